Context: an optimization exercise on an open-source flow, tuned for a short achievable clock period and few clock cycles. The choices shown serve that exercise and are no tape-out recipe.
Where RTL was checked, it was by simulation tests only, not by an equivalence proof against the original.
Order is by start time. A run may have started before the one above it ended, and the first run may already hold edits.
Some runs may be left out. An edit can pass the tests and still lose a function that they never use.
Only the layout flow was run in runs 5 to 7, 9 and 12; the RTL was not checked for function there.
Power and IR drop assume default switching activity.

$ cat flow/design.v
module IF (   
    input clk,
    input rst,
    input [32-1:0] inst_i,   
    input pcsrc,   
    input pcwrite,   
    input [32-1:0] pctarget,   
    output [32-1:0] pcplus4,   
    output reg [32-1:0] pc,   
    output [32-1:0] inst_addr_o,   
    output inst_ce_o,   
    output [32-1:0] instruction   
);
    assign inst_ce_o = ~rst;   
    assign instruction = inst_i;
    assign pcplus4 = pc + 4;
    always @(posedge clk or posedge rst) begin
        if (rst) begin
            pc <= 0;   
        end else if (pcwrite || pcsrc) begin   
            if (pcsrc) begin
                pc <= pctarget;
            end else begin
                pc <= pcplus4;
            end
        end else begin
            pc <= pc;
        end
    end
    assign inst_addr_o = pc;
endmodule
module IFID (
    input clk,
    input rst,
    input ifidwrite,   
    input ifflush,   
    input [32-1:0] pcplus4_if,
    input [32-1:0] pc_if,
    input [32-1:0] instruction_if,
    output reg [32-1:0] pcplus4_id,
    output reg [32-1:0] pc_id,
    output reg [32-1:0] instruction_id
);
    always @(posedge clk or posedge rst) begin
        if (rst) begin
            pcplus4_id <= 0;
            pc_id <= 0;
            instruction_id <= 0;
        end else if (ifflush) begin
            pcplus4_id <= 0;
            pc_id <= 0;
            instruction_id <= 0;
        end else if (ifidwrite) begin
            pcplus4_id <= pcplus4_if;
            pc_id <= pc_if;
            instruction_id <= instruction_if;
        end else begin
            pcplus4_id <= pcplus4_id;
            pc_id <= pc_id;
            instruction_id <= instruction_id;
        end
    end
endmodule
module Control (
    input clk,
    input rst,
    input [7-1:0] opcode,
    input clearcontrol,   
    output branch,
    output memread,
    output memtoreg,
    output [1:0] aluop,
    output memwrite,
    output alusrc,
    output regwrite,
    output reg aluinputpc,   
    output reg branchjalx,   
    output reg alu2pc   
);
    reg [7:0] ctrlcode;
    assign {alusrc, memtoreg, regwrite, memread, memwrite, branch, aluop} = ctrlcode;
    always @(*) begin
        if (clearcontrol || opcode[1:0] == 2'b00) begin
            ctrlcode = 8'b00000000;
        end else begin
        case (opcode[6:2])
            5'b01100: ctrlcode = 8'b00100010;   
            5'b11001: ctrlcode = 8'b10100001;   
            5'b00000: ctrlcode = 8'b11110000;   
            5'b00100: ctrlcode = 8'b10100011;   
            5'b01000: ctrlcode = 8'b10001000;   
            5'b11000: ctrlcode = 8'b00000101;   
            5'b01101: ctrlcode = 8'b10100000;   
            5'b00101: ctrlcode = 8'b10100000;   
            5'b11011: ctrlcode = 8'b00100100;   
            default: ctrlcode = 8'b00000000;
        endcase
        end
    end
    always @(*) begin
        if (clearcontrol) begin
            aluinputpc = 1'b0;
        end else if (opcode[6:2] == 5'b00101) begin
            aluinputpc = 1'b1;
        end else begin
            aluinputpc = 1'b0;
        end
    end
    always @(*) begin
        if (clearcontrol) begin
            branchjalx = 1'b0;
        end else if (opcode[6:2] == 5'b11011 || opcode[6:2] == 5'b11001) begin
            branchjalx = 1'b1;
        end else begin
            branchjalx = 1'b0;
        end
    end
    always @(*) begin
        if (clearcontrol) begin
            alu2pc = 1'b0;
        end else if (opcode[6:2] == 5'b11001) begin
            alu2pc = 1'b1;
        end else begin
            alu2pc = 1'b0;
        end
    end
endmodule
module HazardDetection (
    input clk,
    input rst,
    input [5-1:0] rs1_id,
    input [5-1:0] rs2_id,
    input [5-1:0] rd_ex,
    input memread_ex,
    output pcwrite,
    output ifidwrite,
    output clearcontrol   
);
    wire stall;
    assign stall = memread_ex && ((rd_ex == rs1_id) || (rd_ex == rs2_id));
    assign pcwrite = ~stall;
    assign ifidwrite = ~stall;
    assign clearcontrol = stall;
endmodule
module ImmGen (
    input clk,
    input rst,
    input [32-1:0] instruction,
    output reg [32-1:0] imm   
);
    wire [7-1:0] opcode;   
    assign opcode = instruction[6:0];
    always @(*) begin
        case (opcode[6:2])
            5'b01000:   
            imm = {
                {20{instruction[31]}},
                instruction[31:25],
                instruction[11:8],
                instruction[7]
            };
            5'b11000:   
            imm = {
                {19{instruction[31]}},
                instruction[31],
                instruction[7],
                instruction[30:25],
                instruction[11:8],
                1'b0
            };
            5'b01101, 5'b00101:
            imm = {instruction[31:12], {12{1'b0}}};   
            5'b11011:   
            imm = {
                {11{instruction[31]}},
                instruction[31],
                instruction[19:12],
                instruction[20],
                instruction[30:25],
                instruction[24:21],
                1'b0
            };
            default:   
            imm = {{20{instruction[31]}}, instruction[31:20]};
        endcase
    end
endmodule
module Registers (
    input clk,
    input rst,
    input regwrite,   
    input [5-1:0] rs1,   
    input [5-1:0] rs2,   
    input [5-1:0] rd,   
    input [32-1:0] write_data,
    output reg [32-1:0] read_data1,
    output reg [32-1:0] read_data2
);
    reg [32-1:0] registers[0:32-1];
    always @(posedge clk) begin
        if (rst) begin
            registers[0] <= 0;   
        end else if (regwrite && rd != 0) begin
            registers[rd] <= write_data;
        end else begin
            registers[0] <= 0;
        end
    end
    always @(*) begin
        if (rst) begin
            read_data1 = 0;
            read_data2 = 0;
        end else begin
            read_data1 = (regwrite && rd != 0 && rs1 == rd) ? write_data : registers[rs1];
            read_data2 = (regwrite && rd != 0 && rs2 == rd) ? write_data : registers[rs2];
        end
    end
endmodule
module ID (   
    input clk,
    input rst,
    input [32-1:0] instruction,   
    input [5-1:0] rd_wb,   
    input [32-1:0] write_data_wb,   
    input [5-1:0] rd_ex,   
    input memread_ex,   
    input regwrite_wb,   
    output inst30,   
    output [3-1:0] funct3,   
    output [5-1:0] rd,   
    output [5-1:0] rs2,   
    output [5-1:0] rs1,   
    output branch,   
    output memread,   
    output memtoreg,   
    output [1:0] aluop,   
    output memwrite,   
    output alusrc,   
    output regwrite,   
    output aluinputpc,   
    output branchjalx,   
    output alu2pc,   
    output pcwrite,   
    output ifidwrite,   
    output [32-1:0] read_data1,   
    output [32-1:0] read_data2,   
    output [32-1:0] immediate   
);
    assign inst30 = instruction[30];
    wire [7-1:0] opcode;   
    assign opcode = instruction[6:0];
    assign rs2 = instruction[24:20];
    assign rs1 = (opcode[6:2] == 5'b01101) ? 0 : instruction[19:15];   
    assign funct3 = instruction[14:12];
    assign rd = instruction[11:7];
    wire clearcontrol;   
    Control u_control (
        .clk(clk),
        .rst(rst),
        .opcode(opcode),
        .clearcontrol(clearcontrol),
        .branch(branch),
        .memread(memread),
        .memtoreg(memtoreg),
        .aluop(aluop),
        .memwrite(memwrite),
        .alusrc(alusrc),
        .regwrite(regwrite),
        .aluinputpc(aluinputpc),
        .branchjalx(branchjalx),
        .alu2pc(alu2pc)
    );
    Registers u_registers (
        .clk(clk),
        .rst(rst),
        .regwrite(regwrite_wb),
        .rs1(rs1),
        .rs2(rs2),
        .rd(rd_wb),
        .write_data(write_data_wb),
        .read_data1(read_data1),
        .read_data2(read_data2)
    );
    ImmGen u_immgen (
        .clk(clk),
        .rst(rst),
        .instruction(instruction),
        .imm(immediate)
    );
    HazardDetection u_hazard_detection (
        .clk(clk),
        .rst(rst),
        .rs1_id(rs1),
        .rs2_id(rs2),
        .rd_ex(rd_ex),
        .memread_ex(memread_ex),
        .pcwrite(pcwrite),
        .ifidwrite(ifidwrite),
        .clearcontrol(clearcontrol)
    );
endmodule
module IDEX (
    input clk,
    input rst,
    input idflush,   
    input inst30_id,
    input [3-1:0] funct3_id,
    input [5-1:0] rd_id,
    input [5-1:0] rs2_id,
    input [5-1:0] rs1_id,
    input branch_id,
    input memread_id,
    input memtoreg_id,
    input [1:0] aluop_id,
    input memwrite_id,
    input alusrc_id,
    input regwrite_id,
    input aluinputpc_id,
    input branchjalx_id,
    input alu2pc_id,
    input [32-1:0] read_data1_id,
    input [32-1:0] read_data2_id,
    input [32-1:0] immediate_id,
    input [32-1:0] pcplus4_id,
    input [32-1:0] pc_id,
    output reg inst30_ex,
    output reg [3-1:0] funct3_ex,
    output reg [5-1:0] rd_ex,
    output reg [5-1:0] rs2_ex,
    output reg [5-1:0] rs1_ex,
    output reg branch_ex,
    output reg memread_ex,
    output reg memtoreg_ex,
    output reg [1:0] aluop_ex,
    output reg memwrite_ex,
    output reg alusrc_ex,
    output reg regwrite_ex,
    output reg aluinputpc_ex,
    output reg branchjalx_ex,
    output reg alu2pc_ex,
    output reg [32-1:0] read_data1_ex,
    output reg [32-1:0] read_data2_ex,
    output reg [32-1:0] immediate_ex,
    output reg [32-1:0] pcplus4_ex,
    output reg [32-1:0] pc_ex
);
    always @(posedge clk or posedge rst) begin
        if (rst) begin
            inst30_ex <= 0;
            funct3_ex <= 0;
            rd_ex <= 0;
            rs2_ex <= 0;
            rs1_ex <= 0;
            branch_ex <= 0;
            memread_ex <= 0;
            memtoreg_ex <= 0;
            aluop_ex <= 0;
            memwrite_ex <= 0;
            alusrc_ex <= 0;
            regwrite_ex <= 0;
            aluinputpc_ex <= 0;
            branchjalx_ex <= 0;
            alu2pc_ex <= 0;
            read_data1_ex <= 0;
            read_data2_ex <= 0;
            immediate_ex <= 0;
            pcplus4_ex <= 0;
            pc_ex <= 0;
        end else if (idflush) begin
            inst30_ex <= 0;
            funct3_ex <= 0;
            rd_ex <= 0;
            rs2_ex <= 0;
            rs1_ex <= 0;
            branch_ex <= 0;
            memread_ex <= 0;
            memtoreg_ex <= 0;
            aluop_ex <= 0;
            memwrite_ex <= 0;
            alusrc_ex <= 0;
            regwrite_ex <= 0;
            aluinputpc_ex <= 0;
            branchjalx_ex <= 0;
            alu2pc_ex <= 0;
            read_data1_ex <= 0;
            read_data2_ex <= 0;
            immediate_ex <= 0;
            pcplus4_ex <= 0;
            pc_ex <= 0;
        end else begin
            inst30_ex <= inst30_id;
            funct3_ex <= funct3_id;
            rd_ex <= rd_id;
            rs2_ex <= rs2_id;
            rs1_ex <= rs1_id;
            branch_ex <= branch_id;
            memread_ex <= memread_id;
            memtoreg_ex <= memtoreg_id;
            aluop_ex <= aluop_id;
            memwrite_ex <= memwrite_id;
            alusrc_ex <= alusrc_id;
            regwrite_ex <= regwrite_id;
            aluinputpc_ex <= aluinputpc_id;
            branchjalx_ex <= branchjalx_id;
            alu2pc_ex <= alu2pc_id;
            read_data1_ex <= read_data1_id;
            read_data2_ex <= read_data2_id;
            immediate_ex <= immediate_id;
            pcplus4_ex <= pcplus4_id;
            pc_ex <= pc_id;
        end
    end
endmodule
module Add (
    input clk,
    input rst,
    input signed [32-1:0] pc,
    input signed [32-1:0] immediate,
    output signed [32-1:0] sum   
);
    assign sum = pc + immediate;
endmodule
module ALUMux (
    input clk,
    input rst,
    input [32-1:0] read_data1_ex,
    input [32-1:0] read_data2_ex,
    input [32-1:0] pc_ex,
    input [32-1:0] immediate_ex,
    input [32-1:0] wb_data_mem,   
    input [32-1:0] write_data_wb,   
    input aluinputpc_ex,
    input alusrc_ex,
    input [1:0] forwarda,
    input [1:0] forwardb,
    output reg [32-1:0] read_data2_forwarded,
    output signed [32-1:0] alu_op1,
    output signed [32-1:0] alu_op2
);
    reg [32-1:0] read_data1_forwarded;
    always @(*) begin
        case (forwarda)
            2'b00:   read_data1_forwarded = read_data1_ex;
            2'b10:   read_data1_forwarded = wb_data_mem;
            2'b01:   read_data1_forwarded = write_data_wb;
            2'b11:   read_data1_forwarded = read_data1_ex;
            default: read_data1_forwarded = 0;   
        endcase
    end
    always @(*) begin
        case (forwardb)
            2'b00:   read_data2_forwarded = read_data2_ex;
            2'b10:   read_data2_forwarded = wb_data_mem;
            2'b01:   read_data2_forwarded = write_data_wb;
            2'b11:   read_data2_forwarded = read_data2_ex;
            default: read_data2_forwarded = 0;   
        endcase
    end
    assign alu_op1 = (aluinputpc_ex) ? pc_ex : read_data1_forwarded;   
    assign alu_op2 = (alusrc_ex) ? immediate_ex : read_data2_forwarded;   
endmodule
module ALU (
    input clk,
    input rst,
    input signed [32-1:0] alu_op1,
    input signed [32-1:0] alu_op2,
    input inst30,
    input [3-1:0] funct3,
    input [1:0] aluop,   
    output reg alu_branch,   
    output reg [32-1:0] alu_result
);
    wire [32-1:0] alu_op1_unsigned, alu_op2_unsigned;
    assign alu_op1_unsigned = alu_op1;   
    assign alu_op2_unsigned = alu_op2;   
    always @(*) begin
        case (aluop)   
            2'b00: begin   
                alu_result = alu_op1 + alu_op2;
                alu_branch = 0;
            end
            2'b01: begin   
                alu_result = (alu_op1 + alu_op2) & 32'hFFFFFFFE;   
                case (funct3)
                    3'b000: begin   
                        alu_branch = (alu_op1 == alu_op2);
                    end
                    3'b001: begin   
                        alu_branch = (alu_op1 != alu_op2);
                    end
                    3'b100: begin   
                        alu_branch = (alu_op1 < alu_op2);
                    end
                    3'b101: begin   
                        alu_branch = (alu_op1 >= alu_op2);
                    end
                    3'b110: begin   
                        alu_branch = (alu_op1_unsigned < alu_op2_unsigned);
                    end
                    3'b111: begin   
                        alu_branch = (alu_op1_unsigned >= alu_op2_unsigned);
                    end
                    default: begin   
                        alu_branch = 0;
                    end
                endcase
            end
            2'b10: begin   
                alu_branch = 0;
                case (funct3)
                    3'b000: begin   
                        alu_result = inst30 ? alu_op1 - alu_op2 : alu_op1 + alu_op2;
                    end
                    3'b001: begin   
                        alu_result = alu_op1 << alu_op2[4:0];
                    end
                    3'b010: begin   
                        alu_result = (alu_op1 < alu_op2);
                    end
                    3'b011: begin   
                        alu_result = (alu_op1_unsigned < alu_op2_unsigned);
                    end
                    3'b100: begin   
                        alu_result = alu_op1 ^ alu_op2;
                    end
                    3'b101: begin   
                        alu_result = inst30 ? alu_op1 >>> alu_op2[4:0] : alu_op1 >> alu_op2[4:0];
                    end
                    3'b110: begin   
                        alu_result = alu_op1 | alu_op2;
                    end
                    3'b111: begin   
                        alu_result = alu_op1 & alu_op2;
                    end
                    default: begin   
                        alu_result = 0;
                    end
                endcase
            end
            2'b11: begin   
                alu_branch = 0;
                case (funct3)
                    3'b000: begin   
                        alu_result = alu_op1 + alu_op2;
                    end
                    3'b001: begin   
                        alu_result = alu_op1 << alu_op2[4:0];
                    end
                    3'b010: begin   
                        alu_result = (alu_op1 < alu_op2);
                    end
                    3'b011: begin   
                        alu_result = (alu_op1_unsigned < alu_op2_unsigned);
                    end
                    3'b100: begin   
                        alu_result = alu_op1 ^ alu_op2;
                    end
                    3'b101: begin   
                        alu_result = inst30 ? alu_op1 >>> alu_op2[4:0] : alu_op1 >> alu_op2[4:0];
                    end
                    3'b110: begin   
                        alu_result = alu_op1 | alu_op2;
                    end
                    3'b111: begin   
                        alu_result = alu_op1 & alu_op2;
                    end
                    default: begin   
                        alu_result = 0;
                    end
                endcase
            end
            default: begin   
                alu_result = 0;
                alu_branch = 0;
            end
        endcase
    end
endmodule
module Forwarding (
    input clk,
    input rst,
    input [5-1:0] rs1_ex,
    input [5-1:0] rs2_ex,
    input [5-1:0] rd_mem,
    input [5-1:0] rd_wb,
    input regwrite_mem,
    input regwrite_wb,
    output reg [1:0] forwarda,
    output reg [1:0] forwardb
);
    always @(*) begin
        if (regwrite_mem && rd_mem != 0 && rd_mem == rs1_ex) begin
            forwarda = 2'b10;
        end else if (regwrite_wb && rd_wb != 0 && rd_wb == rs1_ex) begin
            forwarda = 2'b01;
        end else begin
            forwarda = 2'b00;
        end
    end
    always @(*) begin
        if (regwrite_mem && rd_mem != 0 && rd_mem == rs2_ex) begin
            forwardb = 2'b10;
        end else if (regwrite_wb && rd_wb != 0 && rd_wb == rs2_ex) begin
            forwardb = 2'b01;
        end else begin
            forwardb = 2'b00;
        end
    end
endmodule
module EX (   
    input clk,
    input rst,
    input [5-1:0] rs1,
    input [5-1:0] rs2,
    input [32-1:0] pc,   
    input [32-1:0] read_data1,   
    input [32-1:0] read_data2,   
    input [32-1:0] immediate,   
    input [32-1:0] wb_data_mem,   
    input [32-1:0] write_data_wb,   
    input aluinputpc,   
    input alusrc,   
    input inst30,   
    input [3-1:0] funct3,   
    input [1:0] aluop,   
    input [5-1:0] rd_mem,   
    input [5-1:0] rd_wb,   
    input regwrite_mem,   
    input regwrite_wb,   
    output [32-1:0] read_data2_forwarded,   
    output [32-1:0] sum,   
    output alu_branch,   
    output [32-1:0] alu_result   
);
    Add u_add (
        .clk(clk),
        .rst(rst),
        .pc(pc),
        .immediate(immediate),
        .sum(sum)
    );
    wire [32-1:0] alu_op1;
    wire [32-1:0] alu_op2;
    wire [1:0] forwarda;   
    wire [1:0] forwardb;   
    ALUMux u_alumux (
        .clk(clk),
        .rst(rst),
        .read_data1_ex(read_data1),
        .read_data2_ex(read_data2),
        .pc_ex(pc),
        .immediate_ex(immediate),
        .wb_data_mem(wb_data_mem),
        .write_data_wb(write_data_wb),
        .aluinputpc_ex(aluinputpc),
        .alusrc_ex(alusrc),
        .forwarda(forwarda),
        .forwardb(forwardb),
        .read_data2_forwarded(read_data2_forwarded),
        .alu_op1(alu_op1),
        .alu_op2(alu_op2)
    );
    ALU u_alu (
        .clk(clk),
        .rst(rst),
        .alu_op1(alu_op1),
        .alu_op2(alu_op2),
        .inst30(inst30),
        .funct3(funct3),
        .aluop(aluop),
        .alu_branch(alu_branch),
        .alu_result(alu_result)
    );
    Forwarding u_forwarding (
        .clk(clk),
        .rst(rst),
        .rs1_ex(rs1),
        .rs2_ex(rs2),
        .rd_mem(rd_mem),
        .rd_wb(rd_wb),
        .regwrite_mem(regwrite_mem),
        .regwrite_wb(regwrite_wb),
        .forwarda(forwarda),
        .forwardb(forwardb)
    );
endmodule
module EXMEM (
    input clk,
    input rst,
    input exflush,   
    input [32-1:0] read_data2_forwarded_ex,
    input [32-1:0] sum_ex,
    input alu_branch_ex,
    input [32-1:0] alu_result_ex,
    input [5-1:0] rd_ex,
    input branch_ex,
    input memread_ex,
    input memtoreg_ex,
    input memwrite_ex,
    input regwrite_ex,
    input aluinputpc_ex,
    input branchjalx_ex,
    input alu2pc_ex,
    input [32-1:0] pcplus4_ex,
    output reg [32-1:0] read_data2_forwarded_mem,
    output reg [32-1:0] sum_mem,
    output reg alu_branch_mem,
    output reg [32-1:0] alu_result_mem,
    output reg [5-1:0] rd_mem,
    output reg branch_mem,
    output reg memread_mem,
    output reg memtoreg_mem,
    output reg memwrite_mem,
    output reg regwrite_mem,
    output reg aluinputpc_mem,
    output reg branchjalx_mem,
    output reg alu2pc_mem,
    output reg [32-1:0] pcplus4_mem
);
    always @(posedge clk or posedge rst) begin
        if (rst) begin
            read_data2_forwarded_mem <= 0;
            sum_mem <= 0;
            alu_branch_mem <= 0;
            alu_result_mem <= 0;
            rd_mem <= 0;
            branch_mem <= 0;
            memread_mem <= 0;
            memtoreg_mem <= 0;
            memwrite_mem <= 0;
            regwrite_mem <= 0;
            aluinputpc_mem <= 0;
            branchjalx_mem <= 0;
            alu2pc_mem <= 0;
            pcplus4_mem <= 0;
        end else if (exflush) begin
            read_data2_forwarded_mem <= 0;
            sum_mem <= 0;
            alu_branch_mem <= 0;
            alu_result_mem <= 0;
            rd_mem <= 0;
            branch_mem <= 0;
            memread_mem <= 0;
            memtoreg_mem <= 0;
            memwrite_mem <= 0;
            regwrite_mem <= 0;
            aluinputpc_mem <= 0;
            branchjalx_mem <= 0;
            alu2pc_mem <= 0;
            pcplus4_mem <= 0;
        end else begin
            read_data2_forwarded_mem <= read_data2_forwarded_ex;
            sum_mem <= sum_ex;
            alu_branch_mem <= alu_branch_ex;
            alu_result_mem <= alu_result_ex;
            rd_mem <= rd_ex;
            branch_mem <= branch_ex;
            memread_mem <= memread_ex;
            memtoreg_mem <= memtoreg_ex;
            memwrite_mem <= memwrite_ex;
            regwrite_mem <= regwrite_ex;
            aluinputpc_mem <= aluinputpc_ex;
            branchjalx_mem <= branchjalx_ex;
            alu2pc_mem <= alu2pc_ex;
            pcplus4_mem <= pcplus4_ex;
        end
    end
endmodule
module Branch (
    input  clk,
    input  rst,
    input  branch,
    input  alu_branch,
    input  branchjalx,
    output pcsrc,
    output ifflush,
    output idflush,
    output exflush
);
    assign pcsrc = branchjalx || (branch & alu_branch);
    wire flush;
    assign flush = branchjalx || (branch & alu_branch);
    assign ifflush = flush;
    assign idflush = flush;
    assign exflush = flush;
endmodule
module MEM (   
    input clk,
    input rst,
    input memread,   
    input memwrite,   
    input [32-1:0] alu_result,   
    input [32-1:0] read_data2_forwarded,   
    input [32-1:0] pcplus4,   
    input branchjalx,   
    input branch,   
    input alu_branch,   
    input [32-1:0] sum,   
    input alu2pc,   
    output data_we_o,   
    output data_ce_o,   
    output pcsrc,   
    output ifflush,   
    output idflush,   
    output exflush,   
    output [32-1:0] data_addr_o,   
    output [32-1:0] data_o,   
    output [32-1:0] wb_data,   
    output [32-1:0] pctarget   
);
    assign data_ce_o = memread || memwrite;
    assign data_we_o = memwrite;
    assign data_addr_o = alu_result;
    assign data_o = read_data2_forwarded;
    assign wb_data = branchjalx? pcplus4 : alu_result;   
    assign pctarget = alu2pc? alu_result : sum;   
    Branch u_branch (
        .clk(clk),
        .rst(rst),
        .branch(branch),
        .alu_branch(alu_branch),
        .branchjalx(branchjalx),
        .pcsrc(pcsrc),
        .ifflush(ifflush),
        .idflush(idflush),
        .exflush(exflush)
    );
endmodule
module MEMWB (
    input clk,
    input rst,
    input [32-1:0] data_i_mem,
    input [32-1:0] wb_data_mem,
    input [5-1:0] rd_mem,
    input memtoreg_mem,
    input regwrite_mem,
    output reg [32-1:0] data_i_wb,
    output reg [32-1:0] wb_data_wb,
    output reg [5-1:0] rd_wb,
    output reg memtoreg_wb,
    output reg regwrite_wb
);
    always @(posedge clk or posedge rst) begin
        if (rst) begin
            data_i_wb <= 0;
            wb_data_wb <= 0;
            rd_wb <= 0;
            memtoreg_wb <= 0;
            regwrite_wb <= 0;
        end else begin
            data_i_wb <= data_i_mem;
            wb_data_wb <= wb_data_mem;
            rd_wb <= rd_mem;
            memtoreg_wb <= memtoreg_mem;
            regwrite_wb <= regwrite_mem;
        end
    end
endmodule
module WB (
    input clk,
    input rst,
    input [32-1:0] data_i,   
    input [32-1:0] wb_data,   
    input memtoreg,   
    output [32-1:0] write_data   
);
    assign write_data = (memtoreg) ? data_i : wb_data;
endmodule
module riscv (
    input wire clk,
    input wire rst,   
    input  wire [31:0] inst_i,        
    output wire [31:0] inst_addr_o,   
    output wire        inst_ce_o,     
    input wire [31:0] data_i,   
    output wire data_we_o,   
    output wire data_ce_o,   
    output wire [31:0] data_addr_o,   
    output wire [31:0] data_o   
);
    wire pcsrc;
    wire pcwrite;
    wire [32-1:0] pctarget;
    wire [32-1:0] pcplus4_if;
    wire [32-1:0] pc_if;
    wire [32-1:0] instruction_if;
    IF u_IF (
        .clk(clk),
        .rst(rst),
        .inst_i(inst_i),
        .pcsrc(pcsrc),
        .pcwrite(pcwrite),
        .pctarget(pctarget),
        .pcplus4(pcplus4_if),
        .pc(pc_if),
        .inst_addr_o(inst_addr_o),
        .inst_ce_o(inst_ce_o),
        .instruction(instruction_if)
    );
    wire ifidwrite;
    wire ifflush;
    wire [32-1:0] pcplus4_id;
    wire [32-1:0] pc_id;
    wire [32-1:0] instruction_id;
    IFID u_IFID (
        .clk(clk),
        .rst(rst),
        .ifidwrite(ifidwrite),
        .ifflush(ifflush),
        .pcplus4_if(pcplus4_if),
        .pc_if(pc_if),
        .instruction_if(instruction_if),
        .pcplus4_id(pcplus4_id),
        .pc_id(pc_id),
        .instruction_id(instruction_id)
    );
    wire [5-1:0] rd_wb;
    wire [32-1:0] write_data_wb;
    wire [5-1:0] rd_ex;
    wire memread_ex;
    wire regwrite_wb;
    wire inst30_id;
    wire [3-1:0] funct3_id;
    wire [5-1:0] rd_id;
    wire [5-1:0] rs2_id;
    wire [5-1:0] rs1_id;
    wire branch_id;
    wire memread_id;
    wire memtoreg_id;
    wire [1:0] aluop_id;
    wire memwrite_id;
    wire alusrc_id;
    wire regwrite_id;
    wire aluinputpc_id;
    wire branchjalx_id;
    wire alu2pc_id;
    wire [32-1:0] read_data1_id;
    wire [32-1:0] read_data2_id;
    wire [32-1:0] immediate_id;
    ID u_ID (
        .clk(clk),
        .rst(rst),
        .instruction(instruction_id),
        .rd_wb(rd_wb),
        .write_data_wb(write_data_wb),
        .rd_ex(rd_ex),
        .memread_ex(memread_ex),
        .regwrite_wb(regwrite_wb),
        .inst30(inst30_id),
        .funct3(funct3_id),
        .rd(rd_id),
        .rs2(rs2_id),
        .rs1(rs1_id),
        .branch(branch_id),
        .memread(memread_id),
        .memtoreg(memtoreg_id),
        .aluop(aluop_id),
        .memwrite(memwrite_id),
        .alusrc(alusrc_id),
        .regwrite(regwrite_id),
        .aluinputpc(aluinputpc_id),
        .branchjalx(branchjalx_id),
        .alu2pc(alu2pc_id),
        .pcwrite(pcwrite),
        .ifidwrite(ifidwrite),
        .read_data1(read_data1_id),
        .read_data2(read_data2_id),
        .immediate(immediate_id)
    );
    wire idflush;
    wire inst30_ex;
    wire [3-1:0] funct3_ex;
    wire [5-1:0] rs2_ex;
    wire [5-1:0] rs1_ex;
    wire branch_ex;
    wire memtoreg_ex;
    wire [1:0] aluop_ex;
    wire memwrite_ex;
    wire alusrc_ex;
    wire regwrite_ex;
    wire aluinputpc_ex;
    wire branchjalx_ex;
    wire alu2pc_ex;
    wire [32-1:0] read_data1_ex;
    wire [32-1:0] read_data2_ex;
    wire [32-1:0] immediate_ex;
    wire [32-1:0] pcplus4_ex;
    wire [32-1:0] pc_ex;
    IDEX u_IDEX (
        .clk(clk),
        .rst(rst),
        .idflush(idflush),
        .inst30_id(inst30_id),
        .funct3_id(funct3_id),
        .rd_id(rd_id),
        .rs2_id(rs2_id),
        .rs1_id(rs1_id),
        .branch_id(branch_id),
        .memread_id(memread_id),
        .memtoreg_id(memtoreg_id),
        .aluop_id(aluop_id),
        .memwrite_id(memwrite_id),
        .alusrc_id(alusrc_id),
        .regwrite_id(regwrite_id),
        .aluinputpc_id(aluinputpc_id),
        .branchjalx_id(branchjalx_id),
        .alu2pc_id(alu2pc_id),
        .read_data1_id(read_data1_id),
        .read_data2_id(read_data2_id),
        .immediate_id(immediate_id),
        .pcplus4_id(pcplus4_id),
        .pc_id(pc_id),
        .inst30_ex(inst30_ex),
        .funct3_ex(funct3_ex),
        .rd_ex(rd_ex),
        .rs2_ex(rs2_ex),
        .rs1_ex(rs1_ex),
        .branch_ex(branch_ex),
        .memread_ex(memread_ex),
        .memtoreg_ex(memtoreg_ex),
        .aluop_ex(aluop_ex),
        .memwrite_ex(memwrite_ex),
        .alusrc_ex(alusrc_ex),
        .regwrite_ex(regwrite_ex),
        .aluinputpc_ex(aluinputpc_ex),
        .branchjalx_ex(branchjalx_ex),
        .alu2pc_ex(alu2pc_ex),
        .read_data1_ex(read_data1_ex),
        .read_data2_ex(read_data2_ex),
        .immediate_ex(immediate_ex),
        .pcplus4_ex(pcplus4_ex),
        .pc_ex(pc_ex)
    );
    wire [32-1:0] wb_data_mem;
    wire [5-1:0] rd_mem;
    wire regwrite_mem;
    wire [32-1:0] read_data2_forwarded_ex;
    wire [32-1:0] sum_ex;
    wire alu_branch_ex;
    wire [32-1:0] alu_result_ex;
    EX u_EX (
        .clk(clk),
        .rst(rst),
        .rs1(rs1_ex),
        .rs2(rs2_ex),
        .pc(pc_ex),
        .read_data1(read_data1_ex),
        .read_data2(read_data2_ex),
        .immediate(immediate_ex),
        .wb_data_mem(wb_data_mem),
        .write_data_wb(write_data_wb),
        .aluinputpc(aluinputpc_ex),
        .alusrc(alusrc_ex),
        .inst30(inst30_ex),
        .funct3(funct3_ex),
        .aluop(aluop_ex),
        .rd_mem(rd_mem),
        .rd_wb(rd_wb),
        .regwrite_mem(regwrite_mem),
        .regwrite_wb(regwrite_wb),
        .read_data2_forwarded(read_data2_forwarded_ex),
        .sum(sum_ex),
        .alu_branch(alu_branch_ex),
        .alu_result(alu_result_ex)
    );
    wire exflush;
    wire [32-1:0] read_data2_forwarded_mem;
    wire [32-1:0] sum_mem;
    wire alu_branch_mem;
    wire [32-1:0] alu_result_mem;
    wire branch_mem;
    wire memread_mem;
    wire memtoreg_mem;
    wire memwrite_mem;
    wire aluinputpc_mem;
    wire branchjalx_mem;
    wire alu2pc_mem;
    wire [32-1:0] pcplus4_mem;
    EXMEM u_EXMEM (
        .clk(clk),
        .rst(rst),
        .exflush(exflush),
        .read_data2_forwarded_ex(read_data2_forwarded_ex),
        .sum_ex(sum_ex),
        .alu_branch_ex(alu_branch_ex),
        .alu_result_ex(alu_result_ex),
        .rd_ex(rd_ex),
        .branch_ex(branch_ex),
        .memread_ex(memread_ex),
        .memtoreg_ex(memtoreg_ex),
        .memwrite_ex(memwrite_ex),
        .regwrite_ex(regwrite_ex),
        .aluinputpc_ex(aluinputpc_ex),
        .branchjalx_ex(branchjalx_ex),
        .alu2pc_ex(alu2pc_ex),
        .pcplus4_ex(pcplus4_ex),
        .read_data2_forwarded_mem(read_data2_forwarded_mem),
        .sum_mem(sum_mem),
        .alu_branch_mem(alu_branch_mem),
        .alu_result_mem(alu_result_mem),
        .rd_mem(rd_mem),
        .branch_mem(branch_mem),
        .memread_mem(memread_mem),
        .memtoreg_mem(memtoreg_mem),
        .memwrite_mem(memwrite_mem),
        .regwrite_mem(regwrite_mem),
        .aluinputpc_mem(aluinputpc_mem),
        .branchjalx_mem(branchjalx_mem),
        .alu2pc_mem(alu2pc_mem),
        .pcplus4_mem(pcplus4_mem)
    );
    MEM u_MEM (
        .clk(clk),
        .rst(rst),
        .memread(memread_mem),
        .memwrite(memwrite_mem),
        .alu_result(alu_result_mem),
        .read_data2_forwarded(read_data2_forwarded_mem),
        .pcplus4(pcplus4_mem),
        .branchjalx(branchjalx_mem),
        .branch(branch_mem),
        .alu_branch(alu_branch_mem),
        .sum(sum_mem),
        .alu2pc(alu2pc_mem),
        .data_we_o(data_we_o),
        .data_ce_o(data_ce_o),
        .pcsrc(pcsrc),
        .ifflush(ifflush),
        .idflush(idflush),
        .exflush(exflush),
        .data_addr_o(data_addr_o),
        .data_o(data_o),
        .wb_data(wb_data_mem),
        .pctarget(pctarget)
    );
    wire [32-1:0] wb_data_wb;
    wire memtoreg_wb;
    wire [32-1:0] data_i_wb;
    MEMWB u_MEMWB (
        .clk(clk),
        .rst(rst),
        .data_i_mem(data_i),
        .wb_data_mem(wb_data_mem),
        .rd_mem(rd_mem),
        .memtoreg_mem(memtoreg_mem),
        .regwrite_mem(regwrite_mem),
        .data_i_wb(data_i_wb),
        .wb_data_wb(wb_data_wb),
        .rd_wb(rd_wb),
        .memtoreg_wb(memtoreg_wb),
        .regwrite_wb(regwrite_wb)
    );
    WB u_WB (
        .clk(clk),
        .rst(rst),
        .data_i(data_i_wb),
        .wb_data(wb_data_wb),
        .memtoreg(memtoreg_wb),
        .write_data(write_data_wb)
    );
endmodule
$ cat flow/run.sh
#!/bin/bash
# synth_recipe.tcl (not shown) runs the flow's synth.tcl, then flattens the netlist and writes it again
# the make line also repeats each setting of config.mk as NAME=value (left out here)
make -C /OpenROAD-flow-scripts/flow DESIGN_CONFIG=/design/flow/config.mk WORK_HOME=/design/flow/orfs CLKGATE_MAP_FILE= SYNTH_SCRIPT=/design/flow/synth_recipe.tcl finish
$ cat flow/config.mk
export PLATFORM = sky130hd
export DESIGN_NAME = riscv
export DESIGN_NICKNAME = riscv
export VERILOG_FILES = /design/flow/design.v
export SDC_FILE = /design/flow/constraint.sdc
export NUM_CORES = 4
export LEC_CHECK = 0
export CAP_MARGIN = 20
export CORE_MARGIN = 2
export CORE_UTILIZATION = 40
export SLEW_MARGIN = 20
$ cat flow/constraint.sdc
create_clock -name core_clock -period 8.0 [get_ports {clk}]
set_input_delay 1.6000 -clock core_clock [delete_from_list [all_inputs] [get_ports {clk}]]
set_output_delay 1.6000 -clock core_clock [all_outputs]
set_load 0.01 [all_outputs]
==> results of run 1 <==
==> kinds of logic after synthesis <==
family	synth area share [%]
buffers and inverters	3.237
DFF	54.64
xor gates and xnor gates	1.647
muxes	15.50
and+or+nand+nor	11.32
AOI/OAI and AO/OA	11.53
adders and majority gates	2.132
==> area by class of cell <==
| class | count | area share, % |
|---|---|---|
| multi-input combinational | 4475 | 37.58 |
| antenna | 15 | 0.04126 |
| tap | 2656 | 3.653 |
| sequential | 1548 | 48.24 |
| clock inverter | 88 | 1.177 |
| timing repair buffer | 365 | 3.870 |
| clock buffer | 216 | 4.930 |
| inverter | 119 | 0.5033 |
==> per-layer routing <==
layer	global-route usage [%]	vias up	wire length, um
met1	38.16	30620	119400
li1	-	25300	-
met4	15.29	0	17730
met2	46.82	3460	142100
met3	5.302	718	26140
met5	0	-	0
==> stage by stage <==
stage / TNS [ns] / cell area, sq um / hold WS, ns
CTS: 0 / 90900 / 0.4247
global placement: 0 / 85320 / 0.4155
finish: 0 / 90980 / 0.4389
detailed placement: 0 / 85340 / 0.4010
floorplan: -609.17 / 80280 / 0.3461
global route: 0 / 90980 / 0.4342
==> worst max-delay path, stage by stage (launching register included) <==
cell and delay, ns:
dfrtp_1 0.63, or3_4 0.29, o31ai_4 0.13, nor4_4 0.61, buf_4 0.34, nor3_1 0.09, o41ai_2 0.74, ha_1 0.41
inv_1 0.14, a221o_1 0.36, a221oi_2 0.46, nor3_1 0.22, o311ai_1 0.82, o211a_1 0.26, nor4b_1 0.06, a221o_1 0.31
o41a_1 0.41, a311o_1 0.37, a221o_1 0.31, a22oi_1 0.16
==> worst max path at each step <==
stage	startpoint	end
floorplan	rst	u_IDEX.read_data2_ex[0]$_DFF_PP0_
global placement	u_MEMWB.rd_wb[2]$_DFF_PP0_	u_EXMEM.alu_result_mem[31]$_DFF_PP0_
detailed placement	u_MEMWB.rd_wb[4]$_DFF_PP0_	u_EXMEM.alu_result_mem[31]$_DFF_PP0_
CTS	u_MEMWB.rd_wb[4]$_DFF_PP0_	u_EXMEM.alu_result_mem[31]$_DFF_PP0_
global route	u_MEMWB.rd_wb[4]$_DFF_PP0_	u_EXMEM.alu_result_mem[31]$_DFF_PP0_
finish	u_MEMWB.rd_wb[4]$_DFF_PP0_	u_EXMEM.alu_result_mem[31]$_DFF_PP0_
==> cell usage after synthesis (all sizes together) (13+ instances only) <==
| master | instances | area share (%) |
|---|---|---|
| inv | 116 | 0.54 |
| a211oi | 213 | 2.0 |
| mux2i | 461 | 5.7 |
| nor2b | 46 | 0.36 |
| nand2 | 922 | 4.3 |
| buf | 141 | 0.80 |
| clkbuf | 400 | 1.9 |
| and3 | 87 | 0.68 |
| and2 | 138 | 1.1 |
| or3 | 17 | 0.14 |
| xnor2 | 104 | 1.1 |
| a22oi | 19 | 0.18 |
| nor2 | 364 | 1.7 |
| mux2 | 51 | 0.72 |
| o211ai | 25 | 0.24 |
| o31ai | 20 | 0.20 |
| a21o | 32 | 0.30 |
| a21oi | 321 | 2.0 |
| nand2b | 19 | 0.15 |
| edfxtp | 1024 | 38 |
| a31oi | 91 | 0.71 |
| o22ai | 13 | 0.10 |
| xor2 | 47 | 0.51 |
| a311oi | 41 | 0.45 |
| o41ai | 35 | 0.68 |
| a221o | 13 | 0.16 |
| mux4 | 322 | 9.0 |
| o221ai | 178 | 1.9 |
| nand3 | 311 | 1.9 |
| ha | 132 | 2.1 |
| dfrtp | 524 | 16 |
| o21bai | 18 | 0.17 |
| nor3 | 77 | 0.48 |
| o21ai | 203 | 1.3 |
| a221oi | 15 | 0.18 |
==> power by group through the flow <==
stage / Combinational (mW) / Sequential [mW] / Clock (mW)
global placement: 5.78 / 10.4 / 0
floorplan: 3.65 / 9.92 / 0
detailed placement: 5.81 / 10.4 / 0
global route: 6.30 / 10.3 / 8.37
finish: 5.93 / 10.2 / 7.93
CTS: 5.84 / 10.2 / 8.05
==> results.sh, run 1 <==
export IMPL_multi_input_comb_area_sq_um=34200
export IMPL_floorplan_die_height_um=452.0
export IMPL_wire_per_inst_um=32.21
export IMPL_run_status="no timing/DRC/antenna violations"
export IMPL_netlist_area_before_placement_sq_um=80280
export IMPL_ys_dominant_reg_cell="edfxtp_1"
export IMPL_route_antenna_remaining_nets=0
export IMPL_worstPathRequired_ns=8.76
export IMPL_cp_start_kind="flop"
export IMPL_sequentialPowerShare_pct=42.5
export IMPL_antenna_violations_before_repair=14
export IMPL_final_min_clock_period_ns=7.215
export IMPL_worstMarginPinSlew_ns=1.194
export IMPL_vias_per_cell=6.338
export IMPL_finalCoreUtilization_pct=45.57
export IMPL_cp_arrival_ns=7.97
export IMPL_postCtsResizedCells=0
export IMPL_fin_total_pwr_mw=24.11
export IMPL_reg2reg_to="u_EXMEM.alu_result_mem[31]$_DFF_PP0_"
export IMPL_finalNonFillerCells=9482
export IMPL_cts_reportedPaths_clkPinSlew_ns=0.06
export IMPL_place_inst=9161
export IMPL_power_density_nw_per_um2=265.0
export IMPL_finalNetCount=6875
export IMPL_start_util_pct=40.21
export IMPL_switchingPower_mw=7.880
export IMPL_min_delay_start="u_EXMEM.regwrite_mem$_DFF_PP0_"
export IMPL_synth_seq_area_share_pct=54.64
export IMPL_worst_ir_drop_vdd_mv=0.1748
export IMPL_floorplan_die_area_sq_um=204300
export IMPL_detailedPlacementHpwl_um=197600
export IMPL_edff_count_synth=1024
export IMPL_grt_max_degree=159
export IMPL_core_region_area_sq_um=199700
export IMPL_report_final_setup_viol=0
export IMPL_min_delay_path_class="reg2reg"
export IMPL_p_sw_share_pct=32.68
export IMPL_finalWorstSetupSlack_ns=0.7850
export IMPL_drt_iter0_drcs=7600
export IMPL_number_of_global_route_vias_before_repair=58660
export IMPL_remaining_drc_errors=0
export IMPL_power_leakage_nw=33.65
export IMPL_number_of_buffers_added_by_the_clock_tree_synthesis_step=165
export IMPL_clock_fmax_mhz=138.6
export IMPL_largest_register_ffs=1024
export IMPL_globalplace_congestion=1.022
export IMPL_timing_max_cap_violations=0
export IMPL_syn_avg_cell_area_sq_um=12.01
export IMPL_reg2reg_setup_slack_ns=0.79
export IMPL_largest_register="u_ID.u_registers.registers"
export IMPL_synth_fp_nets=6884
export IMPL_tritoncts="done"
export IMPL_portBuffers=164
export IMPL_cts_sink_count=1548
export IMPL_final_layout_size_suffix_gt1_share_pct=13.85
export IMPL_final_min_period_over_clock_period_pct=90.19
export IMPL_number_of_vias_after_detailed_routing=60100
export IMPL_hold_violations=0
export IMPL_ys_warn_count=11
export IMPL_cts_root_buffer="clkbuf_16"
export IMPL_r2r_start="u_MEMWB.rd_wb[4]$_DFF_PP0_"
export IMPL_fraction_of_synthesis_flops_using_an_asynchronous_set_or_reset_pin_pct=33.85
export IMPL_layout_filler_cells=17870
export IMPL_worstRegToRegCells=19
export IMPL_clock_buffer_depth=3
export IMPL_chipWidth_um=452.0
export IMPL_max_slew_margin_pct=18.34
export IMPL_worst_path_max_fanout=19
export IMPL_end_kind="flop"
export IMPL_mostFrequentLayoutCells="edfxtp_1, nand2_1, dfrtp_1, mux2i_1, nor2_1"
export IMPL_top_level_ports=165
export IMPL_std_cell_rows=164
export IMPL_report_final_slew_viol_count=0
export IMPL_postCtsSetupBuffers=0
export IMPL_post_place_ws_ns=0.9444
export IMPL_synthToLayoutAreaGrowth_pct=13.33
export IMPL_post_synth_num_cell_types=97
export IMPL_drt_first_pass_iters=6
export IMPL_grt_remaining_overflow=0
export IMPL_layout_cells_most_common="edfxtp_1"
export IMPL_grt_pass1_wl_um=433800
export IMPL_worstHoldEndpoint="u_MEMWB.regwrite_wb$_DFF_PP0_"
export IMPL_routed_wirelength_um=305400
export IMPL_grt_use_total_pct=29.32
export IMPL_seqCellArea_sq_um=43890
export IMPL_worstSetupPathType="reg2reg"
export IMPL_rsz_0062_raised_after_global_routing="false"
export IMPL_combinationalPowerShare_pct=24.6
export IMPL_syn_inst=6683
export IMPL_power_share_clock_pct=32.9
export IMPL_clock_skew_ns=0.05807
export IMPL_worstHoldPathCells=0
export IMPL_worst_skew_pair_late_latency_ns=0.85
export IMPL_cts_htree_levels=4
export IMPL_internal_power_mw=16.23
export IMPL_holdBufCountCts=0
export IMPL_synth_seq_cells=1548
Testbench counts, summed over its fixed seeds: cycles 60,270.
==> inputs of run 2 (changes only) <==
==> flow/design.v (replaced) <==
module riscv (
    input wire clk,
    input wire rst,   
    input  wire [31:0] inst_i,
    output wire [31:0] inst_addr_o,
    output wire        inst_ce_o,
    input  wire [31:0] data_i,
    output wire        data_we_o,
    output wire        data_ce_o,
    output wire [31:0] data_addr_o,
    output wire [31:0] data_o
);
    reg  [31:0] f_pc;
    reg         f_run;
    reg         d_valid;
    reg  [31:0] d_inst;
    reg  [31:0] d_pc;
    reg  [31:0] d_pc4;
    reg         x_valid;
    reg         x_wen;
    reg         x_load;
    reg         x_store;
    reg         x_br;
    reg         x_jalr;
    reg         x_pred;
    reg  [4:0]  x_rd;
    reg  [31:0] x_a, x_b, x_s, x_pre, x_alt;
    reg         x_fwda, x_fwdb, x_fwds;
    reg         x_add, x_sub, x_sll, x_slt, x_sltu, x_xor, x_srl, x_sra, x_or, x_and, x_selpre;
    reg         x_beq, x_bne, x_blt, x_bge, x_bltu, x_bgeu;
    reg         m_wen;
    reg         m_load;
    reg         m_store;
    reg  [4:0]  m_rd;
    reg  [31:0] m_res;
    reg  [31:0] m_sdata;
    reg  [31:0] rf [1:31];
    wire [31:0] wb_data = m_load ? data_i : m_res;
    assign data_addr_o = m_res;
    assign data_o      = m_sdata;
    assign data_we_o   = m_store;
    assign data_ce_o   = m_store | m_load;
    always @(posedge clk) begin
        if (m_wen) rf[m_rd] <= wb_data;
    end
    wire [4:0] op  = d_inst[6:2];
    wire       ok  = d_inst[1:0] == 2'b11;
    wire [2:0] f3  = d_inst[14:12];
    wire       i30 = d_inst[30];
    wire [4:0] rs1 = d_inst[19:15];
    wire [4:0] rs2 = d_inst[24:20];
    wire [4:0] rd  = d_inst[11:7];
    wire is_op    = ok && op == 5'b01100;
    wire is_opimm = ok && op == 5'b00100;
    wire is_load  = ok && op == 5'b00000;
    wire is_store = ok && op == 5'b01000;
    wire is_br    = ok && op == 5'b11000;
    wire is_lui   = ok && op == 5'b01101;
    wire is_auipc = ok && op == 5'b00101;
    wire is_jal   = ok && op == 5'b11011;
    wire is_jalr  = ok && op == 5'b11001;
    wire use_rs1 = is_op | is_opimm | is_load | is_store | is_br | is_jalr;
    wire use_rs2 = is_op | is_store | is_br;
    wire use_imm = is_opimm | is_load | is_store | is_jalr;
    wire writes  = (is_op | is_opimm | is_load | is_lui | is_auipc | is_jal | is_jalr) && rd != 5'd0;
    wire [31:0] imm_i = {{20{d_inst[31]}}, d_inst[31:20]};
    wire [31:0] imm_s = {{20{d_inst[31]}}, d_inst[31:25], d_inst[11:7]};
    wire [31:0] imm_b = {{20{d_inst[31]}}, d_inst[7], d_inst[30:25], d_inst[11:8], 1'b0};
    wire [31:0] imm_u = {d_inst[31:12], 12'b0};
    wire [31:0] imm_j = {{12{d_inst[31]}}, d_inst[19:12], d_inst[20], d_inst[30:21], 1'b0};
    wire [31:0] imm_alu = is_store ? imm_s : imm_i;
    wire [31:0] imm_pc  = is_jal ? imm_j : (is_br ? imm_b : imm_u);
    wire [31:0] d_target = d_pc + imm_pc;
    wire [31:0] rf1 = (rs1 == 5'd0) ? 32'd0 : rf[rs1];
    wire [31:0] rf2 = (rs2 == 5'd0) ? 32'd0 : rf[rs2];
    wire [31:0] rs1_val = (m_wen && m_rd == rs1) ? wb_data : rf1;
    wire [31:0] rs2_val = (m_wen && m_rd == rs2) ? wb_data : rf2;
    wire load_use = d_valid && x_valid && x_load &&
                    ((use_rs1 && x_rd == rs1) || (use_rs2 && x_rd == rs2));
    wire d_pred   = is_jal | (is_br & d_inst[31]);
    wire d_redir  = d_valid && d_pred && !load_use;
    wire [31:0] a = x_fwda ? m_res : x_a;
    wire [31:0] b = x_fwdb ? m_res : x_b;
    wire [31:0] s = x_fwds ? m_res : x_s;
    wire [31:0] sum  = a + b;
    wire [31:0] diff = a - b;
    wire        eq   = a == b;
    wire        ltu  = a < b;
    wire        lt   = (a[31] ^ b[31]) ? a[31] : ltu;
    wire signed [31:0] a_s = a;
    wire [31:0] shl  = a << b[4:0];
    wire [31:0] shr  = a >> b[4:0];
    wire [31:0] sha  = a_s >>> b[4:0];
    wire [31:0] result =
        ({32{x_add}}    & sum) |
        ({32{x_sub}}    & diff) |
        ({32{x_sll}}    & shl) |
        ({32{x_slt}}    & {31'd0, lt}) |
        ({32{x_sltu}}   & {31'd0, ltu}) |
        ({32{x_xor}}    & (a ^ b)) |
        ({32{x_srl}}    & shr) |
        ({32{x_sra}}    & sha) |
        ({32{x_or}}     & (a | b)) |
        ({32{x_and}}    & (a & b)) |
        ({32{x_selpre}} & x_pre);
    wire taken = (x_beq & eq) | (x_bne & ~eq) | (x_blt & lt) | (x_bge & ~lt) |
                 (x_bltu & ltu) | (x_bgeu & ~ltu);
    wire x_mispred = x_valid & x_br & (taken ^ x_pred);
    wire x_jr      = x_valid & x_jalr;
    wire x_redir   = x_mispred | x_jr;
    wire [31:0] x_target = x_jr ? {sum[31:1], 1'b0} : x_alt;
    assign inst_addr_o = f_pc;
    assign inst_ce_o   = f_run;
    wire [31:0] f_pc4 = f_pc + 32'd4;
    always @(posedge clk or posedge rst) begin
        if (rst) begin
            f_pc  <= 32'd0;
            f_run <= 1'b0;
        end else begin
            f_run <= 1'b1;
            if (x_redir)
                f_pc <= x_target;
            else if (load_use || !f_run)
                f_pc <= f_pc;
            else if (d_redir)
                f_pc <= d_target;
            else
                f_pc <= f_pc4;
        end
    end
    always @(posedge clk or posedge rst) begin
        if (rst) begin
            d_valid <= 1'b0;
        end else if (x_redir) begin
            d_valid <= 1'b0;
        end else if (!load_use) begin
            d_valid <= f_run && !d_redir;
        end
    end
    always @(posedge clk) begin
        if (!load_use) begin
            d_inst <= inst_i;
            d_pc   <= f_pc;
            d_pc4  <= f_pc4;
        end
    end
    always @(posedge clk or posedge rst) begin
        if (rst) begin
            x_valid <= 1'b0;
        end else begin
            x_valid <= d_valid && !load_use && !x_redir;
        end
    end
    wire fwd_ok = x_valid && x_wen && !x_load;
    always @(posedge clk) begin
        x_wen   <= writes;
        x_load  <= is_load;
        x_store <= is_store;
        x_br    <= is_br;
        x_jalr  <= is_jalr;
        x_pred  <= d_pred;
        x_rd    <= rd;
        x_a     <= rs1_val;
        x_b     <= use_imm ? imm_alu : rs2_val;
        x_s     <= rs2_val;
        x_pre   <= is_lui ? imm_u : (is_auipc ? d_target : d_pc4);
        x_alt   <= d_pred ? d_pc4 : d_target;
        x_fwda  <= fwd_ok && x_rd == rs1;
        x_fwdb  <= fwd_ok && x_rd == rs2 && !use_imm;
        x_fwds  <= fwd_ok && x_rd == rs2;
        x_add   <= ((is_op & ~i30) | is_opimm) & f3 == 3'b000 | is_load | is_store;
        x_sub   <= is_op & i30 & f3 == 3'b000;
        x_sll   <= (is_op | is_opimm) & f3 == 3'b001;
        x_slt   <= (is_op | is_opimm) & f3 == 3'b010;
        x_sltu  <= (is_op | is_opimm) & f3 == 3'b011;
        x_xor   <= (is_op | is_opimm) & f3 == 3'b100;
        x_srl   <= (is_op | is_opimm) & f3 == 3'b101 & ~i30;
        x_sra   <= (is_op | is_opimm) & f3 == 3'b101 & i30;
        x_or    <= (is_op | is_opimm) & f3 == 3'b110;
        x_and   <= (is_op | is_opimm) & f3 == 3'b111;
        x_selpre <= is_lui | is_auipc | is_jal | is_jalr;
        x_beq   <= f3 == 3'b000;
        x_bne   <= f3 == 3'b001;
        x_blt   <= f3 == 3'b100;
        x_bge   <= f3 == 3'b101;
        x_bltu  <= f3 == 3'b110;
        x_bgeu  <= f3 == 3'b111;
    end
    always @(posedge clk or posedge rst) begin
        if (rst) begin
            m_wen   <= 1'b0;
            m_load  <= 1'b0;
            m_store <= 1'b0;
        end else begin
            m_wen   <= x_valid & x_wen;
            m_load  <= x_valid & x_load;
            m_store <= x_valid & x_store;
        end
    end
    always @(posedge clk) begin
        m_rd    <= x_rd;
        m_res   <= result;
        m_sdata <= s;
    end
endmodule
==> run 2 against run 1 <==
Still clean on timing, DRC and antenna. Fmax grew 18%. Critical path depth shrank 7. Largest cell class unchanged. Count of clock-buffer cells in the layout shrank 27. Via count shrank 20%. Clock power shrank 11%.
==> results.sh, run 2 <==
export IMPL_run_status="no timing/DRC/antenna violations"
export IMPL_floorplan_die_height_um=425.1
export IMPL_final_min_clock_period_ns=6.104
export IMPL_max_slew_margin_pct=15.31
export IMPL_synthDominantAreaCellType="edfxtp_1"
export IMPL_wire_per_inst_um=32.77
export IMPL_globalplace_congestion=0.9888
export IMPL_final_layout_size_suffix_gt1_share_pct=19.88
export IMPL_crit_path_cell_trace="mux2i_1 -> ha_1 -> nor4_2 -> nand3_1 -> nor4_1 -> mux2i_1 -> and3b_1 -> mux2_4 -> nand3_1 -> nand3_1 -> nor2_1 -> a22o_1"
export IMPL_fraction_of_synthesis_flops_using_an_asynchronous_set_or_reset_pin_pct=2.726
export IMPL_grt_pass1_wl_um=351800
export IMPL_ys_warn_count=1
export IMPL_tritoncts="done"
export IMPL_cp_arrival_ns=6.89
export IMPL_chipWidth_um=425.1
export IMPL_worstMarginPinSlew_ns=1.257
export IMPL_synthMostInstantiatedCell="edfxtp_1"
export IMPL_rsz_0062_raised_after_global_routing="false"
export IMPL_routed_wirelength_um=249700
export IMPL_drt_first_pass_iters=6
export IMPL_finalWorstSetupSlack_ns=1.896
export IMPL_grt_use_total_pct=27.27
export IMPL_number_of_global_route_vias_before_repair=47490
export IMPL_grt_remaining_overflow=0
export IMPL_postCtsSetupBuffers=0
export IMPL_vias_per_cell=6.279
export IMPL_syn_avg_cell_area_sq_um=13.93
export IMPL_setup_total_negative_slack_ns=0
export IMPL_floorplan_die_area_sq_um=180700
export IMPL_drt_iter0_drcs=5770
export IMPL_post_place_ws_ns=2.109
export IMPL_portBuffers=164
export IMPL_post_synth_num_cell_types=89
export IMPL_critPathSlowestCell="dfxtp_2"
export IMPL_cp_start_kind="flop"
export IMPL_min_delay_path_class="reg2reg"
export IMPL_route_antenna_remaining_nets=0
export IMPL_power_density_nw_per_um2=244.3
export IMPL_critical_path_max_stage_delay_ns=1.09
export IMPL_synth_top_cells_by_area="edfxtp_1, mux4_2, dfxtp_1, mux2i_1, ha_1"
export IMPL_power_leakage_nw=27.85
export IMPL_postCtsResizedCells=0
export IMPL_number_of_vias_after_detailed_routing=47830
export IMPL_end_kind="flop"
export IMPL_crit_path_frequent_cell="nand3_1"
export IMPL_antenna_violations_before_repair=8
export IMPL_cts_root_buffer="clkbuf_16"
export IMPL_start_util_pct=40.27
export IMPL_clock_buffer_depth=3
export IMPL_mostFrequentLayoutCells="edfxtp_1, mux4_2, nand2_1, nor2_1, mux2i_1"
export IMPL_finalNetCount=5358
export IMPL_synth_seq_area_share_pct=54.94
export IMPL_synth_seq_cells=1394
export IMPL_clock_skew_ns=0.04942
export IMPL_worst_skew_pair_late_latency_ns=0.84
export IMPL_edff_count_synth=1086
export IMPL_cts_reportedPaths_clkPinSlew_ns=0.06
export IMPL_top_level_ports=165
export IMPL_synth_fp_nets=5297
export IMPL_number_of_buffers_added_by_the_clock_tree_synthesis_step=151
export IMPL_holdBufCountCts=0
export IMPL_core_region_area_sq_um=176100
export IMPL_worstSetupPathType="reg2reg"
export IMPL_largest_register="rf"
export IMPL_cts_htree_levels=4
export IMPL_layout_cells_most_common="edfxtp_1"
export IMPL_clock_fmax_mhz=163.8
export IMPL_netlist_top_cells_count="edfxtp_1, mux4_2, nor2_1, nand2_1, mux2i_1"
export IMPL_post_synth_top_area_fraction_pct=45.98
export IMPL_largest_register_ffs=992
export IMPL_synthToLayoutAreaGrowth_pct=13.33
export IMPL_timing_max_cap_violations=0
export IMPL_netlist_area_before_placement_sq_um=70920
export IMPL_report_final_slew_viol_count=0
export IMPL_grt_max_degree=111
export IMPL_hold_violations=0
export IMPL_final_min_period_over_clock_period_pct=76.30
export IMPL_cts_sink_count=1394
export IMPL_worst_ir_drop_vdd_mv=0.2196
export IMPL_syn_inst=5092
export IMPL_report_final_setup_viol=0
export IMPL_worstPathRequired_ns=8.78
export IMPL_remaining_drc_errors=0
export IMPL_worst_path_max_fanout=23
export IMPL_std_cell_rows=154
export IMPL_detailedPlacementHpwl_um=161800
export IMPL_ys_dominant_reg_cell="edfxtp_1"
[run 2: cell count changes after synthesis, moves of 63 or more]
cell | before | now
o221ai_1 | 178 | 11
mux4_2 | 322 | 549
o22ai_1 | 13 | 81
dfxtp_1 | 0 | 270
nand3_1 | 311 | 63
a21oi_1 | 321 | 258
dfrtp_1 | 524 | 38
and3_1 | 87 | 21
a211oi_1 | 213 | 119
clkbuf_1 | 399 | 278
mux2i_1 | 461 | 317
and2_1 | 138 | 17
nand2_1 | 922 | 336
[run 2: metrics by stage]
stage	power, mW	cell area, sq um	utilization (%)	hold slack (ns)	cells
final	19.63	80370	45.64	0.3968	7618
after global routing	20.26	80370	45.63	0.4049	7616
after CTS	19.69	80370	45.63	0.3964	7616
after detailed placement	12.65	75410	42.82	0.3828	7340
after global placement	12.66	75410	42.82	0.3840	7340
after floorplan	11.03	70920	-	0.3732	5092
[run 2: logic make-up after synthesis]
| group | after synthesis | synth area share, % |
|---|---|---|
| and+or+nand+nor | 950 | 5.854 |
| adders and majority gates | 139 | 2.484 |
| other | 1 | 0.005288 |
| DFF | 1394 | 54.94 |
| buffers and inverters | 529 | 2.883 |
| xor gates and xnor gates | 110 | 1.358 |
| AOI/OAI and AO/OA | 1052 | 9.749 |
| muxes | 917 | 22.72 |
[run 2: area by class of cell]
class / instances / area, sq um
fill: 15580 / 95740
sequential: 1394 / 39010
multi-input combinational: 3169 / 30270
clock buffer: 189 / 4089
tap: 2340 / 2928
timing repair buffer: 284 / 2630
clock inverter: 87 / 864.6
inverter: 153 / 574.3
antenna: 2 / 5.005
[run 2: worst paths after layout]
path | end | startpoint | slack (ns) | cells after the start
setup / recovery | f_pc[5]$_DFFE_PP0P_ | x_fwdb$_DFF_P_ | 1.90 | 12
min in group asynchronous | f_pc[9]$_DFFE_PP0P_ | rst | 1.30 | 2
hold / removal | m_rd[3]$_DFF_P_ | x_rd[3]$_DFF_P_ | 0.40 | 0
max in group asynchronous | m_load$_DFF_PP0_ | rst | 6.00 | 2
hold reg to reg | m_rd[3]$_DFF_P_ | x_rd[3]$_DFF_P_ | 0.40 | 0
setup reg to reg | f_pc[5]$_DFFE_PP0P_ | x_fwdb$_DFF_P_ | 1.90 | 12
[run 2: critical path: cells and delay by family, from the launching register on]
kind	cells	cell delay [ns]
DFF	1	1.09
and+or+nand+nor	7	3.33
adders and majority gates	1	0.44
AOI/OAI and AO/OA	1	0.24
muxes	3	0.93
[run 2: power by group]
part / internal (mW) / switching [mW]
sequential: 8.42 / 0.495
combinational: 1.32 / 2.35
clock: 4.01 / 3.04
[run 2: routing by layer]
metal  global-route usage (%)  routed length, um  vias up
met5                        0                 23        -
met4                    14.42              14860        4
met3                    5.316              19860      584
met2                    44.28             119400     2417
met1                    34.60              95570    24610
li1                         -                  -    20220
Testbench counts for the RTL of run 2, summed over its fixed seeds: cycles 54,883.
==> inputs of run 3 (changes only) <==
--- a/flow/config.mk
+++ b/flow/config.mk
@@ -7,2 +7,3 @@
 export LEC_CHECK = 0
+export ABC_CLOCK_PERIOD_IN_PS = 2500
 export CAP_MARGIN = 20
@@ -10,2 +11,3 @@
 export CORE_UTILIZATION = 40
+export SETUP_SLACK_MARGIN = 5
 export SLEW_MARGIN = 20
==> run 3 against run 2 <==
Still clean. Design area is 11% higher. Die area stayed put. Sequential power is 0.7% lower. Register-to-register slack better by 1.8 ns. Combinational power is 42% higher. Fmax is 42% higher. Final cell count is 5.6% higher. Critical endpoint is now f_pc[22]$_DFFE_PP0P_.
==> results.sh, run 3 <==
export IMPL_number_of_vias_after_detailed_routing=51130
export IMPL_number_of_buffers_added_by_the_clock_tree_synthesis_step=152
export IMPL_chipWidth_um=425.1
export IMPL_power_leakage_nw=31.33
export IMPL_portBuffers=164
export IMPL_cp_start_kind="flop"
export IMPL_largest_register_ffs=992
export IMPL_syn_inst=5092
export IMPL_top_level_ports=165
export IMPL_wire_per_inst_um=34.02
export IMPL_sequentialPowerShare_pct=41.7
export IMPL_cts_sink_count=1394
export IMPL_synthDominantAreaCellType="edfxtp_1"
export IMPL_final_layout_size_suffix_gt1_share_pct=36.53
export IMPL_layout_filler_cells=14610
export IMPL_ys_dominant_reg_cell="edfxtp_1"
export IMPL_finalCoreUtilization_pct=50.65
export IMPL_netlist_top_cells_count="edfxtp_1, mux4_2, nor2_1, nand2_1, mux2i_1"
export IMPL_report_final_setup_viol=0
export IMPL_core_region_area_sq_um=176100
export IMPL_fin_total_pwr_mw=21.26
export IMPL_floorplan_die_height_um=425.1
export IMPL_ys_warn_count=1
export IMPL_final_min_clock_period_ns=4.310
export IMPL_p_sw_share_pct=30.84
export IMPL_grt_use_total_pct=29.47
export IMPL_worst_skew_pair_late_latency_ns=0.84
export IMPL_fraction_of_synthesis_flops_using_an_asynchronous_set_or_reset_pin_pct=2.726
export IMPL_worst_ir_drop_vdd_mv=0.2169
export IMPL_critical_path_max_stage_delay_ns=0.47
export IMPL_remaining_drc_errors=0
export IMPL_max_slew_margin_pct=31.93
export IMPL_netlist_area_before_placement_sq_um=70920
export IMPL_start_util_pct=40.27
export IMPL_synth_top_cells_by_area="edfxtp_1, mux4_2, dfxtp_1, mux2i_1, ha_1"
export IMPL_post_synth_top_area_fraction_pct=45.98
export IMPL_grt_remaining_overflow=0
export IMPL_post_place_ws_ns=1.979
export IMPL_largest_register="rf"
export IMPL_rsz_0062_raised_after_global_routing="true"
export IMPL_final_min_period_over_clock_period_pct=53.88
export IMPL_report_final_slew_viol_count=0
export IMPL_hold_ws_ns=0.3917
export IMPL_route_antenna_remaining_nets=0
export IMPL_cp_arrival_ns=5.02
export IMPL_finalWorstSetupSlack_ns=3.690
export IMPL_worst_path_max_fanout=8
export IMPL_crit_path_cell_trace="buf_12 -> mux2i_4 -> buf_12 -> ha_4 -> nor2b_4 -> or3_4 -> a221o_2 -> a221oi_4 -> buf_4 -> o2bb2ai_4 -> mux2_4 -> and3_4 -> nor3_4 -> buf_12 -> buf_8 -> nand3_1 -> a32o_1"
export IMPL_mostFrequentLayoutCells="edfxtp_1, mux4_2, buf_4, nand2_1, nor2_1"
export IMPL_end_kind="flop"
export IMPL_finalNetCount=5778
export IMPL_layout_cells_most_common="edfxtp_1"
export IMPL_synth_fp_nets=5297
export IMPL_cts_htree_levels=4
export IMPL_globalplace_congestion=0.9803
export IMPL_antenna_violations_before_repair=5
export IMPL_total_buffers_and_inverters_traversed_by_the_critical_path=5
export IMPL_synthMostInstantiatedCell="edfxtp_1"
export IMPL_synth_seq_area_share_pct=54.94
export IMPL_vias_per_cell=6.357
export IMPL_routed_wirelength_um=273600
export IMPL_worstSetupPathType="reg2reg"
export IMPL_run_status="no timing/DRC/antenna violations"
export IMPL_crit_path_frequent_cell="buf_12"
export IMPL_clock_skew_ns=0.04014
export IMPL_number_of_global_route_vias_before_repair=49880
export IMPL_drt_first_pass_iters=8
export IMPL_synthToLayoutAreaGrowth_pct=25.78
export IMPL_setup_total_negative_slack_ns=0
export IMPL_syn_avg_cell_area_sq_um=13.93
export IMPL_cts_reportedPaths_clkPinSlew_ns=0.06
export IMPL_power_share_clock_pct=33.9
export IMPL_internal_power_mw=14.70
export IMPL_switchingPower_mw=6.555
export IMPL_worstPathRequired_ns=8.71
export IMPL_post_synth_num_cell_types=89
export IMPL_synth_seq_cells=1394
export IMPL_tritoncts="done"
export IMPL_clock_fmax_mhz=232.0
export IMPL_edff_count_synth=1086
export IMPL_critPathSlowestCell="a221o_2"
export IMPL_critPathTopFamily="compound AO/OA/AOI/OAI gates"
export IMPL_grt_pass1_wl_um=377600
export IMPL_power_density_nw_per_um2=238.3
export IMPL_min_delay_path_class="reg2reg"
export IMPL_grt_max_degree=69
export IMPL_floorplan_die_area_sq_um=180700
export IMPL_timing_max_cap_violations=0
export IMPL_worstMarginPinSlew_ns=1.017
export IMPL_std_cell_rows=154
export IMPL_clock_buffer_depth=3
export IMPL_hold_violations=0
export IMPL_drt_iter0_drcs=6469
export IMPL_cts_root_buffer="clkbuf_16"
export IMPL_combinationalPowerShare_pct=24.4
export IMPL_detailedPlacementHpwl_um=158600
export IMPL_holdBufCountCts=0
==> run 3: path summary, 6_finish.rpt <==
path / start / end / slack, ns / cells after the start
setup / recovery: x_fwdb$_DFF_P_ / f_pc[22]$_DFFE_PP0P_ / 3.69 / 17
hold / removal: x_rd[1]$_DFF_P_ / m_rd[1]$_DFF_P_ / 0.39 / 0
setup reg to reg: x_fwdb$_DFF_P_ / f_pc[22]$_DFFE_PP0P_ / 3.69 / 17
hold reg to reg: x_rd[1]$_DFF_P_ / m_rd[1]$_DFF_P_ / 0.39 / 0
max in group asynchronous: rst / f_run$_DFF_PP0_ / 5.95 / 2
min in group asynchronous: rst / f_pc[13]$_DFFE_PP0P_ / 1.31 / 2
==> run 3: layout make-up <==
cell class	instances	area, sq um	share of cell area (%)
Antenna cell	3	7.507	0.008416
Multi-Input combinational cell	3172	33930	38.04
Tap cell	2340	2928	3.282
Timing Repair Buffer	694	7456	8.358
Inverter	153	626.9	0.7027
Timing Repair inverter	6	45.04	0.05049
Clock inverter	89	950.9	1.066
Clock buffer	191	4076	4.570
Sequential cell	1394	39180	43.92
==> run 3: power by group through the flow <==
stage	clock, mW	sequential, mW	combinational, mW
after floorplan	0	8.76	2.33
after global placement	0	9.02	3.69
after detailed placement	0	9.02	3.70
after CTS	7.26	8.84	4.68
after global routing	7.55	8.87	5.41
final	7.20	8.86	5.20
==> run 3: routing by layer <==
metal / vias to the layer above / routed length (um) / track usage, %
met5: - / 25 / 0
met3: 728 / 23340 / 6.038
met4: 4 / 20520 / 19.01
li1: 21120 / - / -
met1: 26320 / 98440 / 35.71
met2: 2954 / 131300 / 47.98
==> run 3: repair_timing <==
item / CTS / global route
gates resized for setup: 1172 / 259
endpoints found under the setup margin: 536 / 444
pin swaps: 133 / 130
buffers inserted: 276 / 115
cloned: 26 / 14
==> run 3: through the flow <==
step | instances | area [sq um]
finish | 8042 | 89210
global route | 8039 | 89200
CTS | 7910 | 86850
detailed placement | 7328 | 75630
global placement | 7327 | 75610
floorplan | 5092 | 71400
==> run 3: cell families after synthesis <==
family	count (synthesis)	synth area share, %
AO/OA/AOI/OAI	1052	9.749
flip-flops	1394	54.94
adder cells (fa/ha/maj)	139	2.484
buffers and inverters	529	2.883
multiplexers	917	22.72
XOR/XNOR	110	1.358
AND/OR/NAND/NOR	950	5.854
other	1	0.005288
==> inputs of run 4 (changes only) <==
==> flow/design.v (replaced) <==
module riscv (
    input wire clk,
    input wire rst,   
    input  wire [31:0] inst_i,
    output wire [31:0] inst_addr_o,
    output wire        inst_ce_o,
    input  wire [31:0] data_i,
    output wire        data_we_o,
    output wire        data_ce_o,
    output wire [31:0] data_addr_o,
    output wire [31:0] data_o
);
    reg  [31:0] f_pc;
    reg         f_run;
    reg         btb_v;
    reg  [29:0] btb_tag;
    reg  [11:0] btb_off;
    reg         d_valid;
    reg  [4:0]  d_rs1, d_rs2, d_rd;
    reg  [31:0] d_pc, d_pc4;
    reg  [31:0] d_r1, d_r2;           
    reg  [31:0] d_immpc;              
    reg  [31:0] d_immalu;             
    reg         d_op, d_opimm, d_load, d_store, d_br, d_lui, d_auipc, d_jal, d_jalr;
    reg         d_use1, d_use2, d_useimm, d_wen, d_pred;
    reg  [10:0] d_alu;                
    reg  [5:0]  d_bf;                 
    reg         d_bpred;              
    reg  [11:0] d_boff;
    reg         d_bok;                
    reg         x_valid;
    reg         x_wen, x_load, x_store, x_br, x_jalr, x_pred;
    reg  [4:0]  x_rd;
    reg  [31:0] x_a, x_b, x_s, x_pre, x_alt;
    reg         x_fa, x_fb, x_fs;     
    reg  [10:0] x_alu;
    reg  [5:0]  x_bf;
    reg         m_wen, m_load, m_store;
    reg  [4:0]  m_rd;
    reg  [31:0] m_res, m_sdata;
    reg         w_wen;
    reg  [4:0]  w_rd;
    reg  [31:0] w_data;
    reg  [31:0] rf [1:31];
    localparam A_ADD = 0, A_SUB = 1, A_SLL = 2, A_SLT = 3, A_SLTU = 4, A_XOR = 5,
               A_SRL = 6, A_SRA = 7, A_OR = 8, A_AND = 9, A_PRE = 10;
    localparam B_EQ = 0, B_NE = 1, B_LT = 2, B_GE = 3, B_LTU = 4, B_GEU = 5;
    wire [31:0] wb_data = m_load ? data_i : m_res;
    assign data_addr_o = m_res;
    assign data_o      = m_sdata;
    assign data_we_o   = m_store;
    assign data_ce_o   = m_store | m_load;
    always @(posedge clk) begin
        if (m_wen) rf[m_rd] <= wb_data;
        w_rd   <= m_rd;
        w_data <= wb_data;
    end
    always @(posedge clk or posedge rst) begin
        if (rst) w_wen <= 1'b0;
        else     w_wen <= m_wen;
    end
    wire [31:0] fi  = inst_i;
    wire [4:0]  fop = fi[6:2];
    wire        fok = fi[1:0] == 2'b11;
    wire [2:0]  ff3 = fi[14:12];
    wire        f30 = fi[30];
    wire [4:0]  frs1 = fi[19:15];
    wire [4:0]  frs2 = fi[24:20];
    wire [4:0]  frd  = fi[11:7];
    wire f_op    = fok && fop == 5'b01100;
    wire f_opimm = fok && fop == 5'b00100;
    wire f_load  = fok && fop == 5'b00000;
    wire f_store = fok && fop == 5'b01000;
    wire f_br    = fok && fop == 5'b11000;
    wire f_lui   = fok && fop == 5'b01101;
    wire f_auipc = fok && fop == 5'b00101;
    wire f_jal   = fok && fop == 5'b11011;
    wire f_jalr  = fok && fop == 5'b11001;
    wire f_arith = f_op | f_opimm;
    wire [31:0] fimm_i = {{20{fi[31]}}, fi[31:20]};
    wire [31:0] fimm_s = {{20{fi[31]}}, fi[31:25], fi[11:7]};
    wire [31:0] fimm_b = {{20{fi[31]}}, fi[7], fi[30:25], fi[11:8], 1'b0};
    wire [31:0] fimm_u = {fi[31:12], 12'b0};
    wire [31:0] fimm_j = {{12{fi[31]}}, fi[19:12], fi[20], fi[30:21], 1'b0};
    wire [10:0] f_alu;
    assign f_alu[A_ADD]  = (f_arith & ff3 == 3'b000 & ~(f_op & f30)) | f_load | f_store;
    assign f_alu[A_SUB]  = f_op & ff3 == 3'b000 & f30;
    assign f_alu[A_SLL]  = f_arith & ff3 == 3'b001;
    assign f_alu[A_SLT]  = f_arith & ff3 == 3'b010;
    assign f_alu[A_SLTU] = f_arith & ff3 == 3'b011;
    assign f_alu[A_XOR]  = f_arith & ff3 == 3'b100;
    assign f_alu[A_SRL]  = f_arith & ff3 == 3'b101 & ~f30;
    assign f_alu[A_SRA]  = f_arith & ff3 == 3'b101 & f30;
    assign f_alu[A_OR]   = f_arith & ff3 == 3'b110;
    assign f_alu[A_AND]  = f_arith & ff3 == 3'b111;
    assign f_alu[A_PRE]  = f_lui | f_auipc | f_jal | f_jalr;
    wire [5:0] f_bf;
    assign f_bf[B_EQ]  = ff3 == 3'b000;
    assign f_bf[B_NE]  = ff3 == 3'b001;
    assign f_bf[B_LT]  = ff3 == 3'b100;
    assign f_bf[B_GE]  = ff3 == 3'b101;
    assign f_bf[B_LTU] = ff3 == 3'b110;
    assign f_bf[B_GEU] = ff3 == 3'b111;
    wire [31:0] f_r1 = (frs1 == 5'd0) ? 32'd0 : rf[frs1];
    wire [31:0] f_r2 = (frs2 == 5'd0) ? 32'd0 : rf[frs2];
    wire [31:0] d_target = d_pc + d_immpc;
    wire [31:0] rs1_val = (m_wen && m_rd == d_rs1) ? wb_data :
                          (w_wen && w_rd == d_rs1) ? w_data : d_r1;
    wire [31:0] rs2_val = (m_wen && m_rd == d_rs2) ? wb_data :
                          (w_wen && w_rd == d_rs2) ? w_data : d_r2;
    wire load_use = d_valid && x_valid && x_load &&
                    ((d_use1 && x_rd == d_rs1) || (d_use2 && x_rd == d_rs2));
    wire btb_ok   = d_bok && d_immpc[12:1] == d_boff;
    wire d_redir  = d_valid && !load_use && (d_bpred ? !btb_ok : d_pred);
    wire [31:0] d_rtarget = d_pred ? d_target : d_pc4;
    wire btb_ins  = d_valid && !load_use && d_bok && !(d_bpred && btb_ok);
    wire c00 = ~x_fa & ~x_fb;
    wire c10 =  x_fa & ~x_fb;
    wire c01 = ~x_fa &  x_fb;
    wire c11 =  x_fa &  x_fb;
    wire [31:0] a = x_fa ? m_res : x_a;
    wire [31:0] b = x_fb ? m_res : x_b;
    wire [31:0] s = x_fs ? m_res : x_s;
    wire [31:0] sum00 = x_a + x_b;
    wire [31:0] sum10 = m_res + x_b;
    wire [31:0] sum01 = x_a + m_res;
    wire [31:0] sum11 = {m_res[30:0], 1'b0};
    wire [31:0] sum = ({32{c00}} & sum00) | ({32{c10}} & sum10) |
                      ({32{c01}} & sum01) | ({32{c11}} & sum11);
    wire [31:0] dif00 = x_a - x_b;
    wire [31:0] dif10 = m_res - x_b;
    wire [31:0] dif01 = x_a - m_res;
    wire [31:0] dif = ({32{c00}} & dif00) | ({32{c10}} & dif10) | ({32{c01}} & dif01);
    wire ltu00 = x_a < x_b;
    wire ltu10 = m_res < x_b;
    wire ltu01 = x_a < m_res;
    wire lt00  = (x_a[31] ^ x_b[31]) ? x_a[31] : ltu00;
    wire lt10  = (m_res[31] ^ x_b[31]) ? m_res[31] : ltu10;
    wire lt01  = (x_a[31] ^ m_res[31]) ? x_a[31] : ltu01;
    wire eq00  = x_a == x_b;
    wire eq10  = m_res == x_b;
    wire eq01  = x_a == m_res;
    wire ltu = (c00 & ltu00) | (c10 & ltu10) | (c01 & ltu01);
    wire lt  = (c00 & lt00) | (c10 & lt10) | (c01 & lt01);
    wire t00 = (x_bf[B_EQ] & eq00) | (x_bf[B_NE] & ~eq00) | (x_bf[B_LT] & lt00) |
               (x_bf[B_GE] & ~lt00) | (x_bf[B_LTU] & ltu00) | (x_bf[B_GEU] & ~ltu00);
    wire t10 = (x_bf[B_EQ] & eq10) | (x_bf[B_NE] & ~eq10) | (x_bf[B_LT] & lt10) |
               (x_bf[B_GE] & ~lt10) | (x_bf[B_LTU] & ltu10) | (x_bf[B_GEU] & ~ltu10);
    wire t01 = (x_bf[B_EQ] & eq01) | (x_bf[B_NE] & ~eq01) | (x_bf[B_LT] & lt01) |
               (x_bf[B_GE] & ~lt01) | (x_bf[B_LTU] & ltu01) | (x_bf[B_GEU] & ~ltu01);
    wire t11 = x_bf[B_EQ] | x_bf[B_GE] | x_bf[B_GEU];
    wire taken = (c00 & t00) | (c10 & t10) | (c01 & t01) | (c11 & t11);
    wire signed [31:0] a_s = a;
    wire [31:0] shl = a << b[4:0];
    wire [31:0] shr = a >> b[4:0];
    wire [31:0] sha = a_s >>> b[4:0];
    wire [31:0] result =
        ({32{x_alu[A_ADD]}}  & sum) |
        ({32{x_alu[A_SUB]}}  & dif) |
        ({32{x_alu[A_SLL]}}  & shl) |
        ({32{x_alu[A_SLT]}}  & {31'd0, lt}) |
        ({32{x_alu[A_SLTU]}} & {31'd0, ltu}) |
        ({32{x_alu[A_XOR]}}  & (a ^ b)) |
        ({32{x_alu[A_SRL]}}  & shr) |
        ({32{x_alu[A_SRA]}}  & sha) |
        ({32{x_alu[A_OR]}}   & (a | b)) |
        ({32{x_alu[A_AND]}}  & (a & b)) |
        ({32{x_alu[A_PRE]}}  & x_pre);
    wire x_mispred = x_valid & x_br & (taken ^ x_pred);
    wire x_jr      = x_valid & x_jalr;
    wire x_redir   = x_mispred | x_jr;
    wire [31:0] x_target = x_jalr ? {sum[31:1], 1'b0} : x_alt;
    assign inst_addr_o = f_pc;
    assign inst_ce_o   = f_run;
    wire [31:0] f_pc4  = f_pc + 32'd4;
    wire        f_hit  = btb_v && btb_tag == f_pc[31:2];
    wire [31:0] f_btgt = f_pc + {{19{btb_off[11]}}, btb_off, 1'b0};
    always @(posedge clk or posedge rst) begin
        if (rst) begin
            f_pc  <= 32'd0;
            f_run <= 1'b0;
        end else begin
            f_run <= 1'b1;
            if (x_redir)
                f_pc <= x_target;
            else if (load_use || !f_run)
                f_pc <= f_pc;
            else if (d_redir)
                f_pc <= d_rtarget;
            else if (f_hit)
                f_pc <= f_btgt;
            else
                f_pc <= f_pc4;
        end
    end
    always @(posedge clk or posedge rst) begin
        if (rst) begin
            btb_v <= 1'b0;
        end else if (btb_ins) begin
            btb_v <= 1'b1;
        end
    end
    always @(posedge clk) begin
        if (btb_ins) begin
            btb_tag <= d_pc[31:2];
            btb_off <= d_immpc[12:1];
        end
    end
    always @(posedge clk or posedge rst) begin
        if (rst) begin
            d_valid <= 1'b0;
        end else if (x_redir) begin
            d_valid <= 1'b0;
        end else if (!load_use) begin
            d_valid <= f_run && !d_redir;
        end
    end
    always @(posedge clk) begin
        if (load_use) begin
            d_r1 <= rs1_val;
            d_r2 <= rs2_val;
        end else begin
            d_rs1    <= frs1;
            d_rs2    <= frs2;
            d_rd     <= frd;
            d_pc     <= f_pc;
            d_pc4    <= f_pc4;
            d_r1     <= f_r1;
            d_r2     <= f_r2;
            d_immpc  <= f_jal ? fimm_j : (f_br ? fimm_b : fimm_u);
            d_immalu <= f_store ? fimm_s : fimm_i;
            d_op     <= f_op;
            d_opimm  <= f_opimm;
            d_load   <= f_load;
            d_store  <= f_store;
            d_br     <= f_br;
            d_lui    <= f_lui;
            d_auipc  <= f_auipc;
            d_jal    <= f_jal;
            d_jalr   <= f_jalr;
            d_use1   <= f_arith | f_load | f_store | f_br | f_jalr;
            d_use2   <= f_op | f_store | f_br;
            d_useimm <= f_opimm | f_load | f_store | f_jalr;
            d_wen    <= (f_arith | f_load | f_lui | f_auipc | f_jal | f_jalr) && frd != 5'd0;
            d_pred   <= f_jal | (f_br & fi[31]);
            d_alu    <= f_alu;
            d_bf     <= f_bf;
            d_bpred  <= f_hit;
            d_boff   <= btb_off;
            d_bok    <= f_br & fi[31];
        end
    end
    always @(posedge clk or posedge rst) begin
        if (rst) begin
            x_valid <= 1'b0;
        end else begin
            x_valid <= d_valid && !load_use && !x_redir;
        end
    end
    wire fwd_ok = x_valid && x_wen && !x_load;
    always @(posedge clk) begin
        x_wen   <= d_wen;
        x_load  <= d_load;
        x_store <= d_store;
        x_br    <= d_br;
        x_jalr  <= d_jalr;
        x_pred  <= d_pred;
        x_rd    <= d_rd;
        x_a     <= rs1_val;
        x_b     <= d_useimm ? d_immalu : rs2_val;
        x_s     <= rs2_val;
        x_pre   <= d_lui ? d_immpc : (d_auipc ? d_target : d_pc4);
        x_alt   <= d_pred ? d_pc4 : d_target;
        x_fa    <= fwd_ok && x_rd == d_rs1;
        x_fb    <= fwd_ok && x_rd == d_rs2 && !d_useimm;
        x_fs    <= fwd_ok && x_rd == d_rs2;
        x_alu   <= d_alu;
        x_bf    <= d_bf;
    end
    always @(posedge clk or posedge rst) begin
        if (rst) begin
            m_wen   <= 1'b0;
            m_load  <= 1'b0;
            m_store <= 1'b0;
        end else begin
            m_wen   <= x_valid & x_wen;
            m_load  <= x_valid & x_load;
            m_store <= x_valid & x_store;
        end
    end
    always @(posedge clk) begin
        m_rd    <= x_rd;
        m_res   <= result;
        m_sdata <= s;
    end
endmodule
==> run 4 against run 3 <==
Still clean on timing, DRC and antenna. First-iteration DRC count up 60%. Clock power grew 14%. Sequential share of layout area decreased by 3.7 points.
==> results.sh, run 4 <==
export IMPL_run_status="no timing/DRC/antenna violations"
export IMPL_clock_buffer_depth=3
export IMPL_cp_start_kind="flop"
export IMPL_hold_ws_ns=0.3400
export IMPL_chipWidth_um=474.7
export IMPL_grt_remaining_overflow=0
export IMPL_finish_instance_area_sq_um=110400
export IMPL_synthAdderAreaFrac_pct=4.628
export IMPL_cts_sink_count=1596
export IMPL_synth_fp_nets=7604
export IMPL_worst_skew_pair_late_latency_ns=0.86
export IMPL_holdBufCountCts=0
export IMPL_cp_endpoint="m_res[27]$_DFF_P_"
export IMPL_remaining_drc_errors=0
export IMPL_report_final_slew_viol_count=0
export IMPL_multi_input_comb_area_sq_um=46800
export IMPL_synthMostInstantiatedCell="edfxtp_1"
export IMPL_worst_path_max_fanout=7
export IMPL_fin_total_pwr_mw=24.94
export IMPL_drt_first_pass_iters=8
export IMPL_synth_compound_area_share_pct=11.92
export IMPL_synth_top_family_by_area="multiplexers"
export IMPL_synth_seq_area_share_pct=49.77
export IMPL_grt_pass1_wl_um=501500
export IMPL_tritoncts="done"
export IMPL_rsz_0062_raised_after_global_routing="true"
export IMPL_cts_root_buffer="clkbuf_16"
export IMPL_reg2reg_to="m_res[27]$_DFF_P_"
export IMPL_synthDominantAreaCellType="edfxtp_1"
export IMPL_start_util_pct=40.30
export IMPL_finalNetCount=8130
export IMPL_portBuffers=164
export IMPL_cts_reportedPaths_clkPinSlew_ns=0.07
export IMPL_post_synth_top_area_fraction_pct=40.49
export IMPL_routed_wirelength_um=365900
export IMPL_globalRoute_busiestLayer="met2"
export IMPL_final_layout_size_suffix_gt1_share_pct=32.48
export IMPL_number_of_global_route_vias_before_repair=66020
export IMPL_syn_inst=7215
export IMPL_edff_count_synth=1195
export IMPL_worstRegToRegCells=11
export IMPL_number_of_buffers_added_by_the_clock_tree_synthesis_step=168
export IMPL_layout_filler_cells=18880
export IMPL_clock_fmax_mhz=263.6
export IMPL_globalRouteMet3Util_pct=6.664
export IMPL_synthToLayoutAreaGrowth_pct=24.56
export IMPL_fraction_of_synthesis_flops_using_an_asynchronous_set_or_reset_pin_pct=2.506
export IMPL_clock_skew_ns=0.07062
export IMPL_report_final_setup_viol=0
export IMPL_layout_cells_most_common="edfxtp_1"
export IMPL_ys_warn_count=1
export IMPL_antenna_violations_before_repair=19
export IMPL_place_inst=10010
export IMPL_ys_dominant_reg_cell="edfxtp_1"
export IMPL_worstMarginPinSlew_ns=1.189
export IMPL_dpl_cell_area_sq_um=94350
export IMPL_power_leakage_nw=39.49
export IMPL_met1_usage_pct=38.46
export IMPL_synth_simple_area_share_pct=8.031
export IMPL_mux_cell_area_share_after_synthesis_pct=19.41
export IMPL_hold_violations=0
export IMPL_r2r_start="x_a[10]$_DFF_P_"
export IMPL_timing_max_cap_violations=0
export IMPL_cp_startpoint="x_a[10]$_DFF_P_"
export IMPL_end_kind="flop"
export IMPL_max_slew_margin_pct=19.88
export IMPL_seqCellArea_sq_um=44400
export IMPL_drt_iter0_drcs=10360
export IMPL_core_region_area_sq_um=219900
export IMPL_grt_use_total_pct=31.30
export IMPL_top_level_ports=165
export IMPL_synth_top_cells_by_area="edfxtp_1, mux4_2, dfxtp_1, ha_1, mux2i_1"
export IMPL_mostFrequentLayoutCells="edfxtp_1, mux4_2, nand2_1, buf_4, nor2_1"
export IMPL_number_of_vias_after_detailed_routing=69420
export IMPL_final_min_period_over_clock_period_pct=47.43
export IMPL_detailedPlacementHpwl_um=227400
export IMPL_worstPathRequired_ns=8.70
export IMPL_floorplan_die_area_sq_um=225400
export IMPL_vias_per_cell=6.396
export IMPL_globalplace_congestion=1.073
export IMPL_reg2reg_setup_slack_ns=4.21
export IMPL_met2_usage_pct=50.53
export IMPL_cts_htree_levels=4
export IMPL_syn_avg_cell_area_sq_um=12.28
export IMPL_synth_seq_cells=1596
export IMPL_largest_register="rf"
export IMPL_cp_arrival_ns=4.49
export IMPL_largest_register_ffs=992
export IMPL_netlist_area_before_placement_sq_um=88630
export IMPL_min_delay_path_class="reg2reg"
export IMPL_power_density_nw_per_um2=225.9
export IMPL_worstSetupPathType="reg2reg"
export IMPL_post_synth_num_cell_types=99
export IMPL_final_min_clock_period_ns=3.794
export IMPL_route_antenna_remaining_nets=0
export IMPL_setup_total_negative_slack_ns=0
export IMPL_std_cell_rows=172
export IMPL_netlist_top_cells_count="edfxtp_1, mux4_2, nand2_1, nor2_1, a21oi_1"
export IMPL_floorplan_die_height_um=474.7
export IMPL_synth_xor_xnor_area_share_pct=2.901
export IMPL_worst_ir_drop_vdd_mv=0.2358
export IMPL_grt_max_degree=108
export IMPL_wire_per_inst_um=33.71
export IMPL_finalNonFillerCells=10850
[run 4: changes by cell type in the layout (fill, tap and decap cells not counted), moves of 55 or more]
cell	before	now
nand2_1	324	529
ha_1	77	205
edfxtp_1	1086	1195
nor2_1	301	456
mux2i_1	221	290
a211oi_1	102	47
o21ai_0	130	253
a21oi_1	201	415
buf_4	367	482
xnor2_1	45	193
inv_1	124	222
[run 4: cell families after synthesis]
group | count (synthesis)
flops | 1596
buf+inv | 771
other cells | 1
fa+ha+maj | 323
mux | 995
simple gates | 1581
compound gates | 1656
xor+xnor | 292
[run 4: what timing repair did]
item / in CTS / in global routing
pin swaps: 143 / 170
setup endpoints to repair: 611 / 830
gates resized for setup: 1303 / 399
setup buffers: 303 / 177
gates cloned: 25 / 17
[run 4: routing by layer]
layer | vias to the layer above | share of wire, %
met1 | 34950 | 36
li1 | 28820 | -
met3 | 1136 | 10
met2 | 4501 | 46
met4 | 12 | 7.8
met5 | - | 0.036
[run 4: through the flow]
| stage | worst slack (ns) | util [%] |
|---|---|---|
| global route | 4.161 | 50.19 |
| detailed placement | 2.975 | 42.90 |
| floorplan | 4.604 | - |
| CTS | 4.290 | 48.51 |
| finish | 4.206 | 50.19 |
| global placement | 3.091 | 42.89 |
[run 4: final cells by class]
| class | instances | area share (%) |
|---|---|---|
| multi-input combinational | 4852 | 42.39 |
| sequential | 1596 | 40.22 |
| timing repair buffer | 837 | 7.795 |
| clock buffer | 227 | 4.205 |
| tap | 2958 | 3.353 |
| inverter | 286 | 1.044 |
| clock inverter | 88 | 0.9702 |
| antenna | 10 | 0.02267 |
[run 4: worst min-delay path by stage]
stage / startpoint / endpoint / slack, ns / cells past startpoint
finish: d_jalr$_DFFE_PN_ / x_jalr$_DFF_P_ / 0.34 / 0
floorplan: d_alu[0]$_DFFE_PN_ / x_alu[0]$_DFF_P_ / 0.32 / 0
global route: d_jalr$_DFFE_PN_ / x_jalr$_DFF_P_ / 0.34 / 0
detailed placement: d_jalr$_DFFE_PN_ / x_jalr$_DFF_P_ / 0.33 / 0
CTS: d_alu[1]$_DFFE_PN_ / x_alu[1]$_DFF_P_ / 0.34 / 0
global placement: d_alu[5]$_DFFE_PN_ / x_alu[5]$_DFF_P_ / 0.33 / 0
[run 4: critical path, cell delays in order, from the launching register on]
cell	delay, ns
dfxtp_2	0.49
ha_4	0.28
nor4_4	0.33
o211ai_1	0.16
a21o_4	0.23
a2111oi_4	0.64
o21ai_4	0.20
o41ai_4	0.31
xnor2_1	0.11
mux4_2	0.54
a221oi_2	0.26
nand3_1	0.10
[run 4: where the power goes]
group          leakage, nW  internal (mW)  switching, mW
registers             14.8           9.33          0.450
clock network         2.77           4.72           3.49
logic                 21.9           2.87           4.08
total                 39.5           16.9           8.02
Testbench counts for the RTL of run 4, summed over its fixed seeds: cycles 52,866.
==> inputs of run 5 (changes only) <==
--- a/flow/design.v
+++ b/flow/design.v
@@ -34,6 +34,14 @@
     reg  [31:0] x_a, x_b, x_s, x_pre, x_alt;
-    reg         x_fa, x_fb, x_fs;     
-    reg  [10:0] x_alu;
-    reg  [5:0]  x_bf;
-    reg         m_wen, m_load, m_store;
+    reg         x_fs;                 
+    reg         x_fash, x_fbsh;       
+    reg         x_falg, x_fblg;       
+    reg         r_add00, r_add10, r_add01, r_add11;
+    reg         r_sub00, r_sub10, r_sub01;
+    reg         r_slt00, r_slt10, r_slt01;
+    reg         r_sltu00, r_sltu10, r_sltu01;
+    reg         r_sll, r_srl, r_sra, r_xor, r_or, r_and, r_pre;
+    reg         j00, j10, j01, j11;
+    reg  [5:0]  x_bm;
+    reg         b00, b10, b01, b11;
+    reg         m_wen, m_load, m_store, m_ce;
     reg  [4:0]  m_rd;
@@ -51,3 +59,3 @@
     assign data_we_o   = m_store;
-    assign data_ce_o   = m_store | m_load;
+    assign data_ce_o   = m_ce;
     always @(posedge clk) begin
@@ -57,5 +65,4 @@
     end
-    always @(posedge clk or posedge rst) begin
-        if (rst) w_wen <= 1'b0;
-        else     w_wen <= m_wen;
+    always @(posedge clk) begin
+        w_wen <= m_wen;
     end
@@ -105,3 +112,11 @@
     wire [31:0] f_r2 = (frs2 == 5'd0) ? 32'd0 : rf[frs2];
-    wire [31:0] d_target = d_pc + d_immpc;
+    wire [21:0] t_lo   = {1'b0, d_pc[20:0]} + {1'b0, d_immpc[20:0]};
+    wire [10:0] t_hi0  = d_pc[31:21];
+    wire [10:0] t_hip  = d_pc[31:21] + 11'd1;
+    wire [10:0] t_him  = d_pc[31:21] - 11'd1;
+    wire [10:0] t_hiu  = d_pc[31:21] + d_immpc[31:21];
+    wire        t_neg  = d_immpc[20];
+    wire [10:0] t_hi   = d_auipc ? t_hiu + {10'd0, t_lo[21]} :
+                         (t_lo[21] == t_neg) ? t_hi0 : (t_lo[21] ? t_hip : t_him);
+    wire [31:0] d_target = {t_hi, t_lo[20:0]};
     wire [31:0] rs1_val = (m_wen && m_rd == d_rs1) ? wb_data :
@@ -116,9 +131,7 @@
     wire btb_ins  = d_valid && !load_use && d_bok && !(d_bpred && btb_ok);
-    wire c00 = ~x_fa & ~x_fb;
-    wire c10 =  x_fa & ~x_fb;
-    wire c01 = ~x_fa &  x_fb;
-    wire c11 =  x_fa &  x_fb;
-    wire [31:0] a = x_fa ? m_res : x_a;
-    wire [31:0] b = x_fb ? m_res : x_b;
-    wire [31:0] s = x_fs ? m_res : x_s;
+    wire [31:0] s   = x_fs ? m_res : x_s;
+    wire [31:0] ash = x_fash ? m_res : x_a;
+    wire [31:0] bsh = x_fbsh ? m_res : x_b;
+    wire [31:0] alg = x_falg ? m_res : x_a;
+    wire [31:0] blg = x_fblg ? m_res : x_b;
     wire [31:0] sum00 = x_a + x_b;
@@ -127,4 +140,2 @@
     wire [31:0] sum11 = {m_res[30:0], 1'b0};
-    wire [31:0] sum = ({32{c00}} & sum00) | ({32{c10}} & sum10) |
-                      ({32{c01}} & sum01) | ({32{c11}} & sum11);
     wire [31:0] dif00 = x_a - x_b;
@@ -132,3 +143,2 @@
     wire [31:0] dif01 = x_a - m_res;
-    wire [31:0] dif = ({32{c00}} & dif00) | ({32{c10}} & dif10) | ({32{c01}} & dif01);
     wire ltu00 = x_a < x_b;
@@ -142,32 +152,29 @@
     wire eq01  = x_a == m_res;
-    wire ltu = (c00 & ltu00) | (c10 & ltu10) | (c01 & ltu01);
-    wire lt  = (c00 & lt00) | (c10 & lt10) | (c01 & lt01);
-    wire t00 = (x_bf[B_EQ] & eq00) | (x_bf[B_NE] & ~eq00) | (x_bf[B_LT] & lt00) |
-               (x_bf[B_GE] & ~lt00) | (x_bf[B_LTU] & ltu00) | (x_bf[B_GEU] & ~ltu00);
-    wire t10 = (x_bf[B_EQ] & eq10) | (x_bf[B_NE] & ~eq10) | (x_bf[B_LT] & lt10) |
-               (x_bf[B_GE] & ~lt10) | (x_bf[B_LTU] & ltu10) | (x_bf[B_GEU] & ~ltu10);
-    wire t01 = (x_bf[B_EQ] & eq01) | (x_bf[B_NE] & ~eq01) | (x_bf[B_LT] & lt01) |
-               (x_bf[B_GE] & ~lt01) | (x_bf[B_LTU] & ltu01) | (x_bf[B_GEU] & ~ltu01);
-    wire t11 = x_bf[B_EQ] | x_bf[B_GE] | x_bf[B_GEU];
-    wire taken = (c00 & t00) | (c10 & t10) | (c01 & t01) | (c11 & t11);
-    wire signed [31:0] a_s = a;
-    wire [31:0] shl = a << b[4:0];
-    wire [31:0] shr = a >> b[4:0];
-    wire [31:0] sha = a_s >>> b[4:0];
+    wire signed [31:0] ash_s = ash;
+    wire [31:0] shl = ash << bsh[4:0];
+    wire [31:0] shr = ash >> bsh[4:0];
+    wire [31:0] sha = ash_s >>> bsh[4:0];
     wire [31:0] result =
-        ({32{x_alu[A_ADD]}}  & sum) |
-        ({32{x_alu[A_SUB]}}  & dif) |
-        ({32{x_alu[A_SLL]}}  & shl) |
-        ({32{x_alu[A_SLT]}}  & {31'd0, lt}) |
-        ({32{x_alu[A_SLTU]}} & {31'd0, ltu}) |
-        ({32{x_alu[A_XOR]}}  & (a ^ b)) |
-        ({32{x_alu[A_SRL]}}  & shr) |
-        ({32{x_alu[A_SRA]}}  & sha) |
-        ({32{x_alu[A_OR]}}   & (a | b)) |
-        ({32{x_alu[A_AND]}}  & (a & b)) |
-        ({32{x_alu[A_PRE]}}  & x_pre);
-    wire x_mispred = x_valid & x_br & (taken ^ x_pred);
+        ({32{r_add00}} & sum00) | ({32{r_add10}} & sum10) |
+        ({32{r_add01}} & sum01) | ({32{r_add11}} & sum11) |
+        ({32{r_sub00}} & dif00) | ({32{r_sub10}} & dif10) | ({32{r_sub01}} & dif01) |
+        {31'd0, (r_slt00 & lt00) | (r_slt10 & lt10) | (r_slt01 & lt01) |
+                (r_sltu00 & ltu00) | (r_sltu10 & ltu10) | (r_sltu01 & ltu01)} |
+        ({32{r_sll}} & shl) | ({32{r_srl}} & shr) | ({32{r_sra}} & sha) |
+        ({32{r_xor}} & (alg ^ blg)) | ({32{r_or}} & (alg | blg)) |
+        ({32{r_and}} & (alg & blg)) |
+        ({32{r_pre}} & x_pre);
+    wire m00 = (x_bm[B_EQ] & eq00) | (x_bm[B_NE] & ~eq00) | (x_bm[B_LT] & lt00) |
+               (x_bm[B_GE] & ~lt00) | (x_bm[B_LTU] & ltu00) | (x_bm[B_GEU] & ~ltu00);
+    wire m10 = (x_bm[B_EQ] & eq10) | (x_bm[B_NE] & ~eq10) | (x_bm[B_LT] & lt10) |
+               (x_bm[B_GE] & ~lt10) | (x_bm[B_LTU] & ltu10) | (x_bm[B_GEU] & ~ltu10);
+    wire m01 = (x_bm[B_EQ] & eq01) | (x_bm[B_NE] & ~eq01) | (x_bm[B_LT] & lt01) |
+               (x_bm[B_GE] & ~lt01) | (x_bm[B_LTU] & ltu01) | (x_bm[B_GEU] & ~ltu01);
+    wire m11 = x_bm[B_EQ] | x_bm[B_GE] | x_bm[B_GEU];
+    wire x_mispred = x_valid & ((b00 & m00) | (b10 & m10) | (b01 & m01) | (b11 & m11));
     wire x_jr      = x_valid & x_jalr;
     wire x_redir   = x_mispred | x_jr;
-    wire [31:0] x_target = x_jalr ? {sum[31:1], 1'b0} : x_alt;
+    wire [31:0] jt = ({32{j00}} & sum00) | ({32{j10}} & sum10) |
+                     ({32{j01}} & sum01) | ({32{j11}} & sum11);
+    wire [31:0] x_target = x_jalr ? {jt[31:1], 1'b0} : x_alt;
     assign inst_addr_o = f_pc;
@@ -260,2 +267,12 @@
     wire fwd_ok = x_valid && x_wen && !x_load;
+    wire fa = fwd_ok && x_rd == d_rs1;
+    wire fb = fwd_ok && x_rd == d_rs2 && !d_useimm;
+    wire k00 = ~fa & ~fb;
+    wire k10 =  fa & ~fb;
+    wire k01 = ~fa &  fb;
+    wire k11 =  fa &  fb;
+    wire d_shift = d_alu[A_SLL] | d_alu[A_SRL] | d_alu[A_SRA];
+    wire d_logic = d_alu[A_XOR] | d_alu[A_OR] | d_alu[A_AND];
+    wire [5:0] d_bm = d_pred ? {d_bf[B_LTU], d_bf[B_GEU], d_bf[B_LT], d_bf[B_GE],
+                                d_bf[B_EQ], d_bf[B_NE]} : d_bf;
     always @(posedge clk) begin
@@ -273,18 +290,42 @@
         x_alt   <= d_pred ? d_pc4 : d_target;
-        x_fa    <= fwd_ok && x_rd == d_rs1;
-        x_fb    <= fwd_ok && x_rd == d_rs2 && !d_useimm;
         x_fs    <= fwd_ok && x_rd == d_rs2;
-        x_alu   <= d_alu;
-        x_bf    <= d_bf;
+        x_fash  <= fa & d_shift;
+        x_fbsh  <= fb & d_shift;
+        x_falg  <= fa & d_logic;
+        x_fblg  <= fb & d_logic;
+        r_add00 <= d_alu[A_ADD] & k00;
+        r_add10 <= d_alu[A_ADD] & k10;
+        r_add01 <= d_alu[A_ADD] & k01;
+        r_add11 <= d_alu[A_ADD] & k11;
+        r_sub00 <= d_alu[A_SUB] & k00;
+        r_sub10 <= d_alu[A_SUB] & k10;
+        r_sub01 <= d_alu[A_SUB] & k01;
+        r_slt00 <= d_alu[A_SLT] & k00;
+        r_slt10 <= d_alu[A_SLT] & k10;
+        r_slt01 <= d_alu[A_SLT] & k01;
+        r_sltu00 <= d_alu[A_SLTU] & k00;
+        r_sltu10 <= d_alu[A_SLTU] & k10;
+        r_sltu01 <= d_alu[A_SLTU] & k01;
+        r_sll   <= d_alu[A_SLL];
+        r_srl   <= d_alu[A_SRL];
+        r_sra   <= d_alu[A_SRA];
+        r_xor   <= d_alu[A_XOR];
+        r_or    <= d_alu[A_OR];
+        r_and   <= d_alu[A_AND];
+        r_pre   <= d_alu[A_PRE];
+        j00     <= d_jalr & k00;
+        j10     <= d_jalr & k10;
+        j01     <= d_jalr & k01;
+        j11     <= d_jalr & k11;
+        b00     <= d_br & k00;
+        b10     <= d_br & k10;
+        b01     <= d_br & k01;
+        b11     <= d_br & k11;
+        x_bm    <= d_bm;
     end
-    always @(posedge clk or posedge rst) begin
-        if (rst) begin
-            m_wen   <= 1'b0;
-            m_load  <= 1'b0;
-            m_store <= 1'b0;
-        end else begin
-            m_wen   <= x_valid & x_wen;
-            m_load  <= x_valid & x_load;
-            m_store <= x_valid & x_store;
-        end
+    always @(posedge clk) begin
+        m_wen   <= x_valid & x_wen;
+        m_load  <= x_valid & x_load;
+        m_store <= x_valid & x_store;
+        m_ce    <= x_valid & (x_load | x_store);
     end
==> run 5 against run 4 <==
Critical path type unchanged. Worst setup slack worse by 1.2 ns. Sequential power up 6%. First-iteration DRC count down 8.3%. Clock power barely moved. Total power up 13%. Synthesized cell count grew 1.7%. Fmax shrank 24%. Non-clock buffer count shrank 93. Utilization down 0.79 points. Critical path depth increased by 14. Critical endpoint is now f_pc[30]$_DFFE_PP0P_. Die area increased by 2.3%.
==> results.sh, run 5 <==
export IMPL_detailedPlacementHpwl_um=239100
export IMPL_report_final_slew_viol_count=0
export IMPL_worst_ir_drop_vdd_mv=0.2544
export IMPL_sequentialPowerShare_pct=36.8
export IMPL_power_leakage_nw=39.40
export IMPL_seqCellArea_sq_um=44700
export IMPL_floorplan_die_height_um=480.1
export IMPL_r2r_start="d_pc[1]$_DFFE_PN_"
export IMPL_grt_max_degree=107
export IMPL_std_cell_rows=174
export IMPL_drt_first_pass_iters=9
export IMPL_portBuffers=164
export IMPL_internal_power_mw=18.28
export IMPL_cts_sink_count=1614
export IMPL_layout_cells_most_common="edfxtp_1"
export IMPL_worst_path_max_fanout=4
export IMPL_clock_fmax_mhz=200.7
export IMPL_cts_htree_levels=4
export IMPL_worstMarginPinSlew_ns=1.278
export IMPL_tritoncts="done"
export IMPL_hold_violations=0
export IMPL_max_slew_margin_pct=13.93
export IMPL_ys_dominant_reg_cell="edfxtp_1"
export IMPL_cts_root_buffer="clkbuf_16"
export IMPL_dr_max_layer_used="met5"
export IMPL_synthMostInstantiatedCell="edfxtp_1"
export IMPL_end_kind="flop"
export IMPL_wire_length_the_detailed_router_placed_on_met1_um=144000
export IMPL_finalWorstSetupSlack_ns=3.017
export IMPL_number_of_vias_after_detailed_routing=70080
export IMPL_layout_filler_cells=19440
export IMPL_cp_start_kind="flop"
export IMPL_holdBufCountCts=0
export IMPL_chipWidth_um=480.1
export IMPL_power_density_nw_per_um2=253.2
export IMPL_reg2reg_to="f_pc[30]$_DFFE_PP0P_"
export IMPL_grt_use_total_pct=31.49
export IMPL_report_final_setup_viol=0
export IMPL_clock_buffer_depth=3
export IMPL_post_synth_top_area_fraction_pct=39.57
export IMPL_wire_per_inst_um=34.27
export IMPL_globalplace_congestion=0.9951
export IMPL_largest_register_ffs=992
export IMPL_synthToLayoutAreaGrowth_pct=22.63
export IMPL_number_of_buffers_added_by_the_clock_tree_synthesis_step=174
export IMPL_setup_total_negative_slack_ns=0
export IMPL_ys_warn_count=1
export IMPL_worstHoldPathCells=0
export IMPL_rsz_0062_raised_after_global_routing="true"
export IMPL_vias_per_cell=6.424
export IMPL_final_min_clock_period_ns=4.983
export IMPL_synthDominantAreaCellType="edfxtp_1"
export IMPL_route_antenna_remaining_nets=0
export IMPL_edff_count_synth=1195
export IMPL_fraction_of_synthesis_flops_using_an_asynchronous_set_or_reset_pin_pct=2.230
export IMPL_routed_wirelength_um=373900
export IMPL_netlist_area_before_placement_sq_um=90680
export IMPL_synth_top_cells_by_area="edfxtp_1, mux4_2, dfxtp_1, mux2i_1, ha_1"
export IMPL_wl_met3_um=33640
export IMPL_mostFrequentLayoutCells="edfxtp_1, mux4_2, nand2_1, nor2_1, a21oi_1"
export IMPL_met2_length_um=170600
export IMPL_run_status="no timing/DRC/antenna violations"
export IMPL_worstSetupPathType="reg2reg"
export IMPL_post_synth_num_cell_types=116
export IMPL_worstHoldEndpoint="x_rd[4]$_DFF_P_"
export IMPL_syn_avg_cell_area_sq_um=12.35
export IMPL_start_util_pct=40.28
export IMPL_multi_input_comb_area_sq_um=47760
export IMPL_largest_register="rf"
export IMPL_drt_iter0_drcs=9494
export IMPL_power_share_clock_pct=29.2
export IMPL_final_min_period_over_clock_period_pct=62.29
export IMPL_worst_skew_pair_late_latency_ns=0.87
export IMPL_reg2reg_setup_slack_ns=3.02
export IMPL_remaining_drc_errors=0
export IMPL_netlist_top_cells_count="edfxtp_1, mux4_2, nor2_1, a21oi_1, nand2_1"
export IMPL_clock_skew_ns=0.05645
export IMPL_finalNetCount=8158
export IMPL_number_of_global_route_vias_before_repair=67570
export IMPL_worstPathRequired_ns=8.69
export IMPL_timing_max_cap_violations=0
export IMPL_floorplan_die_area_sq_um=230500
export IMPL_post_place_ws_ns=2.435
export IMPL_grt_pass1_wl_um=517100
export IMPL_min_delay_path_class="reg2reg"
export IMPL_cts_reportedPaths_clkPinSlew_ns=0.06
export IMPL_top_level_ports=165
export IMPL_final_layout_size_suffix_gt1_share_pct=31.02
export IMPL_combinationalPowerShare_pct=34.0
export IMPL_synth_fp_nets=7740
export IMPL_min_delay_start="d_rd[4]$_DFFE_PN_"
export IMPL_p_sw_share_pct=35.07
export IMPL_switchingPower_mw=9.874
export IMPL_synth_seq_area_share_pct=49.02
export IMPL_syn_inst=7341
export IMPL_synth_seq_cells=1614
export IMPL_grt_remaining_overflow=0
export IMPL_cp_arrival_ns=5.67
export IMPL_antenna_violations_before_repair=9
export IMPL_core_region_area_sq_um=225100
export IMPL_worstRegToRegCells=25
==> run 5: changes by cell type after synthesis, moves of 22 or more <==
cell / change
dfxtp_1: +22
mux2i_1: +60
a221oi_1: +30
a222oi_1: +22
o21a_1: +24
a21boi_0: -31
a221o_1: +23
mux2_2: +30
buf_2: +34
nand2_1: -78
nand3_1: +25
inv_1: +37
==> run 5: logic make-up (layout without fill, tap and decap cells) <==
kind of cell	Yosys count	after routing	share of synthesized area [%]
buffers and inverters	811	1378	3.538
AND/OR/NAND/NOR	1510	1510	7.599
multiplexers	1076	1077	19.76
AO/OA/AOI/OAI	1710	1710	12.62
adder cells (fa/ha/maj)	333	333	4.686
other	1	9	0.004135
XOR/XNOR	286	286	2.779
flip-flops	1614	1614	49.02
==> run 5: per-layer routing <==
layer | up-vias | GRT usage [%]
met5 | - | 0
met4 | 8 | 18.00
met3 | 855 | 5.907
met2 | 3988 | 49.15
met1 | 35940 | 41.18
li1 | 29290 | -
==> run 5: power groups by stage <==
stage / clock network (mW) / registers (mW) / logic [mW]
6_report: 8.21 / 10.4 / 9.59
5_1_grt: 8.62 / 10.4 / 10.0
4_1_cts: 8.30 / 10.3 / 8.73
3_5_place_dp: 0 / 10.6 / 7.09
3_3_place_gp: 0 / 10.6 / 7.05
2_1_floorplan: 0 / 10.3 / 4.71
==> run 5: how the worst max path moves through the flow <==
stage                                     from              endpoint  slack [ns]  cells past startpoint
after CTS                    d_pc[1]$_DFFE_PN_  f_pc[29]$_DFFE_PP0P_        3.03                     22
after floorplan           d_immpc[1]$_DFFE_PN_  f_pc[31]$_DFFE_PP0P_        3.29                     22
after global routing      d_immpc[1]$_DFFE_PN_  f_pc[29]$_DFFE_PP0P_        2.80                     22
final                        d_pc[1]$_DFFE_PN_  f_pc[30]$_DFFE_PP0P_        3.02                     25
after detailed placement  d_immpc[1]$_DFFE_PN_  f_pc[30]$_DFFE_PP0P_        2.43                     22
after global placement    d_immpc[1]$_DFFE_PN_  f_pc[30]$_DFFE_PP0P_        2.38                     22
==> run 5: critical path, cell delays in order (launching register included) <==
cell and delay, ns:
edfxtp_1 0.36, ha_2 0.20, inv_2 0.04, fa_2 0.37
nor2b_4 0.16, o31ai_4 0.12, a2111oi_4 0.43, nor2_4 0.10
o31ai_4 0.23, a311o_2 0.31, buf_6 0.12, buf_6 0.09
clkinvlp_4 0.07, buf_6 0.12, ha_4 0.20, a21o_1 0.16
a21oi_2 0.16, o21bai_1 0.11, a2111o_1 0.41, a31o_2 0.26
a21oi_2 0.15, xnor2_1 0.08, mux2i_1 0.14, mux2i_1 0.12
o211ai_1 0.22, o22ai_1 0.10
==> run 5: cell type report <==
cell class                      count  area share, %
Antenna cell                        8        0.01800
Clock buffer                      225          4.189
Inverter                          308          1.105
Multi-Input combinational cell   4917          42.95
Tap cell                         2992          3.366
Timing Repair Buffer              744          7.179
Sequential cell                  1614          40.20
Clock inverter                    101         0.9991
==> run 5: stage by stage <==
stage	total power [mW]	cell area, sq um	hold WS, ns	util, %	cells
after floorplan	15.00	92030	0.3233	-	7341
after global placement	17.67	96320	0.3263	42.79	10170
after detailed placement	17.71	96360	0.3269	42.81	10170
after CTS	27.35	108700	0.3279	48.30	10810
after global routing	29.04	111200	0.3429	49.39	10900
final	28.16	111200	0.3208	49.40	10910
==> run 5: repair_timing <==
action / 4_1_cts / 5_1_grt
endpoints found under the hold margin: 0 / 0
pin swaps: 143 / 142
endpoints found under the setup margin: 441 / 339
resized for setup: 1312 / 326
setup buffers: 279 / 85
gates cloned: 30 / 7
==> inputs of run 6 (changes only) <==
--- a/flow/design.v
+++ b/flow/design.v
@@ -116,7 +116,6 @@
     wire [10:0] t_him  = d_pc[31:21] - 11'd1;
-    wire [10:0] t_hiu  = d_pc[31:21] + d_immpc[31:21];
     wire        t_neg  = d_immpc[20];
-    wire [10:0] t_hi   = d_auipc ? t_hiu + {10'd0, t_lo[21]} :
-                         (t_lo[21] == t_neg) ? t_hi0 : (t_lo[21] ? t_hip : t_him);
-    wire [31:0] d_target = {t_hi, t_lo[20:0]};
+    wire [10:0] t_hi   = (t_lo[21] == t_neg) ? t_hi0 : (t_lo[21] ? t_hip : t_him);
+    wire [31:0] d_target = {t_hi, t_lo[20:0]};    
+    wire [31:0] d_auipc_val = d_pc + d_immpc;
     wire [31:0] rs1_val = (m_wen && m_rd == d_rs1) ? wb_data :
@@ -288,3 +287,3 @@
         x_s     <= rs2_val;
-        x_pre   <= d_lui ? d_immpc : (d_auipc ? d_target : d_pc4);
+        x_pre   <= d_lui ? d_immpc : (d_auipc ? d_auipc_val : d_pc4);
         x_alt   <= d_pred ? d_pc4 : d_target;
==> run 6 against run 5 <==
Largest power group unchanged. Critical path type unchanged. Combinational power is 1% higher. Via count is 1.4% lower. Die area is 0.88% lower. Clock skew is 0.0085 ns lower. Still clean on timing, DRC and antenna.
==> results.sh, run 6 <==
export IMPL_synthToLayoutAreaGrowth_pct=22.52
export IMPL_timing_max_cap_violations=0
export IMPL_hold_violations=0
export IMPL_largest_register="rf"
export IMPL_power_leakage_nw=39.06
export IMPL_globalRoute_busiestLayer="met2"
export IMPL_cts_htree_levels=4
export IMPL_met1_usage_pct=39.08
export IMPL_mostFrequentLayoutCells="edfxtp_1, mux4_2, nor2_1, nand2_1, buf_4"
export IMPL_crit_path_cell_trace="ha_2 -> inv_2 -> fa_2 -> nor2b_2 -> o31a_1 -> a31o_2 -> o31ai_4 -> a31oi_4 -> inv_4 -> ha_4 -> or2_4 -> a21oi_2 -> a31oi_2 -> a21o_1 -> a21oi_2 -> mux2i_2 -> xnor2_1 -> o211ai_1 -> o311ai_1 -> nand2_1 -> a32o_1"
export IMPL_fraction_of_synthesis_flops_using_an_asynchronous_set_or_reset_pin_pct=2.230
export IMPL_layout_cells_most_common="edfxtp_1"
export IMPL_synth_fp_nets=7614
export IMPL_floorplan_die_height_um=478.0
export IMPL_netlist_area_before_placement_sq_um=89870
export IMPL_core_region_area_sq_um=224000
export IMPL_syn_inst=7216
export IMPL_cp_endpoint="f_pc[31]$_DFFE_PP0P_"
export IMPL_std_cell_rows=174
export IMPL_worstPathRequired_ns=8.74
export IMPL_grt_remaining_overflow=0
export IMPL_chipWidth_um=478.0
export IMPL_crit_path_frequent_cell="a21oi_2"
export IMPL_post_synth_top_area_fraction_pct=39.93
export IMPL_synthDominantAreaCellType="edfxtp_1"
export IMPL_portBuffers=164
export IMPL_clock_buffer_depth=3
export IMPL_finalWorstSetupSlack_ns=3.610
export IMPL_synthMostInstantiatedCell="edfxtp_1"
export IMPL_final_min_period_over_clock_period_pct=54.88
export IMPL_report_final_slew_viol_count=0
export IMPL_finalNetCount=8052
export IMPL_clock_fmax_mhz=227.8
export IMPL_rsz_0062_raised_after_global_routing="true"
export IMPL_ys_warn_count=1
export IMPL_tritoncts="done"
export IMPL_floorplan_die_area_sq_um=228500
export IMPL_largest_register_ffs=992
export IMPL_syn_avg_cell_area_sq_um=12.45
export IMPL_netlist_top_cells_count="edfxtp_1, mux4_2, nor2_1, a21oi_1, nand2_1"
export IMPL_wire_per_inst_um=34.10
export IMPL_final_layout_size_suffix_gt1_share_pct=31.47
export IMPL_reg2reg_to="f_pc[31]$_DFFE_PP0P_"
export IMPL_critical_path_max_stage_delay_ns=0.41
export IMPL_drt_first_pass_iters=10
export IMPL_top_level_ports=165
export IMPL_worstHoldPathCells=0
export IMPL_worstMarginPinSlew_ns=1.292
export IMPL_layout_filler_cells=19260
export IMPL_ys_dominant_reg_cell="edfxtp_1"
export IMPL_start_util_pct=40.12
export IMPL_cts_root_buffer="clkbuf_16"
export IMPL_grt_pass1_wl_um=508700
export IMPL_vias_per_cell=6.401
export IMPL_worst_ir_drop_vdd_mv=0.2425
export IMPL_r2r_start="d_pc[1]$_DFFE_PN_"
export IMPL_grt_max_degree=81
export IMPL_route_antenna_remaining_nets=0
export IMPL_setup_total_negative_slack_ns=0
export IMPL_run_status="no timing/DRC/antenna violations"
export IMPL_cp_arrival_ns=5.13
export IMPL_synth_seq_area_share_pct=49.46
export IMPL_report_final_setup_viol=0
export IMPL_globalRouteMet3Util_pct=6.076
export IMPL_number_of_buffers_added_by_the_clock_tree_synthesis_step=173
export IMPL_power_density_nw_per_um2=257.1
export IMPL_post_place_ws_ns=2.606
export IMPL_cts_sink_count=1614
export IMPL_min_delay_path_class="reg2reg"
export IMPL_worstSetupPathType="reg2reg"
export IMPL_cts_reportedPaths_clkPinSlew_ns=0.07
export IMPL_edff_count_synth=1195
export IMPL_antenna_violations_before_repair=18
export IMPL_end_kind="flop"
export IMPL_reg2reg_setup_slack_ns=3.61
export IMPL_grt_use_total_pct=31.20
export IMPL_worstRegToRegCells=21
export IMPL_post_synth_num_cell_types=94
export IMPL_critPathSlowestCell="edfxtp_1"
export IMPL_met2_usage_pct=50.19
export IMPL_routed_wirelength_um=368200
export IMPL_synth_seq_cells=1614
export IMPL_worst_skew_pair_late_latency_ns=0.87
export IMPL_worst_path_max_fanout=7
export IMPL_cp_startpoint="d_pc[1]$_DFFE_PN_"
export IMPL_drt_iter0_drcs=9142
export IMPL_max_slew_margin_pct=13.32
export IMPL_remaining_drc_errors=0
export IMPL_synth_top_cells_by_area="edfxtp_1, mux4_2, dfxtp_1, ha_1, mux2i_1"
export IMPL_final_min_clock_period_ns=4.390
export IMPL_globalplace_congestion=1.030
export IMPL_detailedPlacementHpwl_um=234800
export IMPL_cp_start_kind="flop"
export IMPL_number_of_global_route_vias_before_repair=66740
export IMPL_fin_total_pwr_mw=28.31
export IMPL_clock_skew_ns=0.04793
export IMPL_number_of_vias_after_detailed_routing=69110
[run 6: cell types whose count changed after synthesis, sizes merged, moves of 10 or more]
cell and change:
mux4 +38, nor2 +38, xnor2 +14, a21o +10, nand2 -33, mux2 -15, clkbuf +29, inv -21
nand3 -27, o22ai -12, a221oi -11, mux2i -51, buf -16, o21ai -11
[run 6: layout make-up]
| class | count | area, sq um | share of cell area [%] |
|---|---|---|---|
| multi-input cells | 4795 | 46690 | 42.40 |
| flip-flops and latches | 1614 | 44670 | 40.57 |
| well taps | 2992 | 3744 | 3.400 |
| clock inverters | 91 | 958.4 | 0.8704 |
| repair buffers | 778 | 8069 | 7.328 |
| diodes | 7 | 17.52 | 0.01591 |
| clock buffers | 229 | 4806 | 4.364 |
| inverters | 292 | 1160 | 1.053 |
[run 6: worst max-delay path, delay by kind of cell, from the launching register on]
kind	cells	cell delay, ns
compound gates	11	2.10
fa+ha+maj	3	0.64
buf+inv	2	0.23
flops	1	0.41
simple gates	3	0.38
mux	1	0.31
xor+xnor	1	0.19
[run 6: worst min path at each step]
stage / from / slack, ns / endpoint
floorplan: d_alu[10]$_DFFE_PN_ / 0.32 / r_pre$_DFF_P_
global placement: d_store$_DFFE_PN_ / 0.33 / x_store$_DFF_P_
detailed placement: d_rd[2]$_DFFE_PN_ / 0.33 / x_rd[2]$_DFF_P_
CTS: d_rd[2]$_DFFE_PN_ / 0.34 / x_rd[2]$_DFF_P_
global route: d_alu[10]$_DFFE_PN_ / 0.36 / r_pre$_DFF_P_
finish: d_rd[2]$_DFFE_PN_ / 0.34 / x_rd[2]$_DFF_P_
[run 6: routing by layer]
metal	wire length [um]	up-vias
met5	68	-
met4	26350	10
met3	34200	1011
met2	171800	4095
met1	135800	35190
li1	-	28800
[run 6: metrics by stage]
step	hold WS, ns	util (%)	cell area (sq um)	instances
2_1_floorplan	0.3233	-	91860	7216
3_3_place_gp	0.3281	42.74	95740	10010
3_5_place_dp	0.3291	42.76	95790	10020
4_1_cts	0.3433	48.06	107700	10660
5_1_grt	0.3550	49.15	110100	10790
6_report	0.3421	49.15	110100	10800
[run 6: repair_timing]
item,CTS,global route
hold buffers,0,0
setup buffers,299,127
gates resized for setup,1258,290
pin swaps,178,159
cloned,24,5
setup endpoints to repair,452,416
[run 6: kinds of logic after synthesis]
logic type | Yosys count | share of synthesized area, %
AOI/OAI and AO/OA | 1658 | 12.06
DFF | 1614 | 49.46
and+or+nand+nor | 1456 | 7.248
muxes | 1048 | 20.14
buffers and inverters | 808 | 3.472
adders and majority gates | 332 | 4.697
xor gates and xnor gates | 299 | 2.922
other | 1 | 0.004172
[run 6: power breakdown]
group	internal (mW)	leakage (nW)	switching, mW
combinational	4.02	21.5	5.68
sequential	9.83	14.8	0.570
clock	4.57	2.79	3.63
total	18.4	39.1	9.89
==> inputs of run 7 (changes only) <==
--- a/flow/config.mk
+++ b/flow/config.mk
@@ -10,3 +10,4 @@
 export CORE_MARGIN = 2
-export CORE_UTILIZATION = 40
+export CORE_UTILIZATION = 60
+export CTS_CLUSTER_SIZE = 30
 export SETUP_SLACK_MARGIN = 5
==> run 7 against run 6 <==
Still clean. Register-to-register slack improved by 0.06 ns. Wire length rose by 3.9%. Synthesized cell count did not move. Critical path depth did not move. Combinational power rose by 2%. Fmax rose by 1.3%. Sequential power barely moved. Worst hold slack improved by 0.00067 ns. Sequential share of layout area rose by 0.35 points. Synthesized area did not move. Design area fell by 0.84%. First-iteration DRC count rose by 39%. Critical endpoint unchanged.
==> results.sh, run 7 <==
export IMPL_ys_dominant_reg_cell="edfxtp_1"
export IMPL_final_layout_size_suffix_gt1_share_pct=31.76
export IMPL_tritoncts="done"
export IMPL_grt_pass1_wl_um=525900
export IMPL_route_antenna_remaining_nets=0
export IMPL_cts_htree_levels=4
export IMPL_drt_iter0_drcs=12670
export IMPL_synth_seq_area_share_pct=49.46
export IMPL_mostFrequentLayoutCells="edfxtp_1, mux4_2, nor2_1, buf_4, nand2_1"
export IMPL_final_min_period_over_clock_period_pct=54.16
export IMPL_layout_filler_cells=9467
export IMPL_layout_cells_most_common="edfxtp_1"
export IMPL_ys_warn_count=1
export IMPL_std_cell_rows=142
export IMPL_chipWidth_um=391.0
export IMPL_hold_violations=0
export IMPL_end_kind="flop"
export IMPL_clock_skew_ns=0.05224
export IMPL_detailedPlacementHpwl_um=231200
export IMPL_grt_remaining_overflow=0
export IMPL_clock_buffer_depth=3
export IMPL_worstSetupPathType="reg2reg"
export IMPL_min_delay_path_class="reg2reg"
export IMPL_syn_avg_cell_area_sq_um=12.45
export IMPL_p_sw_share_pct=35.17
export IMPL_worst_ir_drop_vdd_mv=0.2635
export IMPL_globalRoute_busiestLayer="met2"
export IMPL_syn_inst=7216
export IMPL_worst_path_max_fanout=7
export IMPL_cp_arrival_ns=5.08
export IMPL_power_leakage_nw=39.29
export IMPL_worst_skew_pair_late_latency_ns=0.86
export IMPL_netlist_area_before_placement_sq_um=89870
export IMPL_cts_sink_count=1614
export IMPL_synthToLayoutAreaGrowth_pct=21.49
export IMPL_run_status="no timing/DRC/antenna violations"
export IMPL_holdBufCountCts=0
export IMPL_globalRouteMet3Util_pct=15.86
export IMPL_core_region_area_sq_um=149200
export IMPL_synthMostInstantiatedCell="edfxtp_1"
export IMPL_number_of_vias_after_detailed_routing=73380
export IMPL_floorplan_die_height_um=391.0
export IMPL_timing_max_cap_violations=0
export IMPL_routed_wirelength_um=382500
export IMPL_synthDominantAreaCellType="edfxtp_1"
export IMPL_switchingPower_mw=10.08
export IMPL_power_share_clock_pct=29.1
export IMPL_sequentialPowerShare_pct=36.4
export IMPL_fraction_of_synthesis_flops_using_an_asynchronous_set_or_reset_pin_pct=2.230
export IMPL_finalCoreUtilization_pct=73.16
export IMPL_top_level_ports=165
export IMPL_fin_total_pwr_mw=28.66
export IMPL_synth_seq_cells=1614
export IMPL_report_final_setup_viol=0
export IMPL_met2_usage_pct=71.22
export IMPL_largest_register_ffs=992
export IMPL_post_synth_top_area_fraction_pct=39.93
export IMPL_worstMarginPinSlew_ns=1.089
export IMPL_edff_count_synth=1195
export IMPL_max_slew_margin_pct=27.43
export IMPL_rsz_0062_raised_after_global_routing="true"
export IMPL_cts_root_buffer="clkbuf_16"
export IMPL_clock_fmax_mhz=230.8
export IMPL_portBuffers=164
export IMPL_number_of_global_route_vias_before_repair=70310
export IMPL_netlist_top_cells_count="edfxtp_1, mux4_2, nor2_1, a21oi_1, nand2_1"
export IMPL_drt_first_pass_iters=9
export IMPL_cp_start_kind="flop"
export IMPL_grt_use_total_pct=49.03
export IMPL_synth_top_cells_by_area="edfxtp_1, mux4_2, dfxtp_1, ha_1, mux2i_1"
export IMPL_post_synth_num_cell_types=94
export IMPL_internal_power_mw=18.58
export IMPL_globalplace_congestion=1.097
export IMPL_largest_register="rf"
export IMPL_number_of_buffers_added_by_the_clock_tree_synthesis_step=165
export IMPL_cts_reportedPaths_clkPinSlew_ns=0.06
export IMPL_floorplan_die_area_sq_um=152900
export IMPL_wire_per_inst_um=39.14
export IMPL_final_min_clock_period_ns=4.333
export IMPL_start_util_pct=60.22
export IMPL_antenna_violations_before_repair=36
export IMPL_grt_max_degree=84
export IMPL_setup_total_negative_slack_ns=0
export IMPL_finalNetCount=8073
export IMPL_remaining_drc_errors=0
export IMPL_synth_fp_nets=7614
export IMPL_combinationalPowerShare_pct=34.5
export IMPL_worstPathRequired_ns=8.74
export IMPL_power_density_nw_per_um2=262.4
export IMPL_vias_per_cell=7.510
export IMPL_report_final_slew_viol_count=0
export IMPL_met1_usage_pct=61.34
run 7: cell counts after synthesis:
No cell type changed its count.
run 7: layer usage:
metal | wire, um | vias to the layer above
met5 | 135 | -
met4 | 35980 | 22
met3 | 57110 | 1833
met2 | 162900 | 6819
met1 | 126400 | 35850
li1 | - | 28860
run 7: repair_timing:
action / in CTS / in global routing
cloned: 24 / 7
endpoints found under the setup margin: 579 / 586
buffers inserted: 356 / 73
gates resized for setup: 1174 / 317
pin swaps: 210 / 155
run 7: logic make-up (layout without fill, tap and decap cells):
family / count (synthesis) / count (layout) / share of synthesized area (%)
AO/OA/AOI/OAI: 1658 / 1659 / 12.06
XOR/XNOR: 299 / 299 / 2.922
adder cells (fa/ha/maj): 332 / 332 / 4.697
buffers and inverters: 808 / 1406 / 3.472
flip-flops: 1614 / 1614 / 49.46
multiplexers: 1048 / 1048 / 20.14
other: 1 / 12 / 0.004172
AND/OR/NAND/NOR: 1456 / 1457 / 7.248
run 7: final timing paths:
kind	start	end	slack [ns]	cells past startpoint
worst max-delay path	d_pc[1]$_DFFE_PN_	f_pc[31]$_DFFE_PP0P_	3.67	21
worst max register to register	d_pc[1]$_DFFE_PN_	f_pc[31]$_DFFE_PP0P_	3.67	21
worst min register to register	d_wen$_DFFE_PN_	x_wen$_DFF_P_	0.34	0
worst min-delay path	d_wen$_DFFE_PN_	x_wen$_DFF_P_	0.34	0
max in group asynchronous	rst	f_pc[0]$_DFFE_PP0P_	6.30	3
min in group asynchronous	rst	btb_v$_DFFE_PP0P_	1.12	2
run 7: power by group through the flow:
stage	logic [mW]	clock network (mW)	registers, mW
2_1_floorplan	5.00	0	10.3
6_report	9.88	8.34	10.4
4_1_cts	8.95	8.29	10.4
5_1_grt	10.2	8.61	10.4
3_3_place_gp	7.29	0	10.7
3_5_place_dp	7.31	0	10.7
run 7: area by class of cell:
class	count	area (sq um)	share of cell area, %
flip-flops and latches	1614	44680	40.92
multi-input cells	4796	46710	42.78
diodes	11	27.53	0.02521
well taps	1944	2432	2.228
clock buffers	202	4358	3.991
clock inverters	106	1478	1.353
repair inverters	4	31.28	0.02865
repair buffers	802	8287	7.589
inverters	292	1184	1.084
run 7: worst max-delay path, stage by stage (launching register included):
cell and delay [ns]:
edfxtp_1 0.40, ha_2 0.22, inv_2 0.05, fa_2 0.20, nor2b_2 0.05, o31a_1 0.28
a31o_4 0.28, o31ai_4 0.28, a31oi_4 0.19, clkinv_4 0.14, ha_4 0.21, a21o_1 0.20
nand4_1 0.16, a31oi_2 0.12, a21o_1 0.19, a21oi_2 0.18, mux2i_2 0.33, xnor2_2 0.16
o211ai_1 0.10, o311ai_1 0.13, nand2_1 0.13, a32o_1 0.24
run 7: metrics by stage:
stage / instance area [sq um] / cells / hold WS, ns / setup WS (ns)
floorplan: 91860 / 7216 / 0.3233 / 3.994
global placement: 94610 / 8990 / 0.3290 / 2.946
detailed placement: 94630 / 8991 / 0.3285 / 2.876
CTS: 107100 / 9679 / 0.3469 / 3.778
global route: 109200 / 9761 / 0.3505 / 3.525
finish: 109200 / 9771 / 0.3428 / 3.667
==> inputs of run 8 (changes only) <==
--- a/flow/design.v
+++ b/flow/design.v
@@ -14,5 +14,2 @@
     reg         f_run;
-    reg         btb_v;
-    reg  [29:0] btb_tag;
-    reg  [11:0] btb_off;
     reg         d_valid;
@@ -21,3 +18,5 @@
     reg  [31:0] d_r1, d_r2;           
-    reg  [31:0] d_immpc;              
+    reg  [31:0] d_immu;               
+    reg  [31:0] d_btgt;               
+    reg  [31:0] d_jtgt;               
     reg  [31:0] d_immalu;             
@@ -27,5 +26,2 @@
     reg  [5:0]  d_bf;                 
-    reg         d_bpred;              
-    reg  [11:0] d_boff;
-    reg         d_bok;                
     reg         x_valid;
@@ -34,13 +30,5 @@
     reg  [31:0] x_a, x_b, x_s, x_pre, x_alt;
-    reg         x_fs;                 
-    reg         x_fash, x_fbsh;       
-    reg         x_falg, x_fblg;       
-    reg         r_add00, r_add10, r_add01, r_add11;
-    reg         r_sub00, r_sub10, r_sub01;
-    reg         r_slt00, r_slt10, r_slt01;
-    reg         r_sltu00, r_sltu10, r_sltu01;
-    reg         r_sll, r_srl, r_sra, r_xor, r_or, r_and, r_pre;
-    reg         j00, j10, j01, j11;
-    reg  [5:0]  x_bm;
-    reg         b00, b10, b01, b11;
+    reg         x_fa, x_fb, x_fs;     
+    reg  [10:0] x_alu;
+    reg  [5:0]  x_bf;
     reg         m_wen, m_load, m_store, m_ce;
@@ -110,12 +98,19 @@
     assign f_bf[B_GEU] = ff3 == 3'b111;
+    wire [31:0] f_pc4 = f_pc + 32'd4;
+    wire [18:0] f_hi13   = f_pc[31:13];
+    wire [18:0] f_hi13p  = f_pc[31:13] + 19'd1;
+    wire [18:0] f_hi13m  = f_pc[31:13] - 19'd1;
+    wire [13:0] f_blo    = {1'b0, f_pc[12:0]} + {1'b0, fimm_b[12:0]};
+    wire [18:0] f_bhi    = (f_blo[13] == fimm_b[12]) ? f_hi13 : (f_blo[13] ? f_hi13p : f_hi13m);
+    wire [31:0] f_btgt   = {f_bhi, f_blo[12:0]};
+    wire [10:0] f_hi21   = f_pc[31:21];
+    wire [10:0] f_hi21p  = f_pc[31:21] + 11'd1;
+    wire [10:0] f_hi21m  = f_pc[31:21] - 11'd1;
+    wire [21:0] f_jlo    = {1'b0, f_pc[20:0]} + {1'b0, fimm_j[20:0]};
+    wire [10:0] f_jhi    = (f_jlo[21] == fimm_j[20]) ? f_hi21 : (f_jlo[21] ? f_hi21p : f_hi21m);
+    wire [31:0] f_jtgt   = {f_jhi, f_jlo[20:0]};
+    wire        f_bpred  = f_br & fi[31];    
     wire [31:0] f_r1 = (frs1 == 5'd0) ? 32'd0 : rf[frs1];
     wire [31:0] f_r2 = (frs2 == 5'd0) ? 32'd0 : rf[frs2];
-    wire [21:0] t_lo   = {1'b0, d_pc[20:0]} + {1'b0, d_immpc[20:0]};
-    wire [10:0] t_hi0  = d_pc[31:21];
-    wire [10:0] t_hip  = d_pc[31:21] + 11'd1;
-    wire [10:0] t_him  = d_pc[31:21] - 11'd1;
-    wire        t_neg  = d_immpc[20];
-    wire [10:0] t_hi   = (t_lo[21] == t_neg) ? t_hi0 : (t_lo[21] ? t_hip : t_him);
-    wire [31:0] d_target = {t_hi, t_lo[20:0]};    
-    wire [31:0] d_auipc_val = d_pc + d_immpc;
+    wire [31:0] d_auipc_val = d_pc + d_immu;
     wire [31:0] rs1_val = (m_wen && m_rd == d_rs1) ? wb_data :
@@ -126,11 +121,10 @@
                     ((d_use1 && x_rd == d_rs1) || (d_use2 && x_rd == d_rs2));
-    wire btb_ok   = d_bok && d_immpc[12:1] == d_boff;
-    wire d_redir  = d_valid && !load_use && (d_bpred ? !btb_ok : d_pred);
-    wire [31:0] d_rtarget = d_pred ? d_target : d_pc4;
-    wire btb_ins  = d_valid && !load_use && d_bok && !(d_bpred && btb_ok);
-    wire [31:0] s   = x_fs ? m_res : x_s;
-    wire [31:0] ash = x_fash ? m_res : x_a;
-    wire [31:0] bsh = x_fbsh ? m_res : x_b;
-    wire [31:0] alg = x_falg ? m_res : x_a;
-    wire [31:0] blg = x_fblg ? m_res : x_b;
+    wire d_redir  = d_valid && !load_use && d_jal;
+    wire c00 = ~x_fa & ~x_fb;
+    wire c10 =  x_fa & ~x_fb;
+    wire c01 = ~x_fa &  x_fb;
+    wire c11 =  x_fa &  x_fb;
+    wire [31:0] a = x_fa ? m_res : x_a;
+    wire [31:0] b = x_fb ? m_res : x_b;
+    wire [31:0] s = x_fs ? m_res : x_s;
     wire [31:0] sum00 = x_a + x_b;
@@ -139,2 +133,4 @@
     wire [31:0] sum11 = {m_res[30:0], 1'b0};
+    wire [31:0] sum = ({32{c00}} & sum00) | ({32{c10}} & sum10) |
+                      ({32{c01}} & sum01) | ({32{c11}} & sum11);
     wire [31:0] dif00 = x_a - x_b;
@@ -142,2 +138,3 @@
     wire [31:0] dif01 = x_a - m_res;
+    wire [31:0] dif = ({32{c00}} & dif00) | ({32{c10}} & dif10) | ({32{c01}} & dif01);
     wire ltu00 = x_a < x_b;
@@ -151,34 +148,34 @@
     wire eq01  = x_a == m_res;
-    wire signed [31:0] ash_s = ash;
-    wire [31:0] shl = ash << bsh[4:0];
-    wire [31:0] shr = ash >> bsh[4:0];
-    wire [31:0] sha = ash_s >>> bsh[4:0];
+    wire ltu = (c00 & ltu00) | (c10 & ltu10) | (c01 & ltu01);
+    wire lt  = (c00 & lt00) | (c10 & lt10) | (c01 & lt01);
+    wire t00 = (x_bf[B_EQ] & eq00) | (x_bf[B_NE] & ~eq00) | (x_bf[B_LT] & lt00) |
+               (x_bf[B_GE] & ~lt00) | (x_bf[B_LTU] & ltu00) | (x_bf[B_GEU] & ~ltu00);
+    wire t10 = (x_bf[B_EQ] & eq10) | (x_bf[B_NE] & ~eq10) | (x_bf[B_LT] & lt10) |
+               (x_bf[B_GE] & ~lt10) | (x_bf[B_LTU] & ltu10) | (x_bf[B_GEU] & ~ltu10);
+    wire t01 = (x_bf[B_EQ] & eq01) | (x_bf[B_NE] & ~eq01) | (x_bf[B_LT] & lt01) |
+               (x_bf[B_GE] & ~lt01) | (x_bf[B_LTU] & ltu01) | (x_bf[B_GEU] & ~ltu01);
+    wire t11 = x_bf[B_EQ] | x_bf[B_GE] | x_bf[B_GEU];
+    wire taken = (c00 & t00) | (c10 & t10) | (c01 & t01) | (c11 & t11);
+    wire signed [31:0] a_s = a;
+    wire [31:0] shl = a << b[4:0];
+    wire [31:0] shr = a >> b[4:0];
+    wire [31:0] sha = a_s >>> b[4:0];
     wire [31:0] result =
-        ({32{r_add00}} & sum00) | ({32{r_add10}} & sum10) |
-        ({32{r_add01}} & sum01) | ({32{r_add11}} & sum11) |
-        ({32{r_sub00}} & dif00) | ({32{r_sub10}} & dif10) | ({32{r_sub01}} & dif01) |
-        {31'd0, (r_slt00 & lt00) | (r_slt10 & lt10) | (r_slt01 & lt01) |
-                (r_sltu00 & ltu00) | (r_sltu10 & ltu10) | (r_sltu01 & ltu01)} |
-        ({32{r_sll}} & shl) | ({32{r_srl}} & shr) | ({32{r_sra}} & sha) |
-        ({32{r_xor}} & (alg ^ blg)) | ({32{r_or}} & (alg | blg)) |
-        ({32{r_and}} & (alg & blg)) |
-        ({32{r_pre}} & x_pre);
-    wire m00 = (x_bm[B_EQ] & eq00) | (x_bm[B_NE] & ~eq00) | (x_bm[B_LT] & lt00) |
-               (x_bm[B_GE] & ~lt00) | (x_bm[B_LTU] & ltu00) | (x_bm[B_GEU] & ~ltu00);
-    wire m10 = (x_bm[B_EQ] & eq10) | (x_bm[B_NE] & ~eq10) | (x_bm[B_LT] & lt10) |
-               (x_bm[B_GE] & ~lt10) | (x_bm[B_LTU] & ltu10) | (x_bm[B_GEU] & ~ltu10);
-    wire m01 = (x_bm[B_EQ] & eq01) | (x_bm[B_NE] & ~eq01) | (x_bm[B_LT] & lt01) |
-               (x_bm[B_GE] & ~lt01) | (x_bm[B_LTU] & ltu01) | (x_bm[B_GEU] & ~ltu01);
-    wire m11 = x_bm[B_EQ] | x_bm[B_GE] | x_bm[B_GEU];
-    wire x_mispred = x_valid & ((b00 & m00) | (b10 & m10) | (b01 & m01) | (b11 & m11));
+        ({32{x_alu[A_ADD]}}  & sum) |
+        ({32{x_alu[A_SUB]}}  & dif) |
+        ({32{x_alu[A_SLL]}}  & shl) |
+        ({32{x_alu[A_SLT]}}  & {31'd0, lt}) |
+        ({32{x_alu[A_SLTU]}} & {31'd0, ltu}) |
+        ({32{x_alu[A_XOR]}}  & (a ^ b)) |
+        ({32{x_alu[A_SRL]}}  & shr) |
+        ({32{x_alu[A_SRA]}}  & sha) |
+        ({32{x_alu[A_OR]}}   & (a | b)) |
+        ({32{x_alu[A_AND]}}  & (a & b)) |
+        ({32{x_alu[A_PRE]}}  & x_pre);
+    wire x_mispred = x_valid & x_br & (taken ^ x_pred);
     wire x_jr      = x_valid & x_jalr;
     wire x_redir   = x_mispred | x_jr;
-    wire [31:0] jt = ({32{j00}} & sum00) | ({32{j10}} & sum10) |
-                     ({32{j01}} & sum01) | ({32{j11}} & sum11);
-    wire [31:0] x_target = x_jalr ? {jt[31:1], 1'b0} : x_alt;
+    wire [31:0] x_target = x_jalr ? {sum[31:1], 1'b0} : x_alt;
     assign inst_addr_o = f_pc;
     assign inst_ce_o   = f_run;
-    wire [31:0] f_pc4  = f_pc + 32'd4;
-    wire        f_hit  = btb_v && btb_tag == f_pc[31:2];
-    wire [31:0] f_btgt = f_pc + {{19{btb_off[11]}}, btb_off, 1'b0};
     always @(posedge clk or posedge rst) begin
@@ -194,4 +191,4 @@
             else if (d_redir)
-                f_pc <= d_rtarget;
-            else if (f_hit)
+                f_pc <= d_jtgt;
+            else if (f_bpred)
                 f_pc <= f_btgt;
@@ -203,15 +200,2 @@
         if (rst) begin
-            btb_v <= 1'b0;
-        end else if (btb_ins) begin
-            btb_v <= 1'b1;
-        end
-    end
-    always @(posedge clk) begin
-        if (btb_ins) begin
-            btb_tag <= d_pc[31:2];
-            btb_off <= d_immpc[12:1];
-        end
-    end
-    always @(posedge clk or posedge rst) begin
-        if (rst) begin
             d_valid <= 1'b0;
@@ -235,3 +219,5 @@
             d_r2     <= f_r2;
-            d_immpc  <= f_jal ? fimm_j : (f_br ? fimm_b : fimm_u);
+            d_immu   <= fimm_u;
+            d_btgt   <= f_btgt;
+            d_jtgt   <= f_jtgt;
             d_immalu <= f_store ? fimm_s : fimm_i;
@@ -253,5 +239,2 @@
             d_bf     <= f_bf;
-            d_bpred  <= f_hit;
-            d_boff   <= btb_off;
-            d_bok    <= f_br & fi[31];
         end
@@ -266,12 +249,2 @@
     wire fwd_ok = x_valid && x_wen && !x_load;
-    wire fa = fwd_ok && x_rd == d_rs1;
-    wire fb = fwd_ok && x_rd == d_rs2 && !d_useimm;
-    wire k00 = ~fa & ~fb;
-    wire k10 =  fa & ~fb;
-    wire k01 = ~fa &  fb;
-    wire k11 =  fa &  fb;
-    wire d_shift = d_alu[A_SLL] | d_alu[A_SRL] | d_alu[A_SRA];
-    wire d_logic = d_alu[A_XOR] | d_alu[A_OR] | d_alu[A_AND];
-    wire [5:0] d_bm = d_pred ? {d_bf[B_LTU], d_bf[B_GEU], d_bf[B_LT], d_bf[B_GE],
-                                d_bf[B_EQ], d_bf[B_NE]} : d_bf;
     always @(posedge clk) begin
@@ -287,38 +260,9 @@
         x_s     <= rs2_val;
-        x_pre   <= d_lui ? d_immpc : (d_auipc ? d_auipc_val : d_pc4);
-        x_alt   <= d_pred ? d_pc4 : d_target;
+        x_pre   <= d_lui ? d_immu : (d_auipc ? d_auipc_val : d_pc4);
+        x_alt   <= d_pred ? d_pc4 : d_btgt;
+        x_fa    <= fwd_ok && x_rd == d_rs1;
+        x_fb    <= fwd_ok && x_rd == d_rs2 && !d_useimm;
         x_fs    <= fwd_ok && x_rd == d_rs2;
-        x_fash  <= fa & d_shift;
-        x_fbsh  <= fb & d_shift;
-        x_falg  <= fa & d_logic;
-        x_fblg  <= fb & d_logic;
-        r_add00 <= d_alu[A_ADD] & k00;
-        r_add10 <= d_alu[A_ADD] & k10;
-        r_add01 <= d_alu[A_ADD] & k01;
-        r_add11 <= d_alu[A_ADD] & k11;
-        r_sub00 <= d_alu[A_SUB] & k00;
-        r_sub10 <= d_alu[A_SUB] & k10;
-        r_sub01 <= d_alu[A_SUB] & k01;
-        r_slt00 <= d_alu[A_SLT] & k00;
-        r_slt10 <= d_alu[A_SLT] & k10;
-        r_slt01 <= d_alu[A_SLT] & k01;
-        r_sltu00 <= d_alu[A_SLTU] & k00;
-        r_sltu10 <= d_alu[A_SLTU] & k10;
-        r_sltu01 <= d_alu[A_SLTU] & k01;
-        r_sll   <= d_alu[A_SLL];
-        r_srl   <= d_alu[A_SRL];
-        r_sra   <= d_alu[A_SRA];
-        r_xor   <= d_alu[A_XOR];
-        r_or    <= d_alu[A_OR];
-        r_and   <= d_alu[A_AND];
-        r_pre   <= d_alu[A_PRE];
-        j00     <= d_jalr & k00;
-        j10     <= d_jalr & k10;
-        j01     <= d_jalr & k01;
-        j11     <= d_jalr & k11;
-        b00     <= d_br & k00;
-        b10     <= d_br & k10;
-        b01     <= d_br & k01;
-        b11     <= d_br & k11;
-        x_bm    <= d_bm;
+        x_alu   <= d_alu;
+        x_bf    <= d_bf;
     end
--- a/flow/config.mk
+++ b/flow/config.mk
@@ -10,4 +10,3 @@
 export CORE_MARGIN = 2
-export CORE_UTILIZATION = 60
-export CTS_CLUSTER_SIZE = 30
+export CORE_UTILIZATION = 40
 export SETUP_SLACK_MARGIN = 5
==> run 8 against run 7 <==
Still clean on timing, DRC and antenna. Synthesized area decreased by 3.6%. Sequential power decreased by 4%. Combinational power decreased by 14%. Clock skew increased by 0.0074 ns. Die area increased by 44%. First-iteration DRC count decreased by 34%. Global-route usage decreased by 20 points. Non-clock buffer count increased by 134. Synthesized cell count decreased by 4.5%. Critical path type is now in2reg.
==> results.sh, run 8 <==
export IMPL_remaining_drc_errors=0
export IMPL_number_of_buffers_added_by_the_clock_tree_synthesis_step=169
export IMPL_portBuffers=164
export IMPL_chipWidth_um=469.3
export IMPL_edff_count_synth=1175
export IMPL_layout_filler_cells=18040
export IMPL_finalCoreUtilization_pct=51.15
export IMPL_min_delay_path_class="reg2reg"
export IMPL_report_final_slew_viol_count=0
export IMPL_layout_cells_most_common="edfxtp_1"
export IMPL_cp_arrival_ns=5.73
export IMPL_wire_per_inst_um=32.50
export IMPL_grt_max_degree=66
export IMPL_final_min_period_over_clock_period_pct=62.25
export IMPL_dr_max_layer_used="met5"
export IMPL_post_synth_top_area_fraction_pct=40.73
export IMPL_number_of_global_route_vias_before_repair=64310
export IMPL_clock_buffer_depth=3
export IMPL_tritoncts="done"
export IMPL_synthDominantAreaCellType="edfxtp_1"
export IMPL_routed_wirelength_um=342500
export IMPL_detailedPlacementHpwl_um=207500
export IMPL_grt_use_total_pct=29.51
export IMPL_netlist_area_before_placement_sq_um=86620
export IMPL_std_cell_rows=170
export IMPL_drt_iter0_drcs=8382
export IMPL_synth_top_cells_by_area="edfxtp_1, mux4_2, dfxtp_1, ha_1, mux2i_1"
export IMPL_clock_fmax_mhz=200.8
export IMPL_syn_inst=6889
export IMPL_fraction_of_synthesis_flops_using_an_asynchronous_set_or_reset_pin_pct=2.221
export IMPL_wl_met3_um=31530
export IMPL_end_kind="flop"
export IMPL_synth_seq_area_share_pct=50.20
export IMPL_clock_skew_ns=0.05961
export IMPL_ys_dominant_reg_cell="edfxtp_1"
export IMPL_netlist_top_cells_count="edfxtp_1, mux4_2, nor2_1, a21oi_1, nand2_1"
export IMPL_cts_sink_count=1576
export IMPL_vias_per_cell=6.286
export IMPL_globalplace_congestion=0.9901
export IMPL_cts_root_buffer="clkbuf_16"
export IMPL_number_of_vias_after_detailed_routing=66230
export IMPL_grt_pass1_wl_um=470400
export IMPL_dpl_cell_area_sq_um=92520
export IMPL_largest_register="rf"
export IMPL_synthToLayoutAreaGrowth_pct=26.86
export IMPL_timing_max_cap_violations=0
export IMPL_power_leakage_nw=39.81
export IMPL_worstPathRequired_ns=8.75
export IMPL_route_antenna_remaining_nets=0
export IMPL_worstSetupPathType="in2reg"
export IMPL_cp_start_kind="primary input"
export IMPL_synth_fp_nets=7292
export IMPL_start_util_pct=40.32
export IMPL_grt_remaining_overflow=0
export IMPL_largest_register_ffs=992
export IMPL_wire_length_the_detailed_router_placed_on_met1_um=127600
export IMPL_floorplan_die_height_um=469.3
export IMPL_syn_avg_cell_area_sq_um=12.57
export IMPL_cts_htree_levels=4
export IMPL_finish_instance_area_sq_um=109900
export IMPL_worst_path_max_fanout=2
export IMPL_cts_reportedPaths_clkPinSlew_ns=0.06
export IMPL_rsz_0062_raised_after_global_routing="true"
export IMPL_synthMostInstantiatedCell="edfxtp_1"
export IMPL_hold_violations=0
export IMPL_floorplan_die_area_sq_um=220300
export IMPL_antenna_violations_before_repair=13
export IMPL_post_synth_num_cell_types=91
export IMPL_mostFrequentLayoutCells="edfxtp_1, mux4_2, buf_4, nor2_1, nand2_1"
export IMPL_core_region_area_sq_um=214800
export IMPL_top_level_ports=165
export IMPL_worst_skew_pair_late_latency_ns=0.87
export IMPL_final_min_clock_period_ns=4.980
export IMPL_setup_total_negative_slack_ns=0
export IMPL_met2_length_um=159800
export IMPL_max_slew_margin_pct=24.66
export IMPL_power_density_nw_per_um2=240.2
export IMPL_drt_first_pass_iters=6
export IMPL_synth_seq_cells=1576
export IMPL_report_final_setup_viol=0
export IMPL_run_status="no timing/DRC/antenna violations"
export IMPL_ys_warn_count=1
export IMPL_finalNetCount=7951
export IMPL_worstMarginPinSlew_ns=1.120
export IMPL_holdBufCountCts=0
export IMPL_worst_ir_drop_vdd_mv=0.2215
export IMPL_final_layout_size_suffix_gt1_share_pct=35.85
## run 8: power breakdown
group	switching [mW]	internal [mW]	leakage [nW]	total, mW
logic	4.63	3.84	22.4	8.47
registers	0.481	9.47	14.7	9.95
clock network	3.51	4.46	2.71	7.98
## run 8: final timing paths
check / start / endpoint / slack, ns / cells past startpoint
hold reg to reg: d_rd[2]$_DFFE_PN_ / x_rd[2]$_DFF_P_ / 0.32 / 0
setup / recovery: inst_i[8] / f_pc[29]$_DFFE_PP0P_ / 3.02 / 22
max in group asynchronous: rst / f_pc[2]$_DFFE_PP0P_ / 6.36 / 3
hold / removal: d_rd[2]$_DFFE_PN_ / x_rd[2]$_DFF_P_ / 0.32 / 0
min in group asynchronous: rst / f_pc[31]$_DFFE_PP0P_ / 1.18 / 3
setup reg to reg: f_pc[1]$_DFFE_PP0P_ / f_pc[29]$_DFFE_PP0P_ / 3.31 / 22
## run 8: repair_timing
item,CTS,global route
gates cloned,32,23
resized for setup,1531,378
endpoints found under the setup margin,489,302
setup buffers,395,164
pin swaps,240,220
## run 8: cell families after synthesis
kind of cell,after synthesis,synth area share [%]
AO/OA/AOI/OAI,1522,11.05
XOR/XNOR,280,2.831
adder cells (fa/ha/maj),337,4.963
buffers and inverters,758,3.341
flip-flops,1576,50.20
multiplexers,999,20.24
other,1,0.004329
AND/OR/NAND/NOR,1416,7.365
## run 8: final cells by class
type                    count  area, sq um  area share [%]
multi-input cells        4562        45590           41.48
flip-flops and latches   1576        43790           39.85
repair buffers            936        10100           9.190
clock buffers             222         4562           4.151
well taps                2838         3551           3.231
inverters                 302         1225           1.115
clock inverters            92         1050          0.9553
diodes                      7        17.52         0.01594
repair inverters            1        6.256        0.005693
## run 8: through the flow
| stage | hold slack (ns) | setup WS (ns) | total power, mW | cells |
|---|---|---|---|---|
| after detailed placement | 0.3269 | 1.297 | 15.98 | 9601 |
| after floorplan | 0.3233 | 2.022 | 13.92 | 6889 |
| after global placement | 0.3271 | 1.206 | 15.94 | 9598 |
| final | 0.3215 | 3.020 | 26.40 | 10540 |
| after CTS | 0.3294 | 2.854 | 25.52 | 10340 |
| after global routing | 0.3414 | 2.817 | 27.25 | 10530 |
## run 8: metal layers
metal / vias to the layer above / global-route usage (%)
met5: - / 0
met4: 4 / 17.17
met3: 847 / 5.111
met2: 3844 / 46.92
met1: 33730 / 38.07
li1: 27810 / -
## run 8: critical path, stage by stage
cell       delay (ns)
buf_8            0.10
ha_4             0.16
fa_2             0.39
a21o_1           0.19
a21oi_4          0.19
nor2_4           0.07
o31ai_4          0.25
a21oi_4          0.13
buf_6            0.14
fa_2             0.39
nor2b_4          0.14
o21ai_2          0.08
a21oi_2          0.16
o211ai_1         0.13
a211oi_2         0.39
o31ai_2          0.13
a21oi_1          0.18
xnor2_1          0.14
o21ai_1          0.09
o2111ai_1        0.22
nand3_1          0.11
a221o_2          0.35
Testbench counts for the RTL of run 8, summed over its fixed seeds: cycles 51,863.
==> inputs of run 9 (changes only) <==
--- a/flow/design.v
+++ b/flow/design.v
@@ -30,8 +30,16 @@
     reg  [31:0] x_a, x_b, x_s, x_pre, x_alt;
-    reg         x_fa, x_fb, x_fs;     
-    reg  [10:0] x_alu;
-    reg  [5:0]  x_bf;
+    reg         x_issum;              
+    reg         x_fss, x_fso;         
+    reg         x_fas, x_fao, x_fbs, x_fbo;   
+    reg         r_addNN, r_addSN, r_addON, r_addNS, r_addNO, r_addSS, r_addOO;
+    reg         r_subNN, r_subSN, r_subON, r_subNS, r_subNO;
+    reg         kNN, kSN, kON, kNS, kNO;      
+    reg         jNN, jSN, jON, jNS, jNO, jSS, jOO;    
+    reg         bNN, bSN, bON, bNS, bNO, bSS;         
+    reg         r_slt, r_sltu, r_sll, r_srl, r_sra, r_xor, r_or, r_and, r_pre;
+    reg  [5:0]  x_bm;                 
     reg         m_wen, m_load, m_store, m_ce;
     reg  [4:0]  m_rd;
-    reg  [31:0] m_res, m_sdata;
+    reg         m_isoth;
+    reg  [31:0] m_sum, m_oth, m_sdata;
     reg         w_wen;
@@ -43,4 +51,5 @@
     localparam B_EQ = 0, B_NE = 1, B_LT = 2, B_GE = 3, B_LTU = 4, B_GEU = 5;
+    wire [31:0] m_res   = m_isoth ? m_oth : m_sum;
     wire [31:0] wb_data = m_load ? data_i : m_res;
-    assign data_addr_o = m_res;
+    assign data_addr_o = m_sum;
     assign data_o      = m_sdata;
@@ -114,3 +123,3 @@
     wire [31:0] f_r2 = (frs2 == 5'd0) ? 32'd0 : rf[frs2];
-    wire [31:0] d_auipc_val = d_pc + d_immu;
+    wire [31:0] d_auipc_val = {d_pc[31:12] + d_immu[31:12], d_pc[11:0]};
     wire [31:0] rs1_val = (m_wen && m_rd == d_rs1) ? wb_data :
@@ -122,38 +131,25 @@
     wire d_redir  = d_valid && !load_use && d_jal;
-    wire c00 = ~x_fa & ~x_fb;
-    wire c10 =  x_fa & ~x_fb;
-    wire c01 = ~x_fa &  x_fb;
-    wire c11 =  x_fa &  x_fb;
-    wire [31:0] a = x_fa ? m_res : x_a;
-    wire [31:0] b = x_fb ? m_res : x_b;
-    wire [31:0] s = x_fs ? m_res : x_s;
-    wire [31:0] sum00 = x_a + x_b;
-    wire [31:0] sum10 = m_res + x_b;
-    wire [31:0] sum01 = x_a + m_res;
-    wire [31:0] sum11 = {m_res[30:0], 1'b0};
-    wire [31:0] sum = ({32{c00}} & sum00) | ({32{c10}} & sum10) |
-                      ({32{c01}} & sum01) | ({32{c11}} & sum11);
-    wire [31:0] dif00 = x_a - x_b;
-    wire [31:0] dif10 = m_res - x_b;
-    wire [31:0] dif01 = x_a - m_res;
-    wire [31:0] dif = ({32{c00}} & dif00) | ({32{c10}} & dif10) | ({32{c01}} & dif01);
-    wire ltu00 = x_a < x_b;
-    wire ltu10 = m_res < x_b;
-    wire ltu01 = x_a < m_res;
-    wire lt00  = (x_a[31] ^ x_b[31]) ? x_a[31] : ltu00;
-    wire lt10  = (m_res[31] ^ x_b[31]) ? m_res[31] : ltu10;
-    wire lt01  = (x_a[31] ^ m_res[31]) ? x_a[31] : ltu01;
-    wire eq00  = x_a == x_b;
-    wire eq10  = m_res == x_b;
-    wire eq01  = x_a == m_res;
-    wire ltu = (c00 & ltu00) | (c10 & ltu10) | (c01 & ltu01);
-    wire lt  = (c00 & lt00) | (c10 & lt10) | (c01 & lt01);
-    wire t00 = (x_bf[B_EQ] & eq00) | (x_bf[B_NE] & ~eq00) | (x_bf[B_LT] & lt00) |
-               (x_bf[B_GE] & ~lt00) | (x_bf[B_LTU] & ltu00) | (x_bf[B_GEU] & ~ltu00);
-    wire t10 = (x_bf[B_EQ] & eq10) | (x_bf[B_NE] & ~eq10) | (x_bf[B_LT] & lt10) |
-               (x_bf[B_GE] & ~lt10) | (x_bf[B_LTU] & ltu10) | (x_bf[B_GEU] & ~ltu10);
-    wire t01 = (x_bf[B_EQ] & eq01) | (x_bf[B_NE] & ~eq01) | (x_bf[B_LT] & lt01) |
-               (x_bf[B_GE] & ~lt01) | (x_bf[B_LTU] & ltu01) | (x_bf[B_GEU] & ~ltu01);
-    wire t11 = x_bf[B_EQ] | x_bf[B_GE] | x_bf[B_GEU];
-    wire taken = (c00 & t00) | (c10 & t10) | (c01 & t01) | (c11 & t11);
+    wire [31:0] sNN, sSN, sON, sNS, sNO;
+    wire [31:0] dNN, dSN, dON, dNS, dNO;
+    wire        lNN, lSN, lON, lNS, lNO;
+    wire        uNN, uSN, uON, uNS, uNO;
+    wire        eNN, eSN, eON, eNS, eNO;
+    riscv_arith aNN (.a(x_a),   .b(x_b),   .sum(sNN), .dif(dNN), .lt(lNN), .ltu(uNN), .eq(eNN));
+    riscv_arith aSN (.a(m_sum), .b(x_b),   .sum(sSN), .dif(dSN), .lt(lSN), .ltu(uSN), .eq(eSN));
+    riscv_arith aON (.a(m_oth), .b(x_b),   .sum(sON), .dif(dON), .lt(lON), .ltu(uON), .eq(eON));
+    riscv_arith aNS (.a(x_a),   .b(m_sum), .sum(sNS), .dif(dNS), .lt(lNS), .ltu(uNS), .eq(eNS));
+    riscv_arith aNO (.a(x_a),   .b(m_oth), .sum(sNO), .dif(dNO), .lt(lNO), .ltu(uNO), .eq(eNO));
+    wire [31:0] sSS = {m_sum[30:0], 1'b0};
+    wire [31:0] sOO = {m_oth[30:0], 1'b0};
+    wire [31:0] sum_res =
+        ({32{r_addNN}} & sNN) | ({32{r_addSN}} & sSN) | ({32{r_addON}} & sON) |
+        ({32{r_addNS}} & sNS) | ({32{r_addNO}} & sNO) | ({32{r_addSS}} & sSS) |
+        ({32{r_addOO}} & sOO) |
+        ({32{r_subNN}} & dNN) | ({32{r_subSN}} & dSN) | ({32{r_subON}} & dON) |
+        ({32{r_subNS}} & dNS) | ({32{r_subNO}} & dNO);
+    wire lt  = (kNN & lNN) | (kSN & lSN) | (kON & lON) | (kNS & lNS) | (kNO & lNO);
+    wire ltu = (kNN & uNN) | (kSN & uSN) | (kON & uON) | (kNS & uNS) | (kNO & uNO);
+    wire [31:0] a = x_fas ? m_sum : (x_fao ? m_oth : x_a);
+    wire [31:0] b = x_fbs ? m_sum : (x_fbo ? m_oth : x_b);
+    wire [31:0] s = x_fss ? m_sum : (x_fso ? m_oth : x_s);
     wire signed [31:0] a_s = a;
@@ -162,18 +158,26 @@
     wire [31:0] sha = a_s >>> b[4:0];
-    wire [31:0] result =
-        ({32{x_alu[A_ADD]}}  & sum) |
-        ({32{x_alu[A_SUB]}}  & dif) |
-        ({32{x_alu[A_SLL]}}  & shl) |
-        ({32{x_alu[A_SLT]}}  & {31'd0, lt}) |
-        ({32{x_alu[A_SLTU]}} & {31'd0, ltu}) |
-        ({32{x_alu[A_XOR]}}  & (a ^ b)) |
-        ({32{x_alu[A_SRL]}}  & shr) |
-        ({32{x_alu[A_SRA]}}  & sha) |
-        ({32{x_alu[A_OR]}}   & (a | b)) |
-        ({32{x_alu[A_AND]}}  & (a & b)) |
-        ({32{x_alu[A_PRE]}}  & x_pre);
-    wire x_mispred = x_valid & x_br & (taken ^ x_pred);
+    wire [31:0] oth_res =
+        ({32{r_sll}} & shl) | ({32{r_srl}} & shr) | ({32{r_sra}} & sha) |
+        ({32{r_xor}} & (a ^ b)) | ({32{r_or}} & (a | b)) | ({32{r_and}} & (a & b)) |
+        {31'd0, (r_slt & lt) | (r_sltu & ltu)} |
+        ({32{r_pre}} & x_pre);
+    wire mNN = (x_bm[B_EQ] & eNN) | (x_bm[B_NE] & ~eNN) | (x_bm[B_LT] & lNN) |
+               (x_bm[B_GE] & ~lNN) | (x_bm[B_LTU] & uNN) | (x_bm[B_GEU] & ~uNN);
+    wire mSN = (x_bm[B_EQ] & eSN) | (x_bm[B_NE] & ~eSN) | (x_bm[B_LT] & lSN) |
+               (x_bm[B_GE] & ~lSN) | (x_bm[B_LTU] & uSN) | (x_bm[B_GEU] & ~uSN);
+    wire mON = (x_bm[B_EQ] & eON) | (x_bm[B_NE] & ~eON) | (x_bm[B_LT] & lON) |
+               (x_bm[B_GE] & ~lON) | (x_bm[B_LTU] & uON) | (x_bm[B_GEU] & ~uON);
+    wire mNS = (x_bm[B_EQ] & eNS) | (x_bm[B_NE] & ~eNS) | (x_bm[B_LT] & lNS) |
+               (x_bm[B_GE] & ~lNS) | (x_bm[B_LTU] & uNS) | (x_bm[B_GEU] & ~uNS);
+    wire mNO = (x_bm[B_EQ] & eNO) | (x_bm[B_NE] & ~eNO) | (x_bm[B_LT] & lNO) |
+               (x_bm[B_GE] & ~lNO) | (x_bm[B_LTU] & uNO) | (x_bm[B_GEU] & ~uNO);
+    wire mSS = x_bm[B_EQ] | x_bm[B_GE] | x_bm[B_GEU];
+    wire x_mispred = x_valid & ((bNN & mNN) | (bSN & mSN) | (bON & mON) |
+                                (bNS & mNS) | (bNO & mNO) | (bSS & mSS));
     wire x_jr      = x_valid & x_jalr;
     wire x_redir   = x_mispred | x_jr;
-    wire [31:0] x_target = x_jalr ? {sum[31:1], 1'b0} : x_alt;
+    wire [31:0] jt =
+        ({32{jNN}} & sNN) | ({32{jSN}} & sSN) | ({32{jON}} & sON) |
+        ({32{jNS}} & sNS) | ({32{jNO}} & sNO) | ({32{jSS}} & sSS) | ({32{jOO}} & sOO);
+    wire [31:0] x_target = x_jalr ? {jt[31:1], 1'b0} : x_alt;
     assign inst_addr_o = f_pc;
@@ -249,2 +253,16 @@
     wire fwd_ok = x_valid && x_wen && !x_load;
+    wire fa  = fwd_ok && x_rd == d_rs1;
+    wire fb  = fwd_ok && x_rd == d_rs2 && !d_useimm;
+    wire fs2 = fwd_ok && x_rd == d_rs2;
+    wire cNN = ~fa & ~fb;
+    wire cSN =  fa & ~fb &  x_issum;
+    wire cON =  fa & ~fb & ~x_issum;
+    wire cNS = ~fa &  fb &  x_issum;
+    wire cNO = ~fa &  fb & ~x_issum;
+    wire cSS =  fa &  fb &  x_issum;
+    wire cOO =  fa &  fb & ~x_issum;
+    wire d_so = d_alu[A_SLL] | d_alu[A_SRL] | d_alu[A_SRA] |
+                d_alu[A_XOR] | d_alu[A_OR] | d_alu[A_AND];
+    wire [5:0] d_bm = d_pred ? {d_bf[B_LTU], d_bf[B_GEU], d_bf[B_LT], d_bf[B_GE],
+                                d_bf[B_EQ], d_bf[B_NE]} : d_bf;
     always @(posedge clk) begin
@@ -262,7 +280,49 @@
         x_alt   <= d_pred ? d_pc4 : d_btgt;
-        x_fa    <= fwd_ok && x_rd == d_rs1;
-        x_fb    <= fwd_ok && x_rd == d_rs2 && !d_useimm;
-        x_fs    <= fwd_ok && x_rd == d_rs2;
-        x_alu   <= d_alu;
-        x_bf    <= d_bf;
+        x_issum <= d_alu[A_ADD] | d_alu[A_SUB];
+        x_fss   <= fs2 & x_issum;
+        x_fso   <= fs2 & ~x_issum;
+        x_fas   <= fa & x_issum & d_so;
+        x_fao   <= fa & ~x_issum & d_so;
+        x_fbs   <= fb & x_issum & d_so;
+        x_fbo   <= fb & ~x_issum & d_so;
+        r_addNN <= d_alu[A_ADD] & cNN;
+        r_addSN <= d_alu[A_ADD] & cSN;
+        r_addON <= d_alu[A_ADD] & cON;
+        r_addNS <= d_alu[A_ADD] & cNS;
+        r_addNO <= d_alu[A_ADD] & cNO;
+        r_addSS <= d_alu[A_ADD] & cSS;
+        r_addOO <= d_alu[A_ADD] & cOO;
+        r_subNN <= d_alu[A_SUB] & cNN;
+        r_subSN <= d_alu[A_SUB] & cSN;
+        r_subON <= d_alu[A_SUB] & cON;
+        r_subNS <= d_alu[A_SUB] & cNS;
+        r_subNO <= d_alu[A_SUB] & cNO;
+        kNN     <= cNN;
+        kSN     <= cSN;
+        kON     <= cON;
+        kNS     <= cNS;
+        kNO     <= cNO;
+        jNN     <= d_jalr & cNN;
+        jSN     <= d_jalr & cSN;
+        jON     <= d_jalr & cON;
+        jNS     <= d_jalr & cNS;
+        jNO     <= d_jalr & cNO;
+        jSS     <= d_jalr & cSS;
+        jOO     <= d_jalr & cOO;
+        bNN     <= d_br & cNN;
+        bSN     <= d_br & cSN;
+        bON     <= d_br & cON;
+        bNS     <= d_br & cNS;
+        bNO     <= d_br & cNO;
+        bSS     <= d_br & (cSS | cOO);
+        r_slt   <= d_alu[A_SLT];
+        r_sltu  <= d_alu[A_SLTU];
+        r_sll   <= d_alu[A_SLL];
+        r_srl   <= d_alu[A_SRL];
+        r_sra   <= d_alu[A_SRA];
+        r_xor   <= d_alu[A_XOR];
+        r_or    <= d_alu[A_OR];
+        r_and   <= d_alu[A_AND];
+        r_pre   <= d_alu[A_PRE];
+        x_bm    <= d_bm;
     end
@@ -276,3 +336,5 @@
         m_rd    <= x_rd;
-        m_res   <= result;
+        m_isoth <= ~x_issum;
+        m_sum   <= sum_res;
+        m_oth   <= oth_res;
         m_sdata <= s;
@@ -280 +342,16 @@
 endmodule
+module riscv_arith (
+    input  wire [31:0] a,
+    input  wire [31:0] b,
+    output wire [31:0] sum,
+    output wire [31:0] dif,
+    output wire        lt,
+    output wire        ltu,
+    output wire        eq
+);
+    assign sum = a + b;
+    assign dif = a - b;
+    assign ltu = a < b;
+    assign lt  = (a[31] ^ b[31]) ? a[31] : ltu;
+    assign eq  = a == b;
+endmodule
==> run 9 against run 8 <==
Utilization fell by 0.66 points. Register-to-register slack worse by 0.13 ns. Worst setup slack lost 0.017 ns. Clock power up 7.9%. Total power up 15%. Fmax down 0.33%. Critical path type unchanged. Largest power group is now combinational logic. Highest routed layer unchanged.
==> results.sh, run 9 <==
export IMPL_synthToLayoutAreaGrowth_pct=25.48
export IMPL_synth_seq_cells=1639
export IMPL_synth_seq_area_share_pct=45.68
export IMPL_worstHoldEndpoint="x_store$_DFF_P_"
export IMPL_crit_path_frequent_cell="o21bai_1"
export IMPL_min_delay_path_class="reg2reg"
export IMPL_cts_reportedPaths_clkPinSlew_ns=0.06
export IMPL_final_min_period_over_clock_period_pct=62.46
export IMPL_globalplace_congestion=1.014
export IMPL_hold_violations=0
export IMPL_synth_top_cells_by_area="edfxtp_1, mux4_2, dfxtp_1, ha_1, mux2i_1"
export IMPL_max_slew_margin_pct=25.92
export IMPL_grt_max_degree=89
export IMPL_report_final_slew_viol_count=0
export IMPL_run_status="no timing/DRC/antenna violations"
export IMPL_number_of_vias_after_detailed_routing=81380
export IMPL_detailedPlacementHpwl_um=268600
export IMPL_synthDominantAreaCellType="edfxtp_1"
export IMPL_min_delay_start="d_store$_DFFE_PN_"
export IMPL_post_synth_top_area_fraction_pct=36.02
export IMPL_grt_remaining_overflow=0
export IMPL_routed_wirelength_um=430000
export IMPL_tritoncts="done"
export IMPL_netlist_top_cells_count="edfxtp_1, nor2_1, nand2_1, mux4_2, a21oi_1"
export IMPL_worstRegToRegCells=23
export IMPL_ys_dominant_reg_cell="edfxtp_1"
export IMPL_critPathSlowestCell="fa_2"
export IMPL_reg2reg_setup_slack_ns=3.18
export IMPL_start_util_pct=40.24
export IMPL_cp_start_kind="primary input"
export IMPL_syn_inst=8513
export IMPL_number_of_buffers_added_by_the_clock_tree_synthesis_step=179
export IMPL_antenna_violations_before_repair=20
export IMPL_post_synth_num_cell_types=102
export IMPL_synthMostInstantiatedCell="edfxtp_1"
export IMPL_power_leakage_nw=44.65
export IMPL_cts_root_buffer="clkbuf_16"
export IMPL_end_kind="flop"
export IMPL_worstHoldPathCells=0
export IMPL_worstPathRequired_ns=8.62
export IMPL_critPathTopFamily="compound AO/OA/AOI/OAI gates"
export IMPL_finalNetCount=9630
export IMPL_rsz_0062_raised_after_global_routing="true"
export IMPL_fraction_of_synthesis_flops_using_an_asynchronous_set_or_reset_pin_pct=2.135
export IMPL_route_antenna_remaining_nets=0
export IMPL_drt_iter0_drcs=11340
export IMPL_finalCoreUtilization_pct=50.49
export IMPL_syn_avg_cell_area_sq_um=11.51
export IMPL_wire_per_inst_um=34.48
export IMPL_largest_register="rf"
export IMPL_cp_arrival_ns=5.62
export IMPL_std_cell_rows=181
export IMPL_r2r_start="f_pc[1]$_DFFE_PP0P_"
export IMPL_drt_first_pass_iters=9
export IMPL_cts_sink_count=1639
export IMPL_reg2reg_to="f_pc[28]$_DFFE_PP0P_"
export IMPL_ys_warn_count=1
export IMPL_cts_htree_levels=4
export IMPL_worst_path_max_fanout=4
export IMPL_floorplan_die_height_um=498.9
export IMPL_vias_per_cell=6.527
export IMPL_number_of_global_route_vias_before_repair=77320
export IMPL_worst_ir_drop_vdd_mv=0.2009
export IMPL_clock_buffer_depth=3
export IMPL_floorplan_die_area_sq_um=248900
export IMPL_worstSetupPathType="in2reg"
export IMPL_timing_max_cap_violations=0
export IMPL_worst_skew_pair_late_latency_ns=0.88
export IMPL_layout_cells_most_common="edfxtp_1"
export IMPL_grt_pass1_wl_um=582600
export IMPL_grt_use_total_pct=32.62
export IMPL_netlist_area_before_placement_sq_um=97960
export IMPL_edff_count_synth=1175
export IMPL_clock_fmax_mhz=200.1
export IMPL_worstMarginPinSlew_ns=1.111
export IMPL_report_final_setup_viol=0
export IMPL_total_buffers_and_inverters_traversed_by_the_critical_path=4
export IMPL_critical_path_max_stage_delay_ns=0.34
export IMPL_power_density_nw_per_um2=246.6
export IMPL_remaining_drc_errors=0
export IMPL_final_min_clock_period_ns=4.997
export IMPL_chipWidth_um=498.9
export IMPL_synth_fp_nets=9046
export IMPL_top_level_ports=165
export IMPL_portBuffers=164
export IMPL_core_region_area_sq_um=243500
export IMPL_final_layout_size_suffix_gt1_share_pct=30.86
export IMPL_largest_register_ffs=992
export IMPL_clock_skew_ns=0.06995
export IMPL_setup_total_negative_slack_ns=0
export IMPL_holdBufCountCts=0
export IMPL_mostFrequentLayoutCells="edfxtp_1, nand2_1, mux4_2, nor2_1, buf_4"
## run 9: cell count changes after synthesis, moves of 40 or more
| cell | previous run | this run |
|---|---|---|
| o21ai_0 | 391 | 479 |
| a22oi_1 | 26 | 86 |
| mux2i_1 | 319 | 424 |
| dfxtp_1 | 366 | 429 |
| clkbuf_1 | 334 | 422 |
| nand2_1 | 403 | 606 |
| ha_1 | 326 | 452 |
| a21oi_1 | 464 | 558 |
| nor2_1 | 536 | 619 |
| o21a_1 | 27 | 88 |
| nor3_1 | 85 | 125 |
| a221oi_1 | 20 | 77 |
| xnor2_1 | 191 | 261 |
| inv_1 | 296 | 385 |
## run 9: repair_timing
item,4_1_cts,5_1_grt
gates resized for setup,1534,429
cloned,54,32
setup endpoints to repair,550,362
buffers inserted,382,143
pin swaps,225,170
## run 9: worst max-delay path by stage
stage          startpoint                    to  slack, ns  cells after the start
2_1_floorplan  inst_i[22]  d_jtgt[31]$_DFFE_PN_       2.21                     29
3_3_place_gp    inst_i[8]  f_pc[28]$_DFFE_PP0P_       0.96                     22
3_5_place_dp   inst_i[30]  f_pc[28]$_DFFE_PP0P_       0.94                     20
4_1_cts        inst_i[21]  d_jtgt[31]$_DFFE_PN_       3.11                     28
5_1_grt        inst_i[21]  d_jtgt[31]$_DFFE_PN_       2.76                     27
6_report       inst_i[21]  d_jtgt[31]$_DFFE_PN_       3.00                     27
## run 9: layer usage
layer | GRT usage (%) | part of all wire [%] | vias to the layer above
met5 | 0 | 0.017 | -
met4 | 19.44 | 7.8 | 12
met3 | 6.501 | 10 | 1222
met2 | 51.41 | 45 | 5402
met1 | 41.59 | 37 | 40960
li1 | - | - | 33790
## run 9: area by class of cell
| type | instances | area (sq um) |
|---|---|---|
| diodes | 19 | 47.55 |
| clock buffers | 219 | 4775 |
| clock inverters | 113 | 1227 |
| fillers | 20690 | 120500 |
| inverters | 401 | 1603 |
| multi-input cells | 5904 | 55070 |
| flip-flops and latches | 1639 | 45150 |
| well taps | 3202 | 4006 |
| repair buffers | 970 | 11020 |
| repair inverters | 2 | 20.02 |
## run 9: kinds of logic after synthesis
family          Yosys count  share of synthesized area (%)
simple gates           1901                          8.789
mux                    1056                          18.12
fa+ha+maj               467                          6.080
buf+inv                 974                          3.989
xor+xnor                359                          3.217
other cells               1                       0.003828
compound gates         2116                          14.13
flops                  1639                          45.68
## run 9: worst reg2reg max path: stages (launching register included)
cell      delay [ns]
dfrtp_2         0.48
buf_4           0.18
ha_4            0.16
inv_2           0.05
fa_2            0.21
nor2b_2         0.06
o31a_1          0.34
o31ai_4         0.26
a31oi_4         0.14
buf_12          0.16
inv_12          0.08
ha_4            0.21
a211oi_4        0.33
o21bai_4        0.13
o311ai_4        0.29
o21ai_2         0.12
o311a_1         0.34
and3_1          0.19
or4_4           0.44
nand3_4         0.08
nor2_1          0.05
nor3_1          0.18
o221ai_1        0.12
o21a_1          0.12
## run 9: where the power goes
group / internal [mW] / total [mW] / switching [mW]
Clock: 4.89 / 8.61 / 3.72
Combinational: 4.76 / 11.2 / 6.43
Sequential: 9.86 / 10.5 / 0.647
Total: 19.5 / 30.3 / 10.8
## run 9: through the flow
| stage | total power [mW] | std cells | instance area (sq um) | setup WS, ns | hold slack (ns) |
|---|---|---|---|---|---|
| global route | 31.26 | 12460 | 122900 | 2.764 | 0.3484 |
| detailed placement | 18.70 | 11510 | 104300 | 0.9419 | 0.3269 |
| finish | 30.31 | 12470 | 122900 | 3.003 | 0.3410 |
| CTS | 29.18 | 12280 | 119200 | 3.106 | 0.3411 |
| floorplan | 15.90 | 8513 | 100100 | 2.211 | 0.3233 |
| global placement | 18.63 | 11510 | 104200 | 0.9630 | 0.3267 |
==> inputs of run 10 (changes only) <==
==> flow/design.v (replaced) <==
module riscv (
    input wire clk,
    input wire rst,   
    input  wire [31:0] inst_i,
    output wire [31:0] inst_addr_o,
    output wire        inst_ce_o,
    input  wire [31:0] data_i,
    output wire        data_we_o,
    output wire        data_ce_o,
    output wire [31:0] data_addr_o,
    output wire [31:0] data_o
);
    reg  [31:0] f_pc;
    reg         f_run;
    reg         btb_v;
    reg  [29:0] btb_tag;
    reg  [11:0] btb_off;
    reg         d_valid;
    reg  [4:0]  d_rs1, d_rs2, d_rd;
    reg  [31:0] d_pc, d_pc4;
    reg  [31:0] d_r1, d_r2;           
    reg  [31:0] d_immpc;              
    reg  [31:0] d_immalu;             
    reg         d_op, d_opimm, d_load, d_store, d_br, d_lui, d_auipc, d_jal, d_jalr;
    reg         d_use1, d_use2, d_useimm, d_wen, d_pred;
    reg  [10:0] d_alu;                
    reg  [5:0]  d_bf;                 
    reg         d_bpred;              
    reg  [11:0] d_boff;
    reg         d_bok;                
    reg         x_valid;
    reg         x_wen, x_load, x_store, x_br, x_jalr, x_pred;
    reg  [4:0]  x_rd;
    reg  [31:0] x_a, x_b, x_s, x_pre, x_alt;
    reg         x_fa, x_fb, x_fs;     
    reg  [10:0] x_alu;
    reg  [5:0]  x_bf;
    reg         m_wen, m_load, m_store, m_ce;
    reg  [4:0]  m_rd;
    reg  [31:0] m_res, m_sdata;
    reg         w_wen;
    reg  [4:0]  w_rd;
    reg  [31:0] w_data;
    reg  [31:0] rf [1:31];
    localparam A_ADD = 0, A_SUB = 1, A_SLL = 2, A_SLT = 3, A_SLTU = 4, A_XOR = 5,
               A_SRL = 6, A_SRA = 7, A_OR = 8, A_AND = 9, A_PRE = 10;
    localparam B_EQ = 0, B_NE = 1, B_LT = 2, B_GE = 3, B_LTU = 4, B_GEU = 5;
    wire [31:0] wb_data = m_load ? data_i : m_res;
    assign data_addr_o = m_res;
    assign data_o      = m_sdata;
    assign data_we_o   = m_store;
    assign data_ce_o   = m_ce;
    always @(posedge clk) begin
        if (m_wen) rf[m_rd] <= wb_data;
        w_rd   <= m_rd;
        w_data <= wb_data;
    end
    always @(posedge clk) begin
        w_wen <= m_wen;
    end
    wire [31:0] fi  = inst_i;
    wire [4:0]  fop = fi[6:2];
    wire        fok = fi[1:0] == 2'b11;
    wire [2:0]  ff3 = fi[14:12];
    wire        f30 = fi[30];
    wire [4:0]  frs1 = fi[19:15];
    wire [4:0]  frs2 = fi[24:20];
    wire [4:0]  frd  = fi[11:7];
    wire f_op    = fok && fop == 5'b01100;
    wire f_opimm = fok && fop == 5'b00100;
    wire f_load  = fok && fop == 5'b00000;
    wire f_store = fok && fop == 5'b01000;
    wire f_br    = fok && fop == 5'b11000;
    wire f_lui   = fok && fop == 5'b01101;
    wire f_auipc = fok && fop == 5'b00101;
    wire f_jal   = fok && fop == 5'b11011;
    wire f_jalr  = fok && fop == 5'b11001;
    wire f_arith = f_op | f_opimm;
    wire [31:0] fimm_i = {{20{fi[31]}}, fi[31:20]};
    wire [31:0] fimm_s = {{20{fi[31]}}, fi[31:25], fi[11:7]};
    wire [31:0] fimm_b = {{20{fi[31]}}, fi[7], fi[30:25], fi[11:8], 1'b0};
    wire [31:0] fimm_u = {fi[31:12], 12'b0};
    wire [31:0] fimm_j = {{12{fi[31]}}, fi[19:12], fi[20], fi[30:21], 1'b0};
    wire [10:0] f_alu;
    assign f_alu[A_ADD]  = (f_arith & ff3 == 3'b000 & ~(f_op & f30)) | f_load | f_store;
    assign f_alu[A_SUB]  = f_op & ff3 == 3'b000 & f30;
    assign f_alu[A_SLL]  = f_arith & ff3 == 3'b001;
    assign f_alu[A_SLT]  = f_arith & ff3 == 3'b010;
    assign f_alu[A_SLTU] = f_arith & ff3 == 3'b011;
    assign f_alu[A_XOR]  = f_arith & ff3 == 3'b100;
    assign f_alu[A_SRL]  = f_arith & ff3 == 3'b101 & ~f30;
    assign f_alu[A_SRA]  = f_arith & ff3 == 3'b101 & f30;
    assign f_alu[A_OR]   = f_arith & ff3 == 3'b110;
    assign f_alu[A_AND]  = f_arith & ff3 == 3'b111;
    assign f_alu[A_PRE]  = f_lui | f_auipc | f_jal | f_jalr;
    wire [5:0] f_bf;
    assign f_bf[B_EQ]  = ff3 == 3'b000;
    assign f_bf[B_NE]  = ff3 == 3'b001;
    assign f_bf[B_LT]  = ff3 == 3'b100;
    assign f_bf[B_GE]  = ff3 == 3'b101;
    assign f_bf[B_LTU] = ff3 == 3'b110;
    assign f_bf[B_GEU] = ff3 == 3'b111;
    wire [31:0] f_r1 = (frs1 == 5'd0) ? 32'd0 : rf[frs1];
    wire [31:0] f_r2 = (frs2 == 5'd0) ? 32'd0 : rf[frs2];
    wire [31:0] d_target = d_pc + d_immpc;       
    wire [31:0] d_auipc_val = {d_pc[31:12] + d_immpc[31:12], d_pc[11:0]};
    wire [31:0] rs1_val = (m_wen && m_rd == d_rs1) ? wb_data :
                          (w_wen && w_rd == d_rs1) ? w_data : d_r1;
    wire [31:0] rs2_val = (m_wen && m_rd == d_rs2) ? wb_data :
                          (w_wen && w_rd == d_rs2) ? w_data : d_r2;
    wire load_use = d_valid && x_valid && x_load &&
                    ((d_use1 && x_rd == d_rs1) || (d_use2 && x_rd == d_rs2));
    wire btb_ok   = d_bok && d_immpc[12:1] == d_boff;
    wire d_redir  = d_valid && !load_use && (d_bpred ? !btb_ok : d_pred);
    wire [31:0] d_rtarget = d_pred ? d_target : d_pc4;
    wire btb_ins  = d_valid && !load_use && d_bok && !(d_bpred && btb_ok);
    wire c00 = ~x_fa & ~x_fb;
    wire c10 =  x_fa & ~x_fb;
    wire c01 = ~x_fa &  x_fb;
    wire c11 =  x_fa &  x_fb;
    wire [31:0] a = x_fa ? m_res : x_a;
    wire [31:0] b = x_fb ? m_res : x_b;
    wire [31:0] s = x_fs ? m_res : x_s;
    wire [31:0] sum00 = x_a + x_b;
    wire [31:0] sum10 = m_res + x_b;
    wire [31:0] sum01 = x_a + m_res;
    wire [31:0] sum11 = {m_res[30:0], 1'b0};
    wire [31:0] sum = ({32{c00}} & sum00) | ({32{c10}} & sum10) |
                      ({32{c01}} & sum01) | ({32{c11}} & sum11);
    wire [31:0] dif00 = x_a - x_b;
    wire [31:0] dif10 = m_res - x_b;
    wire [31:0] dif01 = x_a - m_res;
    wire [31:0] dif = ({32{c00}} & dif00) | ({32{c10}} & dif10) | ({32{c01}} & dif01);
    wire ltu00 = x_a < x_b;
    wire ltu10 = m_res < x_b;
    wire ltu01 = x_a < m_res;
    wire lt00  = (x_a[31] ^ x_b[31]) ? x_a[31] : ltu00;
    wire lt10  = (m_res[31] ^ x_b[31]) ? m_res[31] : ltu10;
    wire lt01  = (x_a[31] ^ m_res[31]) ? x_a[31] : ltu01;
    wire eq00  = x_a == x_b;
    wire eq10  = m_res == x_b;
    wire eq01  = x_a == m_res;
    wire ltu = (c00 & ltu00) | (c10 & ltu10) | (c01 & ltu01);
    wire lt  = (c00 & lt00) | (c10 & lt10) | (c01 & lt01);
    wire t00 = (x_bf[B_EQ] & eq00) | (x_bf[B_NE] & ~eq00) | (x_bf[B_LT] & lt00) |
               (x_bf[B_GE] & ~lt00) | (x_bf[B_LTU] & ltu00) | (x_bf[B_GEU] & ~ltu00);
    wire t10 = (x_bf[B_EQ] & eq10) | (x_bf[B_NE] & ~eq10) | (x_bf[B_LT] & lt10) |
               (x_bf[B_GE] & ~lt10) | (x_bf[B_LTU] & ltu10) | (x_bf[B_GEU] & ~ltu10);
    wire t01 = (x_bf[B_EQ] & eq01) | (x_bf[B_NE] & ~eq01) | (x_bf[B_LT] & lt01) |
               (x_bf[B_GE] & ~lt01) | (x_bf[B_LTU] & ltu01) | (x_bf[B_GEU] & ~ltu01);
    wire t11 = x_bf[B_EQ] | x_bf[B_GE] | x_bf[B_GEU];
    wire taken = (c00 & t00) | (c10 & t10) | (c01 & t01) | (c11 & t11);
    wire signed [31:0] a_s = a;
    wire [31:0] shl = a << b[4:0];
    wire [31:0] shr = a >> b[4:0];
    wire [31:0] sha = a_s >>> b[4:0];
    wire [31:0] result =
        ({32{x_alu[A_ADD]}}  & sum) |
        ({32{x_alu[A_SUB]}}  & dif) |
        ({32{x_alu[A_SLL]}}  & shl) |
        ({32{x_alu[A_SLT]}}  & {31'd0, lt}) |
        ({32{x_alu[A_SLTU]}} & {31'd0, ltu}) |
        ({32{x_alu[A_XOR]}}  & (a ^ b)) |
        ({32{x_alu[A_SRL]}}  & shr) |
        ({32{x_alu[A_SRA]}}  & sha) |
        ({32{x_alu[A_OR]}}   & (a | b)) |
        ({32{x_alu[A_AND]}}  & (a & b)) |
        ({32{x_alu[A_PRE]}}  & x_pre);
    wire x_mispred = x_valid & x_br & (taken ^ x_pred);
    wire x_jr      = x_valid & x_jalr;
    wire x_redir   = x_mispred | x_jr;
    wire [31:0] x_target = x_jalr ? {sum[31:1], 1'b0} : x_alt;
    assign inst_addr_o = f_pc;
    assign inst_ce_o   = f_run;
    wire [31:0] f_pc4  = f_pc + 32'd4;
    wire        f_hit  = btb_v && btb_tag == f_pc[31:2];
    wire [31:0] f_btgt = f_pc + {{19{btb_off[11]}}, btb_off, 1'b0};
    always @(posedge clk or posedge rst) begin
        if (rst) begin
            f_pc  <= 32'd0;
            f_run <= 1'b0;
        end else begin
            f_run <= 1'b1;
            if (x_redir)
                f_pc <= x_target;
            else if (load_use || !f_run)
                f_pc <= f_pc;
            else if (d_redir)
                f_pc <= d_rtarget;
            else if (f_hit)
                f_pc <= f_btgt;
            else
                f_pc <= f_pc4;
        end
    end
    always @(posedge clk or posedge rst) begin
        if (rst) begin
            btb_v <= 1'b0;
        end else if (btb_ins) begin
            btb_v <= 1'b1;
        end
    end
    always @(posedge clk) begin
        if (btb_ins) begin
            btb_tag <= d_pc[31:2];
            btb_off <= d_immpc[12:1];
        end
    end
    always @(posedge clk or posedge rst) begin
        if (rst) begin
            d_valid <= 1'b0;
        end else if (x_redir) begin
            d_valid <= 1'b0;
        end else if (!load_use) begin
            d_valid <= f_run && !d_redir;
        end
    end
    always @(posedge clk) begin
        if (load_use) begin
            d_r1 <= rs1_val;
            d_r2 <= rs2_val;
        end else begin
            d_rs1    <= frs1;
            d_rs2    <= frs2;
            d_rd     <= frd;
            d_pc     <= f_pc;
            d_pc4    <= f_pc4;
            d_r1     <= f_r1;
            d_r2     <= f_r2;
            d_immpc  <= f_jal ? fimm_j : (f_br ? fimm_b : fimm_u);
            d_immalu <= f_store ? fimm_s : fimm_i;
            d_op     <= f_op;
            d_opimm  <= f_opimm;
            d_load   <= f_load;
            d_store  <= f_store;
            d_br     <= f_br;
            d_lui    <= f_lui;
            d_auipc  <= f_auipc;
            d_jal    <= f_jal;
            d_jalr   <= f_jalr;
            d_use1   <= f_arith | f_load | f_store | f_br | f_jalr;
            d_use2   <= f_op | f_store | f_br;
            d_useimm <= f_opimm | f_load | f_store | f_jalr;
            d_wen    <= (f_arith | f_load | f_lui | f_auipc | f_jal | f_jalr) && frd != 5'd0;
            d_pred   <= f_jal | (f_br & fi[31]);
            d_alu    <= f_alu;
            d_bf     <= f_bf;
            d_bpred  <= f_hit;
            d_boff   <= btb_off;
            d_bok    <= f_br & fi[31];
        end
    end
    always @(posedge clk or posedge rst) begin
        if (rst) begin
            x_valid <= 1'b0;
        end else begin
            x_valid <= d_valid && !load_use && !x_redir;
        end
    end
    wire fwd_ok = x_valid && x_wen && !x_load;
    always @(posedge clk) begin
        x_wen   <= d_wen;
        x_load  <= d_load;
        x_store <= d_store;
        x_br    <= d_br;
        x_jalr  <= d_jalr;
        x_pred  <= d_pred;
        x_rd    <= d_rd;
        x_a     <= rs1_val;
        x_b     <= d_useimm ? d_immalu : rs2_val;
        x_s     <= rs2_val;
        x_pre   <= d_lui ? d_immpc : (d_auipc ? d_auipc_val : d_pc4);
        x_alt   <= d_pred ? d_pc4 : d_target;
        x_fa    <= fwd_ok && x_rd == d_rs1;
        x_fb    <= fwd_ok && x_rd == d_rs2 && !d_useimm;
        x_fs    <= fwd_ok && x_rd == d_rs2;
        x_alu   <= d_alu;
        x_bf    <= d_bf;
    end
    always @(posedge clk) begin
        m_wen   <= x_valid & x_wen;
        m_load  <= x_valid & x_load;
        m_store <= x_valid & x_store;
        m_ce    <= x_valid & (x_load | x_store);
    end
    always @(posedge clk) begin
        m_rd    <= x_rd;
        m_res   <= result;
        m_sdata <= s;
    end
endmodule
==> run 10 against run 9 <==
Critical path depth shrank 12. Count of clock-buffer cells in the layout up 2. Synthesized area decreased by 9.7%.
==> results.sh, run 10 <==
export IMPL_place_inst=9997
export IMPL_post_synth_top_area_fraction_pct=40.56
export IMPL_worstHoldEndpoint="x_load$_DFF_P_"
export IMPL_number_of_buffers_added_by_the_clock_tree_synthesis_step=173
export IMPL_floorplan_die_area_sq_um=225000
export IMPL_cts_root_buffer="clkbuf_16"
export IMPL_finalWorstSetupSlack_ns=4.013
export IMPL_worst_skew_pair_late_latency_ns=0.89
export IMPL_grt_use_total_pct=30.75
export IMPL_synth_fp_nets=7585
export IMPL_mostFrequentLayoutCells="edfxtp_1, mux4_2, nand2_1, nor2_1, buf_4"
export IMPL_portBuffers=164
export IMPL_rsz_0062_raised_after_global_routing="true"
export IMPL_largest_register_ffs=992
export IMPL_min_delay_path_class="reg2reg"
export IMPL_power_share_clock_pct=33.3
export IMPL_worst_path_max_fanout=6
export IMPL_timing_max_cap_violations=0
export IMPL_crit_path_cell_trace="inv_2 -> ha_4 -> o21ai_0 -> o21ai_2 -> a41oi_2 -> o311a_4 -> a31o_4 -> mux2i_2 -> o32ai_2 -> nand4_1 -> mux2i_4 -> nor2_4 -> buf_12 -> clkinv_8 -> mux2_2"
export IMPL_final_min_period_over_clock_period_pct=49.84
export IMPL_max_slew_margin_pct=17.86
export IMPL_cts_htree_levels=4
export IMPL_globalplace_congestion=1.019
export IMPL_final_layout_size_suffix_gt1_share_pct=33.19
export IMPL_min_delay_start="d_load$_DFFE_PN_"
export IMPL_worstRegToRegCells=15
export IMPL_synth_seq_cells=1597
export IMPL_dpl_cell_area_sq_um=94210
export IMPL_post_synth_num_cell_types=98
export IMPL_grt_remaining_overflow=0
export IMPL_clock_buffer_depth=3
export IMPL_tritoncts="done"
export IMPL_worstSetupPathType="reg2reg"
export IMPL_ys_warn_count=1
export IMPL_power_density_nw_per_um2=229.9
export IMPL_chipWidth_um=474.3
export IMPL_hold_violations=0
export IMPL_clock_fmax_mhz=250.8
export IMPL_run_status="no timing/DRC/antenna violations"
export IMPL_fraction_of_synthesis_flops_using_an_asynchronous_set_or_reset_pin_pct=2.254
export IMPL_p_sw_share_pct=32.49
export IMPL_synth_top_cells_by_area="edfxtp_1, mux4_2, dfxtp_1, ha_1, mux2i_1"
export IMPL_detailedPlacementHpwl_um=233600
export IMPL_r2r_start="m_res[19]$_DFF_P_"
export IMPL_routed_wirelength_um=358000
export IMPL_top_level_ports=165
export IMPL_reg2reg_to="f_pc[25]$_DFFE_PP0P_"
export IMPL_remaining_drc_errors=0
export IMPL_netlist_area_before_placement_sq_um=88480
export IMPL_fin_total_pwr_mw=25.36
export IMPL_route_antenna_remaining_nets=0
export IMPL_core_region_area_sq_um=219700
export IMPL_grt_max_degree=102
export IMPL_switchingPower_mw=8.239
export IMPL_number_of_global_route_vias_before_repair=65030
export IMPL_cp_arrival_ns=4.73
export IMPL_reg2reg_setup_slack_ns=4.01
export IMPL_combinationalPowerShare_pct=28.1
export IMPL_sequentialPowerShare_pct=38.6
export IMPL_floorplan_die_height_um=474.3
export IMPL_power_leakage_nw=39.41
export IMPL_synthMostInstantiatedCell="edfxtp_1"
export IMPL_worstMarginPinSlew_ns=1.230
export IMPL_synthToLayoutAreaGrowth_pct=24.63
export IMPL_setup_total_negative_slack_ns=0
export IMPL_cts_reportedPaths_clkPinSlew_ns=0.06
export IMPL_critPathSlowestCell="o311a_4"
export IMPL_edff_count_synth=1195
export IMPL_layout_cells_most_common="edfxtp_1"
export IMPL_number_of_vias_after_detailed_routing=67740
export IMPL_wire_per_inst_um=33.11
export IMPL_std_cell_rows=172
export IMPL_synth_seq_area_share_pct=49.86
export IMPL_syn_inst=7195
export IMPL_ys_dominant_reg_cell="edfxtp_1"
export IMPL_clock_skew_ns=0.06978
export IMPL_synthDominantAreaCellType="edfxtp_1"
export IMPL_cts_sink_count=1597
export IMPL_worstPathRequired_ns=8.74
export IMPL_critical_path_max_stage_delay_ns=0.47
export IMPL_final_min_clock_period_ns=3.987
export IMPL_antenna_violations_before_repair=12
export IMPL_drt_iter0_drcs=9299
export IMPL_syn_avg_cell_area_sq_um=12.30
export IMPL_worstHoldPathCells=0
export IMPL_cp_startpoint="m_res[19]$_DFF_P_"
export IMPL_finalNetCount=8083
export IMPL_end_kind="flop"
export IMPL_largest_register="rf"
export IMPL_post_place_ws_ns=2.496
export IMPL_report_final_slew_viol_count=0
export IMPL_internal_power_mw=17.12
export IMPL_finalNonFillerCells=10810
export IMPL_netlist_top_cells_count="edfxtp_1, mux4_2, nor2_1, a21oi_1, nand2_1"
export IMPL_grt_pass1_wl_um=491900
export IMPL_finish_instance_area_sq_um=110300
export IMPL_drt_first_pass_iters=5
export IMPL_vias_per_cell=6.264
export IMPL_start_util_pct=40.27
export IMPL_report_final_setup_viol=0
export IMPL_worst_ir_drop_vdd_mv=0.2034
export IMPL_cp_start_kind="flop"
-- run 10: cell count changes after synthesis, moves of 54 or more --
cell / change
o21a_1: -67
clkbuf_1: -77
inv_1: -112
mux2i_1: -140
nand2_1: -106
nor2_1: -85
o21ai_0: -111
ha_1: -137
dfxtp_1: -63
nand2b_1: -54
-- run 10: metrics by stage --
stage	hold WS, ns	util [%]
floorplan	0.3233	-
global placement	0.3243	42.85
detailed placement	0.3268	42.88
CTS	0.3107	48.43
global route	0.3221	50.18
finish	0.3062	50.19
-- run 10: power by group through the flow --
stage / clock network (mW) / registers [mW] / logic (mW)
4_1_cts: 8.53 / 9.76 / 6.40
6_report: 8.45 / 9.79 / 7.12
3_3_place_gp: 0 / 9.97 / 5.44
5_1_grt: 8.86 / 9.81 / 7.46
3_5_place_dp: 0 / 9.99 / 5.42
2_1_floorplan: 0 / 9.74 / 3.54
-- run 10: cell families after synthesis --
family                   share of synthesized area, %
buffers and inverters                           3.381
AO/OA/AOI/OAI                                   11.94
multiplexers                                    18.90
flip-flops                                      49.86
AND/OR/NAND/NOR                                 8.019
XOR/XNOR                                        3.237
other                                        0.004238
adder cells (fa/ha/maj)                         4.658
-- run 10: final cells by class --
| class | count | area, sq um |
|---|---|---|
| diodes | 10 | 25.02 |
| clock buffers | 221 | 4703 |
| fillers | 18600 | 109500 |
| flip-flops and latches | 1597 | 44370 |
| clock inverters | 107 | 1301 |
| inverters | 282 | 1136 |
| well taps | 2958 | 3701 |
| multi-input cells | 4828 | 46670 |
| repair buffers | 811 | 8364 |
-- run 10: worst max path at each step --
stage,endpoint,slack [ns],cells after the start
6_report,f_pc[25]$_DFFE_PP0P_,4.01,15
5_1_grt,f_pc[12]$_DFFE_PP0P_,3.99,18
4_1_cts,f_pc[25]$_DFFE_PP0P_,4.07,18
3_5_place_dp,f_pc[25]$_DFFE_PP0P_,2.50,14
3_3_place_gp,f_pc[25]$_DFFE_PP0P_,2.58,14
2_1_floorplan,d_r2[11]$_DFF_P_,4.64,7
-- run 10: critical path, delay by kind of cell (launching register included) --
kind,cells,cell delay (ns)
AO/OA/AOI/OAI,6,1.40
adder cells (fa/ha/maj),1,0.28
buffers and inverters,3,0.31
flip-flops,1,0.40
multiplexers,3,0.81
AND/OR/NAND/NOR,2,0.67
-- run 10: timing repair --
item                       4_1_cts  5_1_grt
setup endpoints to repair      452      340
cloned                          21       12
gates resized for setup       1312      523
pin swaps                      151      194
buffers inserted               261      185
hold buffers                     0        0
hold endpoints to repair         0        0
-- run 10: layer usage --
layer  vias up  GRT usage [%]  share of wire (%)  routed length [um]
li1      28680              -                  -                   -
met1     34480          40.44                 38              137600
met2      3763          48.46                 46              164800
met3       819          5.581                9.1               32430
met4         4          16.19                6.5               23200
met5         -              0             0.0075                  27
Testbench counts for the RTL of run 10, summed over its fixed seeds: cycles 52,866.
==> inputs of run 11 (changes only) <==
--- a/flow/design.v
+++ b/flow/design.v
@@ -28,2 +28,3 @@
     reg         d_bpred;              
+    reg         d_bnop, d_bskip;      
     reg  [11:0] d_boff;
@@ -31,3 +32,3 @@
     reg         x_valid;
-    reg         x_wen, x_load, x_store, x_br, x_jalr, x_pred;
+    reg         x_wen, x_load, x_store, x_br, x_jalr, x_pred, x_skip;
     reg  [4:0]  x_rd;
@@ -169,2 +170,3 @@
     wire x_mispred = x_valid & x_br & (taken ^ x_pred);
+    wire x_kill    = x_valid & x_skip & taken;    
     wire x_jr      = x_valid & x_jalr;
@@ -250,2 +252,4 @@
             d_bok    <= f_br & fi[31];
+            d_bnop   <= f_br & fimm_b == 32'd4;
+            d_bskip  <= f_br & fimm_b == 32'd8;
         end
@@ -256,3 +260,3 @@
         end else begin
-            x_valid <= d_valid && !load_use && !x_redir;
+            x_valid <= d_valid && !load_use && !x_redir && !x_kill;
         end
@@ -260,2 +264,3 @@
     wire fwd_ok = x_valid && x_wen && !x_load;
+    wire skip_ok = d_bskip && !d_bpred && !(f_jal || (f_br && fi[31]) || f_hit);
     always @(posedge clk) begin
@@ -264,3 +269,4 @@
         x_store <= d_store;
-        x_br    <= d_br;
+        x_br    <= d_br & !d_bnop & !skip_ok;
+        x_skip  <= skip_ok;
         x_jalr  <= d_jalr;
==> run 11 against run 10 <==
Still clean on timing, DRC and antenna. Count of clock-buffer cells in the layout is 4 higher. Total power down 0.28%. Synthesized cell count about the same. Largest cell class unchanged.
==> results.sh, run 11 <==
export IMPL_floorplan_die_height_um=476.1
export IMPL_synthMostInstantiatedCell="edfxtp_1"
export IMPL_synth_fp_nets=7590
export IMPL_grt_max_degree=81
export IMPL_cts_sink_count=1600
export IMPL_drt_first_pass_iters=8
export IMPL_grt_remaining_overflow=0
export IMPL_route_antenna_remaining_nets=0
export IMPL_max_slew_margin_pct=19.03
export IMPL_cts_htree_levels=4
export IMPL_clock_skew_ns=0.07138
export IMPL_report_final_slew_viol_count=0
export IMPL_worstHoldPathCells=0
export IMPL_ys_dominant_reg_cell="edfxtp_1"
export IMPL_largest_register_ffs=992
export IMPL_syn_avg_cell_area_sq_um=12.38
export IMPL_top_level_ports=165
export IMPL_grt_pass1_wl_um=501100
export IMPL_final_layout_size_suffix_gt1_share_pct=31.42
export IMPL_netlist_area_before_placement_sq_um=89130
export IMPL_reg2reg_setup_slack_ns=3.92
export IMPL_worstPathRequired_ns=8.79
export IMPL_finalNetCount=8013
export IMPL_layout_filler_cells=19040
export IMPL_drt_iter0_drcs=9733
export IMPL_end_kind="flop"
export IMPL_finalCoreUtilization_pct=49.53
export IMPL_critical_path_max_stage_delay_ns=0.72
export IMPL_setup_total_negative_slack_ns=0
export IMPL_cts_root_buffer="clkbuf_16"
export IMPL_remaining_drc_errors=0
export IMPL_antenna_violations_before_repair=14
export IMPL_power_density_nw_per_um2=230.1
export IMPL_chipWidth_um=476.1
export IMPL_synth_top_cells_by_area="edfxtp_1, mux4_2, dfxtp_1, ha_1, mux2i_1"
export IMPL_worstRegToRegCells=14
export IMPL_tritoncts="done"
export IMPL_post_synth_top_area_fraction_pct=40.33
export IMPL_fraction_of_synthesis_flops_using_an_asynchronous_set_or_reset_pin_pct=2.250
export IMPL_portBuffers=164
export IMPL_syn_inst=7200
export IMPL_clock_buffer_depth=3
export IMPL_cts_reportedPaths_clkPinSlew_ns=0.06
export IMPL_grt_use_total_pct=31.20
export IMPL_ys_warn_count=1
export IMPL_synth_seq_cells=1600
export IMPL_largest_register="rf"
export IMPL_min_delay_path_class="reg2reg"
export IMPL_hold_violations=0
export IMPL_synthDominantAreaCellType="edfxtp_1"
export IMPL_final_min_clock_period_ns=4.077
export IMPL_worstMarginPinSlew_ns=1.203
export IMPL_crit_path_cell_trace="inv_1 -> ha_4 -> nor3_2 -> nand2_1 -> a2111o_1 -> and2_4 -> o41ai_4 -> buf_4 -> a41oi_4 -> o211ai_2 -> nand2_1 -> o2111a_1 -> o41ai_4 -> mux2_4"
export IMPL_std_cell_rows=173
export IMPL_run_status="no timing/DRC/antenna violations"
export IMPL_number_of_global_route_vias_before_repair=65800
export IMPL_mostFrequentLayoutCells="edfxtp_1, mux4_2, nor2_1, nand2_1, a21oi_1"
export IMPL_detailedPlacementHpwl_um=229000
export IMPL_clock_fmax_mhz=245.3
export IMPL_layout_cells_most_common="edfxtp_1"
export IMPL_number_of_buffers_added_by_the_clock_tree_synthesis_step=170
export IMPL_post_synth_num_cell_types=99
export IMPL_finalWorstSetupSlack_ns=3.923
export IMPL_core_region_area_sq_um=221900
export IMPL_rsz_0062_raised_after_global_routing="true"
export IMPL_worst_path_max_fanout=8
export IMPL_netlist_top_cells_count="edfxtp_1, mux4_2, nor2_1, a21oi_1, nand2_1"
export IMPL_vias_per_cell=6.408
export IMPL_cp_start_kind="flop"
export IMPL_routed_wirelength_um=366900
export IMPL_timing_max_cap_violations=0
export IMPL_post_place_ws_ns=2.775
export IMPL_critPathSlowestCell="o41ai_4"
export IMPL_synthToLayoutAreaGrowth_pct=23.30
export IMPL_worstSetupPathType="reg2reg"
export IMPL_number_of_vias_after_detailed_routing=68920
export IMPL_power_leakage_nw=38.68
export IMPL_synth_seq_area_share_pct=49.58
export IMPL_cp_arrival_ns=4.87
export IMPL_start_util_pct=40.17
export IMPL_worst_ir_drop_vdd_mv=0.1818
export IMPL_edff_count_synth=1197
export IMPL_worst_skew_pair_late_latency_ns=0.88
export IMPL_report_final_setup_viol=0
export IMPL_globalplace_congestion=1.025
export IMPL_wire_per_inst_um=34.11
export IMPL_floorplan_die_area_sq_um=226600
export IMPL_final_min_period_over_clock_period_pct=50.96
[run 11: cell types whose count changed after synthesis, moves of 10 or more]
| cell | before | now |
|---|---|---|
| clkbuf_1 | 345 | 331 |
| nand3_1 | 102 | 84 |
| o21ai_0 | 368 | 399 |
| a31oi_1 | 51 | 39 |
| nand2_1 | 500 | 446 |
| a21oi_1 | 519 | 504 |
| inv_1 | 273 | 288 |
| mux4_2 | 575 | 589 |
| a21o_1 | 96 | 79 |
| or3_1 | 19 | 33 |
| nor3_1 | 91 | 106 |
| o21a_1 | 21 | 31 |
| mux2i_1 | 284 | 332 |
| o211ai_1 | 40 | 65 |
[run 11: area by class of cell]
| class | count | area (sq um) | share of cell area, % |
|---|---|---|---|
| inverters | 299 | 1216 | 1.107 |
| clock buffers | 225 | 4633 | 4.216 |
| multi-input cells | 4829 | 46740 | 42.53 |
| clock inverters | 96 | 1194 | 1.086 |
| well taps | 2975 | 3722 | 3.387 |
| flip-flops and latches | 1600 | 44460 | 40.46 |
| repair buffers | 722 | 7899 | 7.188 |
| repair inverters | 1 | 8.758 | 0.007970 |
| diodes | 9 | 22.52 | 0.02049 |
[run 11: layer usage]
metal  vias to the layer above  GRT usage (%)  wire, um
met2                      4368          48.21    165500
met1                     34880          40.60    136400
met5                         -              0        28
met3                       994          5.942     37240
li1                      28680              -         -
met4                         4          19.30     27730
[run 11: cells by family after synthesis]
kind of cell | Yosys count | share of synthesized area, %
multiplexers | 1000 | 19.61
buffers and inverters | 774 | 3.365
flip-flops | 1600 | 49.58
AND/OR/NAND/NOR | 1513 | 7.752
other | 1 | 0.004207
XOR/XNOR | 312 | 3.066
AO/OA/AOI/OAI | 1676 | 12.00
adder cells (fa/ha/maj) | 324 | 4.624
[run 11: final timing paths]
path | to | from
worst max-delay path | f_pc[26]$_DFFE_PP0P_ | x_b[11]$_DFF_P_
worst min-delay path | x_wen$_DFF_P_ | d_wen$_DFFE_PN_
min in group asynchronous | x_valid$_DFF_PP0_ | rst
worst min register to register | x_wen$_DFF_P_ | d_wen$_DFFE_PN_
worst max register to register | f_pc[26]$_DFFE_PP0P_ | x_b[11]$_DFF_P_
max in group asynchronous | f_pc[19]$_DFFE_PP0P_ | rst
[run 11: repair_timing]
action                                   CTS  global route
hold buffers                               0             0
pin swaps                                148           136
endpoints found under the setup margin   543           297
resized for setup                       1298           371
setup buffers                            269           106
cloned                                    25            22
[run 11: where the power goes]
part           switching (mW)  internal, mW
Sequential              0.469          9.36
Combinational            4.23          2.97
Clock                    3.60          4.66
Total                    8.30          17.0
[run 11: worst max-delay path, delay by kind of cell, from the launching register on]
family	cells	cell delay (ns)
compound gates	6	2.12
flops	1	0.42
buf+inv	2	0.32
simple gates	4	0.57
fa+ha+maj	1	0.28
mux	1	0.27
[run 11: through the flow]
stage / hold WS, ns / cell area, sq um / total power [mW] / cells
after global placement: 0.3252 / 94780 / 15.52 / 10000
after global routing: 0.3263 / 109900 / 26.02 / 10750
after detailed placement: 0.3269 / 94850 / 15.53 / 10000
after floorplan: 0.3233 / 90600 / 13.43 / 7200
final: 0.3278 / 109900 / 25.29 / 10760
after CTS: 0.3298 / 106900 / 24.69 / 10620
Testbench counts for the RTL of run 11, summed over its fixed seeds: cycles 52,414.
==> inputs of run 12 (changes only) <==
--- a/flow/design.v
+++ b/flow/design.v
@@ -114,4 +114,6 @@
     wire btb_ok   = d_bok && d_immpc[12:1] == d_boff;
-    wire d_redir  = d_valid && !load_use && (d_bpred ? !btb_ok : d_pred);
-    wire [31:0] d_rtarget = d_pred ? d_target : d_pc4;
+    wire jr_early = d_jalr && x_valid && x_wen && x_alu[A_PRE] && x_rd == d_rs1;
+    wire [31:0] jr_sum = x_pre + d_immalu;
+    wire d_redir  = d_valid && !load_use && (jr_early || (d_bpred ? !btb_ok : d_pred));
+    wire [31:0] d_rtarget = jr_early ? {jr_sum[31:1], 1'b0} : (d_pred ? d_target : d_pc4);
     wire btb_ins  = d_valid && !load_use && d_bok && !(d_bpred && btb_ok);
@@ -271,3 +273,3 @@
         x_skip  <= skip_ok;
-        x_jalr  <= d_jalr;
+        x_jalr  <= d_jalr & !jr_early;
         x_pred  <= d_pred;
--- a/flow/config.mk
+++ b/flow/config.mk
@@ -10,3 +10,4 @@
 export CORE_MARGIN = 2
-export CORE_UTILIZATION = 40
+export CORE_UTILIZATION = 55
+export PLACE_DENSITY = 0.75
 export SETUP_SLACK_MARGIN = 5
==> run 12 against run 11 <==
Still clean. Utilization up 19 points. Non-clock buffer count up 127. Register-to-register slack better by 0.14 ns. Wire length up 8.2%. Global-route usage up 14 points. Combinational power up 12%. Critical path depth up 1. Synthesized area up 1.8%. Clock power down 2%. Sequential share of layout area down 0.81 points. Critical path type unchanged. Largest power group unchanged.
==> results.sh, run 12 <==
export IMPL_power_leakage_nw=40.23
export IMPL_clock_skew_ns=0.08504
export IMPL_cts_htree_levels=4
export IMPL_report_final_setup_viol=0
export IMPL_final_min_period_over_clock_period_pct=49.26
export IMPL_floorplan_die_height_um=410.1
export IMPL_holdBufCountCts=0
export IMPL_fraction_of_synthesis_flops_using_an_asynchronous_set_or_reset_pin_pct=2.250
export IMPL_cp_start_kind="flop"
export IMPL_synthToLayoutAreaGrowth_pct=23.74
export IMPL_detailedPlacementHpwl_um=241200
export IMPL_largest_register="rf"
export IMPL_reg2reg_to="f_pc[30]$_DFFE_PP0P_"
export IMPL_synthMostInstantiatedCell="edfxtp_1"
export IMPL_routed_wirelength_um=397200
export IMPL_hold_violations=0
export IMPL_synth_xor_xnor_area_share_pct=3.341
export IMPL_rsz_0062_raised_after_global_routing="true"
export IMPL_chipWidth_um=410.1
export IMPL_portBuffers=164
export IMPL_worstMarginPinSlew_ns=1.277
export IMPL_worstHoldEndpoint="x_alu[1]$_DFF_P_"
export IMPL_core_region_area_sq_um=164400
export IMPL_edff_count_synth=1197
export IMPL_vias_per_cell=7.344
export IMPL_run_status="no timing/DRC/antenna violations"
export IMPL_clock_buffer_depth=3
export IMPL_drt_iter0_drcs=13290
export IMPL_end_kind="flop"
export IMPL_sequentialPowerShare_pct=37.9
export IMPL_synthDominantAreaCellType="edfxtp_1"
export IMPL_ys_warn_count=1
export IMPL_post_synth_top_area_fraction_pct=39.63
export IMPL_mostFrequentLayoutCells="edfxtp_1, mux4_2, nand2_1, nor2_1, buf_4"
export IMPL_layout_cells_most_common="edfxtp_1"
export IMPL_grt_pass1_wl_um=540000
export IMPL_drt_first_pass_iters=9
export IMPL_combinationalPowerShare_pct=30.9
export IMPL_globalplace_congestion=1.039
export IMPL_syn_inst=7460
export IMPL_cts_reportedPaths_clkPinSlew_ns=0.06
export IMPL_final_layout_size_suffix_gt1_share_pct=31.78
export IMPL_synth_top_cells_by_area="edfxtp_1, mux4_2, dfxtp_1, ha_1, mux2i_1"
export IMPL_timing_max_cap_violations=0
export IMPL_cts_sink_count=1600
export IMPL_synthAdderAreaFrac_pct=4.980
export IMPL_worstPathRequired_ns=8.73
export IMPL_top_level_ports=165
export IMPL_number_of_buffers_added_by_the_clock_tree_synthesis_step=167
export IMPL_min_delay_path_class="reg2reg"
export IMPL_min_delay_start="d_alu[1]$_DFFE_PN_"
export IMPL_report_final_slew_viol_count=0
export IMPL_synth_seq_area_share_pct=48.73
export IMPL_start_util_pct=55.16
export IMPL_layout_filler_cells=11410
export IMPL_r2r_start="x_b[10]$_DFF_P_"
export IMPL_post_synth_num_cell_types=103
export IMPL_worstRegToRegCells=15
export IMPL_std_cell_rows=149
export IMPL_worst_skew_pair_late_latency_ns=0.87
export IMPL_cp_arrival_ns=4.67
export IMPL_cts_root_buffer="clkbuf_16"
export IMPL_synth_fp_nets=7881
export IMPL_finalNetCount=8404
export IMPL_netlist_area_before_placement_sq_um=90700
export IMPL_route_antenna_remaining_nets=0
export IMPL_worst_ir_drop_vdd_mv=0.2487
export IMPL_remaining_drc_errors=0
export IMPL_grt_remaining_overflow=0
export IMPL_largest_register_ffs=992
export IMPL_reg2reg_setup_slack_ns=4.06
export IMPL_synth_simple_area_share_pct=8.141
export IMPL_worstHoldPathCells=0
export IMPL_clock_fmax_mhz=253.7
export IMPL_fin_total_pwr_mw=26.08
export IMPL_worst_path_max_fanout=7
export IMPL_tritoncts="done"
export IMPL_antenna_violations_before_repair=28
export IMPL_grt_use_total_pct=45.51
export IMPL_floorplan_die_area_sq_um=168200
export IMPL_final_min_clock_period_ns=3.941
export IMPL_power_density_nw_per_um2=232.4
export IMPL_power_share_clock_pct=31.2
export IMPL_max_slew_margin_pct=14.55
export IMPL_synth_top_family_by_area="multiplexers"
export IMPL_internal_power_mw=17.14
export IMPL_mux_cell_area_share_after_synthesis_pct=18.81
export IMPL_ys_dominant_reg_cell="edfxtp_1"
export IMPL_p_sw_share_pct=34.28
export IMPL_synth_compound_area_share_pct=12.62
export IMPL_worstSetupPathType="reg2reg"
export IMPL_netlist_top_cells_count="edfxtp_1, mux4_2, a21oi_1, nor2_1, nand2_1"
export IMPL_number_of_global_route_vias_before_repair=72010
export IMPL_grt_max_degree=85
export IMPL_switchingPower_mw=8.942
export IMPL_setup_total_negative_slack_ns=0
export IMPL_wire_per_inst_um=38.43
export IMPL_syn_avg_cell_area_sq_um=12.16
export IMPL_number_of_vias_after_detailed_routing=75890
export IMPL_synth_seq_cells=1600
## run 12: worst max-delay path, cell delays in order, from the launching register on
cell       delay (ns)
dfxtp_4          0.40
inv_2            0.08
ha_4             0.31
and4_4           0.26
and3_4           0.25
o31ai_4          0.12
a311o_1          0.45
a31oi_4          0.20
a2bb2oi_4        0.32
mux2i_2          0.31
nor3_2           0.09
a2111oi_4        0.35
buf_6            0.19
buf_12           0.15
nand2_1          0.06
o32a_1           0.28
## run 12: layout make-up
type | instances | area (sq um) | area share [%]
Timing Repair Buffer | 849 | 9136 | 8.141
Clock buffer | 224 | 4616 | 4.113
Multi-Input combinational cell | 5066 | 48950 | 43.61
Clock inverter | 87 | 1017 | 0.9064
Inverter | 299 | 1229 | 1.095
Tap cell | 2189 | 2739 | 2.441
Antenna cell | 20 | 50.05 | 0.04460
Sequential cell | 1600 | 44490 | 39.65
## run 12: power by group through the flow
stage          clock network, mW  logic (mW)  registers [mW]
3_3_place_gp                   0        5.96            10.1
3_5_place_dp                   0        5.96            10.1
5_1_grt                     8.41        8.32            9.88
2_1_floorplan                  0        3.89            9.77
6_report                    8.13        8.07            9.89
4_1_cts                     8.08        7.24            9.83
## run 12: worst max path at each step
stage / from / to / slack, ns / cells after the start
2_1_floorplan: inst_i[20] / d_r2[22]$_DFF_P_ / 4.64 / 7
3_3_place_gp: m_res[31]$_DFF_P_ / f_pc[30]$_DFFE_PP0P_ / 2.75 / 14
3_5_place_dp: m_res[31]$_DFF_P_ / f_pc[30]$_DFFE_PP0P_ / 2.73 / 14
4_1_cts: x_b[1]$_DFF_P_ / f_pc[29]$_DFFE_PP0P_ / 4.11 / 14
5_1_grt: x_b[24]$_DFF_P_ / f_pc[8]$_DFFE_PP0P_ / 4.05 / 17
6_report: x_b[10]$_DFF_P_ / f_pc[30]$_DFFE_PP0P_ / 4.06 / 15
## run 12: what timing repair did
action	4_1_cts	5_1_grt
pin swaps	162	159
buffers inserted	324	145
setup endpoints to repair	458	314
gates resized for setup	1362	362
gates cloned	28	17
## run 12: cells by family (layout without fill, tap and decap cells)
logic type,after synthesis,count (layout)
xor+xnor,346,346
fa+ha+maj,355,355
buf+inv,794,1459
other cells,1,21
simple gates,1612,1612
flops,1600,1600
compound gates,1783,1783
mux,969,969
## run 12: metrics by stage
step	instances	hold slack [ns]	util, %	setup slack [ns]	instance area, sq um
after floorplan	7460	0.3233	-	4.641	92450
after global placement	9484	0.3235	58.21	2.746	95710
after detailed placement	9488	0.3285	58.24	2.727	95760
after CTS	10150	0.3206	66.38	4.112	109200
after global routing	10320	0.3282	68.22	4.054	112200
final	10330	0.3191	68.25	4.059	112200
## run 12: metal layers
layer / GRT usage, % / share of wire (%) / up-vias
met5: 0 / 0.030 / -
met4: 29.72 / 8.5 / 16
met3: 15.04 / 15 / 1823
met2: 65.58 / 42 / 7155
met1: 58.92 / 35 / 37080
li1: - / - / 29820
==> inputs of run 13 (changes only) <==
--- a/flow/design.v
+++ b/flow/design.v
@@ -14,5 +14,2 @@
     reg         f_run;
-    reg         btb_v;
-    reg  [29:0] btb_tag;
-    reg  [11:0] btb_off;
     reg         d_valid;
@@ -27,6 +24,4 @@
     reg  [5:0]  d_bf;                 
-    reg         d_bpred;              
+    reg         d_fpred;              
     reg         d_bnop, d_bskip;      
-    reg  [11:0] d_boff;
-    reg         d_bok;                
     reg         x_valid;
@@ -113,8 +108,6 @@
                     ((d_use1 && x_rd == d_rs1) || (d_use2 && x_rd == d_rs2));
-    wire btb_ok   = d_bok && d_immpc[12:1] == d_boff;
     wire jr_early = d_jalr && x_valid && x_wen && x_alu[A_PRE] && x_rd == d_rs1;
     wire [31:0] jr_sum = x_pre + d_immalu;
-    wire d_redir  = d_valid && !load_use && (jr_early || (d_bpred ? !btb_ok : d_pred));
+    wire d_redir  = d_valid && !load_use && (jr_early || (d_pred && !d_fpred));
     wire [31:0] d_rtarget = jr_early ? {jr_sum[31:1], 1'b0} : (d_pred ? d_target : d_pc4);
-    wire btb_ins  = d_valid && !load_use && d_bok && !(d_bpred && btb_ok);
     wire c00 = ~x_fa & ~x_fb;
@@ -179,4 +172,11 @@
     wire [31:0] f_pc4  = f_pc + 32'd4;
-    wire        f_hit  = btb_v && btb_tag == f_pc[31:2];
-    wire [31:0] f_btgt = f_pc + {{19{btb_off[11]}}, btb_off, 1'b0};
+    wire        f_isgn  = fi[31];
+    wire [8:0]  f_jlo   = {1'b0, f_pc[7:0]} + {1'b0, fimm_j[7:0]};
+    wire [8:0]  f_blo   = {1'b0, f_pc[7:0]} + {1'b0, fimm_b[7:0]};
+    wire        f_jnear = fimm_j[20:8] == {13{f_isgn}} && f_jlo[8] == f_isgn;
+    wire        f_bnear = fimm_b[12:8] == {5{f_isgn}} && f_blo[8] == f_isgn;
+    wire        f_jp    = f_jal & f_jnear;
+    wire        f_bp    = f_br & f_isgn & f_bnear;
+    wire        f_fpred = f_jp | f_bp;
+    wire [31:0] f_btgt  = {f_pc[31:8], f_jal ? f_jlo[7:0] : f_blo[7:0]};
     always @(posedge clk or posedge rst) begin
@@ -193,3 +193,3 @@
                 f_pc <= d_rtarget;
-            else if (f_hit)
+            else if (f_fpred)
                 f_pc <= f_btgt;
@@ -197,15 +197,2 @@
                 f_pc <= f_pc4;
-        end
-    end
-    always @(posedge clk or posedge rst) begin
-        if (rst) begin
-            btb_v <= 1'b0;
-        end else if (btb_ins) begin
-            btb_v <= 1'b1;
-        end
-    end
-    always @(posedge clk) begin
-        if (btb_ins) begin
-            btb_tag <= d_pc[31:2];
-            btb_off <= d_immpc[12:1];
         end
@@ -251,5 +238,3 @@
             d_bf     <= f_bf;
-            d_bpred  <= f_hit;
-            d_boff   <= btb_off;
-            d_bok    <= f_br & fi[31];
+            d_fpred  <= f_fpred;
             d_bnop   <= f_br & fimm_b == 32'd4;
@@ -266,3 +251,3 @@
     wire fwd_ok = x_valid && x_wen && !x_load;
-    wire skip_ok = d_bskip && !d_bpred && !(f_jal || (f_br && fi[31]) || f_hit);
+    wire skip_ok = d_bskip && !(f_jal || (f_br && fi[31]));
     always @(posedge clk) begin
--- a/flow/config.mk
+++ b/flow/config.mk
@@ -10,4 +10,3 @@
 export CORE_MARGIN = 2
-export CORE_UTILIZATION = 55
-export PLACE_DENSITY = 0.75
+export CORE_UTILIZATION = 40
 export SETUP_SLACK_MARGIN = 5
==> run 13 against run 12 <==
Still clean on timing, DRC and antenna. Non-clock buffer count is 57 lower. Final cell count is 2.5% higher. Design area is 3.4% lower. Die area is 32% higher. Count of clock-buffer cells in the layout is 18 lower. First-iteration DRC count is 33% lower. Sequential power is 3.5% lower. Critical endpoint unchanged. Largest cell class unchanged. Largest power group unchanged.
==> results.sh, run 13 <==
export IMPL_syn_avg_cell_area_sq_um=12.29
export IMPL_grt_pass1_wl_um=496500
export IMPL_cts_reportedPaths_clkPinSlew_ns=0.06
export IMPL_worstPathRequired_ns=8.73
export IMPL_top_level_ports=165
export IMPL_wire_per_inst_um=34.07
export IMPL_clock_buffer_depth=3
export IMPL_synthToLayoutAreaGrowth_pct=24.20
export IMPL_grt_remaining_overflow=0
export IMPL_antenna_violations_before_repair=13
export IMPL_grt_use_total_pct=31.16
export IMPL_synth_simple_area_share_pct=7.915
export IMPL_synth_top_family_by_area="multiplexers"
export IMPL_vias_per_cell=6.440
export IMPL_core_region_area_sq_um=217200
export IMPL_grt_max_degree=90
export IMPL_synth_seq_cells=1544
export IMPL_finalNonFillerCells=10600
export IMPL_critical_path_max_stage_delay_ns=0.46
export IMPL_floorplan_die_height_um=471.2
export IMPL_edff_count_synth=1142
export IMPL_mostFrequentLayoutCells="edfxtp_1, mux4_2, nand2_1, nor2_1, buf_4"
export IMPL_max_slew_margin_pct=18.22
export IMPL_remaining_drc_errors=0
export IMPL_worstSetupPathType="reg2reg"
export IMPL_post_synth_top_area_fraction_pct=39.27
export IMPL_number_of_global_route_vias_before_repair=66200
export IMPL_start_util_pct=40.21
export IMPL_hold_violations=0
export IMPL_worst_skew_pair_late_latency_ns=0.87
export IMPL_end_kind="flop"
export IMPL_run_status="no timing/DRC/antenna violations"
export IMPL_clock_skew_ns=0.05085
export IMPL_ys_warn_count=1
export IMPL_timing_max_cap_violations=0
export IMPL_routed_wirelength_um=361000
export IMPL_number_of_buffers_added_by_the_clock_tree_synthesis_step=165
export IMPL_worst_path_max_fanout=6
export IMPL_power_leakage_nw=38.81
export IMPL_synth_compound_area_share_pct=12.10
export IMPL_fraction_of_synthesis_flops_using_an_asynchronous_set_or_reset_pin_pct=2.267
export IMPL_detailedPlacementHpwl_um=227000
export IMPL_final_min_clock_period_ns=4.039
export IMPL_cp_start_kind="flop"
export IMPL_final_min_period_over_clock_period_pct=50.49
export IMPL_rsz_0062_raised_after_global_routing="true"
export IMPL_synth_fp_nets=7511
export IMPL_post_synth_num_cell_types=115
export IMPL_crit_path_cell_trace="inv_1 -> ha_4 -> buf_4 -> nor2_1 -> a211oi_1 -> nor2_1 -> or4_1 -> a311o_1 -> a31oi_1 -> a21oi_1 -> xnor2_1 -> a22oi_2 -> o211ai_1 -> a32o_1"
export IMPL_cts_sink_count=1544
export IMPL_tritoncts="done"
export IMPL_globalplace_congestion=1.032
export IMPL_floorplan_die_area_sq_um=222100
export IMPL_cts_htree_levels=4
export IMPL_report_final_slew_viol_count=0
export IMPL_number_of_vias_after_detailed_routing=68240
export IMPL_clock_fmax_mhz=247.6
export IMPL_synthMostInstantiatedCell="edfxtp_1"
export IMPL_largest_register="rf"
export IMPL_worstMarginPinSlew_ns=1.225
export IMPL_chipWidth_um=471.2
export IMPL_power_density_nw_per_um2=229.0
export IMPL_final_layout_size_suffix_gt1_share_pct=32.82
export IMPL_mux_cell_area_share_after_synthesis_pct=19.91
export IMPL_place_inst=9816
export IMPL_report_final_setup_viol=0
export IMPL_cp_arrival_ns=4.76
export IMPL_netlist_area_before_placement_sq_um=87320
export IMPL_std_cell_rows=171
export IMPL_syn_inst=7107
export IMPL_ys_dominant_reg_cell="edfxtp_1"
export IMPL_finalNetCount=7999
export IMPL_holdBufCountCts=0
export IMPL_setup_total_negative_slack_ns=0
export IMPL_crit_path_frequent_cell="nor2_1"
export IMPL_synth_xor_xnor_area_share_pct=2.949
export IMPL_worst_ir_drop_vdd_mv=0.2600
export IMPL_drt_first_pass_iters=6
export IMPL_cts_root_buffer="clkbuf_16"
export IMPL_largest_register_ffs=992
export IMPL_synth_seq_area_share_pct=48.69
export IMPL_netlist_top_cells_count="edfxtp_1, mux4_2, nand2_1, nor2_1, a21oi_1"
export IMPL_route_antenna_remaining_nets=0
export IMPL_critPathSlowestCell="o211ai_1"
export IMPL_layout_cells_most_common="edfxtp_1"
export IMPL_layout_filler_cells=18530
export IMPL_synthAdderAreaFrac_pct=4.938
export IMPL_drt_iter0_drcs=8935
export IMPL_synthDominantAreaCellType="edfxtp_1"
export IMPL_synth_top_cells_by_area="edfxtp_1, mux4_2, dfxtp_1, ha_1, mux2i_1"
export IMPL_min_delay_path_class="reg2reg"
export IMPL_portBuffers=164
run 13: critical path: cells and delay by family (launching register included):
kind	cells	cell delay (ns)
AO/OA/AOI/OAI	7	2.18
adder cells (fa/ha/maj)	1	0.30
AND/OR/NAND/NOR	3	0.61
flip-flops	1	0.39
buffers and inverters	2	0.24
XOR/XNOR	1	0.20
run 13: final timing paths:
path | startpoint | endpoint | slack (ns) | cells past startpoint
hold reg to reg | d_rd[0]$_DFFE_PN_ | x_rd[0]$_DFF_P_ | 0.34 | 0
hold / removal | d_rd[0]$_DFFE_PN_ | x_rd[0]$_DFF_P_ | 0.34 | 0
setup reg to reg | x_b[21]$_DFF_P_ | f_pc[30]$_DFFE_PP0P_ | 3.96 | 14
setup / recovery | x_b[21]$_DFF_P_ | f_pc[30]$_DFFE_PP0P_ | 3.96 | 14
min in group asynchronous | rst | f_pc[9]$_DFFE_PP0P_ | 1.20 | 3
max in group asynchronous | rst | f_pc[29]$_DFFE_PP0P_ | 6.31 | 3
run 13: logic make-up (layout without fill, tap and decap cells):
| logic type | after synthesis | after routing |
|---|---|---|
| AOI/OAI and AO/OA | 1634 | 1634 |
| DFF | 1544 | 1544 |
| and+or+nand+nor | 1523 | 1523 |
| muxes | 996 | 996 |
| buffers and inverters | 777 | 1404 |
| adders and majority gates | 338 | 338 |
| xor gates and xnor gates | 294 | 294 |
| other | 1 | 10 |
run 13: layer usage:
layer | GRT usage [%] | routed length (um) | up-vias
li1 | - | - | 28380
met1 | 39.18 | 132600 | 34600
met2 | 49.82 | 166600 | 4245
met3 | 5.207 | 33020 | 1021
met4 | 20.21 | 28770 | 4
met5 | 0 | 29 | -
run 13: timing repair:
item	4_1_cts	5_1_grt
setup buffers	296	118
endpoints found under the hold margin	0	0
setup endpoints to repair	586	315
gates resized for setup	1407	359
pin swaps	164	168
cloned	32	20
run 13: layout make-up:
type	instances	area [sq um]	share of cell area [%]
timing repair inverter	2	15.01	0.01384
antenna	9	22.52	0.02077
timing repair buffer	792	8668	7.993
tap	2854	3571	3.293
sequential	1544	42820	39.48
inverter	304	1221	1.126
clock inverter	100	1122	1.035
clock buffer	206	4429	4.084
multi-input combinational	4786	46580	42.95
run 13: power by group:
group          internal [mW]  total, mW  switching [mW]
Sequential              9.04       9.54           0.504
Clock                   4.54       7.93            3.39
Combinational           3.08       7.37            4.29
run 13: metrics by stage:
stage          cell area (sq um)  utilization [%]  hold WS, ns  setup WS [ns]  power, mW
2_1_floorplan              88690                -       0.3233          3.863      13.20
3_3_place_gp               92780            42.72       0.3245          2.410      15.30
3_5_place_dp               92820            42.74       0.3278          2.377      15.30
4_1_cts                   105600            48.62       0.3417          4.076      24.21
5_1_grt                   108400            49.93       0.3439          3.945      25.55
6_report                  108500            49.94       0.3412          3.961      24.84
Testbench counts for the RTL of run 13, summed over its fixed seeds: cycles 50,859.
==> inputs of run 14 (changes only) <==
--- a/flow/design.v
+++ b/flow/design.v
@@ -25,2 +25,3 @@
     reg         d_fpred;              
+    reg         d_dep1, d_dep2, d_nm1, d_nm2, d_nml1, d_nml2, d_nw1, d_nw2;
     reg         d_bnop, d_bskip;      
@@ -30,2 +31,4 @@
     reg  [31:0] x_a, x_b, x_s, x_pre, x_alt;
+    reg  [31:0] x_eb;                 
+    reg         x_nf;                 
     reg         x_fa, x_fb, x_fs;     
@@ -110,4 +113,2 @@
     wire [31:0] jr_sum = x_pre + d_immalu;
-    wire d_redir  = d_valid && !load_use && (jr_early || (d_pred && !d_fpred));
-    wire [31:0] d_rtarget = jr_early ? {jr_sum[31:1], 1'b0} : (d_pred ? d_target : d_pc4);
     wire c00 = ~x_fa & ~x_fb;
@@ -169,2 +170,35 @@
     wire [31:0] x_target = x_jalr ? {sum[31:1], 1'b0} : x_alt;
+    wire fwd_ok = x_valid && x_wen && !x_load;
+    wire dep1 = d_dep1;
+    wire dep2 = d_dep2;
+    wire mld1 = d_nml1;
+    wire mld2 = d_nml2;
+    wire x_add_t = x_alu[A_ADD] | x_alu[A_SUB];
+    wire x_pre_t = x_alu[A_PRE];
+    function eqsum;
+        input [31:0] ea, eb, v;
+        input        cin;
+        reg   [31:0] c, m;
+        begin
+            c = ea ^ eb ^ v;
+            m = (ea & eb) | (ea & c) | (eb & c);
+            eqsum = (c[0] == cin) && (c[31:1] == m[30:0]);
+        end
+    endfunction
+    wire e_m  = eqsum(x_a, x_eb, m_res, x_alu[A_SUB]);
+    wire e_w  = eqsum(x_a, x_eb, w_data, x_alu[A_SUB]);
+    wire e_r1 = eqsum(x_a, x_eb, d_r1, x_alu[A_SUB]);
+    wire e_r2 = eqsum(x_a, x_eb, d_r2, x_alu[A_SUB]);
+    wire e_o1 = d_nm1 ? e_m : (d_nw1 ? e_w : e_r1);     
+    wire e_o2 = d_nm2 ? e_m : (d_nw2 ? e_w : e_r2);     
+    wire e_eq = (dep1 & dep2) | (dep1 ? e_o2 : e_o1);
+    wire e_ok = d_br && (d_bf[B_EQ] | d_bf[B_NE]) && !d_bnop && !d_bskip &&
+                ((dep1 && dep2) ||
+                 (dep1 && !dep2 && !mld2 && x_add_t && x_nf) ||
+                 (dep2 && !dep1 && !mld1 && x_add_t && x_nf));
+    wire e_taken = d_bf[B_EQ] ? e_eq : ~e_eq;
+    wire e_mis  = e_ok && (e_taken ^ d_pred);
+    wire d_redir  = d_valid && !load_use && (jr_early || (d_pred && !d_fpred) || e_mis);
+    wire [31:0] d_rtarget = jr_early ? {jr_sum[31:1], 1'b0} :
+                            ((d_pred ^ e_mis) ? d_target : d_pc4);
     assign inst_addr_o = f_pc;
@@ -208,2 +242,15 @@
     end
+    wire [4:0] n_rs1 = load_use ? d_rs1 : frs1;
+    wire [4:0] n_rs2 = load_use ? d_rs2 : frs2;
+    wire       n_xw  = d_valid && !load_use && !x_kill && d_wen && !d_load;
+    always @(posedge clk) begin
+        d_dep1 <= n_xw && d_rd == frs1;
+        d_dep2 <= n_xw && d_rd == frs2;
+        d_nm1  <= x_valid && x_wen && x_rd == n_rs1;
+        d_nm2  <= x_valid && x_wen && x_rd == n_rs2;
+        d_nml1 <= x_valid && x_wen && x_load && x_rd == n_rs1;
+        d_nml2 <= x_valid && x_wen && x_load && x_rd == n_rs2;
+        d_nw1  <= m_wen && m_rd == n_rs1;
+        d_nw2  <= m_wen && m_rd == n_rs2;
+    end
     always @(posedge clk) begin
@@ -250,3 +297,2 @@
     end
-    wire fwd_ok = x_valid && x_wen && !x_load;
     wire skip_ok = d_bskip && !(f_jal || (f_br && fi[31]));
@@ -256,3 +302,3 @@
         x_store <= d_store;
-        x_br    <= d_br & !d_bnop & !skip_ok;
+        x_br    <= d_br & !d_bnop & !skip_ok & !e_ok;
         x_skip  <= skip_ok;
@@ -263,2 +309,4 @@
         x_b     <= d_useimm ? d_immalu : rs2_val;
+        x_eb    <= (d_useimm ? d_immalu : rs2_val) ^ {32{d_alu[A_SUB]}};
+        x_nf    <= !(fwd_ok && (x_rd == d_rs1 || (x_rd == d_rs2 && !d_useimm)));
         x_s     <= rs2_val;
==> run 14 against run 13 <==
Design area up 6.6%. Wire length grew 7.9%. Final cell count is 8.3% higher. Synthesized cell count rose by 9.2%. Largest power group unchanged.
==> results.sh, run 14 <==
export IMPL_run_status="no timing/DRC/antenna violations"
export IMPL_clock_fmax_mhz=228.1
export IMPL_grt_remaining_overflow=0
export IMPL_floorplan_die_height_um=486.7
export IMPL_netlist_area_before_placement_sq_um=93220
export IMPL_start_util_pct=40.16
export IMPL_finalNonFillerCells=11470
export IMPL_grt_max_degree=66
export IMPL_routed_wirelength_um=389600
export IMPL_number_of_global_route_vias_before_repair=70730
export IMPL_number_of_buffers_added_by_the_clock_tree_synthesis_step=175
export IMPL_total_buffers_and_inverters_traversed_by_the_critical_path=3
export IMPL_synthToLayoutAreaGrowth_pct=24.03
export IMPL_max_slew_margin_pct=12.13
export IMPL_portBuffers=164
export IMPL_antenna_violations_before_repair=20
export IMPL_detailedPlacementHpwl_um=253100
export IMPL_drt_iter0_drcs=8525
export IMPL_worstHoldPathCells=0
export IMPL_setup_total_negative_slack_ns=0
export IMPL_worstMarginPinSlew_ns=1.315
export IMPL_cp_start_kind="flop"
export IMPL_final_layout_size_suffix_gt1_share_pct=30.97
export IMPL_worstPathRequired_ns=8.72
export IMPL_worst_ir_drop_vdd_mv=0.2017
export IMPL_min_delay_path_class="reg2reg"
export IMPL_wire_per_inst_um=33.96
export IMPL_reg2reg_setup_slack_ns=3.62
export IMPL_post_synth_top_area_fraction_pct=36.47
export IMPL_worst_path_max_fanout=8
export IMPL_tritoncts="done"
export IMPL_critical_path_max_stage_delay_ns=0.60
export IMPL_synth_seq_area_share_pct=46.38
export IMPL_timing_max_cap_violations=0
export IMPL_top_level_ports=165
export IMPL_synth_top_cells_by_area="edfxtp_1, mux4_2, dfxtp_1, ha_1, mux2i_1"
export IMPL_report_final_slew_viol_count=0
export IMPL_syn_avg_cell_area_sq_um=12.01
export IMPL_power_leakage_nw=41.93
export IMPL_place_inst=10630
export IMPL_layout_cells_most_common="edfxtp_1"
export IMPL_largest_register_ffs=992
export IMPL_syn_inst=7764
export IMPL_final_min_period_over_clock_period_pct=54.80
export IMPL_largest_register="rf"
export IMPL_std_cell_rows=177
export IMPL_remaining_drc_errors=0
export IMPL_critPathSlowestCell="or4_4"
export IMPL_synthDominantAreaCellType="edfxtp_1"
export IMPL_rsz_0062_raised_after_global_routing="true"
export IMPL_cts_reportedPaths_clkPinSlew_ns=0.06
export IMPL_critPathTopFamily="simple AND/OR/NAND/NOR gates"
export IMPL_synthMostInstantiatedCell="edfxtp_1"
export IMPL_worstHoldEndpoint="x_store$_DFF_P_"
export IMPL_number_of_vias_after_detailed_routing=72560
export IMPL_power_density_nw_per_um2=228.3
export IMPL_cts_root_buffer="clkbuf_16"
export IMPL_core_region_area_sq_um=232100
export IMPL_cts_sink_count=1585
export IMPL_hold_violations=0
export IMPL_worstRegToRegCells=16
export IMPL_mostFrequentLayoutCells="edfxtp_1, mux4_2, nand2_1, buf_4, nor2_1"
export IMPL_netlist_top_cells_count="edfxtp_1, mux4_2, nand2_1, nor2_1, o21ai_0"
export IMPL_ys_warn_count=1
export IMPL_route_antenna_remaining_nets=0
export IMPL_crit_path_cell_trace="clkinvlp_4 -> ha_4 -> nand4_1 -> or4_4 -> o31a_1 -> a211oi_2 -> nand2_1 -> mux2_4 -> a221oi_4 -> buf_12 -> nor2_4 -> or3_4 -> or2_4 -> buf_12 -> nor2_4 -> a31oi_1"
export IMPL_finalWorstSetupSlack_ns=3.616
export IMPL_end_kind="flop"
export IMPL_final_min_clock_period_ns=4.384
export IMPL_chipWidth_um=486.7
export IMPL_cp_arrival_ns=5.10
export IMPL_post_place_ws_ns=2.132
export IMPL_drt_first_pass_iters=6
export IMPL_report_final_setup_viol=0
export IMPL_clock_skew_ns=0.08808
export IMPL_cts_htree_levels=4
export IMPL_ys_dominant_reg_cell="edfxtp_1"
export IMPL_vias_per_cell=6.324
export IMPL_post_synth_num_cell_types=100
export IMPL_worstSetupPathType="reg2reg"
export IMPL_min_delay_start="d_store$_DFFE_PN_"
export IMPL_globalplace_congestion=1.025
export IMPL_synth_seq_cells=1585
export IMPL_grt_use_total_pct=31.88
export IMPL_reg2reg_to="f_pc[28]$_DFFE_PP0P_"
export IMPL_r2r_start="m_res[31]$_DFF_P_"
export IMPL_worst_skew_pair_late_latency_ns=0.87
export IMPL_clock_buffer_depth=3
export IMPL_edff_count_synth=1132
export IMPL_synth_fp_nets=8292
export IMPL_floorplan_die_area_sq_um=236900
export IMPL_finalNetCount=8798
export IMPL_fraction_of_synthesis_flops_using_an_asynchronous_set_or_reset_pin_pct=2.208
export IMPL_grt_pass1_wl_um=536400
==> run 14: final cells by class <==
class                           count  area, sq um
Clock inverter                     94         1023
Fill cell                       20010       116500
Inverter                          413         1703
Tap cell                         3043         3807
Sequential cell                  1585        43580
Timing Repair Buffer              811         8788
Clock buffer                      231         4755
Multi-Input combinational cell   5278        51870
Antenna cell                       13        32.53
Timing Repair inverter              6        65.06
==> run 14: repair_timing <==
action	4_1_cts	5_1_grt
gates cloned	39	16
hold buffers	0	0
pin swaps	176	149
endpoints found under the hold margin	0	0
gates resized for setup	1384	422
buffers inserted	314	140
endpoints found under the setup margin	474	375
==> run 14: how the worst max path moves through the flow <==
stage                                      from                   end  slack, ns  depth (start not counted)
after floorplan               m_res[22]$_DFF_P_  f_pc[16]$_DFFE_PP0P_       4.12                         16
after global placement           x_a[4]$_DFF_P_  f_pc[15]$_DFFE_PP0P_       2.27                         14
after detailed placement         x_a[4]$_DFF_P_  f_pc[13]$_DFFE_PP0P_       2.13                         13
after CTS                     m_res[24]$_DFF_P_  f_pc[28]$_DFFE_PP0P_       3.71                         16
after global routing      d_immpc[31]$_DFFE_PN_  f_pc[30]$_DFFE_PP0P_       3.58                         14
final                         m_res[31]$_DFF_P_  f_pc[28]$_DFFE_PP0P_       3.62                         16
==> run 14: kinds of logic after synthesis <==
group,after synthesis,synth area share (%)
simple gates,1685,8.278
compound gates,1662,11.20
flops,1585,46.38
mux,974,18.49
buf+inv,907,3.769
xor+xnor,488,4.585
fa+ha+maj,462,7.288
other cells,1,0.004023
==> run 14: per-layer routing <==
layer | GRT usage, % | part of all wire (%) | vias up
met2 | 51.00 | 46 | 4241
met3 | 4.950 | 8.4 | 1025
met5 | 0 | 0.0062 | -
li1 | - | - | 30330
met1 | 40.33 | 37 | 36960
met4 | 20.70 | 8.0 | 4
==> run 14: power by group <==
part	total [mW]	internal (mW)	switching (mW)
clock	8.23	4.59	3.64
combinational	8.28	3.37	4.92
sequential	9.89	9.27	0.614
==> run 14: through the flow <==
step | hold slack [ns] | cell area [sq um] | util, % | power, mW
after floorplan | 0.3233 | 95080 | - | 14.02
after global placement | 0.3283 | 99140 | 42.71 | 16.59
after detailed placement | 0.3294 | 99180 | 42.73 | 16.59
after CTS | 0.3442 | 112400 | 48.44 | 25.83
after global routing | 0.3488 | 115600 | 49.81 | 27.19
final | 0.3419 | 115600 | 49.82 | 26.39
Testbench counts for the RTL of run 14, summed over its fixed seeds: cycles 49,649.
==> inputs of run 15 (changes only) <==
--- a/flow/design.v
+++ b/flow/design.v
@@ -37,2 +37,4 @@
     reg         m_wen, m_load, m_store, m_ce;
+    reg         m_jr;                 
+    reg  [31:0] m_jtgt;
     reg  [4:0]  m_rd;
@@ -167,5 +169,5 @@
     wire x_kill    = x_valid & x_skip & taken;    
-    wire x_jr      = x_valid & x_jalr;
-    wire x_redir   = x_mispred | x_jr;
-    wire [31:0] x_target = x_jalr ? {sum[31:1], 1'b0} : x_alt;
+    wire x_jr      = x_valid & x_jalr & !m_jr;
+    wire x_redir   = x_mispred;
+    wire [31:0] x_target = x_alt;
     wire fwd_ok = x_valid && x_wen && !x_load;
@@ -221,3 +223,5 @@
             f_run <= 1'b1;
-            if (x_redir)
+            if (m_jr)
+                f_pc <= m_jtgt;
+            else if (x_redir)
                 f_pc <= x_target;
@@ -236,3 +240,3 @@
             d_valid <= 1'b0;
-        end else if (x_redir) begin
+        end else if (m_jr || x_redir) begin
             d_valid <= 1'b0;
@@ -294,3 +298,3 @@
         end else begin
-            x_valid <= d_valid && !load_use && !x_redir && !x_kill;
+            x_valid <= d_valid && !load_use && !x_redir && !x_kill && !m_jr;
         end
@@ -321,6 +325,8 @@
     always @(posedge clk) begin
-        m_wen   <= x_valid & x_wen;
-        m_load  <= x_valid & x_load;
-        m_store <= x_valid & x_store;
-        m_ce    <= x_valid & (x_load | x_store);
+        m_wen   <= x_valid & !m_jr & x_wen;
+        m_load  <= x_valid & !m_jr & x_load;
+        m_store <= x_valid & !m_jr & x_store;
+        m_ce    <= x_valid & !m_jr & (x_load | x_store);
+        m_jr    <= x_jr;
+        m_jtgt  <= {sum[31:1], 1'b0};
     end
==> run 15 against run 14 <==
Highest routed layer unchanged. Clock power up 3.2%. Count of clock-buffer cells in the layout down 4. Via count up 1.2%. Final cell count up 1.2%. Still clean. Wire length up 0.20%. Total power up 1.2%. Non-clock buffer count up 6. Die area up 0.74%. Combinational power down 2.8%.
==> results.sh, run 15 <==
export IMPL_reg2reg_to="f_pc[17]$_DFFE_PP0P_"
export IMPL_worstHoldEndpoint="x_alu[3]$_DFF_P_"
export IMPL_clock_skew_ns=0.1002
export IMPL_reg2reg_setup_slack_ns=3.61
export IMPL_timing_max_cap_violations=0
export IMPL_synth_xor_xnor_area_share_pct=4.327
export IMPL_synth_seq_cells=1617
export IMPL_worstPathRequired_ns=8.74
export IMPL_grt_remaining_overflow=0
export IMPL_synth_seq_area_share_pct=46.72
export IMPL_globalplace_congestion=1.030
export IMPL_synthDominantAreaCellType="edfxtp_1"
export IMPL_grt_pass1_wl_um=538900
export IMPL_min_delay_path_class="reg2reg"
export IMPL_top_level_ports=165
export IMPL_syn_inst=7802
export IMPL_syn_avg_cell_area_sq_um=12.04
export IMPL_min_delay_start="d_alu[3]$_DFFE_PN_"
export IMPL_grt_max_degree=106
export IMPL_worstSetupPathType="reg2reg"
export IMPL_number_of_buffers_added_by_the_clock_tree_synthesis_step=177
export IMPL_worst_ir_drop_vdd_mv=0.2321
export IMPL_ys_dominant_reg_cell="edfxtp_1"
export IMPL_number_of_global_route_vias_before_repair=71200
export IMPL_edff_count_synth=1132
export IMPL_hold_violations=0
export IMPL_synth_top_family_by_area="multiplexers"
export IMPL_place_inst=10770
export IMPL_worstMarginPinSlew_ns=1.040
export IMPL_cts_reportedPaths_clkPinSlew_ns=0.06
export IMPL_tritoncts="done"
export IMPL_fraction_of_synthesis_flops_using_an_asynchronous_set_or_reset_pin_pct=2.165
export IMPL_post_synth_top_area_fraction_pct=36.19
export IMPL_largest_register_ffs=992
export IMPL_finalNetCount=8857
export IMPL_netlist_top_cells_count="edfxtp_1, mux4_2, nand2_1, nor2_1, a21oi_1"
export IMPL_power_density_nw_per_um2=228.0
export IMPL_clock_fmax_mhz=227.9
export IMPL_setup_total_negative_slack_ns=0
export IMPL_report_final_setup_viol=0
export IMPL_cp_arrival_ns=5.13
export IMPL_layout_cells_most_common="edfxtp_1"
export IMPL_floorplan_die_height_um=488.6
export IMPL_number_of_vias_after_detailed_routing=73450
export IMPL_finalNonFillerCells=11620
export IMPL_final_min_clock_period_ns=4.389
export IMPL_largest_register="rf"
export IMPL_synthAdderAreaFrac_pct=7.234
export IMPL_vias_per_cell=6.323
export IMPL_finalCoreUtilization_pct=50.28
export IMPL_remaining_drc_errors=0
export IMPL_cts_sink_count=1617
export IMPL_end_kind="flop"
export IMPL_ys_warn_count=1
export IMPL_mostFrequentLayoutCells="edfxtp_1, mux4_2, nand2_1, nor2_1, buf_4"
export IMPL_cp_start_kind="flop"
export IMPL_post_synth_num_cell_types=99
export IMPL_final_layout_size_suffix_gt1_share_pct=31.96
export IMPL_routed_wirelength_um=390400
export IMPL_synth_compound_area_share_pct=11.47
export IMPL_report_final_slew_viol_count=0
export IMPL_detailedPlacementHpwl_um=247700
export IMPL_fin_total_pwr_mw=26.71
export IMPL_cts_htree_levels=4
export IMPL_drt_first_pass_iters=6
export IMPL_route_antenna_remaining_nets=0
export IMPL_drt_iter0_drcs=9316
export IMPL_cp_startpoint="m_res[0]$_DFF_P_"
export IMPL_netlist_area_before_placement_sq_um=93920
export IMPL_floorplan_die_area_sq_um=238700
export IMPL_power_leakage_nw=41.94
export IMPL_synth_fp_nets=8330
export IMPL_antenna_violations_before_repair=24
export IMPL_mux_cell_area_share_after_synthesis_pct=18.34
export IMPL_std_cell_rows=177
export IMPL_rsz_0062_raised_after_global_routing="true"
export IMPL_r2r_start="m_res[0]$_DFF_P_"
export IMPL_worstRegToRegCells=17
export IMPL_synth_top_cells_by_area="edfxtp_1, mux4_2, dfxtp_1, ha_1, mux2i_1"
export IMPL_worstHoldPathCells=0
export IMPL_grt_use_total_pct=31.75
export IMPL_portBuffers=164
export IMPL_final_min_period_over_clock_period_pct=54.86
export IMPL_worst_skew_pair_late_latency_ns=0.88
export IMPL_start_util_pct=40.31
export IMPL_chipWidth_um=488.6
export IMPL_synthMostInstantiatedCell="edfxtp_1"
export IMPL_clock_buffer_depth=3
export IMPL_run_status="no timing/DRC/antenna violations"
export IMPL_wire_per_inst_um=33.61
export IMPL_core_region_area_sq_um=233000
export IMPL_synth_simple_area_share_pct=8.267
export IMPL_cts_root_buffer="clkbuf_16"
export IMPL_synthToLayoutAreaGrowth_pct=24.74
export IMPL_max_slew_margin_pct=30.68
export IMPL_worst_path_max_fanout=5
==> run 15: cell types whose count changed in the layout (fill, tap and decap cells not counted), moves of 21 or more <==
cell	delta
ha_4	+21
buf_6	+34
ha_1	-26
a21oi_1	+23
o21ai_1	-47
dfxtp_1	+39
o2bb2ai_1	+33
buf_4	-21
xor2_2	+26
o21ai_0	-25
o211ai_1	+31
nor2_1	+37
xnor2_1	-47
==> run 15: power breakdown <==
group | internal [mW] | switching [mW] | total [mW]
combinational | 3.31 | 4.75 | 8.05
sequential | 9.48 | 0.693 | 10.2
clock | 4.78 | 3.71 | 8.49
total | 17.6 | 9.15 | 26.7
==> run 15: critical path, stage by stage, from the launching register on <==
cell and delay [ns]:
dfxtp_4 0.40, inv_8 0.07, ha_4 0.13, inv_2 0.04
fa_2 0.39, a211oi_4 0.29, o31ai_4 0.10, o311ai_4 0.45
a211oi_4 0.16, o311ai_2 0.30, a31oi_2 0.16, a2111oi_4 0.36
buf_12 0.19, mux2_8 0.40, or3_4 0.40, nor2_1 0.18
o21ai_1 0.09, o211ai_1 0.15
==> run 15: worst max-delay path by stage <==
| stage | to | slack, ns | cells past startpoint |
|---|---|---|---|
| floorplan | f_pc[10]$_DFFE_PP0P_ | 3.99 | 14 |
| CTS | f_pc[9]$_DFFE_PP0P_ | 3.72 | 14 |
| global route | f_pc[17]$_DFFE_PP0P_ | 3.61 | 17 |
| global placement | f_pc[15]$_DFFE_PP0P_ | 2.15 | 13 |
| detailed placement | f_pc[5]$_DFFE_PP0P_ | 2.41 | 13 |
| finish | f_pc[17]$_DFFE_PP0P_ | 3.61 | 17 |
==> run 15: kinds of logic after synthesis <==
logic type / after synthesis
flip-flops: 1617
adder cells (fa/ha/maj): 462
multiplexers: 970
AND/OR/NAND/NOR: 1716
buffers and inverters: 887
AO/OA/AOI/OAI: 1685
other: 1
XOR/XNOR: 464
==> run 15: cell type report <==
class                      count  area, sq um
fill                       20130       115800
multi-input combinational   5310        52420
sequential                  1617        44230
timing repair buffer         817         8955
clock buffer                 227         4771
tap                         3132         3919
inverter                     406         1638
clock inverter                99         1194
antenna                        8        20.02
==> run 15: through the flow <==
step | setup slack [ns] | hold WS, ns | area, sq um
after detailed placement | 2.412 | 0.3296 | 100100
after floorplan | 3.988 | 0.3233 | 95670
after CTS | 3.719 | 0.3459 | 113700
after global placement | 2.151 | 0.3251 | 100000
after global routing | 3.611 | 0.3484 | 117100
final | 3.611 | 0.3435 | 117200
==> run 15: what timing repair did <==
item,CTS,global route
setup endpoints to repair,427,341
pin swaps,180,158
resized for setup,1380,441
buffers inserted,312,147
hold buffers,0,0
cloned,41,14
==> run 15: per-layer routing <==
layer  wire (um)  vias to the layer above  share of wire (%)  GRT usage (%)
met4       28150                       10                7.2          18.12
met5          69                        -              0.018              0
met3       38260                      975                9.8          6.322
li1            -                    30570                  -              -
met2      178000                     4343                 46          49.74
met1      145900                    37550                 37          41.08
Testbench counts for the RTL of run 15, summed over its fixed seeds: cycles 49,649.
==> inputs of run 16 (changes only) <==
--- a/flow/design.v
+++ b/flow/design.v
@@ -189,3 +189,2 @@
     endfunction
-    wire e_m  = eqsum(x_a, x_eb, m_res, x_alu[A_SUB]);
     wire e_w  = eqsum(x_a, x_eb, w_data, x_alu[A_SUB]);
@@ -193,4 +192,4 @@
     wire e_r2 = eqsum(x_a, x_eb, d_r2, x_alu[A_SUB]);
-    wire e_o1 = d_nm1 ? e_m : (d_nw1 ? e_w : e_r1);     
-    wire e_o2 = d_nm2 ? e_m : (d_nw2 ? e_w : e_r2);     
+    wire e_o1 = d_nw1 ? e_w : e_r1;     
+    wire e_o2 = d_nw2 ? e_w : e_r2;     
     wire e_eq = (dep1 & dep2) | (dep1 ? e_o2 : e_o1);
@@ -198,4 +197,4 @@
                 ((dep1 && dep2) ||
-                 (dep1 && !dep2 && !mld2 && x_add_t && x_nf) ||
-                 (dep2 && !dep1 && !mld1 && x_add_t && x_nf));
+                 (dep1 && !dep2 && !d_nm2 && x_add_t && x_nf) ||
+                 (dep2 && !dep1 && !d_nm1 && x_add_t && x_nf));
     wire e_taken = d_bf[B_EQ] ? e_eq : ~e_eq;
==> run 16 against run 15 <==
Still clean. Worst hold slack got worse by 0.0023 ns. Count of clock-buffer cells in the layout is 3 higher. Total power grew 4.3%. First-iteration DRC count shrank 7.7%. Sequential cell count is 2 lower. Synthesized area shrank 1.2%. Critical path depth shrank 1. Via count down 3.0%. Synthesized cell count is 1.6% lower. Final cell count down 1.8%. Register-to-register slack gained 0.11 ns. Critical path type unchanged. Largest power group unchanged. Highest routed layer unchanged.
==> results.sh, run 16 <==
export IMPL_run_status="no timing/DRC/antenna violations"
export IMPL_hold_violations=0
export IMPL_worst_ir_drop_vdd_mv=0.1970
export IMPL_finish_instance_area_sq_um=115700
export IMPL_number_of_global_route_vias_before_repair=69550
export IMPL_max_slew_margin_pct=27.18
export IMPL_netlist_area_before_placement_sq_um=92820
export IMPL_report_final_slew_viol_count=0
export IMPL_post_synth_top_area_fraction_pct=36.62
export IMPL_tritoncts="done"
export IMPL_synth_seq_area_share_pct=47.23
export IMPL_portBuffers=164
export IMPL_floorplan_die_height_um=485.7
export IMPL_clock_skew_ns=0.1023
export IMPL_synth_fp_nets=8174
export IMPL_cts_htree_levels=4
export IMPL_grt_pass1_wl_um=531600
export IMPL_layout_cells_most_common="edfxtp_1"
export IMPL_synth_top_cells_by_area="edfxtp_1, mux4_2, dfxtp_1, ha_1, mux2i_1"
export IMPL_power_density_nw_per_um2=240.9
export IMPL_synthMostInstantiatedCell="edfxtp_1"
export IMPL_route_antenna_remaining_nets=0
export IMPL_worstSetupPathType="reg2reg"
export IMPL_final_layout_size_suffix_gt1_share_pct=31.66
export IMPL_remaining_drc_errors=0
export IMPL_cts_root_buffer="clkbuf_16"
export IMPL_ys_warn_count=1
export IMPL_chipWidth_um=485.7
export IMPL_reg2reg_setup_slack_ns=3.73
export IMPL_cts_reportedPaths_clkPinSlew_ns=0.06
export IMPL_holdBufCountCts=0
export IMPL_cp_arrival_ns=5.06
export IMPL_syn_inst=7677
export IMPL_setup_total_negative_slack_ns=0
export IMPL_synth_seq_cells=1615
export IMPL_reg2reg_to="f_pc[16]$_DFFE_PP0P_"
export IMPL_layout_filler_cells=19810
export IMPL_worstRegToRegCells=16
export IMPL_syn_avg_cell_area_sq_um=12.09
export IMPL_grt_max_degree=65
export IMPL_vias_per_cell=6.249
export IMPL_end_kind="flop"
export IMPL_drt_iter0_drcs=8602
export IMPL_timing_max_cap_violations=0
export IMPL_worstHoldEndpoint="x_alu[6]$_DFF_P_"
export IMPL_worstHoldPathCells=0
export IMPL_wire_per_inst_um=33.84
export IMPL_cp_start_kind="flop"
export IMPL_netlist_top_cells_count="edfxtp_1, mux4_2, nor2_1, nand2_1, o21ai_0"
export IMPL_worstPathRequired_ns=8.79
export IMPL_number_of_buffers_added_by_the_clock_tree_synthesis_step=178
export IMPL_synthToLayoutAreaGrowth_pct=24.63
export IMPL_mostFrequentLayoutCells="edfxtp_1, mux4_2, nand2_1, nor2_1, buf_4"
export IMPL_floorplan_die_area_sq_um=235900
export IMPL_clock_buffer_depth=3
export IMPL_place_inst=10540
export IMPL_final_min_clock_period_ns=4.275
export IMPL_report_final_setup_viol=0
export IMPL_largest_register_ffs=992
export IMPL_power_leakage_nw=41.84
export IMPL_finalNonFillerCells=11400
export IMPL_std_cell_rows=176
export IMPL_fraction_of_synthesis_flops_using_an_asynchronous_set_or_reset_pin_pct=2.167
export IMPL_r2r_start="x_a[30]$_DFF_P_"
export IMPL_worst_path_max_fanout=11
export IMPL_antenna_violations_before_repair=28
export IMPL_start_util_pct=40.30
export IMPL_ys_dominant_reg_cell="edfxtp_1"
export IMPL_globalplace_congestion=1.010
export IMPL_final_min_period_over_clock_period_pct=53.43
export IMPL_finalNetCount=8701
export IMPL_clock_fmax_mhz=233.9
export IMPL_drt_first_pass_iters=5
export IMPL_core_region_area_sq_um=230300
export IMPL_grt_use_total_pct=31.75
export IMPL_synthDominantAreaCellType="edfxtp_1"
export IMPL_worstMarginPinSlew_ns=1.083
export IMPL_largest_register="rf"
export IMPL_number_of_vias_after_detailed_routing=71250
export IMPL_cts_sink_count=1615
export IMPL_grt_remaining_overflow=0
export IMPL_top_level_ports=165
export IMPL_dpl_cell_area_sq_um=98860
export IMPL_worst_skew_pair_late_latency_ns=0.89
export IMPL_post_synth_num_cell_types=109
export IMPL_min_delay_start="d_alu[6]$_DFFE_PN_"
export IMPL_routed_wirelength_um=385900
export IMPL_rsz_0062_raised_after_global_routing="true"
export IMPL_detailedPlacementHpwl_um=251700
export IMPL_min_delay_path_class="reg2reg"
export IMPL_edff_count_synth=1132
==> run 16: changes by cell type after synthesis, moves of 17 or more <==
cell	delta
fa_1	-31
nand2_1	-47
o2bb2ai_1	-33
clkbuf_1	-17
buf_1	+17
nand4_1	-29
xnor2_1	+58
o211ai_1	-22
o21ai_0	+64
a21oi_1	-30
nor3_1	-27
mux2i_1	+28
xor2_1	-67
==> run 16: final cells by class <==
cell class                      count  area (sq um)  share of cell area, %
Clock inverter                    101          1154                 0.9972
Tap cell                         3026          3786                  3.273
Timing Repair Buffer              830          9169                  7.926
Inverter                          427          1673                  1.446
Timing Repair inverter              1         8.758               0.007571
Multi-Input combinational cell   5151         50790                  43.90
Clock buffer                      230          4846                  4.189
Sequential cell                  1615         44200                  38.21
Antenna cell                       22         55.05                0.04759
==> run 16: power by group <==
group / switching (mW) / total, mW / internal, mW
Clock: 3.73 / 8.48 / 4.75
Sequential: 0.742 / 10.4 / 9.61
Combinational: 5.30 / 9.04 / 3.74
Total: 9.77 / 27.9 / 18.1
==> run 16: repair_timing <==
| item | CTS | global route |
|---|---|---|
| setup buffers | 299 | 158 |
| pin swaps | 180 | 157 |
| gates resized for setup | 1480 | 313 |
| gates cloned | 41 | 10 |
| endpoints found under the setup margin | 471 | 324 |
==> run 16: how the worst max path moves through the flow <==
stage                                 start              endpoint  slack, ns  cells after the start
after floorplan                  inst_i[22]   f_pc[7]$_DFFE_PP0P_       4.19                     17
after global placement      x_a[29]$_DFF_P_  f_pc[30]$_DFFE_PP0P_       2.42                     14
after detailed placement  m_res[30]$_DFF_P_  f_pc[30]$_DFFE_PP0P_       2.41                     15
after CTS                   x_a[20]$_DFF_P_  f_pc[31]$_DFFE_PP0P_       3.82                     14
after global routing       d_r1[30]$_DFF_P_  f_pc[16]$_DFFE_PP0P_       3.62                     16
final                       x_a[30]$_DFF_P_  f_pc[16]$_DFFE_PP0P_       3.73                     16
==> run 16: stage by stage <==
step                power [mW]  worst slack (ns)  utilization, %  hold slack, ns
detailed placement       17.65             2.410           42.92          0.3269
global placement         17.66             2.423           42.90          0.3249
global route             28.76             3.623           50.21          0.3465
CTS                      27.33             3.820           48.93          0.3410
floorplan                14.82             4.190               -          0.3233
finish                   27.87             3.725           50.22          0.3411
==> run 16: layer usage <==
layer	GRT usage [%]	wire length (um)	part of all wire (%)	up-vias
met1	40.34	145700	38	36360
met4	19.90	29420	7.6	14
met3	5.412	32430	8.4	941
met2	50.54	178200	46	3849
li1	-	-	-	30090
met5	0	98	0.025	-
==> run 16: worst max-delay path, cell delays in order (launching register included) <==
cell and delay (ns):
dfxtp_2 0.35, buf_8 0.17, fa_1 0.47, xnor2_1 0.16, nor4_2 0.40, nand4_1 0.37
o31ai_4 0.48, buf_4 0.19, o2bb2ai_1 0.08, o211ai_4 0.25, buf_6 0.19, buf_12 0.16
mux2_2 0.34, nor2_1 0.10, a211oi_1 0.07, o21ai_0 0.28, o211a_1 0.19
==> run 16: cell families (layout without fill, tap and decap cells) <==
logic type | Yosys count | in the layout | synth area share (%)
fa+ha+maj | 431 | 431 | 6.651
other cells | 1 | 23 | 0.004040
simple gates | 1647 | 1651 | 8.065
flops | 1615 | 1615 | 47.23
xor+xnor | 455 | 455 | 4.293
mux | 987 | 987 | 18.72
compound gates | 1626 | 1626 | 11.21
buf+inv | 915 | 1589 | 3.831
Testbench counts for the RTL of run 16, summed over its fixed seeds: cycles 49,649.
==> inputs of run 17 (changes only) <==
--- a/flow/design.v
+++ b/flow/design.v
@@ -25,3 +25,2 @@
     reg         d_fpred;              
-    reg         d_dep1, d_dep2, d_nm1, d_nm2, d_nml1, d_nml2, d_nw1, d_nw2;
     reg         d_bnop, d_bskip;      
@@ -31,4 +30,2 @@
     reg  [31:0] x_a, x_b, x_s, x_pre, x_alt;
-    reg  [31:0] x_eb;                 
-    reg         x_nf;                 
     reg         x_fa, x_fb, x_fs;     
@@ -115,2 +112,4 @@
     wire [31:0] jr_sum = x_pre + d_immalu;
+    wire d_redir  = d_valid && !load_use && (jr_early || (d_pred && !d_fpred));
+    wire [31:0] d_rtarget = jr_early ? {jr_sum[31:1], 1'b0} : (d_pred ? d_target : d_pc4);
     wire c00 = ~x_fa & ~x_fb;
@@ -172,34 +171,2 @@
     wire [31:0] x_target = x_alt;
-    wire fwd_ok = x_valid && x_wen && !x_load;
-    wire dep1 = d_dep1;
-    wire dep2 = d_dep2;
-    wire mld1 = d_nml1;
-    wire mld2 = d_nml2;
-    wire x_add_t = x_alu[A_ADD] | x_alu[A_SUB];
-    wire x_pre_t = x_alu[A_PRE];
-    function eqsum;
-        input [31:0] ea, eb, v;
-        input        cin;
-        reg   [31:0] c, m;
-        begin
-            c = ea ^ eb ^ v;
-            m = (ea & eb) | (ea & c) | (eb & c);
-            eqsum = (c[0] == cin) && (c[31:1] == m[30:0]);
-        end
-    endfunction
-    wire e_w  = eqsum(x_a, x_eb, w_data, x_alu[A_SUB]);
-    wire e_r1 = eqsum(x_a, x_eb, d_r1, x_alu[A_SUB]);
-    wire e_r2 = eqsum(x_a, x_eb, d_r2, x_alu[A_SUB]);
-    wire e_o1 = d_nw1 ? e_w : e_r1;     
-    wire e_o2 = d_nw2 ? e_w : e_r2;     
-    wire e_eq = (dep1 & dep2) | (dep1 ? e_o2 : e_o1);
-    wire e_ok = d_br && (d_bf[B_EQ] | d_bf[B_NE]) && !d_bnop && !d_bskip &&
-                ((dep1 && dep2) ||
-                 (dep1 && !dep2 && !d_nm2 && x_add_t && x_nf) ||
-                 (dep2 && !dep1 && !d_nm1 && x_add_t && x_nf));
-    wire e_taken = d_bf[B_EQ] ? e_eq : ~e_eq;
-    wire e_mis  = e_ok && (e_taken ^ d_pred);
-    wire d_redir  = d_valid && !load_use && (jr_early || (d_pred && !d_fpred) || e_mis);
-    wire [31:0] d_rtarget = jr_early ? {jr_sum[31:1], 1'b0} :
-                            ((d_pred ^ e_mis) ? d_target : d_pc4);
     assign inst_addr_o = f_pc;
@@ -245,15 +212,2 @@
     end
-    wire [4:0] n_rs1 = load_use ? d_rs1 : frs1;
-    wire [4:0] n_rs2 = load_use ? d_rs2 : frs2;
-    wire       n_xw  = d_valid && !load_use && !x_kill && d_wen && !d_load;
-    always @(posedge clk) begin
-        d_dep1 <= n_xw && d_rd == frs1;
-        d_dep2 <= n_xw && d_rd == frs2;
-        d_nm1  <= x_valid && x_wen && x_rd == n_rs1;
-        d_nm2  <= x_valid && x_wen && x_rd == n_rs2;
-        d_nml1 <= x_valid && x_wen && x_load && x_rd == n_rs1;
-        d_nml2 <= x_valid && x_wen && x_load && x_rd == n_rs2;
-        d_nw1  <= m_wen && m_rd == n_rs1;
-        d_nw2  <= m_wen && m_rd == n_rs2;
-    end
     always @(posedge clk) begin
@@ -300,2 +254,3 @@
     end
+    wire fwd_ok = x_valid && x_wen && !x_load;
     wire skip_ok = d_bskip && !(f_jal || (f_br && fi[31]));
@@ -305,3 +260,3 @@
         x_store <= d_store;
-        x_br    <= d_br & !d_bnop & !skip_ok & !e_ok;
+        x_br    <= d_br & !d_bnop & !skip_ok;
         x_skip  <= skip_ok;
@@ -312,4 +267,2 @@
         x_b     <= d_useimm ? d_immalu : rs2_val;
-        x_eb    <= (d_useimm ? d_immalu : rs2_val) ^ {32{d_alu[A_SUB]}};
-        x_nf    <= !(fwd_ok && (x_rd == d_rs1 || (x_rd == d_rs2 && !d_useimm)));
         x_s     <= rs2_val;
==> run 17 against run 16 <==
Still clean. Synthesized area is 5.5% lower. Combinational power is 18% lower. Fmax is 1.6% higher. Non-clock buffer count is 115 lower. Register-to-register slack better by 0.07 ns. Worst setup slack better by 0.066 ns. Synthesized cell count is 5.7% lower. Final cell count is 6.6% lower. Sequential share of layout area is 2.0 points higher. Sequential cell count is 39 lower. Via count is 5.0% lower. Largest cell class unchanged. Largest power group unchanged. Highest routed layer unchanged.
==> results.sh, run 17 <==
export IMPL_run_status="no timing/DRC/antenna violations"
export IMPL_synth_seq_area_share_pct=49.23
export IMPL_synth_fp_nets=7642
export IMPL_worst_skew_pair_late_latency_ns=0.87
export IMPL_routed_wirelength_um=353400
export IMPL_antenna_violations_before_repair=14
export IMPL_drt_iter0_drcs=7952
export IMPL_post_synth_top_area_fraction_pct=39.12
export IMPL_grt_max_degree=80
export IMPL_layout_filler_cells=18590
export IMPL_cp_start_kind="flop"
export IMPL_largest_register_ffs=992
export IMPL_cts_reportedPaths_clkPinSlew_ns=0.06
export IMPL_mostFrequentLayoutCells="edfxtp_1, mux4_2, nand2_1, nor2_1, a21oi_1"
export IMPL_edff_count_synth=1142
export IMPL_wire_per_inst_um=33.16
export IMPL_top_level_ports=165
export IMPL_final_layout_size_suffix_gt1_share_pct=31.43
export IMPL_synthToLayoutAreaGrowth_pct=23.29
export IMPL_grt_pass1_wl_um=488500
export IMPL_cts_htree_levels=4
export IMPL_ys_dominant_reg_cell="edfxtp_1"
export IMPL_timing_max_cap_violations=0
export IMPL_synth_seq_cells=1576
export IMPL_multi_input_comb_area_sq_um=46570
export IMPL_start_util_pct=40.29
export IMPL_clock_fmax_mhz=237.6
export IMPL_finalNonFillerCells=10660
export IMPL_fin_total_pwr_mw=25.35
export IMPL_power_density_nw_per_um2=234.5
export IMPL_ys_warn_count=1
export IMPL_number_of_buffers_added_by_the_clock_tree_synthesis_step=172
export IMPL_std_cell_rows=171
export IMPL_tritoncts="done"
export IMPL_remaining_drc_errors=0
export IMPL_setup_total_negative_slack_ns=0
export IMPL_finalNetCount=8053
export IMPL_floorplan_die_area_sq_um=222900
export IMPL_worstMarginPinSlew_ns=1.206
export IMPL_seqCellArea_sq_um=43430
export IMPL_grt_remaining_overflow=0
export IMPL_fraction_of_synthesis_flops_using_an_asynchronous_set_or_reset_pin_pct=2.221
export IMPL_cts_root_buffer="clkbuf_16"
export IMPL_place_inst=9934
export IMPL_max_slew_margin_pct=19.06
export IMPL_grt_use_total_pct=30.62
export IMPL_largest_register="rf"
export IMPL_min_delay_path_class="reg2reg"
export IMPL_core_region_area_sq_um=217600
export IMPL_synth_top_cells_by_area="edfxtp_1, mux4_2, dfxtp_1, ha_1, mux2i_1"
export IMPL_synthMostInstantiatedCell="edfxtp_1"
export IMPL_layout_cells_most_common="edfxtp_1"
export IMPL_worstPathRequired_ns=8.75
export IMPL_rsz_0062_raised_after_global_routing="true"
export IMPL_cp_arrival_ns=4.96
export IMPL_synthDominantAreaCellType="edfxtp_1"
export IMPL_worstSetupPathType="reg2reg"
export IMPL_end_kind="flop"
export IMPL_final_min_period_over_clock_period_pct=52.61
export IMPL_syn_avg_cell_area_sq_um=12.11
export IMPL_number_of_global_route_vias_before_repair=65440
export IMPL_globalplace_congestion=1.009
export IMPL_floorplan_die_height_um=472.2
export IMPL_detailedPlacementHpwl_um=230200
export IMPL_syn_inst=7238
export IMPL_vias_per_cell=6.355
export IMPL_netlist_top_cells_count="edfxtp_1, mux4_2, nor2_1, a21oi_1, nand2_1"
export IMPL_drt_first_pass_iters=8
export IMPL_route_antenna_remaining_nets=0
export IMPL_netlist_area_before_placement_sq_um=87670
export IMPL_number_of_vias_after_detailed_routing=67720
export IMPL_portBuffers=164
export IMPL_hold_violations=0
export IMPL_worst_path_max_fanout=7
export IMPL_power_leakage_nw=38.83
export IMPL_cts_sink_count=1576
export IMPL_chipWidth_um=472.2
export IMPL_clock_buffer_depth=3
export IMPL_report_final_setup_viol=0
export IMPL_post_synth_num_cell_types=98
export IMPL_final_min_clock_period_ns=4.209
export IMPL_worst_ir_drop_vdd_mv=0.1832
export IMPL_clock_skew_ns=0.05539
export IMPL_report_final_slew_viol_count=0
[run 17: per-stage QoR]
step           utilization [%]  hold WS (ns)  instance area (sq um)  setup WS (ns)
6_report                 49.67        0.3238                 108100          3.791
5_1_grt                  49.67        0.3450                 108100          3.681
4_1_cts                  48.04        0.3298                 104500          3.773
3_5_place_dp             42.95        0.3269                  93460          2.473
3_3_place_gp             42.92        0.3259                  93400          2.583
2_1_floorplan                -        0.3233                  89530          4.193
[run 17: timing repair]
item / CTS / global route
cloned: 31 / 13
buffers inserted: 206 / 145
pin swaps: 127 / 171
resized for setup: 1204 / 520
hold buffers: 0 / 0
endpoints found under the setup margin: 581 / 335
endpoints found under the hold margin: 0 / 0
[run 17: cells by family (layout without fill, tap and decap cells)]
logic type	count (synthesis)	count (layout)	share of synthesized area (%)
xor+xnor	288	288	2.877
compound gates	1711	1713	12.35
buf+inv	791	1342	3.495
fa+ha+maj	338	338	4.918
flops	1576	1576	49.23
other cells	1	9	0.004278
simple gates	1564	1567	8.005
mux	969	969	19.12
[run 17: area by class of cell]
type	instances	area share, %
multi-input combinational	4876	43.09
sequential	1576	40.18
timing repair buffer	715	7.046
clock buffer	223	4.351
tap	2854	3.304
inverter	308	1.128
clock inverter	96	0.8833
antenna	8	0.01852
[run 17: worst paths after layout]
| path | startpoint | endpoint | slack (ns) | cells past startpoint |
|---|---|---|---|---|
| min reg2reg | d_rd[4]$_DFFE_PN_ | x_rd[4]$_DFF_P_ | 0.32 | 0 |
| max reg2reg | m_res[0]$_DFF_P_ | f_pc[19]$_DFFE_PP0P_ | 3.79 | 16 |
| min | d_rd[4]$_DFFE_PN_ | x_rd[4]$_DFF_P_ | 0.32 | 0 |
| max in group asynchronous | rst | f_pc[14]$_DFFE_PP0P_ | 6.36 | 3 |
| min in group asynchronous | rst | f_pc[20]$_DFFE_PP0P_ | 1.18 | 3 |
| max | m_res[0]$_DFF_P_ | f_pc[19]$_DFFE_PP0P_ | 3.79 | 16 |
[run 17: per-layer routing]
metal	wire length [um]	vias to the layer above	GRT usage [%]	part of all wire, %
met5	36	-	0	0.010
met4	23760	8	17.89	6.7
met3	31210	827	5.058	8.8
met2	163000	3833	48.21	46
met1	135400	34470	39.99	38
li1	-	28580	-	-
[run 17: worst max-delay path: stages (launching register included)]
cell	delay, ns
dfxtp_4	0.37
inv_4	0.07
ha_4	0.14
inv_2	0.04
fa_2	0.33
a21o_1	0.20
a21oi_4	0.19
o211ai_4	0.11
a2111o_1	0.44
a31o_4	0.28
a2111o_1	0.37
nand4bb_4	0.30
o21a_4	0.28
or2_4	0.31
buf_12	0.18
and3_1	0.18
or3_1	0.31
[run 17: power breakdown]
part / internal (mW) / switching [mW]
Clock: 4.54 / 3.51
Combinational: 3.04 / 4.36
Sequential: 9.30 / 0.594
Testbench counts for the RTL of run 17, summed over its fixed seeds: cycles 50,859.
==> inputs of run 18 (changes only) <==
--- a/flow/config.mk
+++ b/flow/config.mk
@@ -7,3 +7,3 @@
 export LEC_CHECK = 0
-export ABC_CLOCK_PERIOD_IN_PS = 2500
+export ABC_CLOCK_PERIOD_IN_PS = 3500
 export CAP_MARGIN = 20
@@ -11,3 +11,3 @@
 export CORE_UTILIZATION = 40
-export SETUP_SLACK_MARGIN = 5
+export SETUP_SLACK_MARGIN = 4.3
 export SLEW_MARGIN = 20
==> run 18 against run 17 <==
Still clean on timing, DRC and antenna. Sequential power up 0.7%. Synthesized area unchanged. Fmax down 1.7%. Count of clock-buffer cells in the layout down 8. Clock skew down 0.0036 ns. Via count down 3.3%. Design area down 4.6%. Combinational power down 14%. Worst hold slack better by 0.017 ns. Critical path type unchanged. Largest cell class unchanged.
==> results.sh, run 18 <==
export IMPL_place_inst=9941
export IMPL_cts_root_buffer="clkbuf_16"
export IMPL_globalplace_congestion=1.034
export IMPL_worstPathRequired_ns=8.73
export IMPL_end_kind="flop"
export IMPL_grt_max_degree=115
export IMPL_route_antenna_remaining_nets=0
export IMPL_ys_dominant_reg_cell="edfxtp_1"
export IMPL_power_share_clock_pct=34.0
export IMPL_portBuffers=164
export IMPL_wire_length_the_detailed_router_placed_on_met1_um=132600
export IMPL_internal_power_mw=16.57
export IMPL_synth_top_cells_by_area="edfxtp_1, mux4_2, dfxtp_1, ha_1, mux2i_1"
export IMPL_worstMarginPinSlew_ns=1.112
export IMPL_sequentialPowerShare_pct=40.3
export IMPL_syn_avg_cell_area_sq_um=12.11
export IMPL_largest_register_ffs=992
export IMPL_remaining_drc_errors=0
export IMPL_grt_use_total_pct=29.06
export IMPL_hold_ws_ns=0.3404
export IMPL_synthDominantAreaCellType="edfxtp_1"
export IMPL_clock_skew_ns=0.05175
export IMPL_power_density_nw_per_um2=239.3
export IMPL_detailedPlacementHpwl_um=229600
export IMPL_netlist_area_before_placement_sq_um=87670
export IMPL_worst_path_max_fanout=7
export IMPL_setup_total_negative_slack_ns=0
export IMPL_wl_met3_um=25920
export IMPL_max_slew_margin_pct=25.89
export IMPL_chipWidth_um=472.2
export IMPL_rsz_0062_raised_after_global_routing="true"
export IMPL_report_final_setup_viol=0
export IMPL_clock_fmax_mhz=233.6
export IMPL_run_status="no timing/DRC/antenna violations"
export IMPL_cp_arrival_ns=5.01
export IMPL_combinationalPowerShare_pct=25.6
export IMPL_dr_max_layer_used="met5"
export IMPL_netlist_top_cells_count="edfxtp_1, mux4_2, nor2_1, a21oi_1, nand2_1"
export IMPL_cts_reportedPaths_clkPinSlew_ns=0.06
export IMPL_cp_start_kind="flop"
export IMPL_worstSetupPathType="reg2reg"
export IMPL_hold_violations=0
export IMPL_power_leakage_nw=36.87
export IMPL_p_sw_share_pct=32.90
export IMPL_ys_warn_count=1
export IMPL_synthMostInstantiatedCell="edfxtp_1"
export IMPL_layout_cells_most_common="edfxtp_1"
export IMPL_total_buffers_and_inverters_traversed_by_the_critical_path=3
export IMPL_syn_inst=7238
export IMPL_post_synth_top_area_fraction_pct=39.12
export IMPL_critPathTopFamily="simple AND/OR/NAND/NOR gates"
export IMPL_finalNonFillerCells=10430
export IMPL_fraction_of_synthesis_flops_using_an_asynchronous_set_or_reset_pin_pct=2.221
export IMPL_met2_length_um=157800
export IMPL_final_min_period_over_clock_period_pct=53.50
export IMPL_wire_per_inst_um=32.09
export IMPL_mostFrequentLayoutCells="edfxtp_1, mux4_2, nand2_1, nor2_1, a21oi_1"
export IMPL_cts_htree_levels=4
export IMPL_std_cell_rows=171
export IMPL_worst_skew_pair_late_latency_ns=0.86
export IMPL_synthToLayoutAreaGrowth_pct=17.67
export IMPL_switchingPower_mw=8.121
export IMPL_core_region_area_sq_um=217600
export IMPL_antenna_violations_before_repair=11
export IMPL_finalCoreUtilization_pct=47.41
export IMPL_grt_pass1_wl_um=467100
export IMPL_number_of_global_route_vias_before_repair=63040
export IMPL_final_layout_size_suffix_gt1_share_pct=23.02
export IMPL_critPathSlowestCell="ha_1"
export IMPL_min_delay_path_class="reg2reg"
export IMPL_tritoncts="done"
export IMPL_floorplan_die_area_sq_um=222900
export IMPL_routed_wirelength_um=334700
export IMPL_vias_per_cell=6.278
export IMPL_largest_register="rf"
export IMPL_drt_first_pass_iters=6
export IMPL_post_synth_num_cell_types=98
export IMPL_finalNetCount=7814
export IMPL_grt_remaining_overflow=0
export IMPL_final_min_clock_period_ns=4.280
export IMPL_floorplan_die_height_um=472.2
export IMPL_number_of_buffers_added_by_the_clock_tree_synthesis_step=175
export IMPL_report_final_slew_viol_count=0
export IMPL_worst_ir_drop_vdd_mv=0.2059
export IMPL_holdBufCountCts=0
export IMPL_start_util_pct=40.29
export IMPL_cts_sink_count=1576
export IMPL_synth_seq_area_share_pct=49.23
export IMPL_synth_fp_nets=7642
export IMPL_drt_iter0_drcs=7248
export IMPL_critical_path_max_stage_delay_ns=0.51
export IMPL_edff_count_synth=1142
export IMPL_number_of_vias_after_detailed_routing=65490
export IMPL_synth_seq_cells=1576
export IMPL_timing_max_cap_violations=0
export IMPL_fin_total_pwr_mw=24.69
export IMPL_top_level_ports=165
export IMPL_clock_buffer_depth=3
export IMPL_crit_path_cell_trace="inv_1 -> ha_1 -> nand4_1 -> nor2_1 -> nand4_1 -> mux2_2 -> o211ai_1 -> a2111o_1 -> nand4bb_4 -> nor3_4 -> buf_4 -> or2_4 -> buf_4 -> nor4b_1 -> or3_1"
-- run 18: cell count changes in the layout (fill, tap and decap cells not counted), sizes merged, moves of 6 or more --
| cell | previous run | this run |
|---|---|---|
| buf | 637 | 313 |
| diode | 8 | 15 |
| bufinv | 11 | 17 |
| clkdlybuf4s50 | 47 | 137 |
| bufbuf | 11 | 3 |
| clkbuf | 235 | 219 |
| dlygate4sd2 | 1 | 9 |
| clkinv | 69 | 83 |
-- run 18: layout make-up --
cell class / count / area, sq um
clock buffer: 215 / 4715
timing repair buffer: 474 / 4656
inverter: 308 / 1192
fill: 19110 / 114400
sequential: 1576 / 43270
multi-input combinational: 4875 / 44400
clock inverter: 114 / 1310
tap: 2854 / 3571
antenna: 15 / 37.54
-- run 18: worst paths after layout --
| path | start | end | slack (ns) | cells after the start |
|---|---|---|---|---|
| max | x_b[25]$_DFF_P_ | f_pc[19]$_DFFE_PP0P_ | 3.72 | 15 |
| min | d_load$_DFFE_PN_ | x_load$_DFF_P_ | 0.34 | 0 |
| min in group asynchronous | rst | f_pc[24]$_DFFE_PP0P_ | 1.17 | 3 |
| min reg2reg | d_load$_DFFE_PN_ | x_load$_DFF_P_ | 0.34 | 0 |
| max reg2reg | x_b[25]$_DFF_P_ | f_pc[19]$_DFFE_PP0P_ | 3.72 | 15 |
| max in group asynchronous | rst | f_pc[7]$_DFFE_PP0P_ | 6.42 | 3 |
-- run 18: kinds of logic (layout without fill, tap and decap cells) --
| family | count (synthesis) | count (layout) | share of synthesized area, % |
|---|---|---|---|
| AOI/OAI and AO/OA | 1711 | 1712 | 12.35 |
| xor gates and xnor gates | 288 | 288 | 2.877 |
| adders and majority gates | 338 | 338 | 4.918 |
| buffers and inverters | 791 | 1111 | 3.495 |
| DFF | 1576 | 1576 | 49.23 |
| muxes | 969 | 969 | 19.12 |
| other | 1 | 16 | 0.004278 |
| and+or+nand+nor | 1564 | 1567 | 8.005 |
-- run 18: stage by stage --
stage	area [sq um]	setup WS [ns]
2_1_floorplan	87990	4.221
3_3_place_gp	92920	2.660
3_5_place_dp	92980	2.603
4_1_cts	101500	3.874
5_1_grt	103100	3.691
6_report	103200	3.720
-- run 18: routing by layer --
| metal | vias up | track usage [%] |
|---|---|---|
| met5 | - | 0 |
| met4 | 10 | 14.25 |
| met3 | 636 | 4.586 |
| met2 | 3276 | 46.86 |
| met1 | 33500 | 38.20 |
| li1 | 28070 | - |
-- run 18: power by group through the flow --
stage / Clock (mW) / Sequential [mW] / Combinational, mW
final: 8.40 / 9.96 / 6.33
after global routing: 8.83 / 9.97 / 6.68
after CTS: 8.52 / 9.94 / 5.95
after detailed placement: 0 / 10.1 / 5.59
after global placement: 0 / 10.1 / 5.62
after floorplan: 0 / 9.73 / 3.64
-- run 18: timing repair --
action,4_1_cts,5_1_grt
gates resized for setup,429,237
gates cloned,8,4
pin swaps,81,95
setup buffers,71,63
endpoints found under the setup margin,227,125
==> inputs of run 19 (changes only) <==
--- a/flow/design.v
+++ b/flow/design.v
@@ -34,4 +34,2 @@
     reg         m_wen, m_load, m_store, m_ce;
-    reg         m_jr;                 
-    reg  [31:0] m_jtgt;
     reg  [4:0]  m_rd;
@@ -41,2 +39,5 @@
     reg  [31:0] w_data;
+    reg         v_wen;
+    reg  [4:0]  v_rd;
+    reg  [31:0] v_data;
     reg  [31:0] rf [1:31];
@@ -51,5 +52,8 @@
     always @(posedge clk) begin
-        if (m_wen) rf[m_rd] <= wb_data;
+        if (w_wen) rf[w_rd] <= w_data;
         w_rd   <= m_rd;
         w_data <= wb_data;
+        v_wen  <= w_wen;
+        v_rd   <= w_rd;
+        v_data <= w_data;
     end
@@ -105,5 +109,7 @@
     wire [31:0] rs1_val = (m_wen && m_rd == d_rs1) ? wb_data :
-                          (w_wen && w_rd == d_rs1) ? w_data : d_r1;
+                          (w_wen && w_rd == d_rs1) ? w_data :
+                          (v_wen && v_rd == d_rs1) ? v_data : d_r1;
     wire [31:0] rs2_val = (m_wen && m_rd == d_rs2) ? wb_data :
-                          (w_wen && w_rd == d_rs2) ? w_data : d_r2;
+                          (w_wen && w_rd == d_rs2) ? w_data :
+                          (v_wen && v_rd == d_rs2) ? v_data : d_r2;
     wire load_use = d_valid && x_valid && x_load &&
@@ -168,5 +174,5 @@
     wire x_kill    = x_valid & x_skip & taken;    
-    wire x_jr      = x_valid & x_jalr & !m_jr;
-    wire x_redir   = x_mispred;
-    wire [31:0] x_target = x_alt;
+    wire x_jr      = x_valid & x_jalr;
+    wire x_redir   = x_mispred | x_jr;
+    wire [31:0] x_target = x_jalr ? {sum[31:1], 1'b0} : x_alt;
     assign inst_addr_o = f_pc;
@@ -189,5 +195,3 @@
             f_run <= 1'b1;
-            if (m_jr)
-                f_pc <= m_jtgt;
-            else if (x_redir)
+            if (x_redir)
                 f_pc <= x_target;
@@ -206,3 +210,3 @@
             d_valid <= 1'b0;
-        end else if (m_jr || x_redir) begin
+        end else if (x_redir) begin
             d_valid <= 1'b0;
@@ -251,3 +255,3 @@
         end else begin
-            x_valid <= d_valid && !load_use && !x_redir && !x_kill && !m_jr;
+            x_valid <= d_valid && !load_use && !x_redir && !x_kill;
         end
@@ -277,8 +281,6 @@
     always @(posedge clk) begin
-        m_wen   <= x_valid & !m_jr & x_wen;
-        m_load  <= x_valid & !m_jr & x_load;
-        m_store <= x_valid & !m_jr & x_store;
-        m_ce    <= x_valid & !m_jr & (x_load | x_store);
-        m_jr    <= x_jr;
-        m_jtgt  <= {sum[31:1], 1'b0};
+        m_wen   <= x_valid & x_wen;
+        m_load  <= x_valid & x_load;
+        m_store <= x_valid & x_store;
+        m_ce    <= x_valid & (x_load | x_store);
     end
--- a/flow/config.mk
+++ b/flow/config.mk
@@ -7,3 +7,3 @@
 export LEC_CHECK = 0
-export ABC_CLOCK_PERIOD_IN_PS = 3500
+export ABC_CLOCK_PERIOD_IN_PS = 2500
 export CAP_MARGIN = 20
@@ -11,3 +11,3 @@
 export CORE_UTILIZATION = 40
-export SETUP_SLACK_MARGIN = 4.3
+export SETUP_SLACK_MARGIN = 5
 export SLEW_MARGIN = 20
==> run 19 against run 18 <==
Wire length increased by 10%. Critical endpoint is now m_res[28]$_DFF_P_. Sequential power shrank 0.9%. Via count up 6.1%. Worst hold slack better by 0.0061 ns. Fmax increased by 5.7%. Utilization increased by 2.8 points. Synthesized cell count grew 0.58%. Clock power decreased by 1%. Sequential cell count rose by 6. Combinational power grew 14%. Critical path depth fell by 1.
==> results.sh, run 19 <==
export IMPL_grt_pass1_wl_um=506100
export IMPL_worstMarginPinSlew_ns=1.407
export IMPL_mostFrequentLayoutCells="edfxtp_1, mux4_2, nor2_1, nand2_1, buf_4"
export IMPL_worstSetupPathType="reg2reg"
export IMPL_tritoncts="done"
export IMPL_synth_fp_nets=7684
export IMPL_syn_inst=7280
export IMPL_r2r_start="x_b[0]$_DFF_P_"
export IMPL_reg2reg_to="m_res[28]$_DFF_P_"
export IMPL_power_density_nw_per_um2=230.8
export IMPL_remaining_drc_errors=0
export IMPL_timing_max_cap_violations=0
export IMPL_worst_ir_drop_vdd_mv=0.1917
export IMPL_drt_iter0_drcs=8679
export IMPL_worst_path_max_fanout=3
export IMPL_worst_skew_pair_late_latency_ns=0.85
export IMPL_synthDominantAreaCellType="edfxtp_1"
export IMPL_min_delay_path_class="reg2reg"
export IMPL_final_layout_size_suffix_gt1_share_pct=32.62
export IMPL_synth_seq_area_share_pct=49.18
export IMPL_post_synth_num_cell_types=93
export IMPL_clock_buffer_depth=3
export IMPL_route_antenna_remaining_nets=0
export IMPL_std_cell_rows=172
export IMPL_largest_register="rf"
export IMPL_antenna_violations_before_repair=14
export IMPL_final_min_period_over_clock_period_pct=50.64
export IMPL_globalplace_congestion=0.9956
export IMPL_post_place_ws_ns=2.581
export IMPL_dpl_cell_area_sq_um=93420
export IMPL_finalNonFillerCells=10830
export IMPL_start_util_pct=40.13
export IMPL_rsz_0062_raised_after_global_routing="true"
export IMPL_critPathSlowestCell="or4_4"
export IMPL_synth_top_cells_by_area="edfxtp_1, mux4_2, dfxtp_1, ha_1, mux2i_1"
export IMPL_crit_path_cell_trace="buf_6 -> ha_4 -> fa_2 -> nand2b_4 -> a221oi_2 -> or4_4 -> a31o_4 -> a211oi_4 -> o22a_2 -> nand2_2 -> a2111oi_4 -> a311oi_2 -> o311a_4 -> a221o_1"
export IMPL_floorplan_die_height_um=473.1
export IMPL_synthMostInstantiatedCell="edfxtp_1"
export IMPL_fin_total_pwr_mw=25.40
export IMPL_ys_warn_count=1
export IMPL_reg2reg_setup_slack_ns=3.95
export IMPL_edff_count_synth=1142
export IMPL_chipWidth_um=473.1
export IMPL_end_kind="flop"
export IMPL_clock_fmax_mhz=246.8
export IMPL_syn_avg_cell_area_sq_um=12.09
export IMPL_wire_per_inst_um=34.13
export IMPL_worstRegToRegCells=14
export IMPL_synth_seq_cells=1582
export IMPL_grt_max_degree=80
export IMPL_clock_skew_ns=0.04139
export IMPL_post_synth_top_area_fraction_pct=38.97
export IMPL_detailedPlacementHpwl_um=230700
export IMPL_fraction_of_synthesis_flops_using_an_asynchronous_set_or_reset_pin_pct=2.212
export IMPL_cp_arrival_ns=4.75
export IMPL_hold_ws_ns=0.3466
export IMPL_cts_reportedPaths_clkPinSlew_ns=0.06
export IMPL_run_status="no timing/DRC/antenna violations"
export IMPL_cp_start_kind="flop"
export IMPL_number_of_buffers_added_by_the_clock_tree_synthesis_step=173
export IMPL_number_of_global_route_vias_before_repair=66500
export IMPL_vias_per_cell=6.418
export IMPL_worstHoldEndpoint="x_bf[3]$_DFF_P_"
export IMPL_final_min_clock_period_ns=4.051
export IMPL_finalNetCount=8209
export IMPL_hold_violations=0
export IMPL_cts_sink_count=1582
export IMPL_finalWorstSetupSlack_ns=3.949
export IMPL_critical_path_max_stage_delay_ns=0.52
export IMPL_place_inst=9952
export IMPL_netlist_top_cells_count="edfxtp_1, mux4_2, nor2_1, a21oi_1, nand2_1"
export IMPL_routed_wirelength_um=369700
export IMPL_max_slew_margin_pct=5.232
export IMPL_cts_htree_levels=4
export IMPL_worstHoldPathCells=0
export IMPL_grt_remaining_overflow=0
export IMPL_number_of_vias_after_detailed_routing=69510
export IMPL_worstPathRequired_ns=8.70
export IMPL_ys_dominant_reg_cell="edfxtp_1"
export IMPL_portBuffers=164
export IMPL_finish_instance_area_sq_um=110100
export IMPL_power_leakage_nw=39.71
export IMPL_top_level_ports=165
export IMPL_cts_root_buffer="clkbuf_16"
export IMPL_layout_cells_most_common="edfxtp_1"
export IMPL_setup_total_negative_slack_ns=0
export IMPL_report_final_setup_viol=0
export IMPL_core_region_area_sq_um=219300
export IMPL_report_final_slew_viol_count=0
export IMPL_floorplan_die_area_sq_um=223800
export IMPL_largest_register_ffs=992
export IMPL_finalCoreUtilization_pct=50.19
export IMPL_synthToLayoutAreaGrowth_pct=25.06
export IMPL_grt_use_total_pct=31.71
export IMPL_netlist_area_before_placement_sq_um=88000
export IMPL_drt_first_pass_iters=5
export IMPL_min_delay_start="d_bf[3]$_DFFE_PN_"
==> run 19: cell types whose count changed after synthesis, sizes merged, moves of 25 or more <==
cell     change
a211oi      +46
o22ai       +38
mux2i       -37
clkbuf      +31
o2bb2ai     -31
a21oi       +28
buf         -26
inv         +26
nor3        -25
==> run 19: layer usage <==
metal / routed length [um] / vias up / track usage [%] / part of all wire [%]
met5: 66 / - / 0 / 0.018
met4: 27830 / 12 / 19.88 / 7.5
met3: 35260 / 1002 / 5.934 / 9.5
met2: 168500 / 4243 / 49.70 / 46
met1: 138000 / 35210 / 40.60 / 37
li1: - / 29050 / - / -
==> run 19: cells by family (layout without fill, tap and decap cells) <==
family                   after synthesis  in the layout  synth area share, %
AO/OA/AOI/OAI                       1775           1780                12.72
flip-flops                          1582           1582                49.18
AND/OR/NAND/NOR                     1528           1532                7.764
multiplexers                         937            937                18.92
buffers and inverters                823           1487                3.576
adder cells (fa/ha/maj)              338            338                4.899
XOR/XNOR                             296            296                2.946
other                                  1              7             0.004261
==> run 19: report_power, final <==
group | total (mW) | internal, mW | leakage (nW) | switching (mW)
Combinational | 7.22 | 3.02 | 22.2 | 4.20
Clock | 8.31 | 4.76 | 2.86 | 3.55
Sequential | 9.87 | 9.23 | 14.6 | 0.637
==> run 19: cell type report <==
class | instances | area [sq um]
Timing Repair inverter | 1 | 7.507
Multi-Input combinational cell | 4884 | 46630
Clock inverter | 102 | 1152
Clock buffer | 221 | 4725
Sequential cell | 1582 | 43660
Timing Repair Buffer | 828 | 8955
Fill cell | 18740 | 109200
Antenna cell | 6 | 15.01
Tap cell | 2871 | 3592
Inverter | 335 | 1330
==> run 19: worst max-delay path, delay by kind of cell (launching register included) <==
family                     cells  cell delay (ns)
AOI/OAI and AO/OA              8             2.12
adders and majority gates      2             0.54
buffers and inverters          1             0.14
DFF                            1             0.38
and+or+nand+nor                3             0.71
==> run 19: worst max path at each step <==
stage | cells past startpoint | start | end
3_5_place_dp | 12 | inst_i[25] | f_pc[17]$_DFFE_PP0P_
4_1_cts | 13 | d_immalu[4]$_DFFE_PN_ | f_pc[31]$_DFFE_PP0P_
2_1_floorplan | 14 | inst_i[4] | f_pc[30]$_DFFE_PP0P_
3_3_place_gp | 12 | inst_i[25] | f_pc[8]$_DFFE_PP0P_
6_report | 14 | x_b[0]$_DFF_P_ | m_res[28]$_DFF_P_
5_1_grt | 14 | m_res[9]$_DFF_P_ | f_pc[29]$_DFFE_PP0P_
==> run 19: what timing repair did <==
| item | 4_1_cts | 5_1_grt |
|---|---|---|
| hold endpoints to repair | 0 | 0 |
| pin swaps | 192 | 169 |
| hold buffers | 0 | 0 |
| setup buffers | 356 | 136 |
| gates cloned | 42 | 15 |
| resized for setup | 1423 | 359 |
| endpoints found under the setup margin | 737 | 342 |
Testbench counts for the RTL of run 19, summed over its fixed seeds: cycles 50,859.
==> inputs of run 20 (changes only) <==
--- a/flow/design.v
+++ b/flow/design.v
@@ -31,2 +31,3 @@
     reg         x_fa, x_fb, x_fs;     
+    reg         x_faa, x_fba, x_fac, x_fbc;   
     reg  [10:0] x_alu;
@@ -120,6 +121,2 @@
     wire [31:0] d_rtarget = jr_early ? {jr_sum[31:1], 1'b0} : (d_pred ? d_target : d_pc4);
-    wire c00 = ~x_fa & ~x_fb;
-    wire c10 =  x_fa & ~x_fb;
-    wire c01 = ~x_fa &  x_fb;
-    wire c11 =  x_fa &  x_fb;
     wire [31:0] a = x_fa ? m_res : x_a;
@@ -127,31 +124,13 @@
     wire [31:0] s = x_fs ? m_res : x_s;
-    wire [31:0] sum00 = x_a + x_b;
-    wire [31:0] sum10 = m_res + x_b;
-    wire [31:0] sum01 = x_a + m_res;
-    wire [31:0] sum11 = {m_res[30:0], 1'b0};
-    wire [31:0] sum = ({32{c00}} & sum00) | ({32{c10}} & sum10) |
-                      ({32{c01}} & sum01) | ({32{c11}} & sum11);
-    wire [31:0] dif00 = x_a - x_b;
-    wire [31:0] dif10 = m_res - x_b;
-    wire [31:0] dif01 = x_a - m_res;
-    wire [31:0] dif = ({32{c00}} & dif00) | ({32{c10}} & dif10) | ({32{c01}} & dif01);
-    wire ltu00 = x_a < x_b;
-    wire ltu10 = m_res < x_b;
-    wire ltu01 = x_a < m_res;
-    wire lt00  = (x_a[31] ^ x_b[31]) ? x_a[31] : ltu00;
-    wire lt10  = (m_res[31] ^ x_b[31]) ? m_res[31] : ltu10;
-    wire lt01  = (x_a[31] ^ m_res[31]) ? x_a[31] : ltu01;
-    wire eq00  = x_a == x_b;
-    wire eq10  = m_res == x_b;
-    wire eq01  = x_a == m_res;
-    wire ltu = (c00 & ltu00) | (c10 & ltu10) | (c01 & ltu01);
-    wire lt  = (c00 & lt00) | (c10 & lt10) | (c01 & lt01);
-    wire t00 = (x_bf[B_EQ] & eq00) | (x_bf[B_NE] & ~eq00) | (x_bf[B_LT] & lt00) |
-               (x_bf[B_GE] & ~lt00) | (x_bf[B_LTU] & ltu00) | (x_bf[B_GEU] & ~ltu00);
-    wire t10 = (x_bf[B_EQ] & eq10) | (x_bf[B_NE] & ~eq10) | (x_bf[B_LT] & lt10) |
-               (x_bf[B_GE] & ~lt10) | (x_bf[B_LTU] & ltu10) | (x_bf[B_GEU] & ~ltu10);
-    wire t01 = (x_bf[B_EQ] & eq01) | (x_bf[B_NE] & ~eq01) | (x_bf[B_LT] & lt01) |
-               (x_bf[B_GE] & ~lt01) | (x_bf[B_LTU] & ltu01) | (x_bf[B_GEU] & ~ltu01);
-    wire t11 = x_bf[B_EQ] | x_bf[B_GE] | x_bf[B_GEU];
-    wire taken = (c00 & t00) | (c10 & t10) | (c01 & t01) | (c11 & t11);
+    wire [31:0] aa = x_faa ? m_res : x_a;      
+    wire [31:0] ba = x_fba ? m_res : x_b;
+    wire [31:0] ac = x_fac ? m_res : x_a;      
+    wire [31:0] bc = x_fbc ? m_res : x_b;
+    wire [31:0] sum = aa + ba;
+    wire [31:0] dif = ac - bc;
+    wire        ltu = ac < bc;
+    wire        lt  = (ac[31] ^ bc[31]) ? ac[31] : ltu;
+    wire        eq  = ac == bc;
+    wire taken = (x_bf[B_EQ] & eq) | (x_bf[B_NE] & ~eq) | (x_bf[B_LT] & lt) |
+                 (x_bf[B_GE] & ~lt) | (x_bf[B_LTU] & ltu) | (x_bf[B_GEU] & ~ltu);
     wire signed [31:0] a_s = a;
@@ -276,2 +255,6 @@
         x_fb    <= fwd_ok && x_rd == d_rs2 && !d_useimm;
+        x_faa   <= fwd_ok && x_rd == d_rs1 && (d_alu[A_ADD] | d_jalr);
+        x_fba   <= fwd_ok && x_rd == d_rs2 && !d_useimm && (d_alu[A_ADD] | d_jalr);
+        x_fac   <= fwd_ok && x_rd == d_rs1 && (d_alu[A_SUB] | d_alu[A_SLT] | d_alu[A_SLTU] | d_br);
+        x_fbc   <= fwd_ok && x_rd == d_rs2 && !d_useimm && (d_alu[A_SUB] | d_alu[A_SLT] | d_alu[A_SLTU] | d_br);
         x_fs    <= fwd_ok && x_rd == d_rs2;
==> run 20 against run 19 <==
Via count is 14% lower. Fmax up 2.9%. First-iteration DRC count shrank 16%. Still clean. Sequential cell count rose by 4. Critical path type unchanged. Design area decreased by 8.5%. Total power down 6.9%. Non-clock buffer count fell by 176. Sequential power is 1% lower. Die area fell by 6.1%. Clock power down 1%. Highest routed layer is now met4.
==> results.sh, run 20 <==
export IMPL_final_min_period_over_clock_period_pct=49.21
export IMPL_power_leakage_nw=35.99
export IMPL_chipWidth_um=458.4
export IMPL_edff_count_synth=1142
export IMPL_synth_fp_nets=6476
export IMPL_seqCellArea_sq_um=43610
export IMPL_core_region_area_sq_um=205000
export IMPL_netlist_area_before_placement_sq_um=82590
export IMPL_layout_filler_cells=17300
export IMPL_power_density_nw_per_um2=234.7
export IMPL_wire_per_inst_um=33.26
export IMPL_multi_input_comb_area_sq_um=39730
export IMPL_grt_remaining_overflow=0
export IMPL_post_synth_top_area_fraction_pct=41.52
export IMPL_synth_seq_area_share_pct=52.50
export IMPL_finalNetCount=6888
export IMPL_run_status="no timing/DRC/antenna violations"
export IMPL_largest_register_ffs=992
export IMPL_worstPathRequired_ns=8.75
export IMPL_setup_total_negative_slack_ns=0
export IMPL_place_inst=8760
export IMPL_clock_fmax_mhz=254.0
export IMPL_largest_register="rf"
export IMPL_tritoncts="done"
export IMPL_cts_root_buffer="clkbuf_16"
export IMPL_ys_dominant_reg_cell="edfxtp_1"
export IMPL_clock_skew_ns=0.03376
export IMPL_cts_htree_levels=4
export IMPL_reg2reg_setup_slack_ns=4.06
export IMPL_finalWorstSetupSlack_ns=4.064
export IMPL_rsz_0062_raised_after_global_routing="true"
export IMPL_worst_ir_drop_vdd_mv=0.2282
export IMPL_syn_inst=6202
export IMPL_dr_max_layer_used="met4"
export IMPL_routed_wirelength_um=314400
export IMPL_post_synth_num_cell_types=103
export IMPL_grt_max_degree=65
export IMPL_remaining_drc_errors=0
export IMPL_hold_violations=0
export IMPL_layout_cells_most_common="edfxtp_1"
export IMPL_r2r_start="x_fac$_DFF_P_"
export IMPL_worstMarginPinSlew_ns=1.207
export IMPL_finalNonFillerCells=9454
export IMPL_drt_first_pass_iters=6
export IMPL_worst_path_max_fanout=8
export IMPL_report_final_setup_viol=0
export IMPL_met2_length_um=149300
export IMPL_wl_met3_um=23920
export IMPL_grt_pass1_wl_um=436500
export IMPL_std_cell_rows=166
export IMPL_vias_per_cell=6.332
export IMPL_max_slew_margin_pct=18.82
export IMPL_globalplace_congestion=0.9824
export IMPL_floorplan_die_area_sq_um=210100
export IMPL_cp_start_kind="flop"
export IMPL_fraction_of_synthesis_flops_using_an_asynchronous_set_or_reset_pin_pct=2.207
export IMPL_mostFrequentLayoutCells="edfxtp_1, mux4_2, mux2i_1, nand2_1, dfxtp_1"
export IMPL_grt_use_total_pct=29.03
export IMPL_detailedPlacementHpwl_um=192200
export IMPL_post_place_ws_ns=2.540
export IMPL_final_layout_size_suffix_gt1_share_pct=32.04
export IMPL_cts_reportedPaths_clkPinSlew_ns=0.06
export IMPL_min_delay_path_class="reg2reg"
export IMPL_final_min_clock_period_ns=3.936
export IMPL_top_level_ports=165
export IMPL_end_kind="flop"
export IMPL_synthMostInstantiatedCell="edfxtp_1"
export IMPL_cts_sink_count=1586
export IMPL_synth_top_cells_by_area="edfxtp_1, mux4_2, dfxtp_1, mux2i_1, ha_1"
export IMPL_synth_seq_cells=1586
export IMPL_synthDominantAreaCellType="edfxtp_1"
export IMPL_synthToLayoutAreaGrowth_pct=21.97
export IMPL_clock_buffer_depth=3
export IMPL_start_util_pct=40.29
export IMPL_wire_length_the_detailed_router_placed_on_met1_um=116500
export IMPL_antenna_violations_before_repair=2
export IMPL_timing_max_cap_violations=0
export IMPL_reg2reg_to="f_pc[4]$_DFFE_PP0P_"
export IMPL_syn_avg_cell_area_sq_um=13.32
export IMPL_route_antenna_remaining_nets=0
export IMPL_cp_arrival_ns=4.69
export IMPL_hold_ws_ns=0.3394
export IMPL_number_of_buffers_added_by_the_clock_tree_synthesis_step=173
export IMPL_number_of_global_route_vias_before_repair=58450
export IMPL_worstHoldPathCells=0
export IMPL_ys_warn_count=1
export IMPL_worst_skew_pair_late_latency_ns=0.85
export IMPL_netlist_top_cells_count="edfxtp_1, mux4_2, mux2i_1, dfxtp_1, nand2_1"
export IMPL_worstHoldEndpoint="x_alu[8]$_DFF_P_"
export IMPL_holdBufCountCts=0
export IMPL_number_of_vias_after_detailed_routing=59870
export IMPL_fin_total_pwr_mw=23.65
export IMPL_min_delay_start="d_alu[8]$_DFFE_PN_"
export IMPL_report_final_slew_viol_count=0
export IMPL_drt_iter0_drcs=7290
export IMPL_portBuffers=164
export IMPL_floorplan_die_height_um=458.4
export IMPL_cp_startpoint="x_fac$_DFF_P_"
export IMPL_worstSetupPathType="reg2reg"
export IMPL_worstRegToRegCells=16
## run 20: cell types whose count changed after synthesis, sizes merged, moves of 42 or more
cell and delta:
xnor2 -88, a21oi -170, nor2 -194, mux2i +154, clkbuf -85, mux2 +130, o21ai -105, ha -126
inv -123, nand2 -98, nor3 -42
## run 20: stage by stage
stage | instance area (sq um) | utilization, %
floorplan | 84480 | -
global placement | 88000 | 42.93
detailed placement | 88000 | 42.93
CTS | 98380 | 47.99
global route | 100700 | 49.14
finish | 100700 | 49.14
## run 20: power breakdown
group	switching [mW]	leakage (nW)	internal (mW)
registers	0.513	14.6	9.25
logic	3.26	18.6	2.40
clock network	3.47	2.84	4.76
## run 20: routing by layer
layer / track usage [%] / vias to the layer above
met1: 35.92 / 30670
met5: 0 / -
met2: 47.39 / 3263
met3: 4.483 / 827
met4: 18.93 / 0
li1: - / 25100
## run 20: cells by family (layout without fill, tap and decap cells)
logic type | Yosys count | after routing | share of synthesized area, %
buf+inv | 629 | 1188 | 3.038
flops | 1586 | 1586 | 52.50
xor+xnor | 194 | 194 | 2.057
other cells | 1 | 3 | 0.004541
fa+ha+maj | 208 | 208 | 3.215
compound gates | 1280 | 1280 | 9.870
mux | 1202 | 1202 | 23.30
simple gates | 1102 | 1105 | 6.021
## run 20: final cells by class
type | instances | share of cell area [%]
Antenna cell | 2 | 0.004968
Clock buffer | 244 | 4.981
Clock inverter | 81 | 0.8123
Inverter | 210 | 0.8049
Multi-Input combinational cell | 3990 | 39.44
Sequential cell | 1586 | 43.29
Tap cell | 2688 | 3.339
Timing Repair Buffer | 652 | 7.314
Timing Repair inverter | 1 | 0.004968
## run 20: worst max path at each step
stage	cells after the start	endpoint	slack, ns
after floorplan	12	f_pc[9]$_DFFE_PP0P_	4.36
after detailed placement	13	f_pc[17]$_DFFE_PP0P_	2.54
after global routing	17	f_pc[25]$_DFFE_PP0P_	3.97
after CTS	15	f_pc[19]$_DFFE_PP0P_	4.10
after global placement	13	f_pc[17]$_DFFE_PP0P_	2.60
final	16	f_pc[4]$_DFFE_PP0P_	4.06
## run 20: what timing repair did
action                                 4_1_cts  5_1_grt
setup buffers                              205      118
cloned                                      36        8
setup endpoints to repair                  443      819
resized for setup                          943      273
endpoints found under the hold margin        0        0
pin swaps                                   66       96
## run 20: critical path, stage by stage (launching register included)
cell	delay, ns
dfxtp_4	0.43
buf_12	0.13
buf_16	0.14
mux2_2	0.36
ha_4	0.30
and3_4	0.19
nand4_1	0.22
a211oi_4	0.29
buf_4	0.15
a21oi_4	0.06
nor2_4	0.20
mux2_4	0.35
nor4_4	0.32
a211o_4	0.19
buf_12	0.14
buf_16	0.15
mux2i_1	0.20
Testbench counts for the RTL of run 20, summed over its fixed seeds: cycles 50,859.
==> inputs of run 21 (changes only) <==
--- a/flow/design.v
+++ b/flow/design.v
@@ -31,2 +31,3 @@
     reg         x_fa, x_fb, x_fs;     
+    reg         x_rz, x_rzv;          
     reg         x_faa, x_fba, x_fac, x_fbc;   
@@ -119,4 +120,19 @@
     wire [31:0] jr_sum = x_pre + d_immalu;
-    wire d_redir  = d_valid && !load_use && (jr_early || (d_pred && !d_fpred));
-    wire [31:0] d_rtarget = jr_early ? {jr_sum[31:1], 1'b0} : (d_pred ? d_target : d_pc4);
+    wire e_dep1 = x_valid && x_wen && !x_load && x_rd == d_rs1;
+    wire e_dep2 = x_valid && x_wen && !x_load && x_rd == d_rs2;
+    wire e_ok   = d_br && (d_bf[B_EQ] | d_bf[B_NE]) && !d_bnop && !d_bskip && x_rzv &&
+                  ((e_dep1 && d_rs2 == 5'd0) || (e_dep2 && d_rs1 == 5'd0));
+    wire e_mis  = e_ok && ((d_bf[B_EQ] ? x_rz : ~x_rz) ^ d_pred);
+    wire d_redir  = d_valid && !load_use && (jr_early || (d_pred && !d_fpred) || e_mis);
+    wire [31:0] d_rtarget = jr_early ? {jr_sum[31:1], 1'b0} :
+                            ((d_pred ^ e_mis) ? d_target : d_pc4);
+    function sum_is_zero;
+        input [31:0] za, zb;
+        reg   [31:0] c, m;
+        begin
+            c = za ^ zb;
+            m = (za & zb) | (za & c) | (zb & c);
+            sum_is_zero = !c[0] && (c[31:1] == m[30:0]);
+        end
+    endfunction
     wire [31:0] a = x_fa ? m_res : x_a;
@@ -243,3 +259,5 @@
         x_store <= d_store;
-        x_br    <= d_br & !d_bnop & !skip_ok;
+        x_br    <= d_br & !d_bnop & !skip_ok & !e_ok;
+        x_rz    <= sum_is_zero(rs1_val, d_useimm ? d_immalu : rs2_val);
+        x_rzv   <= d_alu[A_ADD] && !(fwd_ok && (x_rd == d_rs1 || (x_rd == d_rs2 && !d_useimm)));
         x_skip  <= skip_ok;
==> run 21 against run 20 <==
Critical path depth down 1. First-iteration DRC count up 13%. Global-route usage up 1.3 points. Wire length up 6.6%. Design area up 3.3%. Die area up 1.1%. Final cell count up 4.0%. Sequential cell count up 2. Utilization up 1.1 points. Sequential power up 2%. Fmax down 5.4%. Via count up 3.6%.
==> results.sh, run 21 <==
export IMPL_worst_path_max_fanout=8
export IMPL_layout_filler_cells=17490
export IMPL_worstPathRequired_ns=8.76
export IMPL_layout_cells_most_common="edfxtp_1"
export IMPL_report_final_setup_viol=0
export IMPL_top_level_ports=165
export IMPL_clock_fmax_mhz=240.4
export IMPL_final_min_clock_period_ns=4.160
export IMPL_routed_wirelength_um=335100
export IMPL_chipWidth_um=460.9
export IMPL_floorplan_die_height_um=460.9
export IMPL_worstSetupPathType="reg2reg"
export IMPL_synth_seq_area_share_pct=51.96
export IMPL_remaining_drc_errors=0
export IMPL_max_slew_margin_pct=25.34
export IMPL_netlist_top_cells_count="edfxtp_1, mux4_2, nand2_1, o21ai_0, dfxtp_1"
export IMPL_std_cell_rows=167
export IMPL_tritoncts="done"
export IMPL_post_synth_num_cell_types=90
export IMPL_number_of_global_route_vias_before_repair=59220
export IMPL_worst_skew_pair_late_latency_ns=0.87
export IMPL_worst_ir_drop_vdd_mv=0.2490
export IMPL_mostFrequentLayoutCells="edfxtp_1, mux4_2, nand2_1, buf_4, dfxtp_1"
export IMPL_detailedPlacementHpwl_um=204100
export IMPL_syn_avg_cell_area_sq_um=13.08
export IMPL_edff_count_synth=1142
export IMPL_timing_max_cap_violations=0
export IMPL_cts_reportedPaths_clkPinSlew_ns=0.06
export IMPL_cts_htree_levels=4
export IMPL_cp_arrival_ns=4.92
export IMPL_synth_top_cells_by_area="edfxtp_1, mux4_2, dfxtp_1, mux2i_1, ha_1"
export IMPL_synthToLayoutAreaGrowth_pct=24.63
export IMPL_ys_warn_count=1
export IMPL_synthDominantAreaCellType="edfxtp_1"
export IMPL_floorplan_die_area_sq_um=212500
export IMPL_run_status="no timing/DRC/antenna violations"
export IMPL_wire_per_inst_um=34.09
export IMPL_drt_first_pass_iters=6
export IMPL_finalCoreUtilization_pct=50.22
export IMPL_cts_sink_count=1588
export IMPL_clock_buffer_depth=3
export IMPL_min_delay_path_class="reg2reg"
export IMPL_post_synth_top_area_fraction_pct=41.06
export IMPL_portBuffers=164
export IMPL_grt_use_total_pct=30.29
export IMPL_synth_seq_cells=1588
export IMPL_cts_root_buffer="clkbuf_16"
export IMPL_core_region_area_sq_um=207300
export IMPL_synth_fp_nets=6690
export IMPL_post_place_ws_ns=2.667
export IMPL_route_antenna_remaining_nets=0
export IMPL_start_util_pct=40.29
export IMPL_report_final_slew_viol_count=0
export IMPL_final_layout_size_suffix_gt1_share_pct=34.62
export IMPL_finalNonFillerCells=9830
export IMPL_antenna_violations_before_repair=13
export IMPL_number_of_vias_after_detailed_routing=62000
export IMPL_power_leakage_nw=37.59
export IMPL_drt_iter0_drcs=8229
export IMPL_place_inst=9027
export IMPL_grt_pass1_wl_um=456000
export IMPL_grt_remaining_overflow=0
export IMPL_synthMostInstantiatedCell="edfxtp_1"
export IMPL_number_of_buffers_added_by_the_clock_tree_synthesis_step=172
export IMPL_fraction_of_synthesis_flops_using_an_asynchronous_set_or_reset_pin_pct=2.204
export IMPL_largest_register_ffs=992
export IMPL_ys_dominant_reg_cell="edfxtp_1"
export IMPL_finalWorstSetupSlack_ns=3.840
export IMPL_seqCellArea_sq_um=43660
export IMPL_cp_start_kind="flop"
export IMPL_grt_max_degree=80
export IMPL_syn_inst=6385
export IMPL_worstMarginPinSlew_ns=1.118
export IMPL_end_kind="flop"
export IMPL_globalplace_congestion=1.009
export IMPL_largest_register="rf"
export IMPL_multi_input_comb_area_sq_um=41670
export IMPL_reg2reg_setup_slack_ns=3.84
export IMPL_finalNetCount=7189
export IMPL_clock_skew_ns=0.05438
export IMPL_vias_per_cell=6.307
export IMPL_hold_violations=0
export IMPL_power_density_nw_per_um2=234.5
export IMPL_rsz_0062_raised_after_global_routing="true"
export IMPL_final_min_period_over_clock_period_pct=52.00
export IMPL_netlist_area_before_placement_sq_um=83520
export IMPL_hold_ws_ns=0.3383
export IMPL_setup_total_negative_slack_ns=0
-- run 21: cell types whose count changed in the layout (fill, tap and decap cells not counted), sizes merged, moves of 15 or more --
cell / previous run / this run
xnor2: 119 / 143
buf: 571 / 660
o221ai: 8 / 23
a21oi: 375 / 321
o21ai: 282 / 422
o22ai: 86 / 18
nor2: 357 / 338
ha: 201 / 232
clkinv: 53 / 70
a211oi: 143 / 95
mux2: 186 / 240
a221oi: 34 / 19
nand2: 395 / 473
mux2i: 460 / 372
-- run 21: repair_timing --
item	4_1_cts	5_1_grt
hold endpoints to repair	0	0
endpoints found under the setup margin	553	363
resized for setup	1080	386
setup buffers	261	148
hold buffers	0	0
cloned	34	28
pin swaps	109	172
-- run 21: worst paths after layout --
check,start,endpoint,depth (start not counted)
setup / recovery,x_fac$_DFF_P_,f_pc[17]$_DFFE_PP0P_,15
hold / removal,d_load$_DFFE_PN_,x_load$_DFF_P_,0
setup reg to reg,x_fac$_DFF_P_,f_pc[17]$_DFFE_PP0P_,15
hold reg to reg,d_load$_DFFE_PN_,x_load$_DFF_P_,0
max in group asynchronous,rst,f_pc[8]$_DFFE_PP0P_,3
min in group asynchronous,rst,f_pc[21]$_DFFE_PP0P_,3
-- run 21: area by class of cell --
type | instances | area share, %
multi-input combinational | 4136 | 40.04
tap | 2788 | 3.351
clock inverter | 97 | 0.9039
antenna | 9 | 0.02164
timing repair inverter | 1 | 0.004808
sequential | 1588 | 41.95
inverter | 226 | 0.8414
clock buffer | 226 | 4.469
timing repair buffer | 759 | 8.423
-- run 21: per-layer routing --
layer  GRT usage (%)  wire (um)
met5               0         13
met4           18.40      24340
met3           5.547      30930
met2           47.63     154400
met1           38.97     125500
-- run 21: cells by family (layout without fill, tap and decap cells) --
| logic type | count (synthesis) | count (layout) | share of synthesized area, % |
|---|---|---|---|
| AND/OR/NAND/NOR | 1215 | 1216 | 6.595 |
| XOR/XNOR | 231 | 231 | 2.422 |
| flip-flops | 1588 | 1588 | 51.96 |
| adder cells (fa/ha/maj) | 239 | 239 | 3.643 |
| AO/OA/AOI/OAI | 1280 | 1280 | 9.628 |
| buffers and inverters | 662 | 1309 | 3.034 |
| other | 1 | 10 | 0.004490 |
| multiplexers | 1169 | 1169 | 22.71 |
-- run 21: critical path, stage by stage (launching register included) --
cell       delay, ns
dfxtp_4         0.40
buf_12          0.15
buf_12          0.10
mux2_2          0.35
ha_4            0.29
nand4_1         0.15
or4_4           0.51
buf_6           0.15
nor4_4          0.53
mux2i_2         0.33
nand2_2         0.10
a311oi_4        0.37
buf_4           0.22
clkbuf_16       0.18
a211oi_2        0.05
a41oi_1         0.20
-- run 21: metrics by stage --
stage | cell area (sq um) | total power, mW
2_1_floorplan | 85360 | 13.08
3_3_place_gp | 89250 | 15.11
3_5_place_dp | 89250 | 15.13
4_1_cts | 100500 | 23.78
5_1_grt | 104100 | 25.13
6_report | 104100 | 24.41
-- run 21: where the power goes --
group	internal [mW]	switching (mW)	total, mW
Sequential	9.31	0.626	9.94
Combinational	2.78	3.72	6.50
Clock	4.42	3.56	7.97
Testbench counts for the RTL of run 21, summed over its fixed seeds: cycles 49,649.
==> inputs of run 22 (changes only) <==
--- a/flow/design.v
+++ b/flow/design.v
@@ -34,3 +34,3 @@
     reg  [10:0] x_alu;
-    reg  [5:0]  x_bf;
+    reg  [5:0]  x_bm;                 
     reg         m_wen, m_load, m_store, m_ce;
@@ -149,4 +149,4 @@
     wire        eq  = ac == bc;
-    wire taken = (x_bf[B_EQ] & eq) | (x_bf[B_NE] & ~eq) | (x_bf[B_LT] & lt) |
-                 (x_bf[B_GE] & ~lt) | (x_bf[B_LTU] & ltu) | (x_bf[B_GEU] & ~ltu);
+    wire wrong = (x_bm[B_EQ] & eq) | (x_bm[B_NE] & ~eq) | (x_bm[B_LT] & lt) |
+                 (x_bm[B_GE] & ~lt) | (x_bm[B_LTU] & ltu) | (x_bm[B_GEU] & ~ltu);
     wire signed [31:0] a_s = a;
@@ -167,4 +167,4 @@
         ({32{x_alu[A_PRE]}}  & x_pre);
-    wire x_mispred = x_valid & x_br & (taken ^ x_pred);
-    wire x_kill    = x_valid & x_skip & taken;    
+    wire x_mispred = x_valid & x_br & wrong;
+    wire x_kill    = x_valid & x_skip & wrong;    
     wire x_jr      = x_valid & x_jalr;
@@ -279,3 +279,4 @@
         x_alu   <= d_alu;
-        x_bf    <= d_bf;
+        x_bm    <= d_pred ? {d_bf[B_LTU], d_bf[B_GEU], d_bf[B_LT], d_bf[B_GE],
+                                 d_bf[B_EQ], d_bf[B_NE]} : d_bf;
     end
==> run 22 against run 21 <==
Still clean. Clock skew shrank 0.018 ns. Sequential cell count shrank 1. Total power shrank 2.4%. Non-clock buffer count shrank 80. First-iteration DRC count grew 1.9%. Utilization shrank 1.0 points. Critical path type unchanged. Largest cell class unchanged. Largest power group unchanged. Highest routed layer unchanged.
==> results.sh, run 22 <==
export IMPL_grt_pass1_wl_um=454500
export IMPL_internal_power_mw=16.31
export IMPL_finish_instance_area_sq_um=102900
export IMPL_cts_htree_levels=4
export IMPL_cp_arrival_ns=4.61
export IMPL_power_density_nw_per_um2=231.6
export IMPL_clock_fmax_mhz=256.5
export IMPL_floorplan_die_area_sq_um=213600
export IMPL_worstRegToRegCells=15
export IMPL_chipWidth_um=462.1
export IMPL_route_antenna_remaining_nets=0
export IMPL_std_cell_rows=168
export IMPL_grt_remaining_overflow=0
export IMPL_layout_filler_cells=17760
export IMPL_ys_warn_count=1
export IMPL_final_min_period_over_clock_period_pct=48.73
export IMPL_drt_iter0_drcs=8383
export IMPL_floorplan_die_height_um=462.1
export IMPL_reg2reg_to="f_pc[12]$_DFFE_PP0P_"
export IMPL_final_min_clock_period_ns=3.898
export IMPL_worstPathRequired_ns=8.71
export IMPL_report_final_setup_viol=0
export IMPL_finalWorstSetupSlack_ns=4.102
export IMPL_finalNetCount=7067
export IMPL_switchingPower_mw=7.524
export IMPL_power_share_clock_pct=33.9
export IMPL_run_status="no timing/DRC/antenna violations"
export IMPL_p_sw_share_pct=31.56
export IMPL_grt_max_degree=78
export IMPL_setup_total_negative_slack_ns=0
export IMPL_drt_first_pass_iters=17
export IMPL_syn_inst=6335
export IMPL_vias_per_cell=6.384
export IMPL_worst_skew_pair_late_latency_ns=0.86
export IMPL_number_of_global_route_vias_before_repair=59590
export IMPL_post_synth_num_cell_types=103
export IMPL_worstHoldPathCells=0
export IMPL_start_util_pct=40.14
export IMPL_worstMarginPinSlew_ns=1.299
export IMPL_ys_dominant_reg_cell="edfxtp_1"
export IMPL_min_delay_path_class="reg2reg"
export IMPL_timing_max_cap_violations=0
export IMPL_max_slew_margin_pct=12.75
export IMPL_detailedPlacementHpwl_um=204700
export IMPL_fraction_of_synthesis_flops_using_an_asynchronous_set_or_reset_pin_pct=2.205
export IMPL_layout_cells_most_common="edfxtp_1"
export IMPL_synthMostInstantiatedCell="edfxtp_1"
export IMPL_portBuffers=164
export IMPL_largest_register_ffs=992
export IMPL_hold_violations=0
export IMPL_routed_wirelength_um=333200
export IMPL_largest_register="rf"
export IMPL_sequentialPowerShare_pct=41.2
export IMPL_clock_buffer_depth=3
export IMPL_rsz_0062_raised_after_global_routing="true"
export IMPL_remaining_drc_errors=0
export IMPL_worst_path_max_fanout=8
export IMPL_synthToLayoutAreaGrowth_pct=22.60
export IMPL_post_synth_top_area_fraction_pct=40.85
export IMPL_netlist_area_before_placement_sq_um=83960
export IMPL_worstHoldEndpoint="x_alu[10]$_DFF_P_"
export IMPL_core_region_area_sq_um=209200
export IMPL_wire_per_inst_um=34.28
export IMPL_worst_ir_drop_vdd_mv=0.2508
export IMPL_end_kind="flop"
export IMPL_grt_use_total_pct=30.16
export IMPL_cts_sink_count=1587
export IMPL_netlist_top_cells_count="edfxtp_1, mux4_2, mux2i_1, dfxtp_1, nor2_1"
export IMPL_synth_fp_nets=6640
export IMPL_final_layout_size_suffix_gt1_share_pct=33.02
export IMPL_globalplace_congestion=0.9846
export IMPL_worstSetupPathType="reg2reg"
export IMPL_cts_reportedPaths_clkPinSlew_ns=0.06
export IMPL_cts_root_buffer="clkbuf_16"
export IMPL_number_of_buffers_added_by_the_clock_tree_synthesis_step=172
export IMPL_min_delay_start="d_alu[10]$_DFFE_PN_"
export IMPL_mostFrequentLayoutCells="edfxtp_1, mux4_2, mux2i_1, buf_4, nor2_1"
export IMPL_synth_top_cells_by_area="edfxtp_1, mux4_2, dfxtp_1, mux2i_1, ha_1"
export IMPL_top_level_ports=165
export IMPL_combinationalPowerShare_pct=25.0
export IMPL_synth_seq_area_share_pct=51.67
export IMPL_antenna_violations_before_repair=11
export IMPL_synthDominantAreaCellType="edfxtp_1"
export IMPL_report_final_slew_viol_count=0
export IMPL_power_leakage_nw=37.02
export IMPL_reg2reg_setup_slack_ns=4.10
export IMPL_post_place_ws_ns=2.440
export IMPL_cp_start_kind="flop"
export IMPL_clock_skew_ns=0.03600
export IMPL_syn_avg_cell_area_sq_um=13.25
export IMPL_tritoncts="done"
export IMPL_number_of_vias_after_detailed_routing=62050
export IMPL_synth_seq_cells=1587
export IMPL_edff_count_synth=1142
export IMPL_r2r_start="x_fac$_DFF_P_"
export IMPL_dpl_cell_area_sq_um=89410
==> run 22: worst max-delay path by stage <==
stage	start	to	slack, ns	cells after the start
floorplan	inst_i[26]	f_pc[28]$_DFFE_PP0P_	4.17	12
global placement	inst_i[18]	f_pc[20]$_DFFE_PP0P_	2.58	10
detailed placement	inst_i[4]	f_pc[21]$_DFFE_PP0P_	2.44	11
CTS	x_fac$_DFF_P_	f_pc[15]$_DFFE_PP0P_	4.14	15
global route	x_fac$_DFF_P_	f_pc[17]$_DFFE_PP0P_	4.11	15
finish	x_fac$_DFF_P_	f_pc[12]$_DFFE_PP0P_	4.10	15
==> run 22: metal layers <==
layer / global-route usage (%) / up-vias / share of wire [%]
li1: - / 25720 / -
met1: 37.72 / 31630 / 37
met2: 47.90 / 3765 / 46
met3: 5.930 / 925 / 9.4
met4: 19.33 / 6 / 7.6
met5: 0 / - / 0.083
==> run 22: metrics by stage <==
step	power (mW)	std cells	utilization [%]	hold slack [ns]
final	23.84	9720	49.21	0.3417
after global routing	24.51	9717	49.21	0.3445
after CTS	23.39	9615	48.12	0.3415
after detailed placement	14.76	8991	42.75	0.3269
after global placement	14.75	8990	42.74	0.3245
after floorplan	12.94	6335	-	0.3233
==> run 22: timing repair <==
action	4_1_cts	5_1_grt
buffers inserted	260	83
hold buffers	0	0
setup endpoints to repair	489	325
gates cloned	42	16
pin swaps	123	111
gates resized for setup	1087	289
==> run 22: power by group through the flow <==
stage | clock [mW] | sequential [mW] | combinational, mW
4_1_cts | 8.13 | 9.78 | 5.48
5_1_grt | 8.44 | 9.82 | 6.26
3_3_place_gp | 0 | 10.0 | 4.74
2_1_floorplan | 0 | 9.67 | 3.27
6_report | 8.07 | 9.82 | 5.95
3_5_place_dp | 0 | 10.0 | 4.75
==> run 22: layout make-up <==
class                      instances  area (sq um)  share of cell area (%)
clock buffer                     234          4772                   4.636
timing repair buffer             679          7711                   7.492
antenna                            5         12.51                 0.01216
clock inverter                    88         855.8                  0.8315
tap                             2805          3510                   3.410
multi-input combinational       4077         41460                   40.28
sequential                      1587         43650                   42.41
inverter                         243         943.4                  0.9166
timing repair inverter             2         13.76                 0.01337
==> run 22: critical path: stages, from the launching register on <==
cell	delay (ns)
dfxtp_4	0.37
buf_12	0.13
buf_16	0.14
mux2_4	0.31
ha_4	0.28
nand4_1	0.19
nor4_4	0.38
nand4_1	0.37
mux2i_1	0.32
o211ai_1	0.17
a311oi_4	0.31
o221a_4	0.30
buf_12	0.14
buf_12	0.11
clkbuf_16	0.16
o22ai_1	0.08
==> run 22: kinds of logic (layout without fill, tap and decap cells) <==
logic type | Yosys count | in the layout | share of synthesized area [%]
AO/OA/AOI/OAI | 1282 | 1282 | 9.995
XOR/XNOR | 216 | 217 | 2.262
adder cells (fa/ha/maj) | 239 | 239 | 3.624
buffers and inverters | 678 | 1246 | 3.206
flip-flops | 1587 | 1587 | 51.67
multiplexers | 1201 | 1201 | 23.02
other | 1 | 6 | 0.004467
AND/OR/NAND/NOR | 1131 | 1137 | 6.222
Testbench counts for the RTL of run 22, summed over its fixed seeds: cycles 49,649.
==> inputs of run 23 (changes only) <==
--- a/flow/design.v
+++ b/flow/design.v
@@ -32,3 +32,5 @@
     reg         x_rz, x_rzv;          
-    reg         x_faa, x_fba, x_fac, x_fbc;   
+    reg         x_faa, x_fba;         
+    reg         x_fac, x_fbc;         
+    reg         x_fas, x_fbs;         
     reg  [10:0] x_alu;
@@ -120,2 +122,8 @@
     wire [31:0] jr_sum = x_pre + d_immalu;
+    wire [31:0] rs1_nl = (m_wen && !m_load && m_rd == d_rs1) ? m_res :
+                         (w_wen && w_rd == d_rs1) ? w_data :
+                         (v_wen && v_rd == d_rs1) ? v_data : d_r1;
+    wire [31:0] rs2_nl = (m_wen && !m_load && m_rd == d_rs2) ? m_res :
+                         (w_wen && w_rd == d_rs2) ? w_data :
+                         (v_wen && v_rd == d_rs2) ? v_data : d_r2;
     wire e_dep1 = x_valid && x_wen && !x_load && x_rd == d_rs1;
@@ -144,4 +152,8 @@
     wire [31:0] bc = x_fbc ? m_res : x_b;
+    wire [31:0] as = x_fas ? m_res : x_a;      
+    wire [31:0] bs = x_fbs ? m_res : x_b;
     wire [31:0] sum = aa + ba;
-    wire [31:0] dif = ac - bc;
+    wire [31:0] dif = as - bs;
+    wire        sltu_r = as < bs;
+    wire        slt_r  = (as[31] ^ bs[31]) ? as[31] : sltu_r;
     wire        ltu = ac < bc;
@@ -159,4 +171,4 @@
         ({32{x_alu[A_SLL]}}  & shl) |
-        ({32{x_alu[A_SLT]}}  & {31'd0, lt}) |
-        ({32{x_alu[A_SLTU]}} & {31'd0, ltu}) |
+        ({32{x_alu[A_SLT]}}  & {31'd0, slt_r}) |
+        ({32{x_alu[A_SLTU]}} & {31'd0, sltu_r}) |
         ({32{x_alu[A_XOR]}}  & (a ^ b)) |
@@ -260,4 +272,5 @@
         x_br    <= d_br & !d_bnop & !skip_ok & !e_ok;
-        x_rz    <= sum_is_zero(rs1_val, d_useimm ? d_immalu : rs2_val);
-        x_rzv   <= d_alu[A_ADD] && !(fwd_ok && (x_rd == d_rs1 || (x_rd == d_rs2 && !d_useimm)));
+        x_rz    <= sum_is_zero(rs1_nl, d_useimm ? d_immalu : rs2_nl);
+        x_rzv   <= d_alu[A_ADD] && !(fwd_ok && (x_rd == d_rs1 || (x_rd == d_rs2 && !d_useimm))) &&
+                   !(m_load && m_wen && (m_rd == d_rs1 || (m_rd == d_rs2 && !d_useimm)));
         x_skip  <= skip_ok;
@@ -275,4 +288,6 @@
         x_fba   <= fwd_ok && x_rd == d_rs2 && !d_useimm && (d_alu[A_ADD] | d_jalr);
-        x_fac   <= fwd_ok && x_rd == d_rs1 && (d_alu[A_SUB] | d_alu[A_SLT] | d_alu[A_SLTU] | d_br);
-        x_fbc   <= fwd_ok && x_rd == d_rs2 && !d_useimm && (d_alu[A_SUB] | d_alu[A_SLT] | d_alu[A_SLTU] | d_br);
+        x_fac   <= fwd_ok && x_rd == d_rs1 && d_br;
+        x_fbc   <= fwd_ok && x_rd == d_rs2 && d_br;
+        x_fas   <= fwd_ok && x_rd == d_rs1 && (d_alu[A_SUB] | d_alu[A_SLT] | d_alu[A_SLTU]);
+        x_fbs   <= fwd_ok && x_rd == d_rs2 && !d_useimm && (d_alu[A_SUB] | d_alu[A_SLT] | d_alu[A_SLTU]);
         x_fs    <= fwd_ok && x_rd == d_rs2;
==> run 23 against run 22 <==
Wire length is 0.59% lower. Still clean on timing, DRC and antenna. Largest power group unchanged. Total power is 1.7% higher. Critical path depth is 2 higher.
==> results.sh, run 23 <==
export IMPL_worst_ir_drop_vdd_mv=0.2502
export IMPL_cts_sink_count=1589
export IMPL_synth_fp_nets=6957
export IMPL_cp_arrival_ns=4.89
export IMPL_finalNetCount=7367
export IMPL_floorplan_die_area_sq_um=219900
export IMPL_syn_inst=6620
export IMPL_post_synth_num_cell_types=97
export IMPL_switchingPower_mw=7.716
export IMPL_portBuffers=164
export IMPL_final_layout_size_suffix_gt1_share_pct=32.75
export IMPL_p_sw_share_pct=31.84
export IMPL_tritoncts="done"
export IMPL_grt_use_total_pct=29.19
export IMPL_synth_compound_area_share_pct=9.427
export IMPL_netlist_top_cells_count="edfxtp_1, mux2i_1, mux4_2, nand2_1, dfxtp_1"
export IMPL_cts_reportedPaths_clkPinSlew_ns=0.06
export IMPL_worstPathRequired_ns=8.79
export IMPL_remaining_drc_errors=0
export IMPL_layout_cells_most_common="edfxtp_1"
export IMPL_r2r_start="x_fac$_DFF_P_"
export IMPL_worst_path_max_fanout=6
export IMPL_syn_avg_cell_area_sq_um=13.06
export IMPL_min_delay_start="d_store$_DFFE_PN_"
export IMPL_critPathTopFamily="simple AND/OR/NAND/NOR gates"
export IMPL_synth_seq_cells=1589
export IMPL_dpl_cell_area_sq_um=91840
export IMPL_crit_path_cell_trace="buf_12 -> buf_16 -> mux2_4 -> ha_4 -> nand4_1 -> nor3_2 -> and4_4 -> or3b_4 -> a41oi_4 -> mux2_4 -> o31ai_4 -> buf_6 -> buf_6 -> buf_12 -> buf_16 -> a21oi_2 -> a32oi_1"
export IMPL_synthAdderAreaFrac_pct=3.982
export IMPL_synthMostInstantiatedCell="edfxtp_1"
export IMPL_largest_register="rf"
export IMPL_sequentialPowerShare_pct=40.7
export IMPL_top_level_ports=165
export IMPL_holdBufCountCts=0
export IMPL_globalplace_congestion=0.9803
export IMPL_synth_xor_xnor_area_share_pct=2.208
export IMPL_power_density_nw_per_um2=228.8
export IMPL_number_of_global_route_vias_before_repair=61740
export IMPL_mostFrequentLayoutCells="edfxtp_1, mux4_2, mux2i_1, nand2_1, buf_4"
export IMPL_floorplan_die_height_um=469.0
export IMPL_worstHoldEndpoint="x_store$_DFF_P_"
export IMPL_combinationalPowerShare_pct=25.8
export IMPL_fraction_of_synthesis_flops_using_an_asynchronous_set_or_reset_pin_pct=2.203
export IMPL_largest_register_ffs=992
export IMPL_synth_seq_area_share_pct=50.21
export IMPL_run_status="no timing/DRC/antenna violations"
export IMPL_synth_top_family_by_area="multiplexers"
export IMPL_drt_first_pass_iters=6
export IMPL_wire_per_inst_um=33.10
export IMPL_synth_top_cells_by_area="edfxtp_1, mux4_2, dfxtp_1, mux2i_1, ha_1"
export IMPL_timing_max_cap_violations=0
export IMPL_edff_count_synth=1142
export IMPL_number_of_buffers_added_by_the_clock_tree_synthesis_step=171
export IMPL_rsz_0062_raised_after_global_routing="true"
export IMPL_drt_iter0_drcs=8044
export IMPL_final_min_clock_period_ns=4.098
export IMPL_worst_skew_pair_late_latency_ns=0.89
export IMPL_post_synth_top_area_fraction_pct=39.66
export IMPL_std_cell_rows=170
export IMPL_max_slew_margin_pct=23.25
export IMPL_worstMarginPinSlew_ns=1.150
export IMPL_antenna_violations_before_repair=9
export IMPL_mux_cell_area_share_after_synthesis_pct=24.88
export IMPL_ys_dominant_reg_cell="edfxtp_1"
export IMPL_cts_root_buffer="clkbuf_16"
export IMPL_detailedPlacementHpwl_um=202300
export IMPL_netlist_area_before_placement_sq_um=86470
export IMPL_core_region_area_sq_um=214800
export IMPL_synthDominantAreaCellType="edfxtp_1"
export IMPL_reg2reg_setup_slack_ns=3.90
export IMPL_report_final_setup_viol=0
export IMPL_cts_htree_levels=4
export IMPL_clock_fmax_mhz=244.0
export IMPL_chipWidth_um=469.0
export IMPL_power_share_clock_pct=33.6
export IMPL_grt_pass1_wl_um=459200
export IMPL_grt_remaining_overflow=0
export IMPL_synthToLayoutAreaGrowth_pct=22.49
export IMPL_internal_power_mw=16.52
export IMPL_cp_start_kind="flop"
export IMPL_min_delay_path_class="reg2reg"
export IMPL_end_kind="flop"
export IMPL_setup_total_negative_slack_ns=0
export IMPL_power_leakage_nw=37.60
export IMPL_report_final_slew_viol_count=0
export IMPL_final_min_period_over_clock_period_pct=51.23
export IMPL_route_antenna_remaining_nets=0
export IMPL_clock_buffer_depth=3
export IMPL_synth_simple_area_share_pct=6.323
export IMPL_number_of_vias_after_detailed_routing=64050
export IMPL_critical_path_max_stage_delay_ns=0.45
export IMPL_vias_per_cell=6.399
export IMPL_start_util_pct=40.25
export IMPL_clock_skew_ns=0.05309
export IMPL_ys_warn_count=1
export IMPL_finish_instance_area_sq_um=105900
export IMPL_reg2reg_to="f_pc[24]$_DFFE_PP0P_"
export IMPL_worstSetupPathType="reg2reg"
export IMPL_grt_max_degree=77
export IMPL_hold_violations=0
export IMPL_routed_wirelength_um=331300
export IMPL_total_buffers_and_inverters_traversed_by_the_critical_path=6
export IMPL_worstHoldPathCells=0
export IMPL_critPathSlowestCell="dfxtp_4"
export IMPL_worstRegToRegCells=17
==> run 23: changes by cell type in the layout (fill, tap and decap cells not counted), moves of 47 or more <==
cell      change
mux2i_1     +108
nor2_1       -47
o21ai_0      +82
a211oi_1     -62
o21ai_1      +66
inv_1        -60
nand2_1      +94
mux2_2       +71
==> run 23: worst max path at each step <==
stage,cells past startpoint,startpoint,to,slack [ns]
floorplan,10,inst_i[22],f_pc[29]$_DFFE_PP0P_,4.21
global placement,11,inst_i[0],f_pc[19]$_DFFE_PP0P_,2.61
detailed placement,11,inst_i[0],f_pc[19]$_DFFE_PP0P_,2.64
CTS,16,x_fac$_DFF_P_,f_pc[27]$_DFFE_PP0P_,3.96
global route,17,x_fac$_DFF_P_,f_pc[15]$_DFFE_PP0P_,3.87
finish,17,x_fac$_DFF_P_,f_pc[24]$_DFFE_PP0P_,3.90
==> run 23: final cells by class <==
type / count / area (sq um)
antenna: 4 / 10.01
clock inverter: 85 / 1054
timing repair inverter: 1 / 7.507
fill: 18170 / 108900
sequential: 1589 / 43670
multi-input combinational: 4380 / 44160
timing repair buffer: 711 / 8128
clock buffer: 224 / 4642
tap: 2838 / 3551
inverter: 176 / 698.2
==> run 23: worst reg2reg max path: stages (launching register included) <==
cell and delay, ns:
dfxtp_4 0.45, buf_12 0.14, buf_16 0.11, mux2_4 0.31, ha_4 0.27, nand4_1 0.14
nor3_2 0.30, and4_4 0.29, or3b_4 0.41, a41oi_4 0.27, mux2_4 0.37, o31ai_4 0.25
buf_6 0.15, buf_6 0.09, buf_12 0.11, buf_16 0.14, a21oi_2 0.04, a32oi_1 0.21
==> run 23: logic make-up (layout without fill, tap and decap cells) <==
logic type	after synthesis	after routing
flops	1589	1589
mux	1422	1422
compound gates	1275	1275
simple gates	1191	1193
buf+inv	653	1197
fa+ha+maj	271	271
xor+xnor	218	218
other cells	1	5
==> run 23: layer usage <==
metal	share of wire [%]	wire (um)	track usage [%]
met1	38	125300	37.45
met2	46	153300	46.23
met3	9.0	29910	5.369
met4	6.9	22820	17.21
met5	0	0	0.06494
==> run 23: stage by stage <==
step                      instances  hold WS [ns]  worst slack (ns)  total power [mW]  util (%)
after floorplan                6620        0.3233             4.212             13.11         -
after global routing          10010        0.3494             3.874             24.94     49.30
after global placement         9266        0.3260             2.613             14.90     42.74
final                         10010        0.3398             3.902             24.23     49.31
after detailed placement       9266        0.3278             2.641             14.94     42.75
after CTS                      9921        0.3407             3.956             23.81     48.42
==> run 23: power by group through the flow <==
stage | combinational [mW] | sequential [mW] | clock (mW)
5_1_grt | 6.56 | 9.86 | 8.52
6_report | 6.24 | 9.85 | 8.14
3_3_place_gp | 4.85 | 10.0 | 0
3_5_place_dp | 4.89 | 10.1 | 0
2_1_floorplan | 3.39 | 9.72 | 0
4_1_cts | 5.78 | 9.82 | 8.21
==> run 23: what timing repair did <==
action / in CTS / in global routing
pin swaps: 108 / 115
cloned: 43 / 8
endpoints found under the setup margin: 305 / 247
buffers inserted: 303 / 75
gates resized for setup: 1083 / 270
Testbench counts for the RTL of run 23, summed over its fixed seeds: cycles 49,649.
==> inputs of run 24 (changes only) <==
--- a/flow/design.v
+++ b/flow/design.v
@@ -38,2 +38,4 @@
     reg         m_wen, m_load, m_store, m_ce;
+    reg         m_jr;                 
+    reg  [31:0] m_jtgt;
     reg  [4:0]  m_rd;
@@ -181,5 +183,5 @@
     wire x_kill    = x_valid & x_skip & wrong;    
-    wire x_jr      = x_valid & x_jalr;
-    wire x_redir   = x_mispred | x_jr;
-    wire [31:0] x_target = x_jalr ? {sum[31:1], 1'b0} : x_alt;
+    wire x_jr      = x_valid & x_jalr & !m_jr;
+    wire x_redir   = x_mispred;
+    wire [31:0] x_target = x_alt;
     assign inst_addr_o = f_pc;
@@ -202,3 +204,5 @@
             f_run <= 1'b1;
-            if (x_redir)
+            if (m_jr)
+                f_pc <= m_jtgt;
+            else if (x_redir)
                 f_pc <= x_target;
@@ -217,3 +221,3 @@
             d_valid <= 1'b0;
-        end else if (x_redir) begin
+        end else if (m_jr || x_redir) begin
             d_valid <= 1'b0;
@@ -262,3 +266,3 @@
         end else begin
-            x_valid <= d_valid && !load_use && !x_redir && !x_kill;
+            x_valid <= d_valid && !load_use && !x_redir && !x_kill && !m_jr;
         end
@@ -298,6 +302,8 @@
     always @(posedge clk) begin
-        m_wen   <= x_valid & x_wen;
-        m_load  <= x_valid & x_load;
-        m_store <= x_valid & x_store;
-        m_ce    <= x_valid & (x_load | x_store);
+        m_wen   <= x_valid & !m_jr & x_wen;
+        m_load  <= x_valid & !m_jr & x_load;
+        m_store <= x_valid & !m_jr & x_store;
+        m_ce    <= x_valid & !m_jr & (x_load | x_store);
+        m_jr    <= x_jr;
+        m_jtgt  <= {sum[31:1], 1'b0};
     end
==> run 24 against run 23 <==
Global-route usage decreased by 0.22 points. Highest routed layer unchanged. Design area increased by 0.69%. Utilization decreased by 0.050 points. Count of clock-buffer cells in the layout increased by 3. Largest cell class is now sequential cells. First-iteration DRC count increased by 2.6%. Via count increased by 0.18%. Wire length increased by 0.89%. Critical path type unchanged. Synthesized area increased by 0.43%.
==> results.sh, run 24 <==
export IMPL_wire_per_inst_um=32.99
export IMPL_synth_seq_cells=1621
export IMPL_post_synth_top_area_fraction_pct=39.49
export IMPL_cp_start_kind="flop"
export IMPL_vias_per_cell=6.332
export IMPL_worst_skew_pair_late_latency_ns=0.88
export IMPL_top_level_ports=165
export IMPL_total_buffers_and_inverters_traversed_by_the_critical_path=5
export IMPL_report_final_setup_viol=0
export IMPL_number_of_global_route_vias_before_repair=61810
export IMPL_synth_top_cells_by_area="edfxtp_1, mux4_2, dfxtp_1, mux2i_1, ha_1"
export IMPL_largest_register="rf"
export IMPL_grt_max_degree=75
export IMPL_critical_path_max_stage_delay_ns=0.40
export IMPL_remaining_drc_errors=0
export IMPL_worstRegToRegCells=17
export IMPL_syn_inst=6697
export IMPL_grt_pass1_wl_um=461900
export IMPL_layout_cells_most_common="edfxtp_1"
export IMPL_netlist_area_before_placement_sq_um=86840
export IMPL_run_status="no timing/DRC/antenna violations"
export IMPL_worstSetupPathType="reg2reg"
export IMPL_hold_violations=0
export IMPL_cp_startpoint="x_fbc$_DFF_P_"
export IMPL_clock_skew_ns=0.07361
export IMPL_number_of_vias_after_detailed_routing=64160
export IMPL_portBuffers=164
export IMPL_critPathSlowestCell="o31ai_4"
export IMPL_grt_use_total_pct=28.97
export IMPL_edff_count_synth=1142
export IMPL_std_cell_rows=171
export IMPL_cts_htree_levels=4
export IMPL_power_density_nw_per_um2=231.4
export IMPL_fraction_of_synthesis_flops_using_an_asynchronous_set_or_reset_pin_pct=2.159
export IMPL_holdBufCountCts=0
export IMPL_min_delay_start="d_rd[0]$_DFFE_PN_"
export IMPL_finalNetCount=7468
export IMPL_min_delay_path_class="reg2reg"
export IMPL_netlist_top_cells_count="edfxtp_1, mux2i_1, mux4_2, nand2_1, dfxtp_1"
export IMPL_largest_register_ffs=992
export IMPL_report_final_slew_viol_count=0
export IMPL_clock_buffer_depth=3
export IMPL_ys_warn_count=1
export IMPL_floorplan_die_area_sq_um=220900
export IMPL_max_slew_margin_pct=22.66
export IMPL_synthToLayoutAreaGrowth_pct=22.81
export IMPL_globalplace_congestion=1.003
export IMPL_cts_sink_count=1621
export IMPL_clock_fmax_mhz=248.6
export IMPL_synth_seq_area_share_pct=50.73
export IMPL_post_synth_num_cell_types=90
export IMPL_reg2reg_to="f_pc[20]$_DFFE_PP0P_"
export IMPL_critPathTopFamily="compound AO/OA/AOI/OAI gates"
export IMPL_routed_wirelength_um=334300
export IMPL_power_leakage_nw=38.25
export IMPL_final_min_period_over_clock_period_pct=50.28
export IMPL_end_kind="flop"
export IMPL_synth_fp_nets=7034
export IMPL_start_util_pct=40.11
export IMPL_crit_path_frequent_cell="buf_4"
export IMPL_place_inst=9347
export IMPL_chipWidth_um=470.0
export IMPL_tritoncts="done"
export IMPL_cp_arrival_ns=4.75
export IMPL_r2r_start="x_fbc$_DFF_P_"
export IMPL_worst_ir_drop_vdd_mv=0.2312
export IMPL_worst_path_max_fanout=30
export IMPL_rsz_0062_raised_after_global_routing="true"
export IMPL_core_region_area_sq_um=216500
export IMPL_cp_endpoint="f_pc[20]$_DFFE_PP0P_"
export IMPL_route_antenna_remaining_nets=0
export IMPL_drt_first_pass_iters=8
export IMPL_cts_root_buffer="clkbuf_16"
export IMPL_syn_avg_cell_area_sq_um=12.97
export IMPL_cts_reportedPaths_clkPinSlew_ns=0.06
export IMPL_worstSetupPathDepth=17
export IMPL_crit_path_cell_trace="bufbuf_16 -> buf_4 -> mux2i_1 -> ha_1 -> a21oi_2 -> o21ai_1 -> a221o_1 -> o31a_1 -> o31ai_4 -> mux2i_2 -> buf_4 -> a311oi_4 -> buf_12 -> nor3_4 -> buf_4 -> a211oi_1 -> o32ai_1"
export IMPL_synthMostInstantiatedCell="edfxtp_1"
export IMPL_drt_iter0_drcs=8257
export IMPL_ys_dominant_reg_cell="edfxtp_1"
export IMPL_detailedPlacementHpwl_um=206800
export IMPL_setup_total_negative_slack_ns=0
export IMPL_worstPathRequired_ns=8.73
export IMPL_final_layout_size_suffix_gt1_share_pct=32.20
export IMPL_reg2reg_setup_slack_ns=3.98
export IMPL_floorplan_die_height_um=470.0
export IMPL_finalNonFillerCells=10130
export IMPL_synthDominantAreaCellType="edfxtp_1"
export IMPL_timing_max_cap_violations=0
export IMPL_number_of_buffers_added_by_the_clock_tree_synthesis_step=173
export IMPL_mostFrequentLayoutCells="edfxtp_1, mux4_2, mux2i_1, nand2_1, dfxtp_1"
export IMPL_antenna_violations_before_repair=17
export IMPL_final_min_clock_period_ns=4.022
export IMPL_worstMarginPinSlew_ns=1.160
export IMPL_grt_remaining_overflow=0
run 24: cell types whose count changed in the layout (fill, tap and decap cells not counted), moves of 29 or more:
cell / before / now
a21o_1: 63 / 95
o211ai_1: 52 / 83
nor2_1: 287 / 248
o21ai_0: 246 / 275
nand2_1: 427 / 475
dfxtp_1: 330 / 363
run 24: through the flow:
stage / cell area (sq um) / hold slack [ns] / setup slack, ns / util [%] / total power, mW
after global placement: 92280 / 0.3282 / 2.480 / 42.62 / 15.27
after floorplan: 89000 / 0.3233 / 4.010 / - / 13.37
after detailed placement: 92300 / 0.3269 / 2.497 / 42.63 / 15.31
after CTS: 104300 / 0.3335 / 4.023 / 48.15 / 24.25
final: 106700 / 0.3333 / 3.978 / 49.26 / 24.68
after global routing: 106600 / 0.3491 / 3.893 / 49.25 / 25.41
run 24: power breakdown:
part           internal [mW]  total (mW)  switching, mW
Clock                   4.57        8.15           3.58
Combinational           2.76        6.32           3.56
Sequential              9.55        10.2          0.663
Total                   16.9        24.7           7.80
run 24: area by class of cell:
type | instances | area [sq um]
Fill cell | 18390 | 109900
Sequential cell | 1621 | 44320
Multi-Input combinational cell | 4394 | 43660
Timing Repair Buffer | 752 | 8592
Clock buffer | 227 | 4727
Tap cell | 2854 | 3571
Clock inverter | 90 | 1020
Inverter | 189 | 745.7
Antenna cell | 6 | 15.01
run 24: worst min-delay path by stage:
| stage | end | depth (start not counted) |
|---|---|---|
| 3_3_place_gp | x_alu[10]$_DFF_P_ | 0 |
| 2_1_floorplan | x_alu[10]$_DFF_P_ | 0 |
| 6_report | x_rd[0]$_DFF_P_ | 0 |
| 5_1_grt | x_rd[0]$_DFF_P_ | 0 |
| 3_5_place_dp | x_wen$_DFF_P_ | 0 |
| 4_1_cts | x_rd[0]$_DFF_P_ | 0 |
run 24: worst register-to-register path, stage by stage, from the launching register on:
cell,delay [ns]
dfxtp_4,0.39
bufbuf_16,0.30
buf_4,0.14
mux2i_1,0.12
ha_1,0.23
a21oi_2,0.12
o21ai_1,0.11
a221o_1,0.33
o31a_1,0.31
o31ai_4,0.40
mux2i_2,0.15
buf_4,0.16
a311oi_4,0.28
buf_12,0.24
nor3_4,0.08
buf_4,0.21
a211oi_1,0.23
o32ai_1,0.10
run 24: kinds of logic after synthesis:
family / Yosys count / share of synthesized area, %
buf+inv: 684 / 3.030
xor+xnor: 223 / 2.249
other cells: 1 / 0.004318
compound gates: 1337 / 9.824
simple gates: 1183 / 6.188
fa+ha+maj: 271 / 3.965
mux: 1377 / 24.01
flops: 1621 / 50.73
run 24: timing repair:
| item | CTS | global route |
|---|---|---|
| setup buffers | 298 | 117 |
| resized for setup | 1099 | 278 |
| endpoints found under the setup margin | 535 | 436 |
| pin swaps | 115 | 112 |
| gates cloned | 32 | 16 |
run 24: layer usage:
| layer | global-route usage [%] | routed length, um | part of all wire (%) | vias to the layer above |
|---|---|---|---|---|
| met4 | 16.00 | 22020 | 6.6 | 0 |
| li1 | - | - | - | 26890 |
| met1 | 38.23 | 129800 | 39 | 32910 |
| met3 | 5.031 | 29490 | 8.8 | 779 |
| met2 | 45.42 | 152900 | 46 | 3587 |
| met5 | 0 | 0 | 0 | - |
Testbench counts for the RTL of run 24, summed over its fixed seeds: cycles 49,649.
==> inputs of run 25 (changes only) <==
--- a/flow/design.v
+++ b/flow/design.v
@@ -32,2 +32,3 @@
     reg         x_rz, x_rzv;          
+    reg         d_dep1, d_nm1, d_nml1, d_nw1, d_nv1;
     reg         x_faa, x_fba;         
@@ -38,4 +39,2 @@
     reg         m_wen, m_load, m_store, m_ce;
-    reg         m_jr;                 
-    reg  [31:0] m_jtgt;
     reg  [4:0]  m_rd;
@@ -130,2 +129,8 @@
                          (v_wen && v_rd == d_rs2) ? v_data : d_r2;
+    wire z_m  = sum_is_zero(m_res, d_immalu);
+    wire z_w  = sum_is_zero(w_data, d_immalu);
+    wire z_v  = sum_is_zero(v_data, d_immalu);
+    wire z_r  = sum_is_zero(d_r1, d_immalu);
+    wire d_z  = d_nm1 ? z_m : (d_nw1 ? z_w : (d_nv1 ? z_v : z_r));
+    wire d_zv = d_valid && d_opimm && d_alu[A_ADD] && d_wen && !d_dep1 && !d_nml1;
     wire e_dep1 = x_valid && x_wen && !x_load && x_rd == d_rs1;
@@ -183,5 +188,5 @@
     wire x_kill    = x_valid & x_skip & wrong;    
-    wire x_jr      = x_valid & x_jalr & !m_jr;
-    wire x_redir   = x_mispred;
-    wire [31:0] x_target = x_alt;
+    wire x_jr      = x_valid & x_jalr;
+    wire x_redir   = x_mispred | x_jr;
+    wire [31:0] x_target = x_jalr ? {sum[31:1], 1'b0} : x_alt;
     assign inst_addr_o = f_pc;
@@ -195,3 +200,6 @@
     wire        f_jp    = f_jal & f_jnear;
-    wire        f_bp    = f_br & f_isgn & f_bnear;
+    wire        f_zsel  = f_br && (ff3 == 3'b000 || ff3 == 3'b001) && d_zv &&
+                          ((frs2 == 5'd0 && frs1 == d_rd) || (frs1 == 5'd0 && frs2 == d_rd));
+    wire        f_exit  = f_zsel && ((ff3 == 3'b000) ? !d_z : d_z);
+    wire        f_bp    = f_br & f_isgn & f_bnear & !f_exit;
     wire        f_fpred = f_jp | f_bp;
@@ -204,5 +212,3 @@
             f_run <= 1'b1;
-            if (m_jr)
-                f_pc <= m_jtgt;
-            else if (x_redir)
+            if (x_redir)
                 f_pc <= x_target;
@@ -221,3 +227,3 @@
             d_valid <= 1'b0;
-        end else if (m_jr || x_redir) begin
+        end else if (x_redir) begin
             d_valid <= 1'b0;
@@ -227,2 +233,11 @@
     end
+    wire [4:0] n_rs1 = load_use ? d_rs1 : frs1;
+    wire       n_xw  = d_valid && !load_use && !x_kill && d_wen && !d_load;
+    always @(posedge clk) begin
+        d_dep1 <= n_xw && d_rd == frs1;
+        d_nm1  <= x_valid && x_wen && !x_load && x_rd == n_rs1;
+        d_nml1 <= x_valid && x_wen && x_load && x_rd == n_rs1;
+        d_nw1  <= m_wen && m_rd == n_rs1;
+        d_nv1  <= w_wen && w_rd == n_rs1;
+    end
     always @(posedge clk) begin
@@ -254,3 +269,3 @@
             d_wen    <= (f_arith | f_load | f_lui | f_auipc | f_jal | f_jalr) && frd != 5'd0;
-            d_pred   <= f_jal | (f_br & fi[31]);
+            d_pred   <= f_jal | (f_br & fi[31] & !f_exit);
             d_alu    <= f_alu;
@@ -266,3 +281,3 @@
         end else begin
-            x_valid <= d_valid && !load_use && !x_redir && !x_kill && !m_jr;
+            x_valid <= d_valid && !load_use && !x_redir && !x_kill;
         end
@@ -302,8 +317,6 @@
     always @(posedge clk) begin
-        m_wen   <= x_valid & !m_jr & x_wen;
-        m_load  <= x_valid & !m_jr & x_load;
-        m_store <= x_valid & !m_jr & x_store;
-        m_ce    <= x_valid & !m_jr & (x_load | x_store);
-        m_jr    <= x_jr;
-        m_jtgt  <= {sum[31:1], 1'b0};
+        m_wen   <= x_valid & x_wen;
+        m_load  <= x_valid & x_load;
+        m_store <= x_valid & x_store;
+        m_ce    <= x_valid & (x_load | x_store);
     end
==> run 25 against run 24 <==
Synthesized cell count up 7.3%. Worst setup slack worse by 0.11 ns. Sequential cell count down 26. Register-to-register slack worse by 0.11 ns. First-iteration DRC count up 5.3%. Fmax down 2.7%. Wire length up 11%. Clock power up 4.9%. Synthesized area up 2.9%. Count of clock-buffer cells in the layout up 6. Critical path type unchanged. Critical endpoint is now m_res[28]$_DFF_P_. Largest cell class is now multi-input gates.
==> results.sh, run 25 <==
export IMPL_ys_dominant_reg_cell="edfxtp_1"
export IMPL_cp_start_kind="flop"
export IMPL_multi_input_comb_area_sq_um=47370
export IMPL_portBuffers=164
export IMPL_layout_cells_most_common="edfxtp_1"
export IMPL_number_of_vias_after_detailed_routing=68720
export IMPL_drt_first_pass_iters=6
export IMPL_ys_warn_count=1
export IMPL_place_inst=10020
export IMPL_start_util_pct=40.22
export IMPL_largest_register_ffs=992
export IMPL_finalNetCount=8271
export IMPL_detailedPlacementHpwl_um=231500
export IMPL_grt_remaining_overflow=0
export IMPL_worstMarginPinSlew_ns=1.102
export IMPL_std_cell_rows=173
export IMPL_largest_register="rf"
export IMPL_final_layout_size_suffix_gt1_share_pct=33.59
export IMPL_floorplan_die_height_um=476.6
export IMPL_reg2reg_setup_slack_ns=3.87
export IMPL_synthMostInstantiatedCell="edfxtp_1"
export IMPL_clock_fmax_mhz=242.0
export IMPL_worst_path_max_fanout=4
export IMPL_cts_reportedPaths_clkPinSlew_ns=0.06
export IMPL_finish_instance_area_sq_um=113000
export IMPL_cts_sink_count=1595
export IMPL_post_synth_num_cell_types=92
export IMPL_route_antenna_remaining_nets=0
export IMPL_synthDominantAreaCellType="edfxtp_1"
export IMPL_clock_buffer_depth=3
export IMPL_final_min_period_over_clock_period_pct=51.65
export IMPL_min_delay_path_class="reg2reg"
export IMPL_synth_fp_nets=7648
export IMPL_netlist_top_cells_count="edfxtp_1, mux4_2, nand2_1, mux2i_1, dfxtp_1"
export IMPL_number_of_buffers_added_by_the_clock_tree_synthesis_step=175
export IMPL_hold_violations=0
export IMPL_worst_ir_drop_vdd_mv=0.2398
export IMPL_worstSetupPathType="reg2reg"
export IMPL_edff_count_synth=1138
export IMPL_grt_pass1_wl_um=510200
export IMPL_floorplan_die_area_sq_um=227100
export IMPL_syn_inst=7187
export IMPL_synthToLayoutAreaGrowth_pct=26.45
export IMPL_synth_seq_area_share_pct=48.70
export IMPL_dpl_cell_area_sq_um=95390
export IMPL_globalplace_congestion=1.003
export IMPL_setup_total_negative_slack_ns=0
export IMPL_tritoncts="done"
export IMPL_cts_root_buffer="clkbuf_16"
export IMPL_fraction_of_synthesis_flops_using_an_asynchronous_set_or_reset_pin_pct=2.194
export IMPL_drt_iter0_drcs=8696
export IMPL_finalNonFillerCells=10950
export IMPL_report_final_setup_viol=0
export IMPL_remaining_drc_errors=0
export IMPL_report_final_slew_viol_count=0
export IMPL_wire_per_inst_um=33.73
export IMPL_timing_max_cap_violations=0
export IMPL_mostFrequentLayoutCells="edfxtp_1, mux4_2, nand2_1, buf_4, mux2i_1"
export IMPL_worstHoldPathCells=0
export IMPL_syn_avg_cell_area_sq_um=12.43
export IMPL_antenna_violations_before_repair=22
export IMPL_post_synth_top_area_fraction_pct=38.26
export IMPL_chipWidth_um=476.6
export IMPL_end_kind="flop"
export IMPL_worstRegToRegCells=16
export IMPL_cts_htree_levels=4
export IMPL_number_of_global_route_vias_before_repair=66790
export IMPL_core_region_area_sq_um=222100
export IMPL_rsz_0062_raised_after_global_routing="true"
export IMPL_synth_seq_cells=1595
export IMPL_netlist_area_before_placement_sq_um=89320
export IMPL_cp_arrival_ns=4.88
export IMPL_top_level_ports=165
export IMPL_worst_skew_pair_late_latency_ns=0.90
export IMPL_power_density_nw_per_um2=222.6
export IMPL_synth_top_cells_by_area="edfxtp_1, mux4_2, dfxtp_1, ha_1, mux2i_1"
export IMPL_clock_skew_ns=0.08844
export IMPL_final_min_clock_period_ns=4.132
export IMPL_grt_max_degree=75
export IMPL_routed_wirelength_um=369500
export IMPL_vias_per_cell=6.274
export IMPL_power_leakage_nw=41.03
export IMPL_layout_filler_cells=18880
export IMPL_worstPathRequired_ns=8.75
export IMPL_run_status="no timing/DRC/antenna violations"
export IMPL_max_slew_margin_pct=26.52
export IMPL_grt_use_total_pct=31.41
export IMPL_seqCellArea_sq_um=43710
## run 25: cell count changes after synthesis, sizes merged, moves of 48 or more
cell	change
inv	+159
mux2i	-105
xor2	+107
xnor2	+48
nor2	+72
ha	+124
## run 25: stage by stage
step	power, mW	hold slack, ns	setup slack, ns	utilization [%]
global placement	15.13	0.3317	2.165	42.95
global route	25.89	0.3591	3.795	50.85
floorplan	13.03	0.3233	3.669	-
finish	25.14	0.3430	3.868	50.86
detailed placement	15.16	0.3432	2.189	42.95
CTS	24.65	0.3455	3.935	49.62
## run 25: area by class of cell
class / count / share of cell area [%]
Multi-Input combinational cell: 4754 / 41.94
Sequential cell: 1595 / 38.69
Timing Repair Buffer: 927 / 9.331
Clock buffer: 233 / 4.247
Tap cell: 2975 / 3.295
Inverter: 349 / 1.194
Clock inverter: 97 / 1.149
Timing Repair inverter: 8 / 0.1196
Antenna cell: 15 / 0.03323
## run 25: worst max-delay path: stages, from the launching register on
cell and delay, ns:
dfxtp_4 0.36, buf_12 0.12, mux2i_4 0.25, ha_4 0.17, inv_2 0.04, fa_2 0.34
a21o_1 0.18, a21oi_2 0.16, o21bai_2 0.11, a221o_2 0.43, a221oi_4 0.42, a211oi_4 0.16
a221o_1 0.41, a21oi_2 0.19, o21ai_2 0.07, mux2_2 0.27, a2111o_1 0.35
## run 25: metal layers
layer	wire length, um	track usage (%)	vias to the layer above	part of all wire, %
li1	-	-	28800	-
met3	32050	5.551	1005	8.7
met4	28830	20.13	12	7.8
met2	172000	50.35	4024	47
met1	136500	39.27	34880	37
met5	81	0	-	0.022
## run 25: cell families (layout without fill, tap and decap cells)
family                   after synthesis  after routing  synth area share (%)
flip-flops                          1595           1595                 48.70
AO/OA/AOI/OAI                       1400           1400                 9.892
AND/OR/NAND/NOR                     1329           1337                 6.682
multiplexers                        1243           1243                 21.78
buffers and inverters                846           1614                 3.643
adder cells (fa/ha/maj)              395            395                 5.592
XOR/XNOR                             378            378                 3.706
other                                  1             16              0.004198
## run 25: worst paths after layout
| check | endpoint | start |
|---|---|---|
| worst max-delay path | m_res[28]$_DFF_P_ | x_fas$_DFF_P_ |
| min in group asynchronous | f_pc[5]$_DFFE_PP0P_ | rst |
| worst min register to register | x_store$_DFF_P_ | d_store$_DFFE_PN_ |
| max in group asynchronous | f_pc[22]$_DFFE_PP0P_ | rst |
| worst max register to register | m_res[28]$_DFF_P_ | x_fas$_DFF_P_ |
| worst min-delay path | x_store$_DFF_P_ | d_store$_DFFE_PN_ |
## run 25: power breakdown
group | switching [mW] | internal, mW | total, mW | leakage [nW]
clock network | 3.68 | 4.87 | 8.55 | 2.94
logic | 3.97 | 2.88 | 6.85 | 23.4
registers | 0.474 | 9.27 | 9.74 | 14.7
## run 25: timing repair
| action | 4_1_cts | 5_1_grt |
|---|---|---|
| setup endpoints to repair | 501 | 360 |
| resized for setup | 1452 | 313 |
| pin swaps | 188 | 151 |
| cloned | 58 | 14 |
| hold buffers | 0 | 0 |
| buffers inserted | 390 | 124 |
Testbench counts for the RTL of run 25, summed over its fixed seeds: cycles 48,439.
==> inputs of run 26 (changes only) <==
--- a/flow/design.v
+++ b/flow/design.v
@@ -33,5 +33,3 @@
     reg         d_dep1, d_nm1, d_nml1, d_nw1, d_nv1;
-    reg         x_faa, x_fba;         
-    reg         x_fac, x_fbc;         
-    reg         x_fas, x_fbs;         
+    reg         x_faa, x_fba, x_fac, x_fbc;   
     reg  [10:0] x_alu;
@@ -159,8 +157,4 @@
     wire [31:0] bc = x_fbc ? m_res : x_b;
-    wire [31:0] as = x_fas ? m_res : x_a;      
-    wire [31:0] bs = x_fbs ? m_res : x_b;
     wire [31:0] sum = aa + ba;
-    wire [31:0] dif = as - bs;
-    wire        sltu_r = as < bs;
-    wire        slt_r  = (as[31] ^ bs[31]) ? as[31] : sltu_r;
+    wire [31:0] dif = ac - bc;
     wire        ltu = ac < bc;
@@ -178,4 +172,4 @@
         ({32{x_alu[A_SLL]}}  & shl) |
-        ({32{x_alu[A_SLT]}}  & {31'd0, slt_r}) |
-        ({32{x_alu[A_SLTU]}} & {31'd0, sltu_r}) |
+        ({32{x_alu[A_SLT]}}  & {31'd0, lt}) |
+        ({32{x_alu[A_SLTU]}} & {31'd0, ltu}) |
         ({32{x_alu[A_XOR]}}  & (a ^ b)) |
@@ -307,6 +301,4 @@
         x_fba   <= fwd_ok && x_rd == d_rs2 && !d_useimm && (d_alu[A_ADD] | d_jalr);
-        x_fac   <= fwd_ok && x_rd == d_rs1 && d_br;
-        x_fbc   <= fwd_ok && x_rd == d_rs2 && d_br;
-        x_fas   <= fwd_ok && x_rd == d_rs1 && (d_alu[A_SUB] | d_alu[A_SLT] | d_alu[A_SLTU]);
-        x_fbs   <= fwd_ok && x_rd == d_rs2 && !d_useimm && (d_alu[A_SUB] | d_alu[A_SLT] | d_alu[A_SLTU]);
+        x_fac   <= fwd_ok && x_rd == d_rs1 && (d_alu[A_SUB] | d_alu[A_SLT] | d_alu[A_SLTU] | d_br);
+        x_fbc   <= fwd_ok && x_rd == d_rs2 && !d_useimm && (d_alu[A_SUB] | d_alu[A_SLT] | d_alu[A_SLTU] | d_br);
         x_fs    <= fwd_ok && x_rd == d_rs2;
==> run 26 against run 25 <==
Still clean. Non-clock buffer count down 84. Sequential cell count down 2. Wire length fell by 2.1%. Fmax is 5.5% higher. Design area fell by 0.87%. Count of clock-buffer cells in the layout shrank 5. Combinational power rose by 2%. Die area is 0.93% lower. Global-route usage fell by 0.36 points. Synthesized cell count fell by 1.3%. Utilization grew 0.10 points.
==> results.sh, run 26 <==
export IMPL_synthDominantAreaCellType="edfxtp_1"
export IMPL_number_of_buffers_added_by_the_clock_tree_synthesis_step=176
export IMPL_largest_register="rf"
export IMPL_fin_total_pwr_mw=25.29
export IMPL_start_util_pct=40.27
export IMPL_setup_total_negative_slack_ns=0
export IMPL_reg2reg_setup_slack_ns=4.08
export IMPL_power_leakage_nw=40.45
export IMPL_top_level_ports=165
export IMPL_synth_top_cells_by_area="edfxtp_1, mux4_2, dfxtp_1, mux2i_1, ha_1"
export IMPL_cts_htree_levels=4
export IMPL_chipWidth_um=474.3
export IMPL_route_antenna_remaining_nets=0
export IMPL_largest_register_ffs=992
export IMPL_post_synth_top_area_fraction_pct=38.62
export IMPL_clock_buffer_depth=3
export IMPL_final_min_clock_period_ns=3.915
export IMPL_netlist_top_cells_count="edfxtp_1, mux4_2, mux2i_1, nand2_1, dfxtp_1"
export IMPL_report_final_slew_viol_count=0
export IMPL_mostFrequentLayoutCells="edfxtp_1, mux4_2, nand2_1, mux2i_1, buf_4"
export IMPL_globalplace_congestion=0.9815
export IMPL_worst_path_max_fanout=5
export IMPL_cts_sink_count=1593
export IMPL_floorplan_die_height_um=474.3
export IMPL_edff_count_synth=1138
export IMPL_hold_violations=0
export IMPL_max_slew_margin_pct=21.83
export IMPL_multi_input_comb_area_sq_um=47010
export IMPL_ys_warn_count=1
export IMPL_drt_first_pass_iters=8
export IMPL_min_delay_path_class="reg2reg"
export IMPL_cts_root_buffer="clkbuf_16"
export IMPL_vias_per_cell=6.329
export IMPL_portBuffers=164
export IMPL_holdBufCountCts=0
export IMPL_power_density_nw_per_um2=225.9
export IMPL_fraction_of_synthesis_flops_using_an_asynchronous_set_or_reset_pin_pct=2.197
export IMPL_remaining_drc_errors=0
export IMPL_seqCellArea_sq_um=43670
export IMPL_tritoncts="done"
export IMPL_antenna_violations_before_repair=15
export IMPL_rsz_0062_raised_after_global_routing="true"
export IMPL_clock_skew_ns=0.09909
export IMPL_routed_wirelength_um=361800
export IMPL_core_region_area_sq_um=219700
export IMPL_grt_use_total_pct=31.05
export IMPL_worstSetupPathType="reg2reg"
export IMPL_finalNetCount=8066
export IMPL_syn_inst=7092
export IMPL_synth_fp_nets=7521
export IMPL_netlist_area_before_placement_sq_um=88480
export IMPL_grt_max_degree=68
export IMPL_worst_ir_drop_vdd_mv=0.2607
export IMPL_floorplan_die_area_sq_um=225000
export IMPL_run_status="no timing/DRC/antenna violations"
export IMPL_post_synth_num_cell_types=92
export IMPL_worst_skew_pair_late_latency_ns=0.91
export IMPL_number_of_global_route_vias_before_repair=66180
export IMPL_cp_start_kind="flop"
export IMPL_synthMostInstantiatedCell="edfxtp_1"
export IMPL_end_kind="flop"
export IMPL_report_final_setup_viol=0
export IMPL_cts_reportedPaths_clkPinSlew_ns=0.06
export IMPL_timing_max_cap_violations=0
export IMPL_synthToLayoutAreaGrowth_pct=26.55
export IMPL_final_min_period_over_clock_period_pct=48.94
export IMPL_ys_dominant_reg_cell="edfxtp_1"
export IMPL_layout_filler_cells=18310
export IMPL_final_layout_size_suffix_gt1_share_pct=33.61
export IMPL_number_of_vias_after_detailed_routing=68050
export IMPL_synth_seq_area_share_pct=49.11
export IMPL_grt_remaining_overflow=0
export IMPL_grt_pass1_wl_um=495400
export IMPL_syn_avg_cell_area_sq_um=12.48
export IMPL_drt_iter0_drcs=8136
export IMPL_clock_fmax_mhz=255.4
export IMPL_worstMarginPinSlew_ns=1.171
export IMPL_worstPathRequired_ns=8.73
export IMPL_std_cell_rows=172
export IMPL_synth_seq_cells=1593
export IMPL_wire_per_inst_um=33.65
export IMPL_cp_arrival_ns=4.64
export IMPL_layout_cells_most_common="edfxtp_1"
export IMPL_detailedPlacementHpwl_um=224700
==> run 26: changes by cell type after synthesis, moves of 21 or more <==
cell | before | now
buf_2 | 21 | 54
ha_1 | 388 | 356
mux2i_1 | 470 | 502
clkbuf_1 | 365 | 334
mux4_2 | 537 | 512
a21oi_1 | 356 | 332
o211ai_1 | 83 | 60
mux2_2 | 235 | 257
nor3_1 | 68 | 89
==> run 26: area by class of cell <==
type | count | share of cell area (%)
Antenna cell | 4 | 0.008939
Clock buffer | 228 | 4.338
Clock inverter | 102 | 1.164
Inverter | 336 | 1.176
Multi-Input combinational cell | 4684 | 41.98
Sequential cell | 1593 | 39.00
Tap cell | 2958 | 3.305
Timing Repair Buffer | 843 | 8.987
Timing Repair inverter | 3 | 0.03687
==> run 26: stage by stage <==
stage	cell area (sq um)	utilization [%]	hold WS, ns	setup WS, ns	cells
floorplan	89970	-	0.3233	3.938	7092
global placement	94050	42.80	0.3241	2.127	9895
detailed placement	94060	42.81	0.3303	2.125	9896
CTS	109200	49.71	0.3403	4.216	10630
global route	112000	50.96	0.3439	3.975	10750
finish	112000	50.96	0.3347	4.085	10750
==> run 26: logic make-up after synthesis <==
logic type	synth area share (%)
flip-flops	49.11
AO/OA/AOI/OAI	9.761
AND/OR/NAND/NOR	6.667
multiplexers	21.98
buffers and inverters	3.568
XOR/XNOR	3.712
adder cells (fa/ha/maj)	5.192
other	0.004238
==> run 26: power by group <==
part	total (mW)	switching (mW)	internal, mW	leakage (nW)
Clock	8.59	3.68	4.90	2.95
Combinational	6.98	4.07	2.91	22.9
Sequential	9.72	0.442	9.28	14.6
Total	25.3	8.20	17.1	40.4
==> run 26: worst max-delay path, cell delays in order (launching register included) <==
cell      delay, ns
dfxtp_4        0.44
buf_6          0.16
mux2_2         0.36
ha_4           0.32
o21a_1         0.20
o31ai_4        0.12
o31ai_4        0.40
o211ai_1       0.23
a21oi_2        0.23
nor3_4         0.07
buf_12         0.14
o31a_1         0.34
a211oi_4       0.20
buf_6          0.18
nor2_4         0.07
a221o_1        0.29
==> run 26: what timing repair did <==
item | in CTS | in global routing
gates resized for setup | 1475 | 321
setup buffers | 346 | 88
hold endpoints to repair | 0 | 0
pin swaps | 176 | 145
setup endpoints to repair | 502 | 239
gates cloned | 61 | 25
==> run 26: worst paths after layout <==
path / startpoint / to / cells after the start
setup / recovery: x_fac$_DFF_P_ / f_pc[14]$_DFFE_PP0P_ / 15
hold / removal: d_alu[5]$_DFFE_PN_ / x_alu[5]$_DFF_P_ / 0
setup reg to reg: x_fac$_DFF_P_ / f_pc[14]$_DFFE_PP0P_ / 15
hold reg to reg: d_alu[5]$_DFFE_PN_ / x_alu[5]$_DFF_P_ / 0
max in group asynchronous: rst / f_pc[14]$_DFFE_PP0P_ / 3
min in group asynchronous: rst / f_pc[21]$_DFFE_PP0P_ / 3
==> run 26: metal layers <==
metal,GRT usage [%],part of all wire [%]
met1,37.24,36
met2,50.38,47
met3,5.056,8.4
met4,23.16,9.1
met5,0,0.013
Testbench counts for the RTL of run 26, summed over its fixed seeds: cycles 48,439.
==> inputs of run 27 (changes only) <==
--- a/flow/design.v
+++ b/flow/design.v
@@ -37,2 +37,4 @@
     reg         m_wen, m_load, m_store, m_ce;
+    reg         m_jr;                 
+    reg  [31:0] m_jtgt;
     reg  [4:0]  m_rd;
@@ -182,5 +184,5 @@
     wire x_kill    = x_valid & x_skip & wrong;    
-    wire x_jr      = x_valid & x_jalr;
-    wire x_redir   = x_mispred | x_jr;
-    wire [31:0] x_target = x_jalr ? {sum[31:1], 1'b0} : x_alt;
+    wire x_jr      = x_valid & x_jalr & !m_jr;
+    wire x_redir   = x_mispred;
+    wire [31:0] x_target = x_alt;
     assign inst_addr_o = f_pc;
@@ -206,3 +208,5 @@
             f_run <= 1'b1;
-            if (x_redir)
+            if (m_jr)
+                f_pc <= m_jtgt;
+            else if (x_redir)
                 f_pc <= x_target;
@@ -221,3 +225,3 @@
             d_valid <= 1'b0;
-        end else if (x_redir) begin
+        end else if (m_jr || x_redir) begin
             d_valid <= 1'b0;
@@ -275,3 +279,3 @@
         end else begin
-            x_valid <= d_valid && !load_use && !x_redir && !x_kill;
+            x_valid <= d_valid && !load_use && !x_redir && !x_kill && !m_jr;
         end
@@ -309,6 +313,8 @@
     always @(posedge clk) begin
-        m_wen   <= x_valid & x_wen;
-        m_load  <= x_valid & x_load;
-        m_store <= x_valid & x_store;
-        m_ce    <= x_valid & (x_load | x_store);
+        m_wen   <= x_valid & !m_jr & x_wen;
+        m_load  <= x_valid & !m_jr & x_load;
+        m_store <= x_valid & !m_jr & x_store;
+        m_ce    <= x_valid & !m_jr & (x_load | x_store);
+        m_jr    <= x_jr;
+        m_jtgt  <= {sum[31:1], 1'b0};
     end
==> run 27 against run 26 <==
Combinational power rose by 3.7%. Global-route usage is 0.37 points higher. Total power increased by 2.4%. Largest power group unchanged.
==> results.sh, run 27 <==
export IMPL_run_status="no timing/DRC/antenna violations"
export IMPL_crit_path_cell_trace="buf_12 -> clkinvlp_4 -> buf_12 -> ha_1 -> xor2_1 -> nand4_1 -> nor4_1 -> nand4_1 -> buf_4 -> o221a_4 -> or4b_4 -> o2111ai_4 -> buf_6 -> buf_12 -> nor2_4 -> buf_12 -> a211oi_2 -> o21ai_1 -> mux2_4"
export IMPL_grt_pass1_wl_um=504700
export IMPL_largest_register="rf"
export IMPL_cts_htree_levels=4
export IMPL_synth_seq_cells=1625
export IMPL_floorplan_die_height_um=475.5
export IMPL_dpl_cell_area_sq_um=94970
export IMPL_clock_fmax_mhz=241.5
export IMPL_largest_register_ffs=992
export IMPL_critPathSlowestCell="or4b_4"
export IMPL_netlist_top_cells_count="edfxtp_1, nand2_1, mux2i_1, mux4_2, o21ai_0"
export IMPL_fraction_of_synthesis_flops_using_an_asynchronous_set_or_reset_pin_pct=2.154
export IMPL_vias_per_cell=6.292
export IMPL_grt_max_degree=77
export IMPL_setup_total_negative_slack_ns=0
export IMPL_detailedPlacementHpwl_um=228900
export IMPL_min_delay_path_class="reg2reg"
export IMPL_finalNonFillerCells=10890
export IMPL_antenna_violations_before_repair=12
export IMPL_hold_violations=0
export IMPL_std_cell_rows=173
export IMPL_final_min_clock_period_ns=4.141
export IMPL_synthDominantAreaCellType="edfxtp_1"
export IMPL_edff_count_synth=1138
export IMPL_mostFrequentLayoutCells="edfxtp_1, nand2_1, mux4_2, mux2i_1, buf_4"
export IMPL_synth_top_cells_by_area="edfxtp_1, mux4_2, dfxtp_1, mux2i_1, ha_1"
export IMPL_worstPathRequired_ns=8.75
export IMPL_worst_ir_drop_vdd_mv=0.2390
export IMPL_place_inst=10060
export IMPL_power_density_nw_per_um2=233.3
export IMPL_synth_seq_area_share_pct=49.59
export IMPL_number_of_buffers_added_by_the_clock_tree_synthesis_step=175
export IMPL_synth_fp_nets=7665
export IMPL_number_of_vias_after_detailed_routing=68540
export IMPL_cp_start_kind="flop"
export IMPL_worst_skew_pair_late_latency_ns=0.90
export IMPL_timing_max_cap_violations=0
export IMPL_critical_path_max_stage_delay_ns=0.51
export IMPL_routed_wirelength_um=366500
export IMPL_final_layout_size_suffix_gt1_share_pct=30.93
export IMPL_report_final_slew_viol_count=0
export IMPL_cts_reportedPaths_clkPinSlew_ns=0.07
export IMPL_route_antenna_remaining_nets=0
export IMPL_tritoncts="done"
export IMPL_post_synth_num_cell_types=93
export IMPL_finish_instance_area_sq_um=111000
export IMPL_clock_buffer_depth=3
export IMPL_portBuffers=164
export IMPL_grt_remaining_overflow=0
export IMPL_post_synth_top_area_fraction_pct=38.43
export IMPL_crit_path_frequent_cell="buf_12"
export IMPL_cp_arrival_ns=4.89
export IMPL_finalCoreUtilization_pct=50.09
export IMPL_worstMarginPinSlew_ns=1.125
export IMPL_final_min_period_over_clock_period_pct=51.76
export IMPL_syn_inst=7236
export IMPL_ys_warn_count=1
export IMPL_netlist_area_before_placement_sq_um=88920
export IMPL_ys_dominant_reg_cell="edfxtp_1"
export IMPL_number_of_global_route_vias_before_repair=66560
export IMPL_grt_use_total_pct=31.42
export IMPL_syn_avg_cell_area_sq_um=12.29
export IMPL_cts_sink_count=1625
export IMPL_worstSetupPathType="reg2reg"
export IMPL_reg2reg_setup_slack_ns=3.86
export IMPL_worst_path_max_fanout=8
export IMPL_start_util_pct=40.12
export IMPL_synthMostInstantiatedCell="edfxtp_1"
export IMPL_drt_iter0_drcs=9041
export IMPL_top_level_ports=165
export IMPL_floorplan_die_area_sq_um=226100
export IMPL_synthToLayoutAreaGrowth_pct=24.87
export IMPL_hold_ws_ns=0.3406
export IMPL_wire_per_inst_um=33.65
export IMPL_chipWidth_um=475.5
export IMPL_core_region_area_sq_um=221700
export IMPL_clock_skew_ns=0.05291
export IMPL_rsz_0062_raised_after_global_routing="true"
export IMPL_power_leakage_nw=40.31
export IMPL_max_slew_margin_pct=24.74
export IMPL_end_kind="flop"
export IMPL_drt_first_pass_iters=8
export IMPL_remaining_drc_errors=0
export IMPL_finalNetCount=8196
export IMPL_cts_root_buffer="clkbuf_16"
export IMPL_layout_cells_most_common="edfxtp_1"
export IMPL_report_final_setup_viol=0
export IMPL_globalplace_congestion=0.9979
## run 27: changes by cell type in the layout (fill, tap and decap cells not counted), moves of 19 or more
cell      delta
buf_6       +21
o21ai_0     +40
buf_4       +25
mux2_2      -44
mux4_2      -33
mux2i_4     -19
a21oi_1     +28
nor3_1      -34
o21ai_1     +22
dfxtp_1     +33
nand2_1     +33
a211oi_1    +35
xnor2_1     +30
## run 27: path summary, 6_finish.rpt
kind / from / endpoint / cells past startpoint
max reg2reg: d_immpc[31]$_DFFE_PN_ / f_pc[8]$_DFFE_PP0P_ / 19
min reg2reg: d_store$_DFFE_PN_ / x_store$_DFF_P_ / 0
max: d_immpc[31]$_DFFE_PN_ / f_pc[8]$_DFFE_PP0P_ / 19
max in group asynchronous: rst / f_pc[13]$_DFFE_PP0P_ / 3
min in group asynchronous: rst / f_pc[0]$_DFFE_PP0P_ / 3
min: d_store$_DFFE_PN_ / x_store$_DFF_P_ / 0
## run 27: through the flow
step | worst slack (ns) | power (mW)
after floorplan | 3.051 | 13.66
after global placement | 1.989 | 15.87
after detailed placement | 1.955 | 15.91
after CTS | 3.981 | 25.36
after global routing | 3.762 | 26.67
final | 3.859 | 25.90
## run 27: layout make-up
| cell class | count | area (sq um) |
|---|---|---|
| Tap cell | 2975 | 3722 |
| Timing Repair Buffer | 849 | 9539 |
| Fill cell | 18920 | 110600 |
| Sequential cell | 1625 | 44300 |
| Clock inverter | 110 | 1358 |
| Clock buffer | 214 | 4658 |
| Inverter | 343 | 1334 |
| Timing Repair inverter | 5 | 37.54 |
| Antenna cell | 3 | 7.507 |
| Multi-Input combinational cell | 4768 | 46070 |
## run 27: routing by layer
layer	part of all wire, %	wire length [um]	vias to the layer above	global-route usage [%]
met2	46	169400	4086	50.27
met4	8.0	29320	10	20.81
li1	-	-	28720	-
met1	37	135300	34730	39.05
met3	8.9	32480	1001	5.631
met5	0.018	66	-	0
## run 27: repair_timing
| item | 4_1_cts | 5_1_grt |
|---|---|---|
| hold endpoints to repair | 0 | 0 |
| endpoints found under the setup margin | 454 | 398 |
| resized for setup | 1270 | 319 |
| pin swaps | 160 | 112 |
| setup buffers | 315 | 126 |
| gates cloned | 47 | 17 |
| hold buffers | 0 | 0 |
## run 27: critical path, delay by kind of cell, from the launching register on
kind                       cells  cell delay [ns]
muxes                          1             0.27
adders and majority gates      1             0.27
xor gates and xnor gates       1             0.18
AOI/OAI and AO/OA              4             0.52
and+or+nand+nor                5             1.21
DFF                            1             0.41
buffers and inverters          7             1.10
## run 27: power breakdown
| group | switching (mW) | internal, mW |
|---|---|---|
| logic | 4.19 | 3.05 |
| registers | 0.573 | 9.59 |
| clock network | 3.71 | 4.79 |
| total | 8.47 | 17.4 |
## run 27: kinds of logic after synthesis
family	share of synthesized area (%)
flip-flops	49.59
other	0.004217
buffers and inverters	3.668
AO/OA/AOI/OAI	10.72
XOR/XNOR	3.723
multiplexers	20.21
adder cells (fa/ha/maj)	5.167
AND/OR/NAND/NOR	6.915
Testbench counts for the RTL of run 27, summed over its fixed seeds: cycles 48,439.

static timing again, ports no longer ideal:
The results above use ideal ports. As a check the final layouts listed here were re-extracted and re-timed, cells and wires unchanged. Step 1: set_driving_cell puts a clkbuf_16 on clk and a buf_2 on each other input, an assumption about the parent block. Step 2 times the ports against the registers' clock, not the clock port: input delays grow and output delays shrink by t, the midpoint of the rising clock arrivals with the driver on. a / b / c = ideal / step 1 / step 2; a / b = the first two.
run	shift t [ns]	setup WS [ns]	hold slack, ns
run 1	0.917	0.785 / 0.785 / 0.785	0.439 / 0.439 / 0.439
run 2	0.909	1.896 / 1.896 / 1.896	0.397 / 0.397 / 0.397
run 3	0.909	3.690 / 3.690 / 3.690	0.392 / 0.392 / 0.392
run 4	0.924	4.206 / 4.206 / 3.909	0.340 / 0.340 / 0.340
run 5	0.936	3.017 / 3.017 / 3.017	0.321 / 0.321 / 0.321
run 6	0.929	3.610 / 3.610 / 3.610	0.342 / 0.342 / 0.342
run 7	0.925	3.667 / 3.667 / 3.667	0.343 / 0.343 / 0.343
run 8	0.932	3.020 / 2.922 / 1.990	0.322 / 0.322 / 0.322
run 9	0.949	3.003 / 2.869 / 1.920	0.341 / 0.341 / 0.341
run 10	0.943	4.013 / 4.013 / 3.778	0.306 / 0.306 / 0.306
run 11	0.950	3.923 / 3.923 / 3.923	0.328 / 0.328 / 0.328
run 12	0.921	4.059 / 4.059 / 3.858	0.319 / 0.319 / 0.319
run 13	0.932	3.961 / 3.953 / 3.021	0.341 / 0.341 / 0.341
run 14	0.933	3.616 / 3.616 / 3.237	0.342 / 0.342 / 0.342
run 15	0.925	3.611 / 3.611 / 3.080	0.343 / 0.343 / 0.343
run 16	0.924	3.725 / 3.725 / 3.206	0.341 / 0.341 / 0.341
run 17	0.944	3.791 / 3.791 / 3.040	0.324 / 0.324 / 0.324
run 18	0.941	3.720 / 3.720 / 3.086	0.340 / 0.340 / 0.340
run 19	0.925	3.949 / 3.949 / 3.108	0.347 / 0.347 / 0.347
run 20	0.917	4.064 / 4.064 / 3.442	0.339 / 0.339 / 0.339
run 21	0.934	3.840 / 3.840 / 3.254	0.338 / 0.338 / 0.338
run 22	0.929	4.102 / 4.102 / 3.368	0.342 / 0.342 / 0.342
run 23	0.943	3.902 / 3.902 / 3.093	0.340 / 0.340 / 0.340
run 24	0.930	3.978 / 3.978 / 3.266	0.333 / 0.333 / 0.333
run 25	0.942	3.868 / 3.868 / 3.042	0.343 / 0.343 / 0.343
run 26	0.956	4.085 / 4.085 / 3.263	0.335 / 0.335 / 0.335
run 27	0.952	3.859 / 3.859 / 2.912	0.341 / 0.341 / 0.341
After both steps setup and hold are still met in every run listed. For run 9, which loses most, drivers alone change the setup slack by -0.134 ns; drivers and shift together by -1.083 ns.
